This design comes from an exercise in tuning for small area, a short achievable clock period and few clock cycles on the open sky130 flow, not from production work.
Where RTL was checked, it was by simulation tests only, not by an equivalence proof against the original.
Order is by start time. A run may have started before the one above it ended, and the first run may already hold edits.
The series may have gaps, and a smaller design here may also do less where the tests do not look.
Function not checked in runs 3, 4, 9, 12 to 16 and 32: the RTL went through the layout flow alone.

`run.sh`:
```
#!/bin/bash
# synth_recipe.tcl (not shown) runs the flow's synth.tcl, then flattens the netlist and writes it again
# the make line also repeats each setting of config.mk as NAME=value (left out here)
make -C /OpenROAD-flow-scripts/flow DESIGN_CONFIG=/design/flow/config.mk WORK_HOME=/design/flow/orfs CLKGATE_MAP_FILE= SYNTH_SCRIPT=/design/flow/synth_recipe.tcl finish
```
`config.mk`:
```
export PLATFORM = sky130hd
export DESIGN_NAME = cpu
export DESIGN_NICKNAME = cpu
export VERILOG_FILES = /design/flow/design.v
export SDC_FILE = /design/flow/constraint.sdc
export NUM_CORES = 4
export LEC_CHECK = 0
export CAP_MARGIN = 20
export CORE_MARGIN = 2
export CORE_UTILIZATION = 40
export SLEW_MARGIN = 20
```
`constraint.sdc`:
```
create_clock -name core_clock -period 10.0 [get_ports {clk}]
set_input_delay 2.0000 -clock core_clock [delete_from_list [all_inputs] [get_ports {clk}]]
set_output_delay 2.0000 -clock core_clock [all_outputs]
set_load 0.01 [all_outputs]
```
`design.v`:
```
module vDFF(clk,D,Q);
  parameter n=1;
  input clk;
  input [n-1:0] D;
  output [n-1:0] Q;
  reg [n-1:0] Q;
  always @(posedge clk)
    Q <= D;
endmodule
module load_enable_reg(clk, in, load, to_dec);
	parameter n = 16;
	input clk, load;
	input [n-1:0] in;
	output [n-1:0] to_dec;
	wire [n-1:0] next_to_dec;
	reg [n-1:0] to_dec;
	assign next_to_dec = load ? in : to_dec;
	always @(posedge clk) begin
		to_dec <= next_to_dec;
	end
endmodule
module shifter(in, shift, sout);
    input [15:0] in;
    input [1:0] shift;
    output [15:0] sout;
    reg [15:0] sout;
    always @* begin
         case (shift)
				2'b00: sout = in;
				2'b01: begin
							sout = in << 1;
							sout[0] = 1'b0;
						 end
				2'b10: begin
							sout = in >> 1;
							sout[15] = 1'b0;
						 end
				2'b11: begin
							sout = in >> 1;
							sout[15] = in[15];
						 end
			endcase
    end
endmodule
module ALU(Ain, Bin, ALUop, out, Z, N, V);
    input [15:0] Ain, Bin;
    input [1:0] ALUop;
    output [15:0] out;
    output Z, N, V;
    reg [15:0] out;
	 reg Z, N, V;
	 wire nV;
	 wire [15:0] otherout;
	 AddSub #(16) checkOverflow(Ain, Bin, ALUop[0], otherout, nV);
    always @* begin 
        case (ALUop)
            2'b00: out = Ain + Bin;		
            2'b01: out = Ain - Bin; 		
            2'b10: out = Ain & Bin;
            2'b11: out = ~Bin;
            default: out = 16'b0;
        endcase
        if (out == 16'b0)
            Z = 1'b1;
        else
            Z = 1'b0;
		  if (out[15] == 1'b1)
				N = 1'b1;
		  else
				N = 1'b0;
		  if (ALUop !== 2'b00 && ALUop !== 2'b01)
				V = 1'b0;
		  else
				V = nV;
    end  
endmodule
module AddSub(a, b, sub, s, ovf);
  parameter n = 16 ;
  input [n-1:0] a, b ;
  input sub ;            
  output [n-1:0] s ;
  output ovf ;           
  wire c1, c2 ;          
  wire ovf = c1 ^ c2 ;   
  Adder1 #(n-1) ai(a[n-2:0], b[n-2:0]^{n-1{sub}}, sub, c1, s[n-2:0]) ;
  Adder1 #(1)   as(a[n-1], b[n-1]^sub, c1, c2, s[n-1]) ;
endmodule
module Adder1(a,b,cin,cout,s) ;
  parameter n = 8 ;
  input [n-1:0] a, b ;
  input cin ;
  output [n-1:0] s ;
  output cout ;
  wire [n-1:0] s;
  wire cout ;
  assign {cout, s} = a + b + cin ;
endmodule 
module regfile(data_in, writenum, write, readnum, clk, data_out);
	input [15:0] data_in;
	input [2:0] writenum, readnum;
	input write, clk;
	output [15:0] data_out;
	wire [15:0] data_out;
	wire [7:0] hot_write_position;
	wire [7:0] hot_read_position;
	wire [15:0] R0, R1, R2, R3, R4, R5, R6, R7;
	Decode writing(writenum, hot_write_position);
	Decode reading(readnum, hot_read_position);
	vDDFE STORE0(clk, hot_write_position[0] & write, data_in, R0);
	vDDFE STORE1(clk, hot_write_position[1] & write, data_in, R1);
	vDDFE STORE2(clk, hot_write_position[2] & write, data_in, R2);
	vDDFE STORE3(clk, hot_write_position[3] & write, data_in, R3);
	vDDFE STORE4(clk, hot_write_position[4] & write, data_in, R4);
	vDDFE STORE5(clk, hot_write_position[5] & write, data_in, R5);
	vDDFE STORE6(clk, hot_write_position[6] & write, data_in, R6);
	vDDFE STORE7(clk, hot_write_position[7] & write, data_in, R7);
	DataoutMux pickValue(R0, R1, R2, R3, 
								R4, R5, R6, R7, hot_read_position, data_out);
endmodule
module vDDFE(clk, load, indata, outdata);
	parameter n = 16;		 
	input clk, load;
	input [n-1:0] indata;
	output [n-1:0] outdata;
	reg [n-1:0] outdata;
	wire [n-1:0] nextdata;
	assign nextdata = load ? indata : outdata;
	always @(posedge clk)
		outdata <= nextdata;			 
endmodule
module Decode(binpos, hotpos);
	input [2:0] binpos;
	output [7:0] hotpos;
	reg [7:0] hotpos;
	always @* begin
		case (binpos)
			0: hotpos = 8'b00000001;
			1: hotpos = 8'b00000010;
			2: hotpos = 8'b00000100;
			3: hotpos = 8'b00001000;
			4: hotpos = 8'b00010000;
			5: hotpos = 8'b00100000;
			6: hotpos = 8'b01000000;
			7: hotpos = 8'b10000000;
			default: hotpos = 8'b00000000;
		endcase
	end
endmodule
module DataoutMux(outR0, outR1, outR2, outR3, outR4, outR5, outR6, outR7, select, out);
	input [15:0] outR0, outR1, outR2, outR3, outR4, outR5, outR6, outR7;
	input [7:0] select;
	output [15:0] out;
	reg [15:0] out;
	always @* begin
		case(select)
			8'b00000001: out = outR0;
			8'b00000010: out = outR1;
			8'b00000100: out = outR2;
			8'b00001000: out = outR3;
			8'b00010000: out = outR4;
			8'b00100000: out = outR5;
			8'b01000000: out = outR6;
			8'b10000000: out = outR7;
			default: out = 16'b0;			 
		endcase
	end
endmodule
module datapath(clk, readnum, vsel, loada, loadb, shift, asel, bsel, ALUop, loadc, loads, writenum, write, mdata, sximm8, sximm5, PC, statusOut, datapath_out);
	input clk, loada, loadb, asel, bsel, loadc, loads, write;
	input [2:0] readnum, writenum;
	input [3:0] vsel;
	input [1:0] shift, ALUop;
	input [7:0] PC;
	input [15:0] mdata, sximm8, sximm5;
	output [2:0] statusOut;
	output [15:0] datapath_out;
	wire [15:0] data_out_reg, data_to_regfile, data_to_shifter, data_to_operandsA, data_to_operandsB;
	wire [15:0] data_to_ALUA, data_to_ALUB, data_to_c, data_back, datapath_out;
	wire Z, N, V;
	regfile REGFILE(data_to_regfile, writenum, write, readnum, clk, data_out_reg);
	pipelineRegs Aregs(data_out_reg, loada, clk, data_to_operandsA);
	pipelineRegs Bregs(data_out_reg, loadb, clk, data_to_shifter);
	shifter SHIFT(data_to_shifter, shift, data_to_operandsB);
	operandMux Amux(data_to_operandsA, 16'b0, asel, data_to_ALUA);
	operandMux Bmux(data_to_operandsB, sximm5, bsel, data_to_ALUB);
	ALU compute(data_to_ALUA, data_to_ALUB, ALUop, data_to_c, Z, N, V);
	statusReg status(Z, N, V, clk, loads, statusOut);
	pipelineRegs C(data_to_c, loadc, clk, data_back);
	assign datapath_out = data_back;
	writebackMux writeback(mdata, sximm8, {8'b0, PC}, data_back, vsel, data_to_regfile);
endmodule
module writebackMux(mdata, sximm8, zeros_PC, C, vsel, data_out);
	input [3:0] vsel;
	input [15:0] mdata, sximm8, C, zeros_PC;
	output [15:0] data_out;
	reg [15:0] data_out;
	always @* begin
		case (vsel)
			4'b0001: data_out = C;
			4'b0010: data_out = zeros_PC;
			4'b0100: data_out = sximm8;
			4'b1000: data_out = mdata;
			default: data_out = 16'b0;
		endcase
	end
endmodule
module pipelineRegs(data_in, load, clk, data_out);
	input [15:0] data_in;
	input load, clk;
	output [15:0] data_out;
	reg [15:0] data_out;
	wire [15:0] next_out;
	assign next_out = load ? data_in : data_out;		 
	always @(posedge clk) 
		data_out <= next_out;
endmodule
module operandMux(data_in, alternate_data, sel, out);
	input [15:0] data_in, alternate_data;
	input sel;
	output [15:0] out;
	reg [15:0] out;
	always @* begin
		case (sel)
			0: out = data_in;
			1: out = alternate_data;
			default: out = 16'b0;
		endcase
	end
endmodule
module statusReg(Z, N, V, clk, loads, statusOut);
		input Z, loads, clk, N, V;
		output [2:0] statusOut;
		reg [2:0] statusOut;
		wire [2:0] next_statusOut;
		assign next_statusOut = loads ? {N, V, Z} : statusOut;			 
		always @(posedge clk) 
			statusOut <= next_statusOut;
endmodule
module instruction_decoder(regout, nsel, opcode, ALUop, sximm5, sximm8, shift, readnum, writenum, cond);
    parameter n = 1;
    input [15:0] regout;
    input [2:0] nsel;
    output [2:0] opcode;
    output [1:0] ALUop;
    output [15:0] sximm5;
    output [15:0] sximm8;
    output [1:0] shift;
    output [2:0] readnum, cond;
    output [2:0] writenum;
    wire [2:0] Rn;
    wire [2:0] Rd;
    wire [2:0] Rm;
    wire [2:0] Rout;
    wire [4:0] imm5;
    wire [7:0] imm8;
	 wire [2:0] cond;
    assign opcode = regout[15:13];
    assign ALUop =  regout[12:11];
    assign shift = (regout[15] & ~regout[14] & ~regout[13]) ? 2'b0 : regout[4:3];		 
    assign imm5 = regout[4:0];
    assign imm8 = regout[7:0];
    SignExtend #(5,16) se1(imm5,sximm5);
    SignExtend #(8,16) se2(imm8,sximm8);
	 assign cond = (opcode == 3'b001) ? regout[10:8] : 3'b0;
    assign Rn = (opcode == 3'b001) ? 3'b0 : regout[10:8];
    assign Rd = regout[7:5]; 
    assign Rm = regout[2:0];
    Mux3 #(3) mx1(Rn,Rd,Rm,nsel,Rout);
    assign readnum = Rout;
    assign writenum = Rout;
endmodule
module SignExtend(a, b) ; 
    parameter n=2 ;
    parameter m=4 ; 
    input [n-1:0] a ; 
    output [m-1:0] b ;
    assign b = {{n{a[n-1]}},a};
endmodule
module Mux3(a2,a1,a0,s,b);
    parameter k=1;
    input [k-1:0] a0,a1,a2;
    input [2:0] s;
    output [k-1:0] b;
    wire [k-1:0] b = ({k{s[2]}} & a0) |
                      ({k{s[1]}} & a1) |
                      ({k{s[0]}} & a2);
endmodule
module statusComp(N, Z, V, cond, out);
	input N, Z, V;
	input [2:0] cond;
	output out;
	reg out;
	always @* begin
		case (cond)
			3'b001: out = (Z == 1'b1) ? 1'b1 : 1'b0;
			3'b010: out = (Z == 1'b0) ? 1'b1 : 1'b0;
			3'b011: out = N ^ V ? 1'b1 : 1'b0;
			3'b100: out = (N ^ V | (Z == 1'b1)) ? 1'b1 : 1'b0;
			3'b000: out = 1'b1;			 
			default: out = 1'b0;
		endcase
	end
endmodule
module fsm(clk, reset, opcode, op, stats, vsel, asel, bsel, nsel, loada, loadb, loadc, loads, write, load_ir, load_PC, mem_cmd, addr_sel, load_addr, reset_PC, load_sx, halt, load_r7);
	input reset, clk, stats; 
	input [2:0] opcode;
	input [1:0] op;
	output asel, bsel, loada, loadb, loadc, loads, write, load_ir, load_PC, addr_sel, load_addr, reset_PC, load_sx, halt, load_r7;
	output [1:0] mem_cmd;
	output [3:0] vsel;
	output [2:0] nsel;		 
	wire [4:0] p;
	wire [4:0] next_state_reset; 
	reg [4:0] next_state;
	reg [1:0] mem_cmd;
	reg asel, bsel, loada, loadb, loadc, loads, write, load_ir, load_PC, addr_sel, load_addr, reset_PC, load_sx, halt, load_r7;
	reg [3:0] vsel;
	reg [2:0] nsel;
	assign next_state_reset = reset ? 5'b00000 : next_state;
	always @* begin
		casex({p, reset, opcode, op, stats})
			{5'b00000, 7'b1xxxxxx}: begin 
				next_state = 5'b00000;
				reset_PC = 1;
				load_PC = 1;
				load_ir = 0;
				addr_sel = 0;
				mem_cmd = 2'b00;
				load_addr = 0;
				load_sx = 0;
				load_r7 = 0;
				asel = 0;
				bsel = 0;
				loada = 0;
				loadb = 0;
				loadc = 0;
				loads = 0; 
				write = 0;
				vsel = 0;
				nsel = 3'b0;
				halt = 0;
			end
			{5'b00000, 7'b0xxxxxx}: begin 
				next_state = 5'b01000;
				reset_PC = 1;
				load_PC = 1;
				load_ir = 0;
				addr_sel = 0;
				mem_cmd = 2'b00;
				load_addr = 0;
				load_sx = 0;
				load_r7 = 0;
				asel = 0;
				bsel = 0;
				loada = 0;
				loadb = 0;
				loadc = 0;
				loads = 0; 
				write = 0;
				vsel = 0;
				nsel = 3'b0;
				halt = 0;
			end
			{5'b01000, 7'b0xxxxxx}: begin
				next_state = 5'b01100;
				reset_PC = 0;
				load_PC = 0;
				load_ir = 0;
				addr_sel = 1;
				mem_cmd = 2'b10;
				load_addr = 0;
				load_sx = 0;
				load_r7 = 0;
				asel = 0;
				bsel = 0;
				loada = 0;
				loadb = 0;
				loadc = 0;
				loads = 0; 
				write = 0;
				vsel = 4'b1000;
				nsel = 3'b0;
				halt = 0;
			end
			{5'b01100, 7'b0xxxxxx}: begin
				next_state = 5'b01110;
				reset_PC = 0;
				load_PC = 0;
				load_ir = 1;
				addr_sel = 1;
				mem_cmd = 2'b10;
				load_addr = 0;
				load_sx = 0;
				load_r7 = 0;
				asel = 0;
				bsel = 0;
				loada = 0;
				loadb = 0;
				loadc = 0;
				loads = 0; 
				write = 0;
				vsel = 4'b1000;
				nsel = 3'b0;
				halt = 0;
			end
			{5'b01110, 7'b001011x}: begin
				next_state = 5'b00001;
				reset_PC = 0;
				load_PC = 0;
				load_ir = 0;
				addr_sel = 1;
				mem_cmd = 2'b00;
				load_addr = 0;
				load_sx = 0;
				load_r7 = 0;
				asel = 0;
				bsel = 0;
				loada = 0;
				loadb = 0;
				loadc = 0;
				loads = 0; 
				write = 0;
				vsel = 4'b1000;
				nsel = 3'b0;
				halt = 0;
			end
			{5'b01110, 7'b0xxxxxx}: begin
				next_state = 5'b00001;
				reset_PC = 0;
				load_PC = 1;
				load_ir = 0;
				addr_sel = 0;
				mem_cmd = 2'b00;
				load_addr = 0;
				load_sx = 0;
				load_r7 = 0;
				asel = 0;
				bsel = 0;
				loada = 0;
				loadb = 0;
				loadc = 0;
				loads = 0; 
				write = 0;
				vsel = 4'b1000;
				nsel = 3'b0;
				halt = 0;
			end
			{5'b00001, 7'b011010x}: begin 
				next_state = 5'b00010;
				reset_PC = 0;
				load_PC = 0;
				load_ir = 0;
				addr_sel = 0;
				mem_cmd = 2'b00;
				load_addr = 0;
				load_sx = 0;
				load_r7 = 0;
				asel = 0;
				bsel = 0;
				loada = 0;
				loadb = 0;
				loadc = 0;
				loads = 0; 
				write = 1;
				vsel = 4'b0100;
				nsel = 3'b001;		 
				halt = 0;
			end
			{5'b00001, 7'b011000x}, {5'b00001, 7'b010111x}: begin
				next_state = 5'b00011;
				reset_PC = 0;
				load_PC = 0;
				load_ir = 0;
				addr_sel = 0;
				mem_cmd = 2'b00;
				load_addr = 0;
				load_sx = 0;
				load_r7 = 0;
				asel = 0;
				bsel = 0;
				loada = 0;
				loadb = 0;
				loadc = 0;
				loads = 0; 
				write = 0;
				vsel = 4'b0100;
				nsel = 3'b100;		
				halt = 0;
			end
			{5'b00001, 7'b001000x}: begin
				next_state = 5'b00011;
				reset_PC = 0;
				load_PC = 0;
				load_ir = 0;
				addr_sel = 0;
				mem_cmd = 2'b00;
				load_addr = 0;
				load_sx = 0;
				load_r7 = 0;
				asel = 0;
				bsel = 0;
				loada = 0;
				loadb = 0;
				loadc = 0;
				loads = 0; 
				write = 0;
				vsel = 4'b0001;
				nsel = 3'b010;		
				halt = 0;
			end
			{5'b00001, 7'b001100x}, {5'b00001, 7'b010000x}: begin
				next_state = 5'b00111;
				reset_PC = 0;
				load_PC = 0;
				load_ir = 0;
				addr_sel = 0;
				mem_cmd = 2'b00;
				load_addr = 0;
				load_sx = 0;
				load_r7 = 0;
				asel = 0;
				bsel = 0;
				loada = 1;
				loadb = 0;
				loadc = 0;
				loads = 0; 
				write = 0;
				vsel = 4'b1000;
				nsel = 3'b001;	
				halt = 0;
			end
			{5'b00001, 7'b011100x}: begin
				next_state = 5'b01010;
				reset_PC = 0;
				load_PC = 0;
				load_ir = 0;
				addr_sel = 1;
				mem_cmd = 2'b00;
				load_addr = 0;
				load_sx = 0;
				load_r7 = 0;
				asel = 0;
				bsel = 0;
				loada = 0;
				loadb = 0;
				loadc = 0;
				loads = 0; 
				write = 0;
				vsel = 4'b0000;
				nsel = 3'b000;	
				halt = 1;
			end
			{5'b00001, 7'b0001001}: begin
				next_state = 5'b01000;			 
				reset_PC = 0;
				load_PC = 1;		 
				load_ir = 0;
				addr_sel = 1;
				mem_cmd = 2'b10;		 
				load_addr = 0;
				load_sx = 1;			 
				load_r7 = 0;
				asel = 0;
				bsel = 0;
				loada = 0;
				loadb = 0;
				loadc = 0;
				loads = 0; 
				write = 0;
				vsel = 4'b0000;
				nsel = 3'b000;	
				halt = 0;
			end
			{5'b00001, 7'b0001000}: begin
				next_state = 5'b01000;			 
				reset_PC = 0;
				load_PC = 0;		
				load_ir = 0;
				addr_sel = 1;
				mem_cmd = 2'b10;		 
				load_addr = 0;
				load_sx = 0;			 
				load_r7 = 0;
				asel = 0;
				bsel = 0;
				loada = 0;
				loadb = 0;
				loadc = 0;
				loads = 0; 
				write = 0;
				vsel = 4'b0000;
				nsel = 3'b000;	
				halt = 0;
			end
			{5'b00001, 7'b001011x}: begin
				next_state = 5'b00010;
				reset_PC = 0;
				load_PC = 1;		
				load_ir = 0;
				addr_sel = 1;
				mem_cmd = 2'b00;		
				load_addr = 0;
				load_sx = 0;			 
				load_r7 = 0;
				asel = 0;
				bsel = 0;
				loada = 0;
				loadb = 0;
				loadc = 0;
				loads = 0; 
				write = 0;			 
				vsel = 4'b0010;	 
				nsel = 3'b001;	
				halt = 0;
			end
			{5'b00010, 7'b001011x}: begin
				next_state = 5'b01111;
				reset_PC = 0;
				load_PC = 1;		 
				load_ir = 0;
				addr_sel = 1;
				mem_cmd = 2'b10;
				load_addr = 0;
				load_sx = 1;
				load_r7 = 0;
				asel = 0;
				bsel = 0;
				loada = 0;
				loadb = 0;
				loadc = 0;
				loads = 0; 
				write = 1;			 
				vsel = 4'b0010;	 
				nsel = 3'b001;	
				halt = 0;
			end
			{5'b01111, 7'b001011x}: begin
				next_state = 5'b01000;
				reset_PC = 0;
				load_PC = 0;		
				load_ir = 0;
				addr_sel = 1;
				mem_cmd = 2'b10;
				load_addr = 0;
				load_sx = 0;
				load_r7 = 0;
				asel = 0;
				bsel = 0;
				loada = 0;
				loadb = 0;
				loadc = 0;
				loads = 0; 
				write = 0;			
				vsel = 4'b0010;	 
				nsel = 3'b000;	
				halt = 0;
			end
			{5'b01010, 7'b0xxxxxx}: begin
				next_state = reset ? 5'b00000 : 5'b01010;
				reset_PC = 1;
				load_PC = 0;
				load_ir = 0;
				addr_sel = 0;
				mem_cmd = 2'b00;
				load_addr = 0;
				load_sx = 0;
				load_r7 = 0;
				asel = 0;
				bsel = 0;
				loada = 0;
				loadb = 0;
				loadc = 0;
				loads = 0; 
				write = 0;
				vsel = 4'b0000;
				nsel = 3'b000;	
				halt = 1;
			end
			{5'b00011, 7'b011000x}, {5'b00011, 7'b110111x}: begin
				next_state = 5'b00110;
				reset_PC = 0;
				load_PC = 0;
				load_ir = 0;
				addr_sel = 0;
				mem_cmd = 2'b00;
				load_addr = 0;
				load_sx = 0;
				load_r7 = 0;
				asel = 1;
				bsel = 0;
				loada = 0;
				loadb = 1;
				loadc = 0;
				loads = 0; 
				write = 0;
				vsel = 4'b0100;
				nsel = 3'b100;		 
				halt = 0;
			end
			{5'b00011, 7'b001000x}: begin
				next_state = 5'b00110;
				reset_PC = 0;
				load_PC = 0;
				load_ir = 0;
				addr_sel = 0;
				mem_cmd = 2'b00;
				load_addr = 0;
				load_sx = 0;
				load_r7 = 0;
				asel = 1;
				bsel = 0;
				loada = 0;
				loadb = 1;
				loadc = 0;
				loads = 0; 
				write = 0;
				vsel = 4'b0001;
				nsel = 3'b010;		 
				halt = 0;
			end
			{5'b00011, 7'b010101x}: begin
				next_state = 5'b00101;
				reset_PC = 0;
				load_PC = 0;
				load_ir = 0;
				addr_sel = 0;
				mem_cmd = 2'b00;
				load_addr = 0;
				load_sx = 0;
				load_r7 = 0;
				asel = 0;
				bsel = 0;
				loada = 0;
				loadb = 1;
				loadc = 0;
				loads = 0; 
				write = 0;
				vsel = 4'b0001;
				nsel = 3'b100;		
			   halt = 0;	
			end
			{5'b00111, 7'b001100x}, {5'b00111, 7'b010000x}: begin
				next_state = 5'b00110;
				reset_PC = 0;
				load_PC = 0;
				load_ir = 0;
				addr_sel = 0;
				mem_cmd = 2'b00;
				load_addr = 0;
				load_sx = 0;
				load_r7 = 0;
				asel = 0;
				bsel = 1;			 
				loada = 1;
				loadb = 0;
				loadc = 0;			
				loads = 0; 
				write = 0;
				vsel = 4'b0001;
				nsel = 3'b001;
				halt = 0;
			end
			{5'b00110, 7'b001100x}, {5'b00110, 7'b010000x}: begin
				next_state = 5'b00100;					 
				reset_PC = 0;
				load_PC = 0;
				load_ir = 0;
				addr_sel = 0;
				mem_cmd = 2'b00;
				load_addr = 1;	
				load_sx = 0;
				load_r7 = 0;
				asel = 0;
				bsel = 1;
				loada = 0;
				loadb = 0;
				loadc = 1;		 
				loads = 0; 
				write = 0;
				vsel = 4'b0001;
				nsel = 3'b001;	
		      halt = 0;		
			end
			{5'b00110, 7'b001000x}: begin
				next_state = 5'b01111;
				reset_PC = 0;
				load_PC = 0;		 
				load_ir = 0;
				addr_sel = 0;
				mem_cmd = 2'b00;
				load_addr = 0;
				load_sx = 0;
				load_r7 = 1;
				asel = 1;
				bsel = 0;
				loada = 0;
				loadb = 0;
				loadc = 1;
				loads = 0;
				write = 0;
				vsel = 4'b0001;
				nsel = 3'b010;
				halt = 0;
			end
			{5'b10110, 7'b010000x}: begin
				next_state = 5'b01111;
				reset_PC = 0;
				load_PC = 0;
				load_ir = 0;
				addr_sel = 1;
				mem_cmd = 2'b00;
				load_addr = 0;	
				load_sx = 0;
				load_r7 = 0;
				asel = 1;
				bsel = 0;
				loada = 0;
				loadb = 0;
				loadc = 1;		 
				loads = 0; 
				write = 0;
				vsel = 4'b0001;
				nsel = 3'b000;	
				halt = 0;
			end
			{5'b00100, 7'b001100x}: begin
				next_state = 5'b01111;
				reset_PC = 0;
				load_PC = 0;
				load_ir = 0;
				addr_sel = 0;
				mem_cmd = 2'b00;			 
				load_addr = 1;
				load_sx = 0;
				load_r7 = 0;
				asel = 0;
				bsel = 0;
				loada = 0;
				loadb = 0;
				loadc = 0;		
				loads = 0; 
				write = 0;
				vsel = 4'b1000;		 
				nsel = 3'b010;			 
				halt = 0;
			end
			{5'b00100, 7'b010000x}: begin
				next_state = 5'b00011;
				reset_PC = 0;
				load_PC = 0;
				load_ir = 0;
				addr_sel = 0;
				mem_cmd = 2'b00;			 
				load_addr = 1;
				load_sx = 0;
				load_r7 = 0;
				asel = 0;
				bsel = 0;
				loada = 0;
				loadb = 0;
				loadc = 0;		
				loads = 0; 
				write = 0;
				vsel = 4'b1000;		 
				nsel = 3'b010;			 
				halt = 0;
			end
			{5'b00011, 7'b010000x}: begin
				next_state = 5'b10110;
				reset_PC = 0;
				load_PC = 0;
				load_ir = 0;
				addr_sel = 0;
				mem_cmd = 2'b00;
				load_addr = 0;
				load_sx = 0;
				load_r7 = 0;
				asel = 1;
				bsel = 0;
				loada = 0;
				loadb = 1;
				loadc = 0;
				loads = 0; 
				write = 0;
				vsel = 4'b1000;
				nsel = 3'b010;	
				halt = 0;
			end
			{5'b01111, 7'b001000x}: begin
				reset_PC = 0;
				next_state = 5'b01000;
				load_PC = 1;
				load_ir = 0;
				addr_sel = 1;				 
				mem_cmd = 2'b10;			 
				load_addr = 0;
				load_sx = 0;
				load_r7 = 1;
				asel = 0;
				bsel = 0;
				loada = 0;
				loadb = 0;
				loadc = 0;		
				loads = 0; 
				write = 0;
				vsel = 4'b1000;		 
				nsel = 3'b010;		
			   halt = 0;	
			end
			{5'b01111, 7'b001100x}, {5'b01111, 7'b000100x}: begin
				next_state = 5'b00010;
				reset_PC = 0;
				load_PC = 0;
				load_ir = 0;
				addr_sel = 0;
				mem_cmd = 2'b10;			 
				load_addr = 1;
				load_sx = 0;
				load_r7 = 0;
				asel = 0;
				bsel = 0;
				loada = 0;
				loadb = 0;
				loadc = 0;		
				loads = 0; 
				write = 0;
				vsel = 4'b1000;		 
				nsel = 3'b010;		
			   halt = 0;	
			end
			{5'b01111, 7'b010000x}: begin
				next_state = 5'b01000;
				reset_PC = 0;
				load_PC = 0;
				load_ir = 0;
				addr_sel = 0;
				mem_cmd = 2'b01;			 
				load_addr = 0;
				load_sx = 0;
				load_r7 = 0;
				asel = 0;
				bsel = 0;
				loada = 0;
				loadb = 0;
				loadc = 0;		
				loads = 0; 
				write = 0;
				vsel = 4'b1000;		 
				nsel = 3'b010;	
				halt = 0;
			end
			{5'b00010, 7'b001100x}, {5'b00010, 7'b000100x}: begin
				next_state = 5'b01000;
				reset_PC = 0;
				load_PC = 0;
				load_ir = 0;
				addr_sel = 0;
				mem_cmd = 2'b10;
				load_addr = 0;
				load_sx = 0;
				load_r7 = 0;
				asel = 0;
				bsel = 0;
				loada = 0;
				loadb = 0;
				loadc = 0;
				loads = 0; 
				write = 1;
				vsel = 4'b1000;
				nsel = 3'b010;
				halt = 0;
			end
			{5'b00011, 7'b010000x}: begin
				next_state = 5'b10110;
				reset_PC = 0;
				load_PC = 0;
				load_ir = 0;
				addr_sel = 0;
				mem_cmd = 2'b00;
				load_addr = 0;
				load_sx = 0;
				load_r7 = 0;
				asel = 1;
				bsel = 0;
				loada = 0;
				loadb = 1;
				loadc = 0;
				loads = 0; 
				write = 0;
				vsel = 4'b0100;
				nsel = 3'b010;	
				halt = 0;
			end
			{5'b00011, 7'b0xxxxxx}: begin
				next_state = 5'b00110;
				reset_PC = 0;
				load_PC = 0;
				load_ir = 0;
				addr_sel = 0;
				mem_cmd = 2'b00;
				load_addr = 0;
				load_sx = 0;
				load_r7 = 0;
				asel = 0;
				bsel = 0;
				loada = 0;
				loadb = 1;
				loadc = 0;
				loads = 0; 
				write = 0;
				vsel = 4'b0100;
				nsel = 3'b100;		 
				halt = 0;
			end
			{5'b00001, 7'b0101xxx}: begin
				next_state = 5'b00111;
				reset_PC = 0;
				load_PC = 0;
				load_ir = 0;
				addr_sel = 0;
				mem_cmd = 2'b00;
				load_addr = 0;
				load_sx = 0;
				load_r7 = 0;
				asel = 0;
				bsel = 0;
				loada = 0;
				loadb = 0;
				loadc = 0;
				loads = 0; 
				write = 0;
				vsel = 4'b0001;
				nsel = 3'b001;		
			   halt = 0;	
			end
			{5'b00111, 7'b0xxxxxx}: begin
				next_state = 5'b00011;
				reset_PC = 0;
				load_PC = 0;
				load_ir = 0;
				addr_sel = 0;
				mem_cmd = 2'b00;
				load_addr = 0;
				load_sx = 0;
				load_r7 = 0;
				asel = 0;
				bsel = 0;
				loada = 1;
				loadb = 0;
				loadc = 0;			
				loads = 0; 
				write = 0;
				vsel = 4'b0001;
				nsel = 3'b001;
				halt = 0;
			end
			{5'b00111, 7'b0101xxx}: begin
				next_state = 5'b00011;
				reset_PC = 0;
				load_PC = 0;
				load_ir = 0;
				addr_sel = 0;
				mem_cmd = 2'b00;
				load_addr = 0;
				load_sx = 0;
				load_r7 = 0;
				asel = 0;
				bsel = 0;
				loada = 1;
				loadb = 0;
				loadc = 0;
				loads = 0; 
				write = 0;
				vsel = 4'b0001;
				nsel = 3'b001;		 
				halt = 0;
			end
			{5'b00110, 7'b011000x}: begin
				next_state = 5'b00010;
				reset_PC = 0;
				load_PC = 0;
				load_ir = 0;
				addr_sel = 0;
				mem_cmd = 2'b00;
				load_addr = 0;
				load_sx = 0;
				load_r7 = 0;
				asel = 1;
				bsel = 0;
				loada = 0;
				loadb = 0;
				loadc = 1;		 
				loads = 0; 
				write = 0;
				vsel = 4'b0001;
				nsel = 3'b000;			
				halt = 0;
			end
			{5'b00110, 7'b0xxxxxx}: begin
				next_state = 5'b00010;
				reset_PC = 0;
				load_PC = 0;
				load_ir = 0;
				addr_sel = 0;
				mem_cmd = 2'b00;
				load_addr = 0;
				load_sx = 0;
				load_r7 = 0;
				asel = 0;
				bsel = 0;
				loada = 0;
				loadb = 0;
				loadc = 1;		 
				loads = 0; 
				write = 0;
				vsel = 4'b0001;
				nsel = 3'b000;		
		   	halt = 0;	
			end
			{5'b00101, 7'b010101x}: begin
				next_state = 5'b01000;			 
				reset_PC = 0;
				load_PC = 0;
				load_ir = 0;
				addr_sel = 0;
				mem_cmd = 2'b00;
				load_addr = 0;
				load_sx = 0;
				load_r7 = 0;
				asel = 0;
				bsel = 0;
				loada = 0;
				loadb = 0;
				loadc = 0;
				loads = 1; 			 
				write = 0;
				vsel = 4'b0001;
				nsel = 3'b000;
				halt = 0;
			end
			{5'b00010, 7'b011010x}: begin 
				next_state = 5'b01000;
				reset_PC = 0;
				load_PC = 0;
				load_ir = 0;
				addr_sel = 0;
				mem_cmd = 2'b00;
				load_addr = 0;
				load_sx = 0;
				load_r7 = 0;
				asel = 0;
				bsel = 0;
				loada = 0;
				loadb = 0;
				loadc = 0;
				loads = 0; 
				write = 0;
				vsel = 4'b0001;
				nsel = 3'b001;			 
				halt = 0;
			end
			{5'b00010, 7'b0xxxxxx}: begin
				next_state = 5'b01000;
				reset_PC = 0;
				load_PC = 0;
				load_ir = 0;
				addr_sel = 0;
				mem_cmd = 2'b00;
				load_addr = 0;
				load_sx = 0;
				load_r7 = 0;
				asel = 0;
				bsel = 0;
				loada = 0;
				loadb = 0;
				loadc = 0;
				loads = 0; 
				write = 1;
				vsel = 4'b0001;			 
				nsel = 3'b010;		 
				halt = 0;
			end
			default: begin
				next_state = 5'b00000;
				reset_PC = 1'b1;
				load_PC = 0;
				load_ir = 0;
				addr_sel = 0;
				mem_cmd = 2'b00;
				load_addr = 0;
				load_sx = 0;
				load_r7 = 0;
				asel = 0;
				bsel = 0;
				loada = 0;
				loadb = 0;
				loadc = 0;
				loads = 0; 
				write = 0;
				vsel = 0;
				nsel = 3'b0;
				halt = 0;
			end
		endcase
	end
	vDFF #(5) updateState(clk, next_state_reset, p);
endmodule
module cpu(clk, reset, in, out, mem_addr, mem_cmd, halt);
    input clk, reset;
    input [15:0] in;					 
    output [15:0] out;
	 output [8:0] mem_addr;		 
	 output [1:0] mem_cmd;
	 output halt;
    wire [15:0] reg_to_dec, sximm5, sximm8, mdata;
	 wire [8:0] next_pc, PC, data_to_mem_addr;
	 wire [7:0] PC_indata;
	 wire [3:0] vsel;
	 wire [2:0] opcode, readnum, writenum, statusOut, nsel, cond;
	 wire [1:0] ALUop, shift, mem_cmd;
	 wire asel, bsel, loada, loadb, loadc, loads, write, load_ir, load_PC, addr_sel, load_addr, reset_PC, stats, load_sx, load_r7, N, V, Z;
	 assign N = statusOut[2];
	 assign V = statusOut[1];
	 assign Z = statusOut[0];
	 load_enable_reg #(16) instruction_register(clk, in, load_ir, reg_to_dec);
	 load_enable_reg #(9) pc(clk, next_pc, load_PC, PC);
	 assign PC_indata = PC[7:0];
	 load_enable_reg #(9) data_addr(clk, out[8:0], load_addr, data_to_mem_addr);
	 instruction_decoder #(16) decode(reg_to_dec, nsel, opcode, ALUop, sximm5, sximm8, shift, readnum, writenum, cond);
	 datapath DP(clk, readnum, vsel, loada, loadb, shift, asel, bsel, ALUop, loadc, loads, writenum, write, in, sximm8, sximm5, PC_indata, statusOut, out);
	 fsm FSM(clk, reset, opcode, ALUop, stats, vsel, asel, bsel, nsel, loada, loadb, loadc, loads, write, load_ir, load_PC, mem_cmd, addr_sel, load_addr, reset_PC, load_sx, halt, load_r7);
	 general_2MUX #(9) addrMUX(addr_sel, data_to_mem_addr, PC, mem_addr);
     toPC to_pc(load_r7, out[8:0], load_sx, sximm8[8:0], PC, reset_PC, next_pc);
	 statusComp comparestats(N, Z, V, cond, stats);
endmodule
module toPC(load_r7, r7_in, load_sx, sxim8, PC, reset_pc, next_pc);
	input load_sx, reset_pc, load_r7;
	input [8:0] sxim8, PC, r7_in;
	output [8:0] next_pc;
	wire [8:0] pc_added, r7mux_out, loop_back;
	assign loop_back = PC + 9'b000000001;
    general_2MUX #(9) loadR7(load_r7, loop_back, r7_in, r7mux_out);
	assign pc_added = load_sx ? (r7mux_out + sxim8 - 9'b000000001) : r7mux_out;
	general_2MUX #(9) loadMux(reset_pc, pc_added, 9'b0, next_pc);
endmodule
module general_2MUX(sel, in0, in1, out);
	parameter n = 9;
	input sel;
	input [n-1:0] in0, in1;
	output [n-1:0] out;
	assign out = sel ? in1 : in0;
endmodule
```
==> results of run 1 <==
==> cell families (layout without fill, tap and decap cells) <==
kind of cell	after synthesis	after routing	share of synthesized area, %
AO/OA/AOI/OAI	314	314	17.4
adder cells (fa/ha/maj)	47	47	4.54
flip-flops	218	218	49.5
buffers and inverters	114	164	3.68
multiplexers	35	35	2.94
XOR/XNOR	57	57	3.92
AND/OR/NAND/NOR	437	437	18.0
==> routing by layer <==
metal | up-vias | global-route usage (%) | share of wire (%)
li1 | 4801 | - | -
met1 | 5142 | 32.5 | 43
met2 | 441 | 40.7 | 48
met3 | 73 | 3.09 | 6.6
met4 | 0 | 7.08 | 2.8
met5 | - | 0 | 0
==> layout make-up <==
cell class,instances,area [um^2],area share (%)
clock inverters,15,176,1.18
clock buffers,29,641,4.30
well taps,442,553,3.71
inverters,51,191,1.29
flip-flops and latches,218,6500,43.6
multi-input cells,890,6210,41.7
repair buffers,69,631,4.23
==> worst paths after layout <==
check / start / end / cells past startpoint
max: reset / DP.status.statusOut[0]$_DFFE_PP_ / 19
min: DP.REGFILE.STORE7.outdata[4]$_DFFE_PP_ / DP.Bregs.data_out[4]$_DFFE_PP_ / 2
max reg2reg: instruction_register.to_dec[4]$_DFFE_PP_ / DP.status.statusOut[0]$_DFFE_PP_ / 20
min reg2reg: DP.REGFILE.STORE7.outdata[4]$_DFFE_PP_ / DP.Bregs.data_out[4]$_DFFE_PP_ / 2
==> cells in the final DEF (no fill, tap or decap), types with 12 or more instances in the layout <==
master	count
edfxtp_1	213
nand2_1	108
nor2_1	81
a22oi_1	66
a21oi_1	53
inv_1	48
ha_1	46
o21ai_0	45
clkdlybuf4s50_1	45
nand3_1	36
xnor2_1	36
nand4_1	29
nor3_1	26
clkbuf_16	25
buf_4	24
xor2_1	19
nor2b_1	18
and3_1	18
mux2i_1	17
a21o_1	17
mux2_2	16
a31oi_1	13
o211ai_1	12
==> stage by stage <==
stage / cell area [um^2] / util [%]
final: 14900 / 45.9
after global routing: 14900 / 45.9
after CTS: 14900 / 45.9
after detailed placement: 14100 / 43.4
after global placement: 14100 / 43.4
after floorplan: 13100 / -
==> worst reg2reg max path: stages (launching register included) <==
cell,delay [ns]
edfxtp_1,0.81
inv_1,0.50
nor2_1,0.55
inv_1,0.17
ha_1,0.39
nor4b_1,0.63
o31ai_1,0.27
ha_1,0.31
nor2_1,0.14
xor2_1,0.17
ha_1,0.32
nor2b_1,0.18
a221oi_1,0.46
o221ai_2,0.20
a31oi_4,0.31
xnor2_1,0.14
a221oi_1,0.29
o221ai_1,0.19
nor4_1,0.40
nand4bb_1,0.16
nor4_2,0.22
==> results.txt, run 1 <==
* Largest cells by area after synthesis: edfxtp_1 49%, ha_1 4.4%, a22oi_1 3.8%
* Crit end category: flip-flop
* Vias at 10,500
* Reg clk slew, reported paths at 0.06 ns
* Period utilization at 75.3%
* Top-Level Pins at 46
* Post-Syn Nets at 1,287
* Worst path cell trace: clkdlybuf4s50_1, or4bb_1, o22ai_1, a22oi_4, mux2i_1, ha_1, nor2_1, xor2_1, ha_1, nor2b_1, a221oi_1, o221ai_2, a31oi_4, xnor2_1, a221oi_1, o221ai_1, nor4_1, nand4bb_1, nor4_2
* Avg Cell Area, Syn at 10.7 um^2
* Die W at 185 um
* Cts repair resizes at 0
* # DRC at 0
* Crit-path slowest cell: clkdlybuf4s50_1
* HPWL Detailed at 29,700 um
* Worst setup margin at 2.47 ns
* FP Rows at 66
* Cells after Synth at 1,222
* Nature of the critical path startpoint: input port
* Global-route wire length before repair at 62,000 um
* Final hold slack at 0.597 ns
* Pins Over Slew Limit at 0
* DR vias/cell at 6.10
* Synth Cell Area at 13,100 um^2
* H-tree depth at 1
* Global route overflow at 0
* Die area at 34,300 um^2
* Slew HR at 29.2%
* Post-Layout Cell Count at 1,714
* Final Critical Period at 7.53 ns
* Unrepaired setup endpoints after global routing: false
* FMAX at 0.133 GHz
* Filler Cells Inserted at 2,968
* Core ar. at 32,500 um^2
* Synth top cells by count: 213 x edfxtp_1, 108 x nand2_1, 81 x nor2_1, 66 x a22oi_1, 53 x a21oi_1
* Top_reg_cell synth: edfxtp_1
* CTS tree: yes
* Critical Path Fanout Max at 15
* Synth Register Bits at 218
* Area share of the largest cell type after synthesis at 48.7%
* Hold_buf cts at 0
* Clock skew at 0.0108 ns
* Worst-Margin Slew at 1.06 ns
* Post-synth ARST share at 0%
* R2r setup slk at 3.03 ns
* Routability Congestion at 0.970
* CTS Sinks at 218
* Violation count after the first detailed-routing iteration at 1,063
* CTS Buf Count at 25
* CP peak stage delay at 0.71 ns
* ANT cells at 0
* Setup violators final at 0
* Setup WS pre-CTS at 2.06 ns
* Die Ht at 185 um
* Outcome: timing/DRC/antenna clean
* Layout area overhead at 13.4%
* Crit path kind: in2reg
* Synth area leader: edfxtp_1
* Setup TNS at 0 ns
* Placed insts at 1,670
* Final ANT Viol Nets at 0
* Sequential fraction of the synthesis area at 49.5%
* Crit path required time at 10.37 ns
* Root buf cell: clkbuf_16
* Clk buf depth at 3
* CP delay by family, top: compound AO/OA/AOI/OAI gates
* GRT Total Usage at 24.1%
* IO buf count at 45
* # nets final at 1,320
* Initial core utilization at 40.5%
* Synth unique cells at 106
* Arrival @ worst endpoint at 7.90 ns
* Fin. Hold Viols at 0
* Hold crit path type: reg2reg
* Vias in the first global route at 9,928
* Clock latency (worst-skew pair) at 0.54 ns
* DR WL/cell at 24.0 um
* WL final at 41,200 um
* Largest net degree at the start of global routing at 63
* Synth Warn # at 14
* Ratio of cells with drive above 1 in the final layout at 10.8%
* Post-synth EDFFs at 213
* DRT Pass-1 Iters at 6
* Top-count cell post-synth: edfxtp_1
* Post-CTS Setup Inserts at 0
* MaxCap Viol Count at 0
* Critical path buffer and inverter count at 1
* Initial antenna violation count at 0
Testbench counts, summed over its fixed seeds: cycles 171,155.
Power of run 1 is not shown: the default activity estimate is doubtful for this run.
==> run 2, diff against run 1 <==
==> design.v (replaced) <==
module cpu(clk, reset, in, out, mem_addr, mem_cmd, halt);
  input clk, reset;
  input [15:0] in;
  output [15:0] out;
  output [8:0] mem_addr;
  output [1:0] mem_cmd;
  output halt;
  reg [15:0] R [0:7];
  reg [15:0] ir;
  reg        ir_v;      
  reg        infl;      
  reg [8:0]  pcf;       
  reg        go;        
  reg        ldwb;      
  reg [2:0]  ld_rd;
  reg        halted;
  reg        fn, fv, fz;
  wire [2:0] op   = ir[15:13];
  wire       exec = go & ir_v & ~ldwb & ~halted;
  wire       i_mov = (op == 3'b110);
  wire       i_movi = i_mov & ir[12];
  wire       i_alu = (op == 3'b101);
  wire       i_ldr = (op == 3'b011);
  wire       i_str = (op == 3'b100);
  wire       i_b   = (op == 3'b001);
  wire       i_bl  = (op == 3'b010) & ir[12];
  wire       i_bx  = (op == 3'b010) & ~ir[12];
  wire       i_hlt = (op == 3'b111);
  wire [2:0]  rb_sel = (i_str | i_bx) ? ir[7:5] : ir[2:0];
  wire [15:0] ra = R[ir[10:8]];
  wire [15:0] rb = R[rb_sel];
  reg [15:0] sb;
  always @* begin
    case (ir[4:3])
      2'b00: sb = rb;
      2'b01: sb = {rb[14:0], 1'b0};
      2'b10: sb = {1'b0, rb[15:1]};
      default: sb = {rb[15], rb[15:1]};
    endcase
  end
  wire        sub = ir[11];
  wire [15:0] bx  = sub ? ~sb : sb;
  wire [15:0] sum = ra + bx + {15'b0, sub};
  reg  [15:0] res;
  always @* begin
    if (i_mov) res = sb;
    else case (ir[12:11])
      2'b00: res = sum;
      2'b01: res = sum;
      2'b10: res = ra & sb;
      default: res = ~sb;
    endcase
  end
  wire i_cmp = i_alu & (ir[12:11] == 2'b01);
  wire [8:0] pce = pcf - {8'b0, infl};           
  wire [8:0] btgt = pce + {ir[7], ir[7:0]};
  reg take;
  always @* begin
    case (ir[10:8])
      3'b000: take = 1'b1;
      3'b001: take = fz;
      3'b010: take = ~fz;
      3'b011: take = fn ^ fv;
      3'b100: take = (fn ^ fv) | fz;
      default: take = 1'b0;
    endcase
  end
  wire redirect = exec & ((i_b & take) | i_bl | i_bx);
  wire [8:0] rtgt = i_bx ? rb[8:0] : btgt;
  wire [8:0] agen  = ra[8:0] + {{4{ir[4]}}, ir[4:0]};
  wire       dmem  = exec & (i_ldr | i_str);
  wire       fetch = go & ~halted & ~dmem & ~(exec & i_hlt);
  wire [8:0] faddr = redirect ? rtgt : pcf;
  assign mem_addr = dmem ? agen : faddr;
  assign mem_cmd  = dmem ? (i_str ? 2'b01 : 2'b10) : (fetch ? 2'b10 : 2'b00);
  assign out      = rb;
  assign halt     = halted | (exec & i_hlt);
  wire sthit = exec & i_str & infl & (agen == pce);
  reg        we;
  reg [2:0]  wa;
  reg [15:0] wd;
  always @* begin
    we = 1'b0; wa = ir[7:5]; wd = res;
    if (ldwb) begin
      we = go; wa = ld_rd; wd = in;
    end else if (exec) begin
      if (i_movi) begin
        we = 1'b1; wa = ir[10:8]; wd = {{8{ir[7]}}, ir[7:0]};
      end else if (i_bl) begin
        we = 1'b1; wa = 3'b111; wd = {8'b0, pce[7:0]};
      end else if (i_mov | (i_alu & ~i_cmp)) begin
        we = 1'b1;
      end
    end
  end
  always @(posedge clk)
    if (we) R[wa] <= wd;
  always @(posedge clk) begin
    if (reset) begin
      go <= 1'b0; ir_v <= 1'b0; infl <= 1'b0; ldwb <= 1'b0; halted <= 1'b0;
      pcf <= 9'd0;
    end else begin
      go <= 1'b1;
      if (go) begin
        infl <= fetch;
        if (fetch) pcf <= faddr + 9'd1;
        else if (sthit) pcf <= pce;
        if (~(ir_v & ldwb)) begin
          ir   <= in;
          ir_v <= infl & ~redirect & ~sthit;
        end
        ldwb <= exec & i_ldr;
        if (exec & i_hlt) halted <= 1'b1;
      end
    end
  end
  always @(posedge clk) begin
    if (exec & i_ldr) ld_rd <= ir[7:5];
    if (exec & i_cmp) begin
      fn <= sum[15];
      fz <= (sum == 16'b0);
      fv <= (ra[15] ^ sb[15]) & (sum[15] ^ ra[15]);
    end
  end
endmodule
==> run 2 against run 1 <==
  * Clock skew is 0.0074 ns higher
  * Non-clock buffer count is 7 lower
  * Flip-flop and latch count is 51 lower
  * Synthesized cell count is 19% lower
  * First-iteration DRC count is 31% lower
  * Final area is 14% lower
  * Clock-buffer cell count is 12 lower
  * Via count is 21% lower
  * Worst setup slack better by 0.52 ns
  * Utilization is 0.21 points higher
  * Sequential share of layout area is 5.9 points lower
  * Critical endpoint is now mem_addr[8]
==> results.txt, run 2 <==
* Outcome: timing/DRC/antenna clean
* FMAX at 0.143 GHz (+7.4%)
* ANT cells at 0 (unchanged)
* MaxCap Viol Count at 0 (unchanged)
* Period utilization at 70.1% (-5.2 points)
* CP peak stage delay at 0.57 ns (-0.14 ns)
* Largest net degree at the start of global routing at 41 (-35%)
* Hold Crit Endpoint: pcf[0]$_SDFFE_PP0P_
* Pins Over Slew Limit at 0 (unchanged)
* Crit path kind: reg2out
* FP Rows at 61 (-7.6%)
* Worst reg2reg path depth at 21 (+5.0%)
* DR vias/cell at 5.85 (-4.1%)
* R2r setup slk at 3.29 ns (+0.26 ns)
* DRT Pass-1 Iters at 5 (-1)
* Avg Cell Area, Syn at 11.4 um^2 (+6.5%)
* GRT Total Usage at 22.3% (-1.8 points)
* Clk buf depth at 2 (-1)
* Critical Path Fanout Max at 32 (+17)
* Top Metal Used: met4
* Post-route met1 wirelength at 14,600 um (-17%)
* IO buf count at 45 (unchanged)
* Initial antenna violation count at 0 (unchanged)
* Global route overflow at 0 (unchanged)
* Hold_buf cts at 0 (unchanged)
* Hold_sp: pcf[0]$_SDFFE_PP0P_
* CTS tree: yes
* Post-Syn Nets at 1,050 (-18%)
* Layout area overhead at 13.2%
* Clock skew at 0.0183 ns (+0.00742 ns)
* Cell count of the worst hold path at 2 (unchanged)
* Sequential fraction of the synthesis area at 42.7% (-6.8 points)
* Cts repair resizes at 0 (unchanged)
* Hold crit path type: reg2reg
* # nets final at 1,082 (-18%)
* Top-count cell post-synth: edfxtp_1
* Post-synth ARST share at 0% (unchanged)
* Die W at 172 um (-6.9%)
* Initial core utilization at 40.7% (+0.28 points)
* Area share of the largest cell type after synthesis at 39.7% (-9.0 points)
* Clock latency (worst-skew pair) at 0.44 ns (-0.10 ns)
* HPWL Detailed at 22,700 um (-24%)
* Synth Cell Area at 11,300 um^2 (-14%)
* Top_reg_cell synth: edfxtp_1
* Synth Register Bits at 167 (-23%)
* Arrival @ worst endpoint at 5.01 ns (-2.89 ns)
* Setup violators final at 0 (unchanged)
* DR WL/cell at 22.6 um (-6.0%)
* Largest cells by area after synthesis: edfxtp_1 40%, mux2i_1 10%, mux4_2 6.9%
* Crit path required time at 8.00 ns (-2.37 ns)
* Post-synth EDFFs at 150 (-30%)
* Post-CTS Setup Inserts at 0 (unchanged)
* Ratio of cells with drive above 1 in the final layout at 16.4% (+5.5 points)
* WL final at 32,000 um (-22%)
* Vias at 8,275 (-21%)
* Most common cell after layout, fill and taps aside: edfxtp_1
* Most frequent CP cell: a21oi_1
* Die Ht at 172 um (-6.9%)
* Max reg flops at 128
* Top-Level Pins at 46 (unchanged)
* Vias in the first global route at 8,182 (-18%)
* Core ar. at 27,900 um^2 (-14%)
* Reg clk slew, reported paths at 0.08 ns (+0.02 ns)
* CP delay by family, top: multiplexers
* Violation count after the first detailed-routing iteration at 731 (-31%)
* WL met3 at 1800 um (-33%)
* Synth area leader: edfxtp_1
* Final ANT Viol Nets at 0 (unchanged)
* Crit end category: primary output
* Die area at 29,700 um^2 (-13%)
* Worst-Margin Slew at 1.12 ns (+0.0626 ns)
* Largest Register: R
* Reg2reg end: R[2][14]$_DFFE_PP_
* Worst path cell trace: buf_4, mux4_2, mux2i_1, inv_1, ha_1, fa_1, a21o_1, a21oi_1, o21bai_1, a21oi_1, o21bai_1, a21oi_1, xnor2_1, mux2_2, clkdlybuf4s50_1
* Synth top cells by count: 150 x edfxtp_1, 113 x mux2i_1, 76 x nand2_1, 63 x nor2_1, 54 x xnor2_1
* Synth unique cells at 76 (-28%)
* # DRC at 0 (unchanged)
* Final Critical Period at 7.01 ns (-0.519 ns)
* Fin. Hold Viols at 0 (unchanged)
* Unrepaired setup endpoints after global routing: false
* Cells after Synth at 992 (-19%)
* Met2 wire length at 15,200 um (-23%)
* Global-route wire length before repair at 49,000 um (-21%)
* Most frequent cells in the layout: 150 x edfxtp_1, 113 x mux2i_1, 75 x nand2_1, 56 x nor2_1, 54 x xnor2_1
* Critical path buffer and inverter count at 3 (+2)
* CTS Buf Count at 17 (-32%)
* Filler Cells Inserted at 2,556 (-14%)
* CTS Sinks at 167 (-23%)
* Slew HR at 24.3% (-4.9 points)
* Nature of the critical path startpoint: flip-flop
* H-tree depth at 4 (+3)
* Critical R2R Launch: ir[12]$_DFFE_PP_
* Routability Congestion at 0.914 (-5.8%)
* Root buf cell: clkbuf_16
* Setup TNS at 0 ns (unchanged)
* Critical path depth at 15 (-4)
* Synth Warn # at 1 (-13)
* Largest regs: R x128, ir x16, pcf x9
* Crit-path slowest cell: mux4_2
==> run 2: cell types whose count changed after synthesis, sizes merged, moves of 22 or more <==
cell / before / now
nor2: 85 / 63
mux4: 0 / 35
edfxtp: 213 / 150
nand2: 109 / 77
nand4: 29 / 4
mux2i: 19 / 114
a22oi: 67 / 1
mux2: 16 / 52
==> run 2: worst max path at each step <==
stage                           startpoint                  to  slack (ns)
after global placement    ir[12]$_DFFE_PP_        fz$_DFFE_PP_        3.38
after floorplan                  flip-flop         mem_addr[8]        3.80
final                            flip-flop         mem_addr[8]        2.99
after global routing             flip-flop         mem_addr[8]        2.62
after CTS                        flip-flop         mem_addr[8]        2.99
after detailed placement  ir[12]$_DFFE_PP_  R[7][14]$_DFFE_PP_        3.32
==> run 2: layout make-up <==
type | count | area (um^2) | share of cell area (%)
multi-input combinational | 745 | 6220 | 48.4
clock inverter | 15 | 186 | 1.45
sequential | 167 | 4850 | 37.7
timing repair buffer | 62 | 578 | 4.50
inverter | 31 | 116 | 0.906
clock buffer | 17 | 425 | 3.31
tap | 378 | 473 | 3.68
==> run 2: metal layers <==
layer  up-vias  GRT usage (%)
met3        33           3.66
li1       3843              -
met5         -              0
met1      4147           31.2
met4         0           4.75
met2       252           36.5
==> run 2: cells by family (layout without fill, tap and decap cells) <==
family | count (synthesis) | in the layout | share of synthesized area [%]
AOI/OAI and AO/OA | 191 | 191 | 11.5
buffers and inverters | 80 | 125 | 2.98
and+or+nand+nor | 242 | 242 | 10.2
muxes | 201 | 201 | 22.3
adders and majority gates | 40 | 40 | 4.61
xor gates and xnor gates | 71 | 71 | 5.72
DFF | 167 | 167 | 42.7
==> run 2: metrics by stage <==
step | cells | hold slack, ns | util, % | setup slack [ns] | instance area [um^2]
after floorplan | 992 | 0.457 | - | 3.80 | 11300
after global placement | 1383 | 0.470 | 43.9 | 3.38 | 12200
after detailed placement | 1383 | 0.481 | 43.9 | 3.32 | 12200
after CTS | 1415 | 0.492 | 46.1 | 2.99 | 12800
after global routing | 1415 | 0.521 | 46.1 | 2.62 | 12800
final | 1415 | 0.489 | 46.1 | 2.99 | 12800
==> run 2: worst register-to-register path: cells and delay by family (launching register included) <==
family                   cells  cell delay (ns)
buffers and inverters        1             0.24
adder cells (fa/ha/maj)      1             0.46
AO/OA/AOI/OAI               11             2.73
flip-flops                   1             0.36
XOR/XNOR                     2             0.40
AND/OR/NAND/NOR              3             1.10
multiplexers                 3             1.17
Testbench counts for the RTL of run 2, summed over its fixed seeds: cycles 34,507.
Power of run 2 is not shown: the default activity estimate is doubtful for this run.
==> run 3, diff against run 2 <==
==> design.v (replaced) <==
module cpu(clk, reset, in, out, mem_addr, mem_cmd, halt);
  input clk, reset;
  input [15:0] in;
  output [15:0] out;
  output [8:0] mem_addr;
  output [1:0] mem_cmd;
  output halt;
  reg [15:0] R0, R1, R2, R3, R4, R5, R6, R7;
  reg [12:0] ir;        
  reg        ir_v;      
  reg [8:0]  pce;       
  reg        infl;      
  reg [8:0]  pcf;       
  reg        go;        
  reg        ldwb;      
  reg [2:0]  ld_rd;
  reg        halted;
  reg        fn, fv, fz;
  reg c_mov, c_movi, c_alu, c_ldr, c_str, c_b, c_bl, c_bx, c_hlt;
  reg [2:0] rbs;        
  wire exec = go & ir_v & ~ldwb & ~halted;
  function [15:0] rsel(input [2:0] s, input [15:0] a0, a1, a2, a3, a4, a5, a6, a7);
    case (s)
      3'd0: rsel = a0; 3'd1: rsel = a1; 3'd2: rsel = a2; 3'd3: rsel = a3;
      3'd4: rsel = a4; 3'd5: rsel = a5; 3'd6: rsel = a6; default: rsel = a7;
    endcase
  endfunction
  wire [15:0] ra = rsel(ir[10:8], R0, R1, R2, R3, R4, R5, R6, R7);
  wire [15:0] rb = rsel(rbs, R0, R1, R2, R3, R4, R5, R6, R7);
  reg [15:0] sb;
  always @* begin
    case (ir[4:3])
      2'b00: sb = rb;
      2'b01: sb = {rb[14:0], 1'b0};
      2'b10: sb = {1'b0, rb[15:1]};
      default: sb = {rb[15], rb[15:1]};
    endcase
  end
  function [15:0] ksadd(input [15:0] a, input [15:0] b, input ci);
    reg [15:0] g, p, t;
    integer i, d;
    begin
      g = a & b; p = a ^ b; t = p;
      g[0] = g[0] | (p[0] & ci);
      for (d = 1; d < 16; d = d * 2)
        for (i = 15; i >= d; i = i - 1) begin
          g[i] = g[i] | (p[i] & g[i-d]);
          p[i] = p[i] & p[i-d];
        end
      ksadd = t ^ {g[14:0], ci};
    end
  endfunction
  wire        sub = ir[11];
  wire [15:0] sum = ksadd(ra, sub ? ~sb : sb, sub);
  reg  [15:0] res;
  always @* begin
    if (c_mov) res = sb;
    else case (ir[12:11])
      2'b10: res = ra & sb;
      2'b11: res = ~sb;
      default: res = sum;
    endcase
  end
  wire c_cmp = c_alu & (ir[12:11] == 2'b01);
  wire [8:0] btgt = pce + {ir[7], ir[7:0]};
  reg take;
  always @* begin
    case (ir[10:8])
      3'b000: take = 1'b1;
      3'b001: take = fz;
      3'b010: take = ~fz;
      3'b011: take = fn ^ fv;
      3'b100: take = (fn ^ fv) | fz;
      default: take = 1'b0;
    endcase
  end
  wire redirect = exec & ((c_b & take) | c_bl | c_bx);
  wire [8:0] rtgt = c_bx ? rb[8:0] : btgt;
  wire [8:0] agen  = ra[8:0] + {{4{ir[4]}}, ir[4:0]};
  wire       dmem  = exec & (c_ldr | c_str);
  wire       fetch = go & ~halted & ~dmem & ~(exec & c_hlt);
  wire [8:0] faddr = redirect ? rtgt : pcf;
  assign mem_addr = dmem ? agen : faddr;
  assign mem_cmd  = {fetch | (dmem & c_ldr), dmem & c_str};
  assign out      = rb;
  assign halt     = halted | (exec & c_hlt);
  wire sthit = exec & c_str & infl & (agen == pce);
  reg        we;
  reg [2:0]  wa;
  reg [15:0] wd;
  always @* begin
    we = 1'b0; wa = ir[7:5]; wd = res;
    if (ldwb) begin
      we = go; wa = ld_rd; wd = in;
    end else if (exec) begin
      if (c_movi) begin
        we = 1'b1; wa = ir[10:8]; wd = {{8{ir[7]}}, ir[7:0]};
      end else if (c_bl) begin
        we = 1'b1; wa = 3'b111; wd = {8'b0, pce[7:0]};
      end else if (c_mov | (c_alu & ~c_cmp)) begin
        we = 1'b1;
      end
    end
  end
  always @(posedge clk) begin
    if (we & (wa == 3'd0)) R0 <= wd;
    if (we & (wa == 3'd1)) R1 <= wd;
    if (we & (wa == 3'd2)) R2 <= wd;
    if (we & (wa == 3'd3)) R3 <= wd;
    if (we & (wa == 3'd4)) R4 <= wd;
    if (we & (wa == 3'd5)) R5 <= wd;
    if (we & (wa == 3'd6)) R6 <= wd;
    if (we & (wa == 3'd7)) R7 <= wd;
  end
  wire ir_ld = ~(ir_v & ldwb);
  always @(posedge clk) begin
    if (reset) begin
      go <= 1'b0; ir_v <= 1'b0; infl <= 1'b0; ldwb <= 1'b0; halted <= 1'b0;
      pcf <= 9'd0;
    end else begin
      go <= 1'b1;
      if (go) begin
        infl <= fetch;
        if (fetch) pcf <= faddr + 9'd1;
        else if (sthit) pcf <= pce;
        if (ir_ld) ir_v <= infl & ~redirect & ~sthit;
        ldwb <= exec & c_ldr;
        if (exec & c_hlt) halted <= 1'b1;
      end
    end
  end
  always @(posedge clk) begin
    if (ir_ld) begin
      ir    <= in[12:0];
      pce   <= pcf;
      c_mov <= in[15:13] == 3'b110;
      c_movi <= (in[15:13] == 3'b110) & in[12];
      c_alu <= in[15:13] == 3'b101;
      c_ldr <= in[15:13] == 3'b011;
      c_str <= in[15:13] == 3'b100;
      c_b   <= in[15:13] == 3'b001;
      c_bl  <= (in[15:13] == 3'b010) & in[12];
      c_bx  <= (in[15:13] == 3'b010) & ~in[12];
      c_hlt <= in[15:13] == 3'b111;
      rbs   <= (in[15:13] == 3'b100 || in[15:13] == 3'b010) ? in[7:5] : in[2:0];
    end
    if (exec & c_ldr) ld_rd <= ir[7:5];
    if (exec & c_cmp) begin
      fn <= sum[15];
      fz <= (ra == sb);
      fv <= (ra[15] ^ sb[15]) & (sum[15] ^ ra[15]);
    end
  end
endmodule
==> run 3 against run 2 <==
  * Still clean
  * First-iteration DRC count up 45%
  * Worst hold slack got worse by 0.020 ns
  * Synthesized cell count grew 13%
  * Flip-flop and latch count is 15 higher
  * Clock skew down 0.0039 ns
  * Final cell count up 9.7%
  * Critical path type unchanged
==> results.txt, run 3 <==
* Area share of the largest cell type after synthesis at 42.0% (+2.3 points)
* Initial antenna violation count at 1 (+1)
* Unrepaired setup endpoints after global routing: false
* # nets final at 1,216 (+12%)
* Violation count after the first detailed-routing iteration at 1,057 (+45%)
* Most common cell after layout, fill and taps aside: edfxtp_1
* Synth Area in Adders at 5.40% (+0.79 points)
* Period utilization at 72.0% (+1.9 points)
* Vias at 9,538 (+15%)
* Crit path required time at 8.00 ns (about the same)
* Root buf cell: clkbuf_16
* Reg clk slew, reported paths at 0.08 ns (about the same)
* Global route overflow at 0 (unchanged)
* Fin. Hold Viols at 0 (unchanged)
* Ratio of cells with drive above 1 in the final layout at 11.2% (-5.2 points)
* Worst-Margin Slew at 0.994 ns (-0.130 ns)
* MaxCap Viol Count at 0 (unchanged)
* DR WL/cell at 24.0 um (+6.3%)
* Die W at 177 um (+2.8%)
* # DRC at 0 (unchanged)
* Arrival @ worst endpoint at 5.20 ns (+0.19 ns)
* Post-Syn Nets at 1,193 (+14%)
* Post-CTS Setup Inserts at 0 (unchanged)
* Sequential fraction of the synthesis area at 44.4% (+1.7 points)
* Largest net degree at the start of global routing at 54 (+32%)
* DRT Pass-1 Iters at 5 (unchanged)
* Top-count cell post-synth: edfxtp_1
* Filler Cells Inserted at 2,746 (+7.4%)
* Synth unique cells at 94 (+24%)
* Post-synth ARST share at 0% (unchanged)
* IO buf count at 45 (unchanged)
* Synth area leader: edfxtp_1
* CTS Buf Count at 17 (unchanged)
* Vias in the first global route at 8,991 (+9.9%)
* Most frequent cells in the layout: 168 x edfxtp_1, 96 x nor2_1, 79 x a21oi_1, 67 x nand2_1, 55 x o21ai_0
* Top_reg_cell synth: edfxtp_1
* Setup TNS at 0 ns (unchanged)
* Largest cells by area after synthesis: edfxtp_1 42%, ha_1 4.9%, mux2i_1 4.1%
* Hold crit path type: reg2reg
* H-tree depth at 4 (unchanged)
* Final ANT Viol Nets at 0 (unchanged)
* CTS tree: yes
* Compound-Gate Fraction of Synth Area at 19.4% (+7.8 points)
* Synth Area in Simple Gates at 12.5% (+2.3 points)
* Critical Path Fanout Max at 32 (unchanged)
* GRT Total Usage at 24.0% (+1.7 points)
* Clock skew at 0.0143 ns (-0.00392 ns)
* FP Rows at 63 (+3.3%)
* Core ar. at 29,600 um^2 (+6.1%)
* Routability Congestion at 0.887 (-3.0%)
* Main combinational cell family by area after synthesis: compound AO/OA/AOI/OAI gates
* Pins Over Slew Limit at 0 (unchanged)
* Crit end category: primary output
* Clock latency (worst-skew pair) at 0.45 ns (about the same)
* Initial core utilization at 40.6% (-0.13 points)
* Synth Cell Area at 12,000 um^2 (+5.8%)
* Final hold slack at 0.469 ns (-0.0200 ns)
* Cells after Synth at 1,125 (+13%)
* Clk buf depth at 2 (unchanged)
* Layout area overhead at 12.3%
* WL final at 37,300 um (+17%)
* FMAX at 0.139 GHz (-2.6%)
* Final Critical Period at 7.20 ns (+0.189 ns)
* Die area at 31,400 um^2 (+5.6%)
* HPWL Detailed at 26,600 um (+17%)
* Global-route wire length before repair at 55,800 um (+14%)
* Crit path kind: reg2out
* Outcome: timing/DRC/antenna clean
* Hold_buf cts at 0 (unchanged)
* Slew HR at 33.0% (+8.7 points)
* Nature of the critical path startpoint: flip-flop
* DR vias/cell at 6.15 (+5.1%)
* Mux share of post-synthesis cell area at 10.2% (-12 points)
* Setup violators final at 0 (unchanged)
* Synth Warn # at 1 (unchanged)
* Synth top cells by count: 168 x edfxtp_1, 102 x nor2_1, 79 x a21oi_1, 67 x nand2_1, 55 x o21ai_0
* Avg Cell Area, Syn at 10.7 um^2 (-6.7%)
* Cts repair resizes at 0 (unchanged)
* Synth Register Bits at 182 (+9.0%)
* CTS Sinks at 182 (+9.0%)
* Post-Synth XOR/XNOR Area at 4.38% (-1.3 points)
* Die Ht at 177 um (+2.8%)
* Top-Level Pins at 46 (unchanged)
* Post-synth EDFFs at 168 (+12%)
[run 3: cell types whose count changed after synthesis, moves of 10 or more]
| cell | delta |
|---|---|
| a211oi_1 | +16 |
| a21oi_1 | +36 |
| a22oi_1 | +11 |
| edfxtp_1 | +18 |
| ha_1 | +10 |
| mux2_2 | -29 |
| mux2i_1 | -64 |
| mux4_2 | -18 |
| nor2_1 | +39 |
| o21ai_0 | +17 |
| o21ai_1 | +14 |
[run 3: metrics by stage]
step	util [%]	worst slack (ns)	area, um^2	cells
2_1_floorplan	-	4.42	12000	1125
3_3_place_gp	43.4	3.48	12800	1519
3_5_place_dp	43.4	3.34	12800	1519
4_1_cts	45.6	2.86	13500	1551
5_1_grt	45.6	2.48	13500	1551
6_report	45.6	2.80	13500	1552
[run 3: final timing paths]
path / endpoint / from / cells after the start / slack, ns
worst min-delay path: pce[3]$_DFFE_PN_ / pcf[3]$_SDFFE_PP0P_ / 0 / 0.47
worst min register to register: pce[3]$_DFFE_PN_ / pcf[3]$_SDFFE_PP0P_ / 0 / 0.47
worst max register to register: R6[14]$_DFFE_PP_ / ir[8]$_DFFE_PN_ / 16 / 3.96
worst max-delay path: mem_addr[8] / ir[8]$_DFFE_PN_ / 15 / 2.80
[run 3: cell families after synthesis]
family,Yosys count
buffers and inverters,103
adder cells (fa/ha/maj),50
multiplexers,97
flip-flops,182
AND/OR/NAND/NOR,301
AO/OA/AOI/OAI,336
XOR/XNOR,56
[run 3: cell type report]
type	instances	area (um^2)	share of cell area, %
repair buffers	71	646	4.79
diodes	1	2.50	0.0186
inverters	36	135	1.00
clock inverters	15	211	1.57
multi-input cells	840	6250	46.3
clock buffers	17	425	3.16
well taps	390	488	3.62
flip-flops and latches	182	5330	39.5
[run 3: critical path, stage by stage, from the launching register on]
cell,delay (ns)
edfxtp_1,0.84
buf_4,0.52
nand2b_1,0.21
o221ai_1,0.17
a21oi_1,0.46
ha_1,0.29
inv_1,0.07
fa_1,0.42
nor2b_1,0.16
nor3_1,0.06
o21bai_1,0.19
a21oi_1,0.15
o21a_1,0.27
xor2_1,0.19
mux2_2,0.28
clkdlybuf4s50_1,0.47
[run 3: routing by layer]
metal	wire length, um	GRT usage, %	share of wire [%]	up-vias
met4	974	7.68	2.6	0
met2	16800	36.9	45	437
met3	3040	4.96	8.1	58
met1	16400	33.8	44	4681
li1	-	-	-	4362
met5	0	0	0	-
Power of run 3 is not shown: the default activity estimate is doubtful for this run.
==> run 4, diff against run 3 <==
--- a/config.mk
+++ b/config.mk
@@ -10,2 +10,3 @@
 export CORE_UTILIZATION = 40
+export SETUP_SLACK_MARGIN = 5
 export SLEW_MARGIN = 20
==> run 4 against run 3 <==
  * Worst hold slack got worse by 0.0081 ns
  * Worst setup slack gained 1.5 ns
  * Still clean
  * Routed wire length rose by 6.4%
  * Clock-buffer cell count stayed put
  * Critical endpoint unchanged
  * Flip-flop and latch count stayed put
  * Highest routed layer unchanged
  * Fmax grew 27%
==> results.txt, run 4 <==
* Clock latency (worst-skew pair) at 0.45 ns (about the same)
* Reg clk slew, reported paths at 0.08 ns (about the same)
* Routability Congestion at 0.856 (-3.5%)
* Crit path required time at 8.00 ns (about the same)
* Vias at 9,859 (+3.4%)
* Critical path depth at 15 (unchanged)
* Final ANT Viol Nets at 0 (unchanged)
* Sequential fraction of the synthesis area at 44.4% (unchanged)
* MaxCap Viol Count at 0 (unchanged)
* Cell count of the worst hold path at 0 (unchanged)
* Global route overflow at 0 (unchanged)
* GRT Total Usage at 25.4% (+1.4 points)
* Synth top cells by count: 168 x edfxtp_1, 102 x nor2_1, 79 x a21oi_1, 67 x nand2_1, 55 x o21ai_0
* Post-Syn Nets at 1,193 (unchanged)
* DRT Pass-1 Iters at 5 (unchanged)
* Synth area leader: edfxtp_1
* CTS Sinks at 182 (unchanged)
* Initial antenna violation count at 0 (-1)
* Area share of the largest cell type after synthesis at 42.0% (unchanged)
* Cells after Synth at 1,125 (unchanged)
* Largest net degree at the start of global routing at 43 (-20%)
* Layout area overhead at 21.8%
* Unrepaired setup endpoints after global routing: true
* Setup TNS at 0 ns (unchanged)
* Final Critical Period at 5.68 ns (-1.52 ns)
* Top-count cell post-synth: edfxtp_1
* CP delay by family, top: compound AO/OA/AOI/OAI gates
* Post-synth EDFFs at 168 (unchanged)
* Violation count after the first detailed-routing iteration at 1,064 (+0.66%)
* FP Rows at 63 (unchanged)
* Avg Cell Area, Syn at 10.7 um^2 (unchanged)
* Die area at 31,400 um^2 (unchanged)
* WL final at 39,700 um (+6.4%)
* CP peak stage delay at 0.43 ns (-0.41 ns)
* HPWL Detailed at 26,100 um (-1.9%)
* Crit end category: primary output
* Post-Layout Cell Count at 1,606 (+3.5%)
* Slew HR at 24.3% (-8.7 points)
* H-tree depth at 4 (unchanged)
* Crit path kind: reg2out
* Vias in the first global route at 9,571 (+6.5%)
* Die W at 177 um (unchanged)
* Synth unique cells at 94 (unchanged)
* Finished Core Util at 49.5% (+3.9 points)
* Hold crit path type: reg2reg
* R2r setup slk at 5.09 ns (+1.13 ns)
* Synth Warn # at 1 (unchanged)
* Post-synth ARST share at 0% (unchanged)
* Worst-Margin Slew at 1.12 ns (+0.129 ns)
* CTS Buf Count at 17 (unchanged)
* Die Ht at 177 um (unchanged)
* Placed insts at 1,516 (-0.20%)
* CTS tree: yes
* Arrival @ worst endpoint at 3.68 ns (-1.52 ns)
* Setup violators final at 0 (unchanged)
* Most common cell after layout, fill and taps aside: edfxtp_1
* Pins Over Slew Limit at 0 (unchanged)
* Synth Cell Area at 12,000 um^2 (unchanged)
* Critical Path Fanout Max at 20 (-38%)
* Period utilization at 56.8% (-15 points)
* Synth Register Bits at 182 (unchanged)
* Fin. Hold Viols at 0 (unchanged)
* DR WL/cell at 24.7 um (+2.9%)
* Critical path buffer and inverter count at 3 (unchanged)
* # nets final at 1,271 (+4.5%)
* Worst path cell trace: buf_12, or2_1, o22a_2, a21oi_4, ha_4, inv_2, fa_2, nor2b_4, nor3_2, o21bai_1, a21oi_2, o21a_1, xor2_1, mux2_4, buf_6
* Top-Level Pins at 46 (unchanged)
* Clock skew at 0.0137 ns (-0.000649 ns)
* ANT cells at 0 (-1)
* Ratio of cells with drive above 1 in the final layout at 22.1% (+11 points)
* Nature of the critical path startpoint: flip-flop
* Outcome: timing/DRC/antenna clean
* Largest cells by area after synthesis: edfxtp_1 42%, ha_1 4.9%, mux2i_1 4.1%
* Core ar. at 29,600 um^2 (unchanged)
* Worst reg2reg path depth at 19 (+3)
* IO buf count at 45 (unchanged)
* Crit-path slowest cell: edfxtp_1
* Clk buf depth at 2 (unchanged)
* # DRC at 0 (unchanged)
* Root buf cell: clkbuf_16
* FMAX at 0.176 GHz (+27%)
* Initial core utilization at 40.6% (unchanged)
* Most frequent cells in the layout: 168 x edfxtp_1, 87 x nor2_1, 70 x a21oi_1, 66 x nand2_1, 62 x buf_4
* Top_reg_cell synth: edfxtp_1
* DR vias/cell at 6.14 (-0.11%)
* Global-route wire length before repair at 58,900 um (+5.6%)
run 4: cell counts after synthesis:
Identical to the previous run, type by type.
run 4: logic make-up (layout without fill, tap and decap cells):
kind of cell               count (synthesis)  after routing  synth area share, %
DFF                                      182            182                 44.4
xor gates and xnor gates                  56             56                 4.38
adders and majority gates                 50             50                 5.40
buffers and inverters                    103            194                 3.74
AOI/OAI and AO/OA                        336            336                 19.4
muxes                                     97             97                 10.2
and+or+nand+nor                          301            301                 12.5
run 4: repair_timing:
action,4_1_cts,5_1_grt
buffers inserted,37,16
cloned,4,1
hold buffers,0,0
pin swaps,32,34
resized for setup,118,47
setup endpoints to repair,112,77
run 4: path summary, 6_finish.rpt:
check	from	endpoint
min	pcf[5]$_SDFFE_PP0P_	pce[5]$_DFFE_PN_
max	ir[10]$_DFFE_PN_	mem_addr[8]
min reg2reg	pcf[5]$_SDFFE_PP0P_	pce[5]$_DFFE_PN_
max reg2reg	ir[8]$_DFFE_PN_	R3[14]$_DFFE_PP_
run 4: per-stage QoR:
step | area [um^2] | hold WS, ns | setup slack (ns)
after floorplan | 12100 | 0.430 | 5.00
after global routing | 14600 | 0.493 | 4.22
after global placement | 12800 | 0.445 | 3.54
after CTS | 14300 | 0.461 | 4.29
final | 14600 | 0.461 | 4.32
after detailed placement | 12800 | 0.456 | 3.48
run 4: area by class of cell:
class	instances	area, um^2
fill	2615	14900
multi-input combinational	840	6750
sequential	182	5330
timing repair buffer	126	1280
tap	390	488
clock buffer	17	425
clock inverter	15	226
inverter	36	140
run 4: per-layer routing:
layer / GRT usage (%) / wire (um)
met5: 0 / 0
met1: 34.9 / 17100
met4: 9.30 / 1340
met2: 39.8 / 18000
met3: 4.90 / 3150
Power of run 4 is not shown: the default activity estimate is doubtful for this run.
==> run 5, diff against run 4 <==
==> design.v (replaced) <==
module cpu(clk, reset, in, out, mem_addr, mem_cmd, halt);
  input clk, reset;
  input [15:0] in;
  output [15:0] out;
  output [8:0] mem_addr;
  output [1:0] mem_cmd;
  output halt;
  reg [15:0] R0, R1, R2, R3, R4, R5, R6, R7;
  reg [12:0] ir;        
  reg        ir_v;      
  reg [8:0]  pce;       
  reg [8:0]  mar;       
  reg        hz;        
  reg        infl;      
  reg [8:0]  pcf;       
  reg        go;        
  reg        ldwb;      
  reg [2:0]  ld_rd;
  reg        halted;
  reg        fn, fv, fz;
  reg c_mov, c_movi, c_alu, c_cmp, c_ldr, c_str, c_b, c_bl, c_bx, c_hlt;
  reg c_wr;             
  reg [2:0] wa_r;
  reg [2:0] rbs;        
  function [15:0] rsel(input [2:0] s, input [15:0] a0, a1, a2, a3, a4, a5, a6, a7);
    case (s)
      3'd0: rsel = a0; 3'd1: rsel = a1; 3'd2: rsel = a2; 3'd3: rsel = a3;
      3'd4: rsel = a4; 3'd5: rsel = a5; 3'd6: rsel = a6; default: rsel = a7;
    endcase
  endfunction
  function [15:0] ksadd(input [15:0] a, input [15:0] b, input ci);
    reg [15:0] g, p, t;
    integer i, d;
    begin
      g = a & b; p = a ^ b; t = p;
      g[0] = g[0] | (p[0] & ci);
      for (d = 1; d < 16; d = d * 2)
        for (i = 15; i >= d; i = i - 1) begin
          g[i] = g[i] | (p[i] & g[i-d]);
          p[i] = p[i] & p[i-d];
        end
      ksadd = t ^ {g[14:0], ci};
    end
  endfunction
  wire exec = go & ir_v & ~ldwb & ~halted;
  wire hzst = exec & hz;                        
  wire run  = exec & ~hz;                       
  wire [15:0] ra = rsel(ir[10:8], R0, R1, R2, R3, R4, R5, R6, R7);
  wire [15:0] rb = rsel(rbs, R0, R1, R2, R3, R4, R5, R6, R7);
  reg [15:0] sb;
  always @* begin
    case (ir[4:3])
      2'b00: sb = rb;
      2'b01: sb = {rb[14:0], 1'b0};
      2'b10: sb = {1'b0, rb[15:1]};
      default: sb = {rb[15], rb[15:1]};
    endcase
  end
  wire        sub = ir[11];
  wire [15:0] sum = ksadd(ra, sub ? ~sb : sb, sub);
  reg  [15:0] res;
  always @* begin
    if (c_mov) res = sb;
    else case (ir[12:11])
      2'b10: res = ra & sb;
      2'b11: res = ~sb;
      default: res = sum;
    endcase
  end
  reg take;
  always @* begin
    case (ir[10:8])
      3'b000: take = 1'b1;
      3'b001: take = fz;
      3'b010: take = ~fz;
      3'b011: take = fn ^ fv;
      3'b100: take = (fn ^ fv) | fz;
      default: take = 1'b0;
    endcase
  end
  wire redirect = run & ((c_b & take) | c_bl | c_bx);
  wire dmem  = run & (c_ldr | c_str);
  wire fetch = go & ~halted & ~dmem & ~(run & c_hlt);
  assign mem_addr = (dmem | redirect) ? mar : (hzst ? pce : pcf);
  assign mem_cmd  = {fetch | (dmem & c_ldr), dmem & c_str};
  assign out      = rb;
  assign halt     = halted | (run & c_hlt);
  wire sthit = run & c_str & infl & (mar == pce);
  wire        we = ldwb ? go : (run & c_wr & ~c_ldr);
  wire [2:0]  wa = ldwb ? ld_rd : wa_r;
  reg  [15:0] wd;
  always @* begin
    if (ldwb) wd = in;
    else if (c_movi) wd = {{8{ir[7]}}, ir[7:0]};
    else if (c_bl) wd = {8'b0, pce[7:0]};
    else wd = res;
  end
  always @(posedge clk) begin
    if (we & (wa == 3'd0)) R0 <= wd;
    if (we & (wa == 3'd1)) R1 <= wd;
    if (we & (wa == 3'd2)) R2 <= wd;
    if (we & (wa == 3'd3)) R3 <= wd;
    if (we & (wa == 3'd4)) R4 <= wd;
    if (we & (wa == 3'd5)) R5 <= wd;
    if (we & (wa == 3'd6)) R6 <= wd;
    if (we & (wa == 3'd7)) R7 <= wd;
  end
  wire [2:0] iop  = in[15:13];
  wire       d_mov = iop == 3'b110;
  wire       d_alu = iop == 3'b101;
  wire       d_ldr = iop == 3'b011;
  wire       d_str = iop == 3'b100;
  wire       d_b   = iop == 3'b001;
  wire       d_bl  = (iop == 3'b010) & in[12];
  wire       d_bx  = (iop == 3'b010) & ~in[12];
  wire       d_jmp = d_b | d_bl;
  wire [2:0] d_rs  = in[10:8] | (in[7:5] & {3{~in[15] & in[14] & ~in[13]}});
  wire [15:0] d_rv = rsel(d_rs, R0, R1, R2, R3, R4, R5, R6, R7);
  wire [8:0] d_mar = d_jmp ? pcf + {in[7], in[7:0]} : d_rv[8:0] + {{4{in[4]}}, in[4:0]};
  wire       d_hz  = (d_ldr | d_str | d_bx) & exec & c_wr & (wa_r == d_rs);
  wire [8:0] e_mar = c_bx ? rb[8:0] : ra[8:0] + {{4{ir[4]}}, ir[4:0]};
  wire ir_ld = ~(ir_v & (ldwb | hzst));
  always @(posedge clk) begin
    if (reset) begin
      go <= 1'b0; ir_v <= 1'b0; infl <= 1'b0; ldwb <= 1'b0; halted <= 1'b0;
      pcf <= 9'd0;
    end else begin
      go <= 1'b1;
      if (go) begin
        infl <= fetch;
        if (fetch) pcf <= mem_addr + 9'd1;
        else if (sthit) pcf <= pce;
        if (ir_ld) ir_v <= infl & ~redirect & ~sthit;
        ldwb <= run & c_ldr;
        if (run & c_hlt) halted <= 1'b1;
      end
    end
  end
  always @(posedge clk) begin
    if (ir_ld) begin
      ir    <= in[12:0];
      pce   <= pcf;
      mar   <= d_mar;
      hz    <= d_hz;
      c_mov <= d_mov;
      c_movi <= d_mov & in[12];
      c_alu <= d_alu;
      c_cmp <= d_alu & (in[12:11] == 2'b01);
      c_ldr <= d_ldr;
      c_str <= d_str;
      c_b   <= d_b;
      c_bl  <= d_bl;
      c_bx  <= d_bx;
      c_hlt <= iop == 3'b111;
      c_wr  <= d_mov | (d_alu & (in[12:11] != 2'b01)) | d_ldr | d_bl;
      wa_r  <= d_bl ? 3'd7 : (d_mov & in[12]) ? in[10:8] : in[7:5];
      rbs   <= (d_str | (iop == 3'b010)) ? in[7:5] : in[2:0];
    end else if (hzst) begin
      mar <= e_mar;
      hz  <= 1'b0;
    end
    if (run & c_ldr) ld_rd <= wa_r;
    if (run & c_cmp) begin
      fn <= sum[15];
      fz <= (ra == sb);
      fv <= (ra[15] ^ sb[15]) & (sum[15] ^ ra[15]);
    end
  end
endmodule
==> flow/run.sh (new file) <==
#!/bin/bash
set -euo pipefail
bash standard.sh SETUP_SLACK_MARGIN=6.5 finish > standard_flow.log 2>&1
==> standard.sh (new file) <==
#!/bin/bash
# synth_recipe.tcl (not shown) runs the flow's synth.tcl, then flattens the netlist and writes it again
# the make line also repeats each setting of config.mk as NAME=value (left out here)
make -C /OpenROAD-flow-scripts/flow DESIGN_CONFIG=/design/flow/config.mk WORK_HOME=/design/flow/orfs CLKGATE_MAP_FILE= SYNTH_SCRIPT=/design/flow/synth_recipe.tcl "${@:-finish}"
--- a/config.mk
+++ b/config.mk
@@ -10,3 +10,2 @@
 export CORE_UTILIZATION = 40
-export SETUP_SLACK_MARGIN = 5
 export SLEW_MARGIN = 20
removed: run.sh
==> run 5 against run 4 <==
  * Still clean on timing, DRC and antenna
  * Critical path depth rose by 5
  * Worst setup slack improved by 0.62 ns
  * Final area rose by 28%
  * Die area rose by 10%
  * Flip-flop and latch count rose by 14
  * First-iteration DRC count rose by 52%
  * Via count rose by 30%
  * Worst hold slack improved by 0.042 ns
  * Utilization rose by 8.0 points
  * Sequential share of layout area fell by 5.7 points
  * Largest cell class unchanged
==> results.txt, run 5 <==
* Die area at 34,600 um^2 (+10%)
* Top-count cell post-synth: edfxtp_1
* FMAX at 0.198 GHz (+12%)
* Fin. Hold Viols at 0 (unchanged)
* Crit end category: flip-flop
* Outcome: timing/DRC/antenna clean
* Largest net degree at the start of global routing at 50 (+16%)
* Core ar. at 32,600 um^2 (+10%)
* # nets final at 1,634 (+29%)
* Crit path kind: in2reg
* Synth top cells by count: 182 x edfxtp_1, 136 x nand2_1, 110 x nor2_1, 100 x a21oi_1, 65 x o21ai_0
* HPWL Detailed at 31,000 um (+19%)
* Top_reg_cell synth: edfxtp_1
* Global-route wire length before repair at 76,200 um (+29%)
* Setup TNS at 0 ns (unchanged)
* WL final at 53,100 um (+34%)
* Ratio of cells with drive above 1 in the final layout at 39.0% (+17 points)
* Vias at 12,800 (+30%)
* Cells after Synth at 1,304 (+16%)
* FP Rows at 66 (+4.8%)
* CP peak stage delay at 0.52 ns (+0.09 ns)
* Die Ht at 186 um (+5.0%)
* R2r setup slk at 5.14 ns (+0.05 ns)
* Setup violators final at 0 (unchanged)
* Worst path cell trace: buf_12, nor3b_4, a21oi_4, nand2_2, a21oi_2, a31oi_1, nor2_1, o32a_1, ha_4, fa_2, a21oi_2, nor2_1, nor2_2, o21bai_1, a21oi_2, buf_4, xor2_1, nand2_1, o21ai_1, a21oi_1
* Crit-path slowest cell: nor3b_4
* Layout area overhead at 41.3%
* Period utilization at 50.6% (-6.2 points)
* Post-Syn Nets at 1,381 (+16%)
* Cell count of the worst hold path at 0 (unchanged)
* Reg clk slew, reported paths at 0.07 ns (about the same)
* DR WL/cell at 26.4 um (+6.9%)
* Synth area leader: edfxtp_1
* Post-synth EDFFs at 182 (+8.3%)
* Worst-Margin Slew at 0.972 ns (-0.152 ns)
* Arrival @ worst endpoint at 5.25 ns (+1.57 ns)
* Post-synth ARST share at 0% (unchanged)
* DR vias/cell at 6.35 (+3.5%)
* Worst reg2reg path depth at 23 (+4)
* Clock skew at 0.0123 ns (-0.00138 ns)
* Synth Cell Area at 13,300 um^2 (+10%)
* Hold_buf cts at 0 (unchanged)
* CTS Buf Count at 17 (unchanged)
* CTS tree: yes
* Placed standard-cell area at 14,400 um^2 (+12%)
* Avg Cell Area, Syn at 10.2 um^2 (-4.7%)
* Routability Congestion at 0.935 (+9.3%)
* Top-Level Pins at 46 (unchanged)
* # DRC at 0 (unchanged)
* Sequential fraction of the synthesis area at 43.3% (-1.0 points)
* Largest cells by area after synthesis: edfxtp_1 41%, ha_1 5.2%, nand2_1 3.8%
* Area share of the largest cell type after synthesis at 41.2% (-0.82 points)
* Initial core utilization at 40.7% (+0.054 points)
* Clk buf depth at 2 (unchanged)
* Unrepaired setup endpoints after global routing: true
* ANT cells at 0 (unchanged)
* Synth unique cells at 87 (-7.4%)
* Hold_sp: pcf[3]$_SDFFE_PP0P_
* Fin area at 18,700 um^2 (+28%)
* Critical R2R Launch: rbs[2]$_DFFE_PN_
* Final ANT Viol Nets at 0 (unchanged)
* Vias in the first global route at 12,100 (+27%)
* GRT Total Usage at 30.3% (+4.9 points)
* Crit path required time at 10.19 ns (+2.19 ns)
* Most frequent CP cell: a21oi_2
* DRT Pass-1 Iters at 7 (+2)
* IO buf count at 45 (unchanged)
* Root buf cell: clkbuf_16
* Reg2reg end: R7[14]$_DFFE_PP_
* Die W at 186 um (+5.0%)
* Nature of the critical path startpoint: input port
* Crit path from: in[15]
* CTS Sinks at 196 (+7.7%)
* Most common cell after layout, fill and taps aside: edfxtp_1
* H-tree depth at 4 (unchanged)
* Hold crit path type: reg2reg
* Most frequent cells in the layout: 182 x edfxtp_1, 141 x buf_4, 117 x nand2_1, 106 x buf_6, 78 x nor2_1
* MaxCap Viol Count at 0 (unchanged)
* Global route overflow at 0 (unchanged)
* Synth Register Bits at 196 (+7.7%)
* Synth Warn # at 1 (unchanged)
* Critical Path Fanout Max at 6 (-70%)
* Hold Crit Endpoint: pce[3]$_DFFE_PN_
* Initial antenna violation count at 1 (+1)
* Final Critical Period at 5.06 ns (-0.621 ns)
* Slew HR at 35.1% (+11 points)
* Violation count after the first detailed-routing iteration at 1,613 (+52%)
* Clock latency (worst-skew pair) at 0.46 ns (about the same)
* Pins Over Slew Limit at 0 (unchanged)
[run 5: changes by cell type in the layout (fill, tap and decap cells not counted), sizes merged, moves of 9 or more]
cell,delta
a21oi,+23
a31oi,+10
buf,+200
clkdlybuf4s50,-28
edfxtp,+14
nand2,+68
nor2,+10
o211ai,+10
o21ai,+10
o31ai,-9
xor2,+12
[run 5: routing by layer]
metal  vias up  share of wire [%]  global-route usage [%]
li1       5466                  -                       -
met5         -                  0                       0
met4         0                4.8                    13.1
met1      6289                 38                    38.1
met3       212                 11                    9.25
met2       812                 46                    48.1
[run 5: final cells by class]
type                       instances  area, um^2
clock inverter                    14         166
multi-input combinational        992        8420
clock buffer                      18         429
timing repair buffer             305        3230
sequential                       196        5760
tap                              442         553
fill                            2609       13900
inverter                          45         185
[run 5: worst max-delay path by stage]
stage	cells past startpoint	end
after floorplan	19	mar[8]$_DFFE_PP_
after global placement	18	mar[7]$_DFFE_PP_
after detailed placement	18	mar[7]$_DFFE_PP_
after CTS	19	mar[8]$_DFFE_PP_
after global routing	22	mar[6]$_DFFE_PP_
final	20	mar[6]$_DFFE_PP_
[run 5: kinds of logic (layout without fill, tap and decap cells)]
logic type | count (synthesis) | after routing | synth area share, %
AO/OA/AOI/OAI | 397 | 399 | 20.6
flip-flops | 196 | 196 | 43.3
AND/OR/NAND/NOR | 367 | 369 | 12.8
buffers and inverters | 120 | 382 | 3.76
adder cells (fa/ha/maj) | 59 | 59 | 5.79
XOR/XNOR | 69 | 69 | 4.61
multiplexers | 96 | 96 | 9.09
[run 5: metrics by stage]
stage | worst slack [ns] | utilization (%) | hold WS (ns) | cells
5_1_grt | 4.77 | 57.5 | 0.524 | 2012
2_1_floorplan | 4.80 | - | 0.450 | 1304
3_5_place_dp | 3.59 | 44.3 | 0.483 | 1740
4_1_cts | 5.15 | 54.8 | 0.501 | 1968
3_3_place_gp | 3.66 | 44.3 | 0.475 | 1740
6_report | 4.94 | 57.5 | 0.504 | 2012
[run 5: what timing repair did]
item | 4_1_cts | 5_1_grt
gates cloned | 17 | 0
gates resized for setup | 382 | 125
setup buffers | 179 | 44
pin swaps | 76 | 115
setup endpoints to repair | 185 | 169
[run 5: worst max-delay path, delay by kind of cell]
kind,cells,cell delay (ns)
AOI/OAI and AO/OA,9,1.36
xor gates and xnor gates,1,0.12
adders and majority gates,2,0.60
buffers and inverters,2,0.24
and+or+nand+nor,6,0.93
Testbench counts for the RTL of run 5, summed over its fixed seeds: cycles 34,586.
Power of run 5 is not shown: the default activity estimate is doubtful for this run.
==> run 6, diff against run 5 <==
==> run.sh (new file) <==
#!/bin/bash
# synth_recipe.tcl (not shown) runs the flow's synth.tcl, then flattens the netlist and writes it again
# the make line also repeats each setting of config.mk as NAME=value (left out here)
make -C /OpenROAD-flow-scripts/flow DESIGN_CONFIG=/design/flow/config.mk WORK_HOME=/design/flow/orfs CLKGATE_MAP_FILE= SYNTH_SCRIPT=/design/flow/synth_recipe.tcl finish
--- a/config.mk
+++ b/config.mk
@@ -10,2 +10,3 @@
 export CORE_UTILIZATION = 40
+export SETUP_SLACK_MARGIN = 5
 export SLEW_MARGIN = 20
removed: flow/run.sh
removed: standard.sh
==> run 6 against run 5 <==
  * Flip-flop and latch count did not move
  * Global-route usage decreased by 4.1 points
  * Final area down 15%
  * Utilization shrank 8.9 points
  * Routed wire length decreased by 13%
==> results.txt, run 6 <==
* Most frequent cells in the layout: 182 x edfxtp_1, 129 x nand2_1, 99 x nor2_1, 81 x a21oi_1, 81 x buf_4
* Layout area overhead at 19.4%
* Synth unique cells at 87 (unchanged)
* Synth top cells by count: 182 x edfxtp_1, 136 x nand2_1, 110 x nor2_1, 100 x a21oi_1, 65 x o21ai_0
* Worst-Margin Slew at 0.952 ns (-0.0201 ns)
* FP Rows at 66 (unchanged)
* CTS tree: yes
* Critical Path Fanout Max at 4 (-2)
* Clock skew at 0.0180 ns (+0.00573 ns)
* DR WL/cell at 24.9 um (-5.8%)
* Slew HR at 36.6% (+1.4 points)
* Post-synth ARST share at 0% (unchanged)
* Clock latency (worst-skew pair) at 0.46 ns (about the same)
* Die area at 34,600 um^2 (unchanged)
* Nature of the critical path startpoint: input port
* Area share of the largest cell type after synthesis at 41.2% (unchanged)
* Top-Level Pins at 46 (unchanged)
* Initial core utilization at 40.7% (unchanged)
* Synth Cell Area at 13,300 um^2 (unchanged)
* HPWL Detailed at 30,600 um (-1.4%)
* Crit path required time at 10.18 ns (about the same)
* Worst setup margin at 5.00 ns (+0.0605 ns)
* Setup TNS at 0 ns (unchanged)
* Unrepaired setup endpoints after global routing: true
* Largest cells by area after synthesis: edfxtp_1 41%, ha_1 5.2%, nand2_1 3.8%
* # DRC at 0 (unchanged)
* IO buf count at 45 (unchanged)
* Global-route wire length before repair at 66,200 um (-13%)
* Hold crit path type: reg2reg
* Crit end category: flip-flop
* ANT cells at 0 (unchanged)
* Root buf cell: clkbuf_16
* Post-synth EDFFs at 182 (unchanged)
* MaxCap Viol Count at 0 (unchanged)
* Post-Syn Nets at 1,381 (unchanged)
* Largest net degree at the start of global routing at 58 (+16%)
* Top-count cell post-synth: edfxtp_1
* Most common cell after layout, fill and taps aside: edfxtp_1
* Fin area at 15,800 um^2 (-15%)
* Global route overflow at 0 (unchanged)
* Avg Cell Area, Syn at 10.2 um^2 (unchanged)
* Setup WS pre-CTS at 3.54 ns (-0.0458 ns)
* Clk buf depth at 2 (unchanged)
* DR vias/cell at 6.20 (-2.3%)
* Filler Cells Inserted at 2,926 (+12%)
* GRT Total Usage at 26.2% (-4.1 points)
* Die Ht at 186 um (unchanged)
* FMAX at 0.200 GHz (+1.2%)
* Routability Congestion at 0.936 (+0.11%)
* Initial antenna violation count at 1 (unchanged)
* Outcome: timing/DRC/antenna clean
* Synth Warn # at 1 (unchanged)
* Die W at 186 um (unchanged)
* Hold_buf cts at 0 (unchanged)
* Reg clk slew, reported paths at 0.08 ns (about the same)
* Period utilization at 50.0% (-0.60 points)
* Synth area leader: edfxtp_1
* Placed standard-cell area at 14,200 um^2 (-1.9%)
* Crit path kind: in2reg
* Fin. Hold Viols at 0 (unchanged)
* WL final at 46,000 um (-13%)
* Sequential fraction of the synthesis area at 43.3% (unchanged)
* Top_reg_cell synth: edfxtp_1
* Ratio of cells with drive above 1 in the final layout at 20.8% (-18 points)
* CTS Buf Count at 17 (unchanged)
* Setup violators final at 0 (unchanged)
* H-tree depth at 4 (unchanged)
* Final ANT Viol Nets at 0 (unchanged)
* CTS Sinks at 196 (unchanged)
* Final Critical Period at 5.00 ns (-0.0605 ns)
* Core ar. at 32,600 um^2 (unchanged)
* Pins Over Slew Limit at 0 (unchanged)
* Synth Register Bits at 196 (unchanged)
* Vias at 11,500 (-10%)
* DRT Pass-1 Iters at 7 (unchanged)
* Cells after Synth at 1,304 (unchanged)
* # nets final at 1,469 (-10%)
* Violation count after the first detailed-routing iteration at 1,605 (-0.50%)
* Arrival @ worst endpoint at 5.18 ns (-0.07 ns)
* Vias in the first global route at 10,400 (-14%)
==> run 6: cell counts after synthesis <==
No cell type changed its count.
==> run 6: worst paths after layout <==
kind / depth (start not counted) / start / slack (ns) / endpoint
worst min register to register: 2 / infl$_SDFFE_PP0P_ / 0.50 / infl$_SDFFE_PP0P_
worst max register to register: 20 / rbs[0]$_DFFE_PN_ / 5.09 / R7[14]$_DFFE_PP_
worst max-delay path: 21 / in[14] / 5.00 / mar[8]$_DFFE_PP_
worst min-delay path: 2 / infl$_SDFFE_PP0P_ / 0.50 / infl$_SDFFE_PP0P_
==> run 6: critical path, stage by stage <==
cell      delay [ns]
buf_8           0.10
nor3b_4         0.15
buf_6           0.14
buf_6           0.13
a21o_4          0.23
nand2_2         0.06
a21oi_2         0.05
a31oi_1         0.15
nor2_1          0.07
o32a_1          0.33
ha_2            0.22
fa_2            0.40
a21oi_2         0.12
nor2_1          0.05
nor2_1          0.13
o21bai_1        0.12
a21oi_2         0.19
o21ai_2         0.09
xnor2_1         0.16
a21oi_1         0.08
o21bai_4        0.19
==> run 6: final cells by class <==
| class | instances | area, um^2 | share of cell area, % |
|---|---|---|---|
| Multi-Input combinational cell | 993 | 7510 | 47.4 |
| Sequential cell | 196 | 5750 | 36.3 |
| Timing Repair Buffer | 139 | 1280 | 8.08 |
| Tap cell | 442 | 553 | 3.49 |
| Clock buffer | 18 | 429 | 2.71 |
| Inverter | 45 | 176 | 1.11 |
| Clock inverter | 14 | 146 | 0.924 |
==> run 6: timing repair <==
item                                    in CTS  in global routing
gates resized for setup                     76                 58
pin swaps                                   13                 38
cloned                                       5                  2
setup buffers                               33                 36
endpoints found under the setup margin      82                 69
==> run 6: logic make-up (layout without fill, tap and decap cells) <==
| family | count (synthesis) | in the layout | synth area share (%) |
|---|---|---|---|
| AO/OA/AOI/OAI | 397 | 400 | 20.6 |
| XOR/XNOR | 69 | 69 | 4.61 |
| buffers and inverters | 120 | 216 | 3.76 |
| adder cells (fa/ha/maj) | 59 | 59 | 5.79 |
| AND/OR/NAND/NOR | 367 | 369 | 12.8 |
| flip-flops | 196 | 196 | 43.3 |
| multiplexers | 96 | 96 | 9.09 |
==> run 6: per-layer routing <==
layer | up-vias | GRT usage [%] | part of all wire [%]
met5 | - | 0 | 0
met4 | 0 | 8.69 | 2.9
met3 | 98 | 5.60 | 9.8
met2 | 612 | 41.7 | 46
met1 | 5611 | 35.6 | 41
li1 | 5138 | - | -
==> run 6: through the flow <==
| stage | hold slack (ns) | cells | utilization [%] |
|---|---|---|---|
| 2_1_floorplan | 0.450 | 1304 | - |
| 3_3_place_gp | 0.479 | 1739 | 43.4 |
| 3_5_place_dp | 0.481 | 1739 | 43.4 |
| 4_1_cts | 0.503 | 1809 | 47.0 |
| 5_1_grt | 0.534 | 1847 | 48.6 |
| 6_report | 0.500 | 1847 | 48.6 |
Power of run 6 is not shown: the default activity estimate is doubtful for this run.
==> run 7, diff against run 6 <==
==> design.v (replaced) <==
module cpu(clk, reset, in, out, mem_addr, mem_cmd, halt);
  input clk, reset;
  input [15:0] in;
  output [15:0] out;
  output [8:0] mem_addr;
  output [1:0] mem_cmd;
  output halt;
  reg [15:0] R0, R1, R2, R3, R4, R5, R6, R7;
  reg [12:0] ir;        
  reg        ir_v;      
  reg        xv;        
  reg [8:0]  pce;       
  reg [8:0]  mar;       
  reg        hz;        
  reg        infl;      
  reg [8:0]  pcf;       
  reg        go;        
  reg        ldwb;      
  reg [2:0]  ld_rd;
  reg        halted;
  reg        fz, flt;   
  reg c_mov, c_movi, c_bl, c_bx, c_ldr, c_str, c_hlt, c_add, c_cmp, c_and, c_mvn;
  reg c_wr;             
  reg [2:0] wa_r;
  reg j_al, j_eq, j_ne, j_lt, j_le;    
  reg [7:0] asel, bsel;                
  function [15:0] rsel(input [2:0] s, input [15:0] a0, a1, a2, a3, a4, a5, a6, a7);
    case (s)
      3'd0: rsel = a0; 3'd1: rsel = a1; 3'd2: rsel = a2; 3'd3: rsel = a3;
      3'd4: rsel = a4; 3'd5: rsel = a5; 3'd6: rsel = a6; default: rsel = a7;
    endcase
  endfunction
  function [15:0] hsel(input [7:0] s, input [15:0] a0, a1, a2, a3, a4, a5, a6, a7);
    hsel = ({16{s[0]}} & a0) | ({16{s[1]}} & a1) | ({16{s[2]}} & a2) | ({16{s[3]}} & a3) |
           ({16{s[4]}} & a4) | ({16{s[5]}} & a5) | ({16{s[6]}} & a6) | ({16{s[7]}} & a7);
  endfunction
  function [7:0] dec8(input [2:0] n);
    dec8 = 8'b1 << n;
  endfunction
  wire run  = xv & ~hz;                         
  wire hzst = xv & hz;                          
  wire [15:0] ra = hsel(asel, R0, R1, R2, R3, R4, R5, R6, R7);
  wire [15:0] rb = hsel(bsel, R0, R1, R2, R3, R4, R5, R6, R7);
  reg [15:0] sb;
  always @* begin
    case (ir[4:3])
      2'b00: sb = rb;
      2'b01: sb = {rb[14:0], 1'b0};
      2'b10: sb = {1'b0, rb[15:1]};
      default: sb = {rb[15], rb[15:1]};
    endcase
  end
  wire        sub = c_cmp;
  wire [15:0] sum = ra + (sub ? ~sb : sb) + {15'b0, sub};
  reg  [15:0] other;    
  always @* begin
    if (ldwb) other = in;
    else if (c_movi) other = {{8{ir[7]}}, ir[7:0]};
    else if (c_bl) other = {8'b0, pce[7:0]};
    else if (c_mov) other = sb;
    else if (c_and) other = ra & sb;
    else other = ~sb;
  end
  wire [15:0] wd = (c_add & ~ldwb) ? sum : other;
  wire take = j_al | (j_eq & fz) | (j_ne & ~fz) | (j_lt & flt) | (j_le & (flt | fz));
  wire redirect = run & take;
  wire dmem  = run & (c_ldr | c_str);
  wire fetch = go & ~halted & ~dmem & ~(run & c_hlt);
  assign mem_addr = (dmem | redirect) ? mar : (hzst ? pce : pcf);
  assign mem_cmd  = {fetch | (run & c_ldr), run & c_str};
  assign out      = rb;
  assign halt     = halted | (run & c_hlt);
  wire sthit = run & c_str & infl & (mar == pce);
  wire        we = ldwb ? go : (run & c_wr);
  wire [2:0]  wa = ldwb ? ld_rd : wa_r;
  always @(posedge clk) begin
    if (we & (wa == 3'd0)) R0 <= wd;
    if (we & (wa == 3'd1)) R1 <= wd;
    if (we & (wa == 3'd2)) R2 <= wd;
    if (we & (wa == 3'd3)) R3 <= wd;
    if (we & (wa == 3'd4)) R4 <= wd;
    if (we & (wa == 3'd5)) R5 <= wd;
    if (we & (wa == 3'd6)) R6 <= wd;
    if (we & (wa == 3'd7)) R7 <= wd;
  end
  wire [2:0] iop  = in[15:13];
  wire       d_mov = iop == 3'b110;
  wire       d_alu = iop == 3'b101;
  wire       d_ldr = iop == 3'b011;
  wire       d_str = iop == 3'b100;
  wire       d_b   = iop == 3'b001;
  wire       d_bl  = (iop == 3'b010) & in[12];
  wire       d_bx  = (iop == 3'b010) & ~in[12];
  wire [15:0] d_rv = rsel(in[10:8], R0, R1, R2, R3, R4, R5, R6, R7);
  wire [8:0] d_mar = (d_b | d_bl) ? pcf + {in[7], in[7:0]} : d_rv[8:0] + {{4{in[4]}}, in[4:0]};
  wire       d_hz  = ((d_ldr | d_str) & xv & (c_wr | c_ldr) & (wa_r == in[10:8])) | d_bx;
  wire [2:0] d_rb  = (d_str | (iop == 3'b010)) ? in[7:5] : in[2:0];
  wire [8:0] e_mar = c_bx ? rb[8:0] : ra[8:0] + {{4{ir[4]}}, ir[4:0]};
  wire ir_ld = ~(ir_v & (ldwb | hzst));
  reg  ir_v_n, ldwb_n, halted_n;
  always @* begin
    ir_v_n = ir_v; ldwb_n = 1'b0; halted_n = halted;
    if (go) begin
      if (ir_ld) ir_v_n = infl & ~redirect & ~sthit;
      ldwb_n = run & c_ldr;
      if (run & c_hlt) halted_n = 1'b1;
    end
  end
  always @(posedge clk) begin
    if (reset) begin
      go <= 1'b0; ir_v <= 1'b0; infl <= 1'b0; ldwb <= 1'b0; halted <= 1'b0; xv <= 1'b0;
      pcf <= 9'd0;
    end else begin
      go <= 1'b1;
      ir_v <= ir_v_n; ldwb <= ldwb_n; halted <= halted_n;
      xv <= go & ir_v_n & ~ldwb_n & ~halted_n;
      if (go) begin
        infl <= fetch;
        if (fetch) pcf <= mem_addr + 9'd1;
        else if (sthit) pcf <= pce;
      end
    end
  end
  always @(posedge clk) begin
    if (ir_ld) begin
      ir    <= in[12:0];
      pce   <= pcf;
      mar   <= d_mar;
      hz    <= d_hz;
      c_mov <= d_mov & ~in[12];
      c_movi <= d_mov & in[12];
      c_bl  <= d_bl;
      c_bx  <= d_bx;
      c_ldr <= d_ldr;
      c_str <= d_str;
      c_hlt <= iop == 3'b111;
      c_add <= d_alu & (in[12:11] == 2'b00);
      c_cmp <= d_alu & (in[12:11] == 2'b01);
      c_and <= d_alu & (in[12:11] == 2'b10);
      c_mvn <= d_alu & (in[12:11] == 2'b11);
      c_wr  <= d_mov | (d_alu & (in[12:11] != 2'b01)) | d_bl;
      wa_r  <= d_bl ? 3'd7 : (d_mov & in[12]) ? in[10:8] : in[7:5];
      j_al  <= (d_b & (in[10:8] == 3'b000)) | d_bl | d_bx;
      j_eq  <= d_b & (in[10:8] == 3'b001);
      j_ne  <= d_b & (in[10:8] == 3'b010);
      j_lt  <= d_b & (in[10:8] == 3'b011);
      j_le  <= d_b & (in[10:8] == 3'b100);
      asel  <= dec8(in[10:8]);
      bsel  <= dec8(d_rb);
    end else if (hzst) begin
      mar <= e_mar;
      hz  <= 1'b0;
    end
    if (run & c_ldr) ld_rd <= ir[7:5];
    if (run & c_cmp) begin
      fz  <= (ra == sb);
      flt <= (ra[15] ^ sb[15]) ? ra[15] : sum[15];
    end
  end
endmodule
==> run 7 against run 6 <==
  * Final cell count down 10%
  * Fmax up 3.6%
  * Critical path depth down 14
  * Non-clock buffer count down 45
  * Worst setup slack better by 0.17 ns
  * Routed wire length down 6.6%
  * Clock-buffer cell count up 18
  * First-iteration DRC count down 14%
  * Synthesized cell count down 8.5%
  * Sequential share of layout area up 5.0 points
  * Worst hold slack worse by 0.041 ns
  * Die area down 3.4%
  * Largest cell class unchanged
==> results.txt, run 7 <==
* Outcome: timing/DRC/antenna clean
* FP Rows at 65 (-1.5%)
* Crit path required time at 8.00 ns (-2.18 ns)
* Reg clk slew, reported paths at 0.06 ns (-0.02 ns)
* Ratio of cells with drive above 1 in the final layout at 12.6% (-8.1 points)
* Clk buf depth at 3 (+1)
* # nets final at 1,317 (-10%)
* Worst-Margin Slew at 1.14 ns (+0.191 ns)
* GRT Total Usage at 25.0% (-1.2 points)
* HPWL Detailed at 28,800 um (-5.7%)
* Global route overflow at 0 (unchanged)
* Pins Over Slew Limit at 0 (unchanged)
* Die area at 33,400 um^2 (-3.4%)
* Hold_buf cts at 0 (unchanged)
* Initial core utilization at 40.6% (-0.10 points)
* Crit path kind: reg2out
* Cells after Synth at 1,193 (-8.5%)
* Core ar. at 31,600 um^2 (-3.3%)
* Slew HR at 23.0% (-14 points)
* DR vias/cell at 6.37 (+2.7%)
* Sequential fraction of the synthesis area at 48.1% (+4.8 points)
* DRT Pass-1 Iters at 6 (-1)
* ANT cells at 0 (unchanged)
* Vias in the first global route at 10,100 (-3.1%)
* Top_reg_cell synth: edfxtp_1
* Critical Path Fanout Max at 8 (+4)
* Synth top cells by count: 195 x edfxtp_1, 129 x a22oi_1, 81 x nand2_1, 76 x nor2_1, 70 x a21oi_1
* DR WL/cell at 25.9 um (+3.9%)
* Synth unique cells at 73 (-16%)
* Unrepaired setup endpoints after global routing: false
* Final ANT Viol Nets at 0 (unchanged)
* Period utilization at 48.2% (-1.7 points)
* R2r setup slk at 5.35 ns (+0.26 ns)
* Synth Warn # at 1 (unchanged)
* Die Ht at 183 um (-1.7%)
* WL final at 42,900 um (-6.6%)
* Layout area overhead at 16.5%
* Area share of the largest cell type after synthesis at 45.7% (+4.5 points)
* Largest net degree at the start of global routing at 48 (-17%)
* Vias at 10,600 (-7.7%)
* Fin. Hold Viols at 0 (unchanged)
* Arrival @ worst endpoint at 2.82 ns (-2.36 ns)
* Die W at 183 um (-1.7%)
* Initial antenna violation count at 1 (unchanged)
* Final hold slack at 0.459 ns (-0.0407 ns)
* Root buf cell: clkbuf_16
* Crit end category: primary output
* Top-count cell post-synth: edfxtp_1
* CTS Sinks at 210 (+7.1%)
* Final Critical Period at 4.82 ns (-0.174 ns)
* Clock skew at 0.0233 ns (+0.00526 ns)
* MaxCap Viol Count at 0 (unchanged)
* Synth Register Bits at 210 (+7.1%)
* Setup TNS at 0 ns (unchanged)
* H-tree depth at 1 (-3)
* IO buf count at 45 (unchanged)
* # DRC at 0 (unchanged)
* Worst setup margin at 5.18 ns (+0.174 ns)
* Avg Cell Area, Syn at 10.7 um^2 (+5.5%)
* FMAX at 0.207 GHz (+3.6%)
* Violation count after the first detailed-routing iteration at 1,379 (-14%)
* Clock latency (worst-skew pair) at 0.56 ns (+0.10 ns)
* CTS tree: yes
* Synth area leader: edfxtp_1
* Global-route wire length before repair at 62,600 um (-5.5%)
* Setup violators final at 0 (unchanged)
* Most common cell after layout, fill and taps aside: edfxtp_1
* Post-Syn Nets at 1,270 (-8.0%)
* Routability Congestion at 0.914 (-2.4%)
* Synth Cell Area at 12,800 um^2 (-3.5%)
* Post-synth EDFFs at 195 (+7.1%)
* Post-synth ARST share at 0% (unchanged)
* Top-Level Pins at 46 (unchanged)
* Largest cells by area after synthesis: edfxtp_1 46%, a22oi_1 7.6%, ha_1 5.4%
* CTS Buf Count at 26 (+9)
* Nature of the critical path startpoint: flip-flop
* Setup WS pre-CTS at 3.98 ns (+0.438 ns)
* Most frequent cells in the layout: 195 x edfxtp_1, 129 x a22oi_1, 81 x nand2_1, 68 x a21oi_1, 67 x nor2_1
* Hold crit path type: reg2reg
run 7: area by class of cell:
cell class,count,area (um^2)
Tap cell,402,503
Sequential cell,210,6160
Clock buffer,36,729
Multi-Input combinational cell,855,6220
Inverter,53,206
Fill cell,2896,16600
Clock inverter,10,105
Timing Repair Buffer,94,1000
run 7: timing repair:
item / 4_1_cts / 5_1_grt
setup endpoints to repair: 39 / 62
gates resized for setup: 20 / 12
cloned: 2 / 1
setup buffers: 5 / 22
pin swaps: 2 / 5
run 7: final timing paths:
| path | cells after the start | start | to |
|---|---|---|---|
| max | 7 | j_le$_DFFE_PN_ | mem_addr[0] |
| min | 0 | ir[6]$_DFFE_PN_ | ld_rd[1]$_DFFE_PP_ |
| max reg2reg | 15 | bsel[4]$_SDFFCE_PN0N_ | R5[15]$_DFFE_PP_ |
| min reg2reg | 0 | ir[6]$_DFFE_PN_ | ld_rd[1]$_DFFE_PP_ |
run 7: layer usage:
metal | GRT usage [%] | wire, um | up-vias
met5 | 0 | 13 | -
met4 | 10.5 | 1920 | 2
met3 | 4.88 | 4360 | 153
met2 | 39.2 | 19100 | 613
met1 | 33.9 | 17500 | 5119
li1 | - | - | 4686
run 7: critical path: stages, from the launching register on:
cell and delay [ns]:
edfxtp_1 0.38, nor3b_1 0.19, o211ai_1 0.10, buf_4 0.17
o31ai_4 0.35, buf_12 0.18, mux2_2 0.39, clkdlybuf4s50_1 0.50
run 7: stage by stage:
step | utilization, % | std cells | instance area, um^2
2_1_floorplan | - | 1193 | 12800
3_3_place_gp | 43.0 | 1583 | 13600
3_5_place_dp | 43.0 | 1583 | 13600
4_1_cts | 46.4 | 1636 | 14600
5_1_grt | 47.3 | 1660 | 14900
6_report | 47.3 | 1660 | 14900
run 7: cells by family (layout without fill, tap and decap cells):
| group | after synthesis | count (layout) | synth area share, % |
|---|---|---|---|
| buffers and inverters | 128 | 193 | 4.14 |
| AOI/OAI and AO/OA | 378 | 378 | 20.4 |
| adders and majority gates | 59 | 59 | 6.00 |
| xor gates and xnor gates | 70 | 70 | 4.79 |
| DFF | 210 | 210 | 48.1 |
| muxes | 65 | 65 | 5.82 |
| and+or+nand+nor | 283 | 283 | 10.8 |
Testbench counts for the RTL of run 7, summed over its fixed seeds: cycles 35,090.
Power of run 7 is not shown: the default activity estimate is doubtful for this run.
==> run 8, diff against run 7 <==
==> flow/run.sh (new file) <==
#!/bin/bash
set -euo pipefail
bash standard.sh SETUP_SLACK_MARGIN=6.0 finish > standard_flow.log 2>&1
==> standard.sh (new file) <==
#!/bin/bash
# synth_recipe.tcl (not shown) runs the flow's synth.tcl, then flattens the netlist and writes it again
# the make line also repeats each setting of config.mk as NAME=value (left out here)
make -C /OpenROAD-flow-scripts/flow DESIGN_CONFIG=/design/flow/config.mk WORK_HOME=/design/flow/orfs CLKGATE_MAP_FILE= SYNTH_SCRIPT=/design/flow/synth_recipe.tcl "${@:-finish}"
--- a/config.mk
+++ b/config.mk
@@ -10,3 +10,2 @@
 export CORE_UTILIZATION = 40
-export SETUP_SLACK_MARGIN = 5
 export SLEW_MARGIN = 20
removed: run.sh
==> run 8 against run 7 <==
  * Still clean on timing, DRC and antenna
  * Synthesized cell count did not move
  * Sequential share of layout area fell by 4.1 points
  * Final cell count rose by 7.6%
  * Critical path depth did not move
  * Utilization rose by 5.3 points
  * Worst setup slack improved by 0.51 ns
  * Fmax rose by 12%
  * Clock skew rose by 0.027 ns
  * Synthesized area did not move
  * First-iteration DRC count fell by 5.6%
  * Die area did not move
  * Worst hold slack improved by 0.013 ns
  * Critical endpoint is now mem_addr[2]
==> results.txt, run 8 <==
* Outcome: timing/DRC/antenna clean
* Hold crit path type: reg2reg
* # nets final at 1,443 (+9.6%)
* CP peak stage delay at 0.44 ns (-0.06 ns)
* Global route overflow at 0 (unchanged)
* Post-synth ARST share at 0% (unchanged)
* DR vias/cell at 6.30 (-1.0%)
* CP delay by family, top: compound AO/OA/AOI/OAI gates
* CTS Buf Count at 26 (unchanged)
* Worst-Margin Slew at 1.08 ns (-0.0662 ns)
* Critical path depth at 7 (unchanged)
* DRT Pass-1 Iters at 5 (-1)
* Vias in the first global route at 11,100 (+10%)
* Core ar. at 31,600 um^2 (unchanged)
* Global-route wire length before repair at 69,200 um (+10%)
* HPWL Detailed at 29,500 um (+2.2%)
* Largest net degree at the start of global routing at 64 (+33%)
* Fin area at 16,600 um^2 (+11%)
* Top-Level Pins at 46 (unchanged)
* Area share of the largest cell type after synthesis at 45.7% (unchanged)
* # DRC at 0 (unchanged)
* FP Rows at 65 (unchanged)
* Post-synth EDFFs at 195 (unchanged)
* Crit end category: primary output
* Fin. Hold Viols at 0 (unchanged)
* Final Critical Period at 4.31 ns (-0.509 ns)
* Nature of the critical path startpoint: flip-flop
* Die area at 33,400 um^2 (unchanged)
* Unrepaired setup endpoints after global routing: true
* Cell count of the worst hold path at 0 (unchanged)
* Worst path cell trace: nor2_1, o211ai_1, o31ai_4, buf_12, buf_12, mux2_4, buf_6
* Post-route met1 wirelength at 17,900 um (+2.4%)
* Setup TNS at 0 ns (unchanged)
* Period utilization at 43.1% (-5.1 points)
* FMAX at 0.232 GHz (+12%)
* Layout area overhead at 29.6%
* Sequential fraction of the synthesis area at 48.1% (unchanged)
* Root buf cell: clkbuf_16
* Post-Syn Nets at 1,270 (unchanged)
* Placed standard-cell area at 13,700 um^2 (+0.57%)
* DR WL/cell at 26.1 um (+0.76%)
* WL final at 46,500 um (+8.4%)
* Synth top cells by count: 195 x edfxtp_1, 129 x a22oi_1, 81 x nand2_1, 76 x nor2_1, 70 x a21oi_1
* Most common cell after layout, fill and taps aside: edfxtp_1
* Crit-path slowest cell: edfxtp_1
* Clock latency (worst-skew pair) at 0.58 ns (+0.02 ns)
* Met2 wire length at 20,900 um (+9.4%)
* Initial antenna violation count at 0 (-1)
* Violation count after the first detailed-routing iteration at 1,302 (-5.6%)
* Synth Cell Area at 12,800 um^2 (unchanged)
* Most frequent CP cell: buf_12
* WL met3 at 4600 um (+5.5%)
* Reg clk slew, reported paths at 0.06 ns (about the same)
* Top_reg_cell synth: edfxtp_1
* Most frequent cells in the layout: 195 x edfxtp_1, 125 x buf_4, 105 x a22oi_1, 79 x nand2_1, 68 x nor2_1
* Arrival @ worst endpoint at 2.31 ns (-0.51 ns)
* Synth unique cells at 73 (unchanged)
* Avg Cell Area, Syn at 10.7 um^2 (unchanged)
* GRT Total Usage at 27.5% (+2.6 points)
* ANT cells at 0 (unchanged)
* Clock skew at 0.0503 ns (+0.0270 ns)
* Top Metal Used: met4
* Critical path buffer and inverter count at 3 (unchanged)
* Synth Warn # at 1 (unchanged)
* Pins Over Slew Limit at 0 (unchanged)
* Synth Register Bits at 210 (unchanged)
* H-tree depth at 1 (unchanged)
* Ratio of cells with drive above 1 in the final layout at 28.5% (+16 points)
* Filler Cells Inserted at 2,653 (-8.4%)
* Vias at 11,300 (+6.5%)
* CTS Sinks at 210 (unchanged)
* Synth area leader: edfxtp_1
* Cells after Synth at 1,193 (unchanged)
* Crit path required time at 8.00 ns (about the same)
* Largest cells by area after synthesis: edfxtp_1 46%, a22oi_1 7.6%, ha_1 5.4%
* Worst reg2reg path depth at 21 (+6)
* Die W at 183 um (unchanged)
* Slew HR at 28.2% (+5.2 points)
* Clk buf depth at 3 (unchanged)
* IO buf count at 45 (unchanged)
* MaxCap Viol Count at 0 (unchanged)
* Top-count cell post-synth: edfxtp_1
* Routability Congestion at 0.914 (unchanged)
* Final ANT Viol Nets at 0 (unchanged)
* Die Ht at 183 um (unchanged)
* Initial core utilization at 40.6% (unchanged)
* CTS tree: yes
* Setup violators final at 0 (unchanged)
* Critical Path Fanout Max at 6 (-2)
* Crit path kind: reg2out
run 8: cell counts after synthesis:
Identical to the previous run, type by type.
run 8: stage by stage:
stage | std cells | util [%] | hold WS [ns] | worst slack, ns
global placement | 1588 | 43.3 | 0.447 | 4.28
detailed placement | 1589 | 43.3 | 0.450 | 4.21
CTS | 1761 | 51.3 | 0.468 | 5.64
floorplan | 1193 | - | 0.426 | 5.27
finish | 1786 | 52.6 | 0.472 | 5.69
global route | 1786 | 52.6 | 0.493 | 5.58
run 8: metal layers:
metal | global-route usage (%) | vias up
li1 | - | 4959
met1 | 34.7 | 5426
met2 | 44.2 | 668
met3 | 5.78 | 206
met4 | 15.5 | 0
met5 | 0 | -
run 8: cell families (layout without fill, tap and decap cells):
group	after synthesis	in the layout	synth area share, %
flops	210	210	48.1
fa+ha+maj	59	59	6.00
mux	65	65	5.82
xor+xnor	70	70	4.79
compound gates	378	378	20.4
buf+inv	128	319	4.14
simple gates	283	283	10.8
run 8: worst paths after layout:
path                          from  slack [ns]                  to
min                ir[5]$_DFFE_PN_        0.47  ld_rd[0]$_DFFE_PP_
min reg2reg        ir[5]$_DFFE_PN_        0.47  ld_rd[0]$_DFFE_PP_
max reg2reg  bsel[5]$_SDFFCE_PN0N_        5.74    R1[15]$_DFFE_PP_
max                 j_ne$_DFFE_PN_        5.69         mem_addr[2]
run 8: timing repair:
item / 4_1_cts / 5_1_grt
gates resized for setup: 251 / 75
setup endpoints to repair: 149 / 149
hold buffers: 0 / 0
cloned: 4 / 0
buffers inserted: 122 / 25
pin swaps: 67 / 43
run 8: area by class of cell:
class / count / area [um^2] / area share (%)
Timing Repair Buffer: 220 / 2110 / 12.7
Sequential cell: 210 / 6160 / 37.1
Tap cell: 402 / 503 / 3.03
Inverter: 53 / 214 / 1.29
Clock buffer: 36 / 688 / 4.15
Multi-Input combinational cell: 855 / 6760 / 40.8
Clock inverter: 10 / 150 / 0.905
Power of run 8 is not shown: the default activity estimate is doubtful for this run.
==> run 9, diff against run 8 <==
--- a/design.v
+++ b/design.v
@@ -11,2 +11,6 @@
   reg        xv;        
+  reg        rn;        
+  reg        hs;        
+  reg        mi, md;    
+  reg        r_ld, r_eq, r_ne, r_lt, r_le;   
   reg [8:0]  pce;       
@@ -39,4 +43,5 @@
   endfunction
-  wire run  = xv & ~hz;                         
-  wire hzst = xv & hz;                          
+  wire run  = rn;                               
+  wire hzst = hs;                               
+  wire [8:0] mar_e = {mar[8:5] + {md, md, md, mi | md}, mar[4:0]};
   wire [15:0] ra = hsel(asel, R0, R1, R2, R3, R4, R5, R6, R7);
@@ -64,7 +69,7 @@
   wire [15:0] wd = (c_add & ~ldwb) ? sum : other;
-  wire take = j_al | (j_eq & fz) | (j_ne & ~fz) | (j_lt & flt) | (j_le & (flt | fz));
-  wire redirect = run & take;
+  wire redirect = run & (j_al | (j_eq & fz) | (j_ne & ~fz) | (j_lt & flt) | (j_le & (flt | fz)));
+  wire msel = r_ld | (r_eq & fz) | (r_ne & ~fz) | (r_lt & flt) | (r_le & (flt | fz));
   wire dmem  = run & (c_ldr | c_str);
   wire fetch = go & ~halted & ~dmem & ~(run & c_hlt);
-  assign mem_addr = (dmem | redirect) ? mar : (hzst ? pce : pcf);
+  assign mem_addr = msel ? mar_e : (hzst ? pce : pcf);
   assign mem_cmd  = {fetch | (run & c_ldr), run & c_str};
@@ -72,3 +77,3 @@
   assign halt     = halted | (run & c_hlt);
-  wire sthit = run & c_str & infl & (mar == pce);
+  wire sthit = run & c_str & infl & (mar_e == pce);
   wire        we = ldwb ? go : (run & c_wr);
@@ -94,3 +99,7 @@
   wire [15:0] d_rv = rsel(in[10:8], R0, R1, R2, R3, R4, R5, R6, R7);
-  wire [8:0] d_mar = (d_b | d_bl) ? pcf + {in[7], in[7:0]} : d_rv[8:0] + {{4{in[4]}}, in[4:0]};
+  wire [5:0] d_lo  = {1'b0, d_rv[4:0]} + {1'b0, in[4:0]};
+  wire       d_jmp = d_b | d_bl;
+  wire [8:0] d_mar = d_jmp ? pcf + {in[7], in[7:0]} : {d_rv[8:5], d_lo[4:0]};
+  wire       d_mi  = ~d_jmp & d_lo[5] & ~in[4];
+  wire       d_md  = ~d_jmp & ~d_lo[5] & in[4];
   wire       d_hz  = ((d_ldr | d_str) & xv & (c_wr | c_ldr) & (wa_r == in[10:8])) | d_bx;
@@ -100,2 +109,10 @@
   reg  ir_v_n, ldwb_n, halted_n;
+  wire xv_n = go & ir_v_n & ~ldwb_n & ~halted_n;
+  wire hz_n   = ir_ld ? d_hz : (hzst ? 1'b0 : hz);
+  wire ldst_n = ir_ld ? (d_ldr | d_str) : (c_ldr | c_str);
+  wire jal_n  = ir_ld ? ((d_b & (in[10:8] == 3'b000)) | d_bl | d_bx) : j_al;
+  wire jeq_n  = ir_ld ? (d_b & (in[10:8] == 3'b001)) : j_eq;
+  wire jne_n  = ir_ld ? (d_b & (in[10:8] == 3'b010)) : j_ne;
+  wire jlt_n  = ir_ld ? (d_b & (in[10:8] == 3'b011)) : j_lt;
+  wire jle_n  = ir_ld ? (d_b & (in[10:8] == 3'b100)) : j_le;
   always @* begin
@@ -111,2 +128,3 @@
       go <= 1'b0; ir_v <= 1'b0; infl <= 1'b0; ldwb <= 1'b0; halted <= 1'b0; xv <= 1'b0;
+      rn <= 1'b0; hs <= 1'b0; r_ld <= 1'b0; r_eq <= 1'b0; r_ne <= 1'b0; r_lt <= 1'b0; r_le <= 1'b0;
       pcf <= 9'd0;
@@ -115,3 +133,10 @@
       ir_v <= ir_v_n; ldwb <= ldwb_n; halted <= halted_n;
-      xv <= go & ir_v_n & ~ldwb_n & ~halted_n;
+      xv <= xv_n;
+      rn <= xv_n & ~hz_n;
+      hs <= xv_n & hz_n;
+      r_ld <= xv_n & ~hz_n & (ldst_n | jal_n);
+      r_eq <= xv_n & ~hz_n & jeq_n;
+      r_ne <= xv_n & ~hz_n & jne_n;
+      r_lt <= xv_n & ~hz_n & jlt_n;
+      r_le <= xv_n & ~hz_n & jle_n;
       if (go) begin
@@ -128,2 +153,4 @@
       mar   <= d_mar;
+      mi    <= d_mi;
+      md    <= d_md;
       hz    <= d_hz;
@@ -151,2 +178,4 @@
       mar <= e_mar;
+      mi  <= 1'b0;
+      md  <= 1'b0;
       hz  <= 1'b0;
==> flow/run.sh (replaced) <==
#!/bin/bash
set -euo pipefail
bash standard.sh SETUP_SLACK_MARGIN=5.6 finish > standard_flow.log 2>&1
==> run 9 against run 8 <==
  * First-iteration DRC count up 12%
  * Final area down 4.1%
  * Routed wire length down 1.4%
  * Synthesized area up 2.4%
  * Clock-buffer cell count up 1
  * Via count up 0.76%
  * Worst hold slack better by 0.0064 ns
  * Global-route usage down 1.4 points
  * Non-clock buffer count down 69
  * Critical path type unchanged
==> results.txt, run 9 <==
* Pins Over Slew Limit at 0 (unchanged)
* IO buf count at 45 (unchanged)
* Synth unique cells at 75 (+2.7%)
* Synth Warn # at 1 (unchanged)
* Setup TNS at 0 ns (unchanged)
* Clock skew at 0.0234 ns (-0.0269 ns)
* Most frequent CP cell: buf_12
* Most frequent cells in the layout: 191 x edfxtp_1, 129 x a22oi_1, 96 x buf_4, 83 x nand2_1, 78 x nor2_1
* Arrival @ worst endpoint at 2.50 ns (+0.19 ns)
* Area share of the largest cell type after synthesis at 43.8% (-2.0 points)
* Nature of the critical path startpoint: flip-flop
* Post-Syn Nets at 1,308 (+3.0%)
* Vias at 11,300 (+0.76%)
* Crit end category: primary output
* FP Rows at 66 (+1.5%)
* Crit-path slowest cell: clkdlybuf4s50_1
* Largest cells by area after synthesis: edfxtp_1 44%, a22oi_1 7.4%, ha_1 5.3%
* Final Critical Period at 4.50 ns (+0.187 ns)
* Setup violators final at 0 (unchanged)
* ANT cells at 0 (unchanged)
* Most common cell after layout, fill and taps aside: edfxtp_1
* MaxCap Viol Count at 0 (unchanged)
* Worst-Margin Slew at 1.08 ns (+0.00258 ns)
* Cell count of the worst hold path at 2 (+2)
* Die area at 34,200 um^2 (+2.3%)
* Avg Cell Area, Syn at 10.7 um^2 (-0.70%)
* Post-route met1 wirelength at 18,400 um (+2.5%)
* Top-count cell post-synth: edfxtp_1
* Synth Cell Area at 13,100 um^2 (+2.4%)
* H-tree depth at 1 (unchanged)
* Global route overflow at 0 (unchanged)
* Layout area overhead at 21.3%
* Initial core utilization at 40.5% (-0.083 points)
* Die Ht at 185 um (+1.2%)
* R2r setup slk at 5.71 ns (-0.03 ns)
* Ratio of cells with drive above 1 in the final layout at 17.4% (-11 points)
* Worst reg2reg path depth at 13 (-38%)
* Synth area leader: edfxtp_1
* Top Metal Used: met4
* Reg clk slew, reported paths at 0.06 ns (about the same)
* Hold Crit Endpoint: halted$_SDFF_PP0_
* Crit path kind: reg2out
* # DRC at 0 (unchanged)
* Root buf cell: clkbuf_16
* Slew HR at 27.3% (-0.93 points)
* WL met3 at 4630 um (+0.61%)
* DR vias/cell at 6.35 (+0.76%)
* Crit path required time at 8.00 ns (about the same)
* CTS tree: yes
* Top_reg_cell synth: edfxtp_1
* Hold_buf cts at 0 (unchanged)
* CTS Buf Count at 26 (unchanged)
* Unrepaired setup endpoints after global routing: true
* Vias in the first global route at 10,700 (-4.0%)
* Worst setup margin at 5.50 ns (-0.187 ns)
* Outcome: timing/DRC/antenna clean
* Worst path cell trace: nor3b_4, o211ai_4, buf_12, buf_12, mux2i_4, inv_1, clkdlybuf4s50_1
* WL final at 45,900 um (-1.4%)
* Cells after Synth at 1,230 (+3.1%)
* Violation count after the first detailed-routing iteration at 1,455 (+12%)
* DR WL/cell at 25.7 um (-1.4%)
* Post-Layout Cell Count at 1,786 (unchanged)
* Fin. Hold Viols at 0 (unchanged)
* Synth top cells by count: 191 x edfxtp_1, 129 x a22oi_1, 83 x nand2_1, 82 x nor2_1, 67 x a21oi_1
* Final ANT Viol Nets at 0 (unchanged)
* Hold_sp: halted$_SDFF_PP0_
* Placed insts at 1,649 (+3.8%)
* FMAX at 0.222 GHz (-4.2%)
* Largest net degree at the start of global routing at 60 (-6.3%)
* Synth Register Bits at 219 (+4.3%)
* Routability Congestion at 0.929 (+1.7%)
* # nets final at 1,403 (-2.8%)
* Critical Path Fanout Max at 9 (+3)
* CTS Sinks at 219 (+4.3%)
* Period utilization at 45.0% (+1.9 points)
* Met2 wire length at 20,400 um (-2.7%)
* Hold crit path type: reg2reg
* Top-Level Pins at 46 (unchanged)
* CP peak stage delay at 0.48 ns (+0.04 ns)
* GRT Total Usage at 26.2% (-1.4 points)
* Critical R2R Launch: asel[7]$_SDFFCE_PN0N_
* Post-synth EDFFs at 191 (-2.1%)
* Finished Core Util at 49.1% (-3.4 points)
* Initial antenna violation count at 0 (unchanged)
* Setup WS pre-CTS at 4.52 ns (+0.310 ns)
* Core ar. at 32,400 um^2 (+2.6%)
* Sequential fraction of the synthesis area at 48.0% (about the same)
* Clock latency (worst-skew pair) at 0.54 ns (-0.04 ns)
* DRT Pass-1 Iters at 6 (+1)
* HPWL Detailed at 30,100 um (+2.1%)
* Clk buf depth at 3 (unchanged)
* Post-synth ARST share at 0% (unchanged)
* Die W at 185 um (+1.2%)
* Global-route wire length before repair at 66,800 um (-3.4%)
* Reg2reg end: R3[14]$_DFFE_PP_
[run 9: changes by cell type after synthesis, sizes merged, moves of 9 or more]
cell,previous run,this run
nand2b,6,15
a211oi,13,23
nor3,24,15
mux2,25,9
dfxtp,15,28
mux2i,35,52
[run 9: metal layers]
layer  vias to the layer above  track usage (%)
li1                       4927                -
met1                      5503             35.5
met2                       740             41.1
met3                       175             4.62
met4                         0             11.5
met5                         -                0
[run 9: stage by stage]
stage | instance area (um^2) | hold WS, ns
2_1_floorplan | 13200 | 0.426
3_3_place_gp | 13900 | 0.456
3_5_place_dp | 13900 | 0.469
4_1_cts | 15500 | 0.485
5_1_grt | 15900 | 0.512
6_report | 15900 | 0.479
[run 9: how the worst max path moves through the flow]
stage | endpoint | slack, ns | start
after floorplan | mar[4]$_DFFE_PP_ | 5.55 | in[9]
after global placement | mi$_SDFFCE_PP0P_ | 4.57 | in[10]
after detailed placement | mi$_SDFFCE_PP0P_ | 4.52 | in[10]
after CTS | mem_addr[6] | 5.48 | md$_SDFFCE_PP0P_
after global routing | mem_addr[2] | 5.45 | fz$_DFFE_PP_
final | mem_addr[2] | 5.50 | fz$_DFFE_PP_
[run 9: logic make-up after synthesis]
logic type / Yosys count / share of synthesized area [%]
mux: 65 / 5.46
fa+ha+maj: 60 / 6.01
xor+xnor: 67 / 4.59
simple gates: 287 / 10.8
flops: 219 / 48.0
compound gates: 387 / 20.6
buf+inv: 145 / 4.45
[run 9: worst max-delay path: cells and delay by family (launching register included)]
family	cells	cell delay (ns)
buffers and inverters	4	0.86
flip-flops	1	0.46
multiplexers	1	0.23
AO/OA/AOI/OAI	1	0.21
AND/OR/NAND/NOR	1	0.20
[run 9: layout make-up]
type                    count  area (um^2)
inverters                  60          236
clock buffers              37          753
fillers                  2890        16500
clock inverters            10         86.3
multi-input cells         867         6580
flip-flops and latches    219         6300
well taps                 442          553
repair buffers            151         1390
[run 9: timing repair]
item	in CTS	in global routing
resized for setup	56	33
setup endpoints to repair	96	99
pin swaps	5	11
buffers inserted	47	39
gates cloned	3	1
Power of run 9 is not shown: the default activity estimate is doubtful for this run.
==> run 10, diff against run 9 <==
==> design.v: back to that of run 7 <==
==> run 10 against run 9 <==
  * Synthesized cell count fell by 3.0%
  * Worst setup slack improved by 0.045 ns
  * Clock-buffer cell count decreased by 2
  * Utilization decreased by 0.050 points
  * Routed wire length is 3.9% lower
  * Fmax up 1.0%
  * Critical endpoint is now mem_addr[3]
  * First-iteration DRC count fell by 15%
  * Non-clock buffer count decreased by 9
  * Critical path type unchanged
==> results.txt, run 10 <==
* Outcome: timing/DRC/antenna clean
* WL final at 44,100 um (-3.9%)
* FMAX at 0.224 GHz (+1.0%)
* Slew HR at 30.9% (+3.6 points)
* CP peak stage delay at 0.41 ns (-0.07 ns)
* Setup violators final at 0 (unchanged)
* Clock skew at 0.0249 ns (+0.00144 ns)
* Cells after Synth at 1,193 (-3.0%)
* Hold crit path type: reg2reg
* Ratio of cells with drive above 1 in the final layout at 18.9% (+1.5 points)
* Fin. Hold Viols at 0 (unchanged)
* Post-synth ARST share at 0% (unchanged)
* Crit path required time at 8.00 ns (about the same)
* Root buf cell: clkbuf_16
* Synth Cell Area at 12,800 um^2 (-2.3%)
* Initial antenna violation count at 0 (unchanged)
* Post-synth EDFFs at 195 (+2.1%)
* Largest net degree at the start of global routing at 38 (-37%)
* IO buf count at 45 (unchanged)
* Die Ht at 183 um (-1.1%)
* Worst-Margin Slew at 1.03 ns (-0.0451 ns)
* Initial core utilization at 40.6% (+0.083 points)
* # nets final at 1,364 (-2.8%)
* Synth Warn # at 1 (unchanged)
* Most common cell after layout, fill and taps aside: edfxtp_1
* Layout area overhead at 21.0%
* Worst path cell trace: nor3b_2, o211ai_1, buf_4, buf_6, o31ai_4, buf_4, mux2_4, buf_6
* Placed insts at 1,586 (-3.8%)
* Global route overflow at 0 (unchanged)
* Vias at 10,800 (-4.6%)
* Violation count after the first detailed-routing iteration at 1,235 (-15%)
* GRT Total Usage at 25.6% (-0.53 points)
* FP Rows at 65 (-1.5%)
* Die W at 183 um (-1.1%)
* CTS Sinks at 210 (-4.1%)
* Vias in the first global route at 10,300 (-3.6%)
* Reg clk slew, reported paths at 0.06 ns (about the same)
* Nature of the critical path startpoint: flip-flop
* H-tree depth at 1 (unchanged)
* Crit path kind: reg2out
* Clk buf depth at 3 (unchanged)
* Setup TNS at 0 ns (unchanged)
* Sequential fraction of the synthesis area at 48.1% (about the same)
* Crit-path slowest cell: edfxtp_1
* DRT Pass-1 Iters at 6 (unchanged)
* Global-route wire length before repair at 64,100 um (-4.1%)
* CP delay by family, top: buffers and inverters
* Critical Path Fanout Max at 5 (-4)
* Final Critical Period at 4.46 ns (-0.0445 ns)
* Synth unique cells at 73 (-2.7%)
* Routability Congestion at 0.931 (+0.24%)
* HPWL Detailed at 29,100 um (-3.4%)
* Unrepaired setup endpoints after global routing: true
* Largest cells by area after synthesis: edfxtp_1 46%, a22oi_1 7.6%, ha_1 5.4%
* CTS tree: yes
* Synth top cells by count: 195 x edfxtp_1, 129 x a22oi_1, 81 x nand2_1, 76 x nor2_1, 70 x a21oi_1
* # DRC at 0 (unchanged)
* ANT cells at 0 (unchanged)
* Post-Layout Cell Count at 1,707 (-4.4%)
* Final hold slack at 0.452 ns (-0.0263 ns)
* CTS Buf Count at 24 (-7.7%)
* MaxCap Viol Count at 0 (unchanged)
* Synth Register Bits at 210 (-4.1%)
* Synth area leader: edfxtp_1
* Critical path buffer and inverter count at 4 (unchanged)
* Avg Cell Area, Syn at 10.7 um^2 (+0.71%)
* Top_reg_cell synth: edfxtp_1
* Arrival @ worst endpoint at 2.46 ns (-0.04 ns)
* DR vias/cell at 6.34 (-0.23%)
* Period utilization at 44.6% (-0.45 points)
* Crit end category: primary output
* Top-count cell post-synth: edfxtp_1
* Clock latency (worst-skew pair) at 0.56 ns (+0.02 ns)
* Most frequent cells in the layout: 195 x edfxtp_1, 129 x a22oi_1, 78 x nand2_1, 77 x buf_4, 70 x nor2_1
* Pins Over Slew Limit at 0 (unchanged)
* Top-Level Pins at 46 (unchanged)
* Core ar. at 31,600 um^2 (-2.5%)
* Area share of the largest cell type after synthesis at 45.7% (+2.0 points)
* DR WL/cell at 25.8 um (+0.55%)
* Final ANT Viol Nets at 0 (unchanged)
* Post-Syn Nets at 1,270 (-2.9%)
* Die area at 33,400 um^2 (-2.3%)
[run 10: cell types whose count changed after synthesis, moves of 8 or more]
| cell | delta |
|---|---|
| a211oi_1 | -9 |
| buf_2 | -9 |
| clkbuf_1 | -8 |
| dfxtp_1 | -13 |
| inv_1 | -10 |
| mux2_2 | +16 |
| mux2i_1 | -16 |
| nand2b_1 | -9 |
| nand3_1 | +8 |
| nor3_1 | +9 |
[run 10: timing repair]
| item | CTS | global route |
|---|---|---|
| hold buffers | 0 | 0 |
| endpoints found under the setup margin | 99 | 87 |
| resized for setup | 88 | 63 |
| cloned | 4 | 0 |
| buffers inserted | 45 | 28 |
| pin swaps | 11 | 31 |
[run 10: final timing paths]
kind	start	endpoint	slack, ns	cells after the start
setup reg to reg	asel[2]$_SDFFCE_PP0N_	R3[8]$_DFFE_PP_	5.77	13
setup / recovery	j_le$_DFFE_PN_	mem_addr[3]	5.54	8
hold / removal	ir[6]$_DFFE_PN_	ld_rd[1]$_DFFE_PP_	0.45	0
hold reg to reg	ir[6]$_DFFE_PN_	ld_rd[1]$_DFFE_PP_	0.45	0
[run 10: cell type report]
| type | count | area (um^2) |
|---|---|---|
| multi-input cells | 856 | 6460 |
| fillers | 2793 | 16100 |
| well taps | 402 | 503 |
| clock inverters | 9 | 103 |
| inverters | 53 | 210 |
| clock buffers | 35 | 672 |
| flip-flops and latches | 210 | 6160 |
| repair buffers | 142 | 1380 |
[run 10: cells by family (layout without fill, tap and decap cells)]
group,after synthesis,in the layout,share of synthesized area [%]
adders and majority gates,59,59,6.00
AOI/OAI and AO/OA,378,379,20.4
buffers and inverters,128,239,4.14
and+or+nand+nor,283,283,10.8
xor gates and xnor gates,70,70,4.79
DFF,210,210,48.1
muxes,65,65,5.82
[run 10: layer usage]
metal  vias up  part of all wire [%]  GRT usage (%)
met3       152                   9.9           4.57
met4         0                   4.8           11.5
met1      5255                    41           35.0
li1       4796                     -              -
met5         -                     0          0.741
met2       615                    45           39.8
[run 10: stage by stage]
| step | utilization, % | setup slack (ns) | area [um^2] |
|---|---|---|---|
| CTS | 47.9 | 5.44 | 15100 |
| detailed placement | 43.2 | 4.18 | 13600 |
| global route | 49.1 | 5.47 | 15500 |
| finish | 49.1 | 5.54 | 15500 |
| floorplan | - | 5.27 | 12900 |
| global placement | 43.2 | 4.26 | 13600 |
Testbench counts for the RTL of run 10, summed over its fixed seeds: cycles 35,090.
Power of run 10 is not shown: the default activity estimate is doubtful for this run.
==> run 11, diff against run 10 <==
==> flow/run.sh (replaced) <==
#!/bin/bash
set -euo pipefail
bash standard.sh SETUP_SLACK_MARGIN=5.6 "BUFFER_PORTS_ARGS=-buffer_cell sky130_fd_sc_hd__buf_4" finish > standard_flow.log 2>&1
==> run 11 against run 10 <==
  * Still clean
  * Clock-buffer cell count decreased by 9
  * Critical path depth decreased by 1
  * Via count increased by 1.6%
  * Utilization decreased by 0.94 points
  * Clock skew increased by 0.0087 ns
  * Worst hold slack improved by 0.0016 ns
  * Global-route usage increased by 0.44 points
  * Critical endpoint unchanged
==> results.txt, run 11 <==
* Top-count cell post-synth: edfxtp_1
* Root buf cell: clkbuf_16
* Most frequent cells in the layout: 195 x edfxtp_1, 129 x a22oi_1, 126 x buf_4, 80 x nand2_1, 69 x nor2_1
* CTS Buf Count at 24 (unchanged)
* Reg2reg end: R4[12]$_DFFE_PP_
* DR vias/cell at 6.49 (+2.4%)
* Post-Syn Nets at 1,270 (unchanged)
* Setup violators final at 0 (unchanged)
* Die W at 183 um (unchanged)
* IO buf count at 45 (unchanged)
* Largest cells by area after synthesis: edfxtp_1 46%, a22oi_1 7.6%, ha_1 5.4%
* Vias in the first global route at 10,300 (+0.30%)
* Die Ht at 183 um (unchanged)
* Setup TNS at 0 ns (unchanged)
* GRT Total Usage at 26.1% (+0.44 points)
* Initial antenna violation count at 0 (unchanged)
* Clk buf depth at 3 (unchanged)
* Die area at 33,400 um^2 (unchanged)
* DR WL/cell at 26.6 um (+2.8%)
* Nature of the critical path startpoint: flip-flop
* Critical R2R Launch: asel[0]$_SDFFCE_PP0N_
* Post-Synth XOR/XNOR Area at 4.79% (unchanged)
* Synth unique cells at 73 (unchanged)
* Layout area overhead at 18.6%
* Vias at 11,000 (+1.6%)
* Crit path kind: reg2out
* Synth area leader: edfxtp_1
* FP Rows at 65 (unchanged)
* Final Critical Period at 4.45 ns (-0.00869 ns)
* Final ANT Viol Nets at 0 (unchanged)
* MaxCap Viol Count at 0 (unchanged)
* Violation count after the first detailed-routing iteration at 1,389 (+12%)
* CTS Sinks at 210 (unchanged)
* Synth Area in Adders at 6.00% (unchanged)
* Initial core utilization at 40.6% (unchanged)
* Crit end category: primary output
* Synth top cells by count: 195 x edfxtp_1, 129 x a22oi_1, 81 x nand2_1, 76 x nor2_1, 70 x a21oi_1
* Most common cell after layout, fill and taps aside: edfxtp_1
* Worst-Margin Slew at 1.03 ns (-0.00275 ns)
* Pins Over Slew Limit at 0 (unchanged)
* Post-synth ARST share at 0% (unchanged)
* Outcome: timing/DRC/antenna clean
* # nets final at 1,357 (-0.51%)
* Synth Area in Simple Gates at 10.8% (unchanged)
* Avg Cell Area, Syn at 10.7 um^2 (unchanged)
* Synth Cell Area at 12,800 um^2 (unchanged)
* ANT cells at 0 (unchanged)
* Sequential fraction of the synthesis area at 48.1% (unchanged)
* WL final at 45,000 um (+2.1%)
* Synth Warn # at 1 (unchanged)
* Global-route wire length before repair at 65,800 um (+2.7%)
* Post-synth EDFFs at 195 (unchanged)
* Fin. Hold Viols at 0 (unchanged)
* Mux share of post-synthesis cell area at 5.82% (unchanged)
* R2r setup slk at 5.70 ns (-0.07 ns)
* Clock skew at 0.0336 ns (+0.00872 ns)
* Ratio of cells with drive above 1 in the final layout at 20.6% (+1.6 points)
* Crit path required time at 8.00 ns (about the same)
* Cells after Synth at 1,193 (unchanged)
* Slew HR at 30.9% (about the same)
* Main combinational cell family by area after synthesis: compound AO/OA/AOI/OAI gates
* Largest net degree at the start of global routing at 50 (+32%)
* Reg clk slew, reported paths at 0.06 ns (about the same)
* Global route overflow at 0 (unchanged)
* Period utilization at 44.5% (-0.087 points)
* FMAX at 0.225 GHz (+0.20%)
* Unrepaired setup endpoints after global routing: true
* CTS tree: yes
* # DRC at 0 (unchanged)
* Critical Path Sink: mem_addr[3]
* Compound-Gate Fraction of Synth Area at 20.4% (unchanged)
* Hold crit path type: reg2reg
* Worst reg2reg path depth at 14 (+1)
* HPWL Detailed at 29,800 um (+2.4%)
* Synth Register Bits at 210 (unchanged)
* Top-Level Pins at 46 (unchanged)
* Top_reg_cell synth: edfxtp_1
* Fin area at 15,200 um^2 (-1.9%)
* H-tree depth at 1 (unchanged)
* Arrival @ worst endpoint at 2.45 ns (about the same)
* Crit path from: j_le$_DFFE_PN_
* Area share of the largest cell type after synthesis at 45.7% (unchanged)
* Core ar. at 31,600 um^2 (unchanged)
* DRT Pass-1 Iters at 6 (unchanged)
* Clock latency (worst-skew pair) at 0.56 ns (about the same)
* Critical Path Fanout Max at 12 (+7)
* Placed standard-cell area at 13,500 um^2 (-1.2%)
* Routability Congestion at 0.924 (-0.79%)
-- run 11: cell counts after synthesis --
No cell type changed its count.
-- run 11: area by class of cell --
type | instances | area (um^2)
Inverter | 53 | 206
Multi-Input combinational cell | 855 | 6410
Tap cell | 402 | 503
Fill cell | 2827 | 16400
Clock inverter | 13 | 124
Timing Repair Buffer | 136 | 1180
Sequential cell | 210 | 6160
Clock buffer | 26 | 608
-- run 11: worst max-delay path: stages, from the launching register on --
cell	delay (ns)
edfxtp_1	0.42
nor3b_2	0.19
o211ai_1	0.11
buf_4	0.17
o31ai_4	0.26
buf_12	0.18
mux2_2	0.39
buf_4	0.16
-- run 11: metal layers --
layer / up-vias / global-route usage (%) / wire length [um]
met5: - / 0 / 0
met4: 0 / 9.54 / 2140
met3: 172 / 4.73 / 4530
met2: 711 / 40.5 / 20000
met1: 5344 / 36.6 / 18400
li1: 4769 / - / -
-- run 11: kinds of logic after synthesis --
family,count (synthesis)
xor+xnor,70
buf+inv,128
compound gates,378
simple gates,283
fa+ha+maj,59
flops,210
mux,65
-- run 11: metrics by stage --
| stage | instances | setup WS (ns) | utilization (%) | hold slack, ns |
|---|---|---|---|---|
| finish | 1695 | 5.55 | 48.1 | 0.454 |
| floorplan | 1193 | 5.27 | - | 0.426 |
| global placement | 1578 | 4.67 | 42.6 | 0.442 |
| CTS | 1656 | 5.60 | 46.6 | 0.454 |
| detailed placement | 1578 | 4.54 | 42.6 | 0.453 |
| global route | 1695 | 5.45 | 48.1 | 0.476 |
-- run 11: what timing repair did --
action	CTS	global route
resized for setup	37	36
cloned	1	2
setup endpoints to repair	82	95
pin swaps	8	24
hold buffers	0	0
setup buffers	38	37
-- run 11: worst min-delay path by stage --
stage	from	to	slack (ns)	cells past startpoint
3_3_place_gp	ir[6]$_DFFE_PN_	ld_rd[1]$_DFFE_PP_	0.44	0
5_1_grt	ir[5]$_DFFE_PN_	ld_rd[0]$_DFFE_PP_	0.48	0
6_report	ir[6]$_DFFE_PN_	ld_rd[1]$_DFFE_PP_	0.45	0
3_5_place_dp	ir[6]$_DFFE_PN_	ld_rd[1]$_DFFE_PP_	0.45	0
4_1_cts	ir[6]$_DFFE_PN_	ld_rd[1]$_DFFE_PP_	0.45	0
2_1_floorplan	ir[7]$_DFFE_PN_	ld_rd[2]$_DFFE_PP_	0.43	0
Power of run 11 is not shown: the default activity estimate is doubtful for this run.
==> run 12, diff against run 11 <==
==> design.v: back to that of run 9 <==
==> run 12 against run 11 <==
  * Worst hold slack better by 0.026 ns
  * Flip-flop and latch count up 9
  * Final cell count up 2.2%
  * Worst setup slack better by 0.11 ns
  * Critical path depth down 1
  * Utilization down 1.3 points
  * Die area up 2.3%
  * First-iteration DRC count up 14%
  * Sequential share of layout area up 0.96 points
  * Global-route usage down 0.47 points
==> results.txt, run 12 <==
* Routability Congestion at 0.932 (+0.86%)
* Hold crit path type: reg2reg
* Most frequent cells in the layout: 191 x edfxtp_1, 129 x a22oi_1, 97 x buf_4, 83 x nand2_1, 76 x nor2_1
* Setup TNS at 0 ns (unchanged)
* Setup violators final at 0 (unchanged)
* Post-synth ARST share at 0% (unchanged)
* Post-Syn Nets at 1,308 (+3.0%)
* Synth top cells by count: 191 x edfxtp_1, 129 x a22oi_1, 83 x nand2_1, 82 x nor2_1, 67 x a21oi_1
* HPWL Detailed at 30,400 um (+2.2%)
* Synth Warn # at 1 (unchanged)
* Clk buf depth at 3 (unchanged)
* Violation count after the first detailed-routing iteration at 1,590 (+14%)
* Final Critical Period at 4.34 ns (-0.111 ns)
* Final ANT Viol Nets at 0 (unchanged)
* Hold_sp: j_lt$_DFF_P_
* DRT Pass-1 Iters at 6 (unchanged)
* CTS Buf Count at 24 (unchanged)
* Outcome: timing/DRC/antenna clean
* Initial core utilization at 40.5% (-0.083 points)
* Area share of the largest cell type after synthesis at 43.8% (-2.0 points)
* Die area at 34,200 um^2 (+2.3%)
* Critical R2R Launch: asel[0]$_SDFFCE_PP0N_
* DR WL/cell at 25.8 um (-2.8%)
* Fin area at 15,200 um^2 (about the same)
* Arrival @ worst endpoint at 2.34 ns (-0.11 ns)
* DR vias/cell at 6.32 (-2.6%)
* Synth unique cells at 75 (+2.7%)
* H-tree depth at 1 (unchanged)
* Hold_buf cts at 0 (unchanged)
* Vias in the first global route at 10,500 (+1.8%)
* Sequential fraction of the synthesis area at 48.0% (about the same)
* Nature of the critical path startpoint: flip-flop
* # DRC at 0 (unchanged)
* CTS tree: yes
* FMAX at 0.231 GHz (+2.6%)
* Synth Register Bits at 219 (+4.3%)
* Ratio of cells with drive above 1 in the final layout at 16.7% (-3.9 points)
* Unrepaired setup endpoints after global routing: false
* Largest cells by area after synthesis: edfxtp_1 44%, a22oi_1 7.4%, ha_1 5.3%
* Clock latency (worst-skew pair) at 0.53 ns (-0.03 ns)
* Die W at 185 um (+1.2%)
* Initial antenna violation count at 0 (unchanged)
* Pins Over Slew Limit at 0 (unchanged)
* MaxCap Viol Count at 0 (unchanged)
* Die Ht at 185 um (+1.2%)
* Filler Cells Inserted at 2,959 (+4.7%)
* Fin. Hold Viols at 0 (unchanged)
* Reg clk slew, reported paths at 0.06 ns (about the same)
* Top-Level Pins at 46 (unchanged)
* GRT Total Usage at 25.6% (-0.47 points)
* Avg Cell Area, Syn at 10.7 um^2 (-0.70%)
* Critical path buffer and inverter count at 2 (-1)
* Crit path required time at 8.00 ns (about the same)
* Placed standard-cell area at 13,800 um^2 (+2.7%)
* Crit path kind: reg2out
* CP peak stage delay at 0.47 ns (+0.05 ns)
* Layout area overhead at 15.8%
* Root buf cell: clkbuf_16
* Cells after Synth at 1,230 (+3.1%)
* Synth Cell Area at 13,100 um^2 (+2.4%)
* Core ar. at 32,400 um^2 (+2.6%)
* Crit-path slowest cell: fa_2
* IO buf count at 45 (unchanged)
* Top_reg_cell synth: edfxtp_1
* Synth area leader: edfxtp_1
* Crit path from: md$_SDFFCE_PP0P_
* Worst-Margin Slew at 1.09 ns (+0.0578 ns)
* CP delay by family, top: adder cells
* Worst path cell trace: or2_2, ha_1, inv_1, fa_2, mux2i_2, buf_4
* Crit end category: primary output
* Top-count cell post-synth: edfxtp_1
* FP Rows at 66 (+1.5%)
* Critical Path Fanout Max at 3 (-9)
* Most common cell after layout, fill and taps aside: edfxtp_1
* WL final at 44,700 um (-0.70%)
* Period utilization at 43.4% (-1.1 points)
* CTS Sinks at 219 (+4.3%)
* Finished Core Util at 46.9% (-1.3 points)
* Post-synth EDFFs at 191 (-2.1%)
* Global-route wire length before repair at 65,400 um (-0.63%)
* ANT cells at 0 (unchanged)
* Largest net degree at the start of global routing at 59 (+18%)
* Global route overflow at 0 (unchanged)
* Clock skew at 0.0186 ns (-0.0149 ns)
* Vias at 10,900 (-0.44%)
* # nets final at 1,350 (-0.52%)
* Slew HR at 27.4% (-3.5 points)
==> run 12: through the flow <==
stage	instances	setup WS, ns	hold slack, ns
2_1_floorplan	1230	5.55	0.426
3_3_place_gp	1649	5.05	0.454
3_5_place_dp	1649	4.87	0.470
4_1_cts	1719	5.53	0.484
5_1_grt	1732	5.60	0.504
6_report	1732	5.66	0.480
==> run 12: final cells by class <==
class	count	area (um^2)	area share (%)
inverters	60	233	1.53
repair buffers	100	771	5.08
multi-input cells	867	6490	42.7
clock inverters	8	97.6	0.643
flip-flops and latches	219	6300	41.5
well taps	442	553	3.64
clock buffers	36	738	4.86
==> run 12: kinds of logic (layout without fill, tap and decap cells) <==
logic type	after synthesis	in the layout	synth area share, %
compound gates	387	387	20.6
xor+xnor	67	67	4.59
fa+ha+maj	60	60	6.01
buf+inv	145	204	4.45
flops	219	219	48.0
mux	65	65	5.46
simple gates	287	288	10.8
==> run 12: final timing paths <==
path                                         end  slack [ns]  depth (start not counted)
worst min register to register      j_lt$_DFF_P_        0.48                          2
worst max register to register  R6[14]$_DFFE_PP_        5.70                         13
worst min-delay path                j_lt$_DFF_P_        0.48                          2
worst max-delay path                 mem_addr[6]        5.66                          6
==> run 12: repair_timing <==
item	CTS	global route
hold endpoints to repair	0	0
buffers inserted	26	12
pin swaps	1	5
gates cloned	0	1
gates resized for setup	18	29
setup endpoints to repair	89	85
==> run 12: tightest hold or removal path: cells and delay by family, from the launching register on <==
kind	cells	cell delay (ns)
AO/OA/AOI/OAI	1	0.07
flip-flops	1	0.33
AND/OR/NAND/NOR	1	0.05
==> run 12: routing by layer <==
layer  GRT usage (%)  up-vias  wire length, um
li1                -     4802                -
met1            33.4     5311            17800
met2            40.6      694            20100
met3            5.96      141             4680
met4            11.5        0             2170
met5               0        -                0
Power of run 12 is not shown: the default activity estimate is doubtful for this run.
==> run 13, diff against run 12 <==
==> flow/run.sh (replaced) <==
#!/bin/bash
set -euo pipefail
bash standard.sh SETUP_SLACK_MARGIN=6.0 "BUFFER_PORTS_ARGS=-buffer_cell sky130_fd_sc_hd__buf_4" finish > standard_flow.log 2>&1
==> run 13 against run 12 <==
  * Still clean on timing, DRC and antenna
  * Global-route usage up 0.52 points
  * Clock-buffer cell count is 12 lower
  * Worst setup slack gained 0.18 ns
  * Synthesized cell count stayed put
  * Worst hold slack worse by 0.0052 ns
  * Utilization increased by 4.2 points
  * Final area increased by 9.0%
  * Flip-flop and latch count did not move
  * Final cell count increased by 5.4%
  * Routed wire length grew 3.4%
  * Register-to-register slack improved by 0.30 ns
  * Die area unchanged
  * Critical endpoint unchanged
  * Largest cell class unchanged
==> results.txt, run 13 <==
* Violation count after the first detailed-routing iteration at 1,397 (-12%)
* Global-route wire length before repair at 66,700 um (+2.1%)
* Largest cells by area after synthesis: edfxtp_1 44%, a22oi_1 7.4%, ha_1 5.3%
* Setup violators final at 0 (unchanged)
* Post-synth EDFFs at 191 (unchanged)
* # DRC at 0 (unchanged)
* Initial antenna violation count at 0 (unchanged)
* Post-Layout Cell Count at 1,825 (+5.4%)
* Fin. Hold Viols at 0 (unchanged)
* Period utilization at 41.5% (-1.8 points)
* WL final at 46,300 um (+3.4%)
* Critical path buffer and inverter count at 2 (unchanged)
* DR vias/cell at 6.30 (-0.28%)
* Synth Warn # at 1 (unchanged)
* Layout area overhead at 26.2%
* Core ar. at 32,400 um^2 (unchanged)
* Initial core utilization at 40.5% (unchanged)
* Die W at 185 um (unchanged)
* Area share of the largest cell type after synthesis at 43.8% (unchanged)
* Top_reg_cell synth: edfxtp_1
* # nets final at 1,443 (+6.9%)
* Routability Congestion at 0.918 (-1.5%)
* Arrival @ worst endpoint at 2.15 ns (-0.19 ns)
* Area of the multi-input gates at 6820 um^2 (+5.2%)
* Vias in the first global route at 10,700 (+1.9%)
* FMAX at 0.241 GHz (+4.5%)
* Sequential fraction of the synthesis area at 48.0% (unchanged)
* Setup TNS at 0 ns (unchanged)
* Pins Over Slew Limit at 0 (unchanged)
* Reg clk slew, reported paths at 0.07 ns (about the same)
* Most common cell after layout, fill and taps aside: edfxtp_1
* Synth Register Bits at 219 (unchanged)
* Ratio of cells with drive above 1 in the final layout at 26.5% (+9.8 points)
* Clk buf depth at 3 (unchanged)
* Crit-path slowest cell: fa_2
* Top-Level Pins at 46 (unchanged)
* FP Rows at 66 (unchanged)
* Global route overflow at 0 (unchanged)
* Unrepaired setup endpoints after global routing: true
* Die area at 34,200 um^2 (unchanged)
* Slew HR at 33.5% (+6.1 points)
* Most frequent cells in the layout: 191 x edfxtp_1, 155 x buf_4, 119 x a22oi_1, 82 x nand2_1, 73 x nor2_1
* CP delay by family, top: adder cells
* DRT Pass-1 Iters at 6 (unchanged)
* Synth Cell Area at 13,100 um^2 (unchanged)
* Final Critical Period at 4.15 ns (-0.185 ns)
* HPWL Detailed at 29,900 um (-1.8%)
* Worst-Margin Slew at 0.994 ns (-0.0954 ns)
* H-tree depth at 1 (unchanged)
* Hold crit path type: reg2reg
* Filler Cells Inserted at 2,847 (-3.8%)
* CTS Buf Count at 24 (unchanged)
* DR WL/cell at 25.4 um (-1.8%)
* CP peak stage delay at 0.46 ns (about the same)
* Worst path cell trace: or2_4, ha_4, inv_2, fa_2, mux2i_4, buf_6
* Placed insts at 1,647 (-0.12%)
* CTS tree: yes
* IO buf count at 45 (unchanged)
* Clock latency (worst-skew pair) at 0.55 ns (+0.02 ns)
* GRT Total Usage at 26.1% (+0.52 points)
* CTS Sinks at 219 (unchanged)
* Avg Cell Area, Syn at 10.7 um^2 (unchanged)
* Synth area leader: edfxtp_1
* Largest net degree at the start of global routing at 59 (unchanged)
* Post-synth ARST share at 0% (unchanged)
* Cells after Synth at 1,230 (unchanged)
* Top-count cell post-synth: edfxtp_1
* Hold_buf cts at 0 (unchanged)
* Vias at 11,500 (+5.1%)
* Die Ht at 185 um (unchanged)
* Crit end category: primary output
* Crit path kind: reg2out
* Synth top cells by count: 191 x edfxtp_1, 129 x a22oi_1, 83 x nand2_1, 82 x nor2_1, 67 x a21oi_1
* Sequential Area at 6300 um^2 (about the same)
* Final ANT Viol Nets at 0 (unchanged)
* Post-Syn Nets at 1,308 (unchanged)
* Clock skew at 0.0320 ns (+0.0134 ns)
* Critical Path Fanout Max at 2 (-1)
* Outcome: timing/DRC/antenna clean
* Root buf cell: clkbuf_16
* ANT cells at 0 (unchanged)
* Nature of the critical path startpoint: flip-flop
* Crit path required time at 8.00 ns (about the same)
* MaxCap Viol Count at 0 (unchanged)
* Synth unique cells at 75 (unchanged)
==> run 13: cells by family (layout without fill, tap and decap cells) <==
kind of cell / Yosys count / count (layout) / share of synthesized area (%)
muxes: 65 / 65 / 5.46
adders and majority gates: 60 / 60 / 6.01
DFF: 219 / 219 / 48.0
and+or+nand+nor: 287 / 288 / 10.8
buffers and inverters: 145 / 297 / 4.45
AOI/OAI and AO/OA: 387 / 387 / 20.6
xor gates and xnor gates: 67 / 67 / 4.59
==> run 13: metal layers <==
metal	global-route usage (%)	vias up	part of all wire, %
met3	4.50	168	11
met4	10.1	0	4.7
met5	0	-	0
met1	34.5	5576	39
li1	-	5000	-
met2	42.8	759	46
==> run 13: layout make-up <==
class | count | area share [%]
flip-flops and latches | 219 | 38.1
multi-input cells | 867 | 41.2
inverters | 60 | 1.44
well taps | 442 | 3.34
clock buffers | 24 | 3.63
repair buffers | 193 | 10.5
clock inverters | 20 | 1.73
==> run 13: final timing paths <==
check,start,endpoint,slack (ns),depth (start not counted)
worst max-delay path,md$_SDFFCE_PP0P_,mem_addr[6],5.85,6
worst min-delay path,j_lt$_DFF_P_,j_lt$_DFF_P_,0.47,2
worst min register to register,j_lt$_DFF_P_,j_lt$_DFF_P_,0.47,2
worst max register to register,bsel[3]$_SDFFCE_PP0N_,R1[15]$_DFFE_PP_,6.00,16
==> run 13: worst register-to-register path, stage by stage, from the launching register on <==
cell and delay (ns):
edfxtp_1 0.48, buf_6 0.19, a22oi_1 0.20, and4_4 0.33, mux2i_1 0.11, o21ai_2 0.22, xnor2_1 0.15, ha_2 0.34
a21o_1 0.22, a21o_1 0.19, a21oi_1 0.17, a21oi_2 0.08, o41ai_4 0.41, o21ai_2 0.13, xnor2_2 0.25, a221oi_4 0.10
buf_6 0.16
==> run 13: stage by stage <==
step	hold WS [ns]	util (%)	setup slack, ns	instance area [um^2]
final	0.475	51.1	5.85	16500
after global placement	0.455	42.7	4.96	13800
after floorplan	0.426	-	5.56	13200
after CTS	0.475	48.7	5.82	15800
after global routing	0.517	51.1	5.78	16500
after detailed placement	0.457	42.7	4.92	13800
==> run 13: repair_timing <==
| action | CTS | global route |
|---|---|---|
| hold endpoints to repair | 0 | 0 |
| pin swaps | 21 | 41 |
| endpoints found under the setup margin | 137 | 107 |
| setup buffers | 80 | 50 |
| cloned | 2 | 1 |
| resized for setup | 85 | 76 |
Power of run 13 is not shown: the default activity estimate is doubtful for this run.
==> run 14, diff against run 13 <==
==> flow/run.sh (replaced) <==
#!/bin/bash
set -euo pipefail
bash standard.sh SETUP_SLACK_MARGIN=5.8 "BUFFER_PORTS_ARGS=-buffer_cell sky130_fd_sc_hd__buf_4" finish > standard_flow.log 2>&1
==> run 14 against run 13 <==
  * Clock-buffer cell count rose by 7
  * Highest routed layer unchanged
  * Largest cell class unchanged
  * Critical path type unchanged
  * Non-clock buffer count decreased by 47
  * Worst hold slack improved by 0.0042 ns
  * Utilization is 2.3 points lower
  * Synthesized area unchanged
  * Clock skew fell by 0.017 ns
  * Register-to-register slack got worse by 0.18 ns
  * Sequential share of layout area rose by 1.8 points
==> results.txt, run 14 <==
* Worst path cell trace: nor3b_4, o211ai_4, buf_12, mux2i_4, inv_1, buf_4
* Global-route wire length before repair at 66,600 um (-0.19%)
* Crit end category: primary output
* Die area at 34,200 um^2 (unchanged)
* Fin area at 15,800 um^2 (-4.5%)
* Arrival @ worst endpoint at 2.20 ns (+0.05 ns)
* H-tree depth at 1 (unchanged)
* Slew HR at 34.7% (+1.2 points)
* Crit path kind: reg2out
* CP peak stage delay at 0.47 ns (about the same)
* Hold_sp: j_lt$_DFF_P_
* HPWL Detailed at 31,000 um (+3.6%)
* WL final at 45,500 um (-1.6%)
* Largest net degree at the start of global routing at 59 (unchanged)
* Hold crit path type: reg2reg
* # DRC at 0 (unchanged)
* Nature of the critical path startpoint: flip-flop
* Post-synth EDFFs at 191 (unchanged)
* Crit-path slowest cell: edfxtp_1
* Violation count after the first detailed-routing iteration at 1,668 (+19%)
* Setup TNS at 0 ns (unchanged)
* Final ANT Viol Nets at 0 (unchanged)
* Initial antenna violation count at 0 (unchanged)
* Area of the multi-input gates at 6670 um^2 (-2.2%)
* CTS tree: yes
* Synth unique cells at 75 (unchanged)
* # nets final at 1,398 (-3.1%)
* Most common cell after layout, fill and taps aside: edfxtp_1
* Top-count cell post-synth: edfxtp_1
* Filler Cells Inserted at 2,912 (+2.3%)
* Hold_buf cts at 0 (unchanged)
* CTS Sinks at 219 (unchanged)
* Clock latency (worst-skew pair) at 0.53 ns (-0.02 ns)
* Layout area overhead at 20.6%
* Area share of the largest cell type after synthesis at 43.8% (unchanged)
* Final Critical Period at 4.20 ns (+0.0521 ns)
* Crit path required time at 8.00 ns (about the same)
* Setup violators final at 0 (unchanged)
* FMAX at 0.238 GHz (-1.2%)
* Sequential fraction of the synthesis area at 48.0% (unchanged)
* Crit path from: fz$_DFFE_PP_
* Top-Level Pins at 46 (unchanged)
* FP Rows at 66 (unchanged)
* Most frequent cells in the layout: 191 x edfxtp_1, 135 x buf_4, 129 x a22oi_1, 82 x nand2_1, 78 x nor2_1
* Synth Cell Area at 13,100 um^2 (unchanged)
* Sequential Area at 6300 um^2 (unchanged)
* Largest cells by area after synthesis: edfxtp_1 44%, a22oi_1 7.4%, ha_1 5.3%
* MaxCap Viol Count at 0 (unchanged)
* Period utilization at 42.0% (+0.52 points)
* Reg clk slew, reported paths at 0.07 ns (about the same)
* Cells after Synth at 1,230 (unchanged)
* DR WL/cell at 25.6 um (+0.85%)
* Critical Path Fanout Max at 5 (+3)
* Worst-Margin Slew at 0.975 ns (-0.0184 ns)
* Post-synth ARST share at 0% (unchanged)
* Critical path buffer and inverter count at 3 (+1)
* Routability Congestion at 0.942 (+2.6%)
* DR vias/cell at 6.27 (-0.58%)
* Synth top cells by count: 191 x edfxtp_1, 129 x a22oi_1, 83 x nand2_1, 82 x nor2_1, 67 x a21oi_1
* Vias at 11,200 (-3.0%)
* Core ar. at 32,400 um^2 (unchanged)
* ANT cells at 0 (unchanged)
* R2r setup slk at 5.82 ns (-0.18 ns)
* Pins Over Slew Limit at 0 (unchanged)
* CP delay by family, top: flip-flops
* Synth Warn # at 1 (unchanged)
* IO buf count at 45 (unchanged)
* Avg Cell Area, Syn at 10.7 um^2 (unchanged)
* Clk buf depth at 3 (unchanged)
* Die W at 185 um (unchanged)
* Unrepaired setup endpoints after global routing: true
* CTS Buf Count at 26 (+8.3%)
* Post-Syn Nets at 1,308 (unchanged)
* Die Ht at 185 um (unchanged)
* Vias in the first global route at 10,600 (-0.67%)
* Critical R2R Launch: bsel[0]$_SDFFCE_PP0N_
* Outcome: timing/DRC/antenna clean
* GRT Total Usage at 26.1% (-0.049 points)
* DRT Pass-1 Iters at 7 (+1)
* Root buf cell: clkbuf_16
* Clock skew at 0.0152 ns (-0.0168 ns)
* Synth area leader: edfxtp_1
* Fin. Hold Viols at 0 (unchanged)
* Ratio of cells with drive above 1 in the final layout at 21.4% (-5.0 points)
* Initial core utilization at 40.5% (unchanged)
* Top_reg_cell synth: edfxtp_1
* Global route overflow at 0 (unchanged)
* Placed standard-cell area at 13,800 um^2 (about the same)
* Synth Register Bits at 219 (unchanged)
run 14: cell counts after synthesis:
No cell type changed its count.
run 14: timing repair:
action / CTS / global route
hold endpoints to repair: 0 / 0
pin swaps: 7 / 18
buffers inserted: 38 / 44
endpoints found under the setup margin: 114 / 105
resized for setup: 47 / 53
gates cloned: 1 / 1
run 14: stage by stage:
| stage | util (%) | hold WS, ns | worst slack, ns | cells |
|---|---|---|---|---|
| after detailed placement | 42.7 | 0.467 | 4.76 | 1650 |
| final | 48.8 | 0.479 | 5.80 | 1781 |
| after floorplan | - | 0.426 | 5.55 | 1230 |
| after global routing | 48.8 | 0.508 | 5.67 | 1781 |
| after CTS | 47.0 | 0.481 | 5.80 | 1736 |
| after global placement | 42.7 | 0.456 | 4.91 | 1650 |
run 14: worst paths after layout:
check	end	depth (start not counted)
worst max register to register	R6[15]$_DFFE_PP_	16
worst min-delay path	j_lt$_DFF_P_	2
worst max-delay path	mem_addr[5]	6
worst min register to register	j_lt$_DFF_P_	2
run 14: kinds of logic after synthesis:
logic type	Yosys count	synth area share (%)
AO/OA/AOI/OAI	387	20.6
AND/OR/NAND/NOR	287	10.8
flip-flops	219	48.0
buffers and inverters	145	4.45
XOR/XNOR	67	4.59
multiplexers	65	5.46
adder cells (fa/ha/maj)	60	6.01
run 14: final cells by class:
cell class,instances,share of cell area (%)
clock inverters,16,0.982
flip-flops and latches,219,39.9
clock buffers,31,4.43
multi-input cells,867,42.2
well taps,442,3.50
inverters,60,1.47
repair buffers,146,7.53
run 14: metal layers:
layer | vias up | global-route usage [%] | wire (um)
met5 | - | 0 | 0
met4 | 0 | 9.81 | 1980
met3 | 157 | 5.80 | 4720
met2 | 695 | 41.9 | 20700
met1 | 5383 | 34.4 | 18200
li1 | 4926 | - | -
run 14: worst reg2reg max path: stages, from the launching register on:
cell      delay [ns]
edfxtp_1        0.53
buf_4           0.23
a22oi_1         0.19
and4_2          0.37
mux2i_1         0.12
o21ai_2         0.23
xnor2_1         0.10
ha_1            0.41
o21ai_1         0.26
a211oi_2        0.11
nand2_1         0.09
mux2i_2         0.12
o41ai_4         0.42
o21ai_1         0.18
xnor2_2         0.27
a221oi_4        0.08
buf_4           0.21
Power of run 14 is not shown: the default activity estimate is doubtful for this run.
==> run 15, diff against run 14 <==
==> flow/run.sh (replaced) <==
#!/bin/bash
set -euo pipefail
bash standard.sh SETUP_SLACK_MARGIN=5.6 "BUFFER_PORTS_ARGS=-buffer_cell sky130_fd_sc_hd__buf_4" finish > standard_flow.log 2>&1
--- a/config.mk
+++ b/config.mk
@@ -10,2 +10,3 @@
 export CORE_UTILIZATION = 40
+export CTS_BUF_LIST = sky130_fd_sc_hd__clkbuf_4
 export SLEW_MARGIN = 20
==> run 15 against run 14 <==
  * Still clean on timing, DRC and antenna
  * Final area decreased by 3.6%
  * Routed wire length decreased by 1.4%
  * Final cell count increased by 1.3%
  * Synthesized area unchanged
  * Die area unchanged
  * Utilization decreased by 1.8 points
  * Critical path depth unchanged
==> results.txt, run 15 <==
* Reg clk slew, reported paths at 0.06 ns (about the same)
* Synth unique cells at 75 (unchanged)
* Placed insts at 1,649 (-0.061%)
* Clk buf depth at 3 (unchanged)
* Layout area overhead at 16.2%
* Unrepaired setup endpoints after global routing: true
* Final Critical Period at 4.35 ns (+0.141 ns)
* Crit path required time at 8.00 ns (about the same)
* Vias at 11,200 (+0.18%)
* Die Ht at 185 um (unchanged)
* Largest net degree at the start of global routing at 59 (unchanged)
* Initial core utilization at 40.5% (unchanged)
* Root buf cell: clkbuf_4
* Sequential fraction of the synthesis area at 48.0% (unchanged)
* Core ar. at 32,400 um^2 (unchanged)
* Crit-path slowest cell: edfxtp_1
* Top-count cell post-synth: edfxtp_1
* Synth Cell Area at 13,100 um^2 (unchanged)
* WL final at 44,900 um (-1.4%)
* Die W at 185 um (unchanged)
* Critical Path Fanout Max at 10 (+5)
* Setup TNS at 0 ns (unchanged)
* Most common cell after layout, fill and taps aside: edfxtp_1
* Top-Level Pins at 46 (unchanged)
* Placed standard-cell area at 13,800 um^2 (about the same)
* Fin area at 15,200 um^2 (-3.6%)
* Arrival @ worst endpoint at 2.35 ns (+0.15 ns)
* Vias in the first global route at 10,800 (+1.8%)
* Slew HR at 28.8% (-5.9 points)
* Post-synth EDFFs at 191 (unchanged)
* Die area at 34,200 um^2 (unchanged)
* Synth top cells by count: 191 x edfxtp_1, 129 x a22oi_1, 83 x nand2_1, 82 x nor2_1, 67 x a21oi_1
* Nature of the critical path startpoint: flip-flop
* # nets final at 1,394 (-0.29%)
* Global-route wire length before repair at 66,000 um (-0.89%)
* Clock skew at 0.0764 ns (+0.0611 ns)
* IO buf count at 45 (unchanged)
* CTS Sinks at 219 (unchanged)
* Pins Over Slew Limit at 0 (unchanged)
* Ratio of cells with drive above 1 in the final layout at 20.8% (-0.64 points)
* Post-synth ARST share at 0% (unchanged)
* Most frequent cells in the layout: 191 x edfxtp_1, 129 x a22oi_1, 108 x buf_4, 83 x clkbuf_4, 82 x nand2_1
* Worst path cell trace: nor3b_4, o211ai_4, buf_12, mux2i_4, inv_1, buf_4
* Largest cells by area after synthesis: edfxtp_1 44%, a22oi_1 7.4%, ha_1 5.3%
* Cells after Synth at 1,230 (unchanged)
* FP Rows at 66 (unchanged)
* Routability Congestion at 0.932 (-1.1%)
* Global route overflow at 0 (unchanged)
* Hold crit path type: reg2reg
* Violation count after the first detailed-routing iteration at 1,533 (-8.1%)
* Crit path kind: reg2out
* Initial antenna violation count at 1 (+1)
* FMAX at 0.230 GHz (-3.3%)
* Synth area leader: edfxtp_1
* CTS tree: yes
* Clock latency (worst-skew pair) at 0.74 ns (+0.21 ns)
* CTS Buf Count at 58 (+120%)
* Setup violators final at 0 (unchanged)
* Outcome: timing/DRC/antenna clean
* H-tree depth at 2 (+1)
* Post-Layout Cell Count at 1,804 (+1.3%)
* DR WL/cell at 24.9 um (-2.6%)
* DR vias/cell at 6.20 (-1.1%)
* Synth Register Bits at 219 (unchanged)
* Period utilization at 43.5% (+1.4 points)
* Avg Cell Area, Syn at 10.7 um^2 (unchanged)
* CP peak stage delay at 0.48 ns (about the same)
* Crit end category: primary output
* MaxCap Viol Count at 0 (unchanged)
* Worst setup margin at 5.65 ns (-0.141 ns)
* Fin. Hold Viols at 0 (unchanged)
* DRT Pass-1 Iters at 9 (+2)
* GRT Total Usage at 25.9% (-0.17 points)
* Synth Warn # at 1 (unchanged)
* Setup WS pre-CTS at 4.87 ns (+0.112 ns)
* Final ANT Viol Nets at 0 (unchanged)
* HPWL Detailed at 30,400 um (-1.8%)
* Top_reg_cell synth: edfxtp_1
* Post-Syn Nets at 1,308 (unchanged)
* Worst-Margin Slew at 1.07 ns (+0.0928 ns)
* Area share of the largest cell type after synthesis at 43.8% (unchanged)
* # DRC at 0 (unchanged)
run 15: cell counts after synthesis:
Identical to the previous run, type by type.
run 15: area by class of cell:
class / instances / area (um^2)
multi-input combinational: 867 / 6570
clock buffer: 83 / 623
tap: 442 / 553
timing repair buffer: 110 / 842
inverter: 60 / 225
clock inverter: 22 / 118
fill: 3011 / 17100
antenna: 1 / 2.50
sequential: 219 / 6300
run 15: what timing repair did:
action,CTS,global route
hold buffers,0,0
resized for setup,34,26
pin swaps,6,6
setup buffers,33,15
cloned,1,0
setup endpoints to repair,92,84
run 15: per-layer routing:
layer  up-vias  routed length [um]  track usage [%]
li1       4937                   -                -
met1      5443               17800             33.3
met2       667               20700             41.3
met3       134                4620             6.37
met4         0                1810             11.7
met5         -                   0                0
run 15: stage by stage:
stage | hold WS (ns) | utilization [%]
final | 0.479 | 47.0
after global placement | 0.454 | 42.7
after detailed placement | 0.470 | 42.7
after floorplan | 0.426 | -
after CTS | 0.486 | 46.4
after global routing | 0.512 | 47.0
run 15: final timing paths:
path	start	end	slack, ns	cells past startpoint
max	fz$_DFFE_PP_	mem_addr[0]	5.65	6
min	halted$_SDFF_PP0_	halted$_SDFF_PP0_	0.48	2
max reg2reg	asel[3]$_SDFFCE_PP0N_	R4[4]$_DFFE_PP_	5.67	10
min reg2reg	halted$_SDFF_PP0_	halted$_SDFF_PP0_	0.48	2
run 15: critical path, delay by kind of cell (launching register included):
family,cells,cell delay (ns)
and+or+nand+nor,1,0.21
buffers and inverters,3,0.43
muxes,1,0.29
DFF,1,0.48
AOI/OAI and AO/OA,1,0.19
run 15: cell families (layout without fill, tap and decap cells):
| kind of cell | Yosys count | after routing | synth area share, % |
|---|---|---|---|
| AOI/OAI and AO/OA | 387 | 387 | 20.6 |
| and+or+nand+nor | 287 | 288 | 10.8 |
| DFF | 219 | 219 | 48.0 |
| buffers and inverters | 145 | 275 | 4.45 |
| xor gates and xnor gates | 67 | 67 | 4.59 |
| muxes | 65 | 65 | 5.46 |
| adders and majority gates | 60 | 60 | 6.01 |
| other | 0 | 1 | 0 |
Power of run 15 is not shown: the default activity estimate is doubtful for this run.
==> run 16, diff against run 15 <==
--- a/config.mk
+++ b/config.mk
@@ -10,3 +10,3 @@
 export CORE_UTILIZATION = 40
-export CTS_BUF_LIST = sky130_fd_sc_hd__clkbuf_4
+export CTS_BUF_LIST = sky130_fd_sc_hd__clkbuf_8
 export SLEW_MARGIN = 20
==> run 16 against run 15 <==
  * Utilization is 0.21 points lower
  * Critical path depth unchanged
  * Routed wire length barely moved
  * Non-clock buffer count is 3 lower
  * Synthesized cell count unchanged
  * Register-to-register slack improved by 0.06 ns
  * Final area decreased by 0.44%
  * Final cell count fell by 2.1%
  * Critical endpoint is now mem_addr[6]
==> results.txt, run 16 <==
* Clk buf depth at 3 (unchanged)
* Ratio of cells with drive above 1 in the final layout at 18.0% (-2.8 points)
* Die area at 34,200 um^2 (unchanged)
* Largest cells by area after synthesis: edfxtp_1 44%, a22oi_1 7.4%, ha_1 5.3%
* Post-synth EDFFs at 191 (unchanged)
* DR WL/cell at 25.4 um (+2.1%)
* Crit end category: primary output
* CTS Buf Count at 39 (-33%)
* Final ANT Viol Nets at 0 (unchanged)
* Violation count after the first detailed-routing iteration at 1,530 (-0.20%)
* Avg Cell Area, Syn at 10.7 um^2 (unchanged)
* Sequential fraction of the synthesis area at 48.0% (unchanged)
* Hold crit path type: reg2reg
* Worst setup margin at 5.66 ns (+0.000850 ns)
* Synth Cell Area at 13,100 um^2 (unchanged)
* Reg clk slew, reported paths at 0.06 ns (about the same)
* Setup TNS at 0 ns (unchanged)
* GRT Total Usage at 25.8% (-0.12 points)
* H-tree depth at 2 (unchanged)
* Arrival @ worst endpoint at 2.34 ns (about the same)
* Area share of the largest cell type after synthesis at 43.8% (unchanged)
* CTS tree: yes
* Most common cell after layout, fill and taps aside: edfxtp_1
* Slew HR at 28.3% (-0.51 points)
* Synth Area in Adders at 6.01% (unchanged)
* Post-Synth XOR/XNOR Area at 4.59% (unchanged)
* Worst-Margin Slew at 1.08 ns (+0.00771 ns)
* Cells after Synth at 1,230 (unchanged)
* Core ar. at 32,400 um^2 (unchanged)
* Hold_buf cts at 0 (unchanged)
* Top-Level Pins at 46 (unchanged)
* Most frequent cells in the layout: 191 x edfxtp_1, 129 x a22oi_1, 104 x buf_4, 83 x nand2_1, 76 x nor2_1
* FMAX at 0.230 GHz (about the same)
* Clock latency (worst-skew pair) at 0.57 ns (-0.17 ns)
* Crit-path slowest cell: fa_2
* Clock skew at 0.0460 ns (-0.0303 ns)
* DRT Pass-1 Iters at 8 (-1)
* MaxCap Viol Count at 0 (unchanged)
* DR vias/cell at 6.26 (+1.1%)
* IO buf count at 45 (unchanged)
* Crit path kind: reg2out
* Vias in the first global route at 10,600 (-2.3%)
* HPWL Detailed at 30,400 um (unchanged)
* FP Rows at 66 (unchanged)
* Synth unique cells at 75 (unchanged)
* Vias at 11,100 (-0.99%)
* # DRC at 0 (unchanged)
* Period utilization at 43.4% (about the same)
* # nets final at 1,372 (-1.6%)
* Global-route wire length before repair at 65,600 um (-0.68%)
* Die W at 185 um (unchanged)
* Compound-Gate Fraction of Synth Area at 20.6% (unchanged)
* Initial core utilization at 40.5% (unchanged)
* Crit path required time at 8.00 ns (about the same)
* Sequential Area at 6300 um^2 (about the same)
* Layout area overhead at 15.7%
* Top-count cell post-synth: edfxtp_1
* Pins Over Slew Limit at 0 (unchanged)
* Post-synth ARST share at 0% (unchanged)
* CTS Sinks at 219 (unchanged)
* Mux share of post-synthesis cell area at 5.46% (unchanged)
* Worst path cell trace: or2_2, ha_1, inv_1, fa_2, mux2i_4, buf_4
* Area of the multi-input gates at 6490 um^2 (-1.1%)
* Routability Congestion at 0.932 (unchanged)
* Placed standard-cell area at 13,800 um^2 (unchanged)
* Global route overflow at 0 (unchanged)
* Synth Register Bits at 219 (unchanged)
* Setup violators final at 0 (unchanged)
* Synth top cells by count: 191 x edfxtp_1, 129 x a22oi_1, 83 x nand2_1, 82 x nor2_1, 67 x a21oi_1
* Root buf cell: clkbuf_8
* Fin. Hold Viols at 0 (unchanged)
* Unrepaired setup endpoints after global routing: true
* CP peak stage delay at 0.48 ns (about the same)
* Die Ht at 185 um (unchanged)
* Main combinational cell family by area after synthesis: compound AO/OA/AOI/OAI gates
* Synth area leader: edfxtp_1
* Outcome: timing/DRC/antenna clean
* Fin area at 15,200 um^2 (-0.44%)
* Top_reg_cell synth: edfxtp_1
* Filler Cells Inserted at 3,020 (+0.30%)
* Synth Warn # at 1 (unchanged)
* Nature of the critical path startpoint: flip-flop
* WL final at 44,900 um (about the same)
* Synth Area in Simple Gates at 10.8% (unchanged)
* Initial antenna violation count at 1 (unchanged)
* Post-Syn Nets at 1,308 (unchanged)
* Critical Path Fanout Max at 3 (-7)
* Final Critical Period at 4.34 ns (-0.000850 ns)
* Largest net degree at the start of global routing at 59 (unchanged)
* Setup WS pre-CTS at 4.87 ns (unchanged)
-- run 16: cell counts after synthesis --
Identical to the previous run, type by type.
-- run 16: per-layer routing --
layer | up-vias | share of wire, % | global-route usage (%) | routed length [um]
met5 | - | 0 | 0 | 0
met4 | 0 | 5.1 | 11.8 | 2270
met3 | 178 | 10 | 7.39 | 4540
met2 | 635 | 45 | 40.8 | 20100
met1 | 5396 | 40 | 32.6 | 18000
li1 | 4861 | - | - | -
-- run 16: repair_timing --
action	CTS	global route
cloned	0	1
setup buffers	29	16
endpoints found under the setup margin	90	82
pin swaps	2	5
gates resized for setup	21	28
-- run 16: logic make-up (layout without fill, tap and decap cells) --
| family | count (synthesis) | count (layout) |
|---|---|---|
| buffers and inverters | 145 | 238 |
| XOR/XNOR | 67 | 67 |
| other | 0 | 1 |
| AND/OR/NAND/NOR | 287 | 288 |
| AO/OA/AOI/OAI | 387 | 387 |
| adder cells (fa/ha/maj) | 60 | 60 |
| flip-flops | 219 | 219 |
| multiplexers | 65 | 65 |
-- run 16: critical path, delay by kind of cell, from the launching register on --
family,cells,cell delay [ns]
buffers and inverters,2,0.22
flip-flops,1,0.37
AND/OR/NAND/NOR,1,0.30
multiplexers,1,0.19
adder cells (fa/ha/maj),2,0.67
-- run 16: worst paths after layout --
kind                          from               end  slack [ns]  cells after the start
max               md$_SDFFCE_PP0P_       mem_addr[6]        5.66                      6
max reg2reg  asel[0]$_SDFFCE_PP0N_  R5[14]$_DFFE_PP_        5.73                     13
min                   j_lt$_DFF_P_      j_lt$_DFF_P_        0.48                      2
min reg2reg           j_lt$_DFF_P_      j_lt$_DFF_P_        0.48                      2
-- run 16: final cells by class --
class | count | area share (%)
Clock inverter | 26 | 0.966
Multi-Input combinational cell | 867 | 42.8
Tap cell | 442 | 3.65
Inverter | 60 | 1.54
Antenna cell | 1 | 0.0165
Timing Repair Buffer | 107 | 5.39
Sequential cell | 219 | 41.5
Clock buffer | 45 | 4.09
-- run 16: stage by stage --
step	cells	hold WS, ns	util, %
floorplan	1230	0.426	-
global placement	1649	0.454	42.7
detailed placement	1649	0.470	42.7
CTS	1749	0.484	46.1
global route	1766	0.509	46.8
finish	1767	0.479	46.8
Power of run 16 is not shown: the default activity estimate is doubtful for this run.
==> run 17, diff against run 16 <==
--- a/design.v
+++ b/design.v
@@ -10,3 +10,2 @@
   reg        ir_v;      
-  reg        xv;        
   reg        rn;        
@@ -15,3 +14,2 @@
   reg        r_ld, r_eq, r_ne, r_lt, r_le;   
-  reg [8:0]  pce;       
   reg [8:0]  mar;       
@@ -43,2 +41,3 @@
   endfunction
+  wire [8:0] pce = pcf - {8'b0, infl};
   wire run  = rn;                               
@@ -104,3 +103,3 @@
   wire       d_md  = ~d_jmp & ~d_lo[5] & in[4];
-  wire       d_hz  = ((d_ldr | d_str) & xv & (c_wr | c_ldr) & (wa_r == in[10:8])) | d_bx;
+  wire       d_hz  = ((d_ldr | d_str) & (rn | hs) & (c_wr | c_ldr) & (wa_r == in[10:8])) | d_bx;
   wire [2:0] d_rb  = (d_str | (iop == 3'b010)) ? in[7:5] : in[2:0];
@@ -127,3 +126,3 @@
     if (reset) begin
-      go <= 1'b0; ir_v <= 1'b0; infl <= 1'b0; ldwb <= 1'b0; halted <= 1'b0; xv <= 1'b0;
+      go <= 1'b0; ir_v <= 1'b0; infl <= 1'b0; ldwb <= 1'b0; halted <= 1'b0;
       rn <= 1'b0; hs <= 1'b0; r_ld <= 1'b0; r_eq <= 1'b0; r_ne <= 1'b0; r_lt <= 1'b0; r_le <= 1'b0;
@@ -133,3 +132,2 @@
       ir_v <= ir_v_n; ldwb <= ldwb_n; halted <= halted_n;
-      xv <= xv_n;
       rn <= xv_n & ~hz_n;
@@ -151,3 +149,2 @@
       ir    <= in[12:0];
-      pce   <= pcf;
       mar   <= d_mar;
@@ -182,3 +179,3 @@
     end
-    if (run & c_ldr) ld_rd <= ir[7:5];
+    if (run & c_ldr) ld_rd <= wa_r;
     if (run & c_cmp) begin
==> run 17 against run 16 <==
  * Critical path depth grew 7
  * Utilization grew 0.65 points
  * Sequential share of layout area fell by 1.7 points
  * Non-clock buffer count increased by 11
  * Clock-buffer cell count down 3
  * Synthesized cell count rose by 2.9%
  * Via count increased by 1.2%
  * Clock skew is 0.0017 ns higher
  * Die area shrank 0.84%
  * Flip-flop and latch count shrank 10
  * Worst hold slack lost 0.0035 ns
  * Fmax up 0.34%
==> results.txt, run 17 <==
* Arrival @ worst endpoint at 4.63 ns (+2.29 ns)
* Nature of the critical path startpoint: flip-flop
* Synth Cell Area at 13,000 um^2 (-0.86%)
* Post-synth EDFFs at 182 (-4.7%)
* Clock latency (worst-skew pair) at 0.58 ns (about the same)
* Vias in the first global route at 10,600 (+0.76%)
* Root buf cell: clkbuf_8
* DRT Pass-1 Iters at 6 (-2)
* Critical Path Fanout Max at 16 (+13)
* Outcome: timing/DRC/antenna clean
* Post-Layout Cell Count at 1,806 (+2.2%)
* GRT Total Usage at 26.0% (+0.22 points)
* Synth unique cells at 75 (unchanged)
* H-tree depth at 2 (unchanged)
* Hold crit path type: reg2reg
* Largest net degree at the start of global routing at 44 (-25%)
* Most common cell after layout, fill and taps aside: edfxtp_1
* Unrepaired setup endpoints after global routing: true
* Core ar. at 31,800 um^2 (-1.8%)
* Die Ht at 184 um (-0.42%)
* Clock skew at 0.0477 ns (+0.00169 ns)
* IO buf count at 45 (unchanged)
* Synth top cells by count: 182 x edfxtp_1, 132 x a22oi_1, 92 x a21oi_1, 89 x nor2_1, 88 x nand2_1
* Most frequent cells in the layout: 182 x edfxtp_1, 132 x a22oi_1, 115 x buf_4, 88 x nand2_1, 88 x a21oi_1
* Die area at 33,900 um^2 (-0.84%)
* Clk buf depth at 3 (unchanged)
* Violation count after the first detailed-routing iteration at 1,243 (-19%)
* Crit path required time at 10.30 ns (+2.30 ns)
* Initial core utilization at 40.9% (+0.37 points)
* MaxCap Viol Count at 0 (unchanged)
* Slew HR at 13.7% (-15 points)
* # nets final at 1,423 (+3.7%)
* Worst reg2reg path depth at 13 (unchanged)
* Post-synth ARST share at 0% (unchanged)
* Top-count cell post-synth: edfxtp_1
* Cell count of the worst hold path at 2 (unchanged)
* Die W at 184 um (-0.42%)
* Top-Level Pins at 46 (unchanged)
* Final ANT Viol Nets at 0 (unchanged)
* CTS Buf Count at 38 (-2.6%)
* Reg clk slew, reported paths at 0.06 ns (about the same)
* Largest cells by area after synthesis: edfxtp_1 42%, a22oi_1 7.6%, ha_1 5.5%
* Synth Warn # at 1 (unchanged)
* Avg Cell Area, Syn at 10.3 um^2 (-3.7%)
* Worst-Margin Slew at 1.29 ns (+0.216 ns)
* HPWL Detailed at 29,900 um (-1.6%)
* Setup TNS at 0 ns (unchanged)
* Fin. Hold Viols at 0 (unchanged)
* DR vias/cell at 6.21 (-0.94%)
* Vias at 11,200 (+1.2%)
* FMAX at 0.231 GHz (+0.34%)
* CTS tree: yes
* Cells after Synth at 1,266 (+2.9%)
* Setup violators final at 0 (unchanged)
* # DRC at 0 (unchanged)
* FP Rows at 65 (-1.5%)
* Layout area overhead at 16.2%
* Period utilization at 43.3% (-0.15 points)
* Global-route wire length before repair at 66,200 um (+0.95%)
* Area share of the largest cell type after synthesis at 42.1% (-1.7 points)
* Placed insts at 1,681 (+1.9%)
* Initial antenna violation count at 0 (-1)
* DR WL/cell at 24.6 um (-3.3%)
* Global route overflow at 0 (unchanged)
* Sequential fraction of the synthesis area at 46.2% (-1.8 points)
* Post-Syn Nets at 1,346 (+2.9%)
* Routability Congestion at 0.982 (+5.4%)
* ANT cells at 0 (-1)
* Final Critical Period at 4.33 ns (-0.0149 ns)
* Synth area leader: edfxtp_1
* Crit path kind: reg2reg
* Pins Over Slew Limit at 0 (unchanged)
* Crit end category: flip-flop
* CTS Sinks at 209 (-4.6%)
* Top_reg_cell synth: edfxtp_1
* Filler Cells Inserted at 2,945 (-2.5%)
* Ratio of cells with drive above 1 in the final layout at 17.4% (-0.54 points)
* WL final at 44,400 um (-1.1%)
* Synth Register Bits at 209 (-4.6%)
[run 17: timing repair]
item / CTS / global route
gates resized for setup: 20 / 16
hold buffers: 0 / 0
buffers inserted: 31 / 24
gates cloned: 1 / 0
pin swaps: 0 / 9
endpoints found under the hold margin: 0 / 0
endpoints found under the setup margin: 88 / 65
[run 17: cells by family (layout without fill, tap and decap cells)]
family	count (synthesis)	count (layout)	share of synthesized area, %
flip-flops	209	209	46.2
adder cells (fa/ha/maj)	62	62	6.26
multiplexers	45	45	3.92
XOR/XNOR	89	89	6.38
AND/OR/NAND/NOR	318	318	12.3
AO/OA/AOI/OAI	407	407	20.9
buffers and inverters	136	241	4.03
[run 17: stage by stage]
stage          area (um^2)  hold slack, ns  worst slack [ns]  util, %
2_1_floorplan        13000           0.434              5.61        -
3_3_place_gp         13700           0.452              5.01     43.1
3_5_place_dp         13700           0.466              4.99     43.1
6_report             15100           0.475              5.67     47.5
5_1_grt              15100           0.494              5.58     47.5
4_1_cts              14800           0.478              5.62     46.6
[run 17: cell type report]
cell class	count	area [um^2]	area share [%]
Sequential cell	209	6010	39.8
Tap cell	435	544	3.60
Clock buffer	42	578	3.83
Multi-Input combinational cell	921	6670	44.2
Timing Repair Buffer	118	903	5.98
Timing Repair inverter	1	5.00	0.0331
Clock inverter	26	183	1.21
Inverter	54	208	1.38
[run 17: path summary, 6_finish.rpt]
path / startpoint / end / slack [ns]
worst max-delay path: asel[5]$_SDFFCE_PN0N_ / R3[14]$_DFFE_PP_ / 5.67
worst min-delay path: halted$_SDFF_PP0_ / halted$_SDFF_PP0_ / 0.48
worst max register to register: asel[5]$_SDFFCE_PN0N_ / R3[14]$_DFFE_PP_ / 5.67
worst min register to register: halted$_SDFF_PP0_ / halted$_SDFF_PP0_ / 0.48
[run 17: routing by layer]
metal / track usage [%] / share of wire [%] / up-vias
met3: 6.64 / 11 / 140
li1: - / - / 4995
met4: 11.3 / 4.5 / 0
met1: 35.4 / 41 / 5364
met2: 39.2 / 43 / 709
met5: 0 / 0 / -
[run 17: critical path: stages (launching register included)]
cell      delay (ns)
edfxtp_1        0.97
a22oi_1         0.15
nand4_1         0.32
o21ba_2         0.23
or2_2           0.31
fa_1            0.47
nor2b_1         0.12
o21ai_0         0.12
a21oi_2         0.21
a21oi_1         0.12
a31o_2          0.24
o21ai_0         0.21
xnor2_1         0.14
a221oi_4        0.43
Testbench counts for the RTL of run 17, summed over its fixed seeds: cycles 35,090.
Power of run 17 is not shown: the default activity estimate is doubtful for this run.
==> run 18, diff against run 17 <==
--- a/config.mk
+++ b/config.mk
@@ -9,3 +9,3 @@
 export CORE_MARGIN = 2
-export CORE_UTILIZATION = 40
+export CORE_UTILIZATION = 55
 export CTS_BUF_LIST = sky130_fd_sc_hd__clkbuf_8
==> run 18 against run 17 <==
  * Flip-flop and latch count stayed put
  * Sequential share of layout area increased by 0.34 points
  * Clock skew decreased by 0.023 ns
  * Fmax up 0.22%
  * Die area shrank 27%
  * First-iteration DRC count rose by 27%
  * Register-to-register slack improved by 0.13 ns
  * Global-route usage grew 8.2 points
  * Clock-buffer cell count fell by 2
  * Utilization up 17 points
  * Worst setup slack gained 0.0094 ns
  * Non-clock buffer count is the same
  * Critical path type is now reg2out
==> results.txt, run 18 <==
* Final ANT Viol Nets at 0 (unchanged)
* Post-Layout Cell Count at 1,688 (-6.5%)
* Initial core utilization at 55.7% (+15 points)
* Top_reg_cell synth: edfxtp_1
* Synth unique cells at 75 (unchanged)
* Most frequent cells in the layout: 182 x edfxtp_1, 132 x a22oi_1, 115 x buf_4, 88 x nand2_1, 88 x a21oi_1
* WL final at 42,600 um (-3.9%)
* Worst-Margin Slew at 1.11 ns (-0.178 ns)
* CTS Sinks at 209 (unchanged)
* CTS tree: yes
* Vias in the first global route at 10,200 (-4.0%)
* Synth area leader: edfxtp_1
* Layout area overhead at 15.2%
* Reg clk slew, reported paths at 0.06 ns (about the same)
* Most common cell after layout, fill and taps aside: edfxtp_1
* Die Ht at 158 um (-14%)
* Die area at 24,900 um^2 (-27%)
* Die W at 158 um (-14%)
* Crit path kind: reg2out
* ANT cells at 0 (unchanged)
* Area share of the largest cell type after synthesis at 42.1% (unchanged)
* Filler Cells Inserted at 1,949 (-34%)
* Setup TNS at 0 ns (unchanged)
* HPWL Detailed at 29,500 um (-1.6%)
* Vias at 11,000 (-1.8%)
* Global route overflow at 0 (unchanged)
* GRT Total Usage at 34.2% (+8.2 points)
* FP Rows at 56 (-14%)
* Ratio of cells with drive above 1 in the final layout at 16.9% (-0.49 points)
* # DRC at 0 (unchanged)
* Unrepaired setup endpoints after global routing: false
* Violation count after the first detailed-routing iteration at 1,574 (+27%)
* # nets final at 1,421 (-0.14%)
* Cells after Synth at 1,266 (unchanged)
* Largest cells by area after synthesis: edfxtp_1 42%, a22oi_1 7.6%, ha_1 5.5%
* Fin. Hold Viols at 0 (unchanged)
* Core ar. at 23,300 um^2 (-27%)
* Root buf cell: clkbuf_8
* Arrival @ worst endpoint at 2.32 ns (-2.31 ns)
* Fin area at 15,000 um^2 (-0.84%)
* Post-Syn Nets at 1,346 (unchanged)
* Clk buf depth at 3 (unchanged)
* Synth Warn # at 1 (unchanged)
* FMAX at 0.231 GHz (+0.22%)
* Setup WS pre-CTS at 4.92 ns (-0.0686 ns)
* Sequential fraction of the synthesis area at 46.2% (unchanged)
* Global-route wire length before repair at 62,500 um (-5.5%)
* Synth Register Bits at 209 (unchanged)
* Synth top cells by count: 182 x edfxtp_1, 132 x a22oi_1, 92 x a21oi_1, 89 x nor2_1, 88 x nand2_1
* Clock latency (worst-skew pair) at 0.55 ns (-0.03 ns)
* Period utilization at 43.2% (-0.094 points)
* DR vias/cell at 6.52 (+5.1%)
* Post-synth ARST share at 0% (unchanged)
* Setup violators final at 0 (unchanged)
* H-tree depth at 2 (unchanged)
* Hold crit path type: reg2reg
* CTS Buf Count at 36 (-5.3%)
* IO buf count at 45 (unchanged)
* Largest net degree at the start of global routing at 54 (+23%)
* Placed standard-cell area at 13,600 um^2 (-0.93%)
* Routability Congestion at 0.941 (-4.2%)
* Synth Cell Area at 13,000 um^2 (unchanged)
* Avg Cell Area, Syn at 10.3 um^2 (unchanged)
* DRT Pass-1 Iters at 7 (+1)
* Crit path required time at 8.00 ns (-2.30 ns)
* Pins Over Slew Limit at 0 (unchanged)
* Slew HR at 25.2% (+11 points)
* Clock skew at 0.0247 ns (-0.0230 ns)
* Outcome: timing/DRC/antenna clean
* Final Critical Period at 4.32 ns (-0.00943 ns)
* Initial antenna violation count at 2 (+2)
* DR WL/cell at 25.3 um (+2.8%)
* Top-Level Pins at 46 (unchanged)
* Post-synth EDFFs at 182 (unchanged)
* Placed insts at 1,567 (-6.8%)
* Critical Path Fanout Max at 2 (-14)
* Worst setup margin at 5.68 ns (+0.00943 ns)
* Nature of the critical path startpoint: flip-flop
* Top-count cell post-synth: edfxtp_1
* MaxCap Viol Count at 0 (unchanged)
* Crit end category: primary output
-- run 18: cell counts after synthesis --
No cell type changed its count.
-- run 18: cell type report --
type                       instances  area, um^2  area share [%]
clock inverter                    26         228            1.52
timing repair buffer             118         915            6.11
clock buffer                      40         551            3.68
multi-input combinational        921        6660            44.5
inverter                          54         206            1.38
sequential                       209        6010            40.1
tap                              319         399            2.67
timing repair inverter             1        5.00          0.0334
-- run 18: timing repair --
action                                  4_1_cts  5_1_grt
pin swaps                                     1        9
setup buffers                                18       35
cloned                                        1        0
gates resized for setup                      18       11
hold buffers                                  0        0
endpoints found under the setup margin       71       94
-- run 18: logic make-up after synthesis --
group                      Yosys count  share of synthesized area, %
buffers and inverters              136                          4.03
and+or+nand+nor                    318                          12.3
xor gates and xnor gates            89                          6.38
AOI/OAI and AO/OA                  407                          20.9
muxes                               45                          3.92
DFF                                209                          46.2
adders and majority gates           62                          6.26
-- run 18: worst paths after layout --
kind                         startpoint  slack, ns           endpoint  cells past startpoint
hold reg to reg       halted$_SDFF_PP0_       0.48  halted$_SDFF_PP0_                      2
setup reg to reg  bsel[0]$_SDFFCE_PP0N_       5.80   R5[13]$_DFFE_PP_                     15
setup / recovery       md$_SDFFCE_PP0P_       5.68        mem_addr[7]                      6
hold / removal        halted$_SDFF_PP0_       0.48  halted$_SDFF_PP0_                      2
-- run 18: per-stage QoR --
step / utilization, % / hold slack (ns)
2_1_floorplan: - / 0.434
3_3_place_gp: 58.2 / 0.457
3_5_place_dp: 58.2 / 0.465
4_1_cts: 62.7 / 0.482
5_1_grt: 64.2 / 0.504
6_report: 64.2 / 0.480
-- run 18: routing by layer --
metal	up-vias	global-route usage (%)	wire (um)
met5	-	0	0
met4	0	13.2	1810
met3	131	6.24	4140
met2	651	54.1	19500
met1	5245	46.8	17200
li1	4980	-	-
-- run 18: critical path: stages, from the launching register on --
cell	delay, ns
edfxtp_1	0.37
or2_2	0.29
ha_1	0.22
fa_2	0.36
xnor2_2	0.25
mux2i_2	0.13
buf_4	0.16
Power of run 18 is not shown: the default activity estimate is doubtful for this run.
==> run 19, diff against run 18 <==
--- a/config.mk
+++ b/config.mk
@@ -7,2 +7,3 @@
 export LEC_CHECK = 0
+export ABC_AREA = 1
 export CAP_MARGIN = 20
==> run 19 against run 18 <==
  * Still clean
  * First-iteration DRC count fell by 5.9%
  * Worst setup slack got worse by 0.037 ns
  * Critical path depth rose by 10
  * Flip-flop and latch count did not move
==> results.txt, run 19 <==
* Outcome: timing/DRC/antenna clean
* Vias in the first global route at 11,500 (+12%)
* CTS tree: yes
* MaxCap Viol Count at 0 (unchanged)
* Post-synth ARST share at 0% (unchanged)
* Final Critical Period at 4.36 ns (+0.0371 ns)
* DRT Pass-1 Iters at 6 (-1)
* Root buf cell: clkbuf_8
* Vias at 12,600 (+15%)
* Reg clk slew, reported paths at 0.06 ns (about the same)
* FP Rows at 57 (+1.8%)
* Global route overflow at 0 (unchanged)
* Synth area leader: edfxtp_1
* Worst path cell trace: buf_4, inv_1, nand3_1, clkinvlp_4, a22oi_1, a41oi_2, ha_1, fa_1, nand2_1, inv_1, o21ai_0, nand3_1, nand2_1, o22ai_1, nand2_1, nand2_1
* FMAX at 0.229 GHz (-0.85%)
* Die Ht at 161 um (+2.2%)
* Post-synth EDFFs at 182 (unchanged)
* HPWL Detailed at 32,900 um (+12%)
* Largest net degree at the start of global routing at 61 (+13%)
* Fin. Hold Viols at 0 (unchanged)
* Setup TNS at 0 ns (unchanged)
* Synth Register Bits at 209 (unchanged)
* Final ANT Viol Nets at 0 (unchanged)
* WL final at 45,300 um (+6.1%)
* Arrival @ worst endpoint at 4.66 ns (+2.34 ns)
* Most common cell after layout, fill and taps aside: nand2_1
* Hold_buf cts at 0 (unchanged)
* IO buf count at 45 (unchanged)
* Avg Cell Area, Syn at 7.96 um^2 (-22%)
* Synth Cell Area at 13,600 um^2 (+4.6%)
* Area share of the largest cell type after synthesis at 40.2% (-1.8 points)
* Pins Over Slew Limit at 0 (unchanged)
* Cells after Synth at 1,706 (+35%)
* Clk buf depth at 3 (unchanged)
* Most frequent cells in the layout: 531 x nand2_1, 182 x edfxtp_1, 175 x inv_1, 142 x nor2_1, 112 x o21ai_0
* Post-Syn Nets at 1,786 (+33%)
* Setup violators final at 0 (unchanged)
* Worst-Margin Slew at 1.01 ns (-0.107 ns)
* Hold crit path type: reg2reg
* Violation count after the first detailed-routing iteration at 1,481 (-5.9%)
* Crit end category: flip-flop
* Routability Congestion at 0.988 (+5.0%)
* Initial core utilization at 55.9% (+0.18 points)
* CP peak stage delay at 0.41 ns (+0.04 ns)
* Core ar. at 24,300 um^2 (+4.2%)
* GRT Total Usage at 34.7% (+0.49 points)
* DR WL/cell at 21.2 um (-16%)
* H-tree depth at 2 (unchanged)
* # nets final at 1,863 (+31%)
* CP delay by family, top: compound AO/OA/AOI/OAI gates
* Global-route wire length before repair at 67,700 um (+8.2%)
* Period utilization at 43.6% (+0.37 points)
* Clock latency (worst-skew pair) at 0.55 ns (about the same)
* Nature of the critical path startpoint: input port
* Largest cells by area after synthesis: edfxtp_1 40%, nand2_1 15%, ha_1 5.2%
* Slew HR at 32.2% (+7.0 points)
* Ratio of cells with drive above 1 in the final layout at 12.9% (-4.1 points)
* Most frequent CP cell: nand2_1
* Top_reg_cell synth: edfxtp_1
* Clock skew at 0.0368 ns (+0.0121 ns)
* Top-count cell post-synth: nand2_1
* Critical Path Fanout Max at 8 (+6)
* Die W at 161 um (+2.2%)
* # DRC at 0 (unchanged)
* Synth unique cells at 59 (-21%)
* Final hold slack at 0.484 ns (+0.00366 ns)
* Synth top cells by count: 534 x nand2_1, 182 x edfxtp_1, 170 x inv_1, 144 x nor2_1, 113 x o21ai_0
* Placed insts at 2,031 (+30%)
* CTS Buf Count at 38 (+5.6%)
* Crit-path slowest cell: fa_1
* Layout area overhead at 12.8%
* Sequential fraction of the synthesis area at 44.2% (-2.0 points)
* Unrepaired setup endpoints after global routing: true
* ANT cells at 0 (unchanged)
* Top-Level Pins at 46 (unchanged)
* CTS Sinks at 209 (unchanged)
* Synth Warn # at 1 (unchanged)
* Worst setup margin at 5.64 ns (-0.0371 ns)
* Setup WS pre-CTS at 5.07 ns (+0.148 ns)
* Crit path required time at 10.30 ns (+2.30 ns)
* DR vias/cell at 5.92 (-9.3%)
* Initial antenna violation count at 1 (-1)
* Die area at 26,000 um^2 (+4.4%)
* Post-Layout Cell Count at 2,131 (+26%)
* Critical path buffer and inverter count at 4 (+3)
* Crit path kind: in2reg
==> run 19: cell types whose count changed in the layout (fill, tap and decap cells not counted), moves of 35 or more <==
cell,previous run,this run
a22oi_1,132,1
nand3_1,13,76
nor2_1,82,142
o21ai_0,55,112
xnor2_1,47,12
nand2_1,88,531
inv_1,56,175
==> run 19: worst register-to-register path, delay by kind of cell, from the launching register on <==
kind / cells / cell delay, ns
AOI/OAI and AO/OA: 3 / 0.34
DFF: 1 / 0.76
buffers and inverters: 2 / 0.16
adders and majority gates: 1 / 0.18
and+or+nand+nor: 11 / 2.39
==> run 19: cell type report <==
class	count	area, um^2
clock buffers	39	537
clock inverters	25	211
fillers	2176	9000
inverters	183	701
multi-input cells	1258	6720
flip-flops and latches	209	6010
well taps	324	405
repair buffers	93	736
==> run 19: metrics by stage <==
stage	instance area [um^2]	utilization, %
6_report	15300	63.0
5_1_grt	15300	63.0
4_1_cts	15000	61.8
3_5_place_dp	14200	58.2
3_3_place_gp	14200	58.2
2_1_floorplan	13600	-
==> run 19: final timing paths <==
kind / cells after the start / start / end / slack (ns)
setup / recovery: 16 / in[10] / mar[4]$_DFFE_PP_ / 5.64
hold / removal: 2 / halted$_SDFF_PP0_ / halted$_SDFF_PP0_ / 0.48
setup reg to reg: 17 / asel[7]$_SDFFCE_PN0N_ / R0[14]$_DFFE_PP_ / 5.86
hold reg to reg: 2 / halted$_SDFF_PP0_ / halted$_SDFF_PP0_ / 0.48
==> run 19: kinds of logic after synthesis <==
logic type	share of synthesized area (%)
and+or+nand+nor	26.2
AOI/OAI and AO/OA	14.2
buffers and inverters	7.08
DFF	44.2
adders and majority gates	5.99
xor gates and xnor gates	2.32
==> run 19: metal layers <==
metal  wire length [um]  track usage [%]  part of all wire (%)  up-vias
li1                   -                -                     -     5946
met4               1830             12.4                   4.1        0
met3               4610             6.83                    10      140
met1              18400             47.0                    41     5826
met2              20400             55.8                    45      696
met5                  0                0                     0        -
==> run 19: repair_timing <==
| action | CTS | global route |
|---|---|---|
| pin swaps | 2 | 5 |
| setup buffers | 14 | 22 |
| setup endpoints to repair | 10 | 79 |
| resized for setup | 4 | 24 |
| cloned | 0 | 0 |
Power of run 19 is not shown: the default activity estimate is doubtful for this run.
==> run 20, diff against run 19 <==
--- a/config.mk
+++ b/config.mk
@@ -7,6 +7,5 @@
 export LEC_CHECK = 0
-export ABC_AREA = 1
 export CAP_MARGIN = 20
 export CORE_MARGIN = 2
-export CORE_UTILIZATION = 55
+export CORE_UTILIZATION = 70
 export CTS_BUF_LIST = sky130_fd_sc_hd__clkbuf_8
==> run 20 against run 19 <==
  * Now fails the layout checks on max-capacitance violations, max-slew violations
  * Routed wire length decreased by 4.5%
  * Flip-flop and latch count unchanged
  * Final cell count decreased by 26%
  * Critical path depth decreased by 10
  * Clock-buffer cell count decreased by 1
  * Fmax about the same
  * Register-to-register slack got worse by 0.15 ns
  * Sequential share of layout area increased by 1.7 points
  * Clock skew decreased by 0.0028 ns
  * Global-route usage increased by 9.2 points
  * Utilization increased by 18 points
  * Critical endpoint is now mem_addr[7]
  * Largest cell class unchanged
  * Highest routed layer is now met5
==> results.txt, run 20 <==
* Synth Register Bits at 209 (unchanged)
* Initial antenna violation count at 1 (unchanged)
* FMAX at 0.230 GHz (about the same)
* GRT Total Usage at 43.9% (+9.2 points)
* Worst path cell trace: or2_2, ha_1, fa_2, xnor2_2, mux2i_2, buf_4
* Synth top cells by count: 182 x edfxtp_1, 132 x a22oi_1, 92 x a21oi_1, 89 x nor2_1, 88 x nand2_1
* Critical Path Fanout Max at 2 (-6)
* Core ar. at 18,100 um^2 (-26%)
* HPWL Detailed at 29,000 um (-12%)
* Synth unique cells at 75 (+27%)
* Die W at 140 um (-13%)
* Period utilization at 43.5% (about the same)
* Slew HR at -0.211% (-32 points)
* Setup TNS at 0 ns (unchanged)
* H-tree depth at 2 (unchanged)
* Fin. Hold Viols at 0 (unchanged)
* Clk buf depth at 3 (unchanged)
* Synth Cell Area at 13,000 um^2 (-4.4%)
* Global-route wire length before repair at 65,100 um (-3.8%)
* Avg Cell Area, Syn at 10.3 um^2 (+29%)
* Root buf cell: clkbuf_8
* Top-count cell post-synth: edfxtp_1
* Top_reg_cell synth: edfxtp_1
* Placed standard-cell area at 13,400 um^2 (-5.1%)
* Clock skew at 0.0341 ns (-0.00280 ns)
* Post-synth EDFFs at 182 (unchanged)
* Unrepaired setup endpoints after global routing: false
* Post-Syn Nets at 1,346 (-25%)
* Area share of the largest cell type after synthesis at 42.1% (+1.8 points)
* Vias in the first global route at 11,200 (-2.3%)
* Layout area overhead at 13.1%
* Most frequent cells in the layout: 182 x edfxtp_1, 132 x a22oi_1, 107 x buf_4, 89 x a21oi_1, 88 x nand2_1
* Global route overflow at 0 (unchanged)
* Violation count after the first detailed-routing iteration at 1,755 (+19%)
* Final ANT Viol Nets at 0 (unchanged)
* Routability Congestion at 1.05 (+6.6%)
* Filler Cells Inserted at 1,147 (-47%)
* Hold crit path type: reg2reg
* Most common cell after layout, fill and taps aside: edfxtp_1
* Initial core utilization at 71.8% (+16 points)
* Reg clk slew, reported paths at 0.06 ns (about the same)
* Die area at 19,700 um^2 (-24%)
* IO buf count at 45 (unchanged)
* # nets final at 1,415 (-24%)
* Worst-Margin Slew at 1.50 ns (+0.494 ns)
* DR vias/cell at 7.34 (+24%)
* WL final at 43,200 um (-4.5%)
* Worst setup margin at 5.65 ns (+0.00433 ns)
* Largest cells by area after synthesis: edfxtp_1 42%, a22oi_1 7.6%, ha_1 5.5%
* Arrival @ worst endpoint at 2.35 ns (-2.31 ns)
* ANT cells at 0 (unchanged)
* Largest net degree at the start of global routing at 55 (-9.8%)
* CTS Buf Count at 36 (-5.3%)
* Layout check failures: max-capacitance violations, max-slew violations
* Nature of the critical path startpoint: flip-flop
* CP peak stage delay at 0.38 ns (-0.03 ns)
* Critical path buffer and inverter count at 1 (-3)
* Final Critical Period at 4.35 ns (-0.00433 ns)
* CP delay by family, top: adder cells
* Synth area leader: edfxtp_1
* Synth Warn # at 1 (unchanged)
* Pins Over Slew Limit at 10 (+10)
* Setup WS pre-CTS at 5.07 ns (+0.00167 ns)
* CTS tree: yes
* Cells after Synth at 1,266 (-26%)
* Top-Level Pins at 46 (unchanged)
* Vias at 11,600 (-7.6%)
* Clock latency (worst-skew pair) at 0.54 ns (about the same)
* Crit end category: primary output
* DRT Pass-1 Iters at 7 (+1)
* Fin area at 14,700 um^2 (-4.1%)
* Sequential fraction of the synthesis area at 46.2% (+2.0 points)
* Outcome: finished with violations
* DR WL/cell at 27.2 um (+28%)
* # DRC at 0 (unchanged)
* Die Ht at 140 um (-13%)
* Crit path required time at 8.00 ns (-2.30 ns)
* Setup violators final at 0 (unchanged)
* FP Rows at 49 (-14%)
* MaxCap Viol Count at 1 (+1)
* Crit-path slowest cell: edfxtp_1
* Ratio of cells with drive above 1 in the final layout at 16.4% (+3.5 points)
* Crit path kind: reg2out
* Post-synth ARST share at 0% (unchanged)
* CTS Sinks at 209 (unchanged)
[run 20: cell types whose count changed after synthesis, sizes merged, moves of 31 or more]
cell	change
a221oi	-31
a22oi	+131
clkbuf	+40
inv	-128
mux2i	+34
nand2	-455
nand3	-78
nor2	-65
o21ai	-67
xnor2	+35
[run 20: per-layer routing]
| metal | global-route usage (%) | routed length [um] | up-vias |
|---|---|---|---|
| li1 | - | - | 4964 |
| met1 | 56.7 | 14600 | 5363 |
| met2 | 68.6 | 19400 | 1061 |
| met3 | 11.1 | 6170 | 255 |
| met4 | 23.7 | 3060 | 2 |
| met5 | 0 | 13 | - |
[run 20: worst register-to-register path, cell delays in order, from the launching register on]
cell	delay [ns]
edfxtp_1	0.95
a22oi_1	0.17
nand4_1	0.29
o21ba_2	0.25
or2_2	0.32
fa_1	0.46
nor2b_1	0.12
o21ai_0	0.10
a21oi_1	0.26
a21oi_1	0.14
a31o_2	0.24
o21ai_0	0.21
xnor2_1	0.15
a221oi_4	0.41
[run 20: cells by family after synthesis]
logic type | synth area share [%]
AO/OA/AOI/OAI | 20.9
buffers and inverters | 4.03
AND/OR/NAND/NOR | 12.3
flip-flops | 46.2
multiplexers | 3.92
adder cells (fa/ha/maj) | 6.26
XOR/XNOR | 6.38
[run 20: area by class of cell]
cell class / count / area, um^2 / share of cell area (%)
clock inverters: 23 / 101 / 0.690
repair buffers: 112 / 895 / 6.09
well taps: 229 / 287 / 1.95
repair inverters: 1 / 5.00 / 0.0341
multi-input cells: 921 / 6670 / 45.4
inverters: 54 / 210 / 1.43
flip-flops and latches: 209 / 6010 / 40.9
clock buffers: 38 / 523 / 3.56
[run 20: worst paths after layout]
path,startpoint,slack [ns],to,cells past startpoint
setup / recovery,md$_SDFFCE_PP0P_,5.65,mem_addr[7],6
hold / removal,halted$_SDFF_PP0_,0.48,halted$_SDFF_PP0_,2
setup reg to reg,asel[6]$_SDFFCE_PN0N_,5.71,R1[14]$_DFFE_PP_,13
hold reg to reg,halted$_SDFF_PP0_,0.48,halted$_SDFF_PP0_,2
[run 20: stage by stage]
stage	utilization, %	hold slack (ns)	cells
floorplan	-	0.434	1266
global placement	74.2	0.458	1472
detailed placement	74.2	0.468	1472
CTS	79.6	0.481	1563
global route	81.3	0.516	1587
finish	81.3	0.481	1587
[run 20: repair_timing]
item | 4_1_cts | 5_1_grt
resized for setup | 15 | 19
gates cloned | 1 | 0
buffers inserted | 29 | 24
endpoints found under the hold margin | 0 | 0
hold buffers | 0 | 0
pin swaps | 0 | 3
setup endpoints to repair | 86 | 85
Power of run 20 is not shown: the default activity estimate is doubtful for this run.
==> run 21, diff against run 20 <==
--- a/design.v
+++ b/design.v
@@ -100,2 +100,8 @@
   wire       d_jmp = d_b | d_bl;
+  wire       d_j   = d_b & (in[7:0] != 8'd0);
+  wire       d_jal = (d_j & (in[10:8] == 3'b000)) | (d_bl & (in[7:0] != 8'd0)) | d_bx;
+  wire       d_jeq = d_j & (in[10:8] == 3'b001);
+  wire       d_jne = d_j & (in[10:8] == 3'b010);
+  wire       d_jlt = d_j & (in[10:8] == 3'b011);
+  wire       d_jle = d_j & (in[10:8] == 3'b100);
   wire [8:0] d_mar = d_jmp ? pcf + {in[7], in[7:0]} : {d_rv[8:5], d_lo[4:0]};
@@ -111,7 +117,7 @@
   wire ldst_n = ir_ld ? (d_ldr | d_str) : (c_ldr | c_str);
-  wire jal_n  = ir_ld ? ((d_b & (in[10:8] == 3'b000)) | d_bl | d_bx) : j_al;
-  wire jeq_n  = ir_ld ? (d_b & (in[10:8] == 3'b001)) : j_eq;
-  wire jne_n  = ir_ld ? (d_b & (in[10:8] == 3'b010)) : j_ne;
-  wire jlt_n  = ir_ld ? (d_b & (in[10:8] == 3'b011)) : j_lt;
-  wire jle_n  = ir_ld ? (d_b & (in[10:8] == 3'b100)) : j_le;
+  wire jal_n  = ir_ld ? d_jal : j_al;
+  wire jeq_n  = ir_ld ? d_jeq : j_eq;
+  wire jne_n  = ir_ld ? d_jne : j_ne;
+  wire jlt_n  = ir_ld ? d_jlt : j_lt;
+  wire jle_n  = ir_ld ? d_jle : j_le;
   always @* begin
@@ -166,7 +172,7 @@
       wa_r  <= d_bl ? 3'd7 : (d_mov & in[12]) ? in[10:8] : in[7:5];
-      j_al  <= (d_b & (in[10:8] == 3'b000)) | d_bl | d_bx;
-      j_eq  <= d_b & (in[10:8] == 3'b001);
-      j_ne  <= d_b & (in[10:8] == 3'b010);
-      j_lt  <= d_b & (in[10:8] == 3'b011);
-      j_le  <= d_b & (in[10:8] == 3'b100);
+      j_al  <= d_jal;
+      j_eq  <= d_jeq;
+      j_ne  <= d_jne;
+      j_lt  <= d_jlt;
+      j_le  <= d_jle;
       asel  <= dec8(in[10:8]);
--- a/config.mk
+++ b/config.mk
@@ -9,3 +9,3 @@
 export CORE_MARGIN = 2
-export CORE_UTILIZATION = 70
+export CORE_UTILIZATION = 62
 export CTS_BUF_LIST = sky130_fd_sc_hd__clkbuf_8
==> run 21 against run 20 <==
  * Now clean on timing, DRC and antenna
  * First-iteration DRC count is 5.1% lower
  * Synthesized area shrank 0.41%
  * Die area increased by 12%
  * Final area is 0.99% higher
  * Non-clock buffer count is 5 higher
  * Final cell count up 2.6%
==> results.txt, run 21 <==
* H-tree depth at 2 (unchanged)
* Top_reg_cell synth: edfxtp_1
* MaxCap Viol Count at 0 (-1)
* Cells after Synth at 1,258 (-0.63%)
* Post-Syn Nets at 1,338 (-0.59%)
* Global route overflow at 0 (unchanged)
* CTS Buf Count at 37 (+2.8%)
* Setup violators final at 0 (unchanged)
* Slew HR at 22.0% (+22 points)
* DR WL/cell at 25.5 um (-6.5%)
* Crit path required time at 8.00 ns (about the same)
* Synth top cells by count: 182 x edfxtp_1, 135 x a22oi_1, 95 x nand2_1, 91 x nor2_1, 76 x clkbuf_1
* CTS tree: yes
* Reg2reg end: R1[3]$_DFFE_PP_
* FMAX at 0.226 GHz (-1.5%)
* ANT cells at 0 (unchanged)
* Vias at 11,100 (-4.6%)
* Ratio of cells with drive above 1 in the final layout at 15.8% (-0.60 points)
* Synth Area in Adders at 6.29% (+0.026 points)
* Setup TNS at 0 ns (unchanged)
* Root buf cell: clkbuf_8
* Unrepaired setup endpoints after global routing: true
* HPWL Detailed at 28,000 um (-3.2%)
* Largest net degree at the start of global routing at 51 (-7.3%)
* # nets final at 1,411 (-0.28%)
* Crit end category: primary output
* Global-route wire length before repair at 61,700 um (-5.3%)
* Final Critical Period at 4.42 ns (+0.0684 ns)
* Synth Warn # at 1 (unchanged)
* Post-route met1 wirelength at 16,400 um (+12%)
* Compound-Gate Fraction of Synth Area at 21.1% (+0.15 points)
* Crit path kind: reg2out
* Fin. Hold Viols at 0 (unchanged)
* IO buf count at 45 (unchanged)
* Hold_sp: halted$_SDFF_PP0_
* Reg clk slew, reported paths at 0.06 ns (about the same)
* Synth Area in Simple Gates at 12.7% (+0.45 points)
* Die Ht at 148 um (+5.9%)
* Fin area at 14,800 um^2 (+0.99%)
* Area share of the largest cell type after synthesis at 42.2% (+0.17 points)
* Hold crit path type: reg2reg
* Violation count after the first detailed-routing iteration at 1,666 (-5.1%)
* Vias in the first global route at 10,300 (-8.1%)
* Clock latency (worst-skew pair) at 0.57 ns (+0.03 ns)
* Top Metal Used: met5
* WL met3 at 4810 um (-22%)
* Top-count cell post-synth: edfxtp_1
* Nature of the critical path startpoint: flip-flop
* Main combinational cell family by area after synthesis: compound AO/OA/AOI/OAI gates
* Initial antenna violation count at 1 (unchanged)
* Critical Path Fanout Max at 3 (+1)
* Largest cells by area after synthesis: edfxtp_1 42%, a22oi_1 7.8%, ha_1 5.5%
* Final ANT Viol Nets at 0 (unchanged)
* Clk buf depth at 3 (unchanged)
* Mux share of post-synthesis cell area at 3.65% (-0.27 points)
* Hold_buf cts at 0 (unchanged)
* Synth Register Bits at 209 (unchanged)
* Routability Congestion at 0.946 (-10%)
* Cell count of the worst hold path at 2 (unchanged)
* Hold Crit Endpoint: halted$_SDFF_PP0_
* Synth unique cells at 72 (-4.0%)
* Pins Over Slew Limit at 0 (-10)
* Placed standard-cell area at 13,400 um^2 (-0.10%)
* Initial core utilization at 63.5% (-8.3 points)
* Synth Cell Area at 12,900 um^2 (-0.41%)
* Sequential fraction of the synthesis area at 46.4% (+0.19 points)
* Post-Synth XOR/XNOR Area at 5.94% (-0.44 points)
* Post-synth EDFFs at 182 (unchanged)
* DR vias/cell at 6.82 (-7.1%)
* Worst-Margin Slew at 1.16 ns (-0.341 ns)
* Top-Level Pins at 46 (unchanged)
* Die W at 148 um (+5.9%)
* Period utilization at 44.2% (+0.68 points)
* Die area at 22,000 um^2 (+12%)
* Crit path from: pcf[0]$_SDFFE_PP0P_
* Met2 wire length at 18,500 um (-4.5%)
* DRT Pass-1 Iters at 6 (-1)
* Most frequent cells in the layout: 182 x edfxtp_1, 135 x a22oi_1, 114 x buf_4, 95 x nand2_1, 91 x nor2_1
* Clock skew at 0.0272 ns (-0.00689 ns)
* Most common cell after layout, fill and taps aside: edfxtp_1
* GRT Total Usage at 37.4% (-6.5 points)
* Setup WS pre-CTS at 5.00 ns (-0.0636 ns)
* Synth area leader: edfxtp_1
* Worst setup margin at 5.58 ns (-0.0684 ns)
* WL final at 41,500 um (-4.0%)
* Avg Cell Area, Syn at 10.3 um^2 (+0.22%)
* Arrival @ worst endpoint at 2.42 ns (+0.07 ns)
* # DRC at 0 (unchanged)
* FP Rows at 52 (+6.1%)
* Post-synth ARST share at 0% (unchanged)
* Core ar. at 20,400 um^2 (+13%)
* CTS Sinks at 209 (unchanged)
* Critical R2R Launch: bsel[2]$_SDFFCE_PP0N_
* Outcome: timing/DRC/antenna clean
* Filler Cells Inserted at 1,464 (+28%)
* R2r setup slk at 5.80 ns (+0.09 ns)
* Layout area overhead at 14.7%
* Worst reg2reg path depth at 14 (+1)
run 21: kinds of logic after synthesis:
kind of cell    Yosys count
xor+xnor                 83
mux                      44
fa+ha+maj                62
simple gates            332
flops                   209
buf+inv                 132
compound gates          396
run 21: cell type report:
cell class                 instances  area (um^2)  area share [%]
multi-input combinational        917         6620            44.6
sequential                       209         6010            40.5
timing repair buffer             117          886            5.97
clock buffer                      40          551            3.71
tap                              270          338            2.28
clock inverter                    27          249            1.68
inverter                          49          186            1.26
run 21: routing by layer:
layer / up-vias / track usage, %
met5: - / 0
met1: 5238 / 51.6
li1: 4970 / -
met3: 148 / 8.80
met2: 751 / 57.5
met4: 2 / 15.0
run 21: what timing repair did:
item                                    4_1_cts  5_1_grt
gates resized for setup                      22       18
endpoints found under the setup margin       69       78
pin swaps                                     2       15
setup buffers                                27       28
run 21: worst max-delay path by stage:
stage / endpoint / slack [ns] / cells past startpoint
3_3_place_gp: R1[14]$_DFFE_PP_ / 5.11 / 15
3_5_place_dp: R1[14]$_DFFE_PP_ / 5.00 / 15
6_report: mem_addr[6] / 5.58 / 11
5_1_grt: mem_addr[8] / 5.44 / 11
2_1_floorplan: mar[3]$_DFFE_PP_ / 5.59 / 10
4_1_cts: mem_addr[7] / 5.56 / 6
run 21: critical path, stage by stage (launching register included):
cell	delay [ns]
dfxtp_4	0.36
inv_4	0.06
ha_4	0.13
ha_4	0.13
nor3b_4	0.20
buf_4	0.14
nor3b_4	0.20
nand2_1	0.09
xnor2_1	0.17
mux2i_2	0.19
inv_1	0.07
buf_6	0.12
run 21: metrics by stage:
stage / hold WS, ns / utilization (%) / instances
after detailed placement: 0.478 / 65.9 / 1506
after global placement: 0.453 / 65.9 / 1506
after CTS: 0.492 / 71.3 / 1600
after global routing: 0.536 / 72.9 / 1629
after floorplan: 0.438 / - / 1258
final: 0.493 / 72.9 / 1629
Testbench counts for the RTL of run 21, summed over its fixed seeds: cycles 34,686.
Power of run 21 is not shown: the default activity estimate is doubtful for this run.
==> run 22, diff against run 21 <==
--- a/config.mk
+++ b/config.mk
@@ -9,3 +9,3 @@
 export CORE_MARGIN = 2
-export CORE_UTILIZATION = 62
+export CORE_UTILIZATION = 55
 export CTS_BUF_LIST = sky130_fd_sc_hd__clkbuf_8
==> run 22 against run 21 <==
  * Routed wire length increased by 2.6%
  * Highest routed layer is now met4
  * Worst hold slack got worse by 0.022 ns
  * Flip-flop and latch count unchanged
  * Final cell count is 2.6% higher
  * Clock skew rose by 0.0045 ns
  * Register-to-register slack worse by 0.05 ns
  * Via count fell by 1.0%
  * Clock-buffer cell count decreased by 2
  * First-iteration DRC count down 9.1%
  * Worst setup slack gained 0.043 ns
  * Synthesized area stayed put
==> results.txt, run 22 <==
* Cells after Synth at 1,258 (unchanged)
* Initial core utilization at 55.6% (-7.9 points)
* Nature of the critical path startpoint: flip-flop
* HPWL Detailed at 29,100 um (+3.9%)
* Crit path kind: reg2out
* Period utilization at 43.8% (-0.43 points)
* Final ANT Viol Nets at 0 (unchanged)
* Setup violators final at 0 (unchanged)
* Arrival @ worst endpoint at 2.38 ns (-0.04 ns)
* Worst reg2reg path depth at 17 (+3)
* CTS Buf Count at 36 (-2.7%)
* Die Ht at 157 um (+6.0%)
* Root buf cell: clkbuf_8
* Crit path required time at 8.00 ns (about the same)
* Ratio of cells with drive above 1 in the final layout at 15.4% (-0.44 points)
* FP Rows at 56 (+7.7%)
* Reg clk slew, reported paths at 0.06 ns (about the same)
* Critical R2R Launch: bsel[2]$_SDFFCE_PP0N_
* Top-Level Pins at 46 (unchanged)
* CTS Sinks at 209 (unchanged)
* Most frequent cells in the layout: 182 x edfxtp_1, 135 x a22oi_1, 110 x buf_4, 95 x nand2_1, 90 x nor2_1
* Layout area overhead at 13.9%
* Top-count cell post-synth: edfxtp_1
* Routability Congestion at 0.966 (+2.2%)
* Violation count after the first detailed-routing iteration at 1,515 (-9.1%)
* Die area at 24,800 um^2 (+12%)
* Post-Syn Nets at 1,338 (unchanged)
* Largest net degree at the start of global routing at 51 (unchanged)
* Most common cell after layout, fill and taps aside: edfxtp_1
* Global-route wire length before repair at 62,800 um (+1.8%)
* H-tree depth at 2 (unchanged)
* Vias at 11,000 (-1.0%)
* Die W at 157 um (+6.0%)
* Outcome: timing/DRC/antenna clean
* MaxCap Viol Count at 0 (unchanged)
* # DRC at 0 (unchanged)
* IO buf count at 45 (unchanged)
* Synth Register Bits at 209 (unchanged)
* Clk buf depth at 3 (unchanged)
* Setup TNS at 0 ns (unchanged)
* Final Critical Period at 4.38 ns (-0.0432 ns)
* Global route overflow at 0 (unchanged)
* Unrepaired setup endpoints after global routing: true
* Synth Warn # at 1 (unchanged)
* Area share of the largest cell type after synthesis at 42.2% (unchanged)
* DRT Pass-1 Iters at 6 (unchanged)
* # nets final at 1,406 (-0.35%)
* ANT cells at 0 (unchanged)
* Post-synth EDFFs at 182 (unchanged)
* Hold Crit Endpoint: halted$_SDFF_PP0_
* Fin. Hold Viols at 0 (unchanged)
* Hold_sp: halted$_SDFF_PP0_
* Synth unique cells at 72 (unchanged)
* Synth top cells by count: 182 x edfxtp_1, 135 x a22oi_1, 95 x nand2_1, 91 x nor2_1, 76 x clkbuf_1
* Post-synth ARST share at 0% (unchanged)
* Initial antenna violation count at 0 (-1)
* Vias in the first global route at 10,200 (-1.2%)
* Synth Cell Area at 12,900 um^2 (unchanged)
* DR vias/cell at 6.58 (-3.5%)
* Pins Over Slew Limit at 0 (unchanged)
* Clock latency (worst-skew pair) at 0.56 ns (about the same)
* Reg2reg end: R4[14]$_DFFE_PP_
* Worst-Margin Slew at 1.05 ns (-0.105 ns)
* R2r setup slk at 5.75 ns (-0.05 ns)
* Slew HR at 29.8% (+7.7 points)
* CTS tree: yes
* DR WL/cell at 25.5 um (about the same)
* Avg Cell Area, Syn at 10.3 um^2 (unchanged)
* Synth area leader: edfxtp_1
* Largest cells by area after synthesis: edfxtp_1 42%, a22oi_1 7.8%, ha_1 5.5%
* Crit end category: primary output
* Hold_buf cts at 0 (unchanged)
* GRT Total Usage at 34.3% (-3.0 points)
* Clock skew at 0.0317 ns (+0.00449 ns)
* Crit path from: pcf[0]$_SDFFE_PP0P_
* FMAX at 0.228 GHz (+0.99%)
* WL final at 42,600 um (+2.6%)
* Hold crit path type: reg2reg
* Critical Path Fanout Max at 3 (unchanged)
* Cell count of the worst hold path at 2 (unchanged)
* Top_reg_cell synth: edfxtp_1
* Core ar. at 23,300 um^2 (+14%)
* Sequential fraction of the synthesis area at 46.4% (unchanged)
-- run 22: final cells by class --
type / instances / area, um^2
Tap cell: 319 / 399
Inverter: 49 / 184
Fill cell: 1940 / 8520
Clock inverter: 26 / 146
Multi-Input combinational cell: 917 / 6630
Timing Repair Buffer: 113 / 850
Clock buffer: 38 / 523
Sequential cell: 209 / 6010
-- run 22: cells by family after synthesis --
logic type               count (synthesis)  synth area share (%)
XOR/XNOR                                83                  5.94
flip-flops                             209                  46.4
AO/OA/AOI/OAI                          396                  21.1
adder cells (fa/ha/maj)                 62                  6.29
AND/OR/NAND/NOR                        332                  12.7
buffers and inverters                  132                  3.92
multiplexers                            44                  3.65
-- run 22: metal layers --
metal,up-vias,global-route usage [%],wire (um)
li1,4946,-,-
met1,5260,48.1,17800
met2,670,53.0,19100
met3,121,6.19,3930
met4,0,13.5,1670
met5,-,0,0
-- run 22: timing repair --
item | 4_1_cts | 5_1_grt
endpoints found under the setup margin | 85 | 87
buffers inserted | 23 | 24
endpoints found under the hold margin | 0 | 0
pin swaps | 2 | 16
gates resized for setup | 23 | 16
-- run 22: metrics by stage --
stage	worst slack (ns)	cell area, um^2	instances	hold WS [ns]	utilization [%]
3_3_place_gp	5.02	13500	1558	0.452	58.0
6_report	5.62	14700	1671	0.471	63.4
2_1_floorplan	5.59	12900	1258	0.438	-
5_1_grt	5.45	14700	1671	0.487	63.4
4_1_cts	5.60	14500	1645	0.472	62.2
3_5_place_dp	4.85	13500	1558	0.459	58.0
-- run 22: worst max-delay path by stage --
stage | to | slack (ns)
2_1_floorplan | mar[3]$_DFFE_PP_ | 5.59
3_3_place_gp | R0[14]$_DFFE_PP_ | 5.02
3_5_place_dp | R2[12]$_DFFE_PP_ | 4.85
4_1_cts | R4[14]$_DFFE_PP_ | 5.60
5_1_grt | mem_addr[6] | 5.45
6_report | mem_addr[6] | 5.62
-- run 22: worst max-delay path: stages, from the launching register on --
cell     delay, ns
dfxtp_2       0.33
inv_2         0.07
ha_4          0.15
ha_4          0.14
nor3b_4       0.23
nor3b_4       0.24
nand2_1       0.09
xnor2_1       0.16
mux2i_1       0.20
inv_1         0.08
buf_6         0.12
Power of run 22 is not shown: the default activity estimate is doubtful for this run.
==> run 23, diff against run 22 <==
--- a/config.mk
+++ b/config.mk
@@ -12 +12,2 @@
 export SLEW_MARGIN = 20
+export TNS_END_PERCENT = 0
==> run 23 against run 22 <==
  * Final area down 1.1%
  * Critical path depth down 4
  * First-iteration DRC count rose by 0.26%
  * Flip-flop and latch count unchanged
  * Synthesized area unchanged
  * Highest routed layer unchanged
  * Worst hold slack got worse by 0.00052 ns
  * Synthesized cell count stayed put
  * Final cell count shrank 0.96%
  * Via count fell by 0.82%
  * Worst setup slack worse by 0.063 ns
==> results.txt, run 23 <==
* Outcome: timing/DRC/antenna clean
* CTS Sinks at 209 (unchanged)
* Largest net degree at the start of global routing at 51 (unchanged)
* CP delay by family, top: adder cells
* Fin area at 14,600 um^2 (-1.1%)
* Filler Cells Inserted at 1,950 (+0.52%)
* MaxCap Viol Count at 0 (unchanged)
* Reg clk slew, reported paths at 0.06 ns (about the same)
* FP Rows at 56 (unchanged)
* Final Critical Period at 4.44 ns (+0.0629 ns)
* Most common cell after layout, fill and taps aside: edfxtp_1
* Most frequent cells in the layout: 182 x edfxtp_1, 135 x a22oi_1, 95 x nand2_1, 94 x buf_4, 90 x nor2_1
* # nets final at 1,390 (-1.1%)
* FMAX at 0.225 GHz (-1.4%)
* Nature of the critical path startpoint: flip-flop
* H-tree depth at 2 (unchanged)
* Top-count cell post-synth: edfxtp_1
* Top_reg_cell synth: edfxtp_1
* Arrival @ worst endpoint at 2.44 ns (+0.06 ns)
* Clk buf depth at 3 (unchanged)
* Synth Register Bits at 209 (unchanged)
* Fin. Hold Viols at 0 (unchanged)
* Worst-Margin Slew at 1.09 ns (+0.0397 ns)
* Root buf cell: clkbuf_8
* Period utilization at 44.4% (+0.63 points)
* Crit end category: primary output
* Routability Congestion at 0.966 (unchanged)
* Largest cells by area after synthesis: edfxtp_1 42%, a22oi_1 7.8%, ha_1 5.5%
* DR WL/cell at 25.6 um (+0.69%)
* Critical path buffer and inverter count at 1 (-2)
* Layout area overhead at 12.6%
* Worst path cell trace: or2_2, ha_1, fa_1, xnor2_4, a21oi_2, buf_4
* Post-Layout Cell Count at 1,655 (-0.96%)
* Avg Cell Area, Syn at 10.3 um^2 (unchanged)
* Critical Path Fanout Max at 3 (unchanged)
* Crit path kind: reg2out
* DR vias/cell at 6.59 (+0.14%)
* Violation count after the first detailed-routing iteration at 1,519 (+0.26%)
* Sequential fraction of the synthesis area at 46.4% (unchanged)
* IO buf count at 45 (unchanged)
* Hold crit path type: reg2reg
* Final ANT Viol Nets at 0 (unchanged)
* Die Ht at 157 um (unchanged)
* Synth area leader: edfxtp_1
* ANT cells at 0 (unchanged)
* Die area at 24,800 um^2 (unchanged)
* Setup violators final at 0 (unchanged)
* Initial core utilization at 55.6% (unchanged)
* Setup TNS at 0 ns (unchanged)
* CP peak stage delay at 0.45 ns (+0.12 ns)
* Die W at 157 um (unchanged)
* Pins Over Slew Limit at 0 (unchanged)
* Core ar. at 23,300 um^2 (unchanged)
* Cells after Synth at 1,258 (unchanged)
* Slew HR at 26.4% (-3.3 points)
* CTS Buf Count at 36 (unchanged)
* Global route overflow at 0 (unchanged)
* Placed insts at 1,558 (unchanged)
* CTS tree: yes
* WL final at 42,400 um (-0.27%)
* Synth top cells by count: 182 x edfxtp_1, 135 x a22oi_1, 95 x nand2_1, 91 x nor2_1, 76 x clkbuf_1
* Placed standard-cell area at 13,500 um^2 (unchanged)
* Initial antenna violation count at 0 (unchanged)
* Crit-path slowest cell: fa_1
* Clock latency (worst-skew pair) at 0.56 ns (about the same)
* HPWL Detailed at 29,100 um (unchanged)
* Top-Level Pins at 46 (unchanged)
* Synth Warn # at 1 (unchanged)
* Post-synth ARST share at 0% (unchanged)
* Vias in the first global route at 10,200 (-0.18%)
* Global-route wire length before repair at 62,700 um (-0.15%)
* # DRC at 0 (unchanged)
* Crit path required time at 8.00 ns (about the same)
* Ratio of cells with drive above 1 in the final layout at 13.6% (-1.8 points)
* Area share of the largest cell type after synthesis at 42.2% (unchanged)
* Synth unique cells at 72 (unchanged)
* GRT Total Usage at 34.2% (-0.071 points)
* Clock skew at 0.0256 ns (-0.00604 ns)
* Post-synth EDFFs at 182 (unchanged)
* DRT Pass-1 Iters at 5 (-1)
* Unrepaired setup endpoints after global routing: true
* Vias at 10,900 (-0.82%)
* Synth Cell Area at 12,900 um^2 (unchanged)
* Post-Syn Nets at 1,338 (unchanged)
-- run 23: path summary, 6_finish.rpt --
check                         from                end  slack (ns)  cells past startpoint
min reg2reg      halted$_SDFF_PP0_  halted$_SDFF_PP0_        0.47                      2
max reg2reg  bsel[2]$_SDFFCE_PP0N_   R5[13]$_DFFE_PP_        5.66                     16
max               md$_SDFFCE_PP0P_        mem_addr[7]        5.56                      6
min              halted$_SDFF_PP0_  halted$_SDFF_PP0_        0.47                      2
-- run 23: timing repair --
| item | CTS | global route |
|---|---|---|
| gates resized for setup | 11 | 14 |
| endpoints found under the hold margin | 0 | 0 |
| pin swaps | 1 | 5 |
| hold buffers | 0 | 0 |
| buffers inserted | 21 | 9 |
| setup endpoints to repair | 85 | 79 |
| cloned | 0 | 0 |
-- run 23: through the flow --
stage / utilization, % / setup slack, ns / hold slack [ns]
floorplan: - / 5.59 / 0.438
global placement: 58.0 / 5.02 / 0.452
detailed placement: 58.0 / 4.85 / 0.459
CTS: 61.9 / 5.44 / 0.472
global route: 62.7 / 5.42 / 0.487
finish: 62.7 / 5.56 / 0.471
-- run 23: worst register-to-register path: cells and delay by family, from the launching register on --
family,cells,cell delay (ns)
flops,1,0.56
fa+ha+maj,1,0.36
compound gates,10,1.85
simple gates,3,0.85
xor+xnor,1,0.12
mux,1,0.27
-- run 23: cells by family after synthesis --
kind of cell,synth area share [%]
adders and majority gates,6.29
muxes,3.65
and+or+nand+nor,12.7
xor gates and xnor gates,5.94
DFF,46.4
AOI/OAI and AO/OA,21.1
buffers and inverters,3.92
-- run 23: layer usage --
metal / global-route usage (%) / wire length [um] / vias up
met5: 0 / 0 / -
met4: 13.3 / 1570 / 0
met3: 6.17 / 3940 / 113
met2: 52.8 / 19100 / 629
met1: 48.2 / 17800 / 5254
li1: - / - / 4911
-- run 23: layout make-up --
class,instances,area [um^2],area share (%)
inverter,49,184,1.26
multi-input combinational,917,6590,45.2
clock inverter,26,146,1.00
sequential,209,6010,41.2
clock buffer,38,523,3.59
timing repair buffer,97,726,4.98
tap,319,399,2.74
Power of run 23 is not shown: the default activity estimate is doubtful for this run.
==> run 24, diff against run 23 <==
--- a/design.v
+++ b/design.v
@@ -44,3 +44,6 @@
   wire hzst = hs;                               
-  wire [8:0] mar_e = {mar[8:5] + {md, md, md, mi | md}, mar[4:0]};
+  wire [3:0] mar_hi = mar[8:5];
+  wire [3:0] mar_hp = mar_hi + 4'd1;
+  wire [3:0] mar_hm = mar_hi - 4'd1;
+  wire [8:0] mar_e = {mi ? mar_hp : md ? mar_hm : mar_hi, mar[4:0]};
   wire [15:0] ra = hsel(asel, R0, R1, R2, R3, R4, R5, R6, R7);
@@ -72,3 +75,3 @@
   wire fetch = go & ~halted & ~dmem & ~(run & c_hlt);
-  assign mem_addr = msel ? mar_e : (hzst ? pce : pcf);
+  assign mem_addr = msel ? mar_e : pcf;
   assign mem_cmd  = {fetch | (run & c_ldr), run & c_str};
@@ -147,3 +150,3 @@
         infl <= fetch;
-        if (fetch) pcf <= mem_addr + 9'd1;
+        if (fetch) pcf <= mem_addr + {8'b0, ~(xv_n & hz_n)};
         else if (sthit) pcf <= pce;
==> flow/run.sh (replaced) <==
#!/bin/bash
set -euo pipefail
bash standard.sh SETUP_SLACK_MARGIN=6.0 "BUFFER_PORTS_ARGS=-buffer_cell sky130_fd_sc_hd__buf_4" finish > standard_flow.log 2>&1
--- a/config.mk
+++ b/config.mk
@@ -12,2 +12 @@
 export SLEW_MARGIN = 20
-export TNS_END_PERCENT = 0
==> run 24 against run 23 <==
  * Final area up 13%
  * Via count up 8.1%
  * Register-to-register slack better by 0.14 ns
  * Utilization up 8.1 points
  * Highest routed layer unchanged
  * Routed wire length up 9.4%
  * Clock skew down 0.0056 ns
  * Clock-buffer cell count up 2
  * Non-clock buffer count up 124
  * First-iteration DRC count up 6.2%
==> results.txt, run 24 <==
* # nets final at 1,491 (+7.3%)
* Crit path required time at 10.29 ns (+2.29 ns)
* Top-Level Pins at 46 (unchanged)
* Fin area at 16,400 um^2 (+13%)
* Critical Path Fanout Max at 8 (+5)
* Ratio of cells with drive above 1 in the final layout at 29.8% (+16 points)
* GRT Total Usage at 36.4% (+2.2 points)
* Synth area leader: edfxtp_1
* Layout area overhead at 27.6%
* Filler Cells Inserted at 1,715 (-12%)
* Hold crit path type: reg2reg
* Worst path cell trace: buf_4, a22oi_1, nand4_4, a22o_4, mux2_4, fa_2, a21o_1, a21oi_2, nor2b_2, o211ai_1, a31oi_1, nand4_1, nand4b_1, xnor2_2, a222oi_1, buf_4
* Most frequent cells in the layout: 182 x edfxtp_1, 154 x buf_4, 105 x a22oi_1, 82 x nor2_1, 73 x nand2_1
* WL final at 46,400 um (+9.4%)
* Post-Syn Nets at 1,317 (-1.6%)
* Setup TNS at 0 ns (unchanged)
* CTS tree: yes
* Synth Cell Area at 12,900 um^2 (-0.35%)
* Post-synth EDFFs at 182 (unchanged)
* Largest cells by area after synthesis: edfxtp_1 42%, a22oi_1 7.6%, ha_1 5.5%
* Die Ht at 157 um (-0.17%)
* MaxCap Viol Count at 0 (unchanged)
* IO buf count at 45 (unchanged)
* DRT Pass-1 Iters at 7 (+2)
* FMAX at 0.238 GHz (+5.7%)
* Sequential fraction of the synthesis area at 46.6% (+0.16 points)
* WL met3 at 5650 um (+43%)
* H-tree depth at 2 (unchanged)
* Post-synth ARST share at 0% (unchanged)
* CTS Sinks at 209 (unchanged)
* Worst-Margin Slew at 1.18 ns (+0.0835 ns)
* Core ar. at 23,300 um^2 (unchanged)
* Initial core utilization at 55.4% (-0.19 points)
* Crit-path slowest cell: edfxtp_1
* Die area at 24,700 um^2 (-0.34%)
* Slew HR at 21.4% (-5.1 points)
* Crit end category: flip-flop
* Setup violators final at 0 (unchanged)
* DR WL/cell at 26.4 um (+2.9%)
* Clk buf depth at 3 (unchanged)
* Area share of the largest cell type after synthesis at 42.4% (+0.15 points)
* Global route overflow at 0 (unchanged)
* Top-count cell post-synth: edfxtp_1
* Avg Cell Area, Syn at 10.4 um^2 (+1.3%)
* CP peak stage delay at 0.46 ns (about the same)
* Routability Congestion at 0.953 (-1.4%)
* Most frequent CP cell: buf_4
* Vias at 11,800 (+8.1%)
* Synth Warn # at 1 (unchanged)
* Nature of the critical path startpoint: flip-flop
* Synth Register Bits at 209 (unchanged)
* DR vias/cell at 6.70 (+1.7%)
* Violation count after the first detailed-routing iteration at 1,613 (+6.2%)
* Outcome: timing/DRC/antenna clean
* Initial antenna violation count at 0 (unchanged)
* Vias in the first global route at 10,800 (+6.2%)
* Cells after Synth at 1,238 (-1.6%)
* Met2 wire length at 20,100 um (+5.1%)
* Fin. Hold Viols at 0 (unchanged)
* Pins Over Slew Limit at 0 (unchanged)
* Clock latency (worst-skew pair) at 0.55 ns (about the same)
* Most common cell after layout, fill and taps aside: edfxtp_1
* Crit path kind: reg2reg
* Global-route wire length before repair at 66,500 um (+6.1%)
* Final ANT Viol Nets at 0 (unchanged)
* ANT cells at 0 (unchanged)
* Final Critical Period at 4.20 ns (-0.238 ns)
* Clock skew at 0.0200 ns (-0.00564 ns)
* # DRC at 0 (unchanged)
* Period utilization at 42.0% (-2.4 points)
* Root buf cell: clkbuf_8
* Unrepaired setup endpoints after global routing: true
* Synth unique cells at 79 (+9.7%)
* Top_reg_cell synth: edfxtp_1
* Top Metal Used: met4
* Die W at 157 um (-0.17%)
* FP Rows at 56 (unchanged)
* HPWL Detailed at 29,400 um (+0.81%)
* Final hold slack at 0.499 ns (+0.0283 ns)
* CTS Buf Count at 37 (+2.8%)
* Post-route met1 wirelength at 18,600 um (+4.4%)
* Placed standard-cell area at 13,500 um^2 (-0.11%)
* Arrival @ worst endpoint at 4.49 ns (+2.05 ns)
* Synth top cells by count: 182 x edfxtp_1, 130 x a22oi_1, 84 x nor2_1, 79 x nand2_1, 74 x clkbuf_1
* Largest net degree at the start of global routing at 42 (-18%)
* Reg clk slew, reported paths at 0.06 ns (about the same)
run 24: changes by cell type in the layout (fill, tap and decap cells not counted), moves of 11 or more:
cell      change
a21oi_1      -14
nand2_1      -22
a21oi_2      +11
buf_6        +60
a211oi_1     -11
buf_4        +60
a22oi_2      +24
a22oi_1      -30
o21ai_0      +17
run 24: cells by family after synthesis:
logic type / synth area share, %
AOI/OAI and AO/OA: 20.7
xor gates and xnor gates: 5.69
adders and majority gates: 6.15
buffers and inverters: 3.98
DFF: 46.6
muxes: 3.85
and+or+nand+nor: 13.0
run 24: critical path: cells and delay by family, from the launching register on:
family          cells  cell delay (ns)
flops               1             0.46
mux                 1             0.31
fa+ha+maj           1             0.42
buf+inv             2             0.44
xor+xnor            1             0.26
simple gates        4             0.56
compound gates      7             1.49
run 24: worst paths after layout:
path                 endpoint                  start  depth (start not counted)  slack, ns
min reg2reg      j_al$_DFF_P_           j_al$_DFF_P_                          2       0.50
min              j_al$_DFF_P_           j_al$_DFF_P_                          2       0.50
max          R6[14]$_DFFE_PP_  bsel[1]$_SDFFCE_PP0N_                         16       5.80
max reg2reg  R6[14]$_DFFE_PP_  bsel[1]$_SDFFCE_PP0N_                         16       5.80
run 24: layout make-up:
cell class,count,area [um^2],area share [%]
flip-flops and latches,209,6010,36.5
well taps,319,399,2.43
clock buffers,40,551,3.35
clock inverters,27,205,1.25
repair buffers,221,2000,12.1
multi-input cells,901,7120,43.3
inverters,42,170,1.03
run 24: layer usage:
| metal | up-vias | GRT usage (%) |
|---|---|---|
| met3 | 176 | 8.40 |
| met5 | - | 0 |
| met4 | 0 | 13.9 |
| met2 | 807 | 53.9 |
| li1 | 5154 | - |
| met1 | 5649 | 52.3 |
run 24: through the flow:
stage	std cells	util (%)	worst slack (ns)
after floorplan	1238	-	5.61
after global routing	1759	70.7	5.67
after global placement	1538	58.0	4.95
final	1759	70.7	5.80
after CTS	1711	66.6	5.86
after detailed placement	1538	58.0	4.82
run 24: what timing repair did:
item,CTS,global route
pin swaps,31,74
resized for setup,102,133
cloned,2,1
hold endpoints to repair,0,0
setup buffers,104,46
hold buffers,0,0
endpoints found under the setup margin,136,131
Testbench counts for the RTL of run 24, summed over its fixed seeds: cycles 34,686.
Power of run 24 is not shown: the default activity estimate is doubtful for this run.
==> run 25, diff against run 24 <==
==> flow/run.sh (replaced) <==
#!/bin/bash
set -euo pipefail
bash standard.sh SETUP_SLACK_MARGIN=5.8 "BUFFER_PORTS_ARGS=-buffer_cell sky130_fd_sc_hd__buf_4" finish > standard_flow.log 2>&1
==> run 25 against run 24 <==
  * Routed wire length down 3.7%
  * Clock skew up 0.041 ns
  * Via count down 2.7%
  * First-iteration DRC count down 4.0%
  * Register-to-register slack worse by 0.14 ns
  * Utilization down 4.2 points
  * Flip-flop and latch count unchanged
  * Worst setup slack worse by 0.14 ns
  * Still clean
  * Sequential share of layout area up 2.3 points
  * Critical path depth down 1
==> results.txt, run 25 <==
* Post-synth EDFFs at 182 (unchanged)
* Global route overflow at 0 (unchanged)
* Largest net degree at the start of global routing at 54 (+29%)
* Most common cell after layout, fill and taps aside: edfxtp_1
* Die Ht at 157 um (unchanged)
* Top-count cell post-synth: edfxtp_1
* Crit path kind: reg2reg
* Violation count after the first detailed-routing iteration at 1,548 (-4.0%)
* GR Util met3 at 8.26% (-0.14 points)
* DR vias/cell at 6.70 (about the same)
* Routability Congestion at 0.972 (+2.0%)
* DRT Pass-1 Iters at 6 (-1)
* Clock latency (worst-skew pair) at 0.57 ns (+0.02 ns)
* CTS Sinks at 209 (unchanged)
* Layout area overhead at 20.1%
* Vias in the first global route at 10,300 (-4.3%)
* ANT cells at 0 (unchanged)
* Final Critical Period at 4.34 ns (+0.140 ns)
* Placed insts at 1,537 (-0.065%)
* Global-route wire length before repair at 64,400 um (-3.2%)
* Crit path required time at 10.38 ns (+0.09 ns)
* Clk buf depth at 3 (unchanged)
* Critical R2R Launch: bsel[4]$_SDFFCE_PN0N_
* Critical Path Fanout Max at 8 (unchanged)
* GRT Total Usage at 35.3% (-1.1 points)
* Synth unique cells at 79 (unchanged)
* Die W at 157 um (unchanged)
* Synth Cell Area at 12,900 um^2 (unchanged)
* Root buf cell: clkbuf_8
* Met1 Use GR at 51.5% (-0.80 points)
* FMAX at 0.230 GHz (-3.2%)
* Post-synth ARST share at 0% (unchanged)
* Reg2reg end: R3[14]$_DFFE_PP_
* # DRC at 0 (unchanged)
* Reg clk slew, reported paths at 0.07 ns (about the same)
* Outcome: timing/DRC/antenna clean
* R2r setup slk at 5.66 ns (-0.14 ns)
* Hold Crit Endpoint: j_ne$_DFF_P_
* HPWL Detailed at 29,500 um (+0.51%)
* Period utilization at 43.4% (+1.4 points)
* Synth Warn # at 1 (unchanged)
* Pins Over Slew Limit at 0 (unchanged)
* # nets final at 1,442 (-3.3%)
* Initial antenna violation count at 0 (unchanged)
* Crit end category: flip-flop
* Worst-Margin Slew at 1.20 ns (+0.0243 ns)
* Post-Layout Cell Count at 1,711 (-2.7%)
* Largest cells by area after synthesis: edfxtp_1 42%, a22oi_1 7.6%, ha_1 5.5%
* Core ar. at 23,300 um^2 (unchanged)
* Top_reg_cell synth: edfxtp_1
* Final ANT Viol Nets at 0 (unchanged)
* Placed standard-cell area at 13,500 um^2 (-0.13%)
* Top-Level Pins at 46 (unchanged)
* Fin area at 15,500 um^2 (-5.9%)
* GR peak layer: met2
* Sequential fraction of the synthesis area at 46.6% (unchanged)
* H-tree depth at 2 (unchanged)
* Synth area leader: edfxtp_1
* Cells after Synth at 1,238 (unchanged)
* DR WL/cell at 26.1 um (-0.95%)
* Clock skew at 0.0611 ns (+0.0412 ns)
* CTS tree: yes
* Hold_buf cts at 0 (unchanged)
* Nature of the critical path startpoint: flip-flop
* Setup WS pre-CTS at 4.83 ns (+0.0185 ns)
* Worst reg2reg path depth at 15 (-1)
* Vias at 11,500 (-2.7%)
* Avg Cell Area, Syn at 10.4 um^2 (unchanged)
* Setup TNS at 0 ns (unchanged)
* Met2 usage at 52.6% (-1.2 points)
* Hold_sp: j_ne$_DFF_P_
* Slew HR at 19.8% (-1.6 points)
* CTS Buf Count at 38 (+2.7%)
* Arrival @ worst endpoint at 4.72 ns (+0.23 ns)
* Die area at 24,700 um^2 (unchanged)
* Hold crit path type: reg2reg
* Most frequent cells in the layout: 182 x edfxtp_1, 153 x buf_4, 120 x a22oi_1, 83 x nor2_1, 76 x nand2_1
* FP Rows at 56 (unchanged)
* Unrepaired setup endpoints after global routing: true
* IO buf count at 45 (unchanged)
* MaxCap Viol Count at 0 (unchanged)
* Initial core utilization at 55.4% (unchanged)
* Post-Syn Nets at 1,317 (unchanged)
* Fin. Hold Viols at 0 (unchanged)
* Cell count of the worst hold path at 1 (-1)
* WL final at 44,700 um (-3.7%)
* Ratio of cells with drive above 1 in the final layout at 23.3% (-6.5 points)
* Synth top cells by count: 182 x edfxtp_1, 130 x a22oi_1, 84 x nor2_1, 79 x nand2_1, 74 x clkbuf_1
* Area share of the largest cell type after synthesis at 42.4% (unchanged)
* Worst setup margin at 5.66 ns (-0.140 ns)
* Setup violators final at 0 (unchanged)
* Synth Register Bits at 209 (unchanged)
run 25: logic make-up after synthesis:
logic type	synth area share, %
muxes	3.85
AOI/OAI and AO/OA	20.7
DFF	46.6
adders and majority gates	6.15
buffers and inverters	3.98
xor gates and xnor gates	5.69
and+or+nand+nor	13.0
run 25: repair_timing:
item,CTS,global route
gates cloned,0,1
setup buffers,56,48
resized for setup,24,91
pin swaps,12,27
setup endpoints to repair,104,97
run 25: how the worst max path moves through the flow:
| stage | startpoint | cells after the start | endpoint |
|---|---|---|---|
| floorplan | in[10] | 16 | mar[4]$_DFFE_PP_ |
| global placement | bsel[4]$_SDFFCE_PN0N_ | 16 | R6[15]$_DFFE_PP_ |
| detailed placement | bsel[4]$_SDFFCE_PN0N_ | 14 | R3[12]$_DFFE_PP_ |
| CTS | bsel[7]$_SDFFCE_PN0N_ | 5 | out[13] |
| global route | bsel[1]$_SDFFCE_PP0N_ | 15 | R4[14]$_DFFE_PP_ |
| finish | bsel[4]$_SDFFCE_PN0N_ | 15 | R3[14]$_DFFE_PP_ |
run 25: layout make-up:
class,instances,area [um^2]
Clock inverter,28,208
Tap cell,319,399
Fill cell,1858,7780
Timing Repair Buffer,171,1380
Clock buffer,41,564
Sequential cell,209,6010
Multi-Input combinational cell,901,6760
Inverter,42,165
run 25: layer usage:
| metal | up-vias | part of all wire [%] |
|---|---|---|
| li1 | 5033 | - |
| met1 | 5544 | 40 |
| met2 | 748 | 44 |
| met3 | 140 | 12 |
| met4 | 0 | 3.6 |
| met5 | - | 0 |
run 25: per-stage QoR:
step           hold slack (ns)  util, %
3_3_place_gp             0.482     57.9
6_report                 0.511     66.5
3_5_place_dp             0.489     57.9
4_1_cts                  0.506     63.4
5_1_grt                  0.519     66.5
2_1_floorplan            0.447        -
run 25: worst max-delay path, cell delays in order (launching register included):
cell and delay, ns:
edfxtp_1 0.50, a22oi_1 0.26, nand4_1 0.36, a22o_4 0.37, mux2_2 0.30, fa_2 0.41
a21o_1 0.18, a21oi_2 0.19, nor2b_1 0.09, o211ai_1 0.29, a31oi_1 0.16, nand4_1 0.13
nand4b_1 0.17, xnor2_2 0.19, a222oi_1 0.35, buf_4 0.22
Power of run 25 is not shown: the default activity estimate is doubtful for this run.
==> run 26, diff against run 25 <==
==> flow/run.sh (replaced) <==
#!/bin/bash
set -euo pipefail
bash standard.sh SETUP_SLACK_MARGIN=5.6 "BUFFER_PORTS_ARGS=-buffer_cell sky130_fd_sc_hd__buf_4" finish > standard_flow.log 2>&1
==> run 26 against run 25 <==
  * Utilization decreased by 3.0 points
  * Global-route usage decreased by 0.11 points
  * Final area decreased by 4.4%
  * Routed wire length decreased by 2.4%
  * Critical path depth decreased by 11
  * Flip-flop and latch count unchanged
  * Fmax increased by 2.1%
  * Highest routed layer unchanged
  * Clock skew decreased by 0.024 ns
==> results.txt, run 26 <==
* DR vias/cell at 6.73 (+0.48%)
* Synth unique cells at 79 (unchanged)
* Reg clk slew, reported paths at 0.06 ns (about the same)
* IO buf count at 45 (unchanged)
* Die Ht at 157 um (unchanged)
* CP peak stage delay at 0.54 ns (+0.04 ns)
* Global route overflow at 0 (unchanged)
* Placed standard-cell area at 13,400 um^2 (-0.34%)
* Synth Cell Area at 12,900 um^2 (unchanged)
* Hold_buf cts at 0 (unchanged)
* Hold Crit Endpoint: j_al$_DFF_P_
* H-tree depth at 2 (unchanged)
* Post-Syn Nets at 1,317 (unchanged)
* Crit-path slowest cell: edfxtp_1
* Synth Register Bits at 209 (unchanged)
* HPWL Detailed at 29,400 um (-0.44%)
* Core ar. at 23,300 um^2 (unchanged)
* Violation count after the first detailed-routing iteration at 1,443 (-6.8%)
* CTS Sinks at 209 (unchanged)
* Setup violators final at 0 (unchanged)
* Crit path kind: reg2out
* Post-synth EDFFs at 182 (unchanged)
* Largest net degree at the start of global routing at 54 (unchanged)
* CTS tree: yes
* Final Critical Period at 4.26 ns (-0.0873 ns)
* Avg Cell Area, Syn at 10.4 um^2 (unchanged)
* Final hold slack at 0.504 ns (-0.00691 ns)
* Initial antenna violation count at 0 (unchanged)
* Global-route wire length before repair at 64,300 um (-0.12%)
* # DRC at 0 (unchanged)
* Period utilization at 42.6% (-0.87 points)
* Critical path buffer and inverter count at 2 (+1)
* Outcome: timing/DRC/antenna clean
* Synth Warn # at 1 (unchanged)
* Area share of the largest cell type after synthesis at 42.4% (unchanged)
* Hold_sp: j_al$_DFF_P_
* Crit path required time at 8.00 ns (-2.38 ns)
* ANT cells at 0 (unchanged)
* Worst reg2reg path depth at 16 (+1)
* CTS Buf Count at 38 (unchanged)
* MaxCap Viol Count at 0 (unchanged)
* Fin. Hold Viols at 0 (unchanged)
* Cell count of the worst hold path at 2 (+1)
* Nature of the critical path startpoint: flip-flop
* Largest cells by area after synthesis: edfxtp_1 42%, a22oi_1 7.6%, ha_1 5.5%
* Hold crit path type: reg2reg
* Most frequent CP cell: buf_4
* Setup TNS at 0 ns (unchanged)
* Arrival @ worst endpoint at 2.26 ns (-2.46 ns)
* Vias in the first global route at 10,400 (+0.71%)
* Post-synth ARST share at 0% (unchanged)
* Top_reg_cell synth: edfxtp_1
* Root buf cell: clkbuf_8
* Die W at 157 um (unchanged)
* Fin area at 14,800 um^2 (-4.4%)
* CP delay by family, top: buffers and inverters
* R2r setup slk at 5.75 ns (+0.09 ns)
* Vias at 11,200 (-2.3%)
* Clk buf depth at 3 (unchanged)
* Critical Path Fanout Max at 7 (-1)
* Crit path from: bsel[3]$_SDFFCE_PP0N_
* GRT Total Usage at 35.2% (-0.11 points)
* Cells after Synth at 1,238 (unchanged)
* DRT Pass-1 Iters at 8 (+2)
* Sequential fraction of the synthesis area at 46.6% (unchanged)
* Unrepaired setup endpoints after global routing: false
* FMAX at 0.235 GHz (+2.1%)
* Worst-Margin Slew at 1.18 ns (-0.0188 ns)
* Finished Core Util at 63.6% (-3.0 points)
* # nets final at 1,394 (-3.3%)
* Synth top cells by count: 182 x edfxtp_1, 130 x a22oi_1, 84 x nor2_1, 79 x nand2_1, 74 x clkbuf_1
* Reg2reg end: R3[15]$_DFFE_PP_
* Final ANT Viol Nets at 0 (unchanged)
* Most frequent cells in the layout: 182 x edfxtp_1, 130 x a22oi_1, 119 x buf_4, 83 x nor2_1, 79 x nand2_1
* Initial core utilization at 55.4% (unchanged)
* Top-Level Pins at 46 (unchanged)
* Ratio of cells with drive above 1 in the final layout at 16.8% (-6.5 points)
* Slew HR at 21.0% (+1.3 points)
* Layout area overhead at 14.7%
* DR WL/cell at 26.2 um (+0.38%)
* Worst path cell trace: buf_4, a22oi_1, nand4_1, buf_4
* Top-count cell post-synth: edfxtp_1
* Filler Cells Inserted at 1,898 (+2.2%)
* WL final at 43,600 um (-2.4%)
* Clock skew at 0.0371 ns (-0.0240 ns)
* Die area at 24,700 um^2 (unchanged)
* Pins Over Slew Limit at 0 (unchanged)
* Critical R2R Launch: bsel[2]$_SDFFCE_PP0N_
* Most common cell after layout, fill and taps aside: edfxtp_1
* Synth area leader: edfxtp_1
* Crit end category: primary output
* Clock latency (worst-skew pair) at 0.56 ns (about the same)
* FP Rows at 56 (unchanged)
* Routability Congestion at 0.926 (-4.7%)
-- run 26: cell counts after synthesis --
No cell type changed its count.
-- run 26: repair_timing --
item | CTS | global route
gates cloned | 0 | 0
gates resized for setup | 9 | 26
pin swaps | 8 | 6
hold endpoints to repair | 0 | 0
buffers inserted | 37 | 22
setup endpoints to repair | 86 | 81
-- run 26: routing by layer --
| metal | part of all wire (%) | GRT usage (%) | up-vias | wire, um |
|---|---|---|---|---|
| met5 | 0 | 0 | - | 0 |
| met4 | 3.9 | 13.6 | 0 | 1700 |
| met3 | 12 | 8.37 | 142 | 5310 |
| met2 | 43 | 52.6 | 733 | 19000 |
| met1 | 40 | 49.9 | 5382 | 17700 |
| li1 | - | - | 4940 | - |
-- run 26: area by class of cell --
class | instances | area (um^2) | area share, %
clock buffers | 40 | 551 | 3.72
clock inverters | 29 | 230 | 1.56
inverters | 42 | 165 | 1.12
multi-input cells | 901 | 6500 | 43.9
flip-flops and latches | 209 | 6010 | 40.6
well taps | 319 | 399 | 2.70
repair buffers | 123 | 945 | 6.39
-- run 26: stage by stage --
step	cells	setup WS, ns
final	1663	5.74
after floorplan	1238	5.58
after global routing	1663	5.58
after detailed placement	1535	4.78
after global placement	1534	4.84
after CTS	1641	5.59
-- run 26: worst min-delay path: stages, from the launching register on --
cell and delay (ns):
dfxtp_1 0.31, nand2_1 0.05, o31ai_1 0.08
-- run 26: worst max path at each step --
stage	end	cells past startpoint
floorplan	mar[4]$_DFFE_PP_	16
global placement	mar[3]$_DFFE_PP_	12
detailed placement	R3[15]$_DFFE_PP_	15
CTS	R4[15]$_DFFE_PP_	18
global route	R5[9]$_DFFE_PP_	13
finish	out[4]	4
-- run 26: cells by family after synthesis --
logic type / Yosys count / synth area share, %
compound gates: 391 / 20.7
simple gates: 322 / 13.0
flops: 209 / 46.6
buf+inv: 128 / 3.98
xor+xnor: 82 / 5.69
fa+ha+maj: 61 / 6.15
mux: 45 / 3.85
Power of run 26 is not shown: the default activity estimate is doubtful for this run.
==> run 27, diff against run 26 <==
==> flow/run.sh (replaced) <==
#!/bin/bash
set -euo pipefail
bash standard.sh SETUP_SLACK_MARGIN=5.6 "BUFFER_PORTS_ARGS=-buffer_cell sky130_fd_sc_hd__buf_4" "CTS_ARGS=-sink_clustering_enable -repair_clock_nets -buf_list sky130_fd_sc_hd__clkbuf_8 -dont_use_dummy_load" finish > standard_flow.log 2>&1
==> run 27 against run 26 <==
  * Global-route usage fell by 0.12 points
  * Final area fell by 1.4%
  * Register-to-register slack got worse by 0.06 ns
  * Via count fell by 1.4%
  * Highest routed layer unchanged
==> results.txt, run 27 <==
* Outcome: timing/DRC/antenna clean
* FP Rows at 56 (unchanged)
* Critical R2R Launch: bsel[4]$_SDFFCE_PN0N_
* Mux share of post-synthesis cell area at 3.85% (unchanged)
* Reg2reg end: R2[12]$_DFFE_PP_
* Crit path required time at 10.28 ns (+2.28 ns)
* HPWL Detailed at 29,400 um (unchanged)
* Synth top cells by count: 182 x edfxtp_1, 130 x a22oi_1, 84 x nor2_1, 79 x nand2_1, 74 x clkbuf_1
* CTS Sinks at 209 (unchanged)
* Worst setup margin at 5.69 ns (-0.0575 ns)
* Post-Synth XOR/XNOR Area at 5.69% (unchanged)
* Cells after Synth at 1,238 (unchanged)
* Vias in the first global route at 10,300 (-1.0%)
* Vias at 11,000 (-1.4%)
* Layout area overhead at 13.1%
* Crit path kind: reg2reg
* GR Util met3 at 6.99% (-1.4 points)
* Ratio of cells with drive above 1 in the final layout at 16.6% (-0.26 points)
* GRT Total Usage at 35.1% (-0.12 points)
* # DRC at 0 (unchanged)
* Global route overflow at 0 (unchanged)
* Avg Cell Area, Syn at 10.4 um^2 (unchanged)
* Reg clk slew, reported paths at 0.06 ns (about the same)
* Compound-Gate Fraction of Synth Area at 20.7% (unchanged)
* Top-count cell post-synth: edfxtp_1
* Sequential fraction of the synthesis area at 46.6% (unchanged)
* Die W at 157 um (unchanged)
* Die area at 24,700 um^2 (unchanged)
* GR peak layer: met2
* Fin. Hold Viols at 0 (unchanged)
* Final Critical Period at 4.31 ns (+0.0575 ns)
* Hold_buf cts at 0 (unchanged)
* Slew HR at 21.2% (+0.17 points)
* Main combinational cell family by area after synthesis: compound AO/OA/AOI/OAI gates
* Clk buf depth at 3 (unchanged)
* Root buf cell: clkbuf_8
* Met1 Use GR at 50.5% (+0.62 points)
* DRT Pass-1 Iters at 6 (-2)
* Area of the multi-input gates at 6500 um^2 (about the same)
* Core ar. at 23,300 um^2 (unchanged)
* MaxCap Viol Count at 0 (unchanged)
* Area share of the largest cell type after synthesis at 42.4% (unchanged)
* Synth Area in Simple Gates at 13.0% (unchanged)
* Initial antenna violation count at 0 (unchanged)
* Hold crit path type: reg2reg
* Global-route wire length before repair at 64,100 um (-0.37%)
* Die Ht at 157 um (unchanged)
* Post-Layout Cell Count at 1,636 (-1.6%)
* Hold_sp: j_al$_DFF_P_
* Unrepaired setup endpoints after global routing: false
* Cell count of the worst hold path at 2 (unchanged)
* Synth unique cells at 79 (unchanged)
* R2r setup slk at 5.69 ns (-0.06 ns)
* Period utilization at 43.1% (+0.57 points)
* Routability Congestion at 0.926 (unchanged)
* WL final at 43,300 um (-0.75%)
* Placed insts at 1,535 (unchanged)
* Post-Syn Nets at 1,317 (unchanged)
* Synth Cell Area at 12,900 um^2 (unchanged)
* CTS tree: yes
* DR WL/cell at 26.5 um (+0.89%)
* # nets final at 1,398 (+0.29%)
* Sequential Area at 6010 um^2 (unchanged)
* Top-Level Pins at 46 (unchanged)
* Pins Over Slew Limit at 0 (unchanged)
* Nature of the critical path startpoint: flip-flop
* ANT cells at 0 (unchanged)
* IO buf count at 45 (unchanged)
* Worst reg2reg path depth at 15 (-1)
* Critical Path Fanout Max at 8 (+1)
* Most common cell after layout, fill and taps aside: edfxtp_1
* Crit end category: flip-flop
* Filler Cells Inserted at 1,911 (+0.68%)
* Hold Crit Endpoint: j_al$_DFF_P_
* Synth Area in Adders at 6.15% (unchanged)
* Setup TNS at 0 ns (unchanged)
* Top_reg_cell synth: edfxtp_1
* Post-synth ARST share at 0% (unchanged)
* Arrival @ worst endpoint at 4.59 ns (+2.33 ns)
* Met2 usage at 52.5% (-0.17 points)
* Largest net degree at the start of global routing at 54 (unchanged)
* CTS Buf Count at 38 (unchanged)
* Post-synth EDFFs at 182 (unchanged)
* H-tree depth at 2 (unchanged)
* FMAX at 0.232 GHz (-1.3%)
* Setup violators final at 0 (unchanged)
* Most frequent cells in the layout: 182 x edfxtp_1, 130 x a22oi_1, 122 x buf_4, 83 x nor2_1, 79 x nand2_1
* Synth Register Bits at 209 (unchanged)
* Synth Warn # at 1 (unchanged)
* Clock latency (worst-skew pair) at 0.54 ns (-0.02 ns)
* Synth area leader: edfxtp_1
* Final ANT Viol Nets at 0 (unchanged)
* Violation count after the first detailed-routing iteration at 1,504 (+4.2%)
* DR vias/cell at 6.75 (+0.25%)
* Largest cells by area after synthesis: edfxtp_1 42%, a22oi_1 7.6%, ha_1 5.5%
* Worst-Margin Slew at 1.18 ns (-0.00248 ns)
* Initial core utilization at 55.4% (unchanged)
* Clock skew at 0.0412 ns (+0.00409 ns)
* Setup WS pre-CTS at 4.78 ns (unchanged)
-- run 27: timing repair --
| item | 4_1_cts | 5_1_grt |
|---|---|---|
| endpoints found under the setup margin | 86 | 97 |
| resized for setup | 12 | 25 |
| setup buffers | 38 | 25 |
| pin swaps | 8 | 7 |
| cloned | 0 | 0 |
-- run 27: cells by family after synthesis --
group	count (synthesis)
compound gates	391
xor+xnor	82
fa+ha+maj	61
buf+inv	128
flops	209
mux	45
simple gates	322
-- run 27: cell type report --
cell class	count	share of cell area (%)
sequential	209	41.2
tap	319	2.74
multi-input combinational	901	44.5
clock buffer	38	3.59
inverter	42	1.13
timing repair buffer	127	6.83
-- run 27: how the worst max path moves through the flow --
| stage | from | end | cells past startpoint |
|---|---|---|---|
| 6_report | bsel[4]$_SDFFCE_PN0N_ | R2[12]$_DFFE_PP_ | 15 |
| 5_1_grt | bsel[4]$_SDFFCE_PN0N_ | R0[14]$_DFFE_PP_ | 16 |
| 4_1_cts | bsel[3]$_SDFFCE_PP0N_ | R0[12]$_DFFE_PP_ | 15 |
| 3_5_place_dp | bsel[1]$_SDFFCE_PP0N_ | R3[15]$_DFFE_PP_ | 15 |
| 3_3_place_gp | in[10] | mar[3]$_DFFE_PP_ | 12 |
| 2_1_floorplan | in[10] | mar[4]$_DFFE_PP_ | 16 |
-- run 27: metal layers --
metal / vias to the layer above / part of all wire, %
met5: - / 0
met1: 5271 / 41
met4: 0 / 4.3
met2: 701 / 44
li1: 4925 / -
met3: 146 / 11
-- run 27: through the flow --
| step | hold WS (ns) | area (um^2) | utilization [%] |
|---|---|---|---|
| 5_1_grt | 0.529 | 14600 | 62.7 |
| 6_report | 0.496 | 14600 | 62.7 |
| 3_3_place_gp | 0.482 | 13400 | 57.7 |
| 3_5_place_dp | 0.477 | 13400 | 57.7 |
| 4_1_cts | 0.496 | 14300 | 61.5 |
| 2_1_floorplan | 0.447 | 12900 | - |
-- run 27: critical path: stages (launching register included) --
cell	delay (ns)
edfxtp_1	0.52
a22oi_1	0.23
nand4_1	0.29
buf_4	0.25
a22o_2	0.25
mux2_2	0.30
fa_1	0.44
a21o_1	0.19
a21oi_2	0.17
nor2b_1	0.08
o211ai_1	0.29
a31oi_1	0.18
a21oi_1	0.23
xor2_1	0.30
a221oi_4	0.11
buf_4	0.21
Power of run 27 is not shown: the default activity estimate is doubtful for this run.
==> run 28, diff against run 27 <==
==> flow/run.sh (replaced) <==
#!/bin/bash
set -euo pipefail
bash standard.sh SETUP_SLACK_MARGIN=5.6 "BUFFER_PORTS_ARGS=-buffer_cell sky130_fd_sc_hd__buf_4" finish > standard_flow.log 2>&1
--- a/config.mk
+++ b/config.mk
@@ -9,3 +9,3 @@
 export CORE_MARGIN = 2
-export CORE_UTILIZATION = 55
+export CORE_UTILIZATION = 48
 export CTS_BUF_LIST = sky130_fd_sc_hd__clkbuf_8
==> run 28 against run 27 <==
  * Worst hold slack improved by 0.0040 ns
  * Final cell count is 2.9% higher
  * Critical path type is now reg2out
  * First-iteration DRC count is 2.9% lower
  * Clock-buffer cell count is 5 higher
  * Worst setup slack lost 0.010 ns
  * Largest cell class unchanged
==> results.txt, run 28 <==
* Hold_buf cts at 0 (unchanged)
* Ratio of cells with drive above 1 in the final layout at 17.2% (+0.66 points)
* H-tree depth at 2 (unchanged)
* Post-synth ARST share at 0% (unchanged)
* Period utilization at 43.2% (+0.10 points)
* Reg clk slew, reported paths at 0.07 ns (about the same)
* Largest net degree at the start of global routing at 42 (-22%)
* Vias in the first global route at 10,600 (+3.1%)
* Worst-Margin Slew at 1.18 ns (-0.00283 ns)
* Die W at 168 um (+6.9%)
* Slew HR at 20.3% (-0.89 points)
* Crit path kind: reg2out
* Most common cell after layout, fill and taps aside: edfxtp_1
* Finished Core Util at 56.8% (-5.9 points)
* Clock latency (worst-skew pair) at 0.56 ns (+0.02 ns)
* HPWL Detailed at 29,200 um (-0.67%)
* IO buf count at 45 (unchanged)
* Worst path cell trace: buf_4, buf_4, a22oi_1, nand4_1, buf_4
* DRT Pass-1 Iters at 6 (unchanged)
* Critical Path Sink: out[12]
* Worst reg2reg path depth at 16 (+1)
* Synth area leader: edfxtp_1
* Filler Cells Inserted at 2,260 (+18%)
* Cell count of the worst hold path at 1 (-1)
* Synth Warn # at 1 (unchanged)
* Crit end category: primary output
* Core ar. at 26,200 um^2 (+13%)
* Most frequent CP cell: buf_4
* # nets final at 1,397 (-0.072%)
* Nature of the critical path startpoint: flip-flop
* FP Rows at 59 (+5.4%)
* Synth Register Bits at 209 (unchanged)
* Crit path from: bsel[1]$_SDFFCE_PP0N_
* Top_reg_cell synth: edfxtp_1
* Post-synth EDFFs at 182 (unchanged)
* Setup TNS at 0 ns (unchanged)
* Die area at 28,200 um^2 (+14%)
* Initial antenna violation count at 3 (+3)
* GRT Total Usage at 30.1% (-5.0 points)
* Global-route wire length before repair at 63,800 um (-0.35%)
* Clk buf depth at 3 (unchanged)
* Critical Path Fanout Max at 7 (-1)
* MaxCap Viol Count at 0 (unchanged)
* Avg Cell Area, Syn at 10.4 um^2 (unchanged)
* CTS tree: yes
* Sequential Area at 6010 um^2 (unchanged)
* Die Ht at 168 um (+6.9%)
* Sequential fraction of the synthesis area at 46.6% (unchanged)
* Root buf cell: clkbuf_8
* CP peak stage delay at 0.55 ns (+0.03 ns)
* DR vias/cell at 6.54 (-3.1%)
* CTS Sinks at 209 (unchanged)
* # DRC at 0 (unchanged)
* WL final at 43,000 um (-0.77%)
* Top-Level Pins at 46 (unchanged)
* Global route overflow at 0 (unchanged)
* Area of the multi-input gates at 6490 um^2 (about the same)
* Setup violators final at 0 (unchanged)
* Clock skew at 0.0354 ns (-0.00575 ns)
* Layout area overhead at 15.4%
* Top-count cell post-synth: edfxtp_1
* Routability Congestion at 0.908 (-2.0%)
* Synth unique cells at 79 (unchanged)
* Initial core utilization at 49.2% (-6.2 points)
* Synth top cells by count: 182 x edfxtp_1, 130 x a22oi_1, 84 x nor2_1, 79 x nand2_1, 74 x clkbuf_1
* Arrival @ worst endpoint at 2.32 ns (-2.27 ns)
* Unrepaired setup endpoints after global routing: false
* CTS Buf Count at 38 (unchanged)
* Largest cells by area after synthesis: edfxtp_1 42%, a22oi_1 7.6%, ha_1 5.5%
* Area share of the largest cell type after synthesis at 42.4% (unchanged)
* Fin. Hold Viols at 0 (unchanged)
* Crit-path slowest cell: edfxtp_1
* Vias at 11,000 (-0.22%)
* Critical R2R Launch: bsel[4]$_SDFFCE_PN0N_
* Crit path required time at 8.00 ns (-2.28 ns)
* Most frequent cells in the layout: 182 x edfxtp_1, 130 x a22oi_1, 122 x buf_4, 83 x nor2_1, 79 x nand2_1
* Final Critical Period at 4.32 ns (+0.0102 ns)
* Pins Over Slew Limit at 0 (unchanged)
* Outcome: timing/DRC/antenna clean
* Final hold slack at 0.500 ns (+0.00396 ns)
* R2r setup slk at 5.70 ns (about the same)
* Violation count after the first detailed-routing iteration at 1,460 (-2.9%)
* DR WL/cell at 25.5 um (-3.6%)
* FMAX at 0.231 GHz (-0.24%)
* Final ANT Viol Nets at 0 (unchanged)
* Cells after Synth at 1,238 (unchanged)
* Post-Syn Nets at 1,317 (unchanged)
* Reg2reg end: R5[11]$_DFFE_PP_
* Hold crit path type: reg2reg
* Synth Cell Area at 12,900 um^2 (unchanged)
==> run 28: cell counts after synthesis <==
No cell type changed its count.
==> run 28: timing repair <==
action                     CTS  global route
gates resized for setup     11            27
setup endpoints to repair   86            88
pin swaps                    7             9
setup buffers               38            23
==> run 28: how the worst min path moves through the flow <==
stage | slack, ns | from | to
floorplan | 0.45 | j_al$_DFF_P_ | j_al$_DFF_P_
global placement | 0.47 | j_al$_DFF_P_ | j_al$_DFF_P_
detailed placement | 0.49 | j_lt$_DFF_P_ | j_lt$_DFF_P_
CTS | 0.51 | j_al$_DFF_P_ | j_al$_DFF_P_
global route | 0.53 | j_lt$_DFF_P_ | j_lt$_DFF_P_
finish | 0.50 | j_lt$_DFF_P_ | j_lt$_DFF_P_
==> run 28: through the flow <==
stage          instance area [um^2]  setup WS (ns)  std cells
6_report                      14900           5.68       1684
3_3_place_gp                  13500           4.74       1552
4_1_cts                       14600           5.61       1660
3_5_place_dp                  13500           4.69       1552
2_1_floorplan                 12900           5.58       1238
5_1_grt                       14900           5.56       1683
==> run 28: per-layer routing <==
layer	GRT usage, %	vias to the layer above	share of wire [%]
met5	0	-	0
li1	-	4957	-
met2	45.8	651	44
met3	8.67	115	11
met4	11.6	0	3.5
met1	40.7	5296	41
==> run 28: cell families (layout without fill, tap and decap cells) <==
logic type	Yosys count	after routing	share of synthesized area, %
multiplexers	45	45	3.85
adder cells (fa/ha/maj)	61	61	6.15
XOR/XNOR	82	82	5.69
flip-flops	209	209	46.6
other	0	1	0
buffers and inverters	128	238	3.98
AND/OR/NAND/NOR	322	322	13.0
AO/OA/AOI/OAI	391	391	20.7
==> run 28: area by class of cell <==
| type | instances | area share [%] |
|---|---|---|
| multi-input combinational | 901 | 43.6 |
| antenna | 1 | 0.0168 |
| sequential | 209 | 40.3 |
| clock inverter | 27 | 1.56 |
| tap | 335 | 2.82 |
| inverter | 42 | 1.11 |
| clock buffer | 43 | 3.98 |
| timing repair buffer | 126 | 6.54 |
==> run 28: critical path, delay by kind of cell, from the launching register on <==
kind	cells	cell delay, ns
buf+inv	3	0.68
flops	1	0.55
simple gates	1	0.37
compound gates	1	0.18
Power of run 28 is not shown: the default activity estimate is doubtful for this run.
==> run 29, diff against run 28 <==
==> flow/run.sh (replaced) <==
#!/bin/bash
set -euo pipefail
bash standard.sh SETUP_SLACK_MARGIN=5.5 "BUFFER_PORTS_ARGS=-buffer_cell sky130_fd_sc_hd__buf_4" "CTS_ARGS=-sink_clustering_enable -repair_clock_nets -buf_list sky130_fd_sc_hd__clkbuf_8 -dont_use_dummy_load" finish > standard_flow.log 2>&1
--- a/config.mk
+++ b/config.mk
@@ -9,3 +9,3 @@
 export CORE_MARGIN = 2
-export CORE_UTILIZATION = 48
+export CORE_UTILIZATION = 55
 export CTS_BUF_LIST = sky130_fd_sc_hd__clkbuf_8
==> run 29 against run 28 <==
  * Clock skew increased by 0.023 ns
  * Utilization grew 5.5 points
  * Critical path depth rose by 8
  * Register-to-register slack worse by 0.04 ns
  * Worst hold slack barely moved
  * Non-clock buffer count decreased by 3
  * Sequential share of layout area up 1.1 points
  * First-iteration DRC count fell by 7.6%
  * Flip-flop and latch count is the same
  * Routed wire length is 0.56% lower
  * Largest cell class unchanged
  * Highest routed layer unchanged
==> results.txt, run 29 <==
* Crit path from: in[9]
* Routability Congestion at 0.958 (+5.6%)
* Post-synth EDFFs at 182 (unchanged)
* Top-count cell post-synth: edfxtp_1
* Hold crit path type: reg2reg
* Setup violators final at 0 (unchanged)
* Synth Warn # at 1 (unchanged)
* Area share of the largest cell type after synthesis at 42.4% (unchanged)
* # DRC at 0 (unchanged)
* Root buf cell: clkbuf_8
* Global route overflow at 0 (unchanged)
* Synth area leader: edfxtp_1
* Arrival @ worst endpoint at 4.59 ns (+2.27 ns)
* ANT cells at 0 (-1)
* Most frequent cells in the layout: 182 x edfxtp_1, 130 x a22oi_1, 119 x buf_4, 84 x nor2_1, 79 x nand2_1
* Sequential fraction of the synthesis area at 46.6% (unchanged)
* Reg clk slew, reported paths at 0.05 ns (-0.02 ns)
* Period utilization at 43.5% (+0.25 points)
* Final hold slack at 0.500 ns (+0.000143 ns)
* Die W at 157 um (-6.4%)
* Crit end category: flip-flop
* Layout area overhead at 12.5%
* Vias at 11,000 (-0.17%)
* GRT Total Usage at 34.5% (+4.4 points)
* Setup WS pre-CTS at 4.59 ns (-0.0974 ns)
* Largest net degree at the start of global routing at 45 (+7.1%)
* Crit path kind: in2reg
* Placed insts at 1,535 (-1.1%)
* Final Critical Period at 4.35 ns (+0.0251 ns)
* Area of the multi-input gates at 6470 um^2 (-0.33%)
* Critical Path Fanout Max at 41 (+34)
* Post-Syn Nets at 1,317 (unchanged)
* Avg Cell Area, Syn at 10.4 um^2 (unchanged)
* Die Ht at 157 um (-6.4%)
* Hold_buf cts at 0 (unchanged)
* DRT Pass-1 Iters at 6 (unchanged)
* Post-synth ARST share at 0% (unchanged)
* Reg2reg end: R4[14]$_DFFE_PP_
* Sequential Area at 6010 um^2 (unchanged)
* Post-Layout Cell Count at 1,632 (-3.1%)
* Core ar. at 23,300 um^2 (-11%)
* Clock skew at 0.0580 ns (+0.0226 ns)
* Filler Cells Inserted at 2,005 (-11%)
* DR WL/cell at 26.2 um (+2.6%)
* Clk buf depth at 3 (unchanged)
* Final ANT Viol Nets at 0 (unchanged)
* Worst reg2reg path depth at 17 (+1)
* Initial antenna violation count at 0 (-3)
* Synth top cells by count: 182 x edfxtp_1, 130 x a22oi_1, 84 x nor2_1, 79 x nand2_1, 74 x clkbuf_1
* Outcome: timing/DRC/antenna clean
* Slew HR at 21.7% (+1.5 points)
* Synth unique cells at 79 (unchanged)
* DR vias/cell at 6.74 (+3.0%)
* Clock latency (worst-skew pair) at 0.55 ns (about the same)
* CTS Buf Count at 38 (unchanged)
* MaxCap Viol Count at 0 (unchanged)
* Critical Path Sink: mar[3]$_DFFE_PP_
* Synth Cell Area at 12,900 um^2 (unchanged)
* IO buf count at 45 (unchanged)
* Pins Over Slew Limit at 0 (unchanged)
* Initial core utilization at 55.4% (+6.2 points)
* R2r setup slk at 5.66 ns (-0.04 ns)
* Unrepaired setup endpoints after global routing: false
* Synth Register Bits at 209 (unchanged)
* CTS tree: yes
* Most common cell after layout, fill and taps aside: edfxtp_1
* WL final at 42,700 um (-0.56%)
* Critical R2R Launch: bsel[4]$_SDFFCE_PN0N_
* Global-route wire length before repair at 62,500 um (-2.0%)
* Vias in the first global route at 10,200 (-4.0%)
* CTS Sinks at 209 (unchanged)
* FMAX at 0.230 GHz (-0.58%)
* Worst-Margin Slew at 1.17 ns (-0.00564 ns)
* Violation count after the first detailed-routing iteration at 1,349 (-7.6%)
* Nature of the critical path startpoint: input port
* H-tree depth at 2 (unchanged)
* Top_reg_cell synth: edfxtp_1
* Top-Level Pins at 46 (unchanged)
* # nets final at 1,394 (-0.21%)
* Worst setup margin at 5.65 ns (-0.0251 ns)
* Ratio of cells with drive above 1 in the final layout at 16.0% (-1.2 points)
* Cells after Synth at 1,238 (unchanged)
* Fin. Hold Viols at 0 (unchanged)
* HPWL Detailed at 29,100 um (-0.48%)
* Crit path required time at 10.24 ns (+2.24 ns)
* FP Rows at 56 (-5.1%)
* Die area at 24,700 um^2 (-12%)
* Setup TNS at 0 ns (unchanged)
* Largest cells by area after synthesis: edfxtp_1 42%, a22oi_1 7.6%, ha_1 5.5%
-- run 29: cell counts after synthesis --
Identical to the previous run, type by type.
-- run 29: repair_timing --
item                                    4_1_cts  5_1_grt
pin swaps                                     7        8
resized for setup                             7       24
cloned                                        0        0
setup buffers                                40       18
endpoints found under the setup margin       85       80
-- run 29: metal layers --
| layer | share of wire, % | track usage (%) | up-vias |
|---|---|---|---|
| met5 | 0 | 0 | - |
| met4 | 3.5 | 12.5 | 0 |
| met3 | 12 | 9.47 | 135 |
| met2 | 44 | 52.2 | 713 |
| met1 | 40 | 47.8 | 5241 |
| li1 | - | - | 4911 |
-- run 29: worst min path at each step --
stage	startpoint	endpoint	slack (ns)	cells after the start
after floorplan	j_al$_DFF_P_	j_al$_DFF_P_	0.45	2
after global placement	ir_v$_SDFF_PP0_	ir_v$_SDFF_PP0_	0.48	2
after detailed placement	ir_v$_SDFF_PP0_	ir_v$_SDFF_PP0_	0.48	2
after CTS	ir_v$_SDFF_PP0_	ir_v$_SDFF_PP0_	0.49	2
after global routing	j_ne$_DFF_P_	j_ne$_DFF_P_	0.54	1
final	halted$_SDFF_PP0_	halted$_SDFF_PP0_	0.50	2
-- run 29: kinds of logic (layout without fill, tap and decap cells) --
logic type / after synthesis / after routing / share of synthesized area (%)
adder cells (fa/ha/maj): 61 / 61 / 6.15
buffers and inverters: 128 / 203 / 3.98
multiplexers: 45 / 45 / 3.85
AND/OR/NAND/NOR: 322 / 322 / 13.0
XOR/XNOR: 82 / 82 / 5.69
AO/OA/AOI/OAI: 391 / 391 / 20.7
flip-flops: 209 / 209 / 46.6
-- run 29: layout make-up --
class / count / share of cell area (%)
multi-input combinational: 901 / 44.6
sequential: 209 / 41.4
timing repair buffer: 123 / 6.45
clock buffer: 38 / 3.61
tap: 319 / 2.75
inverter: 42 / 1.14
-- run 29: stage by stage --
stage	utilization (%)	cell area, um^2
final	62.3	14500
after global routing	62.3	14500
after CTS	61.4	14300
after detailed placement	57.7	13400
after global placement	57.7	13400
after floorplan	-	12900
-- run 29: critical path, cell delays in order --
cell      delay, ns
buf_8          0.26
nand2b_1       0.30
nor2_1         0.13
a22o_1         0.20
a221oi_1       0.24
a31oi_1        0.20
ha_1           0.32
a21o_1         0.16
a21oi_1        0.26
xnor2_1        0.16
nor2_1         0.05
a211oi_1       0.23
a21oi_1        0.06
Power of run 29 is not shown: the default activity estimate is doubtful for this run.
==> run 30, diff against run 29 <==
==> flow/run.sh (replaced) <==
#!/bin/bash
set -euo pipefail
bash standard.sh SETUP_SLACK_MARGIN=5.7 "BUFFER_PORTS_ARGS=-buffer_cell sky130_fd_sc_hd__buf_4" "CTS_ARGS=-sink_clustering_enable -repair_clock_nets -buf_list sky130_fd_sc_hd__clkbuf_8 -dont_use_dummy_load" finish > standard_flow.log 2>&1
==> run 30 against run 29 <==
  * Synthesized area stayed put
  * Clock-buffer cell count down 2
  * First-iteration DRC count is 7.6% higher
  * Still clean on timing, DRC and antenna
  * Flip-flop and latch count unchanged
==> results.txt, run 30 <==
* Setup violators final at 0 (unchanged)
* CTS tree: yes
* DR WL/cell at 26.2 um (about the same)
* Crit end category: primary output
* Final ANT Viol Nets at 0 (unchanged)
* Clock skew at 0.0546 ns (-0.00336 ns)
* Pins Over Slew Limit at 0 (unchanged)
* CTS Sinks at 209 (unchanged)
* Global-route wire length before repair at 63,500 um (+1.5%)
* Initial antenna violation count at 1 (+1)
* CP peak stage delay at 0.51 ns (+0.19 ns)
* Vias in the first global route at 10,300 (+0.62%)
* Filler Cells Inserted at 1,972 (-1.6%)
* DR vias/cell at 6.79 (+0.69%)
* Vias at 11,200 (+1.9%)
* Post-synth ARST share at 0% (unchanged)
* Sequential fraction of the synthesis area at 46.6% (unchanged)
* Largest net degree at the start of global routing at 48 (+6.7%)
* FMAX at 0.237 GHz (+2.9%)
* Hold crit path type: reg2reg
* Outcome: timing/DRC/antenna clean
* Post-Syn Nets at 1,317 (unchanged)
* Initial core utilization at 55.4% (unchanged)
* Core ar. at 23,300 um^2 (unchanged)
* Nature of the critical path startpoint: flip-flop
* Largest cells by area after synthesis: edfxtp_1 42%, a22oi_1 7.6%, ha_1 5.5%
* H-tree depth at 2 (unchanged)
* Fin. Hold Viols at 0 (unchanged)
* WL final at 43,200 um (+1.2%)
* Final Critical Period at 4.23 ns (-0.122 ns)
* Most common cell after layout, fill and taps aside: edfxtp_1
* Ratio of cells with drive above 1 in the final layout at 19.0% (+3.0 points)
* # DRC at 0 (unchanged)
* FP Rows at 56 (unchanged)
* Area of the multi-input gates at 6580 um^2 (+1.6%)
* GRT Total Usage at 34.8% (+0.29 points)
* Area share of the largest cell type after synthesis at 42.4% (unchanged)
* Die Ht at 157 um (unchanged)
* Most frequent cells in the layout: 182 x edfxtp_1, 139 x buf_4, 129 x a22oi_1, 83 x nor2_1, 78 x nand2_1
* Slew HR at 23.7% (+2.0 points)
* Synth unique cells at 79 (unchanged)
* Setup TNS at 0 ns (unchanged)
* Critical Path Fanout Max at 6 (-85%)
* CTS Buf Count at 36 (-5.3%)
* Violation count after the first detailed-routing iteration at 1,452 (+7.6%)
* DRT Pass-1 Iters at 6 (unchanged)
* Most frequent CP cell: buf_4
* Crit path kind: reg2out
* Clk buf depth at 3 (unchanged)
* Period utilization at 42.3% (-1.2 points)
* Synth Warn # at 1 (unchanged)
* IO buf count at 45 (unchanged)
* CP delay by family, top: buffers and inverters
* # nets final at 1,414 (+1.4%)
* Crit-path slowest cell: edfxtp_1
* Root buf cell: clkbuf_8
* MaxCap Viol Count at 0 (unchanged)
* Routability Congestion at 0.993 (+3.6%)
* Unrepaired setup endpoints after global routing: false
* Die W at 157 um (unchanged)
* Sequential Area at 6010 um^2 (about the same)
* Layout area overhead at 14.7%
* Arrival @ worst endpoint at 2.23 ns (-2.36 ns)
* Post-synth EDFFs at 182 (unchanged)
* Top_reg_cell synth: edfxtp_1
* Synth Register Bits at 209 (unchanged)
* Synth top cells by count: 182 x edfxtp_1, 130 x a22oi_1, 84 x nor2_1, 79 x nand2_1, 74 x clkbuf_1
* Top-Level Pins at 46 (unchanged)
* Synth area leader: edfxtp_1
* Synth Cell Area at 12,900 um^2 (unchanged)
* Clock latency (worst-skew pair) at 0.54 ns (about the same)
* Critical path buffer and inverter count at 3 (+2)
* Cells after Synth at 1,238 (unchanged)
* Global route overflow at 0 (unchanged)
* Reg clk slew, reported paths at 0.06 ns (about the same)
* Worst path cell trace: buf_4, buf_4, a22oi_1, nand4_1, buf_4
* HPWL Detailed at 29,300 um (+0.92%)
* Top-count cell post-synth: edfxtp_1
* Worst-Margin Slew at 1.14 ns (-0.0269 ns)
* Avg Cell Area, Syn at 10.4 um^2 (unchanged)
* ANT cells at 0 (unchanged)
* Crit path required time at 8.00 ns (-2.24 ns)
* Die area at 24,700 um^2 (unchanged)
-- run 30: cell types whose count changed in the layout (fill, tap and decap cells not counted), moves of 2 or more --
| cell | previous run | this run |
|---|---|---|
| clkbuf_8 | 38 | 36 |
| a21oi_1 | 68 | 63 |
| a21oi_2 | 2 | 7 |
| o21ai_2 | 1 | 4 |
| buf_4 | 119 | 139 |
| ha_1 | 57 | 53 |
| buf_12 | 0 | 4 |
| ha_2 | 0 | 4 |
| o21ai_0 | 51 | 49 |
-- run 30: cell type report --
type,instances,share of cell area (%)
multi-input combinational,901,44.5
timing repair buffer,145,7.74
tap,319,2.70
inverter,42,1.12
clock buffer,36,3.35
sequential,209,40.6
-- run 30: cells by family after synthesis --
| kind of cell | after synthesis | share of synthesized area [%] |
|---|---|---|
| AOI/OAI and AO/OA | 391 | 20.7 |
| muxes | 45 | 3.85 |
| DFF | 209 | 46.6 |
| xor gates and xnor gates | 82 | 5.69 |
| adders and majority gates | 61 | 6.15 |
| buffers and inverters | 128 | 3.98 |
| and+or+nand+nor | 322 | 13.0 |
-- run 30: worst reg2reg max path: cells and delay by family (launching register included) --
| family | cells | cell delay, ns |
|---|---|---|
| buffers and inverters | 4 | 0.67 |
| DFF | 1 | 0.51 |
| adders and majority gates | 1 | 0.36 |
| xor gates and xnor gates | 2 | 0.35 |
| and+or+nand+nor | 3 | 0.32 |
| AOI/OAI and AO/OA | 8 | 1.66 |
-- run 30: worst paths after layout --
| kind | start | end | slack [ns] | cells past startpoint |
|---|---|---|---|---|
| min reg2reg | j_al$_DFF_P_ | j_al$_DFF_P_ | 0.51 | 2 |
| min | j_al$_DFF_P_ | j_al$_DFF_P_ | 0.51 | 2 |
| max | bsel[0]$_SDFFCE_PP0N_ | out[13] | 5.77 | 5 |
| max reg2reg | bsel[0]$_SDFFCE_PP0N_ | R5[12]$_DFFE_PP_ | 5.86 | 18 |
-- run 30: repair_timing --
| item | 4_1_cts | 5_1_grt |
|---|---|---|
| pin swaps | 9 | 15 |
| endpoints found under the hold margin | 0 | 0 |
| hold buffers | 0 | 0 |
| setup endpoints to repair | 90 | 82 |
| buffers inserted | 48 | 32 |
| resized for setup | 17 | 40 |
-- run 30: stage by stage --
stage / hold WS (ns) / area (um^2) / worst slack [ns] / utilization (%) / instances
after floorplan: 0.447 / 13000 / 5.61 / - / 1238
after global placement: 0.478 / 13400 / 4.86 / 57.8 / 1535
after detailed placement: 0.491 / 13500 / 4.75 / 57.8 / 1536
after CTS: 0.506 / 14400 / 5.70 / 61.9 / 1620
after global routing: 0.529 / 14800 / 5.66 / 63.6 / 1652
final: 0.506 / 14800 / 5.77 / 63.6 / 1652
-- run 30: routing by layer --
layer	vias up	share of wire, %	track usage [%]	routed length [um]
met1	5431	41	51.3	17800
met5	-	0	0	0
li1	4951	-	-	-
met2	722	44	53.0	19100
met4	0	2.8	9.18	1210
met3	108	12	6.53	5110
Power of run 30 is not shown: the default activity estimate is doubtful for this run.
==> run 31, diff against run 30 <==
==> flow/run.sh (replaced) <==
#!/bin/bash
set -euo pipefail
bash standard.sh SETUP_SLACK_MARGIN=5.7 "BUFFER_PORTS_ARGS=-buffer_cell sky130_fd_sc_hd__buf_4" "CTS_ARGS=-sink_clustering_enable -repair_clock_nets -buf_list sky130_fd_sc_hd__clkbuf_16 -dont_use_dummy_load -sink_clustering_size 25 -sink_clustering_max_diameter 100" finish > standard_flow.log 2>&1
--- a/config.mk
+++ b/config.mk
@@ -10,3 +10,3 @@
 export CORE_UTILIZATION = 55
-export CTS_BUF_LIST = sky130_fd_sc_hd__clkbuf_8
+export CTS_BUF_LIST = sky130_fd_sc_hd__clkbuf_16
 export SLEW_MARGIN = 20
==> run 31 against run 30 <==
  * Synthesized cell count unchanged
  * Global-route usage decreased by 0.36 points
  * Highest routed layer unchanged
  * Sequential share of layout area increased by 0.25 points
  * Die area unchanged
  * Still clean on timing, DRC and antenna
  * Routed wire length decreased by 0.68%
  * Final cell count decreased by 1.2%
==> results.txt, run 31 <==
* Outcome: timing/DRC/antenna clean
* # DRC at 0 (unchanged)
* Synth Area in Adders at 6.15% (unchanged)
* Placed insts at 1,536 (unchanged)
* Fin. Hold Viols at 0 (unchanged)
* Vias at 11,100 (-1.3%)
* CP peak stage delay at 0.52 ns (about the same)
* IO buf count at 45 (unchanged)
* Synth Register Bits at 209 (unchanged)
* Initial core utilization at 55.4% (unchanged)
* HPWL Detailed at 29,300 um (unchanged)
* Synth Cell Area at 12,900 um^2 (unchanged)
* CP delay by family, top: buffers and inverters
* Top_reg_cell synth: edfxtp_1
* DR vias/cell at 6.78 (about the same)
* Synth Area in Simple Gates at 13.0% (unchanged)
* Critical path buffer and inverter count at 6 (+3)
* Initial antenna violation count at 0 (-1)
* FMAX at 0.238 GHz (+0.52%)
* Sequential fraction of the synthesis area at 46.6% (unchanged)
* Crit-path slowest cell: edfxtp_1
* Avg Cell Area, Syn at 10.4 um^2 (unchanged)
* Sequential Area at 6010 um^2 (unchanged)
* Final ANT Viol Nets at 0 (unchanged)
* Routability Congestion at 0.993 (unchanged)
* Ratio of cells with drive above 1 in the final layout at 17.9% (-1.1 points)
* Clk buf depth at 3 (unchanged)
* Synth area leader: edfxtp_1
* Die W at 157 um (unchanged)
* Post-synth ARST share at 0% (unchanged)
* Worst-Margin Slew at 1.15 ns (+0.00416 ns)
* Setup WS pre-CTS at 4.75 ns (unchanged)
* Most common cell after layout, fill and taps aside: edfxtp_1
* Area of the multi-input gates at 6620 um^2 (+0.63%)
* Crit path kind: reg2out
* Post-Layout Cell Count at 1,632 (-1.2%)
* Synth unique cells at 79 (unchanged)
* Top-Level Pins at 46 (unchanged)
* CTS Sinks at 209 (unchanged)
* Finished Core Util at 63.2% (-0.39 points)
* Worst path cell trace: buf_4, buf_4, buf_12, a22oi_1, nand4_1, buf_4, buf_4, buf_4
* Die area at 24,700 um^2 (unchanged)
* CTS tree: yes
* MaxCap Viol Count at 0 (unchanged)
* Post-Synth XOR/XNOR Area at 5.69% (unchanged)
* Layout area overhead at 14.0%
* Clock latency (worst-skew pair) at 0.49 ns (-0.05 ns)
* Setup TNS at 0 ns (unchanged)
* Reg clk slew, reported paths at 0.11 ns (+0.05 ns)
* Hold crit path type: reg2reg
* ANT cells at 0 (unchanged)
* Slew HR at 23.4% (-0.28 points)
* Critical Path Fanout Max at 6 (unchanged)
* Mux share of post-synthesis cell area at 3.85% (unchanged)
* Area share of the largest cell type after synthesis at 42.4% (unchanged)
* Largest net degree at the start of global routing at 48 (unchanged)
* Pins Over Slew Limit at 0 (unchanged)
* Core ar. at 23,300 um^2 (unchanged)
* Setup violators final at 0 (unchanged)
* H-tree depth at 1 (-1)
* Crit path required time at 8.00 ns (about the same)
* Crit end category: primary output
* CTS Buf Count at 12 (-67%)
* Global-route wire length before repair at 62,900 um (-0.88%)
* Synth top cells by count: 182 x edfxtp_1, 130 x a22oi_1, 84 x nor2_1, 79 x nand2_1, 74 x clkbuf_1
* Most frequent cells in the layout: 182 x edfxtp_1, 141 x buf_4, 128 x a22oi_1, 83 x nor2_1, 78 x nand2_1
* WL final at 42,900 um (-0.68%)
* Cell count of the worst hold path at 2 (unchanged)
* # nets final at 1,394 (-1.4%)
* GRT Total Usage at 34.4% (-0.36 points)
* Clock skew at 0.0411 ns (-0.0135 ns)
* Period utilization at 42.1% (-0.22 points)
* Violation count after the first detailed-routing iteration at 1,568 (+8.0%)
* FP Rows at 56 (unchanged)
* DRT Pass-1 Iters at 8 (+2)
* Main combinational cell family by area after synthesis: compound AO/OA/AOI/OAI gates
* Root buf cell: clkbuf_16
* Largest cells by area after synthesis: edfxtp_1 42%, a22oi_1 7.6%, ha_1 5.5%
* Nature of the critical path startpoint: flip-flop
* Worst reg2reg path depth at 16 (-2)
* Filler Cells Inserted at 1,974 (+0.10%)
* Worst setup margin at 5.79 ns (+0.0219 ns)
* Global route overflow at 0 (unchanged)
* DR WL/cell at 26.3 um (+0.53%)
* Post-synth EDFFs at 182 (unchanged)
* Arrival @ worst endpoint at 2.21 ns (-0.02 ns)
* Hold_buf cts at 0 (unchanged)
* Post-Syn Nets at 1,317 (unchanged)
* Critical path depth at 8 (+3)
* Vias in the first global route at 10,100 (-1.7%)
* Die Ht at 157 um (unchanged)
* Compound-Gate Fraction of Synth Area at 20.7% (unchanged)
* Final Critical Period at 4.21 ns (-0.0219 ns)
* Most frequent CP cell: buf_4
* Unrepaired setup endpoints after global routing: true
* Top-count cell post-synth: edfxtp_1
* Synth Warn # at 1 (unchanged)
* Cells after Synth at 1,238 (unchanged)
-- run 31: cell counts after synthesis --
Identical to the previous run, type by type.
-- run 31: repair_timing --
item / CTS / global route
pin swaps: 10 / 18
resized for setup: 20 / 45
setup endpoints to repair: 94 / 82
buffers inserted: 55 / 29
-- run 31: path summary, 6_finish.rpt --
check / slack (ns) / from / endpoint
min reg2reg: 0.52 / j_al$_DFF_P_ / j_al$_DFF_P_
max: 5.79 / bsel[0]$_SDFFCE_PP0N_ / out[4]
max reg2reg: 5.80 / bsel[4]$_SDFFCE_PN0N_ / R4[11]$_DFFE_PP_
min: 0.52 / j_al$_DFF_P_ / j_al$_DFF_P_
-- run 31: metrics by stage --
step / hold WS [ns] / area [um^2]
after floorplan: 0.447 / 13000
after global placement: 0.478 / 13400
after detailed placement: 0.491 / 13500
after CTS: 0.513 / 14300
after global routing: 0.540 / 14700
final: 0.515 / 14700
-- run 31: final cells by class --
| cell class | instances | area share, % |
|---|---|---|
| Timing Repair Buffer | 149 | 8.19 |
| Tap cell | 319 | 2.72 |
| Clock buffer | 12 | 2.04 |
| Sequential cell | 209 | 40.9 |
| Multi-Input combinational cell | 901 | 45.0 |
| Inverter | 42 | 1.16 |
-- run 31: logic make-up after synthesis --
group	after synthesis
compound gates	391
simple gates	322
flops	209
buf+inv	128
xor+xnor	82
fa+ha+maj	61
mux	45
-- run 31: routing by layer --
layer / track usage [%] / up-vias / wire length, um
met5: 0 / - / 0
met4: 7.79 / 0 / 1030
met3: 7.16 / 103 / 4870
met2: 52.9 / 642 / 19000
met1: 50.4 / 5422 / 18000
li1: - / 4903 / -
-- run 31: worst register-to-register path, stage by stage, from the launching register on --
cell,delay [ns]
edfxtp_1,0.47
buf_4,0.20
buf_4,0.15
a22oi_1,0.19
nand4_1,0.29
buf_4,0.26
mux2i_1,0.14
o21ai_1,0.14
xor2_1,0.19
ha_1,0.36
a211o_1,0.35
o2111ai_2,0.26
and2_1,0.18
a21boi_1,0.08
o311ai_2,0.31
a222oi_1,0.14
buf_4,0.23
Power of run 31 is not shown: the default activity estimate is doubtful for this run.
==> run 32, diff against run 31 <==
--- a/design.v
+++ b/design.v
@@ -114,3 +114,4 @@
   wire [2:0] d_rb  = (d_str | (iop == 3'b010)) ? in[7:5] : in[2:0];
-  wire [8:0] e_mar = c_bx ? rb[8:0] : ra[8:0] + {{4{ir[4]}}, ir[4:0]};
+  wire [8:0] e_mar = rb[8:0];
+  wire       rfch  = hzst & ~c_bx;
   wire ir_ld = ~(ir_v & (ldwb | hzst));
@@ -119,2 +120,3 @@
   wire hz_n   = ir_ld ? d_hz : (hzst ? 1'b0 : hz);
+  wire bx_n   = ir_ld ? d_bx : c_bx;
   wire ldst_n = ir_ld ? (d_ldr | d_str) : (c_ldr | c_str);
@@ -129,2 +131,3 @@
       if (ir_ld) ir_v_n = infl & ~redirect & ~sthit;
+      if (rfch) ir_v_n = 1'b0;
       ldwb_n = run & c_ldr;
@@ -150,3 +153,3 @@
         infl <= fetch;
-        if (fetch) pcf <= mem_addr + {8'b0, ~(xv_n & hz_n)};
+        if (fetch) pcf <= mem_addr + ((xv_n & hz_n) ? (bx_n ? 9'd0 : 9'h1ff) : 9'd1);
         else if (sthit) pcf <= pce;
==> flow/run.sh (replaced) <==
#!/bin/bash
set -euo pipefail
bash standard.sh SETUP_SLACK_MARGIN=5.7 "BUFFER_PORTS_ARGS=-buffer_cell sky130_fd_sc_hd__buf_4" "CTS_ARGS=-sink_clustering_enable -repair_clock_nets -buf_list sky130_fd_sc_hd__clkbuf_8 -dont_use_dummy_load" finish > standard_flow.log 2>&1
--- a/config.mk
+++ b/config.mk
@@ -10,3 +10,3 @@
 export CORE_UTILIZATION = 55
-export CTS_BUF_LIST = sky130_fd_sc_hd__clkbuf_16
+export CTS_BUF_LIST = sky130_fd_sc_hd__clkbuf_8
 export SLEW_MARGIN = 20
==> run 32 against run 31 <==
  * Global-route usage increased by 1.1 points
  * Routed wire length grew 2.9%
  * Synthesized area fell by 0.28%
  * Via count rose by 2.5%
  * Critical path depth rose by 7
  * Largest cell class unchanged
  * Sequential share of layout area decreased by 1.3 points
  * Register-to-register slack worse by 0.24 ns
==> results.txt, run 32 <==
* Filler Cells Inserted at 1,825 (-7.5%)
* Post-Syn Nets at 1,309 (-0.61%)
* HPWL Detailed at 29,000 um (-1.1%)
* CP peak stage delay at 0.36 ns (-0.16 ns)
* Die W at 157 um (-0.14%)
* CTS tree: yes
* Worst-Margin Slew at 1.03 ns (-0.120 ns)
* GRT Total Usage at 35.5% (+1.1 points)
* Setup WS pre-CTS at 4.73 ns (-0.0186 ns)
* Global route overflow at 0 (unchanged)
* Core ar. at 22,800 um^2 (-2.1%)
* Routability Congestion at 0.940 (-5.4%)
* Top-Level Pins at 46 (unchanged)
* Critical R2R Launch: bsel[2]$_SDFFCE_PP0N_
* # nets final at 1,426 (+2.3%)
* Crit-path slowest cell: fa_2
* Vias in the first global route at 10,700 (+6.4%)
* Largest cells by area after synthesis: edfxtp_1 42%, a22oi_1 8.1%, ha_1 5.4%
* Synth Warn # at 1 (unchanged)
* Avg Cell Area, Syn at 10.4 um^2 (+0.20%)
* Reg clk slew, reported paths at 0.05 ns (-0.06 ns)
* Clock skew at 0.0757 ns (+0.0346 ns)
* Worst path cell trace: buf_4, nor4_4, a221o_1, nand2b_4, nor2_4, nand2_2, ha_4, fa_2, a21o_1, a21oi_2, o21ai_2, o41ai_2, xnor2_1, and4_1, a311o_1
* Synth Register Bits at 209 (unchanged)
* Synth unique cells at 80 (+1.3%)
* Period utilization at 45.3% (+3.2 points)
* Crit path kind: in2reg
* H-tree depth at 2 (+1)
* CTS Buf Count at 38 (+26)
* DRT Pass-1 Iters at 6 (-2)
* Crit path from: in[12]
* Hold crit path type: reg2reg
* Pins Over Slew Limit at 0 (unchanged)
* DR WL/cell at 26.6 um (+1.1%)
* Layout area overhead at 17.8%
* Setup TNS at 0 ns (unchanged)
* ANT cells at 0 (unchanged)
* Synth Cell Area at 12,900 um^2 (-0.28%)
* Most common cell after layout, fill and taps aside: edfxtp_1
* Outcome: timing/DRC/antenna clean
* Synth top cells by count: 181 x edfxtp_1, 138 x a22oi_1, 91 x nand2_1, 85 x nor2_1, 66 x a21oi_1
* Ratio of cells with drive above 1 in the final layout at 21.5% (+3.6 points)
* Critical Path Fanout Max at 9 (+3)
* Initial core utilization at 56.4% (+1.0 points)
* Die Ht at 157 um (-0.14%)
* Post-synth ARST share at 0% (unchanged)
* Arrival @ worst endpoint at 4.92 ns (+2.71 ns)
* WL final at 44,200 um (+2.9%)
* Setup violators final at 0 (unchanged)
* Unrepaired setup endpoints after global routing: true
* Most frequent cells in the layout: 181 x edfxtp_1, 137 x buf_4, 129 x a22oi_1, 89 x nand2_1, 73 x nor2_1
* Nature of the critical path startpoint: input port
* Top_reg_cell synth: edfxtp_1
* Root buf cell: clkbuf_8
* Slew HR at 30.9% (+7.5 points)
* Largest net degree at the start of global routing at 43 (-10%)
* Initial antenna violation count at 0 (unchanged)
* Global-route wire length before repair at 64,800 um (+2.9%)
* Worst setup margin at 5.47 ns (-0.322 ns)
* Area share of the largest cell type after synthesis at 42.3% (-0.11 points)
* Crit path required time at 10.40 ns (+2.40 ns)
* Clk buf depth at 3 (unchanged)
* MaxCap Viol Count at 0 (unchanged)
* Clock latency (worst-skew pair) at 0.55 ns (+0.06 ns)
* Vias at 11,400 (+2.5%)
* Synth area leader: edfxtp_1
* # DRC at 0 (unchanged)
* FMAX at 0.221 GHz (-7.1%)
* Crit end category: flip-flop
* Sequential fraction of the synthesis area at 46.6% (+0.054 points)
* FP Rows at 55 (-1.8%)
* IO buf count at 45 (unchanged)
* DR vias/cell at 6.84 (+0.80%)
* CTS Sinks at 209 (unchanged)
* Cells after Synth at 1,232 (-0.48%)
* Post-synth EDFFs at 181 (-0.55%)
* Violation count after the first detailed-routing iteration at 1,656 (+5.6%)
* Hold_buf cts at 0 (unchanged)
* Die area at 24,600 um^2 (-0.27%)
* Fin. Hold Viols at 0 (unchanged)
* Top-count cell post-synth: edfxtp_1
* Hold_sp: halted$_SDFF_PP0_
* Final ANT Viol Nets at 0 (unchanged)
* Final Critical Period at 4.53 ns (+0.322 ns)
-- run 32: path summary, 6_finish.rpt --
| path | to | slack [ns] | cells past startpoint |
|---|---|---|---|
| setup reg to reg | flt$_DFFE_PP_ | 5.56 | 16 |
| hold reg to reg | halted$_SDFF_PP0_ | 0.48 | 2 |
| setup / recovery | pcf[8]$_SDFFE_PP0P_ | 5.47 | 15 |
| hold / removal | halted$_SDFF_PP0_ | 0.48 | 2 |
-- run 32: timing repair --
action / in CTS / in global routing
pin swaps: 36 / 35
resized for setup: 41 / 41
cloned: 1 / 1
endpoints found under the setup margin: 97 / 87
setup buffers: 64 / 24
-- run 32: final cells by class --
type	instances	area [um^2]	share of cell area, %
timing repair buffer	154	1330	8.79
sequential	209	6000	39.6
multi-input combinational	907	6750	44.6
clock buffer	38	523	3.45
tap	313	392	2.59
inverter	39	146	0.967
-- run 32: cells by family after synthesis --
logic type / share of synthesized area [%]
adders and majority gates: 5.98
and+or+nand+nor: 13.3
muxes: 3.66
AOI/OAI and AO/OA: 22.1
xor gates and xnor gates: 4.67
buffers and inverters: 3.70
DFF: 46.6
-- run 32: worst max-delay path: cells and delay by family --
kind,cells,cell delay [ns]
buffers and inverters,1,0.16
adders and majority gates,2,0.53
and+or+nand+nor,5,0.84
xor gates and xnor gates,1,0.13
AOI/OAI and AO/OA,6,1.25
-- run 32: routing by layer --
metal  track usage, %  wire length (um)  up-vias  share of wire (%)
li1                 -                 -     5014                  -
met5                0                 0        -                  0
met3             7.90              5370      182                 12
met4             14.9              2230        0                5.1
met1             48.1             17100     5374                 39
met2             55.5             19500      780                 44
-- run 32: metrics by stage --
stage	hold WS (ns)	utilization, %	area [um^2]	instances
after floorplan	0.438	-	13000	1232
after global placement	0.453	59.3	13500	1532
after detailed placement	0.463	59.4	13500	1532
after CTS	0.473	64.7	14700	1635
after global routing	0.519	66.5	15100	1660
final	0.482	66.5	15100	1660
Power of run 32 is not shown: the default activity estimate is doubtful for this run.
==> run 33, diff against run 32 <==
--- a/design.v
+++ b/design.v
@@ -121,2 +121,4 @@
   wire bx_n   = ir_ld ? d_bx : c_bx;
+  wire [8:0] ma_inc = mem_addr + 9'd1;
+  wire [8:0] ma_dec = mem_addr - 9'd1;
   wire ldst_n = ir_ld ? (d_ldr | d_str) : (c_ldr | c_str);
@@ -153,3 +155,3 @@
         infl <= fetch;
-        if (fetch) pcf <= mem_addr + ((xv_n & hz_n) ? (bx_n ? 9'd0 : 9'h1ff) : 9'd1);
+        if (fetch) pcf <= (xv_n & hz_n) ? (bx_n ? mem_addr : ma_dec) : ma_inc;
         else if (sthit) pcf <= pce;
==> run 33 against run 32 <==
  * Fmax is 6.9% higher
  * Synthesized cell count is 1.2% lower
  * Clock skew is 0.012 ns lower
  * Critical path depth stayed put
  * Clock-buffer cell count stayed put
  * Sequential share of layout area is 2.2 points higher
  * First-iteration DRC count is 8.3% lower
  * Routed wire length is 5.3% lower
  * Register-to-register slack better by 0.20 ns
  * Via count is 4.7% lower
  * Highest routed layer unchanged
  * Critical endpoint is now R5[15]$_DFFE_PP_
==> results.txt, run 33 <==
* Global route overflow at 0 (unchanged)
* Critical R2R Launch: bsel[6]$_SDFFCE_PN0N_
* Most common cell after layout, fill and taps aside: edfxtp_1
* Clock latency (worst-skew pair) at 0.54 ns (about the same)
* DR WL/cell at 26.5 um (-0.25%)
* Outcome: timing/DRC/antenna clean
* Post-Layout Cell Count at 1,576 (-5.1%)
* Setup TNS at 0 ns (unchanged)
* CTS Sinks at 209 (unchanged)
* Die W at 156 um (-0.47%)
* Global-route wire length before repair at 62,200 um (-4.0%)
* Synth Warn # at 1 (unchanged)
* Routability Congestion at 0.959 (+2.1%)
* Crit end category: flip-flop
* Final ANT Viol Nets at 0 (unchanged)
* Initial antenna violation count at 0 (unchanged)
* Top-count cell post-synth: edfxtp_1
* Post-synth EDFFs at 181 (unchanged)
* Cells after Synth at 1,217 (-1.2%)
* Sequential fraction of the synthesis area at 47.1% (+0.45 points)
* Synth Cell Area at 12,700 um^2 (-0.96%)
* Avg Cell Area, Syn at 10.5 um^2 (+0.26%)
* MaxCap Viol Count at 0 (unchanged)
* ANT cells at 0 (unchanged)
* Vias at 10,800 (-4.7%)
* Core ar. at 22,700 um^2 (-0.30%)
* Clk buf depth at 3 (unchanged)
* Worst-Margin Slew at 1.07 ns (+0.0378 ns)
* Worst reg2reg path depth at 15 (-1)
* Reg clk slew, reported paths at 0.05 ns (about the same)
* Period utilization at 42.4% (-2.9 points)
* DRT Pass-1 Iters at 6 (unchanged)
* Ratio of cells with drive above 1 in the final layout at 17.2% (-4.3 points)
* Finished Core Util at 63.2% (-3.3 points)
* Largest net degree at the start of global routing at 52 (+21%)
* WL final at 41,800 um (-5.3%)
* Reg2reg end: R5[15]$_DFFE_PP_
* Most frequent cells in the layout: 181 x edfxtp_1, 137 x a22oi_1, 111 x buf_4, 90 x nor2_1, 74 x nand2_1
* Unrepaired setup endpoints after global routing: true
* Pins Over Slew Limit at 0 (unchanged)
* Nature of the critical path startpoint: flip-flop
* Synth top cells by count: 181 x edfxtp_1, 137 x a22oi_1, 92 x nor2_1, 74 x nand2_1, 66 x a21oi_1
* Root buf cell: clkbuf_8
* Placed insts at 1,488 (-2.9%)
* Post-synth ARST share at 0% (unchanged)
* Violation count after the first detailed-routing iteration at 1,519 (-8.3%)
* HPWL Detailed at 28,700 um (-1.0%)
* Hold crit path type: reg2reg
* FP Rows at 55 (unchanged)
* Crit path required time at 10.27 ns (-0.13 ns)
* Critical Path Fanout Max at 8 (-1)
* Fin. Hold Viols at 0 (unchanged)
* H-tree depth at 2 (unchanged)
* Post-Syn Nets at 1,287 (-1.7%)
* Top-Level Pins at 46 (unchanged)
* Clock skew at 0.0640 ns (-0.0117 ns)
* Synth Register Bits at 209 (unchanged)
* Die Ht at 156 um (-0.47%)
* Vias in the first global route at 10,500 (-2.5%)
* # nets final at 1,363 (-4.4%)
* Final Critical Period at 4.24 ns (-0.292 ns)
* Critical Path Sink: R5[15]$_DFFE_PP_
* IO buf count at 45 (unchanged)
* Synth unique cells at 78 (-2.5%)
* Crit path kind: reg2reg
* Area share of the largest cell type after synthesis at 42.7% (+0.41 points)
* Layout area overhead at 12.6%
* Worst setup margin at 5.76 ns (+0.292 ns)
* Setup violators final at 0 (unchanged)
* Arrival @ worst endpoint at 4.50 ns (-0.42 ns)
* Initial core utilization at 56.1% (-0.37 points)
* Slew HR at 28.9% (-2.0 points)
* Die area at 24,400 um^2 (-0.94%)
* FMAX at 0.236 GHz (+6.9%)
* Top_reg_cell synth: edfxtp_1
* Setup WS pre-CTS at 4.88 ns (+0.146 ns)
* Largest cells by area after synthesis: edfxtp_1 43%, a22oi_1 8.1%, ha_1 4.8%
* Synth area leader: edfxtp_1
* # DRC at 0 (unchanged)
* GRT Total Usage at 34.0% (-1.5 points)
* R2r setup slk at 5.76 ns (+0.20 ns)
* CTS tree: yes
* CTS Buf Count at 38 (unchanged)
* DR vias/cell at 6.86 (+0.40%)
* Crit path from: bsel[6]$_SDFFCE_PN0N_
==> run 33: cell count changes after synthesis, sizes merged, moves of 6 or more <==
cell / before / now
o21ai: 60 / 50
mux2i: 29 / 40
nor2: 85 / 93
nand2: 91 / 74
a211oi: 9 / 18
ha: 55 / 49
o211ai: 18 / 8
a211o: 0 / 6
inv: 39 / 45
==> run 33: metal layers <==
| layer | wire (um) | vias to the layer above | global-route usage (%) |
|---|---|---|---|
| met5 | 0 | - | 0 |
| met4 | 1560 | 0 | 12.9 |
| met3 | 4180 | 130 | 6.50 |
| met2 | 19600 | 653 | 55.2 |
| met1 | 16500 | 5206 | 45.6 |
| li1 | - | 4830 | - |
==> run 33: how the worst min path moves through the flow <==
stage	startpoint	to	slack, ns	depth (start not counted)
3_5_place_dp	halted$_SDFF_PP0_	halted$_SDFF_PP0_	0.47	2
5_1_grt	halted$_SDFF_PP0_	halted$_SDFF_PP0_	0.51	2
4_1_cts	halted$_SDFF_PP0_	halted$_SDFF_PP0_	0.48	2
6_report	halted$_SDFF_PP0_	halted$_SDFF_PP0_	0.48	2
3_3_place_gp	halted$_SDFF_PP0_	halted$_SDFF_PP0_	0.46	2
2_1_floorplan	halted$_SDFF_PP0_	halted$_SDFF_PP0_	0.44	2
==> run 33: layout make-up <==
class	instances	area (um^2)
Timing Repair Buffer	116	891
Fill cell	1880	8370
Sequential cell	209	6000
Inverter	47	178
Multi-Input combinational cell	881	6400
Tap cell	285	357
Clock buffer	38	523
==> run 33: critical path, cell delays in order, from the launching register on <==
cell	delay, ns
edfxtp_1	0.53
a22oi_1	0.22
nand4_1	0.28
mux2i_1	0.26
o21ai_1	0.15
xor2_1	0.20
ha_1	0.37
nand3_1	0.11
a221oi_2	0.24
a211oi_2	0.11
a221o_1	0.41
o211ai_1	0.33
o31ai_1	0.15
xnor2_1	0.30
a221oi_4	0.10
buf_4	0.20
==> run 33: metrics by stage <==
stage	hold slack, ns	cell area, um^2
5_1_grt	0.512	14300
2_1_floorplan	0.438	12800
6_report	0.476	14300
3_3_place_gp	0.461	13300
4_1_cts	0.481	14000
3_5_place_dp	0.469	13300
==> run 33: logic make-up after synthesis <==
kind of cell | synth area share, %
multiplexers | 5.27
flip-flops | 47.1
buffers and inverters | 3.98
XOR/XNOR | 5.00
AO/OA/AOI/OAI | 20.3
AND/OR/NAND/NOR | 13.1
adder cells (fa/ha/maj) | 5.29
==> run 33: timing repair <==
action                                  4_1_cts  5_1_grt
setup buffers                                22       28
pin swaps                                     4       11
gates resized for setup                      16       22
endpoints found under the hold margin         0        0
endpoints found under the setup margin       52       61
hold buffers                                  0        0
Testbench counts for the RTL of run 33, summed over its fixed seeds: cycles 34,765.
Power of run 33 is not shown: the default activity estimate is doubtful for this run.
==> run 34, diff against run 33 <==
==> flow/run.sh (replaced) <==
#!/bin/bash
set -euo pipefail
bash standard.sh SETUP_SLACK_MARGIN=5.8 "BUFFER_PORTS_ARGS=-buffer_cell sky130_fd_sc_hd__buf_4" "CTS_ARGS=-sink_clustering_enable -repair_clock_nets -buf_list sky130_fd_sc_hd__clkbuf_8 -dont_use_dummy_load" finish > standard_flow.log 2>&1
==> run 34 against run 33 <==
  * Final cell count up 1.1%
  * Clock-buffer cell count down 2
  * Critical path depth down 10
  * Non-clock buffer count up 19
  * Largest cell class unchanged
  * Flip-flop and latch count unchanged
  * Fmax up 0.57%
  * Global-route usage up 0.20 points
==> results.txt, run 34 <==
* ANT cells at 0 (unchanged)
* Vias at 10,900 (+0.46%)
* Largest net degree at the start of global routing at 44 (-15%)
* Slew HR at 40.8% (+12 points)
* Post-synth ARST share at 0% (unchanged)
* Routability Congestion at 0.930 (-3.1%)
* Global-route wire length before repair at 62,300 um (+0.13%)
* Top_reg_cell synth: edfxtp_1
* Post-synth EDFFs at 181 (unchanged)
* Die Ht at 156 um (unchanged)
* Critical Path Fanout Max at 5 (-3)
* Core ar. at 22,700 um^2 (unchanged)
* DR vias/cell at 6.82 (-0.61%)
* Initial antenna violation count at 0 (unchanged)
* H-tree depth at 2 (unchanged)
* Vias in the first global route at 10,400 (-0.62%)
* Sequential fraction of the synthesis area at 47.1% (unchanged)
* Synth Warn # at 1 (unchanged)
* FP Rows at 55 (unchanged)
* Outcome: timing/DRC/antenna clean
* GRT Total Usage at 34.2% (+0.20 points)
* Fin area at 14,600 um^2 (+1.7%)
* CP peak stage delay at 0.58 ns (+0.05 ns)
* Final ANT Viol Nets at 0 (unchanged)
* Area share of the largest cell type after synthesis at 42.7% (unchanged)
* Arrival @ worst endpoint at 2.21 ns (-2.29 ns)
* Top-Level Pins at 46 (unchanged)
* # nets final at 1,380 (+1.2%)
* Setup TNS at 0 ns (unchanged)
* Worst-Margin Slew at 0.888 ns (-0.179 ns)
* Synth Register Bits at 209 (unchanged)
* Clock skew at 0.0702 ns (+0.00618 ns)
* Crit path required time at 8.00 ns (-2.27 ns)
* Root buf cell: clkbuf_8
* Synth Cell Area at 12,700 um^2 (unchanged)
* Hold_buf cts at 0 (unchanged)
* Hold crit path type: reg2reg
* Nature of the critical path startpoint: flip-flop
* DRT Pass-1 Iters at 7 (+1)
* Initial core utilization at 56.1% (unchanged)
* Largest cells by area after synthesis: edfxtp_1 43%, a22oi_1 8.1%, ha_1 4.8%
* Placed insts at 1,487 (-0.067%)
* CTS Sinks at 209 (unchanged)
* Synth unique cells at 78 (unchanged)
* Final Critical Period at 4.21 ns (-0.0241 ns)
* MaxCap Viol Count at 0 (unchanged)
* Post-Syn Nets at 1,287 (unchanged)
* Die W at 156 um (unchanged)
* Crit end category: primary output
* Crit-path slowest cell: or4b_4
* Most frequent cells in the layout: 181 x edfxtp_1, 136 x a22oi_1, 125 x buf_4, 87 x nor2_1, 74 x nand2_1
* Period utilization at 42.1% (-0.24 points)
* DR WL/cell at 26.2 um (-1.2%)
* Reg clk slew, reported paths at 0.06 ns (about the same)
* Unrepaired setup endpoints after global routing: true
* Critical path buffer and inverter count at 1 (unchanged)
* Finished Core Util at 64.3% (+1.1 points)
* Die area at 24,400 um^2 (unchanged)
* Top-count cell post-synth: edfxtp_1
* Violation count after the first detailed-routing iteration at 1,297 (-15%)
* Avg Cell Area, Syn at 10.5 um^2 (unchanged)
* Synth area leader: edfxtp_1
* Pins Over Slew Limit at 0 (unchanged)
* Clk buf depth at 3 (unchanged)
* Most common cell after layout, fill and taps aside: edfxtp_1
* Clock latency (worst-skew pair) at 0.55 ns (about the same)
* CTS Buf Count at 36 (-5.3%)
* Setup violators final at 0 (unchanged)
* Placed standard-cell area at 13,300 um^2 (about the same)
* Crit path kind: reg2out
* # DRC at 0 (unchanged)
* CP delay by family, top: simple AND/OR/NAND/NOR gates
* WL final at 41,800 um (-0.18%)
* Post-Layout Cell Count at 1,593 (+1.1%)
* Global route overflow at 0 (unchanged)
* CTS tree: yes
* IO buf count at 45 (unchanged)
* Synth top cells by count: 181 x edfxtp_1, 137 x a22oi_1, 92 x nor2_1, 74 x nand2_1, 66 x a21oi_1
* Cells after Synth at 1,217 (unchanged)
* Fin. Hold Viols at 0 (unchanged)
* HPWL Detailed at 28,600 um (-0.28%)
* Layout area overhead at 14.6%
* Worst path cell trace: or4b_4, o22ai_4, nor2_1, mux2_2, buf_4
* Ratio of cells with drive above 1 in the final layout at 19.7% (+2.5 points)
* FMAX at 0.237 GHz (+0.57%)
run 34: cell counts after synthesis:
Identical to the previous run, type by type.
run 34: metrics by stage:
| stage | setup WS, ns | hold slack (ns) |
|---|---|---|
| finish | 5.79 | 0.467 |
| global route | 5.72 | 0.514 |
| CTS | 5.74 | 0.472 |
| detailed placement | 4.94 | 0.459 |
| global placement | 5.08 | 0.460 |
| floorplan | 5.73 | 0.438 |
run 34: worst paths after layout:
path / from / to / slack (ns) / depth (start not counted)
min: halted$_SDFF_PP0_ / halted$_SDFF_PP0_ / 0.47 / 2
max: mar[5]$_DFFE_PP_ / mem_addr[8] / 5.79 / 5
max reg2reg: bsel[2]$_SDFFCE_PP0N_ / R3[12]$_DFFE_PP_ / 5.90 / 17
min reg2reg: halted$_SDFF_PP0_ / halted$_SDFF_PP0_ / 0.47 / 2
run 34: logic make-up after synthesis:
family	share of synthesized area (%)
flops	47.1
compound gates	20.3
mux	5.27
xor+xnor	5.00
simple gates	13.1
fa+ha+maj	5.29
buf+inv	3.98
run 34: layout make-up:
type                       count  area, um^2
fill                        1826        8120
multi-input combinational    881        6520
sequential                   209        6000
timing repair buffer         135        1040
clock buffer                  36         495
tap                          285         357
inverter                      47         178
run 34: timing repair:
item                       in CTS  in global routing
resized for setup              27                 40
setup endpoints to repair     101                 93
setup buffers                  51                 18
pin swaps                      11                 20
run 34: tightest hold or removal path: cells and delay by family, from the launching register on:
family | cells | cell delay, ns
AO/OA/AOI/OAI | 1 | 0.04
flip-flops | 1 | 0.33
AND/OR/NAND/NOR | 1 | 0.07
run 34: routing by layer:
metal | share of wire [%] | vias to the layer above | track usage (%)
met5 | 0 | - | 0
met4 | 3.5 | 0 | 12.8
met3 | 10 | 127 | 5.36
met2 | 47 | 653 | 55.8
met1 | 40 | 5213 | 46.5
li1 | - | 4876 | -
Power of run 34 is not shown: the default activity estimate is doubtful for this run.

==> separate check: timing with driven ports <==
How much do the figures lean on ideal ports? The routed layouts below were timed once more, with nothing changed but the port constraints. Step 1 sets driving cells, clkbuf_16 on the clock port and buf_2 on the other inputs (assumed; they add their load-dependent delay and slew). Step 2, shift: input delay + t, output delay - t, t = (earliest + latest rising clock arrival at the registers) / 2. This alone moves slack from input paths to output paths. Slacks: ideal / step 1 / step 2; pairs: ideal / step 1.
| run | t (ns) | setup slack, ns | pins driven straight from the clock port |
|---|---|---|---|
| run 1 | 0.583 | 2.470 / 2.492 / 1.910 | 1 |
| run 2 | 0.484 | 2.990 / 2.940 / 3.288 | 1 |
| run 3 | 0.491 | 2.801 / 2.750 / 3.241 | 1 |
| run 4 | 0.496 | 4.320 / 4.268 / 4.764 | 1 |
| run 5 | 0.512 | 4.941 / 4.947 / 4.435 | 1 |
| run 6 | 0.502 | 5.002 / 4.989 / 4.505 | 1 |
| run 7 | 0.594 | 5.176 / 5.128 / 4.684 | 1 |
| run 8 | 0.601 | 5.686 / 5.635 / 5.094 | 1 |
| run 9 | 0.579 | 5.498 / 5.450 / 5.120 | 1 |
| run 10 | 0.595 | 5.543 / 5.491 / 5.017 | 1 |
| run 11 | 0.589 | 5.551 / 5.462 / 4.873 | 1 |
| run 12 | 0.575 | 5.663 / 5.611 / 5.244 | 1 |
| run 13 | 0.586 | 5.848 / 5.794 / 5.387 | 1 |
| run 14 | 0.577 | 5.796 / 5.743 / 5.357 | 1 |
| run 15 | 0.745 | 5.654 / 5.606 / 4.995 | 1 |
| run 16 | 0.600 | 5.655 / 5.607 / 5.166 | 1 |
| run 17 | 0.603 | 5.670 / 5.660 / 5.207 | 1 |
| run 18 | 0.585 | 5.679 / 5.631 / 5.186 | 1 |
| run 19 | 0.579 | 5.642 / 5.637 / 5.058 | 1 |
| run 20 | 0.564 | 5.647 / 5.607 / 5.215 | 1 |
| run 21 | 0.605 | 5.578 / 5.531 / 5.201 | 1 |
| run 22 | 0.591 | 5.621 / 5.574 / 5.217 | 1 |
| run 23 | 0.590 | 5.559 / 5.512 / 5.225 | 1 |
| run 24 | 0.586 | 5.796 / 5.762 / 5.448 | 1 |
| run 25 | 0.587 | 5.656 / 5.656 / 5.415 | 1 |
| run 26 | 0.587 | 5.744 / 5.696 / 5.241 | 1 |
| run 27 | 0.564 | 5.686 / 5.686 / 5.252 | 1 |
| run 28 | 0.583 | 5.676 / 5.632 / 5.222 | 1 |
| run 29 | 0.562 | 5.651 / 5.621 / 5.082 | 1 |
| run 30 | 0.555 | 5.773 / 5.731 / 5.271 | 1 |
| run 31 | 0.518 | 5.795 / 5.749 / 5.318 | 1 |
| run 32 | 0.559 | 5.473 / 5.455 / 4.896 | 1 |
| run 33 | 0.550 | 5.765 / 5.762 / 5.283 | 1 |
| run 34 | 0.560 | 5.789 / 5.745 / 5.356 | 1 |
The setup slack of run 11, which loses most, moves by -0.089 ns with the drivers and by -0.678 ns with both steps.
